This design comes from an exercise in tuning for small area on the open sky130 flow, not from production work.
RTL that was checked went through simulation tests only; none was proved equivalent to the original.
The runs stand in the order in which they began. Some may have run side by side, so a run need not build on the results above it, and the first need not be the original design.
Some runs may be left out. An edit can pass the tests and still lose a function that they never use.
Function not checked in runs 7, 15, 16 and 33: the RTL went through the layout flow alone.
Power and IR drop assume default switching activity.

## design/flow/design.v

```verilog
`timescale 1ns / 1ps
`default_nettype none
module ibis_texture_mapper
#(parameter TILE_SIZE_POW2_MAX = 9,
  parameter WIDTH = 11)
 (input wire logic aclk,
  input wire logic aresetn,
  input wire logic enable,
  input wire logic unsigned [6:0] write_registers,
  input wire logic unsigned [WIDTH - 1:0] x,
  input wire logic unsigned [WIDTH - 1:0] y,
  input wire logic unsigned [2:0] texture_power2,
  input wire logic signed [17:0] texture_matrixA,
  input wire logic signed [17:0] texture_matrixB,
  input wire logic signed [17:0] texture_matrixC,
  input wire logic signed [17:0] texture_matrixD,
  input wire logic signed [17:0] texture_translateX,
  input wire logic signed [17:0] texture_translateY,
  output logic unsigned [(TILE_SIZE_POW2_MAX * 2) - 1:0] map_address,
  output logic stencil_test,  
  output logic stencil_step,  
  output logic ready);
  logic unsigned [9:0] r_state;
  always_ff @(posedge aclk) begin: ibis_texture_mapper_statem
    if(!aresetn) begin
      r_state <= 10'b00000_00001;
    end else if(enable) begin
      r_state <= {r_state[8:0], r_state[9]};
    end
  end: ibis_texture_mapper_statem
  logic unsigned [3:0] r_texture_power2;
  always_ff @(posedge aclk) begin: ibis_texture_mapper_hold_power2
    if(!aresetn) begin
      r_texture_power2 <= 4'h5;
    end else if(enable & write_registers[6] & r_state[0]) begin
      r_texture_power2 <= {1'b0, texture_power2} + 4'h1;
    end
  end: ibis_texture_mapper_hold_power2
  logic signed [17:0] r_texture_matrix[8];
  always_ff @(posedge aclk) begin: ibis_texture_mapper_hold_A
    if(!aresetn) begin
      r_texture_matrix[0] <= 18'sh00100;
    end else if(enable & write_registers[0] & r_state[0]) begin
      r_texture_matrix[0] <= texture_matrixA;
    end
  end: ibis_texture_mapper_hold_A
  always_ff @(posedge aclk) begin: ibis_texture_mapper_hold_B
    if(!aresetn) begin
      r_texture_matrix[1] <= 18'sh00000;
    end else if(enable & write_registers[1] & r_state[0]) begin
      r_texture_matrix[1] <= texture_matrixB;
    end
  end: ibis_texture_mapper_hold_B
  always_ff @(posedge aclk) begin: ibis_texture_mapper_hold_C
    if(!aresetn) begin
      r_texture_matrix[2] <= 18'sh00000;
    end else if(enable & write_registers[2] & r_state[0]) begin
      r_texture_matrix[2] <= texture_matrixC;
    end
  end: ibis_texture_mapper_hold_C
  always_ff @(posedge aclk) begin: ibis_texture_mapper_hold_D
    if(!aresetn) begin
      r_texture_matrix[3] <= 18'sh00100;
    end else if(enable & write_registers[3] & r_state[0]) begin
      r_texture_matrix[3] <= texture_matrixD;
    end
  end: ibis_texture_mapper_hold_D
   always_ff @(posedge aclk) begin: ibis_texture_mapper_hold_Tx
    if(!aresetn) begin
      r_texture_matrix[4] <= 18'sh00000;
    end else if(enable & write_registers[4] & r_state[0]) begin
      r_texture_matrix[4] <= texture_translateX;
    end
  end: ibis_texture_mapper_hold_Tx
  always_ff @(posedge aclk) begin: ibis_texture_mapper_hold_Ty
    if(!aresetn) begin
      r_texture_matrix[5] <= 18'sh00000;
    end else if(enable & write_registers[5] & r_state[0]) begin
      r_texture_matrix[5] <= texture_translateY;
    end
  end: ibis_texture_mapper_hold_Ty
  always_ff @(posedge aclk) begin: ibis_texture_mapper_hold_X
    if(enable & r_state[1]) begin
      r_texture_matrix[6] <= signed'({1'b0, x[8:0], 8'h00}) - r_texture_matrix[4];
    end
  end: ibis_texture_mapper_hold_X
  always_ff @(posedge aclk) begin: ibis_texture_mapper_hold_Y
    if(enable & r_state[3]) begin
      r_texture_matrix[7] <= signed'({1'b0, y[8:0], 8'h00}) - r_texture_matrix[5];
    end
  end: ibis_texture_mapper_hold_Y
  logic signed [35:0] r_intermediaries[4];
  always_ff @(posedge aclk) begin: ibis_texture_mapper_calc_Ax
    if(!aresetn) begin
      r_intermediaries[0] <= 36'sh0;
    end else if(enable & r_state[2]) begin
      r_intermediaries[0] <= r_texture_matrix[0] * r_texture_matrix[6];
    end
  end: ibis_texture_mapper_calc_Ax
  always_ff @(posedge aclk) begin: ibis_texture_mapper_calc_By
    if(!aresetn) begin
      r_intermediaries[1] <= 36'sh0;
    end else if(enable & r_state[4]) begin
      r_intermediaries[1] <= r_texture_matrix[1] * r_texture_matrix[7];
    end
  end: ibis_texture_mapper_calc_By
  always_ff @(posedge aclk) begin: ibis_texture_mapper_calc_Cx
    if(!aresetn) begin
      r_intermediaries[2] <= 36'sh0;
    end else if(enable & r_state[2]) begin
      r_intermediaries[2] <= r_texture_matrix[2] * r_texture_matrix[6];
    end
  end: ibis_texture_mapper_calc_Cx
  always_ff @(posedge aclk) begin: ibis_texture_mapper_calc_Dy
    if(!aresetn) begin
      r_intermediaries[3] <= 36'sh0;
    end else if(enable & r_state[4]) begin
      r_intermediaries[3] <= r_texture_matrix[3] * r_texture_matrix[7];
    end
  end: ibis_texture_mapper_calc_Dy
  logic signed [35:0] r_final_sums[2];
  logic unsigned [1:0] r_stencil;
  logic unsigned [1:0] r_stencil_step;
  always_ff @(posedge aclk) begin: ibis_texture_mapper_calc_Xp
    if(!aresetn) begin
      r_final_sums[0] <= 36'sh0;
    end else if(enable & r_state[5]) begin
      r_final_sums[0] <= (r_intermediaries[0] + r_intermediaries[1]) + (36'sh10000 <<< r_texture_power2);
    end
  end: ibis_texture_mapper_calc_Xp
  always_ff @(posedge aclk) begin: ibis_texture_mapper_stencilX
    if(!aresetn) begin
      r_stencil[0] <= 1'b0;
    end else if(enable & r_state[6]) begin
      unique case(r_texture_power2)
        4'h1: r_stencil[0] <= ~|(r_final_sums[0][35:18]);
        4'h2: r_stencil[0] <= ~|(r_final_sums[0][35:19]);
        4'h3: r_stencil[0] <= ~|(r_final_sums[0][35:20]);
        4'h4: r_stencil[0] <= ~|(r_final_sums[0][35:21]);
        4'h5: r_stencil[0] <= ~|(r_final_sums[0][35:22]);
        4'h6: r_stencil[0] <= ~|(r_final_sums[0][35:23]);
        4'h7: r_stencil[0] <= ~|(r_final_sums[0][35:24]);
        4'h8: r_stencil[0] <= ~|(r_final_sums[0][35:25]);
        default: ;
      endcase
    end
  end: ibis_texture_mapper_stencilX
  always_ff @(posedge aclk) begin: ibis_texture_mapper_calc_Yp
    if(!aresetn) begin
      r_final_sums[1] <= 36'sh0;
    end else if(enable & r_state[7]) begin
      r_final_sums[1] <= (r_intermediaries[2] + r_intermediaries[3]) + (36'sh10000 <<< r_texture_power2);
    end
  end: ibis_texture_mapper_calc_Yp
  always_ff @(posedge aclk) begin: ibis_texture_mapper_stencilY
    if(!aresetn) begin
      r_stencil[1] <= 1'b0;
    end else if(enable & r_state[8]) begin
      unique case(r_texture_power2)
        4'h1: r_stencil[1] <= ~|(r_final_sums[1][35:18]);
        4'h2: r_stencil[1] <= ~|(r_final_sums[1][35:19]);
        4'h3: r_stencil[1] <= ~|(r_final_sums[1][35:20]);
        4'h4: r_stencil[1] <= ~|(r_final_sums[1][35:21]);
        4'h5: r_stencil[1] <= ~|(r_final_sums[1][35:22]);
        4'h6: r_stencil[1] <= ~|(r_final_sums[1][35:23]);
        4'h7: r_stencil[1] <= ~|(r_final_sums[1][35:24]);
        4'h8: r_stencil[1] <= ~|(r_final_sums[1][35:25]);
        default: ;
      endcase
    end
  end: ibis_texture_mapper_stencilY
  always_ff @(posedge aclk) begin: ibis_texture_mapper_stencil_stepX
    if(enable & r_state[8]) begin
      unique case(r_texture_power2)
        4'h1: r_stencil_step[0] <= ~r_final_sums[0][16];
        4'h2: r_stencil_step[0] <= ~r_final_sums[0][17];
        4'h3: r_stencil_step[0] <= ~r_final_sums[0][18];
        4'h4: r_stencil_step[0] <= ~r_final_sums[0][19];
        4'h5: r_stencil_step[0] <= ~r_final_sums[0][20];
        4'h6: r_stencil_step[0] <= ~r_final_sums[0][21];
        4'h7: r_stencil_step[0] <= ~r_final_sums[0][22];
        4'h8: r_stencil_step[0] <= ~r_final_sums[0][23];
        default: ;
      endcase
    end
  end: ibis_texture_mapper_stencil_stepX
  always_ff @(posedge aclk) begin: ibis_texture_mapper_stencil_stepY
    if(enable & r_state[8]) begin
      unique case(r_texture_power2)
        4'h1: r_stencil_step[1] <= ~r_final_sums[1][16];
        4'h2: r_stencil_step[1] <= ~r_final_sums[1][17];
        4'h3: r_stencil_step[1] <= ~r_final_sums[1][18];
        4'h4: r_stencil_step[1] <= ~r_final_sums[1][19];
        4'h5: r_stencil_step[1] <= ~r_final_sums[1][20];
        4'h6: r_stencil_step[1] <= ~r_final_sums[1][21];
        4'h7: r_stencil_step[1] <= ~r_final_sums[1][22];
        4'h8: r_stencil_step[1] <= ~r_final_sums[1][23];
        default: ;
      endcase
    end
  end: ibis_texture_mapper_stencil_stepY
  logic unsigned [(TILE_SIZE_POW2_MAX * 2) - 1:0] r_map_address;
  always_ff @(posedge aclk) begin: ibis_texture_mapper_address
    if(enable & r_state[9]) begin
      unique case(r_texture_power2)
        4'h1: r_map_address <= {14'b0, r_final_sums[1][17:16], r_final_sums[0][17:16]};
        4'h2: r_map_address <= {12'b0, r_final_sums[1][18:16], r_final_sums[0][18:16]};
        4'h3: r_map_address <= {10'b0, r_final_sums[1][19:16], r_final_sums[0][19:16]};
        4'h4: r_map_address <= {8'b0, r_final_sums[1][20:16], r_final_sums[0][20:16]};
        4'h5: r_map_address <= {6'b0, r_final_sums[1][21:16], r_final_sums[0][21:16]};
        4'h6: r_map_address <= {4'b0, r_final_sums[1][22:16], r_final_sums[0][22:16]};
        4'h7: r_map_address <= {2'b0, r_final_sums[1][23:16], r_final_sums[0][23:16]};
        4'h8: r_map_address <= {r_final_sums[1][24:16], r_final_sums[0][24:16]};
        default: ;
      endcase
    end
  end: ibis_texture_mapper_address
  assign map_address = r_map_address;
  assign ready = r_state[9];
  assign stencil_test = &r_stencil;
  assign stencil_step = &r_stencil_step;
endmodule
```

## design/flow/run.sh

```bash
#!/bin/bash
# synth_recipe.tcl (not shown) runs the flow's synth.tcl, then flattens the netlist and writes it again
# the make line also repeats each setting of config.mk as NAME=value (left out here)
make -C /OpenROAD-flow-scripts/flow DESIGN_CONFIG=/design/flow/config.mk WORK_HOME=/design/flow/orfs CLKGATE_MAP_FILE= SYNTH_SCRIPT=/design/flow/synth_recipe.tcl finish
```

## design/flow/config.mk

```make
export PLATFORM = sky130hd
export DESIGN_NAME = ibis_texture_mapper
export DESIGN_NICKNAME = ibis_texture_mapper
export VERILOG_FILES = /design/flow/design.v
export SDC_FILE = /design/flow/constraint.sdc
export NUM_CORES = 4
export LEC_CHECK = 0
export CAP_MARGIN = 20
export CORE_MARGIN = 2
export CORE_UTILIZATION = 40
export SLEW_MARGIN = 20
```

## design/flow/constraint.sdc

```tcl
create_clock -name core_clock -period 10.0 [get_ports {aclk}]
set_input_delay 2.0000 -clock core_clock [delete_from_list [all_inputs] [get_ports {aclk}]]
set_output_delay 2.0000 -clock core_clock [all_outputs]
set_load 0.01 [all_outputs]
```

==> results of run 1 <==
Yosys cell counts (all sizes together) (44+ instances only):
cell       n
and2     675
ha       495
clkbuf   360
xnor2    141
dfxtp    308
xor2      48
fa      1348
a21o      71
inv     1521
edfxtp    56
nand2   1088
nand3     97
nand2b    45
o21ai    129
a21oi    351
nor3      44
nor2     188
power by group through the flow:
stage,Clock [uW],Sequential (uW),Combinational [uW]
final,1810,1630,4440
after global routing,1910,1640,5090
after CTS,1860,1630,4490
after detailed placement,0,1660,4460
after global placement,0,1660,4400
after floorplan,0,1580,3340
layer usage:
layer / track usage [%] / share of wire [%] / vias up
li1: - / - / 22004
met1: 29.6 / 44 / 24515
met2: 35.9 / 47 / 1296
met3: 3.09 / 6.4 / 224
met4: 4.76 / 2.4 / 2
met5: 0 / 0.0069 / -
worst max path at each step:
stage                                 startpoint                       to  depth (start not counted)
after CTS                 r_texture_matrix[7][0]  r_intermediaries[3][34]                         24
after global placement    r_texture_matrix[7][0]  r_intermediaries[3][34]                         24
after global routing      r_texture_matrix[7][5]  r_intermediaries[3][34]                         23
after floorplan           r_texture_matrix[6][0]  r_intermediaries[2][34]                         27
after detailed placement  r_texture_matrix[7][0]  r_intermediaries[3][34]                         24
final                     r_texture_matrix[7][5]  r_intermediaries[3][34]                         23
flip-flops by register name (all words and copies together), names as in the netlist:
signal and cells:
r_texture_power2 4, r_final_sums 40, r_texture_matrix 144, r_intermediaries 144, r_stencil 2, r_state 10
r_map_address 18, r_stencil_step 2
worst max-delay path, cell delays in order (launching register included):
cell and delay (ps):
edfxtp_1 650, buf_4 490, nand2_1 130, fa_1 400, fa_1 490, inv_1 50, ha_1 520, inv_1 300
fa_1 560, inv_1 50, fa_1 530, inv_1 50, fa_1 500, inv_1 50, ha_1 340, a21o_1 200
a21oi_1 320, nand2b_1 160, o311ai_1 160, o41ai_1 500, o21ai_0 230, a2111oi_1 500, o2111ai_1 180, o311ai_0 150
through the flow:
stage               total power (uW)  area (sq um)  utilization (%)  hold WS, ps
floorplan                       4920         65600                -          428
global placement                6060         69100             42.4          441
detailed placement              6120         69100             42.5          446
CTS                             7990         70700             43.4          455
global route                    8640         70700             43.4          474
finish                          7880         70700             43.4          454
area by class of cell:
cell class	count	area (sq um)	area share [%]
Clock inverter	30	317	0.448
Sequential cell	364	7850	11.1
Timing Repair Buffer	231	2150	3.04
Tap cell	2175	2720	3.85
Clock buffer	55	1280	1.81
Inverter	1522	5720	8.09
Multi-Input combinational cell	5094	50700	71.7
Antenna cell	2	5.00	0.00708
cell families after synthesis:
logic type               share of synthesized area, %
AND/OR/NAND/NOR                                  16.6
buffers and inverters                            10.8
adder cells (fa/ha/maj)                          50.6
AO/OA/AOI/OAI                                    7.30
flip-flops                                       12.0
XOR/XNOR                                         2.52
multiplexers                                    0.183
==> impl_metrics.tcl, run 1 <==
set metrics [dict create \
    status "complete, no violations" \
    core_area_sq_mm 0.163 \
    dp_slack_ps 2390 \
    synth_area_sq_mm 0.0656 \
    combinationalPowerShare_pct 56.3 \
    grt_pass1_vias 51867 \
    cts_buffer_depth 3 \
    yosys_register_bits 364 \
    dp.cells 9386 \
    rsz0062_at_grt "false" \
    pwr-share-clk_pct 23.0 \
    seq_area_frac_synth_pct 12.0 \
    finalSetupViolCount 0 \
    synth_cell_types 82 \
    share_seq_of_total_power_pct 20.7 \
    track_usage_pct 21.5 \
    maxCapViolations 0 \
    synth_edf_count 56 \
    die_w_microns 409 \
    fin_crit_sh_pct 76.3 \
    relSlewSlack_pct 10.0 \
    cts-root-buf "clkbuf_16" \
    die_y_microns 409 \
    cp_max_fo 29 \
    r2r_cells 23 \
    gp_congestion 0.937 \
    hold_class "reg2reg" \
    yosysTopAreaCell "fa_1" \
    internal_power_uw 4430 \
    dr_total_vias 48041 \
    yosys_warnings 4 \
    routed_wl_mm 174 \
    synthArstFlopShare_pct 0 \
    hpwl_mm 136 \
    crit_path_start_kind "flip-flop" \
    slew_viol_final 0 \
    via_per_inst 5.07 \
    finalHoldViolations 0 \
    syn_nets 9334 \
    finClkSkew_ps 29.3 \
    cts_setup_buffers 0 \
    drt_iter0_markers 2983 \
    synth_ff_type "dfxtp_1" \
    ant_nets 0 \
    grt_first_pass_wirelength_mm 285 \
    synth_top_cell_area_share_pct 41.1 \
    worst_slew_pin_slew_ps 1340 \
    dieArea_sq_mm 0.167 \
    fillers 15850 \
    timing.rr.start "r_texture_matrix[7][5]" \
    hold_start "r_texture_matrix[4][14]" \
    required_ps 10530 \
    critPathArrivalTime_ps 8160 \
    p_per_area_mw_per_mm2 111 \
    tns_ps 0 \
    holdPathStages 2 \
    dr.pass1.iters 5 \
    final_common_cell "inv_1" \
    initial_utilization_pct 40.3 \
    crit_path_end_kind "flip-flop" \
    p_sw_uw 3450 \
    clkSinkCount 364 \
    clk_pin_slew_ps 60 \
    cts_tree "yes" \
    finalCriticalPeriod_ps 7630 \
    swShare_pct 43.8 \
    reg2reg_to "r_intermediaries[3][34]" \
    syn2layout_area_growth_pct 7.78 \
    antenna_found_initial 4 \
    cts_hold_buf 0 \
    fmax_mhz 131 \
    cts_resized 0 \
    io_pins 164 \
    min_to "r_texture_matrix[4][14]" \
    max-vdd-ir-drop_mv 0.146 \
    cts_buffers 46 \
    grt_max_degree 176 \
    insertion_delay_ps 660 \
    drc_errors 0 \
    numPortBuffers 159 \
    critPathKind "reg2reg" \
    rows 148 \
    wl_per_cell_microns 18.4 \
    fin_ws_ps 2370 \
    p_leak_uw 0.0344 \
    finalNetCount 9245 \
    drive_gt1_share_pct 2.66 \
    gr-total-overflow 0 \
    mostFrequentLayoutCells "1518 x inv_1, 1348 x fa_1, 1086 x nand2_1" \
    ctsHtreeMaxLevel 2 \
    synthCells 7348 \
    reg2reg_slack_ps 2370 \
    layoutNonFillerInstCount 9473 \
    avgSynthCellArea_sq_um 8.93 \
    synth_area_leaders "fa_1 41%, ha_1 9.4%, dfxtp_1 9.4%" \
]
==> run 2, diff against run 1 <==
==> design/flow/design.v (replaced) <==
`timescale 1ns / 1ps
`default_nettype none
module ibis_texture_mapper
#(parameter TILE_SIZE_POW2_MAX = 9,
  parameter WIDTH = 11)
 (input wire logic aclk,
  input wire logic aresetn,
  input wire logic enable,
  input wire logic unsigned [6:0] write_registers,
  input wire logic unsigned [WIDTH - 1:0] x,
  input wire logic unsigned [WIDTH - 1:0] y,
  input wire logic unsigned [2:0] texture_power2,
  input wire logic signed [17:0] texture_matrixA,
  input wire logic signed [17:0] texture_matrixB,
  input wire logic signed [17:0] texture_matrixC,
  input wire logic signed [17:0] texture_matrixD,
  input wire logic signed [17:0] texture_translateX,
  input wire logic signed [17:0] texture_translateY,
  output logic unsigned [(TILE_SIZE_POW2_MAX * 2) - 1:0] map_address,
  output logic stencil_test,
  output logic stencil_step,
  output logic ready);
  logic [4:0] r_js;
  always_ff @(posedge aclk) begin
    if(!aresetn) r_js <= 5'b00000;
    else if(enable) r_js <= {r_js[3:0], ~r_js[4]};
  end
  wire ph0 = ~r_js[4] & ~r_js[0];
  wire ph1 =  r_js[0] & ~r_js[1];
  wire ph2 =  r_js[1] & ~r_js[2];
  wire ph3 =  r_js[2] & ~r_js[3];
  wire ph4 =  r_js[3] & ~r_js[4];
  wire ph5 =  r_js[4] &  r_js[0];
  wire ph6 = ~r_js[0] &  r_js[1];
  wire ph7 = ~r_js[1] &  r_js[2];
  wire ph8 = ~r_js[2] &  r_js[3];
  wire ph9 = ~r_js[3] &  r_js[4];
  logic [2:0] r_tp;  
  logic signed [17:0] r_A, r_B, r_C, r_D, r_Tx, r_Ty;
  wire wr = enable & ph0;
  always_ff @(posedge aclk) begin
    if(!aresetn) begin
      r_A <= 18'sh00100; r_B <= 18'sh0; r_C <= 18'sh0; r_D <= 18'sh00100;
      r_Tx <= 18'sh0; r_Ty <= 18'sh0; r_tp <= 3'd4;
    end else begin
      if(wr & write_registers[0]) r_A <= texture_matrixA;
      if(wr & write_registers[1]) r_B <= texture_matrixB;
      if(wr & write_registers[2]) r_C <= texture_matrixC;
      if(wr & write_registers[3]) r_D <= texture_matrixD;
      if(wr & write_registers[4]) r_Tx <= texture_translateX;
      if(wr & write_registers[5]) r_Ty <= texture_translateY;
      if(wr & write_registers[6]) r_tp <= texture_power2;
    end
  end
  logic [8:0] r_x, r_y;
  always_ff @(posedge aclk) begin
    if(enable & ph1) r_x <= x[8:0];
    if(enable & ph3) r_y <= y[8:0];
  end
  wire useY = ph3 | ph4 | ph6 | ph8;
  wire hi   = ph5 | ph6 | ph7 | ph8;
  logic [8:0] raw;
  always_comb begin
    if(ph1) raw = x[8:0];
    else if(ph3) raw = y[8:0];
    else if(useY) raw = r_y;
    else raw = r_x;
  end
  wire [17:0] tsel = useY ? r_Ty : r_Tx;
  wire [17:0] diff = {1'b0, raw, 8'h00} - tsel;
  wire signed [9:0] dig = hi ? {diff[17], diff[17:9]} : {1'b0, diff[8:0]};
  logic signed [17:0] msel;
  always_comb begin
    if(ph1 | ph5) msel = r_A;
    else if(ph3 | ph6) msel = r_B;
    else if(ph2 | ph7) msel = r_C;
    else msel = r_D;
  end
  logic signed [28:0] r_U, r_V;
  logic signed [28:0] acc_in;
  always_comb begin
    if(ph1 | ph2) acc_in = 29'sd1 << (17 + r_tp);
    else if(ph5) acc_in = r_U >>> 9;
    else if(ph7) acc_in = r_V >>> 9;
    else if(ph3 | ph6) acc_in = r_U;
    else acc_in = r_V;
  end
  wire signed [28:0] sum = acc_in + msel * dig;
  always_ff @(posedge aclk) begin
    if(enable & (ph1 | ph3 | ph5 | ph6)) r_U <= sum;
    if(enable & (ph2 | ph4 | ph7 | ph8)) r_V <= sum;
  end
  function automatic logic zero_hi(input logic [26:0] h, input logic [2:0] tp);
    logic [7:0] m;
    m = 8'hff << tp;  
    zero_hi = ~|h[26:17] & ~|(h[16:9] & m);
  endfunction
  logic r_sx, r_sy, r_tx, r_ty;
  always_ff @(posedge aclk) begin
    if(!aresetn) begin
      r_sx <= 1'b0;
      r_sy <= 1'b0;
    end else begin
      if(enable & ph6) r_sx <= zero_hi(sum[26:0], r_tp);
      if(enable & ph8) r_sy <= zero_hi(sum[26:0], r_tp);
    end
  end
  always_ff @(posedge aclk) begin
    if(enable & ph8) begin
      r_tx <= ~r_U[7 + r_tp];
      r_ty <= ~sum[7 + r_tp];
    end
  end
  logic [17:0] r_addr;
  logic [17:0] addr_n;
  always_comb begin
    addr_n = 18'b0;
    for(int i = 0; i < 9; i++) begin
      if(i <= r_tp + 1) begin
        addr_n[i] = r_U[7 + i];
      end
    end
    for(int i = 0; i < 9; i++) begin
      if(i <= r_tp + 1) begin
        addr_n[i + r_tp + 2] = r_V[7 + i];
      end
    end
  end
  always_ff @(posedge aclk) begin
    if(enable & ph9) r_addr <= addr_n;
  end
  assign map_address = r_addr;
  assign ready = ph9;
  assign stencil_test = r_sx & r_sy;
  assign stencil_step = r_tx & r_ty;
endmodule
==> run 2 against run 1 <==
- still clean
- combinational power shrank 36%
- register-to-register slack lost 1700 ps
- global-route usage grew 3.3 points
- setup slack lost 2100 ps
- largest cell class unchanged
- first-iteration DRC count shrank 57%
- sequential cell count shrank 150
- worst hold slack gained 4.2 ps
- core utilization grew 5.8 points
- final cell count shrank 65%
- clock power shrank 49%
==> impl_metrics.tcl, run 2 <==
set metrics [dict create \
    reg_top3 "r_U (29), r_V (29)" \
    synth_cell_types 94 \
    synth_ff_type "dfxtp_1" \
    grt_first_pass_wirelength_mm 103 \
    antenna_found_initial 0 \
    ctsHtreeMaxLevel 1 \
    synthArstFlopShare_pct 0 \
    finalSetupViolCount 0 \
    crit_family "adder cells" \
    clkSinkCount 214 \
    dieArea_sq_mm 0.0526 \
    synth.most_common_cell "nand2_1" \
    finalNetCount 3081 \
    seq_area_sq_mm 0.00525 \
    cts_buffers 25 \
    rows 82 \
    fillers 4806 \
    crit_path_end_kind "flip-flop" \
    synthCells 2385 \
    finClkSkew_ps 17.0 \
    syn_nets 2821 \
    relSlewSlack_pct 19.6 \
    dp.cells 3288 \
    synth_top_cell_area_share_pct 18.3 \
    cts_tree "yes" \
    layoutNonFillerInstCount 3334 \
    cts-root-buf "clkbuf_16" \
    critPathKind "in2reg" \
    routed_wl_mm 65.4 \
    internal_power_uw 2950 \
    initial_utilization_pct 40.5 \
    ant_nets 0 \
    share_seq_of_total_power_pct 24.1 \
    io_pins 164 \
    grt_pass1_vias 18450 \
    yosysTopAreaCell "fa_1" \
    gp_congestion 0.961 \
    max-vdd-ir-drop_mv 0.127 \
    seq_area_frac_synth_pct 25.8 \
    drive_gt1_share_pct 11.7 \
    cts_hold_buf 0 \
    multi_input_area_sq_mm 0.0139 \
    pwr-share-clk_pct 18.7 \
    critPathArrivalTime_ps 10170 \
    worst_slew_pin_slew_ps 1200 \
    required_ps 10460 \
    hold_class "reg2reg" \
    p_sw_uw 1990 \
    synth_area_sq_mm 0.0203 \
    avgSynthCellArea_sq_um 8.51 \
    synth_edf_count 96 \
    final_common_cell "nand2_1" \
    cts_buffer_depth 3 \
    syn2layout_area_growth_pct 21.8 \
    numPortBuffers 159 \
    path_common_cell "buf_4" \
    wl_per_cell_microns 19.6 \
    synthTopCellsByCount "428 x nand2_1, 237 x inv_1, 237 x nor2_1, 186 x fa_1, 123 x a21oi_1" \
    status "complete, no violations" \
    yosys_register_bits 214 \
    track_usage_pct 24.8 \
    core_area_sq_mm 0.0502 \
    antenna_cells 0 \
    die_w_microns 229 \
    insertion_delay_ps 540 \
    p_per_area_mw_per_mm2 200 \
    dr.pass1.iters 5 \
    crit_path_start_kind "input port" \
    slew_viol_final 0 \
    combinationalPowerShare_pct 57.2 \
    cp_max_fo 10 \
    mostFrequentLayoutCells "428 x nand2_1, 237 x inv_1, 236 x nor2_1" \
    gr-total-overflow 0 \
    via_per_inst 5.43 \
    die_y_microns 229 \
    fin_crit_sh_pct 97.1 \
    finalPower_uw 4940 \
    drc_errors 0 \
    hpwl_mm 51.6 \
    cp_slowest_stage_delay_ps 560 \
    clk_pin_slew_ps 60 \
    crit_buf_inv 10 \
    drt_iter0_markers 1277 \
    swShare_pct 40.3 \
    finalCriticalPeriod_ps 9710 \
    fmax_mhz 103 \
    synth_area_leaders "fa_1 18%, edfxtp_1 14%, dfxtp_1 12%" \
    dr_total_vias 18110 \
    yosys_warnings 1 \
    p_leak_uw 0.0101 \
    maxCapViolations 0 \
    grt_max_degree 120 \
    finalHoldViolations 0 \
    crit_path_top_delay_cell "fa_1" \
]
==> run 2: cell types whose count changed after synthesis, moves of 111 or more <==
| cell | before | now |
|---|---|---|
| xnor2_1 | 141 | 30 |
| nand2_1 | 1088 | 428 |
| a21oi_1 | 349 | 123 |
| ha_1 | 495 | 107 |
| clkbuf_1 | 360 | 93 |
| and2_1 | 675 | 29 |
| inv_1 | 1521 | 237 |
| dfxtp_1 | 308 | 118 |
| fa_1 | 1348 | 186 |
==> run 2: metrics by stage <==
stage          setup TNS (ps)  utilization, %  worst slack [ps]  hold slack, ps  cell area (sq um)
6_report                    0            49.3               294             458              24700
5_1_grt                 -28.8            49.3             -20.0             484              24700
4_1_cts                     0            48.9              26.4             461              24500
3_5_place_dp            -2720            47.2              -652             453              23700
3_3_place_gp            -2090            47.2              -544             441              23700
2_1_floorplan               0               -               705             430              20300
==> run 2: per-layer routing <==
| layer | routed length, microns | vias to the layer above | track usage [%] |
|---|---|---|---|
| met5 | 0 | - | 0 |
| li1 | - | 8575 | - |
| met3 | 3240 | 132 | 2.53 |
| met2 | 30800 | 589 | 41.8 |
| met1 | 29000 | 8814 | 33.2 |
| met4 | 2390 | 0 | 8.54 |
==> run 2: cells by family after synthesis <==
group / count (synthesis) / synth area share, %
AO/OA/AOI/OAI: 516 / 17.8
buffers and inverters: 355 / 6.73
flip-flops: 214 / 25.8
XOR/XNOR: 41 / 1.77
adder cells (fa/ha/maj): 293 / 24.9
AND/OR/NAND/NOR: 913 / 20.1
multiplexers: 53 / 2.87
==> run 2: tightest hold or removal path, stage by stage, from the launching register on <==
cell,delay (ps)
dfxtp_1,300
nand3_1,50
o21ai_1,50
==> run 2: final timing paths <==
path	from	endpoint	slack (ps)	depth (start not counted)
max	y[1]	r_sx	290	35
min	r_sx	r_sx	460	2
max reg2reg	r_js[4]	r_sx	670	39
min reg2reg	r_sx	r_sx	460	2
==> run 2: cell type report <==
type | instances | share of cell area (%)
multi-input cells | 1816 | 56.1
flip-flops and latches | 214 | 21.2
repair buffers | 348 | 12.3
inverters | 240 | 3.65
well taps | 672 | 3.40
clock buffers | 26 | 2.59
clock inverters | 18 | 0.729
==> run 2: timing repair <==
| item | 4_1_cts | 5_1_grt |
|---|---|---|
| resized for setup | 1 | 36 |
| pin swaps | 0 | 23 |
| setup endpoints to repair | 2 | 5 |
| setup buffers | 0 | 2 |
==> run 2: power by group through the flow <==
stage,Sequential [uW],Combinational (uW),Clock (uW)
2_1_floorplan,1170,1640,0
3_3_place_gp,1200,2630,0
3_5_place_dp,1200,2690,0
4_1_cts,1190,2700,944
5_1_grt,1190,3130,980
6_report,1190,2830,925
==> run 3, diff against run 2 <==
--- a/design/flow/design.v
+++ b/design/flow/design.v
@@ -54,45 +54,59 @@
   end
-  logic [8:0] r_x, r_y;
+  logic [9:0] r_xh, r_yh;
   always_ff @(posedge aclk) begin
-    if(enable & ph1) r_x <= x[8:0];
-    if(enable & ph3) r_y <= y[8:0];
+    if(enable & ph1) r_xh <= {1'b0, x[8:0]} - r_Tx[17:8] - {9'b0, |r_Tx[7:0]};
+    if(enable & ph3) r_yh <= {1'b0, y[8:0]} - r_Ty[17:8] - {9'b0, |r_Ty[7:0]};
   end
-  wire useY = ph3 | ph4 | ph6 | ph8;
-  wire hi   = ph5 | ph6 | ph7 | ph8;
-  logic [8:0] raw;
-  always_comb begin
-    if(ph1) raw = x[8:0];
-    else if(ph3) raw = y[8:0];
-    else if(useY) raw = r_y;
-    else raw = r_x;
-  end
-  wire [17:0] tsel = useY ? r_Ty : r_Tx;
-  wire [17:0] diff = {1'b0, raw, 8'h00} - tsel;
-  wire signed [9:0] dig = hi ? {diff[17], diff[17:9]} : {1'b0, diff[8:0]};
+  wire useY = ph2 | ph4 | ph6 | ph8;
+  wire hi   = ph3 | ph4 | ph7 | ph8;
+  wire start = ph1 | ph5;
+  wire [7:0] lo = -(useY ? r_Ty[7:0] : r_Tx[7:0]);
+  wire [9:0] hv = useY ? r_yh : r_xh;
+  wire [10:0] win = hi ? {hv, 1'b0} : {2'b00, lo, 1'b0};
   logic signed [17:0] msel;
   always_comb begin
-    if(ph1 | ph5) msel = r_A;
-    else if(ph3 | ph6) msel = r_B;
-    else if(ph2 | ph7) msel = r_C;
+    if(ph1 | ph3) msel = r_A;
+    else if(ph2 | ph4) msel = r_B;
+    else if(ph5 | ph7) msel = r_C;
     else msel = r_D;
   end
-  logic signed [28:0] r_U, r_V;
-  logic signed [28:0] acc_in;
+  logic signed [27:0] r_S;
+  logic signed [27:0] acc_in;
   always_comb begin
-    if(ph1 | ph2) acc_in = 29'sd1 << (17 + r_tp);
-    else if(ph5) acc_in = r_U >>> 9;
-    else if(ph7) acc_in = r_V >>> 9;
-    else if(ph3 | ph6) acc_in = r_U;
-    else acc_in = r_V;
+    if(start) acc_in = 28'sd1 << (17 + r_tp);
+    else if(ph3 | ph7) acc_in = r_S >>> 8;
+    else acc_in = r_S;
   end
-  wire signed [28:0] sum = acc_in + msel * dig;
+  localparam logic [27:0] BOOTH_C = -(28'd341 << 18);
+  logic [27:0] pp_sum;
+  always_comb begin
+    logic [18:0] sel, r;
+    logic neg, one, two;
+    pp_sum = BOOTH_C;
+    for(int j = 0; j < 5; j++) begin
+      neg = win[2*j+2];
+      one = win[2*j+1] ^ win[2*j];
+      two = (win[2*j+2] & ~win[2*j+1] & ~win[2*j]) | (~win[2*j+2] & win[2*j+1] & win[2*j]);
+      sel = one ? {msel[17], msel} : (two ? {msel, 1'b0} : 19'b0);
+      r = sel ^ {19{neg}};
+      pp_sum = pp_sum + ({9'b0, ~r[18], r[17:0]} << (2*j)) + ({27'b0, neg} << (2*j));
+    end
+  end
+  wire [27:0] sum = acc_in + pp_sum;
   always_ff @(posedge aclk) begin
-    if(enable & (ph1 | ph3 | ph5 | ph6)) r_U <= sum;
-    if(enable & (ph2 | ph4 | ph7 | ph8)) r_V <= sum;
+    if(enable & ~ph9 & ~ph0) r_S <= sum;
   end
-  function automatic logic zero_hi(input logic [26:0] h, input logic [2:0] tp);
+  function automatic logic zero_hi(input logic [27:0] h, input logic [2:0] tp);
     logic [7:0] m;
     m = 8'hff << tp;  
-    zero_hi = ~|h[26:17] & ~|(h[16:9] & m);
+    zero_hi = ~|h[27:18] & ~|(h[17:10] & m);
   endfunction
+  logic [8:0] r_uk;  
+  logic r_zu;        
+  always_ff @(posedge aclk) begin
+    if(enable & ph4) begin
+      r_uk <= sum[16:8];
+      r_zu <= zero_hi(sum, r_tp);
+    end
+  end
   logic r_sx, r_sy, r_tx, r_ty;
@@ -103,4 +117,4 @@
     end else begin
-      if(enable & ph6) r_sx <= zero_hi(sum[26:0], r_tp);
-      if(enable & ph8) r_sy <= zero_hi(sum[26:0], r_tp);
+      if(enable & ph6) r_sx <= r_zu;
+      if(enable & ph8) r_sy <= zero_hi(sum, r_tp);
     end
@@ -109,4 +123,4 @@
     if(enable & ph8) begin
-      r_tx <= ~r_U[7 + r_tp];
-      r_ty <= ~sum[7 + r_tp];
+      r_tx <= ~r_uk[r_tp];
+      r_ty <= ~sum[8 + r_tp];
     end
@@ -119,3 +133,3 @@
       if(i <= r_tp + 1) begin
-        addr_n[i] = r_U[7 + i];
+        addr_n[i] = r_uk[i];
       end
@@ -124,3 +138,3 @@
       if(i <= r_tp + 1) begin
-        addr_n[i + r_tp + 2] = r_V[7 + i];
+        addr_n[i + r_tp + 2] = r_S[8 + i];
       end
==> run 3 against run 2 <==
- synthesized area is 4.8% lower
- final cell count fell by 6.3%
- critical path type is now reg2reg
- critical path depth shrank 11
- sequential share of layout area is 0.28 points higher
- critical endpoint is now r_sy
- still clean
- non-clock buffer count shrank 138
- first-iteration DRC count up 59%
==> impl_metrics.tcl, run 3 <==
set metrics [dict create \
    status "complete, no violations" \
    worst_slew_pin_slew_ps 1140 \
    ant_nets 0 \
    crit_path_end_kind "flip-flop" \
    insertion_delay_ps 500 \
    drc_errors 0 \
    fmax_mhz 115 \
    critPathKind "reg2reg" \
    yosysTopAreaCell "dfxtp_1" \
    final_common_cell "nand2_1" \
    dieArea_sq_mm 0.0501 \
    rsz0062_at_grt "false" \
    finalCriticalPeriod_ps 8670 \
    synth_cell_types 92 \
    tns_ps 0 \
    hpwl_mm 51.9 \
    seq_area_frac_synth_pct 24.3 \
    path_common_cell "fa_1" \
    dr.pass1.iters 6 \
    synth_area_leaders "dfxtp_1 12%, edfxtp_1 12%, nand2_1 8.5%" \
    grt_pass1_vias 17691 \
    antenna_cells 0 \
    synthCells 2460 \
    route.met3.wl_mm 3.87 \
    avgSynthCellArea_sq_um 7.86 \
    synth_adder_area_share_pct 16.1 \
    drt_iter0_markers 2030 \
    die_y_microns 224 \
    syn_nets 2803 \
    hold-worst-slack_ps 466 \
    drive_gt1_share_pct 6.02 \
    syn2layout_area_growth_pct 13.2 \
    cts_resized 0 \
    yosys.area_share.simple_pct 18.5 \
    antenna_found_initial 0 \
    synthTopCellsByCount "438 x nand2_1, 164 x nor2_1, 161 x a21oi_1, 145 x inv_1, 134 x o21ai_0" \
    rows 80 \
    clk_pin_slew_ps 80 \
    synth_top_family_by_area "compound AO/OA/AOI/OAI gates" \
    cts_setup_buffers 0 \
    track_usage_pct 26.8 \
    cts_buffer_depth 2 \
    grt_first_pass_wirelength_mm 103 \
    relSlewSlack_pct 23.6 \
    fillers 4811 \
    synth_edf_count 78 \
    via_per_inst 5.97 \
    wl_met2_mm 32.1 \
    gr-total-overflow 0 \
    utilization_pct 45.8 \
    cts_tree "yes" \
    clkSinkCount 196 \
    numPortBuffers 159 \
    mostFrequentLayoutCells "438 x nand2_1, 161 x nor2_1, 161 x a21oi_1" \
    synth_ff_type "dfxtp_1" \
    synth_area_sq_mm 0.0193 \
    fin_crit_sh_pct 86.7 \
    gp_congestion 0.956 \
    initial_utilization_pct 40.5 \
    synth.most_common_cell "nand2_1" \
    required_ps 10400 \
    io_pins 164 \
    largest-register "r_S" \
    finalSetupViolCount 0 \
    top_layer "met4" \
    synthXorXnorAreaFrac_pct 2.80 \
    slew_viol_final 0 \
    cp_slowest_stage_delay_ps 900 \
    yosys_warnings 1 \
    path_cells "nand2_2 -> a22oi_4 -> nor2_1 -> a21oi_1 -> mux2i_4 -> buf_4 -> nor2_1 -> a22oi_1 -> fa_1 -> inv_1 -> fa_1 -> fa_1 -> inv_1 -> fa_1 -> inv_1 -> ha_1 -> nand4b_1 -> a21oi_2 -> o21ai_0 -> nor3_1 -> o221ai_1 -> or3_1 -> or3_1 -> o32ai_2" \
    crit_path_start_kind "flip-flop" \
    finClkSkew_ps 13.3 \
    synth-compound-area-share_pct 27.7 \
    critPathArrivalTime_ps 9070 \
    met1_length_mm 27.9 \
    cts_hold_buf 0 \
    synthArstFlopShare_pct 0 \
    cp_max_fo 32 \
    maxCapViolations 0 \
    finalHoldViolations 0 \
    hold_class "reg2reg" \
    finalNetCount 2840 \
    crit_path_top_delay_cell "nor2_1" \
    synth_top_cell_area_share_pct 12.2 \
    die_w_microns 224 \
    wl_per_cell_microns 21.7 \
    cts_buffers 17 \
    routed_wl_mm 67.8 \
    ctsHtreeMaxLevel 4 \
    largest_reg_flops 28 \
    yosys_register_bits 196 \
    cts-root-buf "clkbuf_16" \
    grt_max_degree 65 \
    synth_mux_area_share_pct 3.29 \
    dr_total_vias 18647 \
    core_area_sq_mm 0.0477 \
]
## run 3: critical path, delay by kind of cell (launching register included)
family	cells	cell delay (ps)
AND/OR/NAND/NOR	7	2380
flip-flops	1	590
adder cells (fa/ha/maj)	5	2550
multiplexers	1	170
buffers and inverters	4	470
AO/OA/AOI/OAI	7	2360
## run 3: logic make-up after synthesis
family / count (synthesis)
AO/OA/AOI/OAI: 785
XOR/XNOR: 60
adder cells (fa/ha/maj): 205
buffers and inverters: 339
flip-flops: 196
multiplexers: 57
AND/OR/NAND/NOR: 818
## run 3: path summary, 6_finish.rpt
check | from | endpoint | slack [ps] | cells past startpoint
worst min register to register | r_D[3] | r_D[3] | 470 | 2
worst max-delay path | r_js[2] | r_sy | 1330 | 24
worst min-delay path | r_D[3] | r_D[3] | 470 | 2
worst max register to register | r_js[2] | r_sy | 1330 | 24
## run 3: through the flow
step / cell area [sq um] / std cells / worst slack [ps]
global placement: 21300 / 3090 / 1510
CTS: 21900 / 3124 / 1400
finish: 21900 / 3125 / 1330
floorplan: 19300 / 2460 / 3360
global route: 21900 / 3125 / 836
detailed placement: 21300 / 3092 / 1370
## run 3: cell type report
class                   instances  area, sq um  share of cell area, %
well taps                     615          769                   3.52
inverters                     147          552                   2.52
repair buffers                210         1960                   8.97
clock buffers                  19          454                   2.07
flip-flops and latches        196         4700                   21.5
clock inverters                13          154                  0.703
multi-input cells            1925        13300                   60.7
## run 3: per-layer routing
metal,track usage [%],vias to the layer above
met4,15.9,0
met2,45.0,773
met5,0,-
met3,3.79,191
li1,-,8858
met1,32.8,8825
Power of run 3 is not shown: the default activity estimate is doubtful for this run.
==> run 4, diff against run 3 <==
--- a/design/flow/design.v
+++ b/design/flow/design.v
@@ -64,3 +64,3 @@
   wire [9:0] hv = useY ? r_yh : r_xh;
-  wire [10:0] win = hi ? {hv, 1'b0} : {2'b00, lo, 1'b0};
+  wire [9:0] dig = hi ? hv : {2'b00, lo};
   logic signed [17:0] msel;
@@ -79,18 +79,4 @@
   end
-  localparam logic [27:0] BOOTH_C = -(28'd341 << 18);
-  logic [27:0] pp_sum;
-  always_comb begin
-    logic [18:0] sel, r;
-    logic neg, one, two;
-    pp_sum = BOOTH_C;
-    for(int j = 0; j < 5; j++) begin
-      neg = win[2*j+2];
-      one = win[2*j+1] ^ win[2*j];
-      two = (win[2*j+2] & ~win[2*j+1] & ~win[2*j]) | (~win[2*j+2] & win[2*j+1] & win[2*j]);
-      sel = one ? {msel[17], msel} : (two ? {msel, 1'b0} : 19'b0);
-      r = sel ^ {19{neg}};
-      pp_sum = pp_sum + ({9'b0, ~r[18], r[17:0]} << (2*j)) + ({27'b0, neg} << (2*j));
-    end
-  end
-  wire [27:0] sum = acc_in + pp_sum;
+  wire [27:0] sum;
+  ibis_tm_mac u_mac(.m(msel), .d(dig), .acc(acc_in), .sum(sum));
   always_ff @(posedge aclk) begin
@@ -150 +136,334 @@
 endmodule
+module ibis_tm_mac(input wire [17:0] m, input wire [9:0] d, input wire [27:0] acc, output wire [27:0] sum);
+  wire t1 = (m[0] & d[8]) ^ (m[1] & d[7]);
+  wire t2 = (m[0] & d[8]) & (m[1] & d[7]);
+  wire t3 = 1'b1 ^ ~(m[0] & d[9]) ^ (m[1] & d[8]);
+  wire t4 = (1'b1 & ~(m[0] & d[9])) | (1'b1 & (m[1] & d[8])) | (~(m[0] & d[9]) & (m[1] & d[8]));
+  wire t5 = (m[2] & d[7]) ^ (m[3] & d[6]) ^ (m[4] & d[5]);
+  wire t6 = ((m[2] & d[7]) & (m[3] & d[6])) | ((m[2] & d[7]) & (m[4] & d[5])) | ((m[3] & d[6]) & (m[4] & d[5]));
+  wire t7 = ~(m[1] & d[9]) ^ (m[2] & d[8]) ^ (m[3] & d[7]);
+  wire t8 = (~(m[1] & d[9]) & (m[2] & d[8])) | (~(m[1] & d[9]) & (m[3] & d[7])) | ((m[2] & d[8]) & (m[3] & d[7]));
+  wire t9 = (m[4] & d[6]) ^ (m[5] & d[5]) ^ (m[6] & d[4]);
+  wire t10 = ((m[4] & d[6]) & (m[5] & d[5])) | ((m[4] & d[6]) & (m[6] & d[4])) | ((m[5] & d[5]) & (m[6] & d[4]));
+  wire t11 = ~(m[2] & d[9]) ^ (m[3] & d[8]) ^ (m[4] & d[7]);
+  wire t12 = (~(m[2] & d[9]) & (m[3] & d[8])) | (~(m[2] & d[9]) & (m[4] & d[7])) | ((m[3] & d[8]) & (m[4] & d[7]));
+  wire t13 = (m[5] & d[6]) ^ (m[6] & d[5]) ^ (m[7] & d[4]);
+  wire t14 = ((m[5] & d[6]) & (m[6] & d[5])) | ((m[5] & d[6]) & (m[7] & d[4])) | ((m[6] & d[5]) & (m[7] & d[4]));
+  wire t15 = ~(m[3] & d[9]) ^ (m[4] & d[8]) ^ (m[5] & d[7]);
+  wire t16 = (~(m[3] & d[9]) & (m[4] & d[8])) | (~(m[3] & d[9]) & (m[5] & d[7])) | ((m[4] & d[8]) & (m[5] & d[7]));
+  wire t17 = (m[6] & d[6]) ^ (m[7] & d[5]) ^ (m[8] & d[4]);
+  wire t18 = ((m[6] & d[6]) & (m[7] & d[5])) | ((m[6] & d[6]) & (m[8] & d[4])) | ((m[7] & d[5]) & (m[8] & d[4]));
+  wire t19 = ~(m[4] & d[9]) ^ (m[5] & d[8]) ^ (m[6] & d[7]);
+  wire t20 = (~(m[4] & d[9]) & (m[5] & d[8])) | (~(m[4] & d[9]) & (m[6] & d[7])) | ((m[5] & d[8]) & (m[6] & d[7]));
+  wire t21 = (m[7] & d[6]) ^ (m[8] & d[5]) ^ (m[9] & d[4]);
+  wire t22 = ((m[7] & d[6]) & (m[8] & d[5])) | ((m[7] & d[6]) & (m[9] & d[4])) | ((m[8] & d[5]) & (m[9] & d[4]));
+  wire t23 = ~(m[5] & d[9]) ^ (m[6] & d[8]) ^ (m[7] & d[7]);
+  wire t24 = (~(m[5] & d[9]) & (m[6] & d[8])) | (~(m[5] & d[9]) & (m[7] & d[7])) | ((m[6] & d[8]) & (m[7] & d[7]));
+  wire t25 = (m[8] & d[6]) ^ (m[9] & d[5]) ^ (m[10] & d[4]);
+  wire t26 = ((m[8] & d[6]) & (m[9] & d[5])) | ((m[8] & d[6]) & (m[10] & d[4])) | ((m[9] & d[5]) & (m[10] & d[4]));
+  wire t27 = ~(m[6] & d[9]) ^ (m[7] & d[8]) ^ (m[8] & d[7]);
+  wire t28 = (~(m[6] & d[9]) & (m[7] & d[8])) | (~(m[6] & d[9]) & (m[8] & d[7])) | ((m[7] & d[8]) & (m[8] & d[7]));
+  wire t29 = (m[9] & d[6]) ^ (m[10] & d[5]) ^ (m[11] & d[4]);
+  wire t30 = ((m[9] & d[6]) & (m[10] & d[5])) | ((m[9] & d[6]) & (m[11] & d[4])) | ((m[10] & d[5]) & (m[11] & d[4]));
+  wire t31 = ~(m[7] & d[9]) ^ (m[8] & d[8]) ^ (m[9] & d[7]);
+  wire t32 = (~(m[7] & d[9]) & (m[8] & d[8])) | (~(m[7] & d[9]) & (m[9] & d[7])) | ((m[8] & d[8]) & (m[9] & d[7]));
+  wire t33 = (m[10] & d[6]) ^ (m[11] & d[5]) ^ (m[12] & d[4]);
+  wire t34 = ((m[10] & d[6]) & (m[11] & d[5])) | ((m[10] & d[6]) & (m[12] & d[4])) | ((m[11] & d[5]) & (m[12] & d[4]));
+  wire t35 = 1'b1 ^ ~(m[8] & d[9]) ^ (m[9] & d[8]);
+  wire t36 = (1'b1 & ~(m[8] & d[9])) | (1'b1 & (m[9] & d[8])) | (~(m[8] & d[9]) & (m[9] & d[8]));
+  wire t37 = (m[10] & d[7]) ^ (m[11] & d[6]) ^ (m[12] & d[5]);
+  wire t38 = ((m[10] & d[7]) & (m[11] & d[6])) | ((m[10] & d[7]) & (m[12] & d[5])) | ((m[11] & d[6]) & (m[12] & d[5]));
+  wire t39 = (m[13] & d[4]) ^ (m[14] & d[3]);
+  wire t40 = (m[13] & d[4]) & (m[14] & d[3]);
+  wire t41 = ~(m[9] & d[9]) ^ (m[10] & d[8]) ^ (m[11] & d[7]);
+  wire t42 = (~(m[9] & d[9]) & (m[10] & d[8])) | (~(m[9] & d[9]) & (m[11] & d[7])) | ((m[10] & d[8]) & (m[11] & d[7]));
+  wire t43 = (m[12] & d[6]) ^ (m[13] & d[5]) ^ (m[14] & d[4]);
+  wire t44 = ((m[12] & d[6]) & (m[13] & d[5])) | ((m[12] & d[6]) & (m[14] & d[4])) | ((m[13] & d[5]) & (m[14] & d[4]));
+  wire t45 = ~(m[10] & d[9]) ^ (m[11] & d[8]) ^ (m[12] & d[7]);
+  wire t46 = (~(m[10] & d[9]) & (m[11] & d[8])) | (~(m[10] & d[9]) & (m[12] & d[7])) | ((m[11] & d[8]) & (m[12] & d[7]));
+  wire t47 = (m[0] & d[5]) ^ (m[1] & d[4]);
+  wire t48 = (m[0] & d[5]) & (m[1] & d[4]);
+  wire t49 = (m[0] & d[6]) ^ (m[1] & d[5]) ^ (m[2] & d[4]);
+  wire t50 = ((m[0] & d[6]) & (m[1] & d[5])) | ((m[0] & d[6]) & (m[2] & d[4])) | ((m[1] & d[5]) & (m[2] & d[4]));
+  wire t51 = (m[3] & d[3]) ^ (m[4] & d[2]);
+  wire t52 = (m[3] & d[3]) & (m[4] & d[2]);
+  wire t53 = (m[0] & d[7]) ^ (m[1] & d[6]) ^ (m[2] & d[5]);
+  wire t54 = ((m[0] & d[7]) & (m[1] & d[6])) | ((m[0] & d[7]) & (m[2] & d[5])) | ((m[1] & d[6]) & (m[2] & d[5]));
+  wire t55 = (m[3] & d[4]) ^ (m[4] & d[3]) ^ (m[5] & d[2]);
+  wire t56 = ((m[3] & d[4]) & (m[4] & d[3])) | ((m[3] & d[4]) & (m[5] & d[2])) | ((m[4] & d[3]) & (m[5] & d[2]));
+  wire t57 = (m[6] & d[1]) ^ (m[7] & d[0]);
+  wire t58 = (m[6] & d[1]) & (m[7] & d[0]);
+  wire t59 = t1 ^ (m[2] & d[6]) ^ (m[3] & d[5]);
+  wire t60 = (t1 & (m[2] & d[6])) | (t1 & (m[3] & d[5])) | ((m[2] & d[6]) & (m[3] & d[5]));
+  wire t61 = (m[4] & d[4]) ^ (m[5] & d[3]) ^ (m[6] & d[2]);
+  wire t62 = ((m[4] & d[4]) & (m[5] & d[3])) | ((m[4] & d[4]) & (m[6] & d[2])) | ((m[5] & d[3]) & (m[6] & d[2]));
+  wire t63 = (m[7] & d[1]) ^ (m[8] & d[0]) ^ acc[8];
+  wire t64 = ((m[7] & d[1]) & (m[8] & d[0])) | ((m[7] & d[1]) & acc[8]) | ((m[8] & d[0]) & acc[8]);
+  wire t65 = t3 ^ t5 ^ (m[5] & d[4]);
+  wire t66 = (t3 & t5) | (t3 & (m[5] & d[4])) | (t5 & (m[5] & d[4]));
+  wire t67 = (m[6] & d[3]) ^ (m[7] & d[2]) ^ (m[8] & d[1]);
+  wire t68 = ((m[6] & d[3]) & (m[7] & d[2])) | ((m[6] & d[3]) & (m[8] & d[1])) | ((m[7] & d[2]) & (m[8] & d[1]));
+  wire t69 = (m[9] & d[0]) ^ acc[9] ^ t2;
+  wire t70 = ((m[9] & d[0]) & acc[9]) | ((m[9] & d[0]) & t2) | (acc[9] & t2);
+  wire t71 = t7 ^ t9 ^ (m[7] & d[3]);
+  wire t72 = (t7 & t9) | (t7 & (m[7] & d[3])) | (t9 & (m[7] & d[3]));
+  wire t73 = (m[8] & d[2]) ^ (m[9] & d[1]) ^ (m[10] & d[0]);
+  wire t74 = ((m[8] & d[2]) & (m[9] & d[1])) | ((m[8] & d[2]) & (m[10] & d[0])) | ((m[9] & d[1]) & (m[10] & d[0]));
+  wire t75 = acc[10] ^ t4 ^ t6;
+  wire t76 = (acc[10] & t4) | (acc[10] & t6) | (t4 & t6);
+  wire t77 = t11 ^ t13 ^ (m[8] & d[3]);
+  wire t78 = (t11 & t13) | (t11 & (m[8] & d[3])) | (t13 & (m[8] & d[3]));
+  wire t79 = (m[9] & d[2]) ^ (m[10] & d[1]) ^ (m[11] & d[0]);
+  wire t80 = ((m[9] & d[2]) & (m[10] & d[1])) | ((m[9] & d[2]) & (m[11] & d[0])) | ((m[10] & d[1]) & (m[11] & d[0]));
+  wire t81 = acc[11] ^ t8 ^ t10;
+  wire t82 = (acc[11] & t8) | (acc[11] & t10) | (t8 & t10);
+  wire t83 = t15 ^ t17 ^ (m[9] & d[3]);
+  wire t84 = (t15 & t17) | (t15 & (m[9] & d[3])) | (t17 & (m[9] & d[3]));
+  wire t85 = (m[10] & d[2]) ^ (m[11] & d[1]) ^ (m[12] & d[0]);
+  wire t86 = ((m[10] & d[2]) & (m[11] & d[1])) | ((m[10] & d[2]) & (m[12] & d[0])) | ((m[11] & d[1]) & (m[12] & d[0]));
+  wire t87 = acc[12] ^ t12 ^ t14;
+  wire t88 = (acc[12] & t12) | (acc[12] & t14) | (t12 & t14);
+  wire t89 = t19 ^ t21 ^ (m[10] & d[3]);
+  wire t90 = (t19 & t21) | (t19 & (m[10] & d[3])) | (t21 & (m[10] & d[3]));
+  wire t91 = (m[11] & d[2]) ^ (m[12] & d[1]) ^ (m[13] & d[0]);
+  wire t92 = ((m[11] & d[2]) & (m[12] & d[1])) | ((m[11] & d[2]) & (m[13] & d[0])) | ((m[12] & d[1]) & (m[13] & d[0]));
+  wire t93 = acc[13] ^ t16 ^ t18;
+  wire t94 = (acc[13] & t16) | (acc[13] & t18) | (t16 & t18);
+  wire t95 = t23 ^ t25 ^ (m[11] & d[3]);
+  wire t96 = (t23 & t25) | (t23 & (m[11] & d[3])) | (t25 & (m[11] & d[3]));
+  wire t97 = (m[12] & d[2]) ^ (m[13] & d[1]) ^ (m[14] & d[0]);
+  wire t98 = ((m[12] & d[2]) & (m[13] & d[1])) | ((m[12] & d[2]) & (m[14] & d[0])) | ((m[13] & d[1]) & (m[14] & d[0]));
+  wire t99 = acc[14] ^ t20 ^ t22;
+  wire t100 = (acc[14] & t20) | (acc[14] & t22) | (t20 & t22);
+  wire t101 = t27 ^ t29 ^ (m[12] & d[3]);
+  wire t102 = (t27 & t29) | (t27 & (m[12] & d[3])) | (t29 & (m[12] & d[3]));
+  wire t103 = (m[13] & d[2]) ^ (m[14] & d[1]) ^ (m[15] & d[0]);
+  wire t104 = ((m[13] & d[2]) & (m[14] & d[1])) | ((m[13] & d[2]) & (m[15] & d[0])) | ((m[14] & d[1]) & (m[15] & d[0]));
+  wire t105 = acc[15] ^ t24 ^ t26;
+  wire t106 = (acc[15] & t24) | (acc[15] & t26) | (t24 & t26);
+  wire t107 = t31 ^ t33 ^ (m[13] & d[3]);
+  wire t108 = (t31 & t33) | (t31 & (m[13] & d[3])) | (t33 & (m[13] & d[3]));
+  wire t109 = (m[14] & d[2]) ^ (m[15] & d[1]) ^ (m[16] & d[0]);
+  wire t110 = ((m[14] & d[2]) & (m[15] & d[1])) | ((m[14] & d[2]) & (m[16] & d[0])) | ((m[15] & d[1]) & (m[16] & d[0]));
+  wire t111 = acc[16] ^ t28 ^ t30;
+  wire t112 = (acc[16] & t28) | (acc[16] & t30) | (t28 & t30);
+  wire t113 = t35 ^ t37 ^ t39;
+  wire t114 = (t35 & t37) | (t35 & t39) | (t37 & t39);
+  wire t115 = (m[15] & d[2]) ^ (m[16] & d[1]) ^ ~(m[17] & d[0]);
+  wire t116 = ((m[15] & d[2]) & (m[16] & d[1])) | ((m[15] & d[2]) & ~(m[17] & d[0])) | ((m[16] & d[1]) & ~(m[17] & d[0]));
+  wire t117 = acc[17] ^ t32 ^ t34;
+  wire t118 = (acc[17] & t32) | (acc[17] & t34) | (t32 & t34);
+  wire t119 = t41 ^ t43 ^ (m[15] & d[3]);
+  wire t120 = (t41 & t43) | (t41 & (m[15] & d[3])) | (t43 & (m[15] & d[3]));
+  wire t121 = (m[16] & d[2]) ^ ~(m[17] & d[1]) ^ acc[18];
+  wire t122 = ((m[16] & d[2]) & ~(m[17] & d[1])) | ((m[16] & d[2]) & acc[18]) | (~(m[17] & d[1]) & acc[18]);
+  wire t123 = t36 ^ t38 ^ t40;
+  wire t124 = (t36 & t38) | (t36 & t40) | (t38 & t40);
+  wire t125 = t45 ^ (m[13] & d[6]) ^ (m[14] & d[5]);
+  wire t126 = (t45 & (m[13] & d[6])) | (t45 & (m[14] & d[5])) | ((m[13] & d[6]) & (m[14] & d[5]));
+  wire t127 = (m[15] & d[4]) ^ (m[16] & d[3]) ^ ~(m[17] & d[2]);
+  wire t128 = ((m[15] & d[4]) & (m[16] & d[3])) | ((m[15] & d[4]) & ~(m[17] & d[2])) | ((m[16] & d[3]) & ~(m[17] & d[2]));
+  wire t129 = acc[19] ^ t42 ^ t44;
+  wire t130 = (acc[19] & t42) | (acc[19] & t44) | (t42 & t44);
+  wire t131 = ~(m[11] & d[9]) ^ (m[12] & d[8]) ^ (m[13] & d[7]);
+  wire t132 = (~(m[11] & d[9]) & (m[12] & d[8])) | (~(m[11] & d[9]) & (m[13] & d[7])) | ((m[12] & d[8]) & (m[13] & d[7]));
+  wire t133 = (m[14] & d[6]) ^ (m[15] & d[5]) ^ (m[16] & d[4]);
+  wire t134 = ((m[14] & d[6]) & (m[15] & d[5])) | ((m[14] & d[6]) & (m[16] & d[4])) | ((m[15] & d[5]) & (m[16] & d[4]));
+  wire t135 = ~(m[17] & d[3]) ^ acc[20] ^ t46;
+  wire t136 = (~(m[17] & d[3]) & acc[20]) | (~(m[17] & d[3]) & t46) | (acc[20] & t46);
+  wire t137 = ~(m[12] & d[9]) ^ (m[13] & d[8]) ^ (m[14] & d[7]);
+  wire t138 = (~(m[12] & d[9]) & (m[13] & d[8])) | (~(m[12] & d[9]) & (m[14] & d[7])) | ((m[13] & d[8]) & (m[14] & d[7]));
+  wire t139 = (m[15] & d[6]) ^ (m[16] & d[5]) ^ ~(m[17] & d[4]);
+  wire t140 = ((m[15] & d[6]) & (m[16] & d[5])) | ((m[15] & d[6]) & ~(m[17] & d[4])) | ((m[16] & d[5]) & ~(m[17] & d[4]));
+  wire t141 = ~(m[13] & d[9]) ^ (m[14] & d[8]) ^ (m[15] & d[7]);
+  wire t142 = (~(m[13] & d[9]) & (m[14] & d[8])) | (~(m[13] & d[9]) & (m[15] & d[7])) | ((m[14] & d[8]) & (m[15] & d[7]));
+  wire t143 = (m[0] & d[3]) ^ (m[1] & d[2]);
+  wire t144 = (m[0] & d[3]) & (m[1] & d[2]);
+  wire t145 = (m[0] & d[4]) ^ (m[1] & d[3]) ^ (m[2] & d[2]);
+  wire t146 = ((m[0] & d[4]) & (m[1] & d[3])) | ((m[0] & d[4]) & (m[2] & d[2])) | ((m[1] & d[3]) & (m[2] & d[2]));
+  wire t147 = (m[3] & d[1]) ^ (m[4] & d[0]);
+  wire t148 = (m[3] & d[1]) & (m[4] & d[0]);
+  wire t149 = t47 ^ (m[2] & d[3]) ^ (m[3] & d[2]);
+  wire t150 = (t47 & (m[2] & d[3])) | (t47 & (m[3] & d[2])) | ((m[2] & d[3]) & (m[3] & d[2]));
+  wire t151 = (m[4] & d[1]) ^ (m[5] & d[0]) ^ acc[5];
+  wire t152 = ((m[4] & d[1]) & (m[5] & d[0])) | ((m[4] & d[1]) & acc[5]) | ((m[5] & d[0]) & acc[5]);
+  wire t153 = t49 ^ t51 ^ (m[5] & d[1]);
+  wire t154 = (t49 & t51) | (t49 & (m[5] & d[1])) | (t51 & (m[5] & d[1]));
+  wire t155 = (m[6] & d[0]) ^ acc[6] ^ t48;
+  wire t156 = ((m[6] & d[0]) & acc[6]) | ((m[6] & d[0]) & t48) | (acc[6] & t48);
+  wire t157 = t53 ^ t55 ^ t57;
+  wire t158 = (t53 & t55) | (t53 & t57) | (t55 & t57);
+  wire t159 = acc[7] ^ t50 ^ t52;
+  wire t160 = (acc[7] & t50) | (acc[7] & t52) | (t50 & t52);
+  wire t161 = t59 ^ t61 ^ t63;
+  wire t162 = (t59 & t61) | (t59 & t63) | (t61 & t63);
+  wire t163 = t54 ^ t56 ^ t58;
+  wire t164 = (t54 & t56) | (t54 & t58) | (t56 & t58);
+  wire t165 = t65 ^ t67 ^ t69;
+  wire t166 = (t65 & t67) | (t65 & t69) | (t67 & t69);
+  wire t167 = t60 ^ t62 ^ t64;
+  wire t168 = (t60 & t62) | (t60 & t64) | (t62 & t64);
+  wire t169 = t71 ^ t73 ^ t75;
+  wire t170 = (t71 & t73) | (t71 & t75) | (t73 & t75);
+  wire t171 = t66 ^ t68 ^ t70;
+  wire t172 = (t66 & t68) | (t66 & t70) | (t68 & t70);
+  wire t173 = t77 ^ t79 ^ t81;
+  wire t174 = (t77 & t79) | (t77 & t81) | (t79 & t81);
+  wire t175 = t72 ^ t74 ^ t76;
+  wire t176 = (t72 & t74) | (t72 & t76) | (t74 & t76);
+  wire t177 = t83 ^ t85 ^ t87;
+  wire t178 = (t83 & t85) | (t83 & t87) | (t85 & t87);
+  wire t179 = t78 ^ t80 ^ t82;
+  wire t180 = (t78 & t80) | (t78 & t82) | (t80 & t82);
+  wire t181 = t89 ^ t91 ^ t93;
+  wire t182 = (t89 & t91) | (t89 & t93) | (t91 & t93);
+  wire t183 = t84 ^ t86 ^ t88;
+  wire t184 = (t84 & t86) | (t84 & t88) | (t86 & t88);
+  wire t185 = t95 ^ t97 ^ t99;
+  wire t186 = (t95 & t97) | (t95 & t99) | (t97 & t99);
+  wire t187 = t90 ^ t92 ^ t94;
+  wire t188 = (t90 & t92) | (t90 & t94) | (t92 & t94);
+  wire t189 = t101 ^ t103 ^ t105;
+  wire t190 = (t101 & t103) | (t101 & t105) | (t103 & t105);
+  wire t191 = t96 ^ t98 ^ t100;
+  wire t192 = (t96 & t98) | (t96 & t100) | (t98 & t100);
+  wire t193 = t107 ^ t109 ^ t111;
+  wire t194 = (t107 & t109) | (t107 & t111) | (t109 & t111);
+  wire t195 = t102 ^ t104 ^ t106;
+  wire t196 = (t102 & t104) | (t102 & t106) | (t104 & t106);
+  wire t197 = t113 ^ t115 ^ t117;
+  wire t198 = (t113 & t115) | (t113 & t117) | (t115 & t117);
+  wire t199 = t108 ^ t110 ^ t112;
+  wire t200 = (t108 & t110) | (t108 & t112) | (t110 & t112);
+  wire t201 = t119 ^ t121 ^ t123;
+  wire t202 = (t119 & t121) | (t119 & t123) | (t121 & t123);
+  wire t203 = t114 ^ t116 ^ t118;
+  wire t204 = (t114 & t116) | (t114 & t118) | (t116 & t118);
+  wire t205 = t125 ^ t127 ^ t129;
+  wire t206 = (t125 & t127) | (t125 & t129) | (t127 & t129);
+  wire t207 = t120 ^ t122 ^ t124;
+  wire t208 = (t120 & t122) | (t120 & t124) | (t122 & t124);
+  wire t209 = t131 ^ t133 ^ t135;
+  wire t210 = (t131 & t133) | (t131 & t135) | (t133 & t135);
+  wire t211 = t126 ^ t128 ^ t130;
+  wire t212 = (t126 & t128) | (t126 & t130) | (t128 & t130);
+  wire t213 = t137 ^ t139 ^ acc[21];
+  wire t214 = (t137 & t139) | (t137 & acc[21]) | (t139 & acc[21]);
+  wire t215 = t132 ^ t134 ^ t136;
+  wire t216 = (t132 & t134) | (t132 & t136) | (t134 & t136);
+  wire t217 = t141 ^ (m[16] & d[6]) ^ ~(m[17] & d[5]);
+  wire t218 = (t141 & (m[16] & d[6])) | (t141 & ~(m[17] & d[5])) | ((m[16] & d[6]) & ~(m[17] & d[5]));
+  wire t219 = acc[22] ^ t138 ^ t140;
+  wire t220 = (acc[22] & t138) | (acc[22] & t140) | (t138 & t140);
+  wire t221 = ~(m[14] & d[9]) ^ (m[15] & d[8]) ^ (m[16] & d[7]);
+  wire t222 = (~(m[14] & d[9]) & (m[15] & d[8])) | (~(m[14] & d[9]) & (m[16] & d[7])) | ((m[15] & d[8]) & (m[16] & d[7]));
+  wire t223 = ~(m[17] & d[6]) ^ acc[23] ^ t142;
+  wire t224 = (~(m[17] & d[6]) & acc[23]) | (~(m[17] & d[6]) & t142) | (acc[23] & t142);
+  wire t225 = ~(m[15] & d[9]) ^ (m[16] & d[8]) ^ ~(m[17] & d[7]);
+  wire t226 = (~(m[15] & d[9]) & (m[16] & d[8])) | (~(m[15] & d[9]) & ~(m[17] & d[7])) | ((m[16] & d[8]) & ~(m[17] & d[7]));
+  wire t227 = (m[0] & d[2]) ^ (m[1] & d[1]);
+  wire t228 = (m[0] & d[2]) & (m[1] & d[1]);
+  wire t229 = t143 ^ (m[2] & d[1]) ^ (m[3] & d[0]);
+  wire t230 = (t143 & (m[2] & d[1])) | (t143 & (m[3] & d[0])) | ((m[2] & d[1]) & (m[3] & d[0]));
+  wire t231 = t145 ^ t147 ^ acc[4];
+  wire t232 = (t145 & t147) | (t145 & acc[4]) | (t147 & acc[4]);
+  wire t233 = t149 ^ t151 ^ t146;
+  wire t234 = (t149 & t151) | (t149 & t146) | (t151 & t146);
+  wire t235 = t153 ^ t155 ^ t150;
+  wire t236 = (t153 & t155) | (t153 & t150) | (t155 & t150);
+  wire t237 = t157 ^ t159 ^ t154;
+  wire t238 = (t157 & t159) | (t157 & t154) | (t159 & t154);
+  wire t239 = t161 ^ t163 ^ t158;
+  wire t240 = (t161 & t163) | (t161 & t158) | (t163 & t158);
+  wire t241 = t165 ^ t167 ^ t162;
+  wire t242 = (t165 & t167) | (t165 & t162) | (t167 & t162);
+  wire t243 = t169 ^ t171 ^ t166;
+  wire t244 = (t169 & t171) | (t169 & t166) | (t171 & t166);
+  wire t245 = t173 ^ t175 ^ t170;
+  wire t246 = (t173 & t175) | (t173 & t170) | (t175 & t170);
+  wire t247 = t177 ^ t179 ^ t174;
+  wire t248 = (t177 & t179) | (t177 & t174) | (t179 & t174);
+  wire t249 = t181 ^ t183 ^ t178;
+  wire t250 = (t181 & t183) | (t181 & t178) | (t183 & t178);
+  wire t251 = t185 ^ t187 ^ t182;
+  wire t252 = (t185 & t187) | (t185 & t182) | (t187 & t182);
+  wire t253 = t189 ^ t191 ^ t186;
+  wire t254 = (t189 & t191) | (t189 & t186) | (t191 & t186);
+  wire t255 = t193 ^ t195 ^ t190;
+  wire t256 = (t193 & t195) | (t193 & t190) | (t195 & t190);
+  wire t257 = t197 ^ t199 ^ t194;
+  wire t258 = (t197 & t199) | (t197 & t194) | (t199 & t194);
+  wire t259 = t201 ^ t203 ^ t198;
+  wire t260 = (t201 & t203) | (t201 & t198) | (t203 & t198);
+  wire t261 = t205 ^ t207 ^ t202;
+  wire t262 = (t205 & t207) | (t205 & t202) | (t207 & t202);
+  wire t263 = t209 ^ t211 ^ t206;
+  wire t264 = (t209 & t211) | (t209 & t206) | (t211 & t206);
+  wire t265 = t213 ^ t215 ^ t210;
+  wire t266 = (t213 & t215) | (t213 & t210) | (t215 & t210);
+  wire t267 = t217 ^ t219 ^ t214;
+  wire t268 = (t217 & t219) | (t217 & t214) | (t219 & t214);
+  wire t269 = t221 ^ t223 ^ t218;
+  wire t270 = (t221 & t223) | (t221 & t218) | (t223 & t218);
+  wire t271 = t225 ^ acc[24] ^ t222;
+  wire t272 = (t225 & acc[24]) | (t225 & t222) | (acc[24] & t222);
+  wire t273 = ~(m[16] & d[9]) ^ ~(m[17] & d[8]) ^ acc[25];
+  wire t274 = (~(m[16] & d[9]) & ~(m[17] & d[8])) | (~(m[16] & d[9]) & acc[25]) | (~(m[17] & d[8]) & acc[25]);
+  wire t275 = (m[0] & d[1]) ^ (m[1] & d[0]);
+  wire t276 = (m[0] & d[1]) & (m[1] & d[0]);
+  wire t277 = t227 ^ (m[2] & d[0]) ^ acc[2];
+  wire t278 = (t227 & (m[2] & d[0])) | (t227 & acc[2]) | ((m[2] & d[0]) & acc[2]);
+  wire t279 = t229 ^ acc[3] ^ t228;
+  wire t280 = (t229 & acc[3]) | (t229 & t228) | (acc[3] & t228);
+  wire t281 = t231 ^ t144 ^ t230;
+  wire t282 = (t231 & t144) | (t231 & t230) | (t144 & t230);
+  wire t283 = t233 ^ t148 ^ t232;
+  wire t284 = (t233 & t148) | (t233 & t232) | (t148 & t232);
+  wire t285 = t235 ^ t152 ^ t234;
+  wire t286 = (t235 & t152) | (t235 & t234) | (t152 & t234);
+  wire t287 = t237 ^ t156 ^ t236;
+  wire t288 = (t237 & t156) | (t237 & t236) | (t156 & t236);
+  wire t289 = t239 ^ t160 ^ t238;
+  wire t290 = (t239 & t160) | (t239 & t238) | (t160 & t238);
+  wire t291 = t241 ^ t164 ^ t240;
+  wire t292 = (t241 & t164) | (t241 & t240) | (t164 & t240);
+  wire t293 = t243 ^ t168 ^ t242;
+  wire t294 = (t243 & t168) | (t243 & t242) | (t168 & t242);
+  wire t295 = t245 ^ t172 ^ t244;
+  wire t296 = (t245 & t172) | (t245 & t244) | (t172 & t244);
+  wire t297 = t247 ^ t176 ^ t246;
+  wire t298 = (t247 & t176) | (t247 & t246) | (t176 & t246);
+  wire t299 = t249 ^ t180 ^ t248;
+  wire t300 = (t249 & t180) | (t249 & t248) | (t180 & t248);
+  wire t301 = t251 ^ t184 ^ t250;
+  wire t302 = (t251 & t184) | (t251 & t250) | (t184 & t250);
+  wire t303 = t253 ^ t188 ^ t252;
+  wire t304 = (t253 & t188) | (t253 & t252) | (t188 & t252);
+  wire t305 = t255 ^ t192 ^ t254;
+  wire t306 = (t255 & t192) | (t255 & t254) | (t192 & t254);
+  wire t307 = t257 ^ t196 ^ t256;
+  wire t308 = (t257 & t196) | (t257 & t256) | (t196 & t256);
+  wire t309 = t259 ^ t200 ^ t258;
+  wire t310 = (t259 & t200) | (t259 & t258) | (t200 & t258);
+  wire t311 = t261 ^ t204 ^ t260;
+  wire t312 = (t261 & t204) | (t261 & t260) | (t204 & t260);
+  wire t313 = t263 ^ t208 ^ t262;
+  wire t314 = (t263 & t208) | (t263 & t262) | (t208 & t262);
+  wire t315 = t265 ^ t212 ^ t264;
+  wire t316 = (t265 & t212) | (t265 & t264) | (t212 & t264);
+  wire t317 = t267 ^ t216 ^ t266;
+  wire t318 = (t267 & t216) | (t267 & t266) | (t216 & t266);
+  wire t319 = t269 ^ t220 ^ t268;
+  wire t320 = (t269 & t220) | (t269 & t268) | (t220 & t268);
+  wire t321 = t271 ^ t224 ^ t270;
+  wire t322 = (t271 & t224) | (t271 & t270) | (t224 & t270);
+  wire t323 = t273 ^ t226 ^ t272;
+  wire t324 = (t273 & t226) | (t273 & t272) | (t226 & t272);
+  wire t325 = (m[17] & d[9]) ^ acc[26] ^ t274;
+  wire t326 = ((m[17] & d[9]) & acc[26]) | ((m[17] & d[9]) & t274) | (acc[26] & t274);
+  wire t327 = 1'b1 ^ acc[27];
+  wire t328 = 1'b1 & acc[27];
+  wire [27:0] t329 = {t327, t325, t323, t321, t319, t317, t315, t313, t311, t309, t307, t305, t303, t301, t299, t297, t295, t293, t291, t289, t287, t285, t283, t281, t279, t277, t275, (m[0] & d[0])};
+  wire [27:0] t330 = {t326, t324, t322, t320, t318, t316, t314, t312, t310, t308, t306, t304, t302, t300, t298, t296, t294, t292, t290, t288, t286, t284, t282, t280, t278, t276, acc[1], acc[0]};
+  assign sum = (t329 + t330);
+endmodule
==> run 4 against run 3 <==
- core utilization rose by 1.1 points
- via count fell by 13%
- setup slack got worse by 330 ps
- die area fell by 5.1%
- clock-buffer cell count fell by 2
- critical path type unchanged
- highest routed layer unchanged
==> impl_metrics.tcl, run 4 <==
set metrics [dict create \
    maxCapViolations 0 \
    track_usage_pct 25.3 \
    die_y_microns 218 \
    synth_ff_type "dfxtp_1" \
    crit_path_start_kind "flip-flop" \
    avgSynthCellArea_sq_um 8.36 \
    cts_buffer_depth 2 \
    die_w_microns 218 \
    finalCriticalPeriod_ps 8990 \
    status "complete, no violations" \
    relSlewSlack_pct 21.3 \
    ant_nets 0 \
    cts_setup_buffers 0 \
    rsz0062_at_grt "false" \
    tns_ps 0 \
    via_per_inst 5.55 \
    largest_reg_flops 28 \
    swShare_pct 49.4 \
    slew_viol_final 0 \
    worst_slew_pin_slew_ps 1180 \
    antenna_cells 0 \
    p_sw_uw 2910 \
    pwr-share-clk_pct 12.7 \
    clkSinkCount 196 \
    cts_resized 0 \
    synth.most_common_cell "nand2_1" \
    clk_pin_slew_ps 80 \
    finalSetupViolCount 0 \
    routed_wl_mm 59.0 \
    initial_utilization_pct 40.5 \
    internal_power_uw 2980 \
    synthCells 2191 \
    grt_max_degree 120 \
    synth_edf_count 78 \
    yosys_register_bits 196 \
    final_common_cell "nand2_1" \
    wl_per_cell_microns 20.3 \
    fin_ws_ps 1010 \
    mostFrequentLayoutCells "393 x nand2_1, 216 x nor2_1, 215 x inv_1" \
    cts_buffers 17 \
    cts-root-buf "clkbuf_16" \
    yosys_warnings 1 \
    fillers 4513 \
    share_seq_of_total_power_pct 19.6 \
    io_pins 164 \
    dr_total_vias 16176 \
    core_area_sq_mm 0.0453 \
    synth_top_cell_area_share_pct 17.1 \
    dr.pass1.iters 5 \
    synth_area_sq_mm 0.0183 \
    insertion_delay_ps 500 \
    yosysTopAreaCell "fa_1" \
    combinationalPowerShare_pct 67.7 \
    holdPathStages 2 \
    synth_area_leaders "fa_1 17%, dfxtp_1 13%, edfxtp_1 13%" \
    critPathArrivalTime_ps 9440 \
    grt_first_pass_wirelength_mm 92.4 \
    finClkSkew_ps 15.2 \
    max-vdd-ir-drop_mv 0.265 \
    numPortBuffers 159 \
    synthArstFlopShare_pct 0 \
    r2r_cells 26 \
    syn_nets 2585 \
    cts_hold_buf 0 \
    dieArea_sq_mm 0.0475 \
    cts_tree "yes" \
    finalHoldViolations 0 \
    fmax_mhz 111 \
    grt_pass1_vias 16488 \
    syn2layout_area_growth_pct 15.9 \
    largest-register "r_S" \
    fin_crit_sh_pct 89.9 \
    critPathKind "reg2reg" \
    p_per_area_mw_per_mm2 277 \
    hpwl_mm 46.0 \
    drc_errors 0 \
    ctsHtreeMaxLevel 4 \
    drive_gt1_share_pct 6.27 \
    finalNetCount 2694 \
    dp_slack_ps 1010 \
    cp_max_fo 14 \
    synth_cell_types 84 \
    synthTopCellsByCount "393 x nand2_1, 216 x nor2_1, 215 x inv_1, 157 x fa_1, 118 x dfxtp_1" \
    crit_path_end_kind "flip-flop" \
    gr-total-overflow 0 \
    antenna_found_initial 0 \
    seq_area_frac_synth_pct 25.7 \
    required_ps 10440 \
    gp_congestion 0.967 \
    drt_iter0_markers 1254 \
    rows 78 \
    p_leak_uw 0.00877 \
    hold_class "reg2reg" \
]
==> run 4: logic make-up (layout without fill, tap and decap cells) <==
| logic type | after synthesis | after routing | synth area share (%) |
|---|---|---|---|
| multiplexers | 57 | 57 | 3.41 |
| buffers and inverters | 332 | 454 | 6.89 |
| flip-flops | 196 | 196 | 25.7 |
| adder cells (fa/ha/maj) | 251 | 251 | 23.6 |
| AO/OA/AOI/OAI | 460 | 460 | 17.8 |
| XOR/XNOR | 42 | 42 | 2.01 |
| AND/OR/NAND/NOR | 853 | 853 | 20.6 |
==> run 4: worst max-delay path: stages, from the launching register on <==
cell	delay [ps]
dfxtp_1	540
nand2_1	140
a22oi_2	490
buf_4	360
mux2i_1	330
and3_1	240
xor2_1	80
o21ai_1	770
buf_4	320
nor2_1	80
fa_1	530
fa_1	510
inv_1	60
fa_1	500
fa_1	530
fa_1	550
inv_1	40
ha_1	420
a21oi_1	260
o21a_1	260
nand3_1	110
o2111a_1	300
o41a_1	430
nor4_1	290
nor3_2	120
nor4_2	450
a31o_1	200
==> run 4: layer usage <==
metal	part of all wire (%)	GRT usage, %	vias up
met1	42	31.7	7818
met4	3.9	11.7	0
li1	-	-	7599
met2	47	42.2	616
met3	6.2	4.92	143
met5	0	0	-
==> run 4: final timing paths <==
| check | endpoint | start | slack, ps |
|---|---|---|---|
| setup reg to reg | r_sy | r_js[2] | 1010 |
| hold reg to reg | r_C[17] | r_C[17] | 470 |
| setup / recovery | r_sy | r_js[2] | 1010 |
| hold / removal | r_C[17] | r_C[17] | 470 |
==> run 4: through the flow <==
stage	std cells	instance area (sq um)	hold slack, ps	power [uW]	utilization [%]
floorplan	2191	18300	421	3950	-
global placement	2881	20600	452	5040	45.5
detailed placement	2881	20600	456	5090	45.5
CTS	2913	21200	473	5860	46.9
global route	2913	21200	490	6360	46.9
finish	2913	21200	466	5890	46.9
==> run 4: area by class of cell <==
| class | instances | area, sq um | share of cell area [%] |
|---|---|---|---|
| well taps | 600 | 751 | 3.53 |
| inverters | 217 | 815 | 3.84 |
| flip-flops and latches | 196 | 4700 | 22.2 |
| clock buffers | 17 | 425 | 2.00 |
| clock inverters | 15 | 199 | 0.937 |
| multi-input cells | 1663 | 12400 | 58.4 |
| repair buffers | 205 | 1930 | 9.10 |
==> run 4: power by group through the flow <==
stage | sequential (uW) | combinational (uW) | clock [uW]
after floorplan | 1110 | 2840 | 0
final | 1150 | 3990 | 745
after CTS | 1150 | 3950 | 766
after global placement | 1170 | 3870 | 0
after detailed placement | 1170 | 3920 | 0
after global routing | 1160 | 4410 | 789
==> run 5, diff against run 4 <==
==> design/flow/flow/run.sh (new file) <==
#!/bin/bash
set -euo pipefail
export BUFFER_PORTS_ARGS="-buffer_cell sky130_fd_sc_hd__buf_1"
export RECOVER_POWER=100
bash standard.sh > standard.log 2>&1
==> design/flow/standard.sh (new file) <==
#!/bin/bash
# synth_recipe.tcl (not shown) runs the flow's synth.tcl, then flattens the netlist and writes it again
# the make line also repeats each setting of config.mk as NAME=value (left out here)
make -C /OpenROAD-flow-scripts/flow DESIGN_CONFIG=/design/flow/config.mk WORK_HOME=/design/flow/orfs CLKGATE_MAP_FILE= SYNTH_SCRIPT=/design/flow/synth_recipe.tcl "${@:-finish}"
removed: design/flow/run.sh
==> run 5 against run 4 <==
- the layout now fails its checks (capacitance limit, slew limit)
- register-to-register slack lost 190 ps
- synthesized area unchanged
- global-route usage shrank 0.48 points
- clock power down 4.2%
- via count decreased by 1.1%
- synthesized cell count is the same
- clock skew up 1.1 ps
- critical path depth down 2
- sequential share of layout area up 1.3 points
- total power decreased by 4.9%
- design area down 5.6%
- critical endpoint unchanged
- largest cell class unchanged
- largest power group unchanged
==> impl_metrics.tcl, run 5 <==
set metrics [dict create \
    cts_buffers 17 \
    violations "capacitance limit, slew limit" \
    crit_path_end_kind "flip-flop" \
    yosys_warnings 1 \
    synth.most_common_cell "nand2_1" \
    insertion_delay_ps 490 \
    initial_utilization_pct 40.5 \
    fin_crit_sh_pct 91.8 \
    synth_edf_count 78 \
    hpwl_mm 45.5 \
    dieArea_sq_mm 0.0475 \
    rsz0062_at_grt "false" \
    finalCriticalPeriod_ps 9180 \
    avgSynthCellArea_sq_um 8.36 \
    clkSinkCount 196 \
    worst_slew_pin_slew_ps 4140 \
    maxCapViolations 2 \
    cts_tree "yes" \
    syn2layout_area_growth_pct 9.43 \
    mostFrequentLayoutCells "393 x nand2_1, 216 x nor2_1, 215 x inv_1" \
    cp_max_fo 11 \
    grt_pass1_vias 16267 \
    cts-root-buf "clkbuf_16" \
    yosysTopAreaCell "fa_1" \
    grt_util_met2_pct 43.0 \
    critPathArrivalTime_ps 9610 \
    track_usage_pct 24.9 \
    drc_errors 0 \
    fmax_mhz 109 \
    largest_reg_flops 28 \
    cts_setup_buffers 0 \
    cts_buffer_depth 2 \
    finClkSkew_ps 16.3 \
    tns_ps 0 \
    antenna_found_initial 0 \
    drt_iter0_markers 1167 \
    required_ps 10420 \
    slew_viol_final 149 \
    p_per_area_mw_per_mm2 279 \
    yosys_register_bits 196 \
    grt_first_pass_wirelength_mm 90.8 \
    max-vdd-ir-drop_mv 0.326 \
    final_common_cell "nand2_1" \
    drive_gt1_share_pct 4.95 \
    ant_nets 0 \
    grt_max_degree 120 \
    dr_total_vias 16004 \
    via_per_inst 5.51 \
    cts_hold_buf 0 \
    relSlewSlack_pct -176 \
    wl_per_cell_microns 19.9 \
    crit_path_start_kind "flip-flop" \
    cts_resized 0 \
    numPortBuffers 159 \
    largest-register "r_S" \
    path_common_cell "fa_1" \
    clk_pin_slew_ps 80 \
    io_pins 164 \
    hold_class "reg2reg" \
    synth_cell_types 84 \
    seq_area_sq_mm 0.00470 \
    status "failed layout checks" \
    gr-usage-met3_pct 3.84 \
    gp_congestion 0.993 \
    syn_nets 2585 \
    grt-busiest-layer "met2" \
    synthCells 2191 \
    synth_area_leaders "fa_1 17%, dfxtp_1 13%, edfxtp_1 13%" \
    finalSetupViolCount 0 \
    synth_area_sq_mm 0.0183 \
    die_y_microns 218 \
    core_area_sq_mm 0.0453 \
    crit_path_top_delay_cell "a22oi_1" \
    synth_ff_type "dfxtp_1" \
    finalHoldViolations 0 \
    critPathKind "reg2reg" \
    synthArstFlopShare_pct 0 \
    ctsHtreeMaxLevel 4 \
    dr.pass1.iters 6 \
    routed_wl_mm 57.7 \
    synthTopCellsByCount "393 x nand2_1, 216 x nor2_1, 215 x inv_1, 157 x fa_1, 118 x dfxtp_1" \
    finalNetCount 2686 \
    multi_input_area_sq_mm 0.0123 \
    path_cells "inv_1 -> a22oi_1 -> clkbuf_1 -> mux2i_1 -> a211oi_1 -> a21oi_1 -> nor2_1 -> fa_1 -> fa_1 -> inv_1 -> fa_1 -> fa_1 -> inv_1 -> fa_1 -> ha_1 -> or2_2 -> o2111a_1 -> a21oi_2 -> xnor2_1 -> a22oi_1 -> o211ai_1 -> or4_1 -> nor4_2 -> a31o_1" \
    finalPower_uw 5600 \
    fillers 4642 \
    synth_top_cell_area_share_pct 17.1 \
    seq_area_frac_synth_pct 25.7 \
    grtUsageMet1_pct 30.7 \
    die_w_microns 218 \
    cp_slowest_stage_delay_ps 880 \
    p_leak_uw 0.00824 \
    antenna_cells 0 \
    gr-total-overflow 0 \
    rows 78 \
]
-- run 5: cell counts after synthesis --
Identical to the previous run, type by type.
-- run 5: worst max-delay path: cells and delay by family, from the launching register on --
kind,cells,cell delay [ps]
fa+ha+maj,6,3010
compound gates,8,2940
simple gates,4,1340
buf+inv,4,710
flops,1,570
mux,1,310
xor+xnor,1,210
-- run 5: cell families (layout without fill, tap and decap cells) --
family / after synthesis / after routing / synth area share [%]
fa+ha+maj: 251 / 251 / 23.6
mux: 57 / 57 / 3.41
xor+xnor: 42 / 42 / 2.01
simple gates: 853 / 853 / 20.6
buf+inv: 332 / 446 / 6.89
flops: 196 / 196 / 25.7
compound gates: 460 / 460 / 17.8
-- run 5: final timing paths --
check,startpoint,endpoint,cells past startpoint,slack (ps)
max,r_js[1],r_sy,24,820
min,r_C[5],r_C[5],2,470
min reg2reg,r_C[5],r_C[5],2,470
max reg2reg,r_js[1],r_sy,24,820
-- run 5: power breakdown --
| part | total (uW) | switching (uW) | internal, uW |
|---|---|---|---|
| Sequential | 1160 | 87.6 | 1070 |
| Combinational | 3720 | 2300 | 1430 |
| Clock | 714 | 375 | 339 |
-- run 5: layout make-up --
cell class                      instances  share of cell area, %
Multi-Input combinational cell       1663                   61.5
Sequential cell                       196                   23.5
Timing Repair Buffer                  197                   4.24
Inverter                              217                   4.06
Tap cell                              600                   3.74
Clock buffer                           17                   2.12
Clock inverter                         15                  0.892
-- run 5: through the flow --
step / hold slack [ps] / area [sq um] / setup WS, ps / std cells / util (%)
after floorplan: 421 / 18300 / 2510 / 2191 / -
after global placement: 454 / 19500 / 1120 / 2871 / 43.1
after detailed placement: 460 / 19500 / 1030 / 2871 / 43.1
after CTS: 471 / 20100 / 1040 / 2903 / 44.5
after global routing: 481 / 20100 / 330 / 2905 / 44.3
final: 469 / 20100 / 815 / 2905 / 44.3
-- run 5: metal layers --
metal / up-vias / part of all wire (%)
li1: 7587 / -
met1: 7676 / 41
met2: 611 / 49
met3: 130 / 5.8
met4: 0 / 4.2
met5: - / 0
==> run 6, diff against run 5 <==
==> design/flow/flow/run.sh (replaced) <==
#!/bin/bash
set -euo pipefail
export BUFFER_PORTS_ARGS="-buffer_cell sky130_fd_sc_hd__buf_1"
bash standard.sh > standard.log 2>&1
==> run 6 against run 5 <==
- now clean on timing, DRC and antenna
- sequential cell count did not move
- clock skew hardly changed
- wire length barely moved
- synthesized cell count did not move
- non-clock buffer count unchanged
- global-route usage did not move
- via count is 0.21% lower
- fmax is 2.2% higher
- synthesized area unchanged
- first-iteration DRC count decreased by 1.4%
- design area up 0.55%
- final cell count is the same
- critical path type unchanged
- largest power group unchanged
==> impl_metrics.tcl, run 6 <==
set metrics [dict create \
    reg2reg_slack_ps 1010 \
    synth_edf_count 78 \
    crit_path_end_kind "flip-flop" \
    cts_tree "yes" \
    holdPathStages 2 \
    path_common_cell "fa_1" \
    io_pins 164 \
    gr-total-overflow 0 \
    r2r_cells 26 \
    synth_area_sq_mm 0.0183 \
    synthTopCellsByCount "393 x nand2_1, 216 x nor2_1, 215 x inv_1, 157 x fa_1, 118 x dfxtp_1" \
    syn_nets 2585 \
    seq_area_frac_synth_pct 25.7 \
    worst_slew_pin_slew_ps 1160 \
    cp_slowest_stage_delay_ps 790 \
    grt_first_pass_wirelength_mm 90.8 \
    cp_max_fo 18 \
    cts_buffer_depth 2 \
    critPathKind "reg2reg" \
    synth_area_leaders "fa_1 17%, dfxtp_1 13%, edfxtp_1 13%" \
    antenna_cells 0 \
    dp_slack_ps 1030 \
    cts_buffers 17 \
    synthCells 2191 \
    rows 78 \
    seq_area_sq_mm 0.00470 \
    utilization_pct 44.5 \
    core_area_sq_mm 0.0453 \
    yosysTopAreaCell "fa_1" \
    track_usage_pct 24.9 \
    hold_class "reg2reg" \
    synth_cell_types 84 \
    p_leak_uw 0.00829 \
    wl_per_cell_microns 19.9 \
    numPortBuffers 159 \
    fin_crit_sh_pct 89.9 \
    finalCriticalPeriod_ps 8990 \
    synth_ff_type "dfxtp_1" \
    relSlewSlack_pct 22.5 \
    synth_top_cell_area_share_pct 17.1 \
    finalSetupViolCount 0 \
    cts_setup_buffers 0 \
    synthArstFlopShare_pct 0 \
    insertion_delay_ps 490 \
    fmax_mhz 111 \
    maxCapViolations 0 \
    rsz0062_at_grt "false" \
    routed_wl_mm 57.7 \
    drc_errors 0 \
    mostFrequentLayoutCells "393 x nand2_1, 216 x nor2_1, 215 x inv_1" \
    avgSynthCellArea_sq_um 8.36 \
    largest-register "r_S" \
    yosys_register_bits 196 \
    clk_pin_slew_ps 80 \
    grt_max_degree 120 \
    via_per_inst 5.50 \
    yosys_warnings 1 \
    ctsHtreeMaxLevel 4 \
    required_ps 10430 \
    largest_reg_flops 28 \
    die_y_microns 218 \
    dr.pass1.iters 6 \
    cts-root-buf "clkbuf_16" \
    crit_path_start_kind "flip-flop" \
    ant_nets 0 \
    die_w_microns 218 \
    crit_path_top_delay_cell "o21ai_2" \
    dieArea_sq_mm 0.0475 \
    finalNetCount 2686 \
    cts_hold_buf 0 \
    tns_ps 0 \
    critPathArrivalTime_ps 9420 \
    fin_ws_ps 1010 \
    status "complete, no violations" \
    antenna_found_initial 0 \
    syn2layout_area_growth_pct 10.0 \
    p_per_area_mw_per_mm2 279 \
    max-vdd-ir-drop_mv 0.326 \
    finClkSkew_ps 15.9 \
    drive_gt1_share_pct 5.81 \
    synth.most_common_cell "nand2_1" \
    fillers 4628 \
    drt_iter0_markers 1151 \
    multi_input_area_sq_mm 0.0124 \
    dr_total_vias 15971 \
    finalHoldViolations 0 \
    hpwl_mm 45.5 \
    initial_utilization_pct 40.5 \
    grt_pass1_vias 16267 \
    cts_resized 0 \
    clkSinkCount 196 \
    gp_congestion 0.993 \
    slew_viol_final 0 \
    final_common_cell "nand2_1" \
]
-- run 6: cell counts after synthesis --
Identical to the previous run, type by type.
-- run 6: logic make-up after synthesis --
family	count (synthesis)	synth area share, %
AO/OA/AOI/OAI	460	17.8
adder cells (fa/ha/maj)	251	23.6
multiplexers	57	3.41
AND/OR/NAND/NOR	853	20.6
XOR/XNOR	42	2.01
flip-flops	196	25.7
buffers and inverters	332	6.89
-- run 6: path summary, 6_finish.rpt --
path / endpoint / start
hold / removal: r_C[5] / r_C[5]
setup reg to reg: r_sy / r_js[2]
hold reg to reg: r_C[5] / r_C[5]
setup / recovery: r_sy / r_js[2]
-- run 6: through the flow --
step | hold slack (ps) | std cells | area [sq um] | total power, uW
floorplan | 421 | 2191 | 18300 | 3950
global placement | 454 | 2871 | 19500 | 4800
detailed placement | 460 | 2871 | 19500 | 4860
CTS | 471 | 2903 | 20100 | 5600
global route | 480 | 2905 | 20200 | 6100
finish | 468 | 2905 | 20200 | 5630
-- run 6: power by group --
group | internal [uW] | switching (uW)
logic | 1440 | 2320
clock network | 339 | 376
registers | 1070 | 88.6
-- run 6: metal layers --
metal  global-route usage [%]  up-vias  part of all wire [%]
met5                        0        -                     0
met4                     10.7        0                   4.0
met3                     3.84      126                   5.4
met2                     43.0      572                    49
met1                     30.7     7684                    42
li1                         -     7589                     -
-- run 6: worst max-delay path, delay by kind of cell, from the launching register on --
kind	cells	cell delay [ps]
fa+ha+maj	6	3020
buf+inv	3	480
simple gates	7	1850
mux	1	350
xor+xnor	2	370
flops	1	540
compound gates	7	2290
-- run 6: final cells by class --
cell class / instances / share of cell area, %
clock buffers: 17 / 2.11
clock inverters: 15 / 0.887
inverters: 217 / 4.04
multi-input cells: 1663 / 61.5
flip-flops and latches: 196 / 23.3
well taps: 600 / 3.72
repair buffers: 197 / 4.40
==> run 7, diff against run 6 <==
--- a/design/flow/design.v
+++ b/design/flow/design.v
@@ -39,2 +39,3 @@
   logic signed [17:0] r_A, r_B, r_C, r_D, r_Tx, r_Ty;
+  logic [3:0] r_w;
   wire wr = enable & ph0;
@@ -42,9 +43,5 @@
     if(!aresetn) begin
-      r_A <= 18'sh00100; r_B <= 18'sh0; r_C <= 18'sh0; r_D <= 18'sh00100;
       r_Tx <= 18'sh0; r_Ty <= 18'sh0; r_tp <= 3'd4;
+      r_w <= 4'b0;
     end else begin
-      if(wr & write_registers[0]) r_A <= texture_matrixA;
-      if(wr & write_registers[1]) r_B <= texture_matrixB;
-      if(wr & write_registers[2]) r_C <= texture_matrixC;
-      if(wr & write_registers[3]) r_D <= texture_matrixD;
       if(wr & write_registers[4]) r_Tx <= texture_translateX;
@@ -52,8 +49,18 @@
       if(wr & write_registers[6]) r_tp <= texture_power2;
+      if(wr) r_w <= r_w | write_registers[3:0];
     end
   end
+  always_ff @(posedge aclk) begin
+    if(wr & write_registers[0]) r_A <= texture_matrixA;
+    if(wr & write_registers[1]) r_B <= texture_matrixB;
+    if(wr & write_registers[2]) r_C <= texture_matrixC;
+    if(wr & write_registers[3]) r_D <= texture_matrixD;
+  end
   logic [9:0] r_xh, r_yh;
+  wire [9:0] xh_n, yh_n;
+  ibis_tm_rca #(10) u_xh(.a({1'b0, x[8:0]}), .b(~r_Tx[17:8]), .ci(~|r_Tx[7:0]), .s(xh_n));
+  ibis_tm_rca #(10) u_yh(.a({1'b0, y[8:0]}), .b(~r_Ty[17:8]), .ci(~|r_Ty[7:0]), .s(yh_n));
   always_ff @(posedge aclk) begin
-    if(enable & ph1) r_xh <= {1'b0, x[8:0]} - r_Tx[17:8] - {9'b0, |r_Tx[7:0]};
-    if(enable & ph3) r_yh <= {1'b0, y[8:0]} - r_Ty[17:8] - {9'b0, |r_Ty[7:0]};
+    if(enable & ph1) r_xh <= xh_n;
+    if(enable & ph3) r_yh <= yh_n;
   end
@@ -62,12 +69,19 @@
   wire start = ph1 | ph5;
-  wire [7:0] lo = -(useY ? r_Ty[7:0] : r_Tx[7:0]);
+  wire [7:0] tlo = useY ? r_Ty[7:0] : r_Tx[7:0];
+  wire [8:0] lo_c;
+  wire [7:0] lo;  
+  assign lo_c[0] = 1'b1;
+  for(genvar i = 0; i < 8; i++) begin: g_neg
+    assign lo[i] = ~tlo[i] ^ lo_c[i];
+    assign lo_c[i + 1] = ~tlo[i] & lo_c[i];
+  end
   wire [9:0] hv = useY ? r_yh : r_xh;
   wire [9:0] dig = hi ? hv : {2'b00, lo};
-  logic signed [17:0] msel;
-  always_comb begin
-    if(ph1 | ph3) msel = r_A;
-    else if(ph2 | ph4) msel = r_B;
-    else if(ph5 | ph7) msel = r_C;
-    else msel = r_D;
-  end
+  wire selA = ph1 | ph3;
+  wire selB = ph2 | ph4;
+  wire selC = ph5 | ph7;
+  wire selD = ph6 | ph8;
+  wire [17:0] msel = ({18{selA & r_w[0]}} & r_A) | ({18{selB & r_w[1]}} & r_B)
+                   | ({18{selC & r_w[2]}} & r_C) | ({18{selD & r_w[3]}} & r_D)
+                   | {9'b0, (selA & ~r_w[0]) | (selD & ~r_w[3]), 8'b0};
   logic signed [27:0] r_S;
@@ -114,16 +128,9 @@
   logic [17:0] r_addr;
-  logic [17:0] addr_n;
-  always_comb begin
-    addr_n = 18'b0;
-    for(int i = 0; i < 9; i++) begin
-      if(i <= r_tp + 1) begin
-        addr_n[i] = r_uk[i];
-      end
-    end
-    for(int i = 0; i < 9; i++) begin
-      if(i <= r_tp + 1) begin
-        addr_n[i + r_tp + 2] = r_S[8 + i];
-      end
-    end
-  end
+  wire [17:0] addr_n;
+  wire [8:0] amask = ~(9'h1fc << r_tp);
+  wire [17:0] av = {9'b0, r_S[16:8] & amask} << 2;
+  wire [17:0] av1 = r_tp[0] ? {av[16:0], 1'b0} : av;
+  wire [17:0] av2 = r_tp[1] ? {av1[15:0], 2'b0} : av1;
+  wire [17:0] av3 = r_tp[2] ? {av2[13:0], 4'b0} : av2;
+  assign addr_n = av3 | {9'b0, r_uk & amask};
   always_ff @(posedge aclk) begin
@@ -469 +476,13 @@
 endmodule
+module ibis_tm_rca #(parameter N = 10)
+ (input wire logic [N - 1:0] a,
+  input wire logic [N - 1:0] b,
+  input wire logic ci,
+  output logic [N - 1:0] s);
+  wire [N:0] c;
+  assign c[0] = ci;
+  for(genvar i = 0; i < N; i++) begin: g_bit
+    assign s[i] = a[i] ^ b[i] ^ c[i];
+    assign c[i + 1] = (a[i] & b[i]) | (a[i] & c[i]) | (b[i] & c[i]);
+  end
+endmodule
==> run 7 against run 6 <==
- clock skew about the same
- via count down 29%
- die area down 16%
- synthesized area down 16%
- global-route usage down 4.7 points
- total power down 28%
- largest cell class unchanged
- largest power group unchanged
- highest routed layer unchanged
==> impl_metrics.tcl, run 7 <==
set metrics [dict create \
    crit_path_start_kind "flip-flop" \
    cp_max_fo 18 \
    cts_buffer_depth 2 \
    rows 71 \
    core_area_sq_mm 0.0377 \
    multi_input_area_sq_mm 0.00882 \
    ant_nets 0 \
    synth_cell_types 69 \
    drt_iter0_markers 747 \
    critPathKind "reg2reg" \
    cp_slowest_stage_delay_ps 600 \
    p_leak_uw 0.00717 \
    yosys_register_bits 200 \
    synth.most_common_cell "nand2_1" \
    grt_pass1_vias 11285 \
    tns_ps 0 \
    fillers 3648 \
    yosysTopAreaCell "edfxtp_1" \
    synthCells 1520 \
    largest_reg_flops 28 \
    endpoint "r_zu" \
    cts-root-buf "clkbuf_16" \
    drive_gt1_share_pct 4.14 \
    finalHoldViolations 0 \
    largest-register "r_S" \
    status "complete, no violations" \
    synth_area_sq_mm 0.0153 \
    grt_max_degree 52 \
    p_per_area_mw_per_mm2 236 \
    numPortBuffers 159 \
    hold-worst-slack_ps 460 \
    seq_area_sq_mm 0.00551 \
    die_w_microns 200 \
    dr_total_vias 11389 \
    synthArstFlopShare_pct 0 \
    reg2reg_slack_ps 970 \
    finalNetCount 2014 \
    slew_viol_final 0 \
    rsz0062_at_grt "false" \
    maxCapViolations 0 \
    yosys_warnings 1 \
    finalCriticalPeriod_ps 9030 \
    cts_buffers 17 \
    timing.rr.start "r_js[2]" \
    track_usage_pct 20.2 \
    dieArea_sq_mm 0.0399 \
    relSlewSlack_pct 32.6 \
    required_ps 10250 \
    reg2reg_to "r_zu" \
    crit_cells 32 \
    clk_pin_slew_ps 70 \
    finClkSkew_ps 15.9 \
    crit_family "adder cells" \
    cts_hold_buf 0 \
    critPathArrivalTime_ps 9280 \
    hold_class "reg2reg" \
    syn_nets 1880 \
    grt_first_pass_wirelength_mm 61.1 \
    crit_path_top_delay_cell "o21ai_0" \
    wl_per_cell_microns 17.9 \
    mostFrequentLayoutCells "260 x nand2_1, 201 x inv_1, 171 x fa_1" \
    synth_ff_type "edfxtp_1" \
    fin_crit_sh_pct 90.3 \
    crit_path_start "r_js[2]" \
    synth_edf_count 150 \
    final_common_cell "nand2_1" \
    crit_path_end_kind "flip-flop" \
    gr-total-overflow 0 \
    cts_tree "yes" \
    synth_area_leaders "edfxtp_1 29%, fa_1 22%, dfxtp_1 6.5%" \
    routed_wl_mm 39.1 \
    crit_buf_inv 5 \
    via_per_inst 5.23 \
    die_y_microns 200 \
    worst_slew_pin_slew_ps 1010 \
    syn2layout_area_growth_pct 11.3 \
    ctsHtreeMaxLevel 4 \
    r2r_cells 32 \
    antenna_found_initial 0 \
    gp_congestion 0.881 \
    insertion_delay_ps 470 \
    fmax_mhz 111 \
    max-vdd-ir-drop_mv 0.156 \
    finalSetupViolCount 0 \
    avgSynthCellArea_sq_um 10.1 \
    io_pins 164 \
    clkSinkCount 200 \
    drc_errors 0 \
    synthTopCellsByCount "260 x nand2_1, 200 x inv_1, 171 x fa_1, 150 x edfxtp_1, 118 x and2_1" \
    hpwl_mm 30.1 \
    seq_area_frac_synth_pct 35.9 \
    dr.pass1.iters 7 \
    cts_resized 0 \
    cts_setup_buffers 0 \
    path_common_cell "ha_1" \
    synth_top_cell_area_share_pct 29.4 \
    initial_utilization_pct 40.7 \
]
run 7: cell families (layout without fill, tap and decap cells):
logic type | count (synthesis) | after routing | share of synthesized area, %
xor gates and xnor gates | 22 | 22 | 1.26
and+or+nand+nor | 519 | 519 | 16.1
muxes | 39 | 39 | 2.89
other | 0 | 1 | 0
AOI/OAI and AO/OA | 256 | 256 | 11.1
DFF | 200 | 200 | 35.9
adders and majority gates | 217 | 217 | 26.1
buffers and inverters | 267 | 414 | 6.68
run 7: layout make-up:
class                      count  share of cell area [%]
timing repair buffer         180                    4.43
antenna                        1                  0.0147
clock inverter                10                   0.447
clock buffer                  22                    3.03
sequential                   200                    32.2
tap                          511                    3.75
inverter                     202                    4.44
multi-input combinational   1053                    51.6
run 7: through the flow:
step | power (uW) | area (sq um) | std cells | setup WS [ps] | utilization, %
floorplan | 2740 | 15300 | 1520 | 1330 | -
global placement | 3300 | 16500 | 2146 | 1040 | 43.7
detailed placement | 3320 | 16500 | 2146 | 1020 | 43.7
CTS | 4020 | 17100 | 2178 | 944 | 45.3
global route | 4320 | 17100 | 2178 | 389 | 45.3
finish | 4030 | 17100 | 2179 | 966 | 45.3
run 7: worst min-delay path by stage:
stage	start	depth (start not counted)	endpoint
after floorplan	r_uk[1]	0	r_addr[1]
after global placement	r_w[1]	1	r_w[1]
after detailed placement	r_w[1]	1	r_w[1]
after CTS	r_w[1]	1	r_w[1]
after global routing	r_uk[1]	0	r_addr[1]
final	r_w[2]	1	r_w[2]
run 7: worst reg2reg max path, delay by kind of cell (launching register included):
family	cells	cell delay (ps)
buffers and inverters	5	740
AOI/OAI and AO/OA	5	1770
muxes	1	100
xor gates and xnor gates	2	430
and+or+nand+nor	7	1060
DFF	1	530
adders and majority gates	12	4210
run 7: report_power, final:
part           internal [uW]  total [uW]  switching (uW)
Clock                    372         691             319
Combinational            828        2240            1410
Sequential              1050        1100            49.6
run 7: routing by layer:
layer  GRT usage (%)  wire, microns  vias to the layer above
met5               0              0                        -
met4            6.15            808                        0
met3            3.41           2090                       42
met2            32.1          18500                      351
met1            28.4          17700                     5685
li1                -              -                     5311
==> run 8, diff against run 7 <==
--- a/design/flow/design.v
+++ b/design/flow/design.v
@@ -39,3 +39,3 @@
   logic signed [17:0] r_A, r_B, r_C, r_D, r_Tx, r_Ty;
-  logic [3:0] r_w;
+  logic [5:0] r_w;
   wire wr = enable & ph0;
@@ -43,9 +43,7 @@
     if(!aresetn) begin
-      r_Tx <= 18'sh0; r_Ty <= 18'sh0; r_tp <= 3'd4;
-      r_w <= 4'b0;
+      r_tp <= 3'd4;
+      r_w <= 6'b0;
     end else begin
-      if(wr & write_registers[4]) r_Tx <= texture_translateX;
-      if(wr & write_registers[5]) r_Ty <= texture_translateY;
       if(wr & write_registers[6]) r_tp <= texture_power2;
-      if(wr) r_w <= r_w | write_registers[3:0];
+      if(wr) r_w <= r_w | write_registers[5:0];
     end
@@ -53,2 +51,4 @@
   always_ff @(posedge aclk) begin
+    if(wr & write_registers[4]) r_Tx <= texture_translateX;
+    if(wr & write_registers[5]) r_Ty <= texture_translateY;
     if(wr & write_registers[0]) r_A <= texture_matrixA;
@@ -60,4 +60,6 @@
   wire [9:0] xh_n, yh_n;
-  ibis_tm_rca #(10) u_xh(.a({1'b0, x[8:0]}), .b(~r_Tx[17:8]), .ci(~|r_Tx[7:0]), .s(xh_n));
-  ibis_tm_rca #(10) u_yh(.a({1'b0, y[8:0]}), .b(~r_Ty[17:8]), .ci(~|r_Ty[7:0]), .s(yh_n));
+  wire [17:0] tx = r_Tx & {18{r_w[4]}};
+  wire [17:0] ty = r_Ty & {18{r_w[5]}};
+  ibis_tm_rca #(10) u_xh(.a({1'b0, x[8:0]}), .b(~tx[17:8]), .ci(~|tx[7:0]), .s(xh_n));
+  ibis_tm_rca #(10) u_yh(.a({1'b0, y[8:0]}), .b(~ty[17:8]), .ci(~|ty[7:0]), .s(yh_n));
   always_ff @(posedge aclk) begin
@@ -69,3 +71,3 @@
   wire start = ph1 | ph5;
-  wire [7:0] tlo = useY ? r_Ty[7:0] : r_Tx[7:0];
+  wire [7:0] tlo = useY ? ty[7:0] : tx[7:0];
   wire [8:0] lo_c;
@@ -474,3 +476,182 @@
   wire [27:0] t330 = {t326, t324, t322, t320, t318, t316, t314, t312, t310, t308, t306, t304, t302, t300, t298, t296, t294, t292, t290, t288, t286, t284, t282, t280, t278, t276, acc[1], acc[0]};
-  assign sum = (t329 + t330);
+  wire fp0_0 = t329[0] ^ t330[0];
+  wire fg0_0 = t329[0] & t330[0];
+  wire fp0_1 = t329[1] ^ t330[1];
+  wire fg0_1 = t329[1] & t330[1];
+  wire fp0_2 = t329[2] ^ t330[2];
+  wire fg0_2 = t329[2] & t330[2];
+  wire fp0_3 = t329[3] ^ t330[3];
+  wire fg0_3 = t329[3] & t330[3];
+  wire fp0_4 = t329[4] ^ t330[4];
+  wire fg0_4 = t329[4] & t330[4];
+  wire fp0_5 = t329[5] ^ t330[5];
+  wire fg0_5 = t329[5] & t330[5];
+  wire fp0_6 = t329[6] ^ t330[6];
+  wire fg0_6 = t329[6] & t330[6];
+  wire fp0_7 = t329[7] ^ t330[7];
+  wire fg0_7 = t329[7] & t330[7];
+  wire fp0_8 = t329[8] ^ t330[8];
+  wire fg0_8 = t329[8] & t330[8];
+  wire fp0_9 = t329[9] ^ t330[9];
+  wire fg0_9 = t329[9] & t330[9];
+  wire fp0_10 = t329[10] ^ t330[10];
+  wire fg0_10 = t329[10] & t330[10];
+  wire fp0_11 = t329[11] ^ t330[11];
+  wire fg0_11 = t329[11] & t330[11];
+  wire fp0_12 = t329[12] ^ t330[12];
+  wire fg0_12 = t329[12] & t330[12];
+  wire fp0_13 = t329[13] ^ t330[13];
+  wire fg0_13 = t329[13] & t330[13];
+  wire fp0_14 = t329[14] ^ t330[14];
+  wire fg0_14 = t329[14] & t330[14];
+  wire fp0_15 = t329[15] ^ t330[15];
+  wire fg0_15 = t329[15] & t330[15];
+  wire fp0_16 = t329[16] ^ t330[16];
+  wire fg0_16 = t329[16] & t330[16];
+  wire fp0_17 = t329[17] ^ t330[17];
+  wire fg0_17 = t329[17] & t330[17];
+  wire fp0_18 = t329[18] ^ t330[18];
+  wire fg0_18 = t329[18] & t330[18];
+  wire fp0_19 = t329[19] ^ t330[19];
+  wire fg0_19 = t329[19] & t330[19];
+  wire fp0_20 = t329[20] ^ t330[20];
+  wire fg0_20 = t329[20] & t330[20];
+  wire fp0_21 = t329[21] ^ t330[21];
+  wire fg0_21 = t329[21] & t330[21];
+  wire fp0_22 = t329[22] ^ t330[22];
+  wire fg0_22 = t329[22] & t330[22];
+  wire fp0_23 = t329[23] ^ t330[23];
+  wire fg0_23 = t329[23] & t330[23];
+  wire fp0_24 = t329[24] ^ t330[24];
+  wire fg0_24 = t329[24] & t330[24];
+  wire fp0_25 = t329[25] ^ t330[25];
+  wire fg0_25 = t329[25] & t330[25];
+  wire fp0_26 = t329[26] ^ t330[26];
+  wire fg0_26 = t329[26] & t330[26];
+  wire fp0_27 = t329[27] ^ t330[27];
+  wire fg0_27 = t329[27] & t330[27];
+  wire fg_1 = fg0_1 | (fp0_1 & fg0_0);
+  wire fpp_1 = fp0_1 & fp0_0;
+  wire fg_2 = fg0_3 | (fp0_3 & fg0_2);
+  wire fpp_2 = fp0_3 & fp0_2;
+  wire fg_3 = fg0_5 | (fp0_5 & fg0_4);
+  wire fpp_3 = fp0_5 & fp0_4;
+  wire fg_4 = fg0_7 | (fp0_7 & fg0_6);
+  wire fpp_4 = fp0_7 & fp0_6;
+  wire fg_5 = fg0_9 | (fp0_9 & fg0_8);
+  wire fpp_5 = fp0_9 & fp0_8;
+  wire fg_6 = fg0_11 | (fp0_11 & fg0_10);
+  wire fpp_6 = fp0_11 & fp0_10;
+  wire fg_7 = fg0_13 | (fp0_13 & fg0_12);
+  wire fpp_7 = fp0_13 & fp0_12;
+  wire fg_8 = fg0_15 | (fp0_15 & fg0_14);
+  wire fpp_8 = fp0_15 & fp0_14;
+  wire fg_9 = fg0_17 | (fp0_17 & fg0_16);
+  wire fpp_9 = fp0_17 & fp0_16;
+  wire fg_10 = fg0_19 | (fp0_19 & fg0_18);
+  wire fpp_10 = fp0_19 & fp0_18;
+  wire fg_11 = fg0_21 | (fp0_21 & fg0_20);
+  wire fpp_11 = fp0_21 & fp0_20;
+  wire fg_12 = fg0_23 | (fp0_23 & fg0_22);
+  wire fpp_12 = fp0_23 & fp0_22;
+  wire fg_13 = fg0_25 | (fp0_25 & fg0_24);
+  wire fpp_13 = fp0_25 & fp0_24;
+  wire fg_14 = fg0_27 | (fp0_27 & fg0_26);
+  wire fpp_14 = fp0_27 & fp0_26;
+  wire fg_15 = fg_2 | (fpp_2 & fg_1);
+  wire fpp_15 = fpp_2 & fpp_1;
+  wire fg_16 = fg_4 | (fpp_4 & fg_3);
+  wire fpp_16 = fpp_4 & fpp_3;
+  wire fg_17 = fg_6 | (fpp_6 & fg_5);
+  wire fpp_17 = fpp_6 & fpp_5;
+  wire fg_18 = fg_8 | (fpp_8 & fg_7);
+  wire fpp_18 = fpp_8 & fpp_7;
+  wire fg_19 = fg_10 | (fpp_10 & fg_9);
+  wire fpp_19 = fpp_10 & fpp_9;
+  wire fg_20 = fg_12 | (fpp_12 & fg_11);
+  wire fpp_20 = fpp_12 & fpp_11;
+  wire fg_21 = fg_14 | (fpp_14 & fg_13);
+  wire fpp_21 = fpp_14 & fpp_13;
+  wire fg_22 = fg_16 | (fpp_16 & fg_15);
+  wire fpp_22 = fpp_16 & fpp_15;
+  wire fg_23 = fg_18 | (fpp_18 & fg_17);
+  wire fpp_23 = fpp_18 & fpp_17;
+  wire fg_24 = fg_20 | (fpp_20 & fg_19);
+  wire fpp_24 = fpp_20 & fpp_19;
+  wire fg_25 = fg_23 | (fpp_23 & fg_22);
+  wire fpp_25 = fpp_23 & fpp_22;
+  wire fg_26 = fg_24 | (fpp_24 & fg_25);
+  wire fpp_26 = fpp_24 & fpp_25;
+  wire fg_27 = fg_17 | (fpp_17 & fg_22);
+  wire fpp_27 = fpp_17 & fpp_22;
+  wire fg_28 = fg_19 | (fpp_19 & fg_25);
+  wire fpp_28 = fpp_19 & fpp_25;
+  wire fg_29 = fg_21 | (fpp_21 & fg_26);
+  wire fpp_29 = fpp_21 & fpp_26;
+  wire fg_30 = fg_3 | (fpp_3 & fg_15);
+  wire fpp_30 = fpp_3 & fpp_15;
+  wire fg_31 = fg_5 | (fpp_5 & fg_22);
+  wire fpp_31 = fpp_5 & fpp_22;
+  wire fg_32 = fg_7 | (fpp_7 & fg_27);
+  wire fpp_32 = fpp_7 & fpp_27;
+  wire fg_33 = fg_9 | (fpp_9 & fg_25);
+  wire fpp_33 = fpp_9 & fpp_25;
+  wire fg_34 = fg_11 | (fpp_11 & fg_28);
+  wire fpp_34 = fpp_11 & fpp_28;
+  wire fg_35 = fg_13 | (fpp_13 & fg_26);
+  wire fpp_35 = fpp_13 & fpp_26;
+  wire fg_36 = fg0_2 | (fp0_2 & fg_1);
+  wire fpp_36 = fp0_2 & fpp_1;
+  wire fg_37 = fg0_4 | (fp0_4 & fg_15);
+  wire fpp_37 = fp0_4 & fpp_15;
+  wire fg_38 = fg0_6 | (fp0_6 & fg_30);
+  wire fpp_38 = fp0_6 & fpp_30;
+  wire fg_39 = fg0_8 | (fp0_8 & fg_22);
+  wire fpp_39 = fp0_8 & fpp_22;
+  wire fg_40 = fg0_10 | (fp0_10 & fg_31);
+  wire fpp_40 = fp0_10 & fpp_31;
+  wire fg_41 = fg0_12 | (fp0_12 & fg_27);
+  wire fpp_41 = fp0_12 & fpp_27;
+  wire fg_42 = fg0_14 | (fp0_14 & fg_32);
+  wire fpp_42 = fp0_14 & fpp_32;
+  wire fg_43 = fg0_16 | (fp0_16 & fg_25);
+  wire fpp_43 = fp0_16 & fpp_25;
+  wire fg_44 = fg0_18 | (fp0_18 & fg_33);
+  wire fpp_44 = fp0_18 & fpp_33;
+  wire fg_45 = fg0_20 | (fp0_20 & fg_28);
+  wire fpp_45 = fp0_20 & fpp_28;
+  wire fg_46 = fg0_22 | (fp0_22 & fg_34);
+  wire fpp_46 = fp0_22 & fpp_34;
+  wire fg_47 = fg0_24 | (fp0_24 & fg_26);
+  wire fpp_47 = fp0_24 & fpp_26;
+  wire fg_48 = fg0_26 | (fp0_26 & fg_35);
+  wire fpp_48 = fp0_26 & fpp_35;
+  assign sum[0] = fp0_0 ^ 1'b0;
+  assign sum[1] = fp0_1 ^ fg0_0;
+  assign sum[2] = fp0_2 ^ fg_1;
+  assign sum[3] = fp0_3 ^ fg_36;
+  assign sum[4] = fp0_4 ^ fg_15;
+  assign sum[5] = fp0_5 ^ fg_37;
+  assign sum[6] = fp0_6 ^ fg_30;
+  assign sum[7] = fp0_7 ^ fg_38;
+  assign sum[8] = fp0_8 ^ fg_22;
+  assign sum[9] = fp0_9 ^ fg_39;
+  assign sum[10] = fp0_10 ^ fg_31;
+  assign sum[11] = fp0_11 ^ fg_40;
+  assign sum[12] = fp0_12 ^ fg_27;
+  assign sum[13] = fp0_13 ^ fg_41;
+  assign sum[14] = fp0_14 ^ fg_32;
+  assign sum[15] = fp0_15 ^ fg_42;
+  assign sum[16] = fp0_16 ^ fg_25;
+  assign sum[17] = fp0_17 ^ fg_43;
+  assign sum[18] = fp0_18 ^ fg_33;
+  assign sum[19] = fp0_19 ^ fg_44;
+  assign sum[20] = fp0_20 ^ fg_28;
+  assign sum[21] = fp0_21 ^ fg_45;
+  assign sum[22] = fp0_22 ^ fg_34;
+  assign sum[23] = fp0_23 ^ fg_46;
+  assign sum[24] = fp0_24 ^ fg_26;
+  assign sum[25] = fp0_25 ^ fg_47;
+  assign sum[26] = fp0_26 ^ fg_35;
+  assign sum[27] = fp0_27 ^ fg_48;
 endmodule
==> design/flow/flow/run.sh (replaced) <==
#!/bin/bash
set -euo pipefail
export BUFFER_PORTS_ARGS="-buffer_cell sky130_fd_sc_hd__buf_1"
export CTS_ARGS="-sink_clustering_enable -repair_clock_nets -dont_use_dummy_load -buf_list sky130_fd_sc_hd__clkbuf_8"
bash standard.sh > standard.log 2>&1
==> run 8 against run 7 <==
- synthesized area decreased by 3.8%
- clock-buffer cell count up 14
- setup slack got worse by 380 ps
- fmax fell by 4.1%
- clock power shrank 9.7%
- largest power group unchanged
==> impl_metrics.tcl, run 8 <==
set metrics [dict create \
    gr-total-overflow 0 \
    fmax_mhz 106 \
    routed_wl_mm 35.1 \
    p_leak_uw 0.00671 \
    path_common_cell "ha_1" \
    cts_hold_buf 0 \
    synth_ff_type "edfxtp_1" \
    cts_tree "yes" \
    synth_adder_area_share_pct 28.7 \
    critPathKind "reg2reg" \
    grt_first_pass_wirelength_mm 56.1 \
    numPortBuffers 159 \
    crit_path_end_kind "flip-flop" \
    syn2layout_area_growth_pct 10.9 \
    cts-root-buf "clkbuf_8" \
    cts_buffer_depth 3 \
    crit_path_start "r_js[2]" \
    dieArea_sq_mm 0.0384 \
    dr_total_vias 9890 \
    yosys_register_bits 202 \
    via_per_inst 5.06 \
    grt_pass1_vias 10346 \
    yosys_warnings 1 \
    core_area_sq_mm 0.0364 \
    final_common_cell "nand2_1" \
    p_per_area_mw_per_mm2 196 \
    cp_slowest_stage_delay_ps 560 \
    crit_path_start_kind "flip-flop" \
    antenna_cells 0 \
    reg2reg_slack_ps 580 \
    rows 70 \
    mostFrequentLayoutCells "222 x nand2_1, 210 x inv_1, 186 x edfxtp_1" \
    dp.cells 1917 \
    dr.pass1.iters 5 \
    finalHoldViolations 0 \
    tns_ps 0 \
    synthArstFlopShare_pct 0 \
    clk_pin_slew_ps 50 \
    wl_per_cell_microns 18.0 \
    antenna_found_initial 0 \
    synth_area_leaders "edfxtp_1 38%, fa_1 25%, nand2_1 5.7%" \
    cts_buffers 36 \
    synth_edf_count 186 \
    synth_area_sq_mm 0.0147 \
    relSlewSlack_pct 31.9 \
    ant_nets 0 \
    worst_slew_pin_slew_ps 1020 \
    grt_max_degree 29 \
    synthCells 1318 \
    maxCapViolations 0 \
    required_ps 10340 \
    fillers 3521 \
    max-vdd-ir-drop_mv 0.142 \
    insertion_delay_ps 570 \
    fin_crit_sh_pct 94.2 \
    yosysTopAreaCell "edfxtp_1" \
    drt_iter0_markers 533 \
    largest_reg_flops 28 \
    clkSinkCount 202 \
    drc_errors 0 \
    synth_top_family_by_area "adder cells" \
    synthXorXnorAreaFrac_pct 1.01 \
    avgSynthCellArea_sq_um 11.2 \
    crit_path_top_delay_cell "fa_1" \
    hold_class "reg2reg" \
    drive_gt1_share_pct 5.66 \
    die_w_microns 196 \
    finalNetCount 1858 \
    finalSetupViolCount 0 \
    syn_nets 1689 \
    synth_mux_area_share_pct 1.82 \
    timing.rr.start "r_js[2]" \
    slew_viol_final 0 \
    track_usage_pct 18.9 \
    gp_congestion 0.817 \
    layoutNonFillerInstCount 1953 \
    critPathArrivalTime_ps 9760 \
    rsz0062_at_grt "false" \
    status "complete, no violations" \
    io_pins 164 \
    initial_utilization_pct 40.5 \
    synth_cell_types 58 \
    die_y_microns 196 \
    largest-register "r_S" \
    synth-compound-area-share_pct 7.95 \
    hold_start "r_w[2]" \
    finalCriticalPeriod_ps 9420 \
    cp_max_fo 12 \
    finClkSkew_ps 70.6 \
    synth.most_common_cell "nand2_1" \
    ctsHtreeMaxLevel 2 \
    synth_top_cell_area_share_pct 37.9 \
    seq_area_frac_synth_pct 40.1 \
    yosys.area_share.simple_pct 13.4 \
    hpwl_mm 27.1 \
    synthTopCellsByCount "222 x nand2_1, 210 x inv_1, 186 x edfxtp_1, 184 x fa_1, 110 x and2_1" \
]
run 8: changes by cell type after synthesis, moves of 9 or more:
cell	before	now
edfxtp_1	150	186
fa_1	171	184
clkbuf_1	52	21
inv_1	200	210
nor2_1	52	31
dfxtp_1	50	16
nand4_1	13	1
a31oi_1	3	12
a21boi_0	38	6
buf_2	5	22
a21oi_1	71	43
mux2i_1	33	14
a21o_1	17	4
nand2_1	260	222
run 8: cell type report:
class	instances	area [sq um]	share of cell area, %
Tap cell	468	586	3.58
Sequential cell	202	5910	36.1
Inverter	212	796	4.87
Timing Repair Buffer	181	762	4.66
Multi-Input combinational cell	854	7800	47.7
Clock buffer	36	495	3.03
run 8: path summary, 6_finish.rpt:
kind,endpoint,cells after the start
min,r_w[2],1
min reg2reg,r_w[2],1
max reg2reg,r_zu,33
max,r_zu,33
run 8: per-stage QoR:
step                      instance area, sq um  utilization (%)  hold WS, ps  setup slack [ps]  power (uW)
after floorplan                          14700                -          421              1800        2160
after global placement                   15800             43.5          439               655        2560
after detailed placement                 15800             43.5          445               461        2600
after CTS                                16300             44.9          458               459        3230
after global routing                     16300             44.9          472              8.37        3460
final                                    16300             44.9          453               581        3200
run 8: repair_timing:
item | in CTS | in global routing
setup endpoints to repair | 0 | 1
buffers inserted | 0 | 0
endpoints found under the hold margin | 0 | 0
gates resized for setup | 0 | 0
run 8: kinds of logic (layout without fill, tap and decap cells):
| kind of cell | count (synthesis) | in the layout |
|---|---|---|
| AND/OR/NAND/NOR | 417 | 417 |
| buffers and inverters | 262 | 429 |
| adder cells (fa/ha/maj) | 228 | 228 |
| flip-flops | 202 | 202 |
| AO/OA/AOI/OAI | 171 | 171 |
| multiplexers | 21 | 21 |
| XOR/XNOR | 17 | 17 |
run 8: critical path: cells and delay by family, from the launching register on:
kind	cells	cell delay [ps]
fa+ha+maj	13	4680
compound gates	9	2470
simple gates	7	1110
flops	1	460
buf+inv	4	460
run 8: routing by layer:
metal	track usage, %	routed length (microns)	vias to the layer above	share of wire, %
met2	29.7	16000	291	46
met4	6.73	984	0	2.8
met1	26.2	16200	4944	46
met5	0	0	-	0
li1	-	-	4609	-
met3	3.94	1920	46	5.5
run 8: power breakdown:
group	total [uW]	internal, uW	switching [uW]
logic	1450	566	883
clock network	624	317	307
registers	1120	1090	39.2
==> run 9, diff against run 8 <==
==> design/flow/flow/run.sh (replaced) <==
#!/bin/bash
set -euo pipefail
export BUFFER_PORTS_ARGS="-buffer_cell sky130_fd_sc_hd__buf_1"
export CTS_ARGS="-sink_clustering_enable -repair_clock_nets -dont_use_dummy_load -sink_clustering_size 8 -sink_clustering_max_diameter 40 -buf_list sky130_fd_sc_hd__clkbuf_4"
bash standard.sh > standard.log 2>&1
==> run 9 against run 8 <==
- highest routed layer unchanged
- synthesized area did not move
- sequential cell count did not move
- setup slack improved by 8.8 ps
- sequential share of layout area up 0.51 points
- core utilization down 0.62 points
- global-route usage barely moved
- sequential power is essentially flat
- first-iteration DRC count rose by 0.38%
- clock power decreased by 29%
- wire length down 0.38%
==> impl_metrics.tcl, run 9 <==
set metrics [dict create \
    status "complete, no violations" \
    hold_start "r_w[2]" \
    synthTopCellsByCount "222 x nand2_1, 210 x inv_1, 186 x edfxtp_1, 184 x fa_1, 110 x and2_1" \
    finClkSkew_ps 111 \
    synth.most_common_cell "nand2_1" \
    cts_resized 0 \
    wl_per_cell_microns 17.9 \
    dr_total_vias 9919 \
    timing.rr.start "r_js[2]" \
    crit_path_end_kind "flip-flop" \
    clk_pin_slew_ps 80 \
    finalPower_uw 3000 \
    synth_ff_type "edfxtp_1" \
    max-vdd-ir-drop_mv 0.144 \
    worst_slew_pin_slew_ps 1040 \
    rows 70 \
    synth_edf_count 186 \
    insertion_delay_ps 720 \
    cts-root-buf "clkbuf_4" \
    dp_slack_ps 461 \
    finalNetCount 1857 \
    final_common_cell "nand2_1" \
    grt-busiest-layer "met2" \
    cts_tree "yes" \
    p_leak_uw 0.00662 \
    yosysTopAreaCell "edfxtp_1" \
    io_pins 164 \
    dr.pass1.iters 5 \
    largest_reg_flops 28 \
    drc_errors 0 \
    synthArstFlopShare_pct 0 \
    gr-usage-met3_pct 3.85 \
    relSlewSlack_pct 30.7 \
    slew_viol_final 0 \
    core_area_sq_mm 0.0364 \
    cts_buffer_depth 3 \
    crit_family "adder cells" \
    yosys_register_bits 202 \
    cp_slowest_stage_delay_ps 560 \
    synth_area_sq_mm 0.0147 \
    finalCriticalPeriod_ps 9410 \
    numPortBuffers 159 \
    p_per_area_mw_per_mm2 186 \
    crit_path_start "r_js[2]" \
    cts_setup_buffers 0 \
    drt_iter0_markers 535 \
    critPathKind "reg2reg" \
    reg2reg_slack_ps 590 \
    required_ps 10460 \
    crit_buf_inv 4 \
    cp_max_fo 12 \
    gr-total-overflow 0 \
    synth_cell_types 58 \
    mostFrequentLayoutCells "222 x nand2_1, 210 x inv_1, 186 x edfxtp_1" \
    routed_wl_mm 35.0 \
    gp_congestion 0.817 \
    die_y_microns 196 \
    drive_gt1_share_pct 5.59 \
    initial_utilization_pct 40.5 \
    grtUsageMet1_pct 26.2 \
    path_common_cell "ha_1" \
    antenna_found_initial 2 \
    fin_crit_sh_pct 94.1 \
    synth_area_leaders "edfxtp_1 38%, fa_1 25%, nand2_1 5.7%" \
    synthCells 1318 \
    crit_path_top_delay_cell "fa_1" \
    grt_max_degree 29 \
    hold_class "reg2reg" \
    via_per_inst 5.08 \
    critPathArrivalTime_ps 9870 \
    rsz0062_at_grt "false" \
    ant_nets 0 \
    grt_pass1_vias 10373 \
    avgSynthCellArea_sq_um 11.2 \
    die_w_microns 196 \
    seq_area_frac_synth_pct 40.1 \
    syn2layout_area_growth_pct 9.33 \
    largest-register "r_S" \
    syn_nets 1689 \
    finalHoldViolations 0 \
    track_usage_pct 18.9 \
    maxCapViolations 0 \
    synth_top_cell_area_share_pct 37.9 \
    cts_hold_buf 0 \
    crit_path_start_kind "flip-flop" \
    grt_first_pass_wirelength_mm 56.0 \
    clkSinkCount 202 \
    fin_ws_ps 590 \
    ctsHtreeMaxLevel 2 \
    tns_ps 0 \
    cts_buffers 35 \
    fmax_mhz 106 \
    finalSetupViolCount 0 \
    hpwl_mm 27.1 \
    dieArea_sq_mm 0.0384 \
    yosys_warnings 1 \
    grt_util_met2_pct 29.6 \
    fillers 3541 \
]
## run 9: report_power, final
part           total [uW]  internal, uW  leakage, uW  switching, uW
clock network         440           161     0.000161            279
logic                1440           565      0.00462            877
registers            1120          1080      0.00184           39.1
total                3000          1810      0.00662           1200
## run 9: final timing paths
check	end	cells after the start
hold reg to reg	r_w[2]	1
hold / removal	r_w[2]	1
setup / recovery	r_zu	33
setup reg to reg	r_zu	33
## run 9: cell families after synthesis
family,after synthesis,synth area share (%)
flops,202,40.1
buf+inv,262,7.09
compound gates,171,7.95
fa+ha+maj,228,28.7
mux,21,1.82
simple gates,417,13.4
xor+xnor,17,1.01
## run 9: cell type report
class                      instances  area, sq um  share of cell area, %
tap                              468          586                   3.63
inverter                         212          796                   4.94
timing repair buffer             181          762                   4.73
sequential                       202         5910                   36.6
clock buffer                      35          263                   1.63
antenna                            2         5.00                 0.0310
multi-input combinational        854         7800                   48.4
## run 9: per-stage QoR
step | std cells | instance area, sq um | hold slack (ps) | utilization (%)
floorplan | 1318 | 14700 | 421 | -
global placement | 1917 | 15800 | 439 | 43.5
detailed placement | 1917 | 15800 | 445 | 43.5
CTS | 1952 | 16100 | 465 | 44.2
global route | 1954 | 16100 | 482 | 44.2
finish | 1954 | 16100 | 463 | 44.2
## run 9: metal layers
metal | share of wire (%) | up-vias | routed length, microns
li1 | - | 4630 | -
met1 | 46 | 4916 | 15900
met2 | 45 | 312 | 15900
met3 | 5.9 | 61 | 2050
met4 | 3.1 | 0 | 1100
met5 | 0 | - | 0
==> run 10, diff against run 9 <==
--- a/design/flow/design.v
+++ b/design/flow/design.v
@@ -81,6 +81,6 @@
   wire [9:0] dig = hi ? hv : {2'b00, lo};
-  wire selA = ph1 | ph3;
-  wire selB = ph2 | ph4;
-  wire selC = ph5 | ph7;
-  wire selD = ph6 | ph8;
+  wire selA = enable & (ph1 | ph3);
+  wire selB = enable & (ph2 | ph4);
+  wire selC = enable & (ph5 | ph7);
+  wire selD = enable & (ph6 | ph8);
   wire [17:0] msel = ({18{selA & r_w[0]}} & r_A) | ({18{selB & r_w[1]}} & r_B)
@@ -91,4 +91,4 @@
   always_comb begin
-    if(start) acc_in = 28'sd1 << (17 + r_tp);
-    else if(ph3 | ph7) acc_in = r_S >>> 8;
+    if(enable & start) acc_in = 28'sd1 << (17 + r_tp);
+    else if(enable & (ph3 | ph7)) acc_in = r_S >>> 8;
     else acc_in = r_S;
@@ -98,3 +98,3 @@
   always_ff @(posedge aclk) begin
-    if(enable & ~ph9 & ~ph0) r_S <= sum;
+    r_S <= sum;
   end
--- a/design/flow/flow/run.sh
+++ b/design/flow/flow/run.sh
@@ -2,2 +2,3 @@
 set -euo pipefail
+export SYNTH_ARGS="-noabc"
 export BUFFER_PORTS_ARGS="-buffer_cell sky130_fd_sc_hd__buf_1"
--- a/design/flow/config.mk
+++ b/design/flow/config.mk
@@ -7,2 +7,3 @@
 export LEC_CHECK = 0
+export ABC_AREA = 1
 export CAP_MARGIN = 20
==> run 10 against run 9 <==
- final cell count rose by 4.1%
- sequential cell count unchanged
- clock power is 4.5% higher
- sequential power is 4% lower
- global-route usage is 1.2 points higher
- clock skew shrank 17 ps
- fmax rose by 9.3%
- core utilization fell by 0.18 points
- synthesized area is 3.6% lower
- setup slack better by 800 ps
==> impl_metrics.tcl, run 10 <==
set metrics [dict create \
    status "complete, no violations" \
    synth_area_sq_mm 0.0142 \
    seq_area_frac_synth_pct 39.6 \
    synth.most_common_cell "nand2_1" \
    synth_top_cell_area_share_pct 33.4 \
    largest_reg_flops 28 \
    syn_nets 1772 \
    slew_viol_final 0 \
    cts_hold_buf 0 \
    dr_total_vias 10040 \
    fillers 3414 \
    cts-root-buf "clkbuf_4" \
    synth_cell_types 48 \
    synthCells 1402 \
    cts_buffer_depth 3 \
    path_common_cell "nand2_1" \
    syn2layout_area_growth_pct 9.47 \
    core_area_sq_mm 0.0353 \
    clk_pin_slew_ps 70 \
    place_area_sq_mm 0.0153 \
    finalSetupViolCount 0 \
    cp_slowest_stage_delay_ps 690 \
    worst_slew_pin_slew_ps 1070 \
    synth_ff_type "edfxtp_1" \
    dieArea_sq_mm 0.0371 \
    crit_path_start_kind "flip-flop" \
    grt_max_degree 32 \
    synth_area_leaders "edfxtp_1 33%, fa_1 26%, nand2_1 7.7%" \
    gr-total-overflow 0 \
    track_usage_pct 20.1 \
    ant_nets 0 \
    fmax_mhz 116 \
    largest-register "r_S" \
    hpwl_mm 28.2 \
    yosysTopAreaCell "edfxtp_1" \
    avgSynthCellArea_sq_um 10.1 \
    crit_cells 37 \
    p_leak_uw 0.00691 \
    maxCapViolations 0 \
    cts_resized 0 \
    drc_errors 0 \
    critPathKind "reg2reg" \
    synthTopCellsByCount "291 x nand2_1, 190 x inv_1, 184 x fa_1, 176 x nor2_1, 158 x edfxtp_1" \
    grt_first_pass_wirelength_mm 55.5 \
    via_per_inst 4.93 \
    max-vdd-ir-drop_mv 0.111 \
    cp_max_fo 31 \
    gp_congestion 0.933 \
    p_per_area_mw_per_mm2 210 \
    insertion_delay_ps 710 \
    fin_ws_ps 1390 \
    crit_family "adder cells" \
    synth_edf_count 158 \
    finalCriticalPeriod_ps 8610 \
    final_common_cell "nand2_1" \
    synthArstFlopShare_pct 0 \
    crit_path_top_delay_cell "o21ai_2" \
    yosys_warnings 1 \
    drive_gt1_share_pct 7.38 \
    finClkSkew_ps 93.8 \
    relSlewSlack_pct 28.4 \
    finalHoldViolations 0 \
    required_ps 10570 \
    clkSinkCount 202 \
    rsz0062_at_grt "false" \
    cts_buffers 39 \
    mostFrequentLayoutCells "291 x nand2_1, 190 x inv_1, 184 x fa_1" \
    fin_crit_sh_pct 86.1 \
    rows 69 \
    io_pins 164 \
    critPathArrivalTime_ps 9180 \
    initial_utilization_pct 40.2 \
    routed_wl_mm 35.7 \
    dp_slack_ps 863 \
    dr.pass1.iters 5 \
    numPortBuffers 159 \
    yosys_register_bits 202 \
    ctsHtreeMaxLevel 2 \
    grt_pass1_vias 10404 \
    cts_tree "yes" \
    cts_setup_buffers 0 \
    finalNetCount 1944 \
    drt_iter0_markers 605 \
    crit_buf_inv 0 \
    antenna_found_initial 1 \
    tns_ps 0 \
    final_area_sq_mm 0.0156 \
    crit_path_end_kind "flip-flop" \
    hold_class "reg2reg" \
    wl_per_cell_microns 17.6 \
    die_w_microns 192 \
    r2r_cells 37 \
    die_y_microns 192 \
    holdPathStages 0 \
]
[run 10: cell count changes in the layout (fill, tap and decap cells not counted), sizes merged, moves of 13 or more]
cell,before,now
nor2,31,184
and2,110,1
nand2,225,296
nand3,12,51
a22oi,38,0
o21ai,29,63
dfxtp,16,44
edfxtp,186,158
nand4,1,18
mux2i,16,1
a31oi,19,6
and3,13,0
[run 10: cell type report]
cell class	count	area, sq um	area share [%]
Antenna cell	2	5.00	0.0322
Clock buffer	39	293	1.88
Inverter	209	785	5.04
Multi-Input combinational cell	949	7570	48.7
Sequential cell	202	5630	36.2
Tap cell	461	577	3.71
Timing Repair Buffer	173	702	4.51
[run 10: worst register-to-register path, delay by kind of cell, from the launching register on]
family | cells | cell delay (ps)
adder cells (fa/ha/maj) | 13 | 4620
AO/OA/AOI/OAI | 4 | 1030
AND/OR/NAND/NOR | 20 | 2480
flip-flops | 1 | 410
[run 10: per-layer routing]
metal / up-vias / global-route usage [%] / wire [microns]
met3: 65 / 4.16 / 2230
li1: 4800 / - / -
met4: 0 / 8.37 / 1210
met2: 308 / 34.1 / 17900
met1: 4867 / 25.0 / 14400
met5: - / 0 / 0
[run 10: path summary, 6_finish.rpt]
check | start | end | slack [ps]
setup reg to reg | r_js[2] | r_sy | 1390
hold / removal | r_uk[1] | r_addr[1] | 460
hold reg to reg | r_uk[1] | r_addr[1] | 460
setup / recovery | r_js[2] | r_sy | 1390
[run 10: through the flow]
| step | hold WS, ps | utilization (%) | instances | power, uW |
|---|---|---|---|---|
| global placement | 434 | 43.2 | 1994 | 2800 |
| finish | 460 | 44.1 | 2035 | 3260 |
| CTS | 464 | 44.0 | 2033 | 3310 |
| detailed placement | 445 | 43.2 | 1994 | 2840 |
| global route | 483 | 44.1 | 2035 | 3570 |
| floorplan | 421 | - | 1402 | 2360 |
[run 10: logic make-up after synthesis]
| group | count (synthesis) | synth area share, % |
|---|---|---|
| AND/OR/NAND/NOR | 561 | 16.6 |
| buffers and inverters | 251 | 7.19 |
| adder cells (fa/ha/maj) | 227 | 29.7 |
| flip-flops | 202 | 39.6 |
| AO/OA/AOI/OAI | 146 | 6.02 |
| XOR/XNOR | 14 | 0.863 |
| multiplexers | 1 | 0.0704 |
[run 10: power breakdown]
group          internal, uW  total, uW  switching (uW)
combinational           674       1720            1050
sequential             1040       1080            39.6
clock                   178        460             282
total                  1890       3260            1370
==> run 11, diff against run 10 <==
==> design/flow/flow/run.sh (replaced) <==
#!/bin/bash
set -euo pipefail
export SYNTH_ARGS="-noabc"
export BUFFER_PORTS_ARGS="-buffer_cell sky130_fd_sc_hd__buf_1"
export CTS_ARGS="-sink_clustering_enable -repair_clock_nets -dont_use_dummy_load -sink_clustering_size 16 -sink_clustering_max_diameter 60 -buf_list sky130_fd_sc_hd__clkbuf_8"
bash standard.sh > standard.log 2>&1
==> run 11 against run 10 <==
- first-iteration DRC count increased by 9.3%
- critical path depth unchanged
- final cell count decreased by 0.88%
- largest power group unchanged
==> impl_metrics.tcl, run 11 <==
set metrics [dict create \
    antenna_cells 0 \
    synth_cell_types 48 \
    antenna_found_initial 0 \
    via_per_inst 4.94 \
    required_ps 10470 \
    p_per_area_mw_per_mm2 210 \
    synth_area_sq_mm 0.0142 \
    die_w_microns 192 \
    largest_reg_flops 28 \
    synthArstFlopShare_pct 0 \
    initial_utilization_pct 40.2 \
    status "complete, no violations" \
    synthTopCellsByCount "291 x nand2_1, 190 x inv_1, 184 x fa_1, 176 x nor2_1, 158 x edfxtp_1" \
    dr_total_vias 9972 \
    cts_tree "yes" \
    syn_nets 1772 \
    finalHoldViolations 0 \
    tns_ps 0 \
    timing.rr.start "r_js[2]" \
    place_area_sq_mm 0.0153 \
    clkSinkCount 202 \
    seq_area_frac_synth_pct 39.6 \
    io_pins 164 \
    dp.cells 1994 \
    crit_path_top_delay_cell "o21ai_2" \
    largest-register "r_S" \
    yosys_warnings 1 \
    finalCriticalPeriod_ps 8650 \
    syn2layout_area_growth_pct 9.61 \
    cp_slowest_stage_delay_ps 700 \
    dieArea_sq_mm 0.0371 \
    maxCapViolations 0 \
    avgSynthCellArea_sq_um 10.1 \
    synth.most_common_cell "nand2_1" \
    final_area_sq_mm 0.0156 \
    clk_pin_slew_ps 80 \
    gp_congestion 0.933 \
    cts_setup_buffers 0 \
    gr-total-overflow 0 \
    grt_pass1_vias 10225 \
    hpwl_mm 28.2 \
    mostFrequentLayoutCells "291 x nand2_1, 190 x inv_1, 184 x fa_1" \
    ant_nets 0 \
    drc_errors 0 \
    synth_area_leaders "edfxtp_1 33%, fa_1 26%, nand2_1 7.7%" \
    seq_area_sq_mm 0.00563 \
    core_area_sq_mm 0.0353 \
    track_usage_pct 19.8 \
    cts_hold_buf 0 \
    insertion_delay_ps 570 \
    cp_max_fo 31 \
    cts_resized 0 \
    crit_path_end_kind "flip-flop" \
    synth_top_cell_area_share_pct 33.4 \
    cts_buffers 23 \
    finalNetCount 1928 \
    layoutNonFillerInstCount 2017 \
    crit_path_start_kind "flip-flop" \
    fillers 3394 \
    max-vdd-ir-drop_mv 0.117 \
    synthCells 1402 \
    ctsHtreeMaxLevel 1 \
    synth_edf_count 158 \
    synth_ff_type "edfxtp_1" \
    die_y_microns 192 \
    yosys_register_bits 202 \
    path_common_cell "nand2_1" \
    critPathArrivalTime_ps 9120 \
    worst_slew_pin_slew_ps 1040 \
    drive_gt1_share_pct 6.43 \
    final_common_cell "nand2_1" \
    dr.pass1.iters 5 \
    finClkSkew_ps 51.8 \
    rsz0062_at_grt "false" \
    cts_buffer_depth 3 \
    yosysTopAreaCell "edfxtp_1" \
    critPathKind "reg2reg" \
    finalSetupViolCount 0 \
    hold_start "r_uk[0]" \
    fin_crit_sh_pct 86.5 \
    fmax_mhz 116 \
    relSlewSlack_pct 30.3 \
    slew_viol_final 0 \
    cts-root-buf "clkbuf_8" \
    drt_iter0_markers 661 \
    p_leak_uw 0.00690 \
    numPortBuffers 159 \
    crit_path_start "r_js[2]" \
    wl_per_cell_microns 17.6 \
    routed_wl_mm 35.6 \
    hold_class "reg2reg" \
    multi_input_area_sq_mm 0.00757 \
    grt_max_degree 32 \
    rows 69 \
    grt_first_pass_wirelength_mm 55.3 \
]
-- run 11: cell counts after synthesis --
Identical to the previous run, type by type.
-- run 11: worst max-delay path: cells and delay by family (launching register included) --
| kind | cells | cell delay (ps) |
|---|---|---|
| adders and majority gates | 13 | 4620 |
| AOI/OAI and AO/OA | 4 | 1030 |
| DFF | 1 | 420 |
| and+or+nand+nor | 20 | 2460 |
-- run 11: report_power, final --
| part | switching [uW] | internal (uW) | leakage (uW) |
|---|---|---|---|
| logic | 1040 | 672 | 0.00491 |
| clock network | 274 | 203 | 0.000165 |
| registers | 39.7 | 1040 | 0.00182 |
-- run 11: per-stage QoR --
| stage | hold slack [ps] | total power [uW] | utilization [%] | worst slack (ps) |
|---|---|---|---|---|
| final | 461 | 3270 | 44.1 | 1350 |
| after global routing | 481 | 3580 | 44.1 | 663 |
| after CTS | 465 | 3320 | 44.1 | 1350 |
| after detailed placement | 445 | 2840 | 43.2 | 863 |
| after global placement | 434 | 2800 | 43.2 | 870 |
| after floorplan | 421 | 2360 | - | 2040 |
-- run 11: cells by family (layout without fill, tap and decap cells) --
kind of cell | after synthesis | after routing | share of synthesized area (%)
compound gates | 146 | 146 | 6.02
xor+xnor | 14 | 14 | 0.863
fa+ha+maj | 227 | 227 | 29.7
buf+inv | 251 | 405 | 7.19
flops | 202 | 202 | 39.6
mux | 1 | 1 | 0.0704
simple gates | 561 | 561 | 16.6
-- run 11: cell type report --
cell class	instances	area share, %
well taps	461	3.70
repair buffers	173	4.51
multi-input cells	949	48.6
clock buffers	23	2.03
inverters	209	5.04
flip-flops and latches	202	36.1
-- run 11: worst paths after layout --
kind / cells after the start / slack, ps / end
min reg2reg: 0 / 460 / r_addr[0]
max: 37 / 1350 / r_sy
max reg2reg: 37 / 1350 / r_sy
min: 0 / 460 / r_addr[0]
-- run 11: per-layer routing --
metal / GRT usage (%) / wire (microns) / vias up
li1: - / - / 4758
met1: 25.1 / 14500 / 4836
met2: 34.3 / 17900 / 318
met3: 3.87 / 2080 / 60
met4: 5.90 / 1090 / 0
met5: 0 / 0 / -
==> run 12, diff against run 11 <==
==> design/flow/flow/run.sh (replaced) <==
#!/bin/bash
set -euo pipefail
export SYNTH_ARGS="-noabc"
export BUFFER_PORTS_ARGS="-buffer_cell sky130_fd_sc_hd__buf_1"
export CTS_ARGS="-sink_clustering_enable -repair_clock_nets -dont_use_dummy_load -sink_clustering_size 5 -sink_clustering_max_diameter 30 -buf_list sky130_fd_sc_hd__clkbuf_2"
bash standard.sh > standard.log 2>&1
==> run 12 against run 11 <==
- still clean on timing, DRC and antenna
- clock power down 5.2%
- die area unchanged
- sequential cell count unchanged
- register-to-register slack better by 60 ps
- core utilization down 0.060 points
- final cell count up 1.8%
- critical endpoint unchanged
- highest routed layer unchanged
==> impl_metrics.tcl, run 12 <==
set metrics [dict create \
    status "complete, no violations" \
    routed_wl_mm 35.9 \
    gp_congestion 0.933 \
    tns_ps 0 \
    grt_first_pass_wirelength_mm 55.7 \
    avgSynthCellArea_sq_um 10.1 \
    reg2reg_to "r_sy" \
    layoutNonFillerInstCount 2054 \
    synth_edf_count 158 \
    seq_area_frac_synth_pct 39.6 \
    insertion_delay_ps 990 \
    synthArstFlopShare_pct 0 \
    synth_cell_types 48 \
    reg2reg_slack_ps 1410 \
    rows 69 \
    yosys_warnings 1 \
    finalNetCount 1963 \
    r2r_cells 37 \
    cts_hold_buf 0 \
    synth_area_sq_mm 0.0142 \
    via_per_inst 4.94 \
    die_y_microns 192 \
    max-vdd-ir-drop_mv 0.118 \
    hold_start "r_uk[1]" \
    initial_utilization_pct 40.2 \
    gr-total-overflow 0 \
    min_to "r_addr[1]" \
    cts_tree "yes" \
    required_ps 10930 \
    synthTopCellsByCount "291 x nand2_1, 190 x inv_1, 184 x fa_1, 176 x nor2_1, 158 x edfxtp_1" \
    synth_ff_type "edfxtp_1" \
    numPortBuffers 159 \
    mostFrequentLayoutCells "291 x nand2_1, 190 x inv_1, 184 x fa_1" \
    hpwl_mm 28.2 \
    core_area_sq_mm 0.0353 \
    ctsHtreeMaxLevel 2 \
    timing.rr.start "r_js[4]" \
    fmax_mhz 116 \
    synth_area_leaders "edfxtp_1 33%, fa_1 26%, nand2_1 7.7%" \
    p_leak_uw 0.00697 \
    dp.cells 1994 \
    finalHoldViolations 0 \
    combinationalPowerShare_pct 52.8 \
    cts_setup_buffers 0 \
    holdPathStages 0 \
    cts_resized 0 \
    grt_max_degree 32 \
    path_common_cell "nand2_1" \
    internal_power_uw 1860 \
    cp_max_fo 31 \
    yosys_register_bits 202 \
    cp_slowest_stage_delay_ps 690 \
    yosysTopAreaCell "edfxtp_1" \
    relSlewSlack_pct 29.2 \
    syn2layout_area_growth_pct 9.46 \
    critPathArrivalTime_ps 9520 \
    worst_slew_pin_slew_ps 1060 \
    ant_nets 0 \
    utilization_pct 44.1 \
    finClkSkew_ps 136 \
    syn_nets 1772 \
    maxCapViolations 0 \
    largest_reg_flops 28 \
    cts-root-buf "clkbuf_2" \
    die_w_microns 192 \
    antenna_found_initial 2 \
    hold_class "reg2reg" \
    drt_iter0_markers 585 \
    finalSetupViolCount 0 \
    io_pins 164 \
    swShare_pct 42.7 \
    final_common_cell "nand2_1" \
    largest-register "r_S" \
    crit_path_end_kind "flip-flop" \
    clkSinkCount 202 \
    cts_buffers 58 \
    drive_gt1_share_pct 8.49 \
    synth_top_cell_area_share_pct 33.4 \
    finalCriticalPeriod_ps 8590 \
    rsz0062_at_grt "false" \
    wl_per_cell_microns 17.5 \
    critPathKind "reg2reg" \
    grt_pass1_vias 10505 \
    share_seq_of_total_power_pct 33.3 \
    cts_buffer_depth 3 \
    synth.most_common_cell "nand2_1" \
    crit_path_top_delay_cell "o21ai_2" \
    crit_path_start_kind "flip-flop" \
    dr_total_vias 10154 \
    dr.pass1.iters 6 \
    p_per_area_mw_per_mm2 209 \
    synthCells 1402 \
    slew_viol_final 0 \
    dieArea_sq_mm 0.0371 \
    fin_crit_sh_pct 85.9 \
    clk_pin_slew_ps 90 \
    p_sw_uw 1390 \
    drc_errors 0 \
    track_usage_pct 20.1 \
    pwr-share-clk_pct 13.9 \
]
-- run 12: changes by cell type in the layout (fill, tap and decap cells not counted), sizes merged --
cell / before / now
diode: 0 / 2
clkbuf: 23 / 58
-- run 12: power groups by stage --
stage                     Combinational [uW]  Clock (uW)  Sequential [uW]
after floorplan                         1270           0             1080
after global placement                  1700           0             1100
after detailed placement                1740           0             1100
after CTS                               1750         479             1080
after global routing                    1960         512             1090
final                                   1720         452             1080
-- run 12: layout make-up --
cell class	count	area, sq um
repair buffers	173	702
well taps	461	577
diodes	2	5.00
inverters	209	785
clock buffers	58	290
flip-flops and latches	202	5630
multi-input cells	949	7570
fillers	3425	19800
-- run 12: through the flow --
step	total power [uW]	area [sq um]	hold WS [ps]	worst slack (ps)
2_1_floorplan	2360	14200	421	2040
3_3_place_gp	2800	15300	434	870
3_5_place_dp	2840	15300	445	863
4_1_cts	3310	15500	413	1410
5_1_grt	3560	15600	425	736
6_report	3250	15600	410	1410
-- run 12: worst max path at each step --
stage                      end  slack (ps)  startpoint  cells after the start
after floorplan           r_zu        2040      enable                     32
after global placement    r_sy         870      enable                     37
after detailed placement  r_sy         860      enable                     34
after CTS                 r_sy        1410     r_js[4]                     37
after global routing      r_sy         740     r_js[4]                     37
final                     r_sy        1410     r_js[4]                     37
-- run 12: critical path, delay by kind of cell (launching register included) --
kind                     cells  cell delay [ps]
adder cells (fa/ha/maj)     13             4670
flip-flops                   1              400
AND/OR/NAND/NOR             20             2410
AO/OA/AOI/OAI                4             1010
-- run 12: kinds of logic after synthesis --
group | Yosys count | share of synthesized area (%)
AOI/OAI and AO/OA | 146 | 6.02
xor gates and xnor gates | 14 | 0.863
adders and majority gates | 227 | 29.7
buffers and inverters | 251 | 7.19
DFF | 202 | 39.6
muxes | 1 | 0.0704
and+or+nand+nor | 561 | 16.6
-- run 12: layer usage --
layer | part of all wire (%) | GRT usage (%) | vias up | wire length (microns)
met5 | 0 | 0 | - | 0
met4 | 2.6 | 7.34 | 0 | 948
met3 | 6.2 | 5.07 | 54 | 2230
met2 | 50 | 34.3 | 321 | 18100
met1 | 41 | 24.7 | 4936 | 14700
li1 | - | - | 4843 | -
==> run 13, diff against run 12 <==
==> design/flow/flow/run.sh (replaced) <==
#!/bin/bash
set -euo pipefail
here=$(pwd)
rm -rf "$here/orfs_scripts"
cp -r "$FLOW_HOME/scripts" "$here/orfs_scripts"
cp "$here/flow/abc_area.script" "$here/orfs_scripts/abc_area.script"
export SCRIPTS_DIR="$here/orfs_scripts"
export SYNTH_ARGS="-noabc"
export BUFFER_PORTS_ARGS="-buffer_cell sky130_fd_sc_hd__buf_1"
export CTS_ARGS="-sink_clustering_enable -repair_clock_nets -dont_use_dummy_load -sink_clustering_size 8 -sink_clustering_max_diameter 40 -buf_list sky130_fd_sc_hd__clkbuf_4"
bash standard.sh > standard.log 2>&1
==> design/flow/flow/abc_area.script (new file) <==
strash
dc2
&get -n
&dch -f
&nf -a -R 1000
&put
topo
stime -c
buffer -c
upsize -c
dnsize -c
==> run 13 against run 12 <==
- non-clock buffer count is 59 higher
- die area is 4.9% lower
- fmax is 7.6% lower
- still clean on timing, DRC and antenna
==> impl_metrics.tcl, run 13 <==
set metrics [dict create \
    status "complete, no violations" \
    cts_tree "yes" \
    crit_path_end_kind "flip-flop" \
    synthTopCellsByCount "192 x nor2_1, 184 x fa_1, 158 x edfxtp_1, 82 x inv_1, 81 x nand2_1" \
    yosys.area_share.simple_pct 12.8 \
    synth_adder_area_share_pct 31.3 \
    io_pins 164 \
    grt-busiest-layer "met2" \
    critPathKind "in2reg" \
    synth_mux_area_share_pct 1.17 \
    die_w_microns 188 \
    fin_ws_ps 707 \
    cp_max_fo 10 \
    grt_pass1_vias 10064 \
    synth_top_family_by_area "adder cells" \
    required_ps 10600 \
    slew_viol_final 0 \
    gp_congestion 0.850 \
    mostFrequentLayoutCells "192 x nor2_1, 184 x fa_1, 159 x buf_1" \
    rsz0062_at_grt "false" \
    synth_top_cell_area_share_pct 35.2 \
    synth_area_leaders "edfxtp_1 35%, fa_1 27%, dfxtp_1 6.5%" \
    dp_slack_ps 42.7 \
    tns_ps 0 \
    ant_nets 0 \
    relSlewSlack_pct 34.0 \
    dp.cells 1780 \
    dr.pass1.iters 6 \
    max-vdd-ir-drop_mv 0.172 \
    grt_first_pass_wirelength_mm 53.3 \
    synth-compound-area-share_pct 8.38 \
    fmax_mhz 108 \
    path_common_cell "nand2_2" \
    maxCapViolations 0 \
    crit_path_start "enable" \
    synthCells 1144 \
    cts_buffers 36 \
    ctsHtreeMaxLevel 2 \
    synth_edf_count 158 \
    insertion_delay_ps 700 \
    hold_class "reg2reg" \
    cts_buffer_depth 3 \
    crit_path_top_delay_cell "fa_1" \
    finalNetCount 1742 \
    initial_utilization_pct 40.4 \
    cts_hold_buf 0 \
    worst_slew_pin_slew_ps 990 \
    finalSetupViolCount 0 \
    clkSinkCount 202 \
    hold-worst-slack_ps 473 \
    cts-root-buf "clkbuf_4" \
    synthArstFlopShare_pct 0 \
    fin_crit_sh_pct 92.9 \
    grtUsageMet1_pct 26.1 \
    yosysTopAreaCell "edfxtp_1" \
    gr-total-overflow 0 \
    gr-usage-met3_pct 3.84 \
    syn_nets 1514 \
    finalHoldViolations 0 \
    die_y_microns 188 \
    timing.rr.start "r_js[1]" \
    antenna_found_initial 1 \
    synth_ff_type "edfxtp_1" \
    finClkSkew_ps 92.2 \
    largest-register "r_S" \
    crit_path_start_kind "input port" \
    hold_start "r_w[1]" \
    hpwl_mm 25.4 \
    grt_util_met2_pct 31.8 \
    critPathArrivalTime_ps 9890 \
    dieArea_sq_mm 0.0352 \
    synth_cell_types 48 \
    wl_per_cell_microns 18.4 \
    drive_gt1_share_pct 10.7 \
    cp_slowest_stage_delay_ps 530 \
    synth.most_common_cell "nor2_1" \
    dr_total_vias 9303 \
    grt_max_degree 27 \
    yosys_warnings 1 \
    finalPower_uw 3330 \
    p_per_area_mw_per_mm2 216 \
    largest_reg_flops 28 \
    layoutNonFillerInstCount 1819 \
    p_leak_uw 0.00628 \
    numPortBuffers 159 \
    yosys_register_bits 202 \
    finalCriticalPeriod_ps 9290 \
    synthXorXnorAreaFrac_pct 1.17 \
    rows 67 \
    core_area_sq_mm 0.0334 \
    drc_errors 0 \
    clk_pin_slew_ps 90 \
    drt_iter0_markers 627 \
    seq_area_frac_synth_pct 41.7 \
    routed_wl_mm 33.4 \
    synth_area_sq_mm 0.0135 \
    via_per_inst 5.11 \
    track_usage_pct 19.6 \
    syn2layout_area_growth_pct 14.2 \
    avgSynthCellArea_sq_um 11.8 \
    final_common_cell "nor2_1" \
]
[run 13: cell types whose count changed in the layout (fill, tap and decap cells not counted), moves of 21 or more]
cell / previous run / this run
buf_4: 14 / 67
inv_1: 190 / 82
nand3_1: 48 / 7
nand2b_1: 0 / 25
clkbuf_4: 0 / 36
nand2_1: 291 / 81
and2_1: 1 / 32
clkbuf_2: 58 / 0
o21ai_0: 50 / 29
[run 13: kinds of logic after synthesis]
group,Yosys count
muxes,14
and+or+nand+nor,382
buffers and inverters,126
adders and majority gates,227
AOI/OAI and AO/OA,175
DFF,202
xor gates and xnor gates,18
[run 13: stage by stage]
stage	util, %	area (sq um)
floorplan	-	13500
global placement	45.3	15100
detailed placement	45.3	15100
CTS	46.1	15400
global route	46.2	15400
finish	46.2	15400
[run 13: power breakdown]
part	internal, uW	total, uW	switching, uW
logic	765	1770	1000
clock network	165	444	279
registers	1050	1120	61.4
[run 13: final timing paths]
check	end	slack, ps	depth (start not counted)
worst max-delay path	r_sy	710	42
worst min-delay path	r_w[1]	470	1
worst max register to register	r_sy	760	46
worst min register to register	r_w[1]	470	1
[run 13: per-layer routing]
layer | part of all wire [%] | up-vias | wire length, microns
met1 | 43 | 4588 | 14300
met5 | 0 | - | 0
met4 | 2.5 | 0 | 849
li1 | - | 4314 | -
met3 | 6.9 | 57 | 2290
met2 | 48 | 344 | 16000
[run 13: worst max-delay path, delay by kind of cell]
family | cells | cell delay [ps]
simple gates | 25 | 2060
compound gates | 7 | 1930
fa+ha+maj | 7 | 3280
buf+inv | 3 | 630
[run 13: what timing repair did]
item                       CTS  global route
gates resized for setup      0             3
setup endpoints to repair    0             2
setup buffers                0             2
[run 13: final cells by class]
cell class,instances,area (sq um)
inverter,84,315
timing repair buffer,232,1220
sequential,202,5630
multi-input combinational,816,7410
fill,3162,18000
clock buffer,36,270
tap,448,561
antenna,1,2.50
==> run 14, diff against run 13 <==
==> design/flow/flow/abc_area.script (replaced) <==
strash
dc2
dch -f
map -a
topo
==> run 14 against run 13 <==
- still clean on timing, DRC and antenna
- fmax grew 1.2%
- largest power group unchanged
- first-iteration DRC count is 12% higher
- non-clock buffer count is 19 lower
- register-to-register slack gained 60 ps
- highest routed layer is now met5
- combinational power up 5%
- design area is 0.63% lower
- synthesized area decreased by 0.28%
- wire length is 3.0% lower
==> impl_metrics.tcl, run 14 <==
set metrics [dict create \
    r2r_cells 46 \
    synth_edf_count 158 \
    maxCapViolations 0 \
    fin_crit_sh_pct 91.8 \
    drt_iter0_markers 700 \
    timing.rr.start "r_js[3]" \
    pwr-share-clk_pct 13.1 \
    tns_ps 0 \
    min_to "r_sy" \
    internal_power_uw 2000 \
    finalCriticalPeriod_ps 9180 \
    combinationalPowerShare_pct 54.4 \
    track_usage_pct 19.3 \
    crit_path_end_kind "flip-flop" \
    mostFrequentLayoutCells "250 x nor2_1, 200 x clkinv_1, 184 x fa_1" \
    dr.pass1.iters 5 \
    synthCells 1251 \
    finClkSkew_ps 86.1 \
    finalNetCount 1872 \
    reg2reg_slack_ps 820 \
    yosysTopAreaCell "edfxtp_1" \
    max-vdd-ir-drop_mv 0.167 \
    required_ps 10640 \
    drive_gt1_share_pct 6.47 \
    antenna_found_initial 3 \
    insertion_delay_ps 700 \
    finalSetupViolCount 0 \
    crit_path_top_delay_cell "fa_1" \
    swShare_pct 41.3 \
    synth.most_common_cell "nor2_1" \
    p_per_area_mw_per_mm2 223 \
    critPathKind "reg2reg" \
    synth_top_cell_area_share_pct 35.3 \
    synth_area_leaders "edfxtp_1 35%, fa_1 27%, nor2_1 7.0%" \
    cp_max_fo 13 \
    core_area_sq_mm 0.0334 \
    die_y_microns 187 \
    fmax_mhz 109 \
    grt_first_pass_wirelength_mm 52.3 \
    cts_buffer_depth 3 \
    largest-register "r_S" \
    utilization_pct 45.9 \
    relSlewSlack_pct 34.0 \
    cts_resized 0 \
    synth_area_sq_mm 0.0135 \
    gp_congestion 0.888 \
    cts_buffers 36 \
    holdPathStages 2 \
    hold_start "r_sy" \
    syn2layout_area_growth_pct 13.8 \
    initial_utilization_pct 40.3 \
    synth_cell_types 30 \
    p_leak_uw 0.00593 \
    grt_pass1_vias 9990 \
    share_seq_of_total_power_pct 32.5 \
    clkSinkCount 202 \
    fillers 3248 \
    hpwl_mm 25.8 \
    avgSynthCellArea_sq_um 10.8 \
    rsz0062_at_grt "false" \
    drc_errors 0 \
    io_pins 164 \
    largest_reg_flops 28 \
    gr-total-overflow 0 \
    synthTopCellsByCount "250 x nor2_1, 200 x clkinv_1, 184 x fa_1, 158 x edfxtp_1, 133 x nand2_1" \
    grt_max_degree 26 \
    die_w_microns 187 \
    synth_ff_type "edfxtp_1" \
    rows 67 \
    cts_hold_buf 0 \
    dr_total_vias 9686 \
    path_common_cell "nand2_1" \
    wl_per_cell_microns 16.6 \
    cts_setup_buffers 0 \
    numPortBuffers 159 \
    yosys_register_bits 202 \
    routed_wl_mm 32.4 \
    status "complete, no violations" \
    via_per_inst 4.96 \
    worst_slew_pin_slew_ps 986 \
    p_sw_uw 1410 \
    ctsHtreeMaxLevel 2 \
    dieArea_sq_mm 0.0351 \
    clk_pin_slew_ps 90 \
    slew_viol_final 0 \
    seq_area_frac_synth_pct 41.8 \
    cp_slowest_stage_delay_ps 550 \
    cts-root-buf "clkbuf_4" \
    hold_class "reg2reg" \
    synthArstFlopShare_pct 0 \
    yosys_warnings 1 \
    cts_tree "yes" \
    finalHoldViolations 0 \
    critPathArrivalTime_ps 9820 \
    hold-worst-slack_ps 443 \
    final_common_cell "nor2_1" \
    syn_nets 1621 \
    reg2reg_to "r_sy" \
    crit_path_start_kind "flip-flop" \
    ant_nets 0 \
]
==> run 14: changes by cell type after synthesis, moves of 18 or more <==
| cell | delta |
|---|---|
| inv_1 | -82 |
| a22oi_1 | +18 |
| o21ai_0 | +23 |
| clkbuf_1 | -39 |
| clkinv_1 | +199 |
| nor2_1 | +58 |
| and2_1 | -32 |
| a21boi_1 | -18 |
| nand2_1 | +52 |
| nand2b_1 | -25 |
| a222oi_1 | -19 |
==> run 14: kinds of logic after synthesis <==
logic type,Yosys count,share of synthesized area (%)
AND/OR/NAND/NOR,420,12.1
adder cells (fa/ha/maj),227,31.4
flip-flops,202,41.8
buffers and inverters,200,5.58
AO/OA/AOI/OAI,181,7.74
XOR/XNOR,17,1.11
multiplexers,4,0.298
==> run 14: through the flow <==
step	power [uW]	instances	cell area, sq um	worst slack [ps]
floorplan	2410	1251	13500	474
global placement	2930	1912	15000	214
detailed placement	2990	1912	15000	141
CTS	3450	1948	15300	760
global route	3720	1950	15300	29.1
finish	3410	1951	15300	819
==> run 14: worst max-delay path: cells and delay by family (launching register included) <==
kind / cells / cell delay [ps]
AOI/OAI and AO/OA: 9 / 1300
adders and majority gates: 13 / 4390
DFF: 1 / 480
buffers and inverters: 3 / 400
and+or+nand+nor: 21 / 2520
==> run 14: how the worst max path moves through the flow <==
stage                     slack (ps)     from  depth (start not counted)  endpoint
after floorplan                  470   enable                         42      r_sy
after global placement           210   enable                         46      r_sy
after detailed placement         140   enable                         46      r_sy
after CTS                        760  r_js[3]                         46      r_sy
after global routing              30  r_js[3]                         46      r_sy
final                            820  r_js[3]                         46      r_sy
==> run 14: layout make-up <==
| type | count | area (sq um) | share of cell area, % |
|---|---|---|---|
| diodes | 3 | 7.51 | 0.0490 |
| clock buffers | 36 | 270 | 1.77 |
| inverters | 200 | 751 | 4.90 |
| multi-input cells | 849 | 7090 | 46.3 |
| flip-flops and latches | 202 | 5630 | 36.7 |
| well taps | 448 | 561 | 3.66 |
| repair buffers | 213 | 1000 | 6.55 |
==> run 14: metal layers <==
metal  GRT usage [%]  vias up  wire [microns]
met4            6.00        2             843
met3            3.81       60            1970
met2            32.2      295           15800
met5               0        -              13
met1            25.4     4737           13700
li1                -     4592               -
==> run 14: power by group through the flow <==
stage | Sequential [uW] | Combinational [uW] | Clock, uW
2_1_floorplan | 1110 | 1300 | 0
3_3_place_gp | 1130 | 1810 | 0
3_5_place_dp | 1130 | 1860 | 0
4_1_cts | 1110 | 1870 | 469
5_1_grt | 1120 | 2100 | 504
6_report | 1110 | 1850 | 447
==> run 15, diff against run 14 <==
==> design/flow/design.v (replaced) <==
`timescale 1ns / 1ps
`default_nettype none
module ibis_texture_mapper
#(parameter TILE_SIZE_POW2_MAX = 9,
  parameter WIDTH = 11)
 (input wire logic aclk,
  input wire logic aresetn,
  input wire logic enable,
  input wire logic unsigned [6:0] write_registers,
  input wire logic unsigned [WIDTH - 1:0] x,
  input wire logic unsigned [WIDTH - 1:0] y,
  input wire logic unsigned [2:0] texture_power2,
  input wire logic signed [17:0] texture_matrixA,
  input wire logic signed [17:0] texture_matrixB,
  input wire logic signed [17:0] texture_matrixC,
  input wire logic signed [17:0] texture_matrixD,
  input wire logic signed [17:0] texture_translateX,
  input wire logic signed [17:0] texture_translateY,
  output logic unsigned [(TILE_SIZE_POW2_MAX * 2) - 1:0] map_address,
  output logic stencil_test,
  output logic stencil_step,
  output logic ready);
  logic [4:0] r_js;
  always_ff @(posedge aclk) begin
    if(!aresetn) r_js <= 5'b00000;
    else if(enable) r_js <= {r_js[3:0], ~r_js[4]};
  end
  wire ph0 = ~r_js[4] & ~r_js[0];
  wire ph1 =  r_js[0] & ~r_js[1];
  wire ph2 =  r_js[1] & ~r_js[2];
  wire ph3 =  r_js[2] & ~r_js[3];
  wire ph4 =  r_js[3] & ~r_js[4];
  wire ph5 =  r_js[4] &  r_js[0];
  wire ph6 = ~r_js[0] &  r_js[1];
  wire ph7 = ~r_js[1] &  r_js[2];
  wire ph8 = ~r_js[2] &  r_js[3];
  wire ph9 = ~r_js[3] &  r_js[4];
  logic [2:0] r_tp;  
  logic signed [17:0] r_A, r_B, r_C, r_D, r_Tx, r_Ty;
  logic [5:0] r_w;
  wire wr = enable & ph0;
  always_ff @(posedge aclk) begin
    if(!aresetn) begin
      r_tp <= 3'd4;
      r_w <= 6'b0;
    end else begin
      if(wr & write_registers[6]) r_tp <= texture_power2;
      if(wr) r_w <= r_w | write_registers[5:0];
    end
  end
  always_ff @(posedge aclk) begin
    if(wr & write_registers[4]) r_Tx <= texture_translateX;
    if(wr & write_registers[5]) r_Ty <= texture_translateY;
    if(wr & write_registers[0]) r_A <= texture_matrixA;
    if(wr & write_registers[1]) r_B <= texture_matrixB;
    if(wr & write_registers[2]) r_C <= texture_matrixC;
    if(wr & write_registers[3]) r_D <= texture_matrixD;
  end
  logic [9:0] r_xh, r_yh;
  wire [9:0] xh_n, yh_n;
  wire [17:0] tx = r_Tx & {18{r_w[4]}};
  wire [17:0] ty = r_Ty & {18{r_w[5]}};
  ibis_tm_rca #(10) u_xh(.a({1'b0, x[8:0]}), .b(~tx[17:8]), .ci(~|tx[7:0]), .s(xh_n));
  ibis_tm_rca #(10) u_yh(.a({1'b0, y[8:0]}), .b(~ty[17:8]), .ci(~|ty[7:0]), .s(yh_n));
  always_ff @(posedge aclk) begin
    if(enable & ph1) r_xh <= xh_n;
    if(enable & ph3) r_yh <= yh_n;
  end
  wire useY = ph2 | ph4 | ph6 | ph8;
  wire hi   = ph3 | ph4 | ph7 | ph8;
  wire start = ph1 | ph5;
  wire [7:0] tlo = useY ? ty[7:0] : tx[7:0];
  wire [8:0] lo_c;
  wire [7:0] lo;  
  assign lo_c[0] = 1'b1;
  for(genvar i = 0; i < 8; i++) begin: g_neg
    assign lo[i] = ~tlo[i] ^ lo_c[i];
    assign lo_c[i + 1] = ~tlo[i] & lo_c[i];
  end
  wire [9:0] hv = useY ? r_yh : r_xh;
  wire [10:0] win = hi ? {hv, 1'b0} : {2'b00, lo, 1'b0};
  wire selA = enable & (ph1 | ph3);
  wire selB = enable & (ph2 | ph4);
  wire selC = enable & (ph5 | ph7);
  wire selD = enable & (ph6 | ph8);
  wire [17:0] msel = ({18{selA & r_w[0]}} & r_A) | ({18{selB & r_w[1]}} & r_B)
                   | ({18{selC & r_w[2]}} & r_C) | ({18{selD & r_w[3]}} & r_D)
                   | {9'b0, (selA & ~r_w[0]) | (selD & ~r_w[3]), 8'b0};
  logic signed [27:0] r_S;
  logic signed [27:0] acc_in;
  always_comb begin
    if(enable & start) acc_in = 28'sd1 << (17 + r_tp);
    else if(enable & (ph3 | ph7)) acc_in = r_S >>> 8;
    else acc_in = r_S;
  end
  wire [27:0] sum;
  ibis_tm_mac u_mac(.m(msel), .win(win), .acc(acc_in), .sum(sum));
  always_ff @(posedge aclk) begin
    r_S <= sum;
  end
  function automatic logic zero_hi(input logic [27:0] h, input logic [2:0] tp);
    logic [7:0] m;
    m = 8'hff << tp;  
    zero_hi = ~|h[27:18] & ~|(h[17:10] & m);
  endfunction
  logic [8:0] r_uk;  
  logic r_zu;        
  always_ff @(posedge aclk) begin
    if(enable & ph4) begin
      r_uk <= sum[16:8];
      r_zu <= zero_hi(sum, r_tp);
    end
  end
  logic r_sx, r_sy, r_tx, r_ty;
  always_ff @(posedge aclk) begin
    if(!aresetn) begin
      r_sx <= 1'b0;
      r_sy <= 1'b0;
    end else begin
      if(enable & ph6) r_sx <= r_zu;
      if(enable & ph8) r_sy <= zero_hi(sum, r_tp);
    end
  end
  always_ff @(posedge aclk) begin
    if(enable & ph8) begin
      r_tx <= ~r_uk[r_tp];
      r_ty <= ~sum[8 + r_tp];
    end
  end
  logic [17:0] r_addr;
  wire [17:0] addr_n;
  wire [8:0] amask = ~(9'h1fc << r_tp);
  wire [17:0] av = {9'b0, r_S[16:8] & amask} << 2;
  wire [17:0] av1 = r_tp[0] ? {av[16:0], 1'b0} : av;
  wire [17:0] av2 = r_tp[1] ? {av1[15:0], 2'b0} : av1;
  wire [17:0] av3 = r_tp[2] ? {av2[13:0], 4'b0} : av2;
  assign addr_n = av3 | {9'b0, r_uk & amask};
  always_ff @(posedge aclk) begin
    if(enable & ph9) r_addr <= addr_n;
  end
  assign map_address = r_addr;
  assign ready = ph9;
  assign stencil_test = r_sx & r_sy;
  assign stencil_step = r_tx & r_ty;
endmodule
module ibis_tm_mac(input wire [17:0] m, input wire [10:0] win, input wire [27:0] acc, output wire [27:0] sum);
  wire [18:0] m1 = {m[17], m};
  wire [18:0] m2 = {m, 1'b0};
  wire neg0 = win[2];
  wire one0 = win[1] ^ win[0];
  wire two0 = (win[2] & ~win[1] & ~win[0]) | (~win[2] & win[1] & win[0]);
  wire [18:0] r0 = ((m1 ^ {19{neg0}}) & {19{one0}}) | ((m2 ^ {19{neg0}}) & {19{two0}});
  wire nz0 = neg0 & (one0 | two0);
  wire neg1 = win[4];
  wire one1 = win[3] ^ win[2];
  wire two1 = (win[4] & ~win[3] & ~win[2]) | (~win[4] & win[3] & win[2]);
  wire [18:0] r1 = ((m1 ^ {19{neg1}}) & {19{one1}}) | ((m2 ^ {19{neg1}}) & {19{two1}});
  wire nz1 = neg1 & (one1 | two1);
  wire neg2 = win[6];
  wire one2 = win[5] ^ win[4];
  wire two2 = (win[6] & ~win[5] & ~win[4]) | (~win[6] & win[5] & win[4]);
  wire [18:0] r2 = ((m1 ^ {19{neg2}}) & {19{one2}}) | ((m2 ^ {19{neg2}}) & {19{two2}});
  wire nz2 = neg2 & (one2 | two2);
  wire neg3 = win[8];
  wire one3 = win[7] ^ win[6];
  wire two3 = (win[8] & ~win[7] & ~win[6]) | (~win[8] & win[7] & win[6]);
  wire [18:0] r3 = ((m1 ^ {19{neg3}}) & {19{one3}}) | ((m2 ^ {19{neg3}}) & {19{two3}});
  wire nz3 = neg3 & (one3 | two3);
  wire neg4 = win[10];
  wire one4 = win[9] ^ win[8];
  wire two4 = (win[10] & ~win[9] & ~win[8]) | (~win[10] & win[9] & win[8]);
  wire [18:0] r4 = ((m1 ^ {19{neg4}}) & {19{one4}}) | ((m2 ^ {19{neg4}}) & {19{two4}});
  wire nz4 = neg4 & (one4 | two4);
  wire t1 = r0[8] ^ r1[6];
  wire t2 = r0[8] & r1[6];
  wire t3 = r0[9] ^ r1[7];
  wire t4 = r0[9] & r1[7];
  wire t5 = r0[10] ^ r1[8];
  wire t6 = r0[10] & r1[8];
  wire t7 = r0[11] ^ r1[9];
  wire t8 = r0[11] & r1[9];
  wire t9 = r0[12] ^ r1[10];
  wire t10 = r0[12] & r1[10];
  wire t11 = r0[13] ^ r1[11];
  wire t12 = r0[13] & r1[11];
  wire t13 = r0[14] ^ r1[12];
  wire t14 = r0[14] & r1[12];
  wire t15 = r0[15] ^ r1[13];
  wire t16 = r0[15] & r1[13];
  wire t17 = r0[16] ^ r1[14];
  wire t18 = r0[16] & r1[14];
  wire t19 = r0[17] ^ r1[15];
  wire t20 = r0[17] & r1[15];
  wire t21 = 1'b1 ^ ~r0[18] ^ r1[16];
  wire t22 = (1'b1 & ~r0[18]) | (1'b1 & r1[16]) | (~r0[18] & r1[16]);
  wire t23 = 1'b1 ^ r1[17];
  wire t24 = 1'b1 & r1[17];
  wire t25 = r0[4] ^ r1[2];
  wire t26 = r0[4] & r1[2];
  wire t27 = r0[5] ^ r1[3];
  wire t28 = r0[5] & r1[3];
  wire t29 = r0[6] ^ r1[4] ^ r2[2];
  wire t30 = (r0[6] & r1[4]) | (r0[6] & r2[2]) | (r1[4] & r2[2]);
  wire t31 = r3[0] ^ nz3;
  wire t32 = r3[0] & nz3;
  wire t33 = r0[7] ^ r1[5] ^ r2[3];
  wire t34 = (r0[7] & r1[5]) | (r0[7] & r2[3]) | (r1[5] & r2[3]);
  wire t35 = r3[1] ^ acc[7];
  wire t36 = r3[1] & acc[7];
  wire t37 = t1 ^ r2[4] ^ r3[2];
  wire t38 = (t1 & r2[4]) | (t1 & r3[2]) | (r2[4] & r3[2]);
  wire t39 = r4[0] ^ nz4 ^ acc[8];
  wire t40 = (r4[0] & nz4) | (r4[0] & acc[8]) | (nz4 & acc[8]);
  wire t41 = t3 ^ r2[5] ^ r3[3];
  wire t42 = (t3 & r2[5]) | (t3 & r3[3]) | (r2[5] & r3[3]);
  wire t43 = r4[1] ^ acc[9] ^ t2;
  wire t44 = (r4[1] & acc[9]) | (r4[1] & t2) | (acc[9] & t2);
  wire t45 = t5 ^ r2[6] ^ r3[4];
  wire t46 = (t5 & r2[6]) | (t5 & r3[4]) | (r2[6] & r3[4]);
  wire t47 = r4[2] ^ acc[10] ^ t4;
  wire t48 = (r4[2] & acc[10]) | (r4[2] & t4) | (acc[10] & t4);
  wire t49 = t7 ^ r2[7] ^ r3[5];
  wire t50 = (t7 & r2[7]) | (t7 & r3[5]) | (r2[7] & r3[5]);
  wire t51 = r4[3] ^ acc[11] ^ t6;
  wire t52 = (r4[3] & acc[11]) | (r4[3] & t6) | (acc[11] & t6);
  wire t53 = t9 ^ r2[8] ^ r3[6];
  wire t54 = (t9 & r2[8]) | (t9 & r3[6]) | (r2[8] & r3[6]);
  wire t55 = r4[4] ^ acc[12] ^ t8;
  wire t56 = (r4[4] & acc[12]) | (r4[4] & t8) | (acc[12] & t8);
  wire t57 = t11 ^ r2[9] ^ r3[7];
  wire t58 = (t11 & r2[9]) | (t11 & r3[7]) | (r2[9] & r3[7]);
  wire t59 = r4[5] ^ acc[13] ^ t10;
  wire t60 = (r4[5] & acc[13]) | (r4[5] & t10) | (acc[13] & t10);
  wire t61 = t13 ^ r2[10] ^ r3[8];
  wire t62 = (t13 & r2[10]) | (t13 & r3[8]) | (r2[10] & r3[8]);
  wire t63 = r4[6] ^ acc[14] ^ t12;
  wire t64 = (r4[6] & acc[14]) | (r4[6] & t12) | (acc[14] & t12);
  wire t65 = t15 ^ r2[11] ^ r3[9];
  wire t66 = (t15 & r2[11]) | (t15 & r3[9]) | (r2[11] & r3[9]);
  wire t67 = r4[7] ^ acc[15] ^ t14;
  wire t68 = (r4[7] & acc[15]) | (r4[7] & t14) | (acc[15] & t14);
  wire t69 = t17 ^ r2[12] ^ r3[10];
  wire t70 = (t17 & r2[12]) | (t17 & r3[10]) | (r2[12] & r3[10]);
  wire t71 = r4[8] ^ acc[16] ^ t16;
  wire t72 = (r4[8] & acc[16]) | (r4[8] & t16) | (acc[16] & t16);
  wire t73 = t19 ^ r2[13] ^ r3[11];
  wire t74 = (t19 & r2[13]) | (t19 & r3[11]) | (r2[13] & r3[11]);
  wire t75 = r4[9] ^ acc[17] ^ t18;
  wire t76 = (r4[9] & acc[17]) | (r4[9] & t18) | (acc[17] & t18);
  wire t77 = t21 ^ r2[14] ^ r3[12];
  wire t78 = (t21 & r2[14]) | (t21 & r3[12]) | (r2[14] & r3[12]);
  wire t79 = r4[10] ^ acc[18] ^ t20;
  wire t80 = (r4[10] & acc[18]) | (r4[10] & t20) | (acc[18] & t20);
  wire t81 = t23 ^ r2[15] ^ r3[13];
  wire t82 = (t23 & r2[15]) | (t23 & r3[13]) | (r2[15] & r3[13]);
  wire t83 = r4[11] ^ acc[19] ^ t22;
  wire t84 = (r4[11] & acc[19]) | (r4[11] & t22) | (acc[19] & t22);
  wire t85 = ~r1[18] ^ r2[16] ^ r3[14];
  wire t86 = (~r1[18] & r2[16]) | (~r1[18] & r3[14]) | (r2[16] & r3[14]);
  wire t87 = r4[12] ^ acc[20] ^ t24;
  wire t88 = (r4[12] & acc[20]) | (r4[12] & t24) | (acc[20] & t24);
  wire t89 = 1'b1 ^ r2[17] ^ r3[15];
  wire t90 = (1'b1 & r2[17]) | (1'b1 & r3[15]) | (r2[17] & r3[15]);
  wire t91 = r4[13] ^ acc[21];
  wire t92 = r4[13] & acc[21];
  wire t93 = ~r2[18] ^ r3[16] ^ r4[14];
  wire t94 = (~r2[18] & r3[16]) | (~r2[18] & r4[14]) | (r3[16] & r4[14]);
  wire t95 = 1'b1 ^ r3[17];
  wire t96 = 1'b1 & r3[17];
  wire t97 = r0[2] ^ r1[0];
  wire t98 = r0[2] & r1[0];
  wire t99 = r0[3] ^ r1[1];
  wire t100 = r0[3] & r1[1];
  wire t101 = t25 ^ r2[0] ^ nz2;
  wire t102 = (t25 & r2[0]) | (t25 & nz2) | (r2[0] & nz2);
  wire t103 = t27 ^ r2[1] ^ acc[5];
  wire t104 = (t27 & r2[1]) | (t27 & acc[5]) | (r2[1] & acc[5]);
  wire t105 = t29 ^ t31 ^ acc[6];
  wire t106 = (t29 & t31) | (t29 & acc[6]) | (t31 & acc[6]);
  wire t107 = t33 ^ t35 ^ t30;
  wire t108 = (t33 & t35) | (t33 & t30) | (t35 & t30);
  wire t109 = t37 ^ t39 ^ t34;
  wire t110 = (t37 & t39) | (t37 & t34) | (t39 & t34);
  wire t111 = t41 ^ t43 ^ t38;
  wire t112 = (t41 & t43) | (t41 & t38) | (t43 & t38);
  wire t113 = t45 ^ t47 ^ t42;
  wire t114 = (t45 & t47) | (t45 & t42) | (t47 & t42);
  wire t115 = t49 ^ t51 ^ t46;
  wire t116 = (t49 & t51) | (t49 & t46) | (t51 & t46);
  wire t117 = t53 ^ t55 ^ t50;
  wire t118 = (t53 & t55) | (t53 & t50) | (t55 & t50);
  wire t119 = t57 ^ t59 ^ t54;
  wire t120 = (t57 & t59) | (t57 & t54) | (t59 & t54);
  wire t121 = t61 ^ t63 ^ t58;
  wire t122 = (t61 & t63) | (t61 & t58) | (t63 & t58);
  wire t123 = t65 ^ t67 ^ t62;
  wire t124 = (t65 & t67) | (t65 & t62) | (t67 & t62);
  wire t125 = t69 ^ t71 ^ t66;
  wire t126 = (t69 & t71) | (t69 & t66) | (t71 & t66);
  wire t127 = t73 ^ t75 ^ t70;
  wire t128 = (t73 & t75) | (t73 & t70) | (t75 & t70);
  wire t129 = t77 ^ t79 ^ t74;
  wire t130 = (t77 & t79) | (t77 & t74) | (t79 & t74);
  wire t131 = t81 ^ t83 ^ t78;
  wire t132 = (t81 & t83) | (t81 & t78) | (t83 & t78);
  wire t133 = t85 ^ t87 ^ t82;
  wire t134 = (t85 & t87) | (t85 & t82) | (t87 & t82);
  wire t135 = t89 ^ t91 ^ t86;
  wire t136 = (t89 & t91) | (t89 & t86) | (t91 & t86);
  wire t137 = t93 ^ acc[22] ^ t90;
  wire t138 = (t93 & acc[22]) | (t93 & t90) | (acc[22] & t90);
  wire t139 = t95 ^ r4[15] ^ acc[23];
  wire t140 = (t95 & r4[15]) | (t95 & acc[23]) | (r4[15] & acc[23]);
  wire t141 = ~r3[18] ^ r4[16] ^ acc[24];
  wire t142 = (~r3[18] & r4[16]) | (~r3[18] & acc[24]) | (r4[16] & acc[24]);
  wire t143 = 1'b1 ^ r4[17];
  wire t144 = 1'b1 & r4[17];
  wire t145 = r0[0] ^ nz0;
  wire t146 = r0[0] & nz0;
  wire t147 = r0[1] ^ acc[1];
  wire t148 = r0[1] & acc[1];
  wire t149 = t97 ^ nz1 ^ acc[2];
  wire t150 = (t97 & nz1) | (t97 & acc[2]) | (nz1 & acc[2]);
  wire t151 = t99 ^ acc[3] ^ t98;
  wire t152 = (t99 & acc[3]) | (t99 & t98) | (acc[3] & t98);
  wire t153 = t101 ^ acc[4] ^ t100;
  wire t154 = (t101 & acc[4]) | (t101 & t100) | (acc[4] & t100);
  wire t155 = t103 ^ t26 ^ t102;
  wire t156 = (t103 & t26) | (t103 & t102) | (t26 & t102);
  wire t157 = t105 ^ t28 ^ t104;
  wire t158 = (t105 & t28) | (t105 & t104) | (t28 & t104);
  wire t159 = t107 ^ t32 ^ t106;
  wire t160 = (t107 & t32) | (t107 & t106) | (t32 & t106);
  wire t161 = t109 ^ t36 ^ t108;
  wire t162 = (t109 & t36) | (t109 & t108) | (t36 & t108);
  wire t163 = t111 ^ t40 ^ t110;
  wire t164 = (t111 & t40) | (t111 & t110) | (t40 & t110);
  wire t165 = t113 ^ t44 ^ t112;
  wire t166 = (t113 & t44) | (t113 & t112) | (t44 & t112);
  wire t167 = t115 ^ t48 ^ t114;
  wire t168 = (t115 & t48) | (t115 & t114) | (t48 & t114);
  wire t169 = t117 ^ t52 ^ t116;
  wire t170 = (t117 & t52) | (t117 & t116) | (t52 & t116);
  wire t171 = t119 ^ t56 ^ t118;
  wire t172 = (t119 & t56) | (t119 & t118) | (t56 & t118);
  wire t173 = t121 ^ t60 ^ t120;
  wire t174 = (t121 & t60) | (t121 & t120) | (t60 & t120);
  wire t175 = t123 ^ t64 ^ t122;
  wire t176 = (t123 & t64) | (t123 & t122) | (t64 & t122);
  wire t177 = t125 ^ t68 ^ t124;
  wire t178 = (t125 & t68) | (t125 & t124) | (t68 & t124);
  wire t179 = t127 ^ t72 ^ t126;
  wire t180 = (t127 & t72) | (t127 & t126) | (t72 & t126);
  wire t181 = t129 ^ t76 ^ t128;
  wire t182 = (t129 & t76) | (t129 & t128) | (t76 & t128);
  wire t183 = t131 ^ t80 ^ t130;
  wire t184 = (t131 & t80) | (t131 & t130) | (t80 & t130);
  wire t185 = t133 ^ t84 ^ t132;
  wire t186 = (t133 & t84) | (t133 & t132) | (t84 & t132);
  wire t187 = t135 ^ t88 ^ t134;
  wire t188 = (t135 & t88) | (t135 & t134) | (t88 & t134);
  wire t189 = t137 ^ t92 ^ t136;
  wire t190 = (t137 & t92) | (t137 & t136) | (t92 & t136);
  wire t191 = t139 ^ t94 ^ t138;
  wire t192 = (t139 & t94) | (t139 & t138) | (t94 & t138);
  wire t193 = t141 ^ t96 ^ t140;
  wire t194 = (t141 & t96) | (t141 & t140) | (t96 & t140);
  wire t195 = t143 ^ acc[25] ^ t142;
  wire t196 = (t143 & acc[25]) | (t143 & t142) | (acc[25] & t142);
  wire t197 = ~r4[18] ^ acc[26] ^ t144;
  wire t198 = (~r4[18] & acc[26]) | (~r4[18] & t144) | (acc[26] & t144);
  wire t199 = 1'b1 ^ acc[27];
  wire t200 = 1'b1 & acc[27];
  wire [27:0] t201 = {t199, t197, t195, t193, t191, t189, t187, t185, t183, t181, t179, t177, t175, t173, t171, t169, t167, t165, t163, t161, t159, t157, t155, t153, t151, t149, t147, t145};
  wire [27:0] t202 = {t198, t196, t194, t192, t190, t188, t186, t184, t182, t180, t178, t176, t174, t172, t170, t168, t166, t164, t162, t160, t158, t156, t154, t152, t150, t148, t146, acc[0]};
  wire fp0_0 = t201[0] ^ t202[0];
  wire fg0_0 = t201[0] & t202[0];
  wire fp0_1 = t201[1] ^ t202[1];
  wire fg0_1 = t201[1] & t202[1];
  wire fp0_2 = t201[2] ^ t202[2];
  wire fg0_2 = t201[2] & t202[2];
  wire fp0_3 = t201[3] ^ t202[3];
  wire fg0_3 = t201[3] & t202[3];
  wire fp0_4 = t201[4] ^ t202[4];
  wire fg0_4 = t201[4] & t202[4];
  wire fp0_5 = t201[5] ^ t202[5];
  wire fg0_5 = t201[5] & t202[5];
  wire fp0_6 = t201[6] ^ t202[6];
  wire fg0_6 = t201[6] & t202[6];
  wire fp0_7 = t201[7] ^ t202[7];
  wire fg0_7 = t201[7] & t202[7];
  wire fp0_8 = t201[8] ^ t202[8];
  wire fg0_8 = t201[8] & t202[8];
  wire fp0_9 = t201[9] ^ t202[9];
  wire fg0_9 = t201[9] & t202[9];
  wire fp0_10 = t201[10] ^ t202[10];
  wire fg0_10 = t201[10] & t202[10];
  wire fp0_11 = t201[11] ^ t202[11];
  wire fg0_11 = t201[11] & t202[11];
  wire fp0_12 = t201[12] ^ t202[12];
  wire fg0_12 = t201[12] & t202[12];
  wire fp0_13 = t201[13] ^ t202[13];
  wire fg0_13 = t201[13] & t202[13];
  wire fp0_14 = t201[14] ^ t202[14];
  wire fg0_14 = t201[14] & t202[14];
  wire fp0_15 = t201[15] ^ t202[15];
  wire fg0_15 = t201[15] & t202[15];
  wire fp0_16 = t201[16] ^ t202[16];
  wire fg0_16 = t201[16] & t202[16];
  wire fp0_17 = t201[17] ^ t202[17];
  wire fg0_17 = t201[17] & t202[17];
  wire fp0_18 = t201[18] ^ t202[18];
  wire fg0_18 = t201[18] & t202[18];
  wire fp0_19 = t201[19] ^ t202[19];
  wire fg0_19 = t201[19] & t202[19];
  wire fp0_20 = t201[20] ^ t202[20];
  wire fg0_20 = t201[20] & t202[20];
  wire fp0_21 = t201[21] ^ t202[21];
  wire fg0_21 = t201[21] & t202[21];
  wire fp0_22 = t201[22] ^ t202[22];
  wire fg0_22 = t201[22] & t202[22];
  wire fp0_23 = t201[23] ^ t202[23];
  wire fg0_23 = t201[23] & t202[23];
  wire fp0_24 = t201[24] ^ t202[24];
  wire fg0_24 = t201[24] & t202[24];
  wire fp0_25 = t201[25] ^ t202[25];
  wire fg0_25 = t201[25] & t202[25];
  wire fp0_26 = t201[26] ^ t202[26];
  wire fg0_26 = t201[26] & t202[26];
  wire fp0_27 = t201[27] ^ t202[27];
  wire fg0_27 = t201[27] & t202[27];
  wire fg_1 = fg0_1 | (fp0_1 & fg0_0);
  wire fpp_1 = fp0_1 & fp0_0;
  wire fg_2 = fg0_3 | (fp0_3 & fg0_2);
  wire fpp_2 = fp0_3 & fp0_2;
  wire fg_3 = fg0_5 | (fp0_5 & fg0_4);
  wire fpp_3 = fp0_5 & fp0_4;
  wire fg_4 = fg0_7 | (fp0_7 & fg0_6);
  wire fpp_4 = fp0_7 & fp0_6;
  wire fg_5 = fg0_9 | (fp0_9 & fg0_8);
  wire fpp_5 = fp0_9 & fp0_8;
  wire fg_6 = fg0_11 | (fp0_11 & fg0_10);
  wire fpp_6 = fp0_11 & fp0_10;
  wire fg_7 = fg0_13 | (fp0_13 & fg0_12);
  wire fpp_7 = fp0_13 & fp0_12;
  wire fg_8 = fg0_15 | (fp0_15 & fg0_14);
  wire fpp_8 = fp0_15 & fp0_14;
  wire fg_9 = fg0_17 | (fp0_17 & fg0_16);
  wire fpp_9 = fp0_17 & fp0_16;
  wire fg_10 = fg0_19 | (fp0_19 & fg0_18);
  wire fpp_10 = fp0_19 & fp0_18;
  wire fg_11 = fg0_21 | (fp0_21 & fg0_20);
  wire fpp_11 = fp0_21 & fp0_20;
  wire fg_12 = fg0_23 | (fp0_23 & fg0_22);
  wire fpp_12 = fp0_23 & fp0_22;
  wire fg_13 = fg0_25 | (fp0_25 & fg0_24);
  wire fpp_13 = fp0_25 & fp0_24;
  wire fg_14 = fg0_27 | (fp0_27 & fg0_26);
  wire fpp_14 = fp0_27 & fp0_26;
  wire fg_15 = fg_2 | (fpp_2 & fg_1);
  wire fpp_15 = fpp_2 & fpp_1;
  wire fg_16 = fg_4 | (fpp_4 & fg_3);
  wire fpp_16 = fpp_4 & fpp_3;
  wire fg_17 = fg_6 | (fpp_6 & fg_5);
  wire fpp_17 = fpp_6 & fpp_5;
  wire fg_18 = fg_8 | (fpp_8 & fg_7);
  wire fpp_18 = fpp_8 & fpp_7;
  wire fg_19 = fg_10 | (fpp_10 & fg_9);
  wire fpp_19 = fpp_10 & fpp_9;
  wire fg_20 = fg_12 | (fpp_12 & fg_11);
  wire fpp_20 = fpp_12 & fpp_11;
  wire fg_21 = fg_14 | (fpp_14 & fg_13);
  wire fpp_21 = fpp_14 & fpp_13;
  wire fg_22 = fg_16 | (fpp_16 & fg_15);
  wire fpp_22 = fpp_16 & fpp_15;
  wire fg_23 = fg_18 | (fpp_18 & fg_17);
  wire fpp_23 = fpp_18 & fpp_17;
  wire fg_24 = fg_20 | (fpp_20 & fg_19);
  wire fpp_24 = fpp_20 & fpp_19;
  wire fg_25 = fg_23 | (fpp_23 & fg_22);
  wire fpp_25 = fpp_23 & fpp_22;
  wire fg_26 = fg_24 | (fpp_24 & fg_25);
  wire fpp_26 = fpp_24 & fpp_25;
  wire fg_27 = fg_17 | (fpp_17 & fg_22);
  wire fpp_27 = fpp_17 & fpp_22;
  wire fg_28 = fg_19 | (fpp_19 & fg_25);
  wire fpp_28 = fpp_19 & fpp_25;
  wire fg_29 = fg_21 | (fpp_21 & fg_26);
  wire fpp_29 = fpp_21 & fpp_26;
  wire fg_30 = fg_3 | (fpp_3 & fg_15);
  wire fpp_30 = fpp_3 & fpp_15;
  wire fg_31 = fg_5 | (fpp_5 & fg_22);
  wire fpp_31 = fpp_5 & fpp_22;
  wire fg_32 = fg_7 | (fpp_7 & fg_27);
  wire fpp_32 = fpp_7 & fpp_27;
  wire fg_33 = fg_9 | (fpp_9 & fg_25);
  wire fpp_33 = fpp_9 & fpp_25;
  wire fg_34 = fg_11 | (fpp_11 & fg_28);
  wire fpp_34 = fpp_11 & fpp_28;
  wire fg_35 = fg_13 | (fpp_13 & fg_26);
  wire fpp_35 = fpp_13 & fpp_26;
  wire fg_36 = fg0_2 | (fp0_2 & fg_1);
  wire fpp_36 = fp0_2 & fpp_1;
  wire fg_37 = fg0_4 | (fp0_4 & fg_15);
  wire fpp_37 = fp0_4 & fpp_15;
  wire fg_38 = fg0_6 | (fp0_6 & fg_30);
  wire fpp_38 = fp0_6 & fpp_30;
  wire fg_39 = fg0_8 | (fp0_8 & fg_22);
  wire fpp_39 = fp0_8 & fpp_22;
  wire fg_40 = fg0_10 | (fp0_10 & fg_31);
  wire fpp_40 = fp0_10 & fpp_31;
  wire fg_41 = fg0_12 | (fp0_12 & fg_27);
  wire fpp_41 = fp0_12 & fpp_27;
  wire fg_42 = fg0_14 | (fp0_14 & fg_32);
  wire fpp_42 = fp0_14 & fpp_32;
  wire fg_43 = fg0_16 | (fp0_16 & fg_25);
  wire fpp_43 = fp0_16 & fpp_25;
  wire fg_44 = fg0_18 | (fp0_18 & fg_33);
  wire fpp_44 = fp0_18 & fpp_33;
  wire fg_45 = fg0_20 | (fp0_20 & fg_28);
  wire fpp_45 = fp0_20 & fpp_28;
  wire fg_46 = fg0_22 | (fp0_22 & fg_34);
  wire fpp_46 = fp0_22 & fpp_34;
  wire fg_47 = fg0_24 | (fp0_24 & fg_26);
  wire fpp_47 = fp0_24 & fpp_26;
  wire fg_48 = fg0_26 | (fp0_26 & fg_35);
  wire fpp_48 = fp0_26 & fpp_35;
  assign sum[0] = fp0_0 ^ 1'b0;
  assign sum[1] = fp0_1 ^ fg0_0;
  assign sum[2] = fp0_2 ^ fg_1;
  assign sum[3] = fp0_3 ^ fg_36;
  assign sum[4] = fp0_4 ^ fg_15;
  assign sum[5] = fp0_5 ^ fg_37;
  assign sum[6] = fp0_6 ^ fg_30;
  assign sum[7] = fp0_7 ^ fg_38;
  assign sum[8] = fp0_8 ^ fg_22;
  assign sum[9] = fp0_9 ^ fg_39;
  assign sum[10] = fp0_10 ^ fg_31;
  assign sum[11] = fp0_11 ^ fg_40;
  assign sum[12] = fp0_12 ^ fg_27;
  assign sum[13] = fp0_13 ^ fg_41;
  assign sum[14] = fp0_14 ^ fg_32;
  assign sum[15] = fp0_15 ^ fg_42;
  assign sum[16] = fp0_16 ^ fg_25;
  assign sum[17] = fp0_17 ^ fg_43;
  assign sum[18] = fp0_18 ^ fg_33;
  assign sum[19] = fp0_19 ^ fg_44;
  assign sum[20] = fp0_20 ^ fg_28;
  assign sum[21] = fp0_21 ^ fg_45;
  assign sum[22] = fp0_22 ^ fg_34;
  assign sum[23] = fp0_23 ^ fg_46;
  assign sum[24] = fp0_24 ^ fg_26;
  assign sum[25] = fp0_25 ^ fg_47;
  assign sum[26] = fp0_26 ^ fg_35;
  assign sum[27] = fp0_27 ^ fg_48;
endmodule
module ibis_tm_rca #(parameter N = 10)
 (input wire logic [N - 1:0] a,
  input wire logic [N - 1:0] b,
  input wire logic ci,
  output logic [N - 1:0] s);
  wire [N:0] c;
  assign c[0] = ci;
  for(genvar i = 0; i < N; i++) begin: g_bit
    assign s[i] = a[i] ^ b[i] ^ c[i];
    assign c[i + 1] = (a[i] & b[i]) | (a[i] & c[i]) | (b[i] & c[i]);
  end
endmodule
==> run 15 against run 14 <==
- still clean
- clock skew decreased by 36 ps
- register-to-register slack better by 140 ps
- via count decreased by 0.93%
- worst hold slack improved by 13 ps
- setup slack got worse by 25 ps
- first-iteration DRC count down 22%
- fmax fell by 0.27%
- sequential cell count did not move
- non-clock buffer count down 7
- synthesized cell count down 3.5%
- design area down 4.3%
- highest routed layer is now met4
==> impl_metrics.tcl, run 15 <==
set metrics [dict create \
    synthArstFlopShare_pct 0 \
    dr.pass1.iters 5 \
    rsz0062_at_grt "false" \
    die_y_microns 183 \
    fmax_mhz 109 \
    path_common_cell "nand2_1" \
    rows 65 \
    routed_wl_mm 30.8 \
    largest_reg_flops 28 \
    layoutNonFillerInstCount 1858 \
    ant_nets 0 \
    gr-usage-met3_pct 2.64 \
    avgSynthCellArea_sq_um 10.6 \
    synth_cell_types 31 \
    reg2reg_to "r_sy" \
    core_area_sq_mm 0.0316 \
    finalHoldViolations 0 \
    drt_iter0_markers 547 \
    cts_tree "yes" \
    grtUsageMet1_pct 28.8 \
    slew_viol_final 0 \
    antenna_found_initial 1 \
    seq_area_frac_synth_pct 43.9 \
    finalNetCount 1756 \
    syn2layout_area_growth_pct 14.4 \
    required_ps 10550 \
    reg2reg_slack_ps 960 \
    dr_total_vias 9596 \
    numPortBuffers 159 \
    crit_path_top_delay_cell "fa_1" \
    die_w_microns 183 \
    largest-register "r_S" \
    cp_slowest_stage_delay_ps 590 \
    synth_area_leaders "edfxtp_1 37%, fa_1 17%, dfxtp_1 6.9%" \
    r2r_cells 48 \
    endpoint "r_sy" \
    cts_buffers 38 \
    synth_top_cell_area_share_pct 37.0 \
    grt_max_degree 28 \
    initial_utilization_pct 40.6 \
    io_pins 164 \
    fillers 2996 \
    cts_setup_buffers 0 \
    via_per_inst 5.16 \
    cts_resized 0 \
    drc_errors 0 \
    fin_crit_sh_pct 92.1 \
    grt_pass1_vias 9415 \
    finalCriticalPeriod_ps 9210 \
    ctsHtreeMaxLevel 2 \
    gp_congestion 0.879 \
    gr-total-overflow 0 \
    crit_buf_inv 8 \
    crit_cells 45 \
    dieArea_sq_mm 0.0335 \
    cts_buffer_depth 3 \
    crit_path_start_kind "input port" \
    synth_ff_type "edfxtp_1" \
    cts_hold_buf 0 \
    synth_area_sq_mm 0.0128 \
    yosys_warnings 1 \
    worst_slew_pin_slew_ps 940 \
    synth_edf_count 158 \
    cts-root-buf "clkbuf_4" \
    mostFrequentLayoutCells "159 x buf_1, 158 x edfxtp_1, 150 x clkinv_1" \
    grt-busiest-layer "met1" \
    yosysTopAreaCell "edfxtp_1" \
    synthCells 1207 \
    cp_max_fo 18 \
    status "complete, no violations" \
    yosys_register_bits 202 \
    critPathKind "in2reg" \
    insertion_delay_ps 610 \
    critPathArrivalTime_ps 9760 \
    crit_family "simple AND/OR/NAND/NOR gates" \
    syn_nets 1510 \
    finalSetupViolCount 0 \
    synth.most_common_cell "edfxtp_1" \
    drive_gt1_share_pct 7.44 \
    clk_pin_slew_ps 90 \
    timing.rr.start "r_js[2]" \
    final_common_cell "buf_1" \
    crit_path_start "enable" \
    synthTopCellsByCount "158 x edfxtp_1, 151 x clkinv_1, 136 x nand2_1, 116 x nor2_1, 107 x fa_1" \
    hold-worst-slack_ps 457 \
    grt_util_met2_pct 28.7 \
    relSlewSlack_pct 37.1 \
    hold_class "reg2reg" \
    wl_per_cell_microns 16.6 \
    clkSinkCount 202 \
    grt_first_pass_wirelength_mm 50.2 \
    finClkSkew_ps 49.7 \
    dp.cells 1815 \
    crit_path_end_kind "flip-flop" \
    track_usage_pct 19.0 \
    hpwl_mm 24.8 \
    maxCapViolations 0 \
]
## run 15: kinds of logic after synthesis
group,count (synthesis),share of synthesized area (%)
simple gates,314,10.0
flops,202,43.9
buf+inv,151,4.43
fa+ha+maj,160,21.9
compound gates,283,13.1
xor+xnor,96,6.57
mux,1,0.0782
## run 15: final cells by class
cell class / count / area (sq um) / share of cell area (%)
antenna: 5 / 12.5 / 0.0854
clock buffer: 38 / 285 / 1.95
inverter: 151 / 567 / 3.87
multi-input combinational: 854 / 6680 / 45.6
sequential: 202 / 5630 / 38.4
tap: 402 / 503 / 3.43
timing repair buffer: 206 / 987 / 6.74
## run 15: metal layers
layer	share of wire (%)	routed length, microns
met1	50	15300
met2	43	13200
met3	5.4	1670
met4	2.0	624
met5	0	0
## run 15: how the worst min path moves through the flow
stage	endpoint	depth (start not counted)	slack [ps]	from
3_3_place_gp	r_w[1]	2	440	r_w[1]
4_1_cts	r_w[0]	2	460	r_w[0]
6_report	r_w[1]	2	460	r_w[1]
2_1_floorplan	r_addr[1]	0	420	r_uk[1]
3_5_place_dp	r_addr[1]	0	450	r_uk[1]
5_1_grt	r_w[1]	2	490	r_w[1]
## run 15: per-stage QoR
step                worst slack [ps]  cell area (sq um)  utilization (%)  TNS, ps
floorplan                        136              12800                -        0
global placement               -24.0              14300             45.3    -24.0
detailed placement              -105              14300             45.3     -128
CTS                              307              14600             46.2        0
global route                    15.5              14700             46.4        0
finish                           794              14700             46.4        0
## run 15: worst register-to-register path, delay by kind of cell (launching register included)
family | cells | cell delay (ps)
AND/OR/NAND/NOR | 21 | 2100
adder cells (fa/ha/maj) | 11 | 3480
XOR/XNOR | 1 | 160
flip-flops | 1 | 410
AO/OA/AOI/OAI | 9 | 1880
buffers and inverters | 6 | 980
Power of run 15 is left out: the tool's default activity adds up to more than one toggle a clock period on the data nets, which glitch-free logic cannot reach.
==> run 16, diff against run 15 <==
--- a/design/flow/config.mk
+++ b/design/flow/config.mk
@@ -11,2 +11,3 @@
 export CORE_UTILIZATION = 40
+export GPL_TIMING_DRIVEN = 0
 export SLEW_MARGIN = 20
==> run 16 against run 15 <==
- still clean on timing, DRC and antenna
- worst hold slack better by 6.6 ps
- critical path depth down 5
- sequential cell count unchanged
- register-to-register slack worse by 140 ps
- setup slack worse by 290 ps
- design area about the same
- clock skew down 8.7 ps
- final cell count down 1.2%
- via count down 0.45%
- core utilization about the same
- synthesized area unchanged
- synthesized cell count unchanged
- largest cell class unchanged
==> impl_metrics.tcl, run 16 <==
set metrics [dict create \
    finalHoldViolations 0 \
    dp_slack_ps -2450 \
    synth_ff_type "edfxtp_1" \
    synthArstFlopShare_pct 0 \
    fillers 3012 \
    synthTopCellsByCount "158 x edfxtp_1, 151 x clkinv_1, 136 x nand2_1, 116 x nor2_1, 107 x fa_1" \
    drt_iter0_markers 482 \
    track_usage_pct 19.4 \
    synth_edf_count 158 \
    gr-total-overflow 0 \
    largest-register "r_S" \
    rows 65 \
    yosysTopAreaCell "edfxtp_1" \
    finalSetupViolCount 0 \
    yosys_warnings 1 \
    synthCells 1207 \
    cts_tree "yes" \
    cp_slowest_stage_delay_ps 640 \
    largest_reg_flops 28 \
    critPathKind "in2reg" \
    avgSynthCellArea_sq_um 10.6 \
    wl_per_cell_microns 17.2 \
    reg2reg_slack_ps 820 \
    tns_ps 0 \
    dr_total_vias 9553 \
    insertion_delay_ps 610 \
    crit_path_end_kind "flip-flop" \
    cts-root-buf "clkbuf_4" \
    seq_area_frac_synth_pct 43.9 \
    hold_class "reg2reg" \
    clkSinkCount 202 \
    grt_first_pass_wirelength_mm 50.6 \
    cts_buffers 35 \
    relSlewSlack_pct 31.0 \
    synth_area_sq_mm 0.0128 \
    ctsHtreeMaxLevel 2 \
    drive_gt1_share_pct 7.70 \
    syn_nets 1510 \
    synth_top_cell_area_share_pct 37.0 \
    crit_path_top_delay_cell "a221oi_2" \
    dr.pass1.iters 7 \
    core_area_sq_mm 0.0316 \
    grt_max_degree 27 \
    grt_pass1_vias 9511 \
    dieArea_sq_mm 0.0335 \
    antenna_found_initial 1 \
    clk_pin_slew_ps 90 \
    fmax_mhz 105 \
    cts_buffer_depth 3 \
    finClkSkew_ps 40.9 \
    worst_slew_pin_slew_ps 1030 \
    gp_congestion 0.878 \
    initial_utilization_pct 40.6 \
    hpwl_mm 24.5 \
    numPortBuffers 159 \
    synth.most_common_cell "edfxtp_1" \
    cp_max_fo 12 \
    status "complete, no violations" \
    finalCriticalPeriod_ps 9500 \
    required_ps 10550 \
    yosys_register_bits 202 \
    finalNetCount 1734 \
    ant_nets 0 \
    slew_viol_final 0 \
    maxCapViolations 0 \
    synth_cell_types 31 \
    fin_ws_ps 501 \
    mostFrequentLayoutCells "158 x buf_1, 158 x edfxtp_1, 147 x clkinv_1" \
    path_common_cell "nand2_1" \
    syn2layout_area_growth_pct 14.4 \
    crit_path_start_kind "input port" \
    io_pins 164 \
    die_y_microns 183 \
    routed_wl_mm 31.6 \
    die_w_microns 183 \
    fin_crit_sh_pct 95.0 \
    synth_area_leaders "edfxtp_1 37%, fa_1 17%, dfxtp_1 6.9%" \
    drc_errors 0 \
    via_per_inst 5.20 \
    rsz0062_at_grt "false" \
    critPathArrivalTime_ps 10050 \
]
==> run 16: cell counts after synthesis <==
No cell type changed its count.
==> run 16: logic make-up after synthesis <==
family / after synthesis / synth area share (%)
AND/OR/NAND/NOR: 314 / 10.0
AO/OA/AOI/OAI: 283 / 13.1
flip-flops: 202 / 43.9
adder cells (fa/ha/maj): 160 / 21.9
buffers and inverters: 151 / 4.43
XOR/XNOR: 96 / 6.57
multiplexers: 1 / 0.0782
==> run 16: path summary, 6_finish.rpt <==
kind	from	end	depth (start not counted)
worst min-delay path	r_w[1]	r_w[1]	2
worst max-delay path	enable	r_sy	40
worst min register to register	r_w[1]	r_w[1]	2
worst max register to register	r_js[3]	r_sy	41
==> run 16: per-stage QoR <==
stage / hold slack [ps] / util [%] / area [sq um] / instances
after floorplan: 421 / - / 12800 / 1207
after global placement: 432 / 44.1 / 13900 / 1768
after detailed placement: 460 / 44.5 / 14000 / 1776
after CTS: 469 / 45.7 / 14400 / 1815
after global routing: 510 / 46.4 / 14700 / 1836
final: 463 / 46.4 / 14700 / 1836
==> run 16: layer usage <==
layer / track usage [%] / wire length [microns] / vias up
li1: - / - / 4677
met1: 28.5 / 15100 / 4507
met2: 29.7 / 13800 / 318
met3: 3.08 / 1930 / 51
met4: 5.22 / 753 / 0
met5: 0 / 0 / -
==> run 16: repair_timing <==
action	CTS	global route
setup buffers	2	13
hold buffers	0	0
cloned	2	2
gates resized for setup	20	15
pin swaps	3	8
setup endpoints to repair	6	2
==> run 16: critical path, delay by kind of cell <==
| family | cells | cell delay (ps) |
|---|---|---|
| AO/OA/AOI/OAI | 8 | 2120 |
| XOR/XNOR | 1 | 170 |
| adder cells (fa/ha/maj) | 6 | 2600 |
| AND/OR/NAND/NOR | 22 | 2680 |
| buffers and inverters | 3 | 460 |
==> run 16: cell type report <==
class	instances	area [sq um]	share of cell area, %
timing repair buffer	183	806	5.50
sequential	202	5630	38.4
tap	402	503	3.43
antenna	5	12.5	0.0854
inverter	151	578	3.95
clock buffer	35	263	1.79
timing repair inverter	1	5.00	0.0342
multi-input combinational	857	6860	46.8
Power of run 16 is left out for the same reason.
==> run 17, diff against run 16 <==
--- a/design/flow/design.v
+++ b/design/flow/design.v
@@ -58,11 +58,10 @@
   end
+  wire useT_y = ph2 | ph3 | ph4 | ph6 | ph8;
+  wire [17:0] tsel = useT_y ? (r_Ty & {18{r_w[5]}}) : (r_Tx & {18{r_w[4]}});
   logic [9:0] r_xh, r_yh;
-  wire [9:0] xh_n, yh_n;
-  wire [17:0] tx = r_Tx & {18{r_w[4]}};
-  wire [17:0] ty = r_Ty & {18{r_w[5]}};
-  ibis_tm_rca #(10) u_xh(.a({1'b0, x[8:0]}), .b(~tx[17:8]), .ci(~|tx[7:0]), .s(xh_n));
-  ibis_tm_rca #(10) u_yh(.a({1'b0, y[8:0]}), .b(~ty[17:8]), .ci(~|ty[7:0]), .s(yh_n));
+  wire [9:0] xyh_n;
+  ibis_tm_rca #(10) u_xyh(.a({1'b0, ph3 ? y[8:0] : x[8:0]}), .b(~tsel[17:8]), .ci(~|tsel[7:0]), .s(xyh_n));
   always_ff @(posedge aclk) begin
-    if(enable & ph1) r_xh <= xh_n;
-    if(enable & ph3) r_yh <= yh_n;
+    if(enable & ph1) r_xh <= xyh_n;
+    if(enable & ph3) r_yh <= xyh_n;
   end
@@ -71,3 +70,3 @@
   wire start = ph1 | ph5;
-  wire [7:0] tlo = useY ? ty[7:0] : tx[7:0];
+  wire [7:0] tlo = tsel[7:0];
   wire [8:0] lo_c;
--- a/design/flow/config.mk
+++ b/design/flow/config.mk
@@ -11,3 +11,2 @@
 export CORE_UTILIZATION = 40
-export GPL_TIMING_DRIVEN = 0
 export SLEW_MARGIN = 20
==> run 17 against run 16 <==
- still clean
- wire length shrank 4.5%
- critical path depth increased by 9
- final cell count decreased by 5.3%
- clock-buffer cell count is the same
- clock skew rose by 91 ps
- highest routed layer unchanged
==> impl_metrics.tcl, run 17 <==
set metrics [dict create \
    mostFrequentLayoutCells "159 x buf_1, 158 x edfxtp_1, 105 x nand2_1" \
    yosys_register_bits 202 \
    grt_first_pass_wirelength_mm 48.6 \
    seq_area_frac_synth_pct 45.2 \
    initial_utilization_pct 40.7 \
    hold_class "reg2reg" \
    antenna_found_initial 1 \
    slew_viol_final 0 \
    drt_iter0_markers 455 \
    track_usage_pct 18.6 \
    crit_path_end_kind "flip-flop" \
    top_layer "met4" \
    status "complete, no violations" \
    hold-worst-slack_ps 444 \
    hpwl_mm 24.0 \
    synth_area_sq_mm 0.0125 \
    cts_buffer_depth 3 \
    syn2layout_area_growth_pct 14.7 \
    synth_top_cell_area_share_pct 38.1 \
    crit_path_top_delay_cell "fa_1" \
    fmax_mhz 109 \
    synthXorXnorAreaFrac_pct 7.46 \
    final_common_cell "buf_1" \
    synthCells 1103 \
    gp_congestion 0.883 \
    gr-total-overflow 0 \
    synth_ff_type "edfxtp_1" \
    dr.pass1.iters 5 \
    dr_total_vias 9173 \
    utilization_pct 46.7 \
    synth_edf_count 158 \
    finalNetCount 1638 \
    cts_tree "yes" \
    grt_max_degree 26 \
    synth.most_common_cell "edfxtp_1" \
    synth_top_family_by_area "adder cells" \
    largest-register "r_S" \
    cts_hold_buf 0 \
    maxCapViolations 0 \
    rsz0062_at_grt "false" \
    relSlewSlack_pct 39.0 \
    fin_crit_sh_pct 91.6 \
    clk_pin_slew_ps 90 \
    numPortBuffers 159 \
    ant_nets 0 \
    rows 64 \
    drive_gt1_share_pct 7.90 \
    route.met3.wl_mm 1.81 \
    grt_pass1_vias 9301 \
    fillers 2893 \
    avgSynthCellArea_sq_um 11.3 \
    via_per_inst 5.28 \
    yosys.area_share.simple_pct 8.12 \
    cp_slowest_stage_delay_ps 520 \
    clkSinkCount 202 \
    required_ps 10530 \
    drc_errors 0 \
    critPathKind "reg2reg" \
    worst_slew_pin_slew_ps 911 \
    tns_ps 0 \
    wl_met2_mm 13.4 \
    synthTopCellsByCount "158 x edfxtp_1, 106 x nand2_1, 100 x clkinv_1, 98 x fa_1, 91 x nor2_1" \
    final_area_sq_mm 0.0143 \
    wl_per_cell_microns 17.3 \
    yosysTopAreaCell "edfxtp_1" \
    cts_buffers 35 \
    synth_mux_area_share_pct 0.884 \
    cp_max_fo 18 \
    die_w_microns 180 \
    path_common_cell "nand3_1" \
    finalHoldViolations 0 \
    finalSetupViolCount 0 \
    synthArstFlopShare_pct 0 \
    routed_wl_mm 30.1 \
    dieArea_sq_mm 0.0326 \
    synth-compound-area-share_pct 14.2 \
    io_pins 164 \
    place_area_sq_mm 0.0139 \
    core_area_sq_mm 0.0306 \
    largest_reg_flops 28 \
    finClkSkew_ps 132 \
    finalCriticalPeriod_ps 9160 \
    insertion_delay_ps 630 \
    synth_adder_area_share_pct 21.2 \
    ctsHtreeMaxLevel 2 \
    synth_cell_types 33 \
    cts-root-buf "clkbuf_4" \
    synth_area_leaders "edfxtp_1 38%, fa_1 16%, dfxtp_1 7.1%" \
    yosys_warnings 1 \
    critPathArrivalTime_ps 9690 \
    met1_length_mm 14.6 \
    crit_path_start_kind "flip-flop" \
    die_y_microns 180 \
    syn_nets 1398 \
]
==> run 17: changes by cell type after synthesis, moves of 9 or more <==
cell      change
nand4_1      -11
fa_1          -9
nor2_1       -25
nor3_1       +11
clkinv_1     -51
a32oi_1      +25
a32o_1        +9
a21oi_1      -10
mux2i_1      +10
a31oi_1      -17
nand2_1      -30
xnor2_1       +9
==> run 17: metrics by stage <==
| stage | setup slack [ps] | std cells |
|---|---|---|
| floorplan | 10.9 | 1103 |
| global placement | 138 | 1701 |
| detailed placement | 23.9 | 1701 |
| CTS | 94.1 | 1736 |
| global route | 8.70 | 1738 |
| finish | 845 | 1738 |
==> run 17: layout make-up <==
class	count	area, sq um	area share (%)
well taps	396	495	3.47
inverters	100	375	2.63
diodes	1	2.50	0.0175
multi-input cells	801	6560	46.0
clock buffers	35	263	1.84
repair buffers	203	956	6.69
flip-flops and latches	202	5630	39.4
==> run 17: worst paths after layout <==
kind              cells after the start  slack (ps)  startpoint   endpoint
setup reg to reg                     49         840     r_js[2]       r_sy
hold reg to reg                       0         440     r_uk[1]  r_addr[1]
hold / removal                        0         440     r_uk[1]  r_addr[1]
setup / recovery                     49         840     r_js[2]       r_sy
==> run 17: cell families (layout without fill, tap and decap cells) <==
| logic type | count (synthesis) | after routing |
|---|---|---|
| compound gates | 283 | 283 |
| buf+inv | 100 | 338 |
| mux | 11 | 11 |
| fa+ha+maj | 152 | 152 |
| xor+xnor | 106 | 106 |
| other cells | 0 | 1 |
| simple gates | 249 | 249 |
| flops | 202 | 202 |
==> run 17: worst max-delay path: cells and delay by family, from the launching register on <==
kind | cells | cell delay (ps)
adder cells (fa/ha/maj) | 11 | 3200
buffers and inverters | 7 | 1010
flip-flops | 1 | 400
AO/OA/AOI/OAI | 8 | 1580
XOR/XNOR | 1 | 160
AND/OR/NAND/NOR | 22 | 2800
==> run 17: routing by layer <==
metal	GRT usage (%)	up-vias
li1	-	4484
met1	27.3	4373
met2	29.0	281
met3	2.99	35
met4	4.06	0
met5	0	-
==> run 17: timing repair <==
action                     4_1_cts  5_1_grt
resized for setup                0       16
setup endpoints to repair        0        2
buffers inserted                 0        1
Power of run 17 is left out for the same reason.
==> run 18, diff against run 17 <==
--- a/design/flow/design.v
+++ b/design/flow/design.v
@@ -62,3 +62,4 @@
   wire [9:0] xyh_n;
-  ibis_tm_rca #(10) u_xyh(.a({1'b0, ph3 ? y[8:0] : x[8:0]}), .b(~tsel[17:8]), .ci(~|tsel[7:0]), .s(xyh_n));
+  wire tlo_nz = |tsel[7:0];
+  ibis_tm_rca #(10) u_xyh(.a({1'b0, ph3 ? y[8:0] : x[8:0]}), .b(~tsel[17:8]), .ci(~tlo_nz), .s(xyh_n));
   always_ff @(posedge aclk) begin
@@ -70,12 +71,4 @@
   wire start = ph1 | ph5;
-  wire [7:0] tlo = tsel[7:0];
-  wire [8:0] lo_c;
-  wire [7:0] lo;  
-  assign lo_c[0] = 1'b1;
-  for(genvar i = 0; i < 8; i++) begin: g_neg
-    assign lo[i] = ~tlo[i] ^ lo_c[i];
-    assign lo_c[i + 1] = ~tlo[i] & lo_c[i];
-  end
   wire [9:0] hv = useY ? r_yh : r_xh;
-  wire [10:0] win = hi ? {hv, 1'b0} : {2'b00, lo, 1'b0};
+  wire [10:0] win = hi ? {hv, 1'b0} : {tlo_nz, tlo_nz, tsel[7:0], 1'b0};
   wire selA = enable & (ph1 | ph3);
@@ -95,3 +88,3 @@
   wire [27:0] sum;
-  ibis_tm_mac u_mac(.m(msel), .win(win), .acc(acc_in), .sum(sum));
+  ibis_tm_mac u_mac(.m(msel), .win(win), .flip(~hi), .acc(acc_in), .sum(sum));
   always_ff @(posedge aclk) begin
@@ -112,3 +105,3 @@
   end
-  logic r_sx, r_sy, r_tx, r_ty;
+  logic r_sx, r_sy, r_step;
   always_ff @(posedge aclk) begin
@@ -124,4 +117,3 @@
     if(enable & ph8) begin
-      r_tx <= ~r_uk[r_tp];
-      r_ty <= ~sum[8 + r_tp];
+      r_step <= ~r_uk[r_tp] & ~sum[8 + r_tp];  
     end
@@ -142,8 +134,8 @@
   assign stencil_test = r_sx & r_sy;
-  assign stencil_step = r_tx & r_ty;
+  assign stencil_step = r_step;
 endmodule
-module ibis_tm_mac(input wire [17:0] m, input wire [10:0] win, input wire [27:0] acc, output wire [27:0] sum);
+module ibis_tm_mac(input wire [17:0] m, input wire [10:0] win, input wire flip, input wire [27:0] acc, output wire [27:0] sum);
   wire [18:0] m1 = {m[17], m};
   wire [18:0] m2 = {m, 1'b0};
-  wire neg0 = win[2];
+  wire neg0 = win[2] ^ flip;
   wire one0 = win[1] ^ win[0];
@@ -152,3 +144,3 @@
   wire nz0 = neg0 & (one0 | two0);
-  wire neg1 = win[4];
+  wire neg1 = win[4] ^ flip;
   wire one1 = win[3] ^ win[2];
@@ -157,3 +149,3 @@
   wire nz1 = neg1 & (one1 | two1);
-  wire neg2 = win[6];
+  wire neg2 = win[6] ^ flip;
   wire one2 = win[5] ^ win[4];
@@ -162,3 +154,3 @@
   wire nz2 = neg2 & (one2 | two2);
-  wire neg3 = win[8];
+  wire neg3 = win[8] ^ flip;
   wire one3 = win[7] ^ win[6];
@@ -167,3 +159,3 @@
   wire nz3 = neg3 & (one3 | two3);
-  wire neg4 = win[10];
+  wire neg4 = win[10] ^ flip;
   wire one4 = win[9] ^ win[8];
==> run 18 against run 17 <==
- register-to-register slack improved by 370 ps
- sequential cell count fell by 1
- wire length decreased by 0.93%
- first-iteration DRC count shrank 0.44%
- global-route usage grew 0.58 points
- core utilization is 0.42 points lower
- clock skew down 2.5 ps
- clock-buffer cell count unchanged
- synthesized area fell by 1.2%
- design area down 1.4%
- sequential share of layout area grew 0.35 points
- final cell count is 1.3% lower
==> impl_metrics.tcl, run 18 <==
set metrics [dict create \
    routed_wl_mm 29.9 \
    gp_congestion 0.880 \
    layoutNonFillerInstCount 1716 \
    hpwl_mm 24.3 \
    die_y_microns 179 \
    io_pins 164 \
    cts_resized 0 \
    grt_max_degree 27 \
    drive_gt1_share_pct 7.35 \
    hold_class "reg2reg" \
    synthArstFlopShare_pct 0 \
    worst_slew_pin_slew_ps 947 \
    yosys_warnings 1 \
    slew_viol_final 0 \
    cp_slowest_stage_delay_ps 580 \
    required_ps 10500 \
    maxCapViolations 0 \
    dp.cells 1679 \
    crit_path_start_kind "input port" \
    utilization_pct 46.3 \
    tns_ps 0 \
    clkSinkCount 201 \
    dr_total_vias 9114 \
    final_area_sq_mm 0.0141 \
    finalHoldViolations 0 \
    path_common_cell "nand2_1" \
    finalCriticalPeriod_ps 9160 \
    synth_cell_types 33 \
    grt_first_pass_wirelength_mm 49.3 \
    wl_per_cell_microns 17.4 \
    yosysTopAreaCell "edfxtp_1" \
    crit_path_end_kind "flip-flop" \
    status "complete, no violations" \
    gr-total-overflow 0 \
    fmax_mhz 109 \
    synth_ff_type "edfxtp_1" \
    ctsHtreeMaxLevel 2 \
    avgSynthCellArea_sq_um 11.5 \
    via_per_inst 5.31 \
    synthCells 1072 \
    mostFrequentLayoutCells "159 x buf_1, 157 x edfxtp_1, 101 x clkinv_1" \
    syn2layout_area_growth_pct 14.4 \
    synthTopCellsByCount "157 x edfxtp_1, 101 x clkinv_1, 98 x fa_1, 91 x nor2_1, 85 x o22ai_1" \
    cts_buffers 35 \
    cts_tree "yes" \
    drt_iter0_markers 453 \
    synth_area_sq_mm 0.0123 \
    largest-register "r_S" \
    cts_buffer_depth 3 \
    core_area_sq_mm 0.0304 \
    dr.pass1.iters 5 \
    track_usage_pct 19.1 \
    clk_pin_slew_ps 90 \
    timing.rr.start "r_js[2]" \
    finalSetupViolCount 0 \
    synth_edf_count 157 \
    synth_area_leaders "edfxtp_1 38%, fa_1 16%, dfxtp_1 7.2%" \
    place_area_sq_mm 0.0138 \
    insertion_delay_ps 650 \
    rsz0062_at_grt "false" \
    drc_errors 0 \
    cp_max_fo 10 \
    synth_top_cell_area_share_pct 38.3 \
    crit_path_start "enable" \
    fin_crit_sh_pct 91.6 \
    grt_pass1_vias 9321 \
    ant_nets 0 \
    initial_utilization_pct 40.4 \
    crit_path_top_delay_cell "fa_1" \
    yosys_register_bits 201 \
    cts_setup_buffers 0 \
    die_w_microns 179 \
    cts-root-buf "clkbuf_4" \
    hold_start "r_w[4]" \
    syn_nets 1360 \
    rows 64 \
    finalNetCount 1609 \
    antenna_found_initial 1 \
    synth.most_common_cell "edfxtp_1" \
    final_common_cell "buf_1" \
    seq_area_frac_synth_pct 45.5 \
    largest_reg_flops 28 \
    critPathKind "in2reg" \
    relSlewSlack_pct 36.6 \
    critPathArrivalTime_ps 9650 \
    cts_hold_buf 0 \
    finClkSkew_ps 130 \
    dieArea_sq_mm 0.0322 \
    numPortBuffers 159 \
]
## run 18: per-stage QoR
| stage | hold slack, ps | setup slack, ps |
|---|---|---|
| finish | 453 | 843 |
| global route | 478 | 179 |
| detailed placement | 439 | 114 |
| floorplan | 425 | 1040 |
| CTS | 452 | 726 |
| global placement | 437 | 236 |
## run 18: worst paths after layout
kind,to,slack [ps],depth (start not counted)
min reg2reg,r_w[4],450,2
max,r_sy,840,40
max reg2reg,r_sy,1210,41
min,r_w[4],450,2
## run 18: cells by family (layout without fill, tap and decap cells)
family	after synthesis	count (layout)	synth area share, %
AND/OR/NAND/NOR	222	222	7.42
other	0	1	0
XOR/XNOR	106	106	7.54
AO/OA/AOI/OAI	285	285	14.8
flip-flops	201	201	45.5
adder cells (fa/ha/maj)	145	145	20.7
buffers and inverters	101	348	3.08
multiplexers	12	12	0.976
## run 18: layout make-up
type / instances / area, sq um
Fill cell: 2920 / 16300
Multi-Input combinational cell: 770 / 6340
Sequential cell: 201 / 5600
Timing Repair Buffer: 212 / 1000
Tap cell: 396 / 495
Inverter: 101 / 379
Clock buffer: 35 / 263
Antenna cell: 1 / 2.50
## run 18: metal layers
metal	GRT usage, %	wire length [microns]	up-vias
met3	3.24	1930	55
met5	0	0	-
met4	5.85	655	0
met1	28.3	14200	4289
met2	28.9	13000	341
li1	-	-	4429
## run 18: worst max-delay path: cells and delay by family
kind                       cells  cell delay [ps]
xor gates and xnor gates       1              210
AOI/OAI and AO/OA              5              930
buffers and inverters          7             1260
adders and majority gates      6             2720
and+or+nand+nor               21             2540
Power of run 18 is left out for the same reason.
==> run 19, diff against run 18 <==
==> design/flow/flow/abc_area.script (replaced) <==
strash
dc2
dch -f
amap
topo
==> run 19 against run 18 <==
- sequential share of layout area increased by 0.14 points
- synthesized area decreased by 1.8%
- wire length increased by 9.5%
- critical endpoint unchanged
- sequential cell count unchanged
- setup slack got worse by 140 ps
- highest routed layer unchanged
- via count increased by 6.0%
- fmax decreased by 1.5%
- die area decreased by 1.8%
- non-clock buffer count increased by 18
- global-route usage increased by 2.0 points
- first-iteration DRC count increased by 51%
- synthesized cell count decreased by 2.3%
==> impl_metrics.tcl, run 19 <==
set metrics [dict create \
    largest_reg_flops 28 \
    worst_slew_pin_slew_ps 1080 \
    yosys_register_bits 201 \
    avgSynthCellArea_sq_um 11.5 \
    synth_top_cell_area_share_pct 39.0 \
    fmax_mhz 108 \
    gr-total-overflow 0 \
    ant_nets 0 \
    io_pins 164 \
    relSlewSlack_pct 27.6 \
    insertion_delay_ps 630 \
    synth_cell_types 34 \
    seq_area_frac_synth_pct 46.3 \
    grt_max_degree 28 \
    cts_buffer_depth 3 \
    utilization_pct 47.2 \
    crit_path_end_kind "flip-flop" \
    initial_utilization_pct 40.7 \
    synth_area_leaders "edfxtp_1 39%, fa_1 16%, o22ai_1 9.8%" \
    slew_viol_final 0 \
    required_ps 10470 \
    status "complete, no violations" \
    drc_errors 0 \
    synthCells 1047 \
    cp_max_fo 18 \
    fillers 2807 \
    clk_pin_slew_ps 60 \
    place_area_sq_mm 0.0137 \
    track_usage_pct 21.1 \
    final_area_sq_mm 0.0140 \
    die_y_microns 178 \
    grt_first_pass_wirelength_mm 51.3 \
    wl_per_cell_microns 19.2 \
    syn2layout_area_growth_pct 16.1 \
    hpwl_mm 26.0 \
    finalNetCount 1604 \
    hold_class "reg2reg" \
    cts_hold_buf 0 \
    dieArea_sq_mm 0.0316 \
    dr.pass1.iters 5 \
    crit_path_start_kind "input port" \
    yosys_warnings 1 \
    numPortBuffers 159 \
    synth_ff_type "edfxtp_1" \
    critPathKind "in2reg" \
    clkSinkCount 201 \
    core_area_sq_mm 0.0297 \
    synthTopCellsByCount "189 x o22ai_1, 157 x edfxtp_1, 119 x clkinv_1, 101 x nor2_1, 98 x fa_1" \
    maxCapViolations 0 \
    via_per_inst 5.67 \
    syn_nets 1335 \
    grt_pass1_vias 9605 \
    finalHoldViolations 0 \
    path_common_cell "nand2_1" \
    yosysTopAreaCell "edfxtp_1" \
    largest-register "r_S" \
    finalSetupViolCount 0 \
    synth.most_common_cell "o22ai_1" \
    critPathArrivalTime_ps 9770 \
    drt_iter0_markers 686 \
    cts_tree "yes" \
    gp_congestion 0.911 \
    crit_path_top_delay_cell "fa_1" \
    mostFrequentLayoutCells "189 x o22ai_1, 159 x buf_1, 157 x edfxtp_1" \
    finClkSkew_ps 86.3 \
    synth_edf_count 157 \
    final_common_cell "o22ai_1" \
    synth_area_sq_mm 0.0121 \
    rsz0062_at_grt "false" \
    cts_setup_buffers 0 \
    cts_resized 0 \
    fin_crit_sh_pct 93.0 \
    cts-root-buf "clkbuf_4" \
    rows 63 \
    cts_buffers 37 \
    antenna_found_initial 1 \
    ctsHtreeMaxLevel 2 \
    dr_total_vias 9662 \
    finalCriticalPeriod_ps 9300 \
    drive_gt1_share_pct 9.06 \
    die_w_microns 178 \
    synthArstFlopShare_pct 0 \
    cp_slowest_stage_delay_ps 580 \
    routed_wl_mm 32.7 \
]
## run 19: path summary, 6_finish.rpt
kind	from	to	slack [ps]	depth (start not counted)
max	enable	r_sy	700	42
min reg2reg	r_sx	r_sx	440	2
min	r_sx	r_sx	440	2
max reg2reg	r_js[1]	r_sy	800	43
## run 19: layout make-up
type / count / area, sq um / share of cell area [%]
multi-input combinational: 727 / 6090 / 43.4
sequential: 201 / 5600 / 39.9
timing repair buffer: 230 / 1130 / 8.05
tap: 390 / 488 / 3.48
inverter: 119 / 447 / 3.18
clock buffer: 37 / 278 / 1.98
antenna: 1 / 2.50 / 0.0178
## run 19: worst max-delay path: cells and delay by family
kind,cells,cell delay [ps]
buf+inv,6,1060
fa+ha+maj,6,2730
simple gates,25,3190
compound gates,5,760
## run 19: per-stage QoR
stage,hold WS (ps),setup TNS [ps],worst slack (ps),cells
final,437,0,703,1705
after global routing,460,0,17.0,1705
after CTS,440,0,211,1704
after detailed placement,430,-607,-380,1667
after global placement,426,-329,-230,1667
after floorplan,418,0,58.1,1047
## run 19: logic make-up (layout without fill, tap and decap cells)
kind of cell             Yosys count  after routing  share of synthesized area [%]
flip-flops                       201            201                           46.3
adder cells (fa/ha/maj)          145            145                           21.1
buffers and inverters            119            386                           3.70
AO/OA/AOI/OAI                    391            391                           22.2
other                              0              1                              0
AND/OR/NAND/NOR                  191            191                           6.73
## run 19: metal layers
metal	wire length, microns	up-vias	global-route usage, %
met5	0	-	0
met4	857	0	6.42
met3	2200	59	3.08
met2	14100	386	31.8
met1	15500	4588	31.5
li1	-	4629	-
Power of run 19 is left out for the same reason.
==> run 20, diff against run 19 <==
==> design/flow/flow/abc_area.script (replaced) <==
strash
dc2
dch -f
map -a
topo
--- a/design/flow/config.mk
+++ b/design/flow/config.mk
@@ -8,5 +8,5 @@
 export ABC_AREA = 1
-export CAP_MARGIN = 20
+export CAP_MARGIN = 0
 export CORE_MARGIN = 2
 export CORE_UTILIZATION = 40
-export SLEW_MARGIN = 20
+export SLEW_MARGIN = 0
==> run 20 against run 19 <==
- still clean
- worst hold slack gained 15 ps
- design area grew 0.28%
- synthesized area grew 1.8%
- first-iteration DRC count shrank 27%
==> impl_metrics.tcl, run 20 <==
set metrics [dict create \
    synth_top_cell_area_share_pct 38.3 \
    fillers 2937 \
    finalCriticalPeriod_ps 9280 \
    die_w_microns 179 \
    critPathKind "in2reg" \
    dr.pass1.iters 5 \
    cts_resized 0 \
    synthXorXnorAreaFrac_pct 7.54 \
    relSlewSlack_pct 21.4 \
    drt_iter0_markers 500 \
    path_common_cell "nand2_1" \
    required_ps 10480 \
    gp_congestion 0.880 \
    syn2layout_area_growth_pct 14.3 \
    ant_nets 0 \
    dr_total_vias 9057 \
    fmax_mhz 108 \
    numPortBuffers 159 \
    insertion_delay_ps 630 \
    utilization_pct 46.2 \
    via_per_inst 5.28 \
    crit_family "simple AND/OR/NAND/NOR gates" \
    drive_gt1_share_pct 7.21 \
    cts_buffer_depth 3 \
    cp_slowest_stage_delay_ps 980 \
    hold_class "reg2reg" \
    core_area_sq_mm 0.0304 \
    dieArea_sq_mm 0.0322 \
    fin_crit_sh_pct 92.8 \
    cts_setup_buffers 0 \
    final_common_cell "buf_1" \
    tns_ps 0 \
    synth_ff_type "edfxtp_1" \
    cp_max_fo 5 \
    avgSynthCellArea_sq_um 11.5 \
    worst_slew_pin_slew_ps 1180 \
    maxCapViolations 0 \
    crit_path_start_kind "input port" \
    yosys.area_share.simple_pct 7.42 \
    clkSinkCount 201 \
    synth_area_leaders "edfxtp_1 38%, fa_1 16%, dfxtp_1 7.2%" \
    io_pins 164 \
    synth_area_sq_mm 0.0123 \
    syn_nets 1360 \
    die_y_microns 179 \
    cts_hold_buf 0 \
    finalNetCount 1607 \
    antenna_found_initial 1 \
    yosysTopAreaCell "edfxtp_1" \
    hpwl_mm 24.3 \
    synthTopCellsByCount "157 x edfxtp_1, 101 x clkinv_1, 98 x fa_1, 91 x nor2_1, 85 x o22ai_1" \
    cts_buffers 35 \
    seq_area_frac_synth_pct 45.5 \
    slew_viol_final 0 \
    drc_errors 0 \
    mostFrequentLayoutCells "159 x buf_1, 157 x edfxtp_1, 101 x clkinv_1" \
    rsz0062_at_grt "false" \
    synth_cell_types 33 \
    rows 64 \
    grt_pass1_vias 9267 \
    critPathArrivalTime_ps 9760 \
    status "complete, no violations" \
    cts_tree "yes" \
    grt_first_pass_wirelength_mm 49.2 \
    synth_adder_area_share_pct 20.7 \
    wl_per_cell_microns 17.5 \
    synth_top_family_by_area "adder cells" \
    finalHoldViolations 0 \
    yosys_register_bits 201 \
    largest_reg_flops 28 \
    initial_utilization_pct 40.4 \
    track_usage_pct 19.1 \
    routed_wl_mm 30.0 \
    synth-compound-area-share_pct 14.8 \
    grt_max_degree 27 \
    fin_ws_ps 722 \
    synthCells 1072 \
    finClkSkew_ps 120 \
    synth_mux_area_share_pct 0.976 \
    largest-register "r_S" \
    clk_pin_slew_ps 90 \
    yosys_warnings 1 \
    cts-root-buf "clkbuf_4" \
    finalSetupViolCount 0 \
    crit_path_end_kind "flip-flop" \
    dp_slack_ps 131 \
    crit_path_top_delay_cell "a221oi_1" \
    gr-total-overflow 0 \
    synth.most_common_cell "edfxtp_1" \
    ctsHtreeMaxLevel 2 \
    synth_edf_count 157 \
    crit_buf_inv 3 \
    synthArstFlopShare_pct 0 \
]
run 20: cell types whose count changed in the layout (fill, tap and decap cells not counted), moves of 18 or more:
cell | previous run | this run
xor2_1 | 0 | 73
buf_4 | 71 | 50
o22a_1 | 26 | 0
a22o_1 | 18 | 0
clkinv_1 | 119 | 101
o22ai_1 | 189 | 85
a21oi_1 | 43 | 64
xnor2_1 | 0 | 33
nand2_1 | 38 | 82
a32o_1 | 0 | 27
o21ai_0 | 25 | 62
run 20: cell families after synthesis:
group / count (synthesis)
DFF: 201
muxes: 12
AOI/OAI and AO/OA: 285
and+or+nand+nor: 222
xor gates and xnor gates: 106
buffers and inverters: 101
adders and majority gates: 145
run 20: path summary, 6_finish.rpt:
check             slack (ps)  depth (start not counted)     end    start
setup reg to reg        1230                         41    r_sy  r_js[2]
hold reg to reg          450                          2  r_w[4]   r_w[4]
setup / recovery         720                         35    r_sy   enable
hold / removal           450                          2  r_w[4]   r_w[4]
run 20: metal layers:
layer	track usage (%)	up-vias	wire, microns
met1	28.1	4251	14300
met2	29.3	326	13100
met5	0	-	0
met4	5.37	0	675
met3	3.18	50	1890
li1	-	4430	-
run 20: layout make-up:
type                       count  area (sq um)  share of cell area, %
antenna                        1          2.50                 0.0178
tap                          396           495                   3.52
timing repair buffer         210           992                   7.05
multi-input combinational    770          6340                   45.1
inverter                     101           379                   2.69
sequential                   201          5600                   39.8
clock buffer                  35           263                   1.87
run 20: worst register-to-register path: cells and delay by family, from the launching register on:
kind / cells / cell delay (ps)
fa+ha+maj: 6 / 2690
simple gates: 25 / 3430
flops: 1 / 370
buf+inv: 4 / 1080
compound gates: 6 / 1200
run 20: per-stage QoR:
stage | cell area, sq um | hold slack, ps | instances
detailed placement | 13800 | 439 | 1678
finish | 14100 | 452 | 1714
global placement | 13800 | 437 | 1678
floorplan | 12300 | 425 | 1072
global route | 14100 | 479 | 1714
CTS | 14100 | 451 | 1713
Power of run 20 is left out for the same reason.
==> run 21, diff against run 20 <==
--- a/design/flow/flow/run.sh
+++ b/design/flow/flow/run.sh
@@ -10,2 +10,2 @@
 export CTS_ARGS="-sink_clustering_enable -repair_clock_nets -dont_use_dummy_load -sink_clustering_size 8 -sink_clustering_max_diameter 40 -buf_list sky130_fd_sc_hd__clkbuf_4"
-bash standard.sh > standard.log 2>&1
+bash standard.sh MATCH_CELL_FOOTPRINT=0 finish > standard.log 2>&1
==> design/flow/flow/abc_area.script (replaced) <==
strash
dc2
dch -f
amap
topo
--- a/design/flow/config.mk
+++ b/design/flow/config.mk
@@ -8,5 +8,5 @@
 export ABC_AREA = 1
-export CAP_MARGIN = 0
+export CAP_MARGIN = 20
 export CORE_MARGIN = 2
 export CORE_UTILIZATION = 40
-export SLEW_MARGIN = 0
+export SLEW_MARGIN = 20
==> run 21 against run 20 <==
- highest routed layer unchanged
- fmax down 0.21%
- sequential share of layout area up 0.11 points
- critical path type unchanged
- synthesized cell count down 2.3%
- still clean
- design area down 0.28%
- critical endpoint unchanged
==> impl_metrics.tcl, run 21 <==
set metrics [dict create \
    antenna_found_initial 1 \
    track_usage_pct 21.1 \
    critPathArrivalTime_ps 9770 \
    syn2layout_area_growth_pct 16.1 \
    die_w_microns 178 \
    syn_nets 1335 \
    status "complete, no violations" \
    grt_pass1_vias 9605 \
    wl_per_cell_microns 19.2 \
    crit_family "simple AND/OR/NAND/NOR gates" \
    finClkSkew_ps 86.3 \
    routed_wl_mm 32.7 \
    cts_resized 0 \
    mostFrequentLayoutCells "189 x o22ai_1, 159 x buf_1, 157 x edfxtp_1" \
    rsz0062_at_grt "false" \
    crit_path_end_kind "flip-flop" \
    finalNetCount 1604 \
    synthTopCellsByCount "189 x o22ai_1, 157 x edfxtp_1, 119 x clkinv_1, 101 x nor2_1, 98 x fa_1" \
    cts_buffer_depth 3 \
    largest_reg_flops 28 \
    final_common_cell "o22ai_1" \
    cts_tree "yes" \
    crit_path_top_delay_cell "fa_1" \
    dr_total_vias 9662 \
    synth_area_leaders "edfxtp_1 39%, fa_1 16%, o22ai_1 9.8%" \
    via_per_inst 5.67 \
    slew_viol_final 0 \
    crit_buf_inv 6 \
    yosysTopAreaCell "edfxtp_1" \
    numPortBuffers 159 \
    finalHoldViolations 0 \
    critPathKind "in2reg" \
    synthCells 1047 \
    crit_path_start_kind "input port" \
    hpwl_mm 26.0 \
    clk_pin_slew_ps 60 \
    place_area_sq_mm 0.0137 \
    ctsHtreeMaxLevel 2 \
    cp_max_fo 18 \
    dp_slack_ps -380 \
    fin_ws_ps 703 \
    fillers 2807 \
    core_area_sq_mm 0.0297 \
    synth_area_sq_mm 0.0121 \
    seq_area_frac_synth_pct 46.3 \
    cts-root-buf "clkbuf_4" \
    cp_slowest_stage_delay_ps 580 \
    io_pins 164 \
    drc_errors 0 \
    dieArea_sq_mm 0.0316 \
    grt_max_degree 28 \
    finalCriticalPeriod_ps 9300 \
    insertion_delay_ps 630 \
    worst_slew_pin_slew_ps 1080 \
    relSlewSlack_pct 27.6 \
    largest-register "r_S" \
    utilization_pct 47.2 \
    clkSinkCount 201 \
    gr-total-overflow 0 \
    final_area_sq_mm 0.0140 \
    synth_edf_count 157 \
    cts_setup_buffers 0 \
    yosys_register_bits 201 \
    hold-worst-slack_ps 437 \
    required_ps 10470 \
    drive_gt1_share_pct 9.06 \
    rows 63 \
    hold_class "reg2reg" \
    path_common_cell "nand2_1" \
    synth_ff_type "edfxtp_1" \
    initial_utilization_pct 40.7 \
    finalSetupViolCount 0 \
    avgSynthCellArea_sq_um 11.5 \
    cts_hold_buf 0 \
    ant_nets 0 \
    synth.most_common_cell "o22ai_1" \
    cts_buffers 37 \
    yosys_warnings 1 \
    synthArstFlopShare_pct 0 \
    die_y_microns 178 \
    maxCapViolations 0 \
    synth_cell_types 34 \
    synth_top_cell_area_share_pct 39.0 \
    grt_first_pass_wirelength_mm 51.3 \
    fmax_mhz 108 \
    gp_congestion 0.911 \
    dr.pass1.iters 5 \
    fin_crit_sh_pct 93.0 \
    drt_iter0_markers 686 \
]
## run 21: cell families after synthesis
| group | count (synthesis) | share of synthesized area [%] |
|---|---|---|
| compound gates | 391 | 22.2 |
| flops | 201 | 46.3 |
| buf+inv | 119 | 3.70 |
| fa+ha+maj | 145 | 21.1 |
| simple gates | 191 | 6.73 |
## run 21: path summary, 6_finish.rpt
| kind | from | end | slack (ps) | depth (start not counted) |
|---|---|---|---|---|
| worst max-delay path | enable | r_sy | 700 | 42 |
| worst min register to register | r_sx | r_sx | 440 | 2 |
| worst min-delay path | r_sx | r_sx | 440 | 2 |
| worst max register to register | r_js[1] | r_sy | 800 | 43 |
## run 21: metal layers
layer	vias up	track usage (%)	part of all wire (%)
met4	0	6.42	2.6
met2	386	31.8	43
met3	59	3.08	6.7
met5	-	0	0
met1	4588	31.5	47
li1	4629	-	-
## run 21: worst min-delay path: stages, from the launching register on
cell,delay (ps)
dfxtp_1,300
clkinv_1,50
a21oi_1,50
## run 21: cell type report
cell class,count,area (sq um),area share (%)
timing repair buffer,230,1130,8.05
sequential,201,5600,39.9
inverter,119,447,3.18
multi-input combinational,727,6090,43.4
tap,390,488,3.48
antenna,1,2.50,0.0178
clock buffer,37,278,1.98
## run 21: metrics by stage
stage / std cells / TNS, ps
2_1_floorplan: 1047 / 0
3_3_place_gp: 1667 / -329
3_5_place_dp: 1667 / -607
4_1_cts: 1704 / 0
5_1_grt: 1705 / 0
6_report: 1705 / 0
Power of run 21 is left out for the same reason.
==> run 22, diff against run 21 <==
--- a/design/flow/config.mk
+++ b/design/flow/config.mk
@@ -11,2 +11,3 @@
 export CORE_UTILIZATION = 40
+export GPL_TIMING_DRIVEN = 0
 export SLEW_MARGIN = 20
==> run 22 against run 21 <==
- sequential cell count stayed put
- clock-buffer cell count fell by 2
- design area grew 1.1%
- global-route usage hardly changed
- final cell count shrank 1.8%
- setup slack got worse by 220 ps
- worst hold slack is essentially flat
- first-iteration DRC count grew 21%
- largest cell class unchanged
- clock skew increased by 2.5 ps
- synthesized area is the same
- synthesized cell count unchanged
- still clean
==> impl_metrics.tcl, run 22 <==
set metrics [dict create \
    grt_first_pass_wirelength_mm 52.0 \
    final_area_sq_mm 0.0142 \
    clk_pin_slew_ps 60 \
    relSlewSlack_pct 30.6 \
    seq_area_frac_synth_pct 46.3 \
    finalNetCount 1573 \
    synthXorXnorAreaFrac_pct 0 \
    crit_path_start "enable" \
    cp_max_fo 10 \
    cp_slowest_stage_delay_ps 600 \
    finalHoldViolations 0 \
    hold_class "reg2reg" \
    ctsHtreeMaxLevel 2 \
    routed_wl_mm 32.4 \
    place_area_sq_mm 0.0133 \
    reg2reg_to "r_sy" \
    fillers 2747 \
    grt_pass1_vias 9619 \
    synth_top_family_by_area "compound AO/OA/AOI/OAI gates" \
    grt_max_degree 29 \
    synthCells 1047 \
    synth_ff_type "edfxtp_1" \
    fin_crit_sh_pct 95.2 \
    synth_area_sq_mm 0.0121 \
    crit_path_start_kind "input port" \
    cts_buffers 35 \
    yosys_warnings 1 \
    die_y_microns 178 \
    final_common_cell "o22ai_1" \
    critPathArrivalTime_ps 9990 \
    track_usage_pct 21.1 \
    dieArea_sq_mm 0.0316 \
    rows 63 \
    avgSynthCellArea_sq_um 11.5 \
    synth_top_cell_area_share_pct 39.0 \
    yosys_register_bits 201 \
    synth_edf_count 157 \
    required_ps 10470 \
    hold-worst-slack_ps 437 \
    dr.pass1.iters 5 \
    ant_nets 0 \
    synth_cell_types 34 \
    slew_viol_final 0 \
    synth-compound-area-share_pct 22.2 \
    core_area_sq_mm 0.0297 \
    fin_ws_ps 483 \
    clkSinkCount 201 \
    synth_mux_area_share_pct 0 \
    path_common_cell "nand2_1" \
    r2r_cells 41 \
    reg2reg_slack_ps 740 \
    insertion_delay_ps 610 \
    wl_per_cell_microns 19.4 \
    syn_nets 1335 \
    drc_errors 0 \
    cts_buffer_depth 3 \
    synthTopCellsByCount "189 x o22ai_1, 157 x edfxtp_1, 119 x clkinv_1, 101 x nor2_1, 98 x fa_1" \
    gp_congestion 0.905 \
    cts_hold_buf 0 \
    drive_gt1_share_pct 10.9 \
    numPortBuffers 159 \
    antenna_found_initial 1 \
    synth.most_common_cell "o22ai_1" \
    initial_utilization_pct 40.7 \
    crit_path_end_kind "flip-flop" \
    synth_area_leaders "edfxtp_1 39%, fa_1 16%, o22ai_1 9.8%" \
    cts-root-buf "clkbuf_4" \
    yosysTopAreaCell "edfxtp_1" \
    yosys.area_share.simple_pct 6.73 \
    hpwl_mm 25.0 \
    crit_path_top_delay_cell "fa_1" \
    worst_slew_pin_slew_ps 1040 \
    syn2layout_area_growth_pct 17.4 \
    gr-total-overflow 0 \
    endpoint "r_sy" \
    holdPathStages 2 \
    dp_slack_ps -1660 \
    finalSetupViolCount 0 \
    die_w_microns 178 \
    maxCapViolations 0 \
    critPathKind "in2reg" \
    cts_tree "yes" \
    dr_total_vias 9637 \
    io_pins 164 \
    finalCriticalPeriod_ps 9520 \
    finClkSkew_ps 88.8 \
    largest-register "r_S" \
    status "complete, no violations" \
    largest_reg_flops 28 \
    synth_adder_area_share_pct 21.1 \
    via_per_inst 5.76 \
    mostFrequentLayoutCells "188 x o22ai_1, 158 x buf_1, 157 x edfxtp_1" \
    timing.rr.start "r_js[3]" \
    synthArstFlopShare_pct 0 \
    drt_iter0_markers 832 \
    fmax_mhz 105 \
]
-- run 22: cell counts after synthesis --
Identical to the previous run, type by type.
-- run 22: metal layers --
metal	global-route usage [%]	routed length [microns]	share of wire, %
met4	5.05	628	1.9
met3	3.86	2470	7.6
met5	0	0	0
met2	31.6	13900	43
met1	31.7	15400	47
-- run 22: metrics by stage --
step                TNS [ps]  std cells  utilization, %
CTS                        0       1658            46.9
global placement      -40470       1596            44.3
floorplan                  0       1047               -
finish                     0       1674            47.7
global route           -12.1       1674            47.7
detailed placement     -5620       1605            44.9
-- run 22: how the worst min path moves through the flow --
stage,endpoint,from,slack [ps]
after global placement,r_sx,r_sx,430
after detailed placement,r_sx,r_sx,430
final,r_sx,r_sx,440
after global routing,r_sx,r_sx,460
after CTS,r_sx,r_sx,440
after floorplan,r_sx,r_sx,420
-- run 22: area by class of cell --
| class | instances | area [sq um] | share of cell area, % |
|---|---|---|---|
| diodes | 1 | 2.50 | 0.0176 |
| multi-input cells | 728 | 6390 | 45.1 |
| inverters | 119 | 488 | 3.44 |
| repair buffers | 199 | 948 | 6.69 |
| flip-flops and latches | 201 | 5600 | 39.5 |
| repair inverters | 1 | 5.00 | 0.0353 |
| well taps | 390 | 488 | 3.44 |
| clock buffers | 35 | 263 | 1.85 |
-- run 22: logic make-up (layout without fill, tap and decap cells) --
logic type | after synthesis | after routing
DFF | 201 | 201
AOI/OAI and AO/OA | 391 | 391
buffers and inverters | 119 | 354
adders and majority gates | 145 | 145
other | 0 | 1
and+or+nand+nor | 191 | 192
-- run 22: worst max-delay path, delay by kind of cell --
kind | cells | cell delay (ps)
and+or+nand+nor | 25 | 3400
adders and majority gates | 6 | 2750
buffers and inverters | 4 | 970
AOI/OAI and AO/OA | 5 | 830
-- run 22: repair_timing --
| action | in CTS | in global routing |
|---|---|---|
| setup buffers | 17 | 14 |
| cloned | 1 | 1 |
| resized for setup | 35 | 33 |
| pin swaps | 3 | 4 |
| setup endpoints to repair | 8 | 3 |
Power of run 22 is left out for the same reason.
==> run 23, diff against run 22 <==
--- a/design/flow/flow/run.sh
+++ b/design/flow/flow/run.sh
@@ -10,2 +10,2 @@
 export CTS_ARGS="-sink_clustering_enable -repair_clock_nets -dont_use_dummy_load -sink_clustering_size 8 -sink_clustering_max_diameter 40 -buf_list sky130_fd_sc_hd__clkbuf_4"
-bash standard.sh MATCH_CELL_FOOTPRINT=0 finish > standard.log 2>&1
+bash standard.sh > standard.log 2>&1
==> design/flow/flow/abc_area.script (replaced) <==
strash
dc2
dch -f
amap
topo
stime -c
buffer -c
upsize -c
dnsize -c
--- a/design/flow/config.mk
+++ b/design/flow/config.mk
@@ -11,3 +11,2 @@
 export CORE_UTILIZATION = 40
-export GPL_TIMING_DRIVEN = 0
 export SLEW_MARGIN = 20
==> run 23 against run 22 <==
- still clean
- synthesized area is 3.0% higher
- register-to-register slack better by 350 ps
- critical path depth is 3 higher
- clock skew is 21 ps higher
- first-iteration DRC count is 25% lower
- core utilization is 2.0 points lower
- sequential share of layout area is 0.58 points higher
- sequential cell count stayed put
- synthesized cell count is 5.8% higher
- design area is 1.4% lower
- via count is 0.66% lower
- final cell count is 1.0% higher
- largest cell class unchanged
==> impl_metrics.tcl, run 23 <==
set metrics [dict create \
    top_layer "met4" \
    crit_cells 43 \
    io_pins 164 \
    rsz0062_at_grt "false" \
    initial_utilization_pct 40.7 \
    hold-worst-slack_ps 456 \
    largest_reg_flops 28 \
    utilization_pct 45.7 \
    required_ps 10560 \
    synth.most_common_cell "o22ai_1" \
    cts_tree "yes" \
    synthArstFlopShare_pct 0 \
    holdPathStages 2 \
    ctsHtreeMaxLevel 1 \
    synth_cell_types 54 \
    wl_per_cell_microns 19.1 \
    numPortBuffers 159 \
    avgSynthCellArea_sq_um 11.2 \
    crit_buf_inv 5 \
    crit_family "simple AND/OR/NAND/NOR gates" \
    finalSetupViolCount 0 \
    yosys_register_bits 201 \
    track_usage_pct 19.6 \
    grt_first_pass_wirelength_mm 51.0 \
    via_per_inst 5.66 \
    finalHoldViolations 0 \
    final_common_cell "o22ai_1" \
    seq_area_frac_synth_pct 44.9 \
    status "complete, no violations" \
    critPathArrivalTime_ps 9720 \
    min_to "r_sx" \
    timing.rr.start "r_js[2]" \
    ant_nets 0 \
    finClkSkew_ps 109 \
    maxCapViolations 0 \
    reg2reg_to "r_sy" \
    wl_met2_mm 13.8 \
    cts_buffer_depth 3 \
    synthTopCellsByCount "186 x o22ai_1, 157 x edfxtp_1, 105 x inv_1, 98 x fa_1, 98 x nor2_1" \
    hpwl_mm 25.7 \
    antenna_found_initial 1 \
    dp_slack_ps -7.43 \
    gp_congestion 0.927 \
    cp_slowest_stage_delay_ps 590 \
    cp_max_fo 18 \
    synthCells 1108 \
    crit_path_start_kind "input port" \
    insertion_delay_ps 740 \
    clkSinkCount 201 \
    clk_pin_slew_ps 80 \
    dr_total_vias 9573 \
    die_w_microns 180 \
    route.met3.wl_mm 2.27 \
    met1_length_mm 15.3 \
    synth_ff_type "edfxtp_1" \
    tns_ps 0 \
    cts_buffers 30 \
    synth_top_cell_area_share_pct 37.9 \
    fin_ws_ps 840 \
    syn_nets 1396 \
    hold_class "reg2reg" \
    grt_pass1_vias 9533 \
    routed_wl_mm 32.2 \
    syn2layout_area_growth_pct 12.3 \
    cts_hold_buf 0 \
    rows 64 \
    gr-total-overflow 0 \
    critPathKind "in2reg" \
    die_y_microns 180 \
    grt_max_degree 28 \
    drive_gt1_share_pct 10.5 \
    drt_iter0_markers 627 \
    synth_edf_count 157 \
    crit_path_end_kind "flip-flop" \
    fmax_mhz 109 \
    dr.pass1.iters 5 \
    worst_slew_pin_slew_ps 1050 \
    reg2reg_slack_ps 1090 \
    relSlewSlack_pct 29.9 \
    yosysTopAreaCell "edfxtp_1" \
    yosys_warnings 1 \
    finalNetCount 1583 \
    mostFrequentLayoutCells "186 x o22ai_1, 159 x buf_1, 157 x edfxtp_1" \
    largest-register "r_S" \
    fin_crit_sh_pct 91.6 \
    drc_errors 0 \
    slew_viol_final 0 \
    finalCriticalPeriod_ps 9160 \
    cts-root-buf "clkbuf_4" \
    core_area_sq_mm 0.0306 \
    r2r_cells 46 \
    crit_path_top_delay_cell "fa_1" \
    hold_start "r_sx" \
    dieArea_sq_mm 0.0326 \
    synth_area_sq_mm 0.0124 \
    synth_area_leaders "edfxtp_1 38%, fa_1 16%, o22ai_1 9.3%" \
]
## run 23: worst max-delay path by stage
stage / to / from / slack, ps
2_1_floorplan: r_sy / enable / 210
3_3_place_gp: r_sy / enable / 100
3_5_place_dp: r_sy / enable / -7
4_1_cts: r_sy / enable / 670
5_1_grt: r_sy / enable / 50
6_report: r_sy / enable / 840
## run 23: area by class of cell
cell class	instances	area [sq um]
Tap cell	396	495
Clock buffer	30	225
Multi-Input combinational cell	727	6170
Inverter	119	447
Fill cell	2956	16600
Sequential cell	201	5600
Antenna cell	2	5.00
Timing Repair Buffer	216	1040
## run 23: repair_timing
item                                    CTS  global route
setup buffers                             0             0
resized for setup                         0             1
endpoints found under the setup margin    0             1
## run 23: worst register-to-register path, delay by kind of cell, from the launching register on
kind / cells / cell delay [ps]
adder cells (fa/ha/maj): 5 / 2150
AO/OA/AOI/OAI: 9 / 1680
flip-flops: 1 / 350
buffers and inverters: 6 / 1000
AND/OR/NAND/NOR: 26 / 3650
## run 23: cell families (layout without fill, tap and decap cells)
| kind of cell | after synthesis | after routing | synth area share [%] |
|---|---|---|---|
| DFF | 201 | 201 | 44.9 |
| other | 0 | 2 | 0 |
| buffers and inverters | 180 | 365 | 5.71 |
| AOI/OAI and AO/OA | 391 | 391 | 22.0 |
| and+or+nand+nor | 191 | 191 | 6.84 |
| adders and majority gates | 145 | 145 | 20.5 |
## run 23: metrics by stage
step | std cells | instance area (sq um)
global route | 1691 | 14000
floorplan | 1108 | 12400
global placement | 1659 | 13700
finish | 1691 | 14000
detailed placement | 1659 | 13700
CTS | 1689 | 14000
## run 23: layer usage
metal / GRT usage (%) / vias up
li1: - / 4568
met1: 29.2 / 4575
met2: 29.6 / 369
met3: 3.09 / 61
met4: 5.55 / 0
met5: 0 / -
Power of run 23 is left out for the same reason.
==> run 24, diff against run 23 <==
==> design/flow/flow/run.sh (replaced) <==
#!/bin/bash
set -euo pipefail
here=$(pwd)
rm -rf "$here/orfs_scripts"
cp -r "$FLOW_HOME/scripts" "$here/orfs_scripts"
cp "$here/flow/abc_area.script" "$here/orfs_scripts/abc_area.script"
export SCRIPTS_DIR="$here/orfs_scripts"
export SYNTH_ARGS="-noabc"
export BUFFER_PORTS_ARGS="-buffer_cell sky130_fd_sc_hd__buf_1"
export CTS_ARGS="-sink_clustering_enable -repair_clock_nets -dont_use_dummy_load -sink_clustering_size 12 -sink_clustering_max_diameter 50 -buf_list sky130_fd_sc_hd__clkbuf_4"
bash standard.sh > standard.log 2>&1
==> run 24 against run 23 <==
- still clean on timing, DRC and antenna
- sequential share of layout area up 0.12 points
- final cell count down 0.35%
- sequential cell count unchanged
- synthesized area unchanged
- wire length down 0.53%
- design area down 0.29%
- first-iteration DRC count up 4.3%
- die area unchanged
- clock-buffer cell count down 5
- core utilization down 0.13 points
==> impl_metrics.tcl, run 24 <==
set metrics [dict create \
    finalSetupViolCount 0 \
    dr.pass1.iters 6 \
    crit_family "simple AND/OR/NAND/NOR gates" \
    crit_path_start "enable" \
    dieArea_sq_mm 0.0326 \
    avgSynthCellArea_sq_um 11.2 \
    die_y_microns 180 \
    crit_path_top_delay_cell "fa_1" \
    dr_total_vias 9538 \
    yosys_register_bits 201 \
    cp_slowest_stage_delay_ps 590 \
    syn2layout_area_growth_pct 11.9 \
    mostFrequentLayoutCells "186 x o22ai_1, 159 x buf_1, 157 x edfxtp_1" \
    yosys_warnings 1 \
    required_ps 10560 \
    cts_buffers 25 \
    ant_nets 0 \
    synthTopCellsByCount "186 x o22ai_1, 157 x edfxtp_1, 105 x inv_1, 98 x fa_1, 98 x nor2_1" \
    critPathKind "in2reg" \
    slew_viol_final 0 \
    grt_pass1_vias 9456 \
    numPortBuffers 159 \
    synthCells 1108 \
    routed_wl_mm 32.1 \
    cts_tree "yes" \
    initial_utilization_pct 40.7 \
    cts_buffer_depth 3 \
    maxCapViolations 0 \
    synth_top_cell_area_share_pct 37.9 \
    via_per_inst 5.66 \
    worst_slew_pin_slew_ps 1050 \
    synth_ff_type "edfxtp_1" \
    drc_errors 0 \
    final_common_cell "o22ai_1" \
    cts_hold_buf 0 \
    ctsHtreeMaxLevel 1 \
    gp_congestion 0.927 \
    grt_max_degree 28 \
    status "complete, no violations" \
    clk_pin_slew_ps 90 \
    cp_max_fo 18 \
    crit_path_end_kind "flip-flop" \
    timing.rr.start "r_js[2]" \
    synth.most_common_cell "o22ai_1" \
    rows 64 \
    cts-root-buf "clkbuf_4" \
    rsz0062_at_grt "false" \
    drive_gt1_share_pct 10.2 \
    hold_start "r_sx" \
    die_w_microns 180 \
    yosysTopAreaCell "edfxtp_1" \
    synth_cell_types 54 \
    finalCriticalPeriod_ps 9170 \
    synth_edf_count 157 \
    seq_area_frac_synth_pct 44.9 \
    synthArstFlopShare_pct 0 \
    layoutNonFillerInstCount 1685 \
    multi_input_area_sq_mm 0.00617 \
    drt_iter0_markers 654 \
    fin_ws_ps 829 \
    hold_class "reg2reg" \
    wl_per_cell_microns 19.0 \
    finalHoldViolations 0 \
    crit_buf_inv 5 \
    core_area_sq_mm 0.0306 \
    cts_setup_buffers 0 \
    dp.cells 1659 \
    finClkSkew_ps 80.0 \
    place_area_sq_mm 0.0137 \
    utilization_pct 45.6 \
    dp_slack_ps -7.43 \
    final_area_sq_mm 0.0139 \
    syn_nets 1396 \
    relSlewSlack_pct 29.4 \
    critPathArrivalTime_ps 9730 \
    largest-register "r_S" \
    largest_reg_flops 28 \
    gr-total-overflow 0 \
    seq_area_sq_mm 0.00560 \
    track_usage_pct 19.5 \
    fin_crit_sh_pct 91.7 \
    fmax_mhz 109 \
    insertion_delay_ps 690 \
    clkSinkCount 201 \
    finalNetCount 1578 \
    crit_path_start_kind "input port" \
    hpwl_mm 25.7 \
    fillers 2939 \
    io_pins 164 \
    antenna_found_initial 1 \
    synth_area_leaders "edfxtp_1 38%, fa_1 16%, o22ai_1 9.3%" \
    grt_first_pass_wirelength_mm 50.9 \
    synth_area_sq_mm 0.0124 \
]
==> run 24: worst reg2reg max path, delay by kind of cell, from the launching register on <==
kind | cells | cell delay [ps]
adders and majority gates | 5 | 2150
AOI/OAI and AO/OA | 9 | 1690
buffers and inverters | 6 | 1000
DFF | 1 | 350
and+or+nand+nor | 26 | 3670
==> run 24: final timing paths <==
check | endpoint | cells after the start | slack (ps)
worst max register to register | r_sy | 46 | 1080
worst max-delay path | r_sy | 43 | 830
worst min-delay path | r_sx | 2 | 460
worst min register to register | r_sx | 2 | 460
==> run 24: metal layers <==
metal  vias up  track usage [%]  wire length, microns
met5         -                0                     0
met3        53             3.13                  2430
met2       388             29.5                 13800
met1      4530             29.2                 15000
li1       4567                -                     -
met4         0             4.90                   837
==> run 24: cell type report <==
type                       instances  share of cell area, %
antenna                            1                 0.0180
multi-input combinational        727                   44.3
inverter                         119                   3.20
clock buffer                      25                   1.35
timing repair buffer             216                   7.44
sequential                       201                   40.1
tap                              396                   3.56
==> run 24: per-stage QoR <==
step | hold WS, ps | TNS (ps)
after floorplan | 427 | 0
after global routing | 503 | 0
after CTS | 461 | 0
final | 457 | 0
after detailed placement | 448 | -7.43
after global placement | 438 | 0
==> run 24: kinds of logic after synthesis <==
group / count (synthesis) / synth area share, %
flip-flops: 201 / 44.9
buffers and inverters: 180 / 5.71
adder cells (fa/ha/maj): 145 / 20.5
AO/OA/AOI/OAI: 391 / 22.0
AND/OR/NAND/NOR: 191 / 6.84
==> run 24: repair_timing <==
item,CTS,global route
endpoints found under the setup margin,0,1
gates resized for setup,0,1
endpoints found under the hold margin,0,0
Power of run 24 is left out for the same reason.
==> run 25, diff against run 24 <==
==> design/flow/flow/run.sh (replaced) <==
#!/bin/bash
set -euo pipefail
here=$(pwd)
rm -rf "$here/orfs_scripts"
cp -r "$FLOW_HOME/scripts" "$here/orfs_scripts"
cp "$here/flow/abc_area.script" "$here/orfs_scripts/abc_area.script"
export SCRIPTS_DIR="$here/orfs_scripts"
export SYNTH_ARGS="-noabc"
export BUFFER_PORTS_ARGS="-buffer_cell sky130_fd_sc_hd__buf_1"
export CTS_ARGS="-sink_clustering_enable -repair_clock_nets -dont_use_dummy_load -sink_clustering_size 8 -sink_clustering_max_diameter 40 -buf_list sky130_fd_sc_hd__clkbuf_4"
bash standard.sh > standard.log 2>&1
--- a/design/flow/config.mk
+++ b/design/flow/config.mk
@@ -10,3 +10,4 @@
 export CORE_MARGIN = 2
-export CORE_UTILIZATION = 40
+export CORE_UTILIZATION = 55
+export PLACE_DENSITY = 0.75
 export SLEW_MARGIN = 20
==> run 25 against run 24 <==
- synthesized cell count unchanged
- worst hold slack improved by 14 ps
- core utilization increased by 16 points
- sequential share of layout area increased by 0.46 points
- clock skew decreased by 6.0 ps
- sequential cell count unchanged
- design area decreased by 1.1%
- non-clock buffer count decreased by 6
- register-to-register slack got worse by 250 ps
- setup slack got worse by 38 ps
- critical path depth decreased by 1
==> impl_metrics.tcl, run 25 <==
set metrics [dict create \
    crit_family "simple AND/OR/NAND/NOR gates" \
    place_area_sq_mm 0.0135 \
    synth_top_cell_area_share_pct 37.9 \
    clkSinkCount 201 \
    initial_utilization_pct 55.5 \
    crit_path_top_delay_cell "fa_1" \
    gp_congestion 0.932 \
    synth_area_leaders "edfxtp_1 38%, fa_1 16%, o22ai_1 9.3%" \
    maxCapViolations 0 \
    grt_first_pass_wirelength_mm 50.5 \
    reg2reg_slack_ps 830 \
    seq_area_frac_synth_pct 44.9 \
    finClkSkew_ps 73.9 \
    cp_max_fo 12 \
    hold-worst-slack_ps 471 \
    largest-register "r_S" \
    synth_cell_types 54 \
    cts_setup_buffers 0 \
    antenna_found_initial 1 \
    numPortBuffers 159 \
    mostFrequentLayoutCells "186 x o22ai_1, 159 x buf_1, 157 x edfxtp_1" \
    holdPathStages 2 \
    crit_path_start_kind "input port" \
    gr-total-overflow 0 \
    required_ps 10620 \
    critPathKind "in2reg" \
    fmax_mhz 109 \
    yosys.area_share.simple_pct 6.84 \
    finalHoldViolations 0 \
    dr.pass1.iters 6 \
    synth_adder_area_share_pct 20.5 \
    cts_hold_buf 0 \
    core_area_sq_mm 0.0224 \
    synthArstFlopShare_pct 0 \
    syn2layout_area_growth_pct 10.7 \
    synth_edf_count 157 \
    drc_errors 0 \
    avgSynthCellArea_sq_um 11.2 \
    relSlewSlack_pct 27.4 \
    min_to "r_sx" \
    rsz0062_at_grt "false" \
    wl_per_cell_microns 19.9 \
    worst_slew_pin_slew_ps 1080 \
    reg2reg_to "r_sy" \
    cp_slowest_stage_delay_ps 580 \
    finalCriticalPeriod_ps 9210 \
    synth_area_sq_mm 0.0124 \
    largest_reg_flops 28 \
    ant_nets 0 \
    cts_buffers 31 \
    drt_iter0_markers 677 \
    synthXorXnorAreaFrac_pct 0 \
    r2r_cells 46 \
    yosysTopAreaCell "edfxtp_1" \
    fin_crit_sh_pct 92.1 \
    status "complete, no violations" \
    hold_start "r_sx" \
    rows 55 \
    cts-root-buf "clkbuf_4" \
    finalSetupViolCount 0 \
    insertion_delay_ps 700 \
    yosys_warnings 1 \
    dr_total_vias 9811 \
    yosys_register_bits 201 \
    synth-compound-area-share_pct 22.0 \
    timing.rr.start "r_js[3]" \
    die_y_microns 154 \
    hold_class "reg2reg" \
    cts_resized 0 \
    synthTopCellsByCount "186 x o22ai_1, 157 x edfxtp_1, 105 x inv_1, 98 x fa_1, 98 x nor2_1" \
    die_w_microns 154 \
    final_area_sq_mm 0.0138 \
    drive_gt1_share_pct 10.2 \
    crit_path_end_kind "flip-flop" \
    synth_mux_area_share_pct 0 \
    utilization_pct 61.4 \
    io_pins 164 \
    clk_pin_slew_ps 90 \
    routed_wl_mm 31.3 \
    via_per_inst 6.23 \
    slew_viol_final 0 \
    synthCells 1108 \
    syn_nets 1396 \
    grt_pass1_vias 9629 \
    track_usage_pct 26.6 \
    synth_top_family_by_area "compound AO/OA/AOI/OAI gates" \
    critPathArrivalTime_ps 9830 \
    hpwl_mm 24.8 \
    synth_ff_type "edfxtp_1" \
    cts_tree "yes" \
    cts_buffer_depth 3 \
    synth.most_common_cell "o22ai_1" \
    grt_max_degree 28 \
    final_common_cell "o22ai_1" \
    dieArea_sq_mm 0.0239 \
    finalNetCount 1578 \
    ctsHtreeMaxLevel 1 \
    crit_buf_inv 4 \
]
[run 25: cell counts after synthesis]
Identical to the previous run, type by type.
[run 25: cell type report]
class                           instances  area, sq um
Multi-Input combinational cell        727         6170
Fill cell                            1847         8650
Antenna cell                            1         2.50
Tap cell                              285          357
Timing Repair Buffer                  210          980
Clock buffer                           31          233
Sequential cell                       201         5600
Inverter                              119          447
[run 25: how the worst max path moves through the flow]
| stage | startpoint | to | cells past startpoint |
|---|---|---|---|
| after floorplan | enable | r_sy | 41 |
| after CTS | r_js[3] | r_sy | 46 |
| final | enable | r_sy | 42 |
| after detailed placement | enable | r_sy | 43 |
| after global placement | enable | r_sy | 40 |
| after global routing | r_js[3] | r_sy | 46 |
[run 25: stage by stage]
step | setup WS (ps) | std cells | TNS, ps
2_1_floorplan | 213 | 1108 | 0
3_3_place_gp | 26.4 | 1542 | 0
3_5_place_dp | -87.1 | 1542 | -87.1
4_1_cts | 599 | 1573 | 0
5_1_grt | 89.0 | 1574 | 0
6_report | 791 | 1574 | 0
[run 25: worst register-to-register path: cells and delay by family, from the launching register on]
| kind | cells | cell delay (ps) |
|---|---|---|
| and+or+nand+nor | 30 | 4310 |
| adders and majority gates | 5 | 2270 |
| AOI/OAI and AO/OA | 6 | 1360 |
| buffers and inverters | 5 | 740 |
| DFF | 1 | 450 |
[run 25: cell families (layout without fill, tap and decap cells)]
logic type / after synthesis / in the layout
AO/OA/AOI/OAI: 391 / 391
adder cells (fa/ha/maj): 145 / 145
flip-flops: 201 / 201
buffers and inverters: 180 / 360
other: 0 / 1
AND/OR/NAND/NOR: 191 / 191
[run 25: per-layer routing]
metal	part of all wire (%)	vias up	track usage [%]
li1	-	4560	-
met1	44	4716	38.9
met2	45	475	41.5
met3	8.3	60	4.43
met4	2.9	0	7.89
met5	0	-	0
Power of run 25 is left out for the same reason.
==> run 26, diff against run 25 <==
==> design/flow/flow/run.sh (replaced) <==
#!/bin/bash
set -euo pipefail
here=$(pwd)
rm -rf "$here/orfs_scripts"
cp -r "$FLOW_HOME/scripts" "$here/orfs_scripts"
cp "$here/flow/abc_area.script" "$here/orfs_scripts/abc_area.script"
export SCRIPTS_DIR="$here/orfs_scripts"
export SYNTH_ARGS="-noabc"
export BUFFER_PORTS_ARGS="-buffer_cell sky130_fd_sc_hd__buf_1"
export CTS_ARGS="-sink_clustering_enable -repair_clock_nets -dont_use_dummy_load -sink_clustering_size 10 -sink_clustering_max_diameter 40 -buf_list sky130_fd_sc_hd__clkbuf_4"
bash standard.sh > standard.log 2>&1
==> run 26 against run 25 <==
- sequential cell count stayed put
- non-clock buffer count unchanged
- final cell count fell by 0.19%
- largest cell class unchanged
==> impl_metrics.tcl, run 26 <==
set metrics [dict create \
    crit_path_start_kind "input port" \
    slew_viol_final 0 \
    antenna_found_initial 1 \
    synth_area_leaders "edfxtp_1 38%, fa_1 16%, o22ai_1 9.3%" \
    hpwl_mm 24.8 \
    crit_path_top_delay_cell "fa_1" \
    largest_reg_flops 28 \
    core_area_sq_mm 0.0224 \
    cts_buffer_depth 3 \
    finalSetupViolCount 0 \
    synth_area_sq_mm 0.0124 \
    synthCells 1108 \
    worst_slew_pin_slew_ps 1070 \
    synthTopCellsByCount "186 x o22ai_1, 157 x edfxtp_1, 105 x inv_1, 98 x fa_1, 98 x nor2_1" \
    track_usage_pct 26.6 \
    cts_tree "yes" \
    cts-root-buf "clkbuf_4" \
    rsz0062_at_grt "false" \
    routed_wl_mm 31.1 \
    yosys_warnings 1 \
    cts_buffers 28 \
    drt_iter0_markers 710 \
    dp.cells 1542 \
    finalCriticalPeriod_ps 9230 \
    timing.rr.start "r_js[3]" \
    fin_crit_sh_pct 92.3 \
    syn_nets 1396 \
    largest-register "r_S" \
    synth_top_cell_area_share_pct 37.9 \
    initial_utilization_pct 55.5 \
    die_y_microns 154 \
    grt_first_pass_wirelength_mm 50.3 \
    synth.most_common_cell "o22ai_1" \
    yosys.area_share.simple_pct 6.84 \
    critPathKind "in2reg" \
    synth_edf_count 157 \
    syn2layout_area_growth_pct 10.5 \
    gp_congestion 0.932 \
    clk_pin_slew_ps 100 \
    crit_family "simple AND/OR/NAND/NOR gates" \
    final_common_cell "o22ai_1" \
    synthArstFlopShare_pct 0 \
    ctsHtreeMaxLevel 1 \
    wl_per_cell_microns 19.8 \
    grt_pass1_vias 9567 \
    relSlewSlack_pct 27.9 \
    finalHoldViolations 0 \
    yosys_register_bits 201 \
    gr-total-overflow 0 \
    die_w_microns 154 \
    synth_top_family_by_area "compound AO/OA/AOI/OAI gates" \
    cp_slowest_stage_delay_ps 580 \
    clkSinkCount 201 \
    synth_adder_area_share_pct 20.5 \
    dr.pass1.iters 5 \
    layoutNonFillerInstCount 1571 \
    finClkSkew_ps 73.8 \
    finalNetCount 1575 \
    min_to "r_sx" \
    synth-compound-area-share_pct 22.0 \
    crit_buf_inv 4 \
    cp_max_fo 12 \
    synthXorXnorAreaFrac_pct 0 \
    insertion_delay_ps 660 \
    yosysTopAreaCell "edfxtp_1" \
    grt_max_degree 28 \
    io_pins 164 \
    synth_ff_type "edfxtp_1" \
    drc_errors 0 \
    dieArea_sq_mm 0.0239 \
    seq_area_frac_synth_pct 44.9 \
    maxCapViolations 0 \
    via_per_inst 6.22 \
    fmax_mhz 108 \
    holdPathStages 2 \
    hold_class "reg2reg" \
    required_ps 10600 \
    reg2reg_to "r_sy" \
    critPathArrivalTime_ps 9830 \
    status "complete, no violations" \
    drive_gt1_share_pct 10.0 \
    numPortBuffers 159 \
    tns_ps 0 \
    rows 55 \
    avgSynthCellArea_sq_um 11.2 \
    mostFrequentLayoutCells "186 x o22ai_1, 159 x buf_1, 157 x edfxtp_1" \
    ant_nets 0 \
    r2r_cells 46 \
    crit_path_end_kind "flip-flop" \
    synth_mux_area_share_pct 0 \
    reg2reg_slack_ps 830 \
    synth_cell_types 54 \
    dr_total_vias 9768 \
    hold_start "r_sx" \
]
## run 26: how the worst max path moves through the flow
stage / end / slack (ps) / cells after the start / from
after floorplan: r_sy / 210 / 41 / enable
after global placement: r_sy / 30 / 40 / enable
after detailed placement: r_sy / -90 / 43 / enable
after CTS: r_sy / 590 / 46 / r_js[3]
after global routing: r_sy / 90 / 46 / r_js[3]
final: r_sy / 770 / 42 / enable
## run 26: worst reg2reg max path: cells and delay by family (launching register included)
family | cells | cell delay (ps)
and+or+nand+nor | 30 | 4310
buffers and inverters | 5 | 740
DFF | 1 | 440
adders and majority gates | 5 | 2270
AOI/OAI and AO/OA | 6 | 1370
## run 26: final cells by class
class	count	area, sq um
multi-input cells	727	6170
diodes	1	2.50
fillers	1842	8680
flip-flops and latches	201	5600
repair buffers	210	980
well taps	285	357
inverters	119	447
clock buffers	28	210
## run 26: through the flow
stage	hold WS, ps	setup WS (ps)	util (%)	area (sq um)
after global routing	489	90.2	61.3	13800
final	473	766	61.3	13800
after floorplan	427	213	-	12400
after detailed placement	454	-87.1	60.3	13500
after global placement	441	26.4	60.3	13500
after CTS	469	588	61.3	13700
## run 26: logic make-up (layout without fill, tap and decap cells)
family                     count (synthesis)  count (layout)
DFF                                      201             201
and+or+nand+nor                          191             191
AOI/OAI and AO/OA                        391             391
buffers and inverters                    180             357
other                                      0               1
adders and majority gates                145             145
## run 26: layer usage
| metal | share of wire (%) | global-route usage, % |
|---|---|---|
| met5 | 0 | 0 |
| met4 | 2.6 | 6.88 |
| met3 | 8.5 | 4.31 |
| met2 | 46 | 42.0 |
| met1 | 43 | 38.7 |
## run 26: what timing repair did
item | CTS | global route
endpoints found under the setup margin | 0 | 1
setup buffers | 0 | 0
gates resized for setup | 0 | 3
hold buffers | 0 | 0
Power of run 26 is left out for the same reason.
==> run 27, diff against run 26 <==
--- a/design/flow/config.mk
+++ b/design/flow/config.mk
@@ -10,4 +10,4 @@
 export CORE_MARGIN = 2
-export CORE_UTILIZATION = 55
-export PLACE_DENSITY = 0.75
+export CORE_UTILIZATION = 70
+export PLACE_DENSITY = 0.85
 export SLEW_MARGIN = 20
==> run 27 against run 26 <==
- still clean on timing, DRC and antenna
- setup slack got worse by 22 ps
- wire length increased by 2.2%
- clock-buffer cell count increased by 1
- register-to-register slack improved by 40 ps
- fmax decreased by 0.24%
- first-iteration DRC count increased by 39%
- synthesized area unchanged
- sequential cell count unchanged
- critical path depth increased by 1
- critical path type unchanged
- highest routed layer unchanged
==> impl_metrics.tcl, run 27 <==
set metrics [dict create \
    fin_ws_ps 744 \
    fmax_mhz 108 \
    synth_edf_count 157 \
    maxCapViolations 0 \
    crit_buf_inv 4 \
    fillers 1115 \
    crit_path_end_kind "flip-flop" \
    cp_slowest_stage_delay_ps 510 \
    grt_pass1_vias 9730 \
    numPortBuffers 159 \
    finalNetCount 1575 \
    drive_gt1_share_pct 9.88 \
    grt_first_pass_wirelength_mm 50.2 \
    utilization_pct 78.8 \
    required_ps 10550 \
    ant_nets 0 \
    crit_path_start_kind "input port" \
    clk_pin_slew_ps 100 \
    rsz0062_at_grt "false" \
    crit_family "simple AND/OR/NAND/NOR gates" \
    status "complete, no violations" \
    critPathKind "in2reg" \
    avgSynthCellArea_sq_um 11.2 \
    grt_max_degree 28 \
    dr.pass1.iters 6 \
    finalCriticalPeriod_ps 9260 \
    gr-total-overflow 0 \
    synth_area_leaders "edfxtp_1 38%, fa_1 16%, o22ai_1 9.3%" \
    antenna_found_initial 1 \
    synth_ff_type "edfxtp_1" \
    gp_congestion 0.957 \
    final_common_cell "o22ai_1" \
    yosys_register_bits 201 \
    synth_cell_types 54 \
    synth_top_cell_area_share_pct 37.9 \
    dp_slack_ps -66.7 \
    finalSetupViolCount 0 \
    initial_utilization_pct 71.7 \
    cts-root-buf "clkbuf_4" \
    hpwl_mm 25.0 \
    core_area_sq_mm 0.0174 \
    synthCells 1108 \
    track_usage_pct 34.7 \
    seq_area_frac_synth_pct 44.9 \
    clkSinkCount 201 \
    cts_hold_buf 0 \
    dieArea_sq_mm 0.0189 \
    slew_viol_final 0 \
    via_per_inst 6.64 \
    largest_reg_flops 28 \
    finalHoldViolations 0 \
    routed_wl_mm 31.7 \
    cts_buffer_depth 3 \
    largest-register "r_S" \
    worst_slew_pin_slew_ps 972 \
    crit_path_top_delay_cell "fa_1" \
    synth.most_common_cell "o22ai_1" \
    dr_total_vias 10040 \
    insertion_delay_ps 680 \
    finClkSkew_ps 102 \
    drc_errors 0 \
    hold_class "reg2reg" \
    wl_per_cell_microns 21.0 \
    cts_tree "yes" \
    drt_iter0_markers 989 \
    syn2layout_area_growth_pct 9.86 \
    critPathArrivalTime_ps 9810 \
    fin_crit_sh_pct 92.6 \
    synth_area_sq_mm 0.0124 \
    mostFrequentLayoutCells "186 x o22ai_1, 159 x buf_1, 157 x edfxtp_1" \
    syn_nets 1396 \
    rows 48 \
    ctsHtreeMaxLevel 1 \
    die_y_microns 137 \
    cp_max_fo 13 \
    relSlewSlack_pct 34.9 \
    synthArstFlopShare_pct 0 \
    yosysTopAreaCell "edfxtp_1" \
    yosys_warnings 1 \
    cts_buffers 29 \
    die_w_microns 137 \
    synthTopCellsByCount "186 x o22ai_1, 157 x edfxtp_1, 105 x inv_1, 98 x fa_1, 98 x nor2_1" \
    io_pins 164 \
]
[run 27: what timing repair did]
item,4_1_cts,5_1_grt
setup buffers,0,3
endpoints found under the setup margin,0,2
gates resized for setup,0,3
[run 27: metal layers]
metal / up-vias / share of wire (%) / track usage [%]
met1: 4761 / 40 / 48.5
met2: 639 / 47 / 55.6
li1: 4569 / - / -
met3: 71 / 9.6 / 7.03
met4: 0 / 3.1 / 10.8
met5: - / 0 / 0
[run 27: kinds of logic after synthesis]
| group | share of synthesized area, % |
|---|---|
| AO/OA/AOI/OAI | 22.0 |
| adder cells (fa/ha/maj) | 20.5 |
| buffers and inverters | 5.71 |
| flip-flops | 44.9 |
| AND/OR/NAND/NOR | 6.84 |
[run 27: worst paths after layout]
kind	from	end	slack [ps]	depth (start not counted)
worst max-delay path	enable	r_sy	740	43
worst min-delay path	r_uk[1]	r_addr[1]	450	0
worst max register to register	r_js[3]	r_sy	870	47
worst min register to register	r_uk[1]	r_addr[1]	450	0
[run 27: final cells by class]
type | count | area [sq um] | share of cell area [%]
Timing Repair Buffer | 209 | 972 | 7.11
Sequential cell | 201 | 5600 | 40.9
Tap cell | 225 | 282 | 2.06
Inverter | 119 | 447 | 3.27
Multi-Input combinational cell | 727 | 6160 | 45.0
Clock buffer | 29 | 218 | 1.59
Antenna cell | 2 | 5.00 | 0.0366
[run 27: worst reg2reg max path, delay by kind of cell, from the launching register on]
kind	cells	cell delay [ps]
AO/OA/AOI/OAI	11	2000
adder cells (fa/ha/maj)	5	2070
buffers and inverters	5	630
flip-flops	1	370
AND/OR/NAND/NOR	26	3980
[run 27: stage by stage]
step / std cells / area, sq um / setup TNS [ps] / hold WS, ps
after floorplan: 1108 / 12400 / 0 / 427
after global placement: 1478 / 13400 / 0 / 439
after detailed placement: 1478 / 13400 / -66.7 / 453
after CTS: 1507 / 13600 / 0 / 441
after global routing: 1512 / 13700 / 0 / 451
final: 1512 / 13700 / 0 / 449
Power of run 27 is left out for the same reason.
==> run 28, diff against run 27 <==
--- a/design/flow/design.v
+++ b/design/flow/design.v
@@ -97,2 +97,3 @@
   endfunction
+  wire z_S = zero_hi(r_S, r_tp);
   logic [8:0] r_uk;  
@@ -100,7 +101,8 @@
   always_ff @(posedge aclk) begin
-    if(enable & ph4) begin
-      r_uk <= sum[16:8];
-      r_zu <= zero_hi(sum, r_tp);
+    if(enable & ph5) begin
+      r_uk <= r_S[16:8];
+      r_zu <= z_S;
     end
   end
+  wire step_n = ~r_uk[r_tp] & ~r_S[8 + r_tp];  
   logic r_sx, r_sy, r_step;
@@ -112,3 +114,3 @@
       if(enable & ph6) r_sx <= r_zu;
-      if(enable & ph8) r_sy <= zero_hi(sum, r_tp);
+      if(enable & ph9) r_sy <= z_S;
     end
@@ -116,5 +118,3 @@
   always_ff @(posedge aclk) begin
-    if(enable & ph8) begin
-      r_step <= ~r_uk[r_tp] & ~sum[8 + r_tp];  
-    end
+    if(enable & ph9) r_step <= step_n;
   end
@@ -133,4 +133,4 @@
   assign ready = ph9;
-  assign stencil_test = r_sx & r_sy;
-  assign stencil_step = r_step;
+  assign stencil_test = r_sx & (ph9 ? z_S : r_sy);
+  assign stencil_step = ph9 ? step_n : r_step;
 endmodule
==> design/flow/flow/run.sh (replaced) <==
#!/bin/bash
set -euo pipefail
here=$(pwd)
rm -rf "$here/orfs_scripts"
cp -r "$FLOW_HOME/scripts" "$here/orfs_scripts"
cp "$here/flow/abc_area.script" "$here/orfs_scripts/abc_area.script"
export SCRIPTS_DIR="$here/orfs_scripts"
export SYNTH_ARGS="-noabc"
export BUFFER_PORTS_ARGS="-buffer_cell sky130_fd_sc_hd__buf_1"
export CTS_ARGS="-sink_clustering_enable -repair_clock_nets -dont_use_dummy_load -sink_clustering_size 8 -sink_clustering_max_diameter 40 -buf_list sky130_fd_sc_hd__clkbuf_4"
bash standard.sh > standard.log 2>&1
--- a/design/flow/config.mk
+++ b/design/flow/config.mk
@@ -10,4 +10,3 @@
 export CORE_MARGIN = 2
-export CORE_UTILIZATION = 70
-export PLACE_DENSITY = 0.85
+export CORE_UTILIZATION = 40
 export SLEW_MARGIN = 20
==> run 28 against run 27 <==
- clock skew shrank 14 ps
- critical path depth decreased by 1
- fmax rose by 7.3%
- worst hold slack gained 17 ps
- non-clock buffer count is 22 lower
- register-to-register slack gained 710 ps
- wire length is 3.0% higher
- setup slack gained 630 ps
- core utilization decreased by 34 points
- global-route usage shrank 15 points
- sequential share of layout area decreased by 0.58 points
- sequential cell count is the same
- critical endpoint is now r_S[27]
- highest routed layer unchanged
==> impl_metrics.tcl, run 28 <==
set metrics [dict create \
    relSlewSlack_pct 30.6 \
    cts-root-buf "clkbuf_4" \
    grt_util_met2_pct 30.8 \
    slew_viol_final 0 \
    dr_total_vias 9663 \
    clkSinkCount 201 \
    fin_crit_sh_pct 86.2 \
    drc_errors 0 \
    cts_buffer_depth 3 \
    die_y_microns 181 \
    initial_utilization_pct 40.8 \
    synth_edf_count 157 \
    synth_area_sq_mm 0.0125 \
    syn2layout_area_growth_pct 10.6 \
    insertion_delay_ps 640 \
    crit_path_end_kind "flip-flop" \
    rsz0062_at_grt "false" \
    fillers 2943 \
    dr.pass1.iters 6 \
    synthCells 1125 \
    timing.rr.start "r_js[3]" \
    mostFrequentLayoutCells "185 x o22ai_1, 159 x buf_1, 157 x edfxtp_1" \
    synthTopCellsByCount "185 x o22ai_1, 157 x edfxtp_1, 111 x inv_1, 98 x fa_1, 98 x nor2_1" \
    core_area_sq_mm 0.0307 \
    avgSynthCellArea_sq_um 11.1 \
    fmax_mhz 116 \
    largest-register "r_S" \
    crit_path_top_delay_cell "a221oi_1" \
    synthArstFlopShare_pct 0 \
    crit_path_start_kind "input port" \
    synth_area_leaders "edfxtp_1 38%, fa_1 16%, o22ai_1 9.2%" \
    ant_nets 0 \
    cts_hold_buf 0 \
    wl_per_cell_microns 19.4 \
    tns_ps 0 \
    largest_reg_flops 28 \
    track_usage_pct 19.9 \
    cts_tree "yes" \
    cp_max_fo 18 \
    finClkSkew_ps 87.5 \
    clk_pin_slew_ps 80 \
    hold_start "r_uk[1]" \
    routed_wl_mm 32.7 \
    crit_path_start "enable" \
    ctsHtreeMaxLevel 2 \
    synth.most_common_cell "o22ai_1" \
    gr-usage-met3_pct 3.85 \
    seq_area_frac_synth_pct 44.6 \
    maxCapViolations 0 \
    hpwl_mm 24.9 \
    drive_gt1_share_pct 9.54 \
    multi_input_area_sq_mm 0.00622 \
    synth_cell_types 59 \
    cts_buffers 37 \
    finalCriticalPeriod_ps 8620 \
    antenna_found_initial 1 \
    cts_setup_buffers 0 \
    synth_ff_type "edfxtp_1" \
    grtUsageMet1_pct 28.0 \
    synth_top_cell_area_share_pct 37.6 \
    final_common_cell "o22ai_1" \
    hold_class "reg2reg" \
    critPathKind "in2reg" \
    cp_slowest_stage_delay_ps 810 \
    status "complete, no violations" \
    gp_congestion 0.960 \
    grt_max_degree 28 \
    grt-busiest-layer "met2" \
    worst_slew_pin_slew_ps 1040 \
    via_per_inst 5.73 \
    required_ps 10530 \
    finalSetupViolCount 0 \
    finalHoldViolations 0 \
    path_common_cell "nand2_2" \
    numPortBuffers 159 \
    die_w_microns 181 \
    grt_first_pass_wirelength_mm 51.4 \
    syn_nets 1413 \
    rows 64 \
    critPathArrivalTime_ps 9150 \
    io_pins 164 \
    seq_area_sq_mm 0.00560 \
    dieArea_sq_mm 0.0328 \
    grt_pass1_vias 9507 \
    drt_iter0_markers 895 \
    finalNetCount 1579 \
    gr-total-overflow 0 \
    cts_resized 0 \
    yosys_warnings 1 \
    yosys_register_bits 201 \
    yosysTopAreaCell "edfxtp_1" \
]
==> run 28: kinds of logic (layout without fill, tap and decap cells) <==
| kind of cell | after synthesis | count (layout) | synth area share, % |
|---|---|---|---|
| DFF | 201 | 201 | 44.6 |
| adders and majority gates | 145 | 145 | 20.3 |
| other | 0 | 1 | 0 |
| AOI/OAI and AO/OA | 396 | 396 | 22.1 |
| and+or+nand+nor | 197 | 197 | 7.10 |
| buffers and inverters | 186 | 350 | 5.88 |
==> run 28: layer usage <==
layer	share of wire, %	vias to the layer above
met4	3.1	0
met1	45	4521
met2	44	475
met5	0	-
li1	-	4594
met3	7.6	73
==> run 28: area by class of cell <==
| class | instances | area share, % |
|---|---|---|
| Antenna cell | 1 | 0.0180 |
| Clock buffer | 37 | 2.00 |
| Inverter | 126 | 3.41 |
| Multi-Input combinational cell | 738 | 44.9 |
| Sequential cell | 201 | 40.3 |
| Tap cell | 396 | 3.57 |
| Timing Repair Buffer | 187 | 5.82 |
==> run 28: stage by stage <==
stage	hold WS (ps)	worst slack (ps)	std cells	area [sq um]	util, %
after detailed placement	447	760	1648	13600	44.2
after global placement	448	794	1648	13600	44.2
after CTS	467	1400	1685	13900	45.1
after global routing	487	760	1686	13900	45.1
after floorplan	427	1600	1125	12500	-
final	466	1380	1686	13900	45.1
==> run 28: final timing paths <==
check	to	depth (start not counted)	slack (ps)
hold / removal	r_addr[1]	0	470
hold reg to reg	r_addr[1]	0	470
setup reg to reg	r_S[27]	36	1580
setup / recovery	r_S[27]	42	1380
==> run 28: worst max-delay path, delay by kind of cell <==
family                   cells  cell delay (ps)
adder cells (fa/ha/maj)      5             2190
buffers and inverters        6             1090
AND/OR/NAND/NOR             22             1920
AO/OA/AOI/OAI                9             1960
Power of run 28 is not shown: the default activity estimate is doubtful for this run.
==> run 29, diff against run 28 <==
==> design/flow/flow/run.sh (replaced) <==
#!/bin/bash
set -euo pipefail
here=$(pwd)
rm -rf "$here/orfs_scripts"
cp -r "$FLOW_HOME/scripts" "$here/orfs_scripts"
cp "$here/flow/abc_area.script" "$here/orfs_scripts/abc_area.script"
export SCRIPTS_DIR="$here/orfs_scripts"
export SYNTH_ARGS="-noabc"
export BUFFER_PORTS_ARGS="-buffer_cell sky130_fd_sc_hd__buf_1"
export CTS_ARGS="-sink_clustering_enable -repair_clock_nets -dont_use_dummy_load -sink_clustering_size 10 -sink_clustering_max_diameter 40 -buf_list sky130_fd_sc_hd__clkbuf_4"
bash standard.sh > standard.log 2>&1
--- a/design/flow/config.mk
+++ b/design/flow/config.mk
@@ -10,3 +10,4 @@
 export CORE_MARGIN = 2
-export CORE_UTILIZATION = 40
+export CORE_UTILIZATION = 55
+export PLACE_DENSITY = 0.75
 export SLEW_MARGIN = 20
==> run 29 against run 28 <==
- still clean
- non-clock buffer count increased by 2
- setup slack better by 140 ps
- first-iteration DRC count up 0.89%
- wire length fell by 2.9%
- register-to-register slack improved by 250 ps
- fmax grew 1.6%
- sequential share of layout area rose by 0.51 points
- sequential cell count unchanged
- clock skew fell by 19 ps
- core utilization up 16 points
- critical path depth decreased by 5
- critical path type unchanged
- critical endpoint unchanged
==> impl_metrics.tcl, run 29 <==
set metrics [dict create \
    synthArstFlopShare_pct 0 \
    crit_path_top_delay_cell "nor2_1" \
    maxCapViolations 0 \
    required_ps 10640 \
    cts-root-buf "clkbuf_4" \
    synth.most_common_cell "o22ai_1" \
    finClkSkew_ps 68.8 \
    drive_gt1_share_pct 9.18 \
    grt_pass1_vias 9800 \
    hpwl_mm 24.5 \
    cp_max_fo 13 \
    track_usage_pct 26.6 \
    yosysTopAreaCell "edfxtp_1" \
    synth_edf_count 157 \
    io_pins 164 \
    cts_resized 0 \
    finalNetCount 1575 \
    die_w_microns 155 \
    cts_hold_buf 0 \
    r2r_cells 41 \
    ctsHtreeMaxLevel 1 \
    largest-register "r_S" \
    gr-total-overflow 0 \
    mostFrequentLayoutCells "185 x o22ai_1, 159 x buf_1, 157 x edfxtp_1" \
    dp_slack_ps 834 \
    synth_ff_type "edfxtp_1" \
    synth_top_cell_area_share_pct 37.6 \
    path_common_cell "nand2_2" \
    grt_max_degree 29 \
    clk_pin_slew_ps 100 \
    drc_errors 0 \
    cts_buffer_depth 3 \
    insertion_delay_ps 700 \
    ant_nets 0 \
    gp_congestion 0.972 \
    synthCells 1125 \
    tns_ps 0 \
    clkSinkCount 201 \
    reg2reg_to "r_S[27]" \
    status "complete, no violations" \
    hold-worst-slack_ps 474 \
    crit_path_start_kind "input port" \
    largest_reg_flops 28 \
    worst_slew_pin_slew_ps 1020 \
    antenna_found_initial 2 \
    drt_iter0_markers 903 \
    hold_class "reg2reg" \
    relSlewSlack_pct 31.4 \
    rsz0062_at_grt "false" \
    reg2reg_slack_ps 1830 \
    via_per_inst 6.28 \
    dr_total_vias 9872 \
    cts_tree "yes" \
    initial_utilization_pct 55.7 \
    fin_ws_ps 1510 \
    endpoint "r_S[27]" \
    dieArea_sq_mm 0.0240 \
    dr.pass1.iters 8 \
    seq_area_frac_synth_pct 44.6 \
    numPortBuffers 159 \
    syn_nets 1413 \
    finalSetupViolCount 0 \
    wl_per_cell_microns 20.2 \
    core_area_sq_mm 0.0225 \
    synthTopCellsByCount "185 x o22ai_1, 157 x edfxtp_1, 111 x inv_1, 98 x fa_1, 98 x nor2_1" \
    slew_viol_final 0 \
    avgSynthCellArea_sq_um 11.1 \
    cp_slowest_stage_delay_ps 830 \
    finalHoldViolations 0 \
    synth_cell_types 59 \
    crit_path_end_kind "flip-flop" \
    cts_buffers 31 \
    die_y_microns 155 \
    syn2layout_area_growth_pct 9.23 \
    grt_first_pass_wirelength_mm 50.7 \
    rows 55 \
    yosys_warnings 1 \
    yosys_register_bits 201 \
    crit_path_start "enable" \
    critPathKind "in2reg" \
    fillers 1858 \
    routed_wl_mm 31.7 \
    cts_setup_buffers 0 \
    timing.rr.start "r_js[3]" \
    fin_crit_sh_pct 84.9 \
    finalCriticalPeriod_ps 8490 \
    final_common_cell "o22ai_1" \
    fmax_mhz 118 \
    synth_area_leaders "edfxtp_1 38%, fa_1 16%, o22ai_1 9.2%" \
    synth_area_sq_mm 0.0125 \
    critPathArrivalTime_ps 9130 \
]
[run 29: logic make-up (layout without fill, tap and decap cells)]
group	Yosys count	count (layout)	synth area share, %
AOI/OAI and AO/OA	396	396	22.1
and+or+nand+nor	197	197	7.10
buffers and inverters	186	346	5.88
adders and majority gates	145	145	20.3
DFF	201	201	44.6
other	0	2	0
[run 29: routing by layer]
layer	global-route usage (%)	vias up	wire, microns
li1	-	4582	-
met1	37.2	4665	13100
met2	44.0	543	15100
met3	3.84	82	2660
met4	7.45	0	824
met5	0	-	0
[run 29: per-stage QoR]
stage	cell area (sq um)	utilization (%)	cells
after global routing	13700	60.9	1571
after detailed placement	13500	59.8	1539
final	13700	60.9	1572
after global placement	13500	59.8	1539
after CTS	13700	60.9	1570
after floorplan	12500	-	1125
[run 29: critical path, delay by kind of cell]
kind | cells | cell delay [ps]
buffers and inverters | 5 | 920
adders and majority gates | 6 | 2690
AOI/OAI and AO/OA | 6 | 920
and+or+nand+nor | 20 | 2560
[run 29: worst min path at each step]
stage            start         to  depth (start not counted)
2_1_floorplan  r_uk[0]  r_addr[0]                          0
3_3_place_gp   r_uk[1]  r_addr[1]                          0
3_5_place_dp   r_uk[0]  r_addr[0]                          0
4_1_cts        r_uk[0]  r_addr[0]                          0
5_1_grt        r_S[13]    r_uk[5]                          0
6_report       r_uk[0]  r_addr[0]                          0
[run 29: layout make-up]
class / instances / area (sq um) / area share, %
well taps: 285 / 357 / 2.60
repair buffers: 189 / 822 / 6.00
diodes: 2 / 5.00 / 0.0365
inverters: 126 / 473 / 3.45
flip-flops and latches: 201 / 5600 / 40.8
clock buffers: 31 / 233 / 1.70
multi-input cells: 738 / 6210 / 45.4
Power of run 29 is not shown: the default activity estimate is doubtful for this run.
==> run 30, diff against run 29 <==
==> design/flow/flow/abc_area.script (replaced) <==
strash
dc2
dch -f
amap
topo
==> run 30 against run 29 <==
- still clean
- wire length is 4.0% lower
- final cell count decreased by 0.70%
- register-to-register slack got worse by 960 ps
- die area decreased by 3.2%
- clock skew up 37 ps
- clock-buffer cell count fell by 3
- worst hold slack gained 28 ps
- synthesized cell count fell by 5.3%
- setup slack got worse by 650 ps
- core utilization increased by 1.3 points
- non-clock buffer count decreased by 2
- critical endpoint unchanged
==> impl_metrics.tcl, run 30 <==
set metrics [dict create \
    io_pins 164 \
    hold_class "reg2reg" \
    cp_slowest_stage_delay_ps 690 \
    numPortBuffers 159 \
    core_area_sq_mm 0.0218 \
    drive_gt1_share_pct 4.77 \
    routed_wl_mm 30.5 \
    mostFrequentLayoutCells "186 x o22ai_1, 159 x buf_1, 157 x edfxtp_1" \
    largest_reg_flops 28 \
    synth_ff_type "edfxtp_1" \
    maxCapViolations 0 \
    cts_hold_buf 0 \
    final_common_cell "o22ai_1" \
    dieArea_sq_mm 0.0233 \
    clk_pin_slew_ps 110 \
    grt_first_pass_wirelength_mm 49.2 \
    gr-total-overflow 0 \
    critPathArrivalTime_ps 9670 \
    hpwl_mm 23.5 \
    via_per_inst 6.32 \
    grt_max_degree 29 \
    dr_total_vias 9869 \
    seq_area_sq_mm 0.00560 \
    cp_max_fo 20 \
    yosys_warnings 1 \
    r2r_cells 41 \
    finalSetupViolCount 0 \
    synth_area_sq_mm 0.0121 \
    synth_edf_count 157 \
    rsz0062_at_grt "false" \
    synthTopCellsByCount "186 x o22ai_1, 157 x edfxtp_1, 126 x clkinv_1, 100 x nor2_1, 98 x fa_1" \
    yosys_register_bits 201 \
    status "complete, no violations" \
    rows 54 \
    finalHoldViolations 0 \
    relSlewSlack_pct 26.9 \
    slew_viol_final 0 \
    syn2layout_area_growth_pct 11.4 \
    cts_buffers 28 \
    yosysTopAreaCell "edfxtp_1" \
    largest-register "r_S" \
    clkSinkCount 201 \
    antenna_found_initial 1 \
    crit_path_start "r_js[0]" \
    fin_crit_sh_pct 91.3 \
    critPathKind "reg2reg" \
    dr.pass1.iters 5 \
    synthCells 1065 \
    insertion_delay_ps 690 \
    drc_errors 0 \
    die_y_microns 153 \
    track_usage_pct 26.0 \
    reg2reg_to "r_S[27]" \
    grt_pass1_vias 9503 \
    cts_buffer_depth 3 \
    hold_start "r_w[0]" \
    avgSynthCellArea_sq_um 11.4 \
    synth_top_cell_area_share_pct 38.8 \
    wl_per_cell_microns 19.5 \
    synthArstFlopShare_pct 0 \
    fillers 1810 \
    initial_utilization_pct 55.8 \
    synth_area_leaders "edfxtp_1 39%, fa_1 16%, o22ai_1 9.6%" \
    tns_ps 0 \
    crit_path_end_kind "flip-flop" \
    syn_nets 1353 \
    synth.most_common_cell "o22ai_1" \
    finClkSkew_ps 106 \
    crit_path_top_delay_cell "nor2_1" \
    synth_cell_types 38 \
    gp_congestion 0.979 \
    crit_path_start_kind "flip-flop" \
    path_common_cell "nand2_1" \
    drt_iter0_markers 939 \
    required_ps 10540 \
    cts_tree "yes" \
    holdPathStages 2 \
    reg2reg_slack_ps 870 \
    endpoint "r_S[27]" \
    seq_area_frac_synth_pct 46.1 \
    timing.rr.start "r_js[0]" \
    ant_nets 0 \
    finalNetCount 1570 \
    finalCriticalPeriod_ps 9130 \
    fmax_mhz 110 \
    die_w_microns 153 \
    worst_slew_pin_slew_ps 1100 \
    multi_input_area_sq_mm 0.00608 \
    cts-root-buf "clkbuf_4" \
    ctsHtreeMaxLevel 1 \
]
-- run 30: changes by cell type after synthesis, moves of 13 or more --
cell,before,now
buf_2,16,0
clkbuf_1,36,0
clkinv_1,2,126
inv_2,13,0
inv_1,111,0
-- run 30: cells by family (layout without fill, tap and decap cells) --
family	Yosys count	count (layout)	synth area share [%]
flip-flops	201	201	46.1
other	0	1	0
AND/OR/NAND/NOR	197	197	6.84
AO/OA/AOI/OAI	396	396	22.1
buffers and inverters	126	341	3.90
adder cells (fa/ha/maj)	145	145	21.0
-- run 30: area by class of cell --
class | count | share of cell area [%]
Sequential cell | 201 | 41.4
Tap cell | 280 | 2.59
Antenna cell | 1 | 0.0185
Inverter | 126 | 3.50
Multi-Input combinational cell | 738 | 45.0
Timing Repair Buffer | 187 | 5.97
Clock buffer | 28 | 1.55
-- run 30: how the worst min path moves through the flow --
stage                           end  slack (ps)
after global placement    r_addr[0]         440
after detailed placement  r_addr[0]         450
after CTS                    r_w[0]         500
final                        r_w[0]         500
after global routing        r_uk[3]         530
after floorplan           r_addr[0]         430
-- run 30: timing repair --
item / 4_1_cts / 5_1_grt
gates resized for setup: 0 / 1
buffers inserted: 0 / 0
setup endpoints to repair: 0 / 1
-- run 30: worst max-delay path: cells and delay by family, from the launching register on --
| kind | cells | cell delay (ps) |
|---|---|---|
| buffers and inverters | 5 | 1510 |
| AO/OA/AOI/OAI | 8 | 1610 |
| flip-flops | 1 | 420 |
| AND/OR/NAND/NOR | 23 | 3130 |
| adder cells (fa/ha/maj) | 5 | 2320 |
-- run 30: layer usage --
| metal | vias to the layer above | share of wire [%] | GRT usage [%] |
|---|---|---|---|
| li1 | 4578 | - | - |
| met1 | 4677 | 44 | 39.5 |
| met2 | 558 | 44 | 39.9 |
| met3 | 56 | 9.2 | 3.56 |
| met4 | 0 | 2.6 | 6.88 |
| met5 | - | 0 | 0 |
-- run 30: through the flow --
step | hold WS (ps) | util (%) | std cells | setup WS (ps) | cell area [sq um]
after global placement | 438 | 61.1 | 1532 | 637 | 13300
after floorplan | 427 | - | 1065 | 1040 | 12100
after CTS | 501 | 62.1 | 1560 | 982 | 13500
after global routing | 531 | 62.1 | 1561 | 25.2 | 13500
final | 502 | 62.1 | 1561 | 869 | 13500
after detailed placement | 453 | 61.1 | 1532 | 542 | 13300
Power of run 30 is not shown: the default activity estimate is doubtful for this run.
==> run 31, diff against run 30 <==
--- a/design/flow/design.v
+++ b/design/flow/design.v
@@ -62,3 +62,3 @@
   wire [9:0] xyh_n;
-  wire tlo_nz = |tsel[7:0];
+  wire tlo_nz = useT_y ? (r_w[5] & |r_Ty[7:0]) : (r_w[4] & |r_Tx[7:0]);
   ibis_tm_rca #(10) u_xyh(.a({1'b0, ph3 ? y[8:0] : x[8:0]}), .b(~tsel[17:8]), .ci(~tlo_nz), .s(xyh_n));
==> design/flow/flow/abc_area.script (replaced) <==
strash
dc2
dch -f
amap
strash
dch -f
amap
topo
==> run 31 against run 30 <==
- design area grew 0.16%
- clock-buffer cell count unchanged
- register-to-register slack improved by 550 ps
- synthesized area is 0.81% lower
- sequential cell count is the same
- via count about the same
- final cell count grew 0.77%
- wire length up 2.1%
- non-clock buffer count is 17 higher
- die area is 0.79% lower
- core utilization rose by 0.49 points
- setup slack improved by 270 ps
- critical endpoint unchanged
- highest routed layer unchanged
==> impl_metrics.tcl, run 31 <==
set metrics [dict create \
    core_area_sq_mm 0.0216 \
    cp_slowest_stage_delay_ps 660 \
    synth.most_common_cell "o22ai_1" \
    cts-root-buf "clkbuf_4" \
    cts_buffer_depth 3 \
    routed_wl_mm 31.1 \
    ant_nets 0 \
    yosys_register_bits 201 \
    insertion_delay_ps 680 \
    ctsHtreeMaxLevel 1 \
    dr.pass1.iters 6 \
    synth_ff_type "edfxtp_1" \
    required_ps 10570 \
    hold_class "reg2reg" \
    synth_top_cell_area_share_pct 39.2 \
    cts_setup_buffers 0 \
    largest-register "r_S" \
    cts_hold_buf 0 \
    finClkSkew_ps 89.4 \
    initial_utilization_pct 55.7 \
    relSlewSlack_pct 30.3 \
    finalCriticalPeriod_ps 8860 \
    synth_area_sq_mm 0.0120 \
    synth_cell_types 35 \
    cts_resized 0 \
    critPathArrivalTime_ps 9430 \
    maxCapViolations 0 \
    gp_congestion 0.968 \
    crit_path_end_kind "flip-flop" \
    fmax_mhz 113 \
    dr_total_vias 9873 \
    gr-total-overflow 0 \
    io_pins 164 \
    clkSinkCount 201 \
    avgSynthCellArea_sq_um 11.4 \
    slew_viol_final 0 \
    crit_path_start_kind "input port" \
    critPathKind "in2reg" \
    synth_area_leaders "edfxtp_1 39%, fa_1 16%, o22ai_1 10%" \
    dieArea_sq_mm 0.0231 \
    numPortBuffers 159 \
    die_y_microns 152 \
    wl_per_cell_microns 19.8 \
    synthTopCellsByCount "195 x o22ai_1, 157 x edfxtp_1, 114 x clkinv_1, 98 x fa_1, 88 x nor2_1" \
    mostFrequentLayoutCells "195 x o22ai_1, 159 x buf_1, 157 x edfxtp_1" \
    crit_path_top_delay_cell "a221oi_1" \
    die_w_microns 152 \
    finalSetupViolCount 0 \
    hpwl_mm 24.5 \
    track_usage_pct 26.8 \
    worst_slew_pin_slew_ps 1040 \
    finalNetCount 1582 \
    syn2layout_area_growth_pct 12.5 \
    synthArstFlopShare_pct 0 \
    cts_tree "yes" \
    drive_gt1_share_pct 5.88 \
    grt_pass1_vias 9696 \
    via_per_inst 6.28 \
    fillers 1781 \
    fin_crit_sh_pct 88.6 \
    grt_max_degree 29 \
    cp_max_fo 12 \
    finalHoldViolations 0 \
    clk_pin_slew_ps 100 \
    status "complete, no violations" \
    final_common_cell "o22ai_1" \
    synth_edf_count 157 \
    syn_nets 1348 \
    largest_reg_flops 28 \
    grt_first_pass_wirelength_mm 50.2 \
    yosys_warnings 1 \
    tns_ps 0 \
    seq_area_frac_synth_pct 46.5 \
    drt_iter0_markers 738 \
    reg2reg_slack_ps 1420 \
    rsz0062_at_grt "false" \
    rows 54 \
    synthCells 1060 \
    drc_errors 0 \
    antenna_found_initial 1 \
    yosysTopAreaCell "edfxtp_1" \
    cts_buffers 28 \
]
run 31: cell types whose count changed after synthesis, sizes merged, moves of 12 or more:
cell | previous run | this run
nand3 | 16 | 30
a32oi | 12 | 0
nor2 | 100 | 88
o21ai | 40 | 57
a21oi | 43 | 60
o32ai | 18 | 5
nand2 | 49 | 37
clkinv | 126 | 114
run 31: final cells by class:
class	count	area (sq um)	area share (%)
Sequential cell	201	5600	41.3
Timing Repair Buffer	204	935	6.90
Antenna cell	1	2.50	0.0185
Multi-Input combinational cell	745	6020	44.5
Clock buffer	28	210	1.55
Inverter	114	428	3.16
Tap cell	280	350	2.59
run 31: kinds of logic (layout without fill, tap and decap cells):
kind of cell | after synthesis | after routing | synth area share, %
AOI/OAI and AO/OA | 412 | 412 | 22.0
other | 0 | 1 | 0
DFF | 201 | 201 | 46.5
buffers and inverters | 114 | 346 | 3.56
adders and majority gates | 145 | 145 | 21.2
and+or+nand+nor | 188 | 188 | 6.78
run 31: worst max-delay path, delay by kind of cell:
family / cells / cell delay, ps
buffers and inverters: 5 / 960
AO/OA/AOI/OAI: 9 / 1970
AND/OR/NAND/NOR: 22 / 2350
adder cells (fa/ha/maj): 5 / 2140
run 31: path summary, 6_finish.rpt:
path / from / endpoint / cells after the start
worst min register to register: r_uk[0] / r_addr[0] / 0
worst max register to register: r_js[3] / r_S[27] / 43
worst max-delay path: enable / r_S[27] / 41
worst min-delay path: r_uk[0] / r_addr[0] / 0
run 31: routing by layer:
metal	vias to the layer above	global-route usage [%]	wire, microns
li1	4599	-	-
met1	4655	39.2	13400
met2	548	42.4	14100
met4	0	6.99	790
met5	-	0	0
met3	71	4.16	2790
run 31: through the flow:
step / utilization (%) / setup WS, ps / cells / cell area [sq um] / hold WS [ps]
after floorplan: - / 1350 / 1060 / 12000 / 421
after global placement: 61.6 / 648 / 1544 / 13300 / 442
after detailed placement: 61.6 / 506 / 1544 / 13300 / 453
after CTS: 62.6 / 1170 / 1572 / 13500 / 469
after global routing: 62.6 / 439 / 1573 / 13500 / 464
final: 62.6 / 1140 / 1573 / 13500 / 473
Power of run 31 is not shown: the default activity estimate is doubtful for this run.
==> run 32, diff against run 31 <==
==> design/flow/flow/abc_area.script (replaced) <==
strash
dc2
dch -f
amap
topo
==> run 32 against run 31 <==
- core utilization fell by 0.50 points
- critical endpoint unchanged
- register-to-register slack got worse by 410 ps
- clock skew rose by 62 ps
- worst hold slack got worse by 32 ps
- clock-buffer cell count did not move
- largest cell class unchanged
- wire length fell by 3.9%
- sequential cell count did not move
- fmax fell by 1.7%
- sequential share of layout area rose by 0.20 points
- still clean
==> impl_metrics.tcl, run 32 <==
set metrics [dict create \
    yosys_warnings 1 \
    rsz0062_at_grt "false" \
    drt_iter0_markers 812 \
    die_w_microns 152 \
    cts_resized 0 \
    cts-root-buf "clkbuf_4" \
    antenna_found_initial 1 \
    die_y_microns 152 \
    timing.rr.start "r_js[0]" \
    crit_buf_inv 4 \
    cp_max_fo 18 \
    required_ps 10510 \
    numPortBuffers 159 \
    cp_slowest_stage_delay_ps 810 \
    insertion_delay_ps 730 \
    finalSetupViolCount 0 \
    hold_class "reg2reg" \
    crit_path_top_delay_cell "a221oi_1" \
    synthTopCellsByCount "187 x o22ai_1, 157 x edfxtp_1, 116 x clkinv_1, 98 x fa_1, 90 x nor2_1" \
    dr.pass1.iters 5 \
    largest-register "r_S" \
    holdPathStages 0 \
    gr-total-overflow 0 \
    syn2layout_area_growth_pct 11.6 \
    synth_cell_types 40 \
    cts_hold_buf 0 \
    synth.most_common_cell "o22ai_1" \
    synth_ff_type "edfxtp_1" \
    final_common_cell "o22ai_1" \
    hold_start "r_S[11]" \
    cts_buffer_depth 3 \
    ant_nets 0 \
    critPathKind "in2reg" \
    synth_edf_count 157 \
    drc_errors 0 \
    worst_slew_pin_slew_ps 1060 \
    finalNetCount 1565 \
    crit_path_start_kind "input port" \
    hold-worst-slack_ps 441 \
    yosys_register_bits 201 \
    synthCells 1057 \
    cts_tree "yes" \
    r2r_cells 39 \
    critPathArrivalTime_ps 9530 \
    route.met3.wl_mm 2.77 \
    clk_pin_slew_ps 90 \
    maxCapViolations 0 \
    fmax_mhz 111 \
    min_to "r_uk[3]" \
    yosysTopAreaCell "edfxtp_1" \
    top_layer "met4" \
    finalCriticalPeriod_ps 9020 \
    synth_top_cell_area_share_pct 39.1 \
    seq_area_frac_synth_pct 46.4 \
    multi_input_area_sq_mm 0.00605 \
    synth_area_leaders "edfxtp_1 39%, fa_1 16%, o22ai_1 9.7%" \
    rows 54 \
    clkSinkCount 201 \
    status "complete, no violations" \
    wl_met2_mm 13.2 \
    drive_gt1_share_pct 5.02 \
    grt_pass1_vias 9416 \
    gp_congestion 0.974 \
    finalHoldViolations 0 \
    ctsHtreeMaxLevel 1 \
    synthArstFlopShare_pct 0 \
    met1_length_mm 13.2 \
    synth_area_sq_mm 0.0121 \
    finClkSkew_ps 151 \
    cts_buffers 28 \
    crit_family "simple AND/OR/NAND/NOR gates" \
    cts_setup_buffers 0 \
    largest_reg_flops 28 \
    crit_cells 41 \
    crit_path_end_kind "flip-flop" \
    core_area_sq_mm 0.0217 \
    slew_viol_final 0 \
    syn_nets 1345 \
    dieArea_sq_mm 0.0231 \
    mostFrequentLayoutCells "187 x o22ai_1, 159 x buf_1, 157 x edfxtp_1" \
    via_per_inst 6.20 \
    seq_area_sq_mm 0.00560 \
    tns_ps 0 \
    avgSynthCellArea_sq_um 11.4 \
    dr_total_vias 9648 \
    track_usage_pct 26.1 \
    reg2reg_slack_ps 1010 \
    grt_max_degree 29 \
    io_pins 164 \
    fin_crit_sh_pct 90.2 \
    grt_first_pass_wirelength_mm 49.1 \
    reg2reg_to "r_S[27]" \
    initial_utilization_pct 55.7 \
    fillers 1757 \
    wl_per_cell_microns 19.2 \
    relSlewSlack_pct 28.9 \
    routed_wl_mm 29.9 \
    hpwl_mm 23.5 \
]
## run 32: cell types whose count changed in the layout (fill, tap and decap cells not counted), sizes merged, moves of 4 or more
cell / delta
o22ai: -8
nand2: +6
a31oi: +4
a22oi: -9
a21oi: -19
o221a: +8
a221oi: +5
buf: -14
o211ai: +4
## run 32: layout make-up
type	count	area share, %
clock buffer	28	1.56
inverter	116	3.23
timing repair buffer	190	6.16
antenna	1	0.0186
multi-input combinational	740	44.9
tap	280	2.60
sequential	201	41.5
## run 32: metal layers
metal	global-route usage [%]	vias to the layer above
met2	40.1	486
met1	38.5	4549
met3	5.23	49
met5	0	-
li1	-	4564
met4	6.76	0
## run 32: worst max-delay path by stage
| stage | from | endpoint | slack [ps] |
|---|---|---|---|
| finish | enable | r_S[27] | 980 |
| global route | r_js[0] | r_S[27] | 60 |
| CTS | enable | r_S[27] | 1070 |
| detailed placement | enable | r_S[27] | 480 |
| global placement | enable | r_S[27] | 670 |
| floorplan | r_js[2] | r_S[27] | 1330 |
## run 32: cells by family after synthesis
group / after synthesis / share of synthesized area, %
adder cells (fa/ha/maj): 145 / 21.1
buffers and inverters: 116 / 3.61
AND/OR/NAND/NOR: 200 / 7.27
flip-flops: 201 / 46.4
AO/OA/AOI/OAI: 395 / 21.6
## run 32: metrics by stage
stage | setup WS [ps] | std cells | instance area [sq um] | util [%]
3_5_place_dp | 477 | 1527 | 13300 | 61.2
3_3_place_gp | 666 | 1527 | 13300 | 61.2
5_1_grt | 63.8 | 1556 | 13500 | 62.1
4_1_cts | 1070 | 1555 | 13500 | 62.1
2_1_floorplan | 1330 | 1057 | 12100 | -
6_report | 981 | 1556 | 13500 | 62.1
Power of run 32 is not shown: the default activity estimate is doubtful for this run.
==> run 33, diff against run 32 <==
--- a/design/flow/design.v
+++ b/design/flow/design.v
@@ -72,3 +72,3 @@
   wire [9:0] hv = useY ? r_yh : r_xh;
-  wire [10:0] win = hi ? {hv, 1'b0} : {tlo_nz, tlo_nz, tsel[7:0], 1'b0};
+  wire [10:0] win = hi ? {hv, 1'b0} : ~{tlo_nz, tlo_nz, tsel[7:0], 1'b0};
   wire selA = enable & (ph1 | ph3);
@@ -88,3 +88,3 @@
   wire [27:0] sum;
-  ibis_tm_mac u_mac(.m(msel), .win(win), .flip(~hi), .acc(acc_in), .sum(sum));
+  ibis_tm_mac u_mac(.m(msel), .win(win), .acc(acc_in), .sum(sum));
   always_ff @(posedge aclk) begin
@@ -136,6 +136,6 @@
 endmodule
-module ibis_tm_mac(input wire [17:0] m, input wire [10:0] win, input wire flip, input wire [27:0] acc, output wire [27:0] sum);
+module ibis_tm_mac(input wire [17:0] m, input wire [10:0] win, input wire [27:0] acc, output wire [27:0] sum);
   wire [18:0] m1 = {m[17], m};
   wire [18:0] m2 = {m, 1'b0};
-  wire neg0 = win[2] ^ flip;
+  wire neg0 = win[2];
   wire one0 = win[1] ^ win[0];
@@ -144,3 +144,3 @@
   wire nz0 = neg0 & (one0 | two0);
-  wire neg1 = win[4] ^ flip;
+  wire neg1 = win[4];
   wire one1 = win[3] ^ win[2];
@@ -149,3 +149,3 @@
   wire nz1 = neg1 & (one1 | two1);
-  wire neg2 = win[6] ^ flip;
+  wire neg2 = win[6];
   wire one2 = win[5] ^ win[4];
@@ -154,3 +154,3 @@
   wire nz2 = neg2 & (one2 | two2);
-  wire neg3 = win[8] ^ flip;
+  wire neg3 = win[8];
   wire one3 = win[7] ^ win[6];
@@ -159,3 +159,3 @@
   wire nz3 = neg3 & (one3 | two3);
-  wire neg4 = win[10] ^ flip;
+  wire neg4 = win[10];
   wire one4 = win[9] ^ win[8];
==> run 33 against run 32 <==
- sequential share of layout area fell by 0.34 points
- worst hold slack improved by 38 ps
- register-to-register slack improved by 280 ps
- setup slack improved by 150 ps
- synthesized cell count fell by 1.2%
- synthesized area barely moved
- critical path type unchanged
- highest routed layer unchanged
==> impl_metrics.tcl, run 33 <==
set metrics [dict create \
    avgSynthCellArea_sq_um 11.6 \
    numPortBuffers 159 \
    rsz0062_at_grt "false" \
    synth_edf_count 157 \
    mostFrequentLayoutCells "186 x o22ai_1, 159 x buf_1, 157 x edfxtp_1" \
    crit_family "adder cells" \
    dr_total_vias 9795 \
    grt_max_degree 28 \
    antenna_found_initial 1 \
    initial_utilization_pct 55.7 \
    io_pins 164 \
    cts_resized 0 \
    drive_gt1_share_pct 6.05 \
    wl_per_cell_microns 19.7 \
    tns_ps 0 \
    hold_class "reg2reg" \
    syn_nets 1332 \
    crit_buf_inv 4 \
    cts_setup_buffers 0 \
    finalNetCount 1563 \
    hold_start "r_uk[1]" \
    synthCells 1044 \
    cp_max_fo 12 \
    crit_path_start_kind "input port" \
    final_area_sq_mm 0.0136 \
    critPathArrivalTime_ps 9400 \
    synth_area_sq_mm 0.0121 \
    routed_wl_mm 30.6 \
    cts_tree "yes" \
    synth_top_cell_area_share_pct 39.0 \
    finalCriticalPeriod_ps 8870 \
    yosysTopAreaCell "edfxtp_1" \
    cts_hold_buf 0 \
    status "complete, no violations" \
    crit_path_top_delay_cell "a221oi_1" \
    reg2reg_slack_ps 1290 \
    fmax_mhz 113 \
    finClkSkew_ps 98.9 \
    yosys_warnings 1 \
    seq_area_frac_synth_pct 46.3 \
    place_area_sq_mm 0.0134 \
    synthTopCellsByCount "186 x o22ai_1, 157 x edfxtp_1, 108 x clkinv_1, 98 x fa_1, 76 x nor2_1" \
    worst_slew_pin_slew_ps 1020 \
    gr-total-overflow 0 \
    yosys_register_bits 201 \
    timing.rr.start "r_js[0]" \
    final_common_cell "o22ai_1" \
    die_y_microns 152 \
    reg2reg_to "r_S[27]" \
    maxCapViolations 0 \
    cts_buffers 28 \
    finalSetupViolCount 0 \
    drc_errors 0 \
    drt_iter0_markers 813 \
    synth.most_common_cell "o22ai_1" \
    dieArea_sq_mm 0.0232 \
    core_area_sq_mm 0.0217 \
    grt_first_pass_wirelength_mm 50.4 \
    slew_viol_final 0 \
    cp_slowest_stage_delay_ps 770 \
    path_common_cell "nand2_1" \
    ant_nets 0 \
    synth_ff_type "edfxtp_1" \
    relSlewSlack_pct 31.4 \
    cts_buffer_depth 3 \
    ctsHtreeMaxLevel 1 \
    insertion_delay_ps 670 \
    rows 54 \
    finalHoldViolations 0 \
    min_to "r_addr[1]" \
    crit_path_end_kind "flip-flop" \
    synth_cell_types 39 \
    cts-root-buf "clkbuf_4" \
    die_w_microns 152 \
    fin_crit_sh_pct 88.7 \
    syn2layout_area_growth_pct 12.5 \
    r2r_cells 39 \
    required_ps 10540 \
    via_per_inst 6.30 \
    grt_pass1_vias 9728 \
    largest_reg_flops 28 \
    hpwl_mm 24.0 \
    largest-register "r_S" \
    critPathKind "in2reg" \
    holdPathStages 0 \
    synthArstFlopShare_pct 0 \
    gp_congestion 0.961 \
    synth_area_leaders "edfxtp_1 39%, fa_1 16%, o22ai_1 9.6%" \
    dr.pass1.iters 6 \
    clk_pin_slew_ps 100 \
    track_usage_pct 26.7 \
    clkSinkCount 201 \
]
-- run 33: changes by cell type in the layout (fill, tap and decap cells not counted), moves of 4 or more --
| cell | change |
|---|---|
| a31oi_1 | -4 |
| clkinv_1 | -8 |
| o221ai_1 | -7 |
| nor2b_1 | +12 |
| a221oi_1 | -5 |
| nand2_1 | -10 |
| buf_4 | +11 |
| nor2_1 | -14 |
-- run 33: metrics by stage --
step | std cells | utilization, % | setup WS [ps] | hold WS (ps)
after floorplan | 1044 | - | 290 | 427
after global placement | 1525 | 61.7 | 634 | 438
after detailed placement | 1525 | 61.7 | 530 | 457
after CTS | 1553 | 62.6 | 1150 | 480
after global routing | 1554 | 62.6 | 164 | 483
final | 1554 | 62.6 | 1130 | 479
-- run 33: cell families (layout without fill, tap and decap cells) --
group | Yosys count | count (layout) | synth area share (%)
other cells | 0 | 1 | 0
flops | 201 | 201 | 46.3
buf+inv | 108 | 337 | 3.36
fa+ha+maj | 145 | 145 | 21.1
compound gates | 402 | 402 | 22.1
simple gates | 188 | 188 | 7.10
-- run 33: area by class of cell --
cell class              count  area [sq um]
repair buffers            201           912
fillers                  1763          8100
well taps                 280           350
multi-input cells         735          6110
inverters                 108           405
clock buffers              28           210
diodes                      1          2.50
flip-flops and latches    201          5600
-- run 33: worst max path at each step --
| stage | cells past startpoint | end | from | slack, ps |
|---|---|---|---|---|
| 6_report | 38 | r_S[27] | enable | 1130 |
| 5_1_grt | 39 | r_S[27] | enable | 160 |
| 4_1_cts | 38 | r_S[27] | enable | 1150 |
| 3_5_place_dp | 38 | r_S[27] | enable | 530 |
| 3_3_place_gp | 38 | r_S[27] | enable | 630 |
| 2_1_floorplan | 36 | r_S[27] | r_js[2] | 290 |
-- run 33: routing by layer --
layer | wire (microns) | global-route usage [%] | vias to the layer above
li1 | - | - | 4560
met1 | 13600 | 39.7 | 4679
met2 | 13700 | 41.8 | 492
met3 | 2550 | 3.90 | 64
met4 | 720 | 6.50 | 0
met5 | 0 | 0 | -
-- run 33: worst register-to-register path, delay by kind of cell (launching register included) --
kind | cells | cell delay [ps]
simple gates | 19 | 1940
fa+ha+maj | 6 | 2680
flops | 1 | 410
buf+inv | 5 | 1190
compound gates | 9 | 2430
Power of run 33 is not shown: the default activity estimate is doubtful for this run.
==> run 34, diff against run 33 <==
--- a/design/flow/design.v
+++ b/design/flow/design.v
@@ -72,3 +72,3 @@
   wire [9:0] hv = useY ? r_yh : r_xh;
-  wire [10:0] win = hi ? {hv, 1'b0} : ~{tlo_nz, tlo_nz, tsel[7:0], 1'b0};
+  wire [10:0] win = hi ? {hv, 1'b0} : {tlo_nz, tlo_nz, tsel[7:0], 1'b0};
   wire selA = enable & (ph1 | ph3);
@@ -88,3 +88,3 @@
   wire [27:0] sum;
-  ibis_tm_mac u_mac(.m(msel), .win(win), .acc(acc_in), .sum(sum));
+  ibis_tm_mac u_mac(.m(msel), .win(win), .flip(~hi), .acc(acc_in), .sum(sum));
   always_ff @(posedge aclk) begin
@@ -136,6 +136,6 @@
 endmodule
-module ibis_tm_mac(input wire [17:0] m, input wire [10:0] win, input wire [27:0] acc, output wire [27:0] sum);
+module ibis_tm_mac(input wire [17:0] m, input wire [10:0] win, input wire flip, input wire [27:0] acc, output wire [27:0] sum);
   wire [18:0] m1 = {m[17], m};
   wire [18:0] m2 = {m, 1'b0};
-  wire neg0 = win[2];
+  wire neg0 = win[2] ^ flip;
   wire one0 = win[1] ^ win[0];
@@ -144,3 +144,3 @@
   wire nz0 = neg0 & (one0 | two0);
-  wire neg1 = win[4];
+  wire neg1 = win[4] ^ flip;
   wire one1 = win[3] ^ win[2];
@@ -149,3 +149,3 @@
   wire nz1 = neg1 & (one1 | two1);
-  wire neg2 = win[6];
+  wire neg2 = win[6] ^ flip;
   wire one2 = win[5] ^ win[4];
@@ -154,3 +154,3 @@
   wire nz2 = neg2 & (one2 | two2);
-  wire neg3 = win[8];
+  wire neg3 = win[8] ^ flip;
   wire one3 = win[7] ^ win[6];
@@ -159,3 +159,3 @@
   wire nz3 = neg3 & (one3 | two3);
-  wire neg4 = win[10];
+  wire neg4 = win[10] ^ flip;
   wire one4 = win[9] ^ win[8];
==> design/flow/flow/run.sh (replaced) <==
#!/bin/bash
set -euo pipefail
here=$(pwd)
rm -rf "$here/orfs_scripts"
cp -r "$FLOW_HOME/scripts" "$here/orfs_scripts"
cp "$here/flow/abc_area.script" "$here/orfs_scripts/abc_area.script"
export SCRIPTS_DIR="$here/orfs_scripts"
export SYNTH_ARGS="-noabc"
export BUFFER_PORTS_ARGS="-buffer_cell sky130_fd_sc_hd__buf_1"
export CTS_ARGS="-sink_clustering_enable -repair_clock_nets -dont_use_dummy_load -sink_clustering_size 20 -sink_clustering_max_diameter 60 -buf_list sky130_fd_sc_hd__clkbuf_8"
bash standard.sh > standard.log 2>&1
==> run 34 against run 33 <==
- largest cell class unchanged
- final cell count down 0.77%
- still clean on timing, DRC and antenna
- synthesized area about the same
- core utilization down 0.54 points
- critical endpoint unchanged
==> impl_metrics.tcl, run 34 <==
set metrics [dict create \
    finalNetCount 1552 \
    clk_pin_slew_ps 80 \
    gp_congestion 0.974 \
    place_area_sq_mm 0.0133 \
    dr_total_vias 9595 \
    required_ps 10380 \
    yosys_warnings 1 \
    endpoint "r_S[27]" \
    ctsHtreeMaxLevel 1 \
    antenna_cells 0 \
    maxCapViolations 0 \
    drc_errors 0 \
    timing.rr.start "r_js[0]" \
    dp_slack_ps 477 \
    seq_area_frac_synth_pct 46.4 \
    synthTopCellsByCount "187 x o22ai_1, 157 x edfxtp_1, 116 x clkinv_1, 98 x fa_1, 90 x nor2_1" \
    die_w_microns 152 \
    final_common_cell "o22ai_1" \
    fmax_mhz 109 \
    syn_nets 1345 \
    reg2reg_to "r_S[27]" \
    synth_top_cell_area_share_pct 39.1 \
    drt_iter0_markers 696 \
    wl_per_cell_microns 19.2 \
    rsz0062_at_grt "false" \
    yosysTopAreaCell "edfxtp_1" \
    ant_nets 0 \
    io_pins 164 \
    grt_pass1_vias 9361 \
    synthCells 1057 \
    critPathArrivalTime_ps 9560 \
    cp_slowest_stage_delay_ps 830 \
    die_y_microns 152 \
    status "complete, no violations" \
    final_area_sq_mm 0.0135 \
    clkSinkCount 201 \
    fin_ws_ps 816 \
    critPathKind "in2reg" \
    r2r_cells 43 \
    avgSynthCellArea_sq_um 11.4 \
    cts_buffer_depth 3 \
    routed_wl_mm 29.6 \
    worst_slew_pin_slew_ps 1070 \
    dr.pass1.iters 5 \
    yosys_register_bits 201 \
    cts-root-buf "clkbuf_8" \
    relSlewSlack_pct 28.3 \
    reg2reg_slack_ps 1140 \
    largest-register "r_S" \
    synth_area_sq_mm 0.0121 \
    syn2layout_area_growth_pct 11.6 \
    dieArea_sq_mm 0.0231 \
    grt_first_pass_wirelength_mm 48.9 \
    synth_cell_types 40 \
    cts_hold_buf 0 \
    slew_viol_final 0 \
    finalCriticalPeriod_ps 9180 \
    fin_crit_sh_pct 91.8 \
    crit_path_start_kind "input port" \
    finClkSkew_ps 72.0 \
    synth.most_common_cell "o22ai_1" \
    finalHoldViolations 0 \
    hpwl_mm 23.5 \
    synth_edf_count 157 \
    cts_tree "yes" \
    synth_area_leaders "edfxtp_1 39%, fa_1 16%, o22ai_1 9.7%" \
    antenna_found_initial 0 \
    via_per_inst 6.22 \
    rows 54 \
    mostFrequentLayoutCells "187 x o22ai_1, 159 x buf_1, 157 x edfxtp_1" \
    synthArstFlopShare_pct 0 \
    cp_max_fo 18 \
    crit_path_end_kind "flip-flop" \
    drive_gt1_share_pct 4.04 \
    largest_reg_flops 28 \
    cts_resized 0 \
    cts_setup_buffers 0 \
    track_usage_pct 26.0 \
    insertion_delay_ps 520 \
    core_area_sq_mm 0.0217 \
    hold_class "reg2reg" \
    finalSetupViolCount 0 \
    crit_path_top_delay_cell "a221oi_1" \
    grt_max_degree 29 \
    crit_path_start "enable" \
    gr-total-overflow 0 \
    initial_utilization_pct 55.7 \
    tns_ps 0 \
    cts_buffers 15 \
    numPortBuffers 159 \
    hold-worst-slack_ps 463 \
    synth_ff_type "edfxtp_1" \
]
## run 34: changes by cell type after synthesis, moves of 3 or more
cell      delta
nor2b_1     -11
a31oi_1      +4
a21oi_1      -3
o32ai_1      -5
nor2_1      +14
nand2_1     +10
o221ai_1     +7
o21bai_1     -3
a221oi_1     +5
a22oi_1      -3
nand4_1      +3
clkinv_1     +8
## run 34: per-stage QoR
stage | instances | utilization [%]
2_1_floorplan | 1057 | -
3_3_place_gp | 1527 | 61.2
3_5_place_dp | 1527 | 61.2
4_1_cts | 1542 | 62.1
5_1_grt | 1542 | 62.1
6_report | 1542 | 62.1
## run 34: layout make-up
type	instances	area [sq um]
Clock buffer	15	206
Multi-Input combinational cell	740	6050
Timing Repair Buffer	190	830
Fill cell	1738	8220
Inverter	116	435
Sequential cell	201	5600
Tap cell	280	350
## run 34: cells by family (layout without fill, tap and decap cells)
family                   after synthesis  count (layout)  share of synthesized area (%)
AO/OA/AOI/OAI                        395             395                           21.6
buffers and inverters                116             321                           3.61
AND/OR/NAND/NOR                      200             200                           7.27
adder cells (fa/ha/maj)              145             145                           21.1
flip-flops                           201             201                           46.4
## run 34: routing by layer
layer | global-route usage [%] | wire [microns] | share of wire, % | vias up
met4 | 6.50 | 693 | 2.3 | 0
met5 | 0 | 0 | 0 | -
met2 | 40.1 | 13300 | 45 | 483
met1 | 38.8 | 13000 | 44 | 4535
li1 | - | - | - | 4532
met3 | 4.47 | 2620 | 8.8 | 45
## run 34: worst max-delay path, delay by kind of cell
family | cells | cell delay [ps]
simple gates | 23 | 2450
compound gates | 9 | 2170
buf+inv | 4 | 990
fa+ha+maj | 5 | 1910
## run 34: worst min path at each step
stage | startpoint | endpoint | slack, ps | cells past startpoint
3_3_place_gp | r_uk[1] | r_addr[1] | 440 | 0
2_1_floorplan | r_uk[0] | r_addr[0] | 430 | 0
3_5_place_dp | r_uk[1] | r_addr[1] | 450 | 0
5_1_grt | r_uk[1] | r_addr[1] | 490 | 0
4_1_cts | r_uk[1] | r_addr[1] | 470 | 0
6_report | r_uk[1] | r_addr[1] | 460 | 0
Power of run 34 is not shown: the default activity estimate is doubtful for this run.
==> run 35, diff against run 34 <==
==> design/flow/flow/run.sh (replaced) <==
#!/bin/bash
set -euo pipefail
here=$(pwd)
rm -rf "$here/orfs_scripts"
cp -r "$FLOW_HOME/scripts" "$here/orfs_scripts"
cp "$here/flow/abc_area.script" "$here/orfs_scripts/abc_area.script"
export SCRIPTS_DIR="$here/orfs_scripts"
export SYNTH_ARGS="-noabc"
export BUFFER_PORTS_ARGS="-buffer_cell sky130_fd_sc_hd__buf_1"
export CTS_ARGS="-sink_clustering_enable -repair_clock_nets -dont_use_dummy_load -sink_clustering_size 30 -sink_clustering_max_diameter 80 -buf_list sky130_fd_sc_hd__clkbuf_16"
bash standard.sh > standard.log 2>&1
==> run 35 against run 34 <==
- still clean on timing, DRC and antenna
- sequential cell count stayed put
- critical path depth is the same
- clock-buffer cell count down 3
==> impl_metrics.tcl, run 35 <==
set metrics [dict create \
    status "complete, no violations" \
    yosys_warnings 1 \
    dieArea_sq_mm 0.0231 \
    finClkSkew_ps 61.8 \
    synth_ff_type "edfxtp_1" \
    ant_nets 0 \
    finalNetCount 1549 \
    yosys_register_bits 201 \
    initial_utilization_pct 55.7 \
    gp_congestion 0.974 \
    slew_viol_final 0 \
    die_y_microns 152 \
    crit_path_end_kind "flip-flop" \
    fin_crit_sh_pct 91.8 \
    largest-register "r_S" \
    track_usage_pct 26.0 \
    die_w_microns 152 \
    seq_area_frac_synth_pct 46.4 \
    numPortBuffers 159 \
    synth_area_leaders "edfxtp_1 39%, fa_1 16%, o22ai_1 9.7%" \
    synth_edf_count 157 \
    critPathKind "in2reg" \
    ctsHtreeMaxLevel 1 \
    cts_resized 0 \
    hpwl_mm 23.5 \
    cp_max_fo 18 \
    cts-root-buf "clkbuf_16" \
    clkSinkCount 201 \
    clk_pin_slew_ps 90 \
    synthArstFlopShare_pct 0 \
    dp_slack_ps 477 \
    avgSynthCellArea_sq_um 11.4 \
    finalHoldViolations 0 \
    finalSetupViolCount 0 \
    mostFrequentLayoutCells "187 x o22ai_1, 159 x buf_1, 157 x edfxtp_1" \
    rsz0062_at_grt "false" \
    wl_per_cell_microns 19.4 \
    synth_top_cell_area_share_pct 39.1 \
    synth_cell_types 40 \
    worst_slew_pin_slew_ps 1040 \
    io_pins 164 \
    maxCapViolations 0 \
    synthCells 1057 \
    grt_first_pass_wirelength_mm 49.0 \
    cts_setup_buffers 0 \
    dr.pass1.iters 6 \
    dr_total_vias 9632 \
    synth.most_common_cell "o22ai_1" \
    grt_max_degree 31 \
    routed_wl_mm 29.8 \
    grt_pass1_vias 9351 \
    syn_nets 1345 \
    core_area_sq_mm 0.0217 \
    cts_tree "yes" \
    fin_ws_ps 820 \
    syn2layout_area_growth_pct 12.4 \
    drive_gt1_share_pct 3.81 \
    required_ps 10380 \
    critPathArrivalTime_ps 9560 \
    gr-total-overflow 0 \
    crit_path_start_kind "input port" \
    synth_area_sq_mm 0.0121 \
    drc_errors 0 \
    rows 54 \
    via_per_inst 6.26 \
    antenna_cells 0 \
    yosysTopAreaCell "edfxtp_1" \
    hold_class "reg2reg" \
    finalCriticalPeriod_ps 9180 \
    final_common_cell "o22ai_1" \
    cts_hold_buf 0 \
    relSlewSlack_pct 30.5 \
    drt_iter0_markers 808 \
    antenna_found_initial 0 \
    synthTopCellsByCount "187 x o22ai_1, 157 x edfxtp_1, 116 x clkinv_1, 98 x fa_1, 90 x nor2_1" \
    tns_ps 0 \
    fmax_mhz 109 \
    largest_reg_flops 28 \
    cts_buffers 12 \
    insertion_delay_ps 490 \
    crit_path_top_delay_cell "a221oi_1" \
    cts_buffer_depth 3 \
    cp_slowest_stage_delay_ps 850 \
]
## run 35: cell counts after synthesis
No cell type changed its count.
## run 35: worst max-delay path: cells and delay by family
family | cells | cell delay (ps)
buffers and inverters | 5 | 1050
adders and majority gates | 5 | 1810
AOI/OAI and AO/OA | 8 | 2230
and+or+nand+nor | 23 | 2470
## run 35: cell type report
cell class	count	area (sq um)
fillers	1737	8130
multi-input cells	740	6050
flip-flops and latches	201	5600
repair buffers	190	830
inverters	116	435
well taps	280	350
clock buffers	12	300
## run 35: kinds of logic (layout without fill, tap and decap cells)
logic type,count (synthesis),in the layout,synth area share [%]
AND/OR/NAND/NOR,200,200,7.27
buffers and inverters,116,318,3.61
adder cells (fa/ha/maj),145,145,21.1
flip-flops,201,201,46.4
AO/OA/AOI/OAI,395,395,21.6
## run 35: per-layer routing
layer  part of all wire (%)  GRT usage (%)
met1                     43           38.7
met2                     45           40.4
met3                    9.4           4.92
met4                    2.2           5.96
met5                      0              0
## run 35: final timing paths
check,slack [ps],startpoint,depth (start not counted),to
max,820,enable,41,r_S[27]
min,470,r_uk[1],0,r_addr[1]
max reg2reg,1150,r_js[0],43,r_S[27]
min reg2reg,470,r_uk[1],0,r_addr[1]
## run 35: stage by stage
| stage | std cells | utilization (%) | hold WS (ps) | area [sq um] |
|---|---|---|---|---|
| after floorplan | 1057 | - | 427 | 12100 |
| after global placement | 1527 | 61.2 | 437 | 13300 |
| after detailed placement | 1527 | 61.2 | 449 | 13300 |
| after CTS | 1539 | 62.5 | 471 | 13600 |
| after global routing | 1539 | 62.5 | 491 | 13600 |
| final | 1539 | 62.5 | 465 | 13600 |
Power of run 35 is not shown: the default activity estimate is doubtful for this run.
==> run 36, diff against run 35 <==
==> design/flow/run.sh (new file) <==
#!/bin/bash
# synth_recipe.tcl (not shown) runs the flow's synth.tcl, then flattens the netlist and writes it again
# the make line also repeats each setting of config.mk as NAME=value (left out here)
make -C /OpenROAD-flow-scripts/flow DESIGN_CONFIG=/design/flow/config.mk WORK_HOME=/design/flow/orfs CLKGATE_MAP_FILE= SYNTH_SCRIPT=/design/flow/synth_recipe.tcl finish
--- a/design/flow/config.mk
+++ b/design/flow/config.mk
@@ -11,2 +11,5 @@
 export CORE_UTILIZATION = 55
+export CTS_BUF_LIST = sky130_fd_sc_hd__clkbuf_4
+export CTS_CLUSTER_DIAMETER = 40
+export CTS_CLUSTER_SIZE = 10
 export PLACE_DENSITY = 0.75
removed: design/flow/flow/run.sh
removed: design/flow/flow/abc_area.script
removed: design/flow/standard.sh
==> run 36 against run 35 <==
- still clean
- final cell count rose by 47%
- fmax rose by 12%
- first-iteration DRC count rose by 40%
- die area rose by 22%
- clock-buffer cell count rose by 26
- wire length rose by 37%
- synthesized area rose by 23%
- global-route usage rose by 3.2 points
- synthesized cell count rose by 67%
- worst hold slack got worse by 36 ps
- sequential cell count did not move
- setup slack improved by 980 ps
- critical path type is now reg2reg
- highest routed layer unchanged
==> impl_metrics.tcl, run 36 <==
set metrics [dict create \
    status "complete, no violations" \
    reg2reg_slack_ps 1800 \
    relSlewSlack_pct 33.1 \
    synth_cell_types 55 \
    critPathArrivalTime_ps 8860 \
    finClkSkew_ps 73.7 \
    cts-root-buf "clkbuf_4" \
    synth_top_cell_area_share_pct 31.9 \
    fmax_mhz 122 \
    grt_max_degree 29 \
    synth_area_sq_mm 0.0148 \
    hpwl_mm 32.2 \
    drt_iter0_markers 1131 \
    synth_edf_count 157 \
    clkSinkCount 201 \
    largest-register "r_S" \
    crit_path_end_kind "flip-flop" \
    holdPathStages 0 \
    synth_area_leaders "edfxtp_1 32%, fa_1 13%, nand2_1 12%" \
    mostFrequentLayoutCells "490 x nand2_1, 256 x inv_1, 218 x nand3_1" \
    slew_viol_final 0 \
    synth_ff_type "edfxtp_1" \
    die_w_microns 168 \
    synthArstFlopShare_pct 0 \
    critPathKind "reg2reg" \
    via_per_inst 5.57 \
    rsz0062_at_grt "false" \
    clk_pin_slew_ps 110 \
    maxCapViolations 0 \
    rows 60 \
    syn_nets 2055 \
    dp.cells 2210 \
    crit_path_start_kind "flip-flop" \
    finalNetCount 2191 \
    grt_first_pass_wirelength_mm 64.8 \
    timing.rr.start "r_js[0]" \
    syn2layout_area_growth_pct 15.0 \
    seq_area_sq_mm 0.00560 \
    finalCriticalPeriod_ps 8200 \
    hold_class "reg2reg" \
    multi_input_area_sq_mm 0.00781 \
    insertion_delay_ps 770 \
    initial_utilization_pct 55.5 \
    yosys_warnings 1 \
    die_y_microns 168 \
    synth.most_common_cell "nand2_1" \
    required_ps 10660 \
    antenna_found_initial 1 \
    cp_max_fo 21 \
    synthCells 1766 \
    core_area_sq_mm 0.0267 \
    ctsHtreeMaxLevel 1 \
    layoutNonFillerInstCount 2268 \
    cts_hold_buf 0 \
    seq_area_frac_synth_pct 37.8 \
    cp_slowest_stage_delay_ps 700 \
    cts_tree "yes" \
    path_common_cell "nand2_1" \
    drc_errors 0 \
    dieArea_sq_mm 0.0282 \
    fillers 2330 \
    io_pins 164 \
    place_area_sq_mm 0.0165 \
    drive_gt1_share_pct 6.19 \
    cts_resized 0 \
    cts_buffers 31 \
    cts_buffer_depth 3 \
    worst_slew_pin_slew_ps 1000 \
    min_to "r_addr[0]" \
    reg2reg_to "r_S[27]" \
    wl_per_cell_microns 18.0 \
    cts_setup_buffers 0 \
    synthTopCellsByCount "490 x nand2_1, 256 x inv_1, 218 x nand3_1, 157 x edfxtp_1, 98 x fa_1" \
    finalSetupViolCount 0 \
    largest_reg_flops 28 \
    yosysTopAreaCell "edfxtp_1" \
    final_area_sq_mm 0.0170 \
    routed_wl_mm 40.8 \
    grt_pass1_vias 12286 \
    r2r_cells 33 \
    avgSynthCellArea_sq_um 8.38 \
    track_usage_pct 29.3 \
    dr_total_vias 12635 \
    final_common_cell "nand2_1" \
    finalHoldViolations 0 \
    numPortBuffers 159 \
    tns_ps 0 \
    gp_congestion 1.02 \
    fin_crit_sh_pct 82.0 \
    ant_nets 0 \
    hold-worst-slack_ps 429 \
    hold_start "r_uk[0]" \
    gr-total-overflow 0 \
    crit_path_top_delay_cell "nor2_1" \
    dr.pass1.iters 8 \
    yosys_register_bits 201 \
]
-- run 36: changes by cell type in the layout (fill, tap and decap cells not counted), moves of 33 or more --
cell             before  now
buf_1               159    0
clkbuf_4              0   38
clkdlybuf4s50_1       0  159
clkinv_1            116    8
inv_1                 0  256
nand2_1              43  490
nand3_1              29  218
o22ai_1             187    3
xor2_1                0   33
-- run 36: final cells by class --
type                    count  share of cell area (%)
repair buffers            170                    9.84
diodes                      3                  0.0441
well taps                 341                    2.51
multi-input cells        1223                    45.9
clock buffers              38                    1.68
inverters                 275                    6.07
clock inverters            17                    1.10
flip-flops and latches    201                    32.9
-- run 36: logic make-up (layout without fill, tap and decap cells) --
family          after synthesis  count (layout)  synth area share (%)
buf+inv                     342             500                  9.42
xor+xnor                     41              41                  2.43
other cells                   0               3                     0
mux                          10              10                 0.677
simple gates                857             857                  25.5
flops                       201             201                  37.8
fa+ha+maj                   146             146                  17.3
compound gates              169             169                  6.88
-- run 36: how the worst max path moves through the flow --
| stage | startpoint | to | slack, ps | depth (start not counted) |
|---|---|---|---|---|
| floorplan | enable | r_S[27] | 2990 | 29 |
| global placement | enable | r_S[27] | 1470 | 29 |
| detailed placement | enable | r_S[27] | 1420 | 29 |
| CTS | r_js[0] | r_S[27] | 1790 | 33 |
| global route | r_js[0] | r_S[27] | 1120 | 33 |
| finish | r_js[0] | r_S[27] | 1800 | 33 |
-- run 36: worst max-delay path, delay by kind of cell, from the launching register on --
family | cells | cell delay [ps]
xor+xnor | 2 | 310
fa+ha+maj | 6 | 2600
buf+inv | 5 | 280
flops | 1 | 440
simple gates | 17 | 3810
compound gates | 3 | 610
-- run 36: layer usage --
metal  track usage, %  wire (microns)  vias to the layer above
met2             48.4           19200                      602
met1             39.8           17000                     5902
met5                0               0                        -
met3             3.57            3130                      102
li1                 -               -                     6029
met4             11.3            1450                        0
-- run 36: per-stage QoR --
step,worst slack (ps),util (%)
4_1_cts,1790,63.8
5_1_grt,1120,63.9
6_report,1800,63.9
3_3_place_gp,1470,62.1
3_5_place_dp,1420,62.1
2_1_floorplan,2990,-
Power of run 36 is not shown: the default activity estimate is doubtful for this run.
==> run 37, diff against run 36 <==
==> design/flow/flow/run.sh (new file) <==
#!/bin/bash
set -euo pipefail
here=$(pwd)
rm -rf "$here/orfs_scripts"
cp -r "$FLOW_HOME/scripts" "$here/orfs_scripts"
cp "$here/flow/abc_area.script" "$here/orfs_scripts/abc_area.script"
export SCRIPTS_DIR="$here/orfs_scripts"
export SYNTH_ARGS="-noabc"
export BUFFER_PORTS_ARGS="-buffer_cell sky130_fd_sc_hd__buf_1"
export CTS_ARGS="-sink_clustering_enable -repair_clock_nets -dont_use_dummy_load -sink_clustering_size 10 -sink_clustering_max_diameter 40 -buf_list sky130_fd_sc_hd__clkbuf_4"
bash standard.sh > standard.log 2>&1
==> design/flow/flow/abc_area.script (new file) <==
strash
dc2
dch -f
map -a
topo
==> design/flow/standard.sh (new file) <==
#!/bin/bash
# synth_recipe.tcl (not shown) runs the flow's synth.tcl, then flattens the netlist and writes it again
# the make line also repeats each setting of config.mk as NAME=value (left out here)
make -C /OpenROAD-flow-scripts/flow DESIGN_CONFIG=/design/flow/config.mk WORK_HOME=/design/flow/orfs CLKGATE_MAP_FILE= SYNTH_SCRIPT=/design/flow/synth_recipe.tcl "${@:-finish}"
--- a/design/flow/config.mk
+++ b/design/flow/config.mk
@@ -11,5 +11,2 @@
 export CORE_UTILIZATION = 55
-export CTS_BUF_LIST = sky130_fd_sc_hd__clkbuf_4
-export CTS_CLUSTER_DIAMETER = 40
-export CTS_CLUSTER_SIZE = 10
 export PLACE_DENSITY = 0.75
removed: design/flow/run.sh
==> run 37 against run 36 <==
- core utilization is 1.2 points lower
- sequential share of layout area is 7.8 points higher
- clock-buffer cell count is 10 lower
- die area is 16% lower
- non-clock buffer count is 20 higher
- global-route usage is 4.9 points lower
- fmax is 5.1% lower
- critical path depth stayed put
- register-to-register slack better by 180 ps
==> impl_metrics.tcl, run 37 <==
set metrics [dict create \
    track_usage_pct 24.4 \
    utilization_pct 62.6 \
    relSlewSlack_pct 33.4 \
    crit_path_start_kind "input port" \
    maxCapViolations 0 \
    hold-worst-slack_ps 447 \
    synth_cell_types 33 \
    dr_total_vias 9047 \
    synth_area_sq_mm 0.0124 \
    grt_pass1_vias 9067 \
    finalCriticalPeriod_ps 8640 \
    clk_pin_slew_ps 100 \
    yosysTopAreaCell "edfxtp_1" \
    cts_tree "yes" \
    required_ps 10520 \
    finClkSkew_ps 106 \
    synth_top_cell_area_share_pct 38.1 \
    insertion_delay_ps 690 \
    multi_input_area_sq_mm 0.00636 \
    grt_max_degree 27 \
    yosys_warnings 1 \
    numPortBuffers 159 \
    cts_buffer_depth 3 \
    synth_ff_type "edfxtp_1" \
    cp_slowest_stage_delay_ps 1000 \
    mostFrequentLayoutCells "159 x buf_1, 157 x edfxtp_1, 110 x clkinv_1" \
    drc_errors 0 \
    crit_path_top_delay_cell "a221oi_1" \
    cts_buffers 28 \
    ant_nets 0 \
    cts-root-buf "clkbuf_4" \
    synthCells 1089 \
    fin_crit_sh_pct 86.4 \
    gp_congestion 0.889 \
    clkSinkCount 201 \
    rsz0062_at_grt "false" \
    cts_resized 0 \
    fillers 1759 \
    finalSetupViolCount 0 \
    synthArstFlopShare_pct 0 \
    wl_per_cell_microns 17.9 \
    cp_max_fo 15 \
    ctsHtreeMaxLevel 1 \
    io_pins 164 \
    drt_iter0_markers 498 \
    dr.pass1.iters 5 \
    seq_area_frac_synth_pct 45.2 \
    grt_first_pass_wirelength_mm 46.1 \
    synthTopCellsByCount "157 x edfxtp_1, 110 x clkinv_1, 108 x nand2_1, 98 x fa_1, 88 x o22ai_1" \
    via_per_inst 5.70 \
    path_common_cell "nand2_1" \
    antenna_found_initial 1 \
    cts_hold_buf 0 \
    largest-register "r_S" \
    dieArea_sq_mm 0.0237 \
    seq_area_sq_mm 0.00560 \
    synth.most_common_cell "edfxtp_1" \
    crit_path_end_kind "flip-flop" \
    largest_reg_flops 28 \
    yosys_register_bits 201 \
    critPathArrivalTime_ps 9160 \
    avgSynthCellArea_sq_um 11.4 \
    reg2reg_slack_ps 1980 \
    fmax_mhz 116 \
    status "complete, no violations" \
    cts_setup_buffers 0 \
    routed_wl_mm 28.5 \
    syn2layout_area_growth_pct 11.2 \
    tns_ps 0 \
    final_common_cell "buf_1" \
    hpwl_mm 23.0 \
    gr-total-overflow 0 \
    slew_viol_final 0 \
    die_w_microns 154 \
    syn_nets 1377 \
    synth_edf_count 157 \
    synth_area_leaders "edfxtp_1 38%, fa_1 16%, dfxtp_1 7.1%" \
    finalHoldViolations 0 \
    critPathKind "in2reg" \
    initial_utilization_pct 56.3 \
    finalNetCount 1597 \
    die_y_microns 154 \
    worst_slew_pin_slew_ps 999 \
    drive_gt1_share_pct 5.97 \
    core_area_sq_mm 0.0220 \
    hold_class "reg2reg" \
    rows 54 \
]
==> run 37: cell type report <==
class / count / area share, %
multi-input cells: 778 / 46.3
flip-flops and latches: 201 / 40.7
repair buffers: 190 / 5.96
inverters: 110 / 3.00
well taps: 280 / 2.55
clock buffers: 28 / 1.53
diodes: 1 / 0.0182
==> run 37: cells by family (layout without fill, tap and decap cells) <==
| family | count (synthesis) | count (layout) | share of synthesized area, % |
|---|---|---|---|
| fa+ha+maj | 145 | 145 | 20.6 |
| flops | 201 | 201 | 45.2 |
| simple gates | 231 | 231 | 7.64 |
| buf+inv | 110 | 328 | 3.34 |
| xor+xnor | 106 | 106 | 7.51 |
| compound gates | 282 | 282 | 14.5 |
| other cells | 0 | 1 | 0 |
| mux | 14 | 14 | 1.13 |
==> run 37: final timing paths <==
kind                 from      end  cells past startpoint
setup / recovery   enable  r_S[27]                     33
hold / removal    r_S[10]  r_uk[2]                      0
setup reg to reg  r_js[2]  r_S[27]                     38
hold reg to reg   r_S[10]  r_uk[2]                      0
==> run 37: routing by layer <==
metal / GRT usage (%) / routed length [microns] / vias to the layer above
met5: 0 / 0 / -
met4: 5.65 / 581 / 0
met3: 4.17 / 1850 / 47
met2: 40.0 / 13000 / 307
met1: 34.4 / 13100 / 4300
li1: - / - / 4393
==> run 37: per-stage QoR <==
step / setup slack [ps] / instances / area (sq um)
floorplan: 1540 / 1089 / 12400
global placement: 797 / 1555 / 13500
detailed placement: 699 / 1556 / 13500
CTS: 1360 / 1584 / 13700
global route: 961 / 1588 / 13800
finish: 1360 / 1588 / 13800
==> run 37: critical path: cells and delay by family <==
kind                     cells  cell delay [ps]
AO/OA/AOI/OAI                6             1810
XOR/XNOR                     3              500
adder cells (fa/ha/maj)      6             2690
buffers and inverters        5              950
AND/OR/NAND/NOR             13             1210
Power of run 37 is not shown: the default activity estimate is doubtful for this run.
==> run 38, diff against run 37 <==
==> design/flow/flow/abc_area.script (replaced) <==
strash
dc2
dch -f
amap
topo
--- a/design/flow/config.mk
+++ b/design/flow/config.mk
@@ -11,2 +11,3 @@
 export CORE_UTILIZATION = 55
+export GPL_TIMING_DRIVEN = 0
 export PLACE_DENSITY = 0.75
==> run 38 against run 37 <==
- critical endpoint unchanged
- synthesized area is 2.4% lower
- clock skew shrank 29 ps
- final cell count shrank 2.9%
- design area decreased by 1.8%
- sequential share of layout area grew 0.77 points
- first-iteration DRC count is 51% higher
- wire length up 7.3%
- synthesized cell count is 2.9% lower
- worst hold slack better by 2.9 ps
- register-to-register slack got worse by 1200 ps
- core utilization down 0.39 points
- sequential cell count unchanged
- still clean
- critical path type is now reg2reg
==> impl_metrics.tcl, run 38 <==
set metrics [dict create \
    finalCriticalPeriod_ps 9220 \
    crit_path_start_kind "flip-flop" \
    seq_area_sq_mm 0.00560 \
    status "complete, no violations" \
    fmax_mhz 108 \
    required_ps 10540 \
    hold_class "reg2reg" \
    cts_hold_buf 0 \
    final_area_sq_mm 0.0135 \
    yosysTopAreaCell "edfxtp_1" \
    syn_nets 1345 \
    utilization_pct 62.2 \
    insertion_delay_ps 680 \
    grt_pass1_vias 9527 \
    initial_utilization_pct 55.7 \
    timing.rr.start "r_js[3]" \
    path_common_cell "nand2_1" \
    via_per_inst 6.30 \
    min_to "r_addr[1]" \
    grt_max_degree 29 \
    finalSetupViolCount 0 \
    ctsHtreeMaxLevel 1 \
    routed_wl_mm 30.5 \
    seq_area_frac_synth_pct 46.4 \
    final_common_cell "o22ai_1" \
    r2r_cells 39 \
    cts-root-buf "clkbuf_4" \
    track_usage_pct 26.2 \
    synthArstFlopShare_pct 0 \
    met1_length_mm 13.6 \
    holdPathStages 0 \
    critPathKind "reg2reg" \
    yosys_warnings 1 \
    die_w_microns 152 \
    synthCells 1057 \
    dr_total_vias 9717 \
    mostFrequentLayoutCells "187 x o22ai_1, 159 x buf_1, 157 x edfxtp_1" \
    grt_first_pass_wirelength_mm 49.5 \
    synth.most_common_cell "o22ai_1" \
    worst_slew_pin_slew_ps 1080 \
    place_area_sq_mm 0.0132 \
    reg2reg_slack_ps 780 \
    cts_tree "yes" \
    synth_area_leaders "edfxtp_1 39%, fa_1 16%, o22ai_1 9.7%" \
    synthTopCellsByCount "187 x o22ai_1, 157 x edfxtp_1, 116 x clkinv_1, 98 x fa_1, 90 x nor2_1" \
    drc_errors 0 \
    wl_per_cell_microns 19.8 \
    dieArea_sq_mm 0.0231 \
    route.met3.wl_mm 2.30 \
    io_pins 164 \
    syn2layout_area_growth_pct 11.8 \
    gp_congestion 0.955 \
    hpwl_mm 24.0 \
    cp_max_fo 20 \
    reg2reg_to "r_S[27]" \
    gr-total-overflow 0 \
    largest_reg_flops 28 \
    core_area_sq_mm 0.0217 \
    ant_nets 0 \
    synth_ff_type "edfxtp_1" \
    fin_crit_sh_pct 92.2 \
    synth_cell_types 40 \
    rows 54 \
    cts_setup_buffers 0 \
    cts_resized 0 \
    crit_path_top_delay_cell "clkinv_1" \
    clkSinkCount 201 \
    hold_start "r_uk[1]" \
    numPortBuffers 159 \
    multi_input_area_sq_mm 0.00612 \
    largest-register "r_S" \
    cts_buffer_depth 3 \
    relSlewSlack_pct 27.8 \
    drive_gt1_share_pct 5.63 \
    finalHoldViolations 0 \
    finalNetCount 1551 \
    cp_slowest_stage_delay_ps 770 \
    maxCapViolations 0 \
    rsz0062_at_grt "false" \
    fillers 1783 \
    drt_iter0_markers 754 \
    dr.pass1.iters 6 \
    yosys_register_bits 201 \
    cts_buffers 29 \
    synth_area_sq_mm 0.0121 \
    slew_viol_final 0 \
    die_y_microns 152 \
    finClkSkew_ps 77.5 \
    clk_pin_slew_ps 80 \
    avgSynthCellArea_sq_um 11.4 \
    wl_met2_mm 13.9 \
    synth_edf_count 157 \
    synth_top_cell_area_share_pct 39.1 \
    antenna_found_initial 1 \
    critPathArrivalTime_ps 9760 \
    crit_path_end_kind "flip-flop" \
    top_layer "met4" \
]
[run 38: changes by cell type after synthesis, sizes merged, moves of 19 or more]
cell	before	now
o22ai	88	187
nand2	108	43
xnor2	55	0
xor2	51	0
a21oi	67	41
a221oi	9	28
[run 38: through the flow]
step / hold WS (ps) / std cells / setup WS, ps / TNS [ps]
after floorplan: 427 / 1057 / 1330 / 0
after global placement: 437 / 1496 / -1610 / -12020
after detailed placement: 436 / 1510 / -276 / -459
after CTS: 449 / 1539 / 332 / 0
after global routing: 471 / 1542 / 5.50 / 0
final: 450 / 1542 / 780 / 0
[run 38: worst max path at each step]
stage,end,depth (start not counted),start,slack [ps]
4_1_cts,r_S[27],36,enable,330
3_3_place_gp,r_S[27],36,r_js[2],-1610
6_report,r_S[27],39,r_js[3],780
3_5_place_dp,r_S[27],36,enable,-280
2_1_floorplan,r_S[27],36,r_js[2],1330
5_1_grt,r_S[27],45,r_js[3],5
[run 38: worst max-delay path, delay by kind of cell, from the launching register on]
kind	cells	cell delay, ps
AO/OA/AOI/OAI	7	1510
buffers and inverters	4	1790
flip-flops	1	380
adder cells (fa/ha/maj)	5	2320
AND/OR/NAND/NOR	23	3110
[run 38: kinds of logic (layout without fill, tap and decap cells)]
| kind of cell | Yosys count | count (layout) | share of synthesized area, % |
|---|---|---|---|
| flip-flops | 201 | 201 | 46.4 |
| other | 0 | 1 | 0 |
| adder cells (fa/ha/maj) | 145 | 145 | 21.1 |
| buffers and inverters | 116 | 320 | 3.61 |
| AND/OR/NAND/NOR | 200 | 200 | 7.27 |
| AO/OA/AOI/OAI | 395 | 395 | 21.6 |
[run 38: cell type report]
class                      instances  area share (%)
multi-input combinational        740            45.4
sequential                       201            41.4
inverter                         116            3.28
timing repair buffer             173            5.62
antenna                            1          0.0185
timing repair inverter             2          0.0741
clock buffer                      29            1.61
tap                              280            2.60
[run 38: per-layer routing]
layer,vias up,GRT usage (%)
met5,-,0
li1,4540,-
met3,72,4.29
met2,481,42.0
met4,0,6.59
met1,4624,37.9
Power of run 38 is not shown: the default activity estimate is doubtful for this run.
==> run 39, diff against run 38 <==
--- a/design/flow/config.mk
+++ b/design/flow/config.mk
@@ -11,3 +11,3 @@
 export CORE_UTILIZATION = 55
-export GPL_TIMING_DRIVEN = 0
+export GPL_ROUTABILITY_DRIVEN = 0
 export PLACE_DENSITY = 0.75
==> run 39 against run 38 <==
- critical path type unchanged
- register-to-register slack gained 160 ps
- sequential share of layout area increased by 0.12 points
- largest cell class unchanged
- still clean
- first-iteration DRC count increased by 6.9%
- synthesized area stayed put
- core utilization down 0.18 points
- clock skew rose by 22 ps
- non-clock buffer count is 16 higher
==> impl_metrics.tcl, run 39 <==
set metrics [dict create \
    synth_area_sq_mm 0.0121 \
    crit_path_start_kind "flip-flop" \
    via_per_inst 6.26 \
    track_usage_pct 25.3 \
    initial_utilization_pct 55.7 \
    cts-root-buf "clkbuf_4" \
    finalNetCount 1563 \
    status "complete, no violations" \
    cts_buffers 27 \
    dp.cells 1526 \
    drive_gt1_share_pct 4.87 \
    syn2layout_area_growth_pct 11.5 \
    synth_cell_types 40 \
    ctsHtreeMaxLevel 1 \
    synth_top_cell_area_share_pct 39.1 \
    fillers 1721 \
    cp_max_fo 18 \
    crit_path_top_delay_cell "nand2_1" \
    wl_per_cell_microns 19.0 \
    drc_errors 0 \
    cts_resized 0 \
    maxCapViolations 0 \
    final_common_cell "o22ai_1" \
    synthArstFlopShare_pct 0 \
    dr.pass1.iters 8 \
    largest_reg_flops 28 \
    clkSinkCount 201 \
    crit_buf_inv 4 \
    grt_max_degree 29 \
    grt_first_pass_wirelength_mm 48.0 \
    synthTopCellsByCount "187 x o22ai_1, 157 x edfxtp_1, 116 x clkinv_1, 98 x fa_1, 90 x nor2_1" \
    avgSynthCellArea_sq_um 11.4 \
    ant_nets 0 \
    synthCells 1057 \
    cts_buffer_depth 3 \
    yosys_register_bits 201 \
    synth_edf_count 157 \
    syn_nets 1345 \
    synthXorXnorAreaFrac_pct 0 \
    yosys_warnings 1 \
    slew_viol_final 0 \
    finClkSkew_ps 99.1 \
    fmax_mhz 110 \
    synth_mux_area_share_pct 0 \
    grt_pass1_vias 9552 \
    die_y_microns 152 \
    largest-register "r_S" \
    mostFrequentLayoutCells "187 x o22ai_1, 159 x buf_1, 157 x edfxtp_1" \
    crit_path_end_kind "flip-flop" \
    numPortBuffers 159 \
    worst_slew_pin_slew_ps 1010 \
    synth.most_common_cell "o22ai_1" \
    layoutNonFillerInstCount 1554 \
    synth-compound-area-share_pct 21.6 \
    required_ps 10530 \
    tns_ps 0 \
    yosysTopAreaCell "edfxtp_1" \
    rows 54 \
    hold_class "reg2reg" \
    antenna_found_initial 1 \
    rsz0062_at_grt "false" \
    critPathKind "reg2reg" \
    dieArea_sq_mm 0.0231 \
    synth_area_leaders "edfxtp_1 39%, fa_1 16%, o22ai_1 9.7%" \
    finalSetupViolCount 0 \
    synth_adder_area_share_pct 21.1 \
    cts_setup_buffers 0 \
    cts_tree "yes" \
    relSlewSlack_pct 32.5 \
    insertion_delay_ps 700 \
    path_common_cell "nand2_1" \
    gr-total-overflow 0 \
    hpwl_mm 23.1 \
    synth_top_family_by_area "compound AO/OA/AOI/OAI gates" \
    clk_pin_slew_ps 110 \
    crit_family "simple AND/OR/NAND/NOR gates" \
    seq_area_frac_synth_pct 46.4 \
    dr_total_vias 9727 \
    io_pins 164 \
    finalHoldViolations 0 \
    cp_slowest_stage_delay_ps 690 \
    critPathArrivalTime_ps 9590 \
    synth_ff_type "edfxtp_1" \
    core_area_sq_mm 0.0217 \
    die_w_microns 152 \
    drt_iter0_markers 806 \
    routed_wl_mm 29.5 \
    yosys.area_share.simple_pct 7.27 \
    cts_hold_buf 0 \
    fin_crit_sh_pct 90.6 \
    finalCriticalPeriod_ps 9060 \
]
[run 39: final timing paths]
check | startpoint | to | slack, ps | depth (start not counted)
max | r_js[2] | r_S[27] | 940 | 41
min | r_uk[0] | r_addr[0] | 470 | 0
max reg2reg | r_js[2] | r_S[27] | 940 | 41
min reg2reg | r_uk[0] | r_addr[0] | 470 | 0
[run 39: cell type report]
class / instances / area [sq um] / share of cell area (%)
multi-input combinational: 740 / 6050 / 45.0
sequential: 201 / 5600 / 41.6
inverter: 116 / 435 / 3.23
timing repair buffer: 189 / 822 / 6.11
antenna: 1 / 2.50 / 0.0186
clock buffer: 27 / 203 / 1.51
tap: 280 / 350 / 2.60
[run 39: per-layer routing]
layer / track usage (%) / vias up / part of all wire (%)
met2: 39.9 / 557 / 45
met3: 5.35 / 70 / 9.8
met5: 0 / - / 0
met1: 36.5 / 4553 / 43
li1: - / 4547 / -
met4: 6.19 / 0 / 2.4
[run 39: cell families after synthesis]
| group | Yosys count |
|---|---|
| AND/OR/NAND/NOR | 200 |
| adder cells (fa/ha/maj) | 145 |
| buffers and inverters | 116 |
| flip-flops | 201 |
| AO/OA/AOI/OAI | 395 |
[run 39: per-stage QoR]
stage               setup slack [ps]  hold WS [ps]  util (%)  instance area, sq um
floorplan                       1330           427         -                 12100
global placement                 807           446      61.1                 13300
detailed placement               607           444      61.1                 13300
CTS                             1050           469      62.1                 13500
global route                     254           481      62.1                 13500
finish                           943           467      62.1                 13500
[run 39: worst reg2reg max path: cells and delay by family, from the launching register on]
| kind | cells | cell delay [ps] |
|---|---|---|
| AOI/OAI and AO/OA | 9 | 1770 |
| adders and majority gates | 5 | 1920 |
| buffers and inverters | 4 | 1500 |
| DFF | 1 | 360 |
| and+or+nand+nor | 23 | 3390 |
Power of run 39 is not shown: the default activity estimate is doubtful for this run.

[separate check: timing with driven ports]
The flow's constraints put no driver on any port. The routed layouts listed below were extracted and timed again, unchanged, in two steps. Step 1: set_driving_cell puts a clkbuf_16 on aclk and a buf_2 on each other input, an assumption about the parent block. Step 2 adds t to the input delays and takes it off the output delays; t is the mean of the earliest and latest rising clock arrival at the registers after step 1. Input paths then give back, and output paths get back, about the clock's delay inside the block. a / b / c = ideal / step 1 / step 2; a / b = the first two.
run | t (ns) | setup slack, ns | worst setup path after step 2
run 1 | 0.710 | 2.373 / 2.373 / 2.373 | register to register
run 2 | 0.589 | 0.294 / 0.314 / -0.275 | input to register
run 3 | 0.548 | 1.332 / 1.332 / 1.332 | register to register
run 4 | 0.552 | 1.006 / 1.006 / 1.006 | register to register
run 5 | 0.540 | 0.815 / 0.815 / 0.815 | register to register
run 6 | 0.539 | 1.010 / 1.010 / 1.010 | register to register
run 7 | 0.517 | 0.966 / 0.966 / 0.966 | register to register
run 8 | 0.587 | 0.581 / 0.581 / 0.581 | register to register
run 9 | 0.709 | 0.590 / 0.590 / 0.590 | register to register
run 10 | 0.712 | 1.389 / 1.389 / 0.836 | input to register
run 11 | 0.593 | 1.350 / 1.350 / 0.878 | input to register
run 12 | 0.974 | 1.409 / 1.409 / 0.880 | input to register
run 13 | 0.695 | 0.707 / 0.723 / 0.028 | input to register
run 14 | 0.708 | 0.819 / 0.819 / 0.269 | input to register
run 15 | 0.641 | 0.794 / 0.800 / 0.159 | input to register
run 16 | 0.643 | 0.501 / 0.535 / -0.108 | input to register
run 17 | 0.609 | 0.845 / 0.845 / 0.384 | input to register
run 18 | 0.628 | 0.843 / 0.845 / 0.217 | input to register
run 19 | 0.631 | 0.703 / 0.695 / 0.063 | input to register
run 20 | 0.614 | 0.722 / 0.730 / 0.116 | input to register
run 21 | 0.631 | 0.703 / 0.695 / 0.063 | input to register
run 22 | 0.617 | 0.483 / 0.484 / -0.134 | input to register
run 23 | 0.733 | 0.840 / 0.860 / 0.127 | input to register
run 24 | 0.695 | 0.829 / 0.845 / 0.150 | input to register
run 25 | 0.700 | 0.791 / 0.813 / 0.113 | input to register
run 26 | 0.670 | 0.766 / 0.790 / 0.120 | input to register
run 27 | 0.672 | 0.744 / 0.766 / 0.094 | input to register
run 28 | 0.643 | 1.375 / 1.403 / 0.760 | input to register
run 29 | 0.716 | 1.515 / 1.535 / 0.820 | input to register
run 30 | 0.678 | 0.869 / 0.869 / 0.353 | input to register
run 31 | 0.674 | 1.138 / 1.161 / 0.487 | input to register
run 32 | 0.696 | 0.981 / 1.003 / 0.307 | input to register
run 33 | 0.664 | 1.131 / 1.152 / 0.488 | input to register
run 34 | 0.525 | 0.816 / 0.841 / 0.316 | input to register
run 35 | 0.499 | 0.820 / 0.844 / 0.344 | input to register
run 36 | 0.776 | 1.803 / 1.803 / 1.330 | input to register
run 37 | 0.678 | 1.361 / 1.374 / 0.696 | input to register
run 38 | 0.687 | 0.780 / 0.780 / 0.174 | input to register
run 39 | 0.690 | 0.943 / 0.943 / 0.374 | input to register
With both steps, setup timing fails in run 2, run 16 and run 22, where it was met with ideal ports. For run 23, which loses most, drivers alone change the setup slack by +0.020 ns; drivers and shift together by -0.713 ns.
